What follows belongs to an exercise in optimizing a design on an open flow for small area, a short achievable clock period and few clock cycles; a production flow would make more cautious choices.
Where RTL was checked, it was by simulation tests only, not by an equivalence proof against the original.
Runs are listed by start time; runs that overlapped did not see each other's results, and the first one shown may already differ from the original design.
Not every run is shown, and edits may drop behaviour that the tests do not exercise.
For runs 5, 8 to 17, 19 to 29, 32, 33, 38 to 50, 52 to 56, 62 and 63, only the layout was checked, not whether the RTL still works.

File: flow/design.v
`timescale 1ns / 1ps
module mul12(
input logic[11:0] input0,
input logic[11:0] input1,
output logic[23:0] output0
);
always_comb begin
	output0 <= input0 * input1;
end
endmodule
`timescale 1ns / 1ps
module mul24_ins(
input  logic clk,
input  logic rst,  
input  logic start,
output logic ready,
input  logic[23:0] input0,
input  logic[23:0] input1,
output logic[47:0] output0
);
logic [11:0] mul1_input0, mul1_input1;
logic [23:0] mul1_output0;
mul12 mul12_1 ( 
	.input0(mul1_input0),
	.input1(mul1_input1),
	.output0(mul1_output0)
);
logic [11:0] a0, a1, b0, b1;  
assign a0 = input0[11:0];
assign a1 = input0[23:12];
assign b0 = input1[11:0];
assign b1 = input1[23:12];
logic [23:0] tmp;  
logic [47:0] result;
assign output0 = result;
enum {
	IDLE=0, 
	P0, 
	P1, 
	P2, 
	DONE
} state;
always_ff @(posedge clk) begin: fsm
	if (rst) begin
		state <= IDLE;
		ready <= 1'b0;
	end else
	case(state)
		IDLE: begin
			ready <= 1'b0;  
			if ( start == 1'b0) begin
				state <= IDLE;
			end else begin
				ready <= 1'b0;
				result <= 48'h0;
				tmp <= mul1_output0;  
				state <= P0;
			end
		end
		P0: begin
			result[23:0] <= tmp;
			tmp <= mul1_output0;  
			state <= P1;
		end
		P1: begin
			result[35:12] <= result[35:12] + tmp;
			tmp <= mul1_output0;  
			state <= P2;
		end
		P2: begin
			result[36:12] <= result[35:12] + tmp;
			tmp <= mul1_output0;  
			state <= DONE;
		end
		DONE: begin
			result[47:24] <= result[47:24] + tmp;
			ready <= 1'b1;
			state <= IDLE;
		end
	endcase
end: fsm
always_comb begin
	case(state)
		IDLE: begin
			mul1_input0 = a0; mul1_input1 = b0;  
		end
		P0: begin
			mul1_input0 = a1; mul1_input1 = b0;  
		end
		P1: begin
			mul1_input0 = a0; mul1_input1 = b1;  
		end
		P2: begin
			mul1_input0 = a1; mul1_input1 = b1;  
		end
		default: begin
			mul1_input0 = a0; mul1_input1 = b0;
		end
	endcase;
end
endmodule
`timescale 1ns / 1ps
module full_reciprocal(
input logic clk,
input logic rst,  
input logic start,
output logic ready,
input logic [15:0] input0,
output logic [23:0] output0  
);
localparam logic [23:0] A    = 24'h0F0F0D;  
localparam logic [23:0] B    = 24'h169696;  
localparam logic [23:0] HALF = 24'h040000;  
localparam logic [23:0] TWO  = 24'h100000;  
logic [4:0]   scaling;    
logic [47:0] mulResult;  
logic [23:0] scaledVal;
logic [23:0] approxVal;
logic [23:0] newVal;
logic mul_start;
logic mul_ready;
logic[23:0] mul_input0;
logic[23:0] mul_input1;
logic[47:0] mul_output0;
mul24_ins mul24_0( 
	.clk(clk),
	.rst(rst),
	.start(mul_start),
	.ready(mul_ready),
	.input0(mul_input0),
	.input1(mul_input1),
	.output0(mul_output0) 
);
enum {
	IDLE=0, 
	COMP_AND_SCALE, 
	MUL_A,
	SUB_B, 
	MUL_SCALED, 
	SUB_2, 
	MUL_NEW,
	CHECK_EQ, 
	ASSIGN_NEW, 
	MUL_SCALING, 
	DONE
} state;
always_ff @(posedge clk) begin: fsm
	if (rst) begin
		state <= IDLE;
		ready <= 1'b0;
	end else
	case(state)
		IDLE: begin
			ready <= 1'b0;
			if (start == 1'b0) begin
				state <= IDLE;
			end else begin
				scaledVal <= input0;
				scaling = 5'd19;
				state <= COMP_AND_SCALE;
			end
		end
		COMP_AND_SCALE: begin
			if( scaledVal < HALF ) begin
				scaledVal <= scaledVal << 1;
				scaling --;
				state <= COMP_AND_SCALE;
			end else begin
				state <= MUL_A;
			end
		end
		MUL_A: begin
			if ( mul_ready == 1'b1 ) begin
				mulResult <= mul_output0;
				state <= SUB_B;
			end else begin
				state <= MUL_A;  
			end
		end
		SUB_B: begin
			approxVal <= B - mulResult[42:19];
			state <= MUL_SCALED;
		end
		MUL_SCALED: begin
			if ( mul_ready == 1'b1 ) begin
				mulResult <= mul_output0;
				state <= SUB_2;
			end else begin
				state <= MUL_SCALED;  
			end
		end
		SUB_2: begin
			newVal <= TWO - mulResult[42:19];
			state <= MUL_NEW;
		end
		MUL_NEW: begin
			if ( mul_ready == 1'b1 ) begin
				mulResult <= mul_output0;
				state <= CHECK_EQ;
			end else begin
				state <= MUL_NEW;  
			end
		end
		CHECK_EQ: begin
			if ( approxVal == mulResult[42:19] ) begin
				state <= DONE;
			end else begin
				state <= ASSIGN_NEW;
				newVal <= mulResult[42:19];
			end
		end
		ASSIGN_NEW: begin
			approxVal <= newVal;
			state <= MUL_SCALED;
		end
		DONE: begin
			output0 <= (approxVal >> scaling);
			ready <= 1'b1;
			state <= IDLE;
		end
	endcase
end: fsm
always_comb begin
	case(state)
		MUL_A: begin
			mul_start <= ~mul_ready;
			mul_input0 <= A;
			mul_input1 <= scaledVal;
		end
		MUL_SCALING: begin
			mul_start <= ~mul_ready;
			mul_input0 <= scaling;
			mul_input1 <= approxVal;
		end
		MUL_SCALED: begin
			mul_start <= ~mul_ready;
			mul_input0 <= approxVal;
			mul_input1 <= scaledVal;
		end
		MUL_NEW: begin
			mul_start <= ~mul_ready;
			mul_input0 <= newVal;
			mul_input1 <= approxVal;
		end
		default: begin
			mul_start <= 1'b0;
			mul_input0 <= A;
			mul_input1 <= scaledVal;
		end
	endcase
end
endmodule
File: flow/run.sh
#!/bin/bash
# synth_recipe.tcl (not shown) runs the flow's synth.tcl, then flattens the netlist and writes it again
# the make line also repeats each setting of config.mk as NAME=value (left out here)
make -C /OpenROAD-flow-scripts/flow DESIGN_CONFIG=/design/flow/config.mk WORK_HOME=/design/flow/orfs CLKGATE_MAP_FILE= SYNTH_SCRIPT=/design/flow/synth_recipe.tcl finish
File: flow/config.mk
export PLATFORM = sky130hd
export DESIGN_NAME = full_reciprocal
export DESIGN_NICKNAME = full_reciprocal
export VERILOG_FILES = /design/flow/design.v
export SDC_FILE = /design/flow/constraint.sdc
export NUM_CORES = 4
export LEC_CHECK = 0
export CAP_MARGIN = 20
export CORE_MARGIN = 2
export CORE_UTILIZATION = 40
export SLEW_MARGIN = 20
File: flow/constraint.sdc
create_clock -name core_clock -period 8.0 [get_ports {clk}]
set_input_delay 1.6000 -clock core_clock [delete_from_list [all_inputs] [get_ports {clk}]]
set_output_delay 1.6000 -clock core_clock [all_outputs]
set_load 0.01 [all_outputs]
==> results of run 1 <==
registers in the layout (all words and copies together) (netlist names):
signal,cells
newVal,24
output0,24
mulResult,24
state,4
mul24_0.tmp,24
mul24_0.result,31
scaledVal,24
scaling,5
mul24_0.ready,1
ready,1
approxVal,24
mul24_0.state,3
critical path, delay by kind of cell (launching register included):
kind            cells  cell delay, ps
fa+ha+maj           6            2820
compound gates      7            1430
simple gates        5            1370
flops               1             710
buf+inv             4             380
xor+xnor            1             160
routing by layer:
layer  vias up  part of all wire, %
met2       446                   48
met1      6279                   43
met5         -                    0
li1       6040                    -
met4         0                  3.6
met3        80                  5.5
synthesized netlist by cell type, drive strengths merged (33+ instances only):
| library cell | instances |
|---|---|
| a21o | 33 |
| a21oi | 109 |
| and2 | 36 |
| buf | 39 |
| clkbuf | 60 |
| edfxtp | 180 |
| fa | 102 |
| ha | 107 |
| inv | 166 |
| nand2 | 196 |
| nor2 | 132 |
| o21ai | 83 |
| xnor2 | 60 |
| xor2 | 59 |
cell families after synthesis:
logic type,count (synthesis),share of synthesized area [%]
and+or+nand+nor,510,14.3
AOI/OAI and AO/OA,379,14.5
buffers and inverters,265,6.21
adders and majority gates,209,20.1
DFF,189,33.2
xor gates and xnor gates,119,6.20
muxes,65,5.44
worst max-delay path by stage:
stage,startpoint,endpoint,slack (ps),cells past startpoint
6_report,state[0]$_SDFFE_PP0P_,mul24_0.tmp[22]$_DFFE_PP_,860,23
5_1_grt,state[0]$_SDFFE_PP0P_,mul24_0.tmp[22]$_DFFE_PP_,510,24
4_1_cts,state[0]$_SDFFE_PP0P_,mul24_0.tmp[22]$_DFFE_PP_,890,23
3_5_place_dp,state[0]$_SDFFE_PP0P_,mul24_0.tmp[22]$_DFFE_PP_,930,23
3_3_place_gp,state[0]$_SDFFE_PP0P_,mul24_0.tmp[22]$_DFFE_PP_,1060,23
2_1_floorplan,state[2]$_SDFFE_PP0P_,mul24_0.tmp[22]$_DFFE_PP_,1700,25
through the flow:
| stage | util (%) | area, um2 | hold slack (ps) | setup WS, ps |
|---|---|---|---|---|
| floorplan | - | 16800 | 431 | 1700 |
| global placement | 42.4 | 17700 | 456 | 1060 |
| detailed placement | 42.4 | 17700 | 464 | 933 |
| CTS | 43.9 | 18300 | 482 | 893 |
| global route | 43.9 | 18400 | 500 | 511 |
| finish | 43.9 | 18400 | 482 | 863 |
area by class of cell:
type | count | share of cell area [%]
sequential | 189 | 30.4
inverter | 166 | 3.40
clock buffer | 17 | 2.32
clock inverter | 15 | 1.08
tap | 539 | 3.68
timing repair buffer | 69 | 3.41
multi-input combinational | 1282 | 55.7
==> notes.md, run 1 <==
Using the TritonRoute via totals, the vias-per-cell ratio works out to 5.64. The logs give 4 for the H-tree level count and 0 for the final max-slew violation count. Counting along the longest clock path gives a buffer depth of 2. The hold-critical path endpoint was mulResult[36]$_DFFE_PP_. The setup check on the worst reg-to-reg path leaves a slack of 860 ps. The register bit total from synthesis was 189. The tools report the start of the worst register-to-register path as state[0]$_SDFFE_PP0P_. The worst hold path begins at mul24_0.result[36]$_SDFFCE_PP0P_.

The logs give 12.8k for the overall via count from detail_route and 0 for the antenna diode count. Between clock sinks in the finished design, the worst skew comes to 14.3 ps. Yosys attributes the largest share of cell area to edfxtp_1 32%, fa_1 12%, ha_1 8.0%. The sequential cells in the finished layout cover a total of 5590 um2. For this run, the slowest stage of the critical path takes 710 ps. The length in cells of the worst reg-to-reg path works out to 23. The die footprint came out at 43700 um2. The run gives 1953 as the final net count.

The count of nets left with antenna violations once routing finished came out at 0. For this run, the number of Yosys warnings is 3. Global routing finished with a remaining overflow of 0. The run gives 44 as the I/O pin total. The clock edge transition at the registers on the reported setup and hold paths came out at 80 ps. Synthesis handed over a netlist of 1736 instances. The global routing met2 resource utilization was 36.0%; the post-route fraction of the period consumed by the critical path was 89.2%.

The busiest layer in global routing is met2. The worst setup path is captured at a register. Entering global routing, the biggest net connects 36 pins. The tools report the library cell used as clock root buffer as clkbuf_16. The total global-route track usage was 21.8%. The cell area after technology mapping is 16800 um2. The hold path depth was 0; the average cell area after synthesis was 9.68 um2.

The first routing iteration left 1031 violations. The library cells used most frequently in the layout, excluding fill and tap cells, are 195 x nand2_1, 180 x edfxtp_1, 161 x inv_1. The tools report the final-report hold violation count as 0.

The path class of the tightest hold or removal check is reg2reg. The accumulated negative setup slack is 0 ps, and the count of TritonRoute iterations in the first routing pass is 5. The total detailed-routing wirelength is 46.6 mm, and the area share of the largest cell type after synthesis is 32.2%.

Post-CTS setup-driven buffer insertion count: 0. The finished layout holds 2277 standard cells, fillers aside. The number of global-route vias before repair is 12.5k, and the routability-driven placement congestion ratio is 0.926. The count of distinct cell types in the synthesized netlist was 81. Setup repair after global routing left no endpoint under its margin.

The first global-routing pass estimated 73.2 mm of wire. The critical path goes through and4bb_1 > a21o_4 > nand2_2 > a221o_1 > a21o_1 > o221ai_2 > buf_4 > or2_1 > fa_1 > fa_1 > inv_1 > fa_1 > fa_1 > inv_1 > fa_1 > inv_1 > ha_1 > or3_1 > nor3_1 > a221oi_1 > a2111oi_0 > o31ai_1 > xor2_1. The endpoint identified for the worst register-to-register timing path is mul24_0.tmp[22]$_DFFE_PP_. Among all flip-flop cells after synthesis, the most frequent one is edfxtp_1. The global routing usage on met1 came out at 29.3%. Summed over all instances, the cell type with the most area after synthesis is edfxtp_1. Insertion delay to the later sink of the worst-skew pair: 460 ps. The layout filler cell count came out at 4000. Once detailed placement completed, the half-perimeter wirelength came to 36.8 mm. Counting flops with a built-in enable in the synthesized netlist gives 180.

The run finished with no timing, DRC or antenna violations. For the pin with the worst max-slew slack, the measured transition is 1120 ps. The placed cell count was 2245; the area of the core was 41800 um2. For met3 alone, demand over resource in global routing was 2.86%. The width of the die works out to 209 um.

Startpoint type of the worst setup path: a register. The relative area change from synthesis to final layout came out at 9.15%. Counting flops with an async set or reset pin after synthesis yields a share of 0%.

The slowest stage of the critical path is the dfxtp_1 cell. The logs give 0 for the max-cap check violation count and 0 for the post-detailed-route DRC marker count. Buffers placed on the I/O ports in this run total 43.

The total setup violations reported at the end of the flow was 0; the fraction of final layout cells with drive strength greater than 1 was 7.71%. Sequential elements use 33.2% of the synthesized area. Counting stages on the worst path, the most repeated cell is fa_1. TritonCTS built the clock tree. Kind of critical path: reg2reg.

The initial antenna violation count was 0. The clock drives 189 sinks. The run gives 10200 um2 as the footprint of the multi-input gates.

The average wire length per cell after detail routing is 20.5 um. The required time reported for the critical path endpoint is 8200 ps, and the placement row count is 75. In this run the vertical extent of the chip is 209 um. Of all nets on the critical path, the largest fanout is 16.

The number of clock buffers added by TritonCTS is 17. Static timing analysis puts the maximum clock frequency at 140 MHz. The post-cts hold buffer count is 0. Measured against its own limit, the worst slew margin works out to 25.0%.

The commonest non-fill, non-tap cell in the layout is nand2_1. In this run, post-CTS repair resized a total of 0 instances. STA puts the critical path data arrival time at 7340 ps. The time the final worst path needs with I/O delays and setup is 7140 ps.

The initial core utilization came out at 40.3%.
Testbench counts, summed over its fixed seeds: cycles 87,368.
Power of run 1 is left out: the tool's default activity adds up to more than one toggle a clock period on the data nets, which glitch-free logic cannot reach.
==> inputs of run 2 (changes only) <==
==> flow/design.v (replaced) <==
`timescale 1ns / 1ps
module full_reciprocal(
input logic clk,
input logic rst,  
input logic start,
output logic ready,
input logic [15:0] input0,
output logic [23:0] output0  
);
logic        busy;
logic [15:0] x;      
logic [16:0] p;      
logic [19:0] q;      
logic [19:0] res;    
assign output0 = {4'b0, res};
logic [15:0] sm;     
always_comb begin
	sm[15] = input0[15];
	for (int i = 14; i >= 0; i--) sm[i] = sm[i+1] | input0[i];
end
logic [16:0] p0;
assign p0 = {sm, 1'b1} & ~{1'b0, sm};
logic [16:0] diff;
logic        qb;
logic [15:0] r;
assign diff = p - {1'b0, x};
assign qb   = ~diff[16] | p[16];
assign r    = qb ? diff[15:0] : p[15:0];
logic        pow2;
logic [15:0] xrev;
assign pow2 = (x & (x - 16'd1)) == 16'd0;
always_comb for (int i = 0; i < 16; i++) xrev[i] = x[15-i];
logic done;
assign done = busy & q[19];
always_ff @(posedge clk) begin
	if (!busy) begin
		x <= input0;
		p <= p0;
		q <= {3'b0, p0};
	end else begin
		p <= {r, 1'b0};
		q <= {q[18:0], qb};
	end
	if (done && !rst)
		res <= pow2 ? {xrev, 4'b0} : {q[18:0], qb};
	if (rst) begin
		busy  <= 1'b0;
		ready <= 1'b0;
	end else begin
		busy  <= busy ? ~q[19] : start;
		ready <= done;
	end
end
endmodule
==> run 2 against run 1 <==
Compared with the run above:
- maximum frequency is 87% higher
- die area is 76% lower
- worst hold slack worse by 29 ps
- global-route usage is 3.7 points lower
- still clean on timing, DRC and antenna
- final area is 75% lower
- clock skew is 6.3 ps lower
- non-clock buffer count is 26 lower
==> notes.md, run 2 <==
The nature of the critical path endpoint was a register (unchanged). The max-cap check violation count is 0 (unchanged). The run gives 35 (was 75) as the placement row count. Accumulated negative setup slack: 0 ps (unchanged). The number of input and output port buffers inserted is 39 (was 43).

Beginning of the critical path: input0[14] (was state[0]$_SDFFE_PP0P_). Average cell area after synthesis: 10.5 um2 (was 9.68 um2). The startpoint type of the worst setup path was an input pin (was a register). Number of global-route vias before repair: 2731 (was 12.5k).

The start of the worst register-to-register path was x[0]$_DFFE_PN_ (was state[0]$_SDFFE_PP0P_). The run gives 2 (unchanged) as the maximum buffer depth of the clock tree. The tools report the die footprint as 10400 um2 (was 43700 um2). Library cell occupying the most area in the post-synthesis netlist: edfxtp_1 (unchanged).

The family with the most delay on the worst path was simple AND/OR/NAND/NOR gates (was adder cells). The total detailed-routing wirelength was 8.65 mm (was 46.6 mm); the share of the yosys chip area belonging to registers was 48.4% (was 33.2%). H-tree level count: 3 (was 4). The relative area change from synthesis to final layout is 18.6% (was 9.15%). The initial core utilization was 41.4% (was 40.3%); the time the final worst path needs with I/O delays and setup was 3820 ps (was 7140 ps). The run gives 8310 ps (was 8200 ps) as the required time reported for the critical path endpoint. For the global routing usage on met1, the log shows 23.2% (was 29.3%).

The total setup violations reported at the end of the flow was 0 (unchanged). The insertion delay to the later sink of the worst-skew pair was 360 ps (was 460 ps); the data arrival time at the worst-slack endpoint was 4140 ps (was 7340 ps). The logs give 416 um (was 2.58 mm) for the routed length on met3 and 18.0% (was 21.8%) for the total global-route track usage. The post-cts hold buffer count is 0 (unchanged). TritonCTS built the clock tree. Fraction of final layout cells with drive strength greater than 1: 10.4% (was 7.71%).

Path type of the worst min-delay path: reg2reg (unchanged). The kind of critical path was in2reg (was reg2reg). The average wire length per cell after detail routing is 15.9 um (was 20.5 um). End point of the critical path: q[0]$_DFF_P_ (was mul24_0.tmp[22]$_DFFE_PP_). The highest cell delay on the worst timing path was 510 ps (was 710 ps); the count of synthesis-stage warnings from yosys was 1 (was 3).

The chip height is 102 um (was 209 um). The largest registers in the layout are q: 20 flops, res: 20 flops, p: 17 flops. Count of distinct cell types in the synthesized netlist: 58 (was 81).

The run finished with no timing, DRC or antenna violations. The number of nets still failing antenna checks after routing is 0 (unchanged), and the largest fanout on the critical path is 6 (was 16). The I/O pin total was 44 (unchanged).

The area share of the largest cell type after synthesis works out to 28.1% (was 32.2%). The count of TritonRoute iterations in the first routing pass is 4 (was 5), and the met2 wire length is 4.01 mm (was 22.2 mm). Highest achievable clock rate: 262 MHz (was 140 MHz). The run gives 98 (was 1031) as the DRC marker count from the first detailed-route iteration. The length in cells of the worst reg-to-reg path was 10 (was 23).
[run 2: cell count changes after synthesis, moves of 57 or more]
cell      delta
fa_1       -101
nor2_1     -107
edfxtp_1   -144
xor2_1      -57
a21oi_1     -95
nand2_1    -162
inv_1      -135
ha_1        -91
[run 2: kinds of logic (layout without fill, tap and decap cells)]
group,Yosys count,after routing,share of synthesized area (%)
simple gates,112,112,14.7
flops,75,75,48.4
buf+inv,39,86,4.85
xor+xnor,9,9,2.05
fa+ha+maj,19,19,6.25
other cells,1,4,0.0976
mux,27,27,8.50
compound gates,83,83,15.1
[run 2: worst min path at each step]
stage	from	to	slack [ps]	cells past startpoint
3_3_place_gp	q[16]$_DFF_P_	q[17]$_SDFF_PN0_	430	1
5_1_grt	q[17]$_SDFF_PN0_	q[18]$_SDFF_PN0_	470	1
3_5_place_dp	q[16]$_DFF_P_	q[17]$_SDFF_PN0_	440	1
2_1_floorplan	q[2]$_DFF_P_	q[3]$_DFF_P_	420	2
4_1_cts	q[0]$_DFF_P_	q[1]$_DFF_P_	460	2
6_report	q[0]$_DFF_P_	q[1]$_DFF_P_	450	2
[run 2: per-stage QoR]
stage / hold WS [ps] / cells / cell area (um2) / setup slack (ps) / utilization, %
after floorplan: 418 / 368 / 3850 / 4890 / -
after global placement: 430 / 528 / 4350 / 3880 / 46.9
after detailed placement: 439 / 528 / 4350 / 3760 / 46.9
after CTS: 459 / 544 / 4560 / 4140 / 49.1
after global routing: 474 / 544 / 4560 / 3900 / 49.1
final: 454 / 544 / 4560 / 4180 / 49.1
[run 2: final cells by class]
| type | count | area (um2) |
|---|---|---|
| tap | 129 | 161 |
| sequential | 75 | 1860 |
| clock buffer | 10 | 138 |
| multi-input combinational | 254 | 1810 |
| timing repair buffer | 43 | 420 |
| fill | 862 | 4720 |
| clock inverter | 6 | 70.1 |
| inverter | 27 | 101 |
[run 2: tightest hold or removal path: stages, from the launching register on]
cell	delay [ps]
dfxtp_1	320
nand2_1	60
nand2_1	40
Testbench counts for the RTL of run 2, summed over its fixed seeds: cycles 7,283.
Power of run 2 is not shown: the default activity estimate is doubtful for this run.
==> inputs of run 3 (changes only) <==
--- a/flow/config.mk
+++ b/flow/config.mk
@@ -5,7 +5,9 @@
 export SDC_FILE = /design/flow/constraint.sdc
 export NUM_CORES = 4
 export LEC_CHECK = 0
+export ABC_CLOCK_PERIOD_IN_PS = 2500
 export CAP_MARGIN = 20
 export CORE_MARGIN = 2
 export CORE_UTILIZATION = 40
+export SETUP_SLACK_MARGIN = 5
 export SLEW_MARGIN = 20
==> run 3 against run 2 <==
Compared with the run above:
- still clean on timing, DRC and antenna
- routed wire length increased by 2.3%
- sequential share of layout area decreased by 2.2 points
- worst hold slack got worse by 3.5 ps
- die area did not move
- register-to-register slack gained 420 ps
- synthesized cell count unchanged
- global-route usage fell by 0.70 points
- setup slack improved by 910 ps
- flip-flop and latch count unchanged
- cell count rose by 3.1%
==> notes.md, run 3 <==
Hold-critical path endpoint: q[3]$_DFF_P_ (was q[1]$_DFF_P_). The clock edge transition at the registers on the reported setup and hold paths works out to 90 ps (was 80 ps). The tightest hold margin was 450 ps (was 454 ps). The detail-routed via count per cell works out to 5.26 (was 5.21).

The count of distinct cell types in the synthesized netlist came out at 58 (unchanged). Detailed placer's ending HPWL: 6.24 mm (was 6.47 mm). TritonCTS built the clock tree.

For the number of buffers added by the clock tree synthesis step, the log shows 9 (unchanged). The routability-driven placement congestion ratio is 0.875 (was 0.852). The hold path depth was 2 (unchanged); the area of the core was 9280 um2 (unchanged).

The area fraction in compound gates after synthesis is 15.1% (unchanged), and the relative area change from synthesis to final layout is 25.3% (was 18.6%). The tools report the maximum buffer depth of the clock tree as 2 (unchanged). The average cell area after synthesis was 10.5 um2 (unchanged); the required time reported for the critical path endpoint was 8110 ps (was 8310 ps). Antenna diode count: 0 (unchanged). The kind of critical path is reg2reg (was in2reg). XOR/XNOR share of the synthesized area: 2.05% (unchanged). Top library cells by usage in the layout, fill and taps aside: 39 x dfxtp_1, 36 x edfxtp_1, 32 x nand2_1, 32 x clkdlybuf4s50_1 (was 39 x dfxtp_1, 39 x clkdlybuf4s50_1, 36 x edfxtp_1).

Largest registers: q: 20 flops, res: 20 flops, p: 17 flops (unchanged). The area share of the largest cell type after synthesis was 28.1% (unchanged); the DRC marker count from the first detailed-route iteration was 171 (was 98). The run gives 51.9% (was 49.1%) as the final cell utilization of the core.

The final max-slew violation count came out at 0 (unchanged). Slowest cell on the critical path: edfxtp_1 (was clkdlybuf4s50_1). The insertion delay to the later sink of the worst-skew pair is 350 ps (was 360 ps). Dominant combinational cell family by area after synthesis: compound AO/OA/AOI/OAI gates (unchanged).

The path type of the worst min-delay path was reg2reg (unchanged). The H-tree level count is 3 (unchanged). Time the final worst path needs with I/O delays and setup: 2910 ps (was 3820 ps). The width of the die is 102 um (unchanged). Setup repair after global routing left no endpoint under its margin. The post-layout worst setup margin was 5090 ps (was 4180 ps).

The commonest non-fill, non-tap cell in the layout is dfxtp_1. Count of synthesis-stage warnings from yosys: 1 (unchanged). The tools report the total global-route track usage as 17.3% (was 18.0%). The family with the most delay on the worst path was compound AO/OA/AOI/OAI gates (was simple AND/OR/NAND/NOR gates).

The number of input and output port buffers inserted works out to 39 (unchanged). The reg-to-reg endpoint was res[16]$_DFFE_PP_ (was p[9]$_DFF_P_). The number of instances in the synthesized netlist was 365 (unchanged). Post-CTS setup-driven buffer insertion count: 5 (was 0). The flow ran to the end and the layout has no timing, DRC or antenna violations. The post-route fraction of the period consumed by the critical path works out to 36.4% (was 47.8%). Most instantiated cells after synthesis: 39 x dfxtp_1, 36 x edfxtp_1, 33 x nand2_1 (unchanged). The register bit total from synthesis was 75 (unchanged); the cell area after technology mapping was 3840 um2 (unchanged). The largest net degree at the start of global routing is 33 (unchanged), and the slack of the worst reg-to-reg path is 5090 ps (was 4670 ps).
## run 3: cell counts after synthesis
Identical to the previous run, type by type.
## run 3: how the worst max path moves through the flow
| stage | startpoint | endpoint | slack, ps | depth (start not counted) |
|---|---|---|---|---|
| after floorplan | input0[14] | q[0]$_DFF_P_ | 5010 | 7 |
| after global placement | input0[14] | q[0]$_DFF_P_ | 4110 | 8 |
| after detailed placement | input0[14] | q[0]$_DFF_P_ | 4070 | 8 |
| after CTS | input0[14] | q[0]$_DFF_P_ | 4960 | 8 |
| after global routing | input0[14] | q[0]$_DFF_P_ | 4990 | 8 |
| final | x[0]$_DFFE_PN_ | res[16]$_DFFE_PP_ | 5090 | 9 |
## run 3: cell type report
| type | count | area, um2 |
|---|---|---|
| fill | 843 | 4470 |
| multi-input combinational | 256 | 1950 |
| sequential | 75 | 1860 |
| timing repair buffer | 58 | 544 |
| tap | 129 | 161 |
| clock buffer | 9 | 124 |
| inverter | 27 | 101 |
| clock inverter | 7 | 75.1 |
## run 3: worst min-delay path: stages (launching register included)
cell	delay, ps
dfxtp_1	310
nand2_1	60
nand2_1	40
## run 3: routing by layer
layer	GRT usage, %	vias to the layer above	wire length (um)
met3	3.28	12	342
met5	0	-	0
met1	23.4	1439	4200
met2	28.2	51	4180
met4	5.54	0	125
li1	-	1448	-
## run 3: cells by family after synthesis
family                     count (synthesis)
other                                      1
and+or+nand+nor                          112
muxes                                     27
AOI/OAI and AO/OA                         83
buffers and inverters                     39
xor gates and xnor gates                   9
adders and majority gates                 19
DFF                                       75
## run 3: stage by stage
| step | cell area [um2] | cells |
|---|---|---|
| 6_report | 4810 | 561 |
| 3_3_place_gp | 4360 | 527 |
| 5_1_grt | 4810 | 561 |
| 3_5_place_dp | 4360 | 527 |
| 4_1_cts | 4680 | 549 |
| 2_1_floorplan | 3870 | 368 |
Power of run 3 is not shown: the default activity estimate is doubtful for this run.
==> inputs of run 4 (changes only) <==
--- a/flow/config.mk
+++ b/flow/config.mk
@@ -9,5 +9,4 @@
 export CAP_MARGIN = 20
 export CORE_MARGIN = 2
 export CORE_UTILIZATION = 40
-export SETUP_SLACK_MARGIN = 5
 export SLEW_MARGIN = 20
==> run 4 against run 3 <==
Compared with the run above:
- via count decreased by 4.0%
- final area decreased by 5.3%
- clock-buffer cell count increased by 1
- die area unchanged
- critical path depth decreased by 1
- register-to-register slack got worse by 420 ps
- clock skew decreased by 3.2 ps
- first-iteration DRC count decreased by 43%
- setup slack got worse by 910 ps
- critical endpoint is now q[0]$_DFF_P_
- highest routed layer unchanged
==> notes.md, run 4 <==
The flow ran to the end and the layout has no timing, DRC or antenna violations. The path type of the worst min-delay path is reg2reg (unchanged). The clock sink count is 75 (unchanged). The XOR/XNOR share of the synthesized area was 2.05% (unchanged).

Initial core utilization: 41.4% (unchanged). The highest achievable clock rate is 262 MHz (was 343 MHz). The average wire length per cell after detail routing is 15.9 um (was 15.8 um).

Library cell occupying the most area in the post-synthesis netlist: edfxtp_1 (unchanged). The antenna diode count was 0 (unchanged). The tools report the startpoint type of the worst setup path as an input pin (was a register). The length in cells of the worst reg-to-reg path works out to 10 (was 9). The number of input and output port buffers inserted is 39 (unchanged). The top metal layer carrying routed signals is met4 (unchanged). For the layout filler cell count, the log shows 862 (was 843).

The run gives 365 (unchanged) as the number of instances in the synthesized netlist. The logs give 10400 um2 (unchanged) for the die footprint and 0 (unchanged) for the max-cap check violation count. The area of the core is 9280 um2 (unchanged). The arithmetic-cell share of the synthesized area counting full adders, half adders and majority gates came out at 6.25% (unchanged).

The time the final worst path needs with I/O delays and setup was 3820 ps (was 2910 ps). Accumulated negative setup slack: 0 ps (unchanged). Nature of the critical path endpoint: a register (unchanged). Largest registers: q: 20 flops, res: 20 flops, p: 17 flops (unchanged). The hold-critical path endpoint is q[1]$_DFF_P_ (was q[3]$_DFF_P_). The area share of the largest cell type after synthesis is 28.1% (unchanged). The largest fanout on the critical path came out at 6 (was 5). The total setup violations reported at the end of the flow was 0 (unchanged); the H-tree level count was 3 (unchanged).

The detail-routed via count per cell is 5.21 (was 5.26). The tools report the routed length on met3 as 416 um (was 342 um). The tools report the reg-to-reg endpoint as p[9]$_DFF_P_ (was res[16]$_DFFE_PP_). The clock edge transition at the registers on the reported setup and hold paths came out at 80 ps (was 90 ps). The tools report the start of the worst register-to-register path as x[0]$_DFFE_PN_ (unchanged). For the met2 wire length, the log shows 4.01 mm (was 4.18 mm).

The share of the yosys chip area belonging to registers is 48.4% (unchanged), and the width of the die is 102 um (unchanged). The count of TritonRoute iterations in the first routing pass is 4 (unchanged), and the mux cell area share after synthesis is 8.50% (unchanged). The chip height came out at 102 um (unchanged).

Kind of critical path: in2reg (was reg2reg). The post-CTS setup-driven buffer insertion count came out at 0 (was 5). The run gives 49.1% (was 51.9%) as the final cell utilization of the core. The overall via count from detail_route was 2832 (was 2950); the hold path depth was 2 (unchanged). The worst clock skew was 8.01 ps (was 11.2 ps); the post-layout worst setup margin was 4180 ps (was 5090 ps). The run gives 0 (unchanged) as the final max-slew violation count.

The total detailed-routing wirelength was 8.65 mm (was 8.85 mm); the number of nets still failing antenna checks after routing was 0 (unchanged).
[run 4: cell counts after synthesis]
No cell type changed its count.
[run 4: cell families after synthesis]
| kind of cell | after synthesis |
|---|---|
| buf+inv | 39 |
| xor+xnor | 9 |
| simple gates | 112 |
| compound gates | 83 |
| fa+ha+maj | 19 |
| other cells | 1 |
| flops | 75 |
| mux | 27 |
[run 4: per-layer routing]
layer	track usage (%)	vias to the layer above
met5	0	-
met4	6.87	0
met3	4.79	13
met2	29.2	61
met1	23.2	1341
li1	-	1417
[run 4: layout make-up]
type	count	area (um2)	area share, %
clock inverters	6	70.1	1.54
multi-input cells	254	1810	39.6
well taps	129	161	3.54
repair buffers	43	420	9.22
flip-flops and latches	75	1860	40.8
inverters	27	101	2.22
clock buffers	10	138	3.02
[run 4: worst max path at each step]
stage / endpoint / slack [ps] / cells past startpoint
floorplan: q[0]$_DFF_P_ / 4890 / 7
global placement: q[0]$_DFF_P_ / 3880 / 8
detailed placement: q[0]$_DFF_P_ / 3760 / 8
CTS: q[0]$_DFF_P_ / 4140 / 8
global route: q[0]$_DFF_P_ / 3900 / 8
finish: q[0]$_DFF_P_ / 4180 / 8
[run 4: tightest hold or removal path: cells and delay by family (launching register included)]
kind | cells | cell delay (ps)
flip-flops | 1 | 320
AND/OR/NAND/NOR | 2 | 100
[run 4: metrics by stage]
| step | hold WS [ps] | std cells |
|---|---|---|
| after CTS | 459 | 544 |
| after global routing | 474 | 544 |
| final | 454 | 544 |
| after detailed placement | 439 | 528 |
| after global placement | 430 | 528 |
| after floorplan | 418 | 368 |
Power of run 4 is not shown: the default activity estimate is doubtful for this run.
==> inputs of run 5 (changes only) <==
==> flow/design.v (replaced) <==
`timescale 1ns / 1ps
module full_reciprocal(
input logic clk,
input logic rst,  
input logic start,
output logic ready,
input logic [15:0] input0,
output logic [23:0] output0  
);
localparam int FL = 15;           
localparam int XW = FL - 1;       
localparam int KMAX = 1 << (20 - FL);
logic          busy;
logic [XW-1:0] x;      
logic [XW:0]   p;      
logic [19:0]   q;      
logic [19:0]   res;    
assign output0 = {4'b0, res};
logic fast;
assign fast = |input0[15:FL-1];
logic [KMAX+1:8] t;    
always_comb begin
	for (int k = 8; k <= KMAX; k++) t[k] = ({4'b0, input0} <= 20'(524288 / k));
	t[KMAX+1] = 1'b0;
end
logic [19:0] fq;
always_comb begin
	fq = '0;
	for (int k = 8; k <= KMAX; k++)
		if (t[k] & ~t[k+1]) fq = fq | 20'(k);
end
logic [XW:0] p0;
always_comb begin
	logic any;
	any = 1'b0;
	for (int i = XW; i >= 1; i--) begin
		p0[i] = input0[i-1] & ~any;
		any = any | input0[i-1];
	end
	p0[0] = ~any;
end
logic [XW+1:0] diff;
logic          qb;
logic [XW-1:0] r;
assign diff = {1'b0, p} - {2'b0, x};
assign qb   = ~diff[XW+1];
assign r    = qb ? diff[XW-1:0] : p[XW-1:0];
logic        pow2;
logic [19:0] xrev;
always_ff @(posedge clk) pow2 <= (x & (x - 1'b1)) == '0;
always_comb begin
	xrev = '0;
	for (int i = 0; i < XW; i++) xrev[19-i] = x[i];
end
logic done;
assign done = busy & q[19];
always_ff @(posedge clk) begin
	if (!busy) begin
		x <= input0[XW-1:0];
		p <= p0;
		q <= {{(19-XW){1'b0}}, p0};
	end else begin
		p <= {r, 1'b0};
		q <= {q[18:0], qb};
	end
	if (!rst) begin
		if (done)
			res <= pow2 ? xrev : {q[18:0], qb};
		else if (!busy && start && fast)
			res <= fq;
	end
	if (rst) begin
		busy  <= 1'b0;
		ready <= 1'b0;
	end else begin
		busy  <= busy ? ~q[19] : start & ~fast;
		ready <= done | (~busy & start & fast);
	end
end
endmodule
--- a/flow/config.mk
+++ b/flow/config.mk
@@ -5,8 +5,8 @@
 export SDC_FILE = /design/flow/constraint.sdc
 export NUM_CORES = 4
 export LEC_CHECK = 0
-export ABC_CLOCK_PERIOD_IN_PS = 2500
 export CAP_MARGIN = 20
 export CORE_MARGIN = 2
 export CORE_UTILIZATION = 40
+export SETUP_SLACK_MARGIN = 5
 export SLEW_MARGIN = 20
==> run 5 against run 4 <==
Compared with the run above:
- via count rose by 80%
- flip-flop and latch count fell by 3
- cell count rose by 44%
- sequential share of layout area fell by 15 points
- critical endpoint is now res[1]$_DFFE_PP_
- final area rose by 49%
- synthesized cell count rose by 57%
- largest cell class is now multi-input combinational cells
- critical path depth did not move
- clock skew fell by 1.1 ps
- clock-buffer cell count rose by 1
- maximum frequency rose by 15%
- still clean
- highest routed layer is now met5
- register-to-register slack improved by 540 ps
- synthesized area rose by 27%
==> notes.md, run 5 <==
The register bit total from synthesis is 72 (was 75). Biggest cell category by area in the final layout: multi-input combinational cells (was sequential cells). The number of sequential cells in the layout was 72 (was 75); the proportion of synthesized flip-flops having asynchronous set or reset was 0% (unchanged). The kind of critical path is in2reg (unchanged).

The post-cts hold buffer count came out at 0 (unchanged). The dominant synthesized flop cell was dfxtp_1 (unchanged). The slowest cell on the critical path was nor3_1 (was clkdlybuf4s50_1).

The footprint of the multi-input gates was 3330 um2 (was 1810 um2). The post-route fraction of the period consumed by the critical path came out at 41.7% (was 47.8%). The largest net degree at the start of global routing was 33 (unchanged); the fraction of final layout cells with drive strength greater than 1 was 26.1% (was 10.4%). Path type of the worst min-delay path: reg2reg (unchanged).

The logs give 300 MHz (was 262 MHz) for the highest achievable clock rate and 6.90 ps (was 8.01 ps) for the worst clock skew. The dominant combinational cell family by area after synthesis was simple AND/OR/NAND/NOR gates (was compound AO/OA/AOI/OAI gates). Count of inverters not on the clock network in the layout: 24 (was 27).

The total global-route track usage was 27.5% (was 18.0%); the I/O pin total was 44 (unchanged). Ordered cell list for the critical path: clkbuf_4 > inv_1 > nand4b_1 > nor4_2 > nor3_1 > nor2_1 > nor4_4 > a21oi_2 (was clkdlybuf4s50_1 > nor4_1 > nand3_1 > nor4_2 > nand2_1 > nor3_1 > nor3b_1 > a21o_1). The tools report the origin of the worst min-delay path as q[2]$_DFF_P_ (was q[0]$_DFF_P_).

The max-cap check violation count came out at 0 (unchanged). The DRC marker count from the first detailed-route iteration is 630 (was 98). Most instantiated cells after synthesis: 59 x nor2_1, 45 x nand2_1, 38 x clkbuf_1, 38 x dfxtp_1 (was 39 x dfxtp_1, 36 x edfxtp_1, 33 x nand2_1). Total setup violations reported at the end of the flow: 0 (unchanged). Largest registers: q: 20 flops, res: 20 flops, p: 15 flops (was q: 20 flops, res: 20 flops, p: 17 flops). The detailed placer's ending HPWL is 11.5 mm (was 6.47 mm), and the accumulated negative setup slack is 0 ps (unchanged).

The length in cells of the worst reg-to-reg path works out to 9 (was 10). Library cell occupying the most area in the post-synthesis netlist: edfxtp_1 (unchanged). The initial antenna violation count was 1 (was 0); the count of distinct cell types in the synthesized netlist was 76 (was 58). The maximum buffer depth of the clock tree is 2 (unchanged), and the overall via count from detail_route is 5097 (was 2832). The flow ran to the end and the layout has no timing, DRC or antenna violations. The startpoint type of the worst setup path is an input pin (unchanged). The hold-critical path endpoint is q[3]$_DFF_P_ (was q[1]$_DFF_P_). For the placement row count, the log shows 40 (was 35). The run gives 11 (was 10) as the number of clock buffers in the layout. The time the final worst path needs with I/O delays and setup was 3340 ps (was 3820 ps). Top library cells by usage in the layout, fill and taps aside: 53 x nor2_1, 41 x nand2_1, 38 x dfxtp_1 (was 39 x dfxtp_1, 39 x clkdlybuf4s50_1, 36 x edfxtp_1). The required time reported for the critical path endpoint is 8080 ps (was 8310 ps).

The arithmetic-cell share of the synthesized area counting full adders, half adders and majority gates is 4.64% (was 6.25%). The hold path depth was 2 (unchanged). The sequential portion of the cell area was 26.2% (was 40.8%); the tap cell count was 147 (was 129). The H-tree level count was 3 (unchanged); the layout filler cell count was 1093 (was 862). Total detailed-routing wirelength: 18.3 mm (was 8.65 mm).
run 5: cells by family (layout without fill, tap and decap cells):
kind of cell,Yosys count,after routing
AOI/OAI and AO/OA,150,151
xor gates and xnor gates,10,10
adders and majority gates,18,18
buffers and inverters,70,130
DFF,72,72
muxes,25,25
other,1,4
and+or+nand+nor,227,227
run 5: timing repair:
item	in CTS	in global routing
setup buffers	25	15
endpoints found under the setup margin	52	38
endpoints found under the hold margin	0	0
gates resized for setup	171	47
pin swaps	23	30
gates cloned	6	2
run 5: how the worst max path moves through the flow:
stage          startpoint                to  slack, ps  cells past startpoint
2_1_floorplan  input0[13]  res[1]$_DFFE_PP_       4520                      7
3_3_place_gp   input0[13]  res[1]$_DFFE_PP_       3090                      7
3_5_place_dp   input0[13]  res[1]$_DFFE_PP_       3180                      7
4_1_cts        input0[12]  res[1]$_DFFE_PP_       4590                      7
5_1_grt         input0[6]  res[0]$_DFFE_PP_       4640                      9
6_report       input0[15]  res[1]$_DFFE_PP_       4660                      8
run 5: metal layers:
layer  up-vias  global-route usage, %  wire length [um]
met3       105                   10.1              2310
met1      2371                   36.2              7380
met2       361                   40.6              7830
li1       2258                      -                 -
met4         2                   11.7               796
met5         -                      0                13
run 5: worst register-to-register path: stages (launching register included):
cell and delay, ps:
edfxtp_1 500, inv_1 80, ha_1 360, and2_1 170, o21ai_0 210, and3_1 250, o21ai_1 170, a31oi_2 460
mux2_2 390, o21ai_1 130
run 5: per-stage QoR:
step / setup WS (ps) / utilization, % / cell area [um2] / hold WS [ps] / cells
3_5_place_dp: 3180 / 45.0 / 5390 / 438 / 720
6_report: 4660 / 56.8 / 6800 / 448 / 784
2_1_floorplan: 4520 / - / 5010 / 425 / 576
4_1_cts: 4590 / 53.8 / 6430 / 451 / 767
3_3_place_gp: 3090 / 45.0 / 5390 / 440 / 720
5_1_grt: 4640 / 56.8 / 6800 / 477 / 784
Power of run 5 is not shown: the default activity estimate is doubtful for this run.
==> inputs of run 6 (changes only) <==
--- a/flow/design.v
+++ b/flow/design.v
@@ -7,7 +7,7 @@
 input logic [15:0] input0,
 output logic [23:0] output0  
 );
-localparam int FL = 15;           
+localparam int FL = 16;           
 localparam int XW = FL - 1;       
 localparam int KMAX = 1 << (20 - FL);
 logic          busy;
--- a/flow/config.mk
+++ b/flow/config.mk
@@ -5,6 +5,7 @@
 export SDC_FILE = /design/flow/constraint.sdc
 export NUM_CORES = 4
 export LEC_CHECK = 0
+export ABC_AREA = 1
 export CAP_MARGIN = 20
 export CORE_MARGIN = 2
 export CORE_UTILIZATION = 40
==> run 6 against run 5 <==
Compared with the run above:
- sequential share of layout area increased by 8.0 points
- critical path type unchanged
- final area decreased by 21%
- still clean
- synthesized cell count increased by 13%
- flip-flop and latch count increased by 2
- cell count increased by 6.3%
==> notes.md, run 6 <==
Count of TritonRoute iterations in the first routing pass: 4 (was 8). The run finished with no timing, DRC or antenna violations. The tools report the origin of the worst min-delay path as q[15]$_DFF_P_ (was q[2]$_DFF_P_). The logs give 4314 (was 5097) for the overall via count from detail_route and 11300 um2 (was 12000 um2) for the area of the core.

The overall overflow remaining after global route was 0 (unchanged). For the count of synthesis-stage warnings from yosys, the log shows 1 (unchanged). The accumulated negative setup slack was 0 ps (unchanged); the total setup violations reported at the end of the flow was 0 (unchanged).

For the routability-driven placement congestion ratio, the log shows 0.961 (was 0.970). The dominant combinational cell family by area after synthesis was simple AND/OR/NAND/NOR gates (unchanged). Clock sink count: 74 (was 72). The detailed placer's ending HPWL is 9.81 mm (was 11.5 mm). The logs give 37.1% (was 35.1%) for the remaining max-slew budget at the tightest pin and 649 (was 573) for the number of instances in the synthesized netlist.

The logs give 12.5 mm (was 18.3 mm) for the total detailed-routing wirelength and 2390 um2 (was 3330 um2) for the footprint of the multi-input gates. The data arrival time at the worst-slack endpoint was 2930 ps (was 3420 ps). The width of the die was 111 um (was 115 um).

Ordered cell list for the critical path: clkdlybuf4s50_1 > nand3_1 > a21oi_2 > buf_4 (was clkbuf_4 > inv_1 > nand4b_1 > nor4_2 > nor3_1 > nor2_1 > nor4_4 > a21oi_2). The count of distinct cell types in the synthesized netlist was 39 (was 76); the post-route fraction of the period consumed by the critical path was 36.3% (was 41.7%). The die footprint was 12400 um2 (was 13100 um2); the post-route standard cell area excluding fillers was 5350 um2 (was 6800 um2). The tools report the cell area after technology mapping as 4620 um2 (was 4880 um2). The number of input and output port buffers inserted was 39 (unchanged); the post-placement cell area was 5080 um2 (was 5390 um2). The tools report the required time reported for the critical path endpoint as 8020 ps (was 8080 ps).

The H-tree level count is 3 (unchanged). The slack of the worst reg-to-reg path is 5470 ps (was 5210 ps). The highest achievable clock rate is 344 MHz (was 300 MHz), and the mux cell area share after synthesis is 0% (was 5.17%).

Most instantiated cells after synthesis: 203 x nand2_1, 86 x nor2_1, 79 x inv_1 (was 59 x nor2_1, 45 x nand2_1, 38 x clkbuf_1, 38 x dfxtp_1). Start of the worst register-to-register path: x[0]$_DFFE_PN_ (was x[3]$_DFFE_PN_). The maximum buffer depth of the clock tree is 2 (unchanged). The chip height was 111 um (was 115 um).

The proportion of synthesized flip-flops having asynchronous set or reset is 0% (unchanged), and the highest cell delay on the worst timing path is 520 ps (was 380 ps). Length in cells of the worst reg-to-reg path: 11 (was 9). Main area contributors after synthesis: edfxtp_1 23%, dfxtp_1 17%, nand2_1 17% (was edfxtp_1 21%, dfxtp_1 16%, mux2i_1 4.7%). Commonest non-fill, non-tap cell in the layout: nand2_1 (was nor2_1). The tools report the max-cap check violation count as 0 (unchanged). TritonCTS built the clock tree. The total number of cells along the worst setup path was 4 (was 8). The largest fanout on the critical path is 18 (was 22). The run gives 0 (unchanged) as the post-cts hold buffer count. Buffering stage count on the worst path with inverters included: 2 (unchanged). The hold path depth was 2 (unchanged); the number of nets still failing antenna checks after routing was 0 (unchanged).
run 6: changes by cell type after synthesis, moves of 11 or more:
cell and delta:
nor2_1 +27, nand3_1 +28, clkbuf_1 -31, nand2_1 +158
a31oi_1 -11, mux2i_1 -23, inv_1 +55
run 6: layout make-up:
class | instances | share of cell area (%)
Inverter | 79 | 5.54
Timing Repair Buffer | 43 | 6.71
Multi-Input combinational cell | 478 | 44.6
Sequential cell | 74 | 34.2
Clock inverter | 5 | 1.01
Clock buffer | 11 | 4.54
Tap cell | 143 | 3.35
run 6: through the flow:
step	std cells	hold slack [ps]
4_1_cts	833	433
3_5_place_dp	815	423
2_1_floorplan	652	408
5_1_grt	833	441
6_report	833	432
3_3_place_gp	815	415
run 6: cells by family after synthesis:
| logic type | after synthesis |
|---|---|
| AOI/OAI and AO/OA | 83 |
| xor gates and xnor gates | 7 |
| adders and majority gates | 18 |
| buffers and inverters | 100 |
| DFF | 74 |
| other | 1 |
| and+or+nand+nor | 366 |
run 6: worst paths after layout:
path / end
min: q[16]$_SDFF_PN0_
max: res[11]$_SDFFCE_PN0P_
min reg2reg: q[16]$_SDFF_PN0_
max reg2reg: p[12]$_DFF_P_
run 6: worst reg2reg max path, stage by stage, from the launching register on:
cell	delay, ps
edfxtp_1	440
ha_1	260
fa_1	430
o21ai_2	270
nand2_2	100
nand2_4	100
nand3_4	130
nand2_4	280
nand2_1	230
nand2_1	110
nand2_1	60
nand2_1	60
run 6: per-layer routing:
metal | vias to the layer above | track usage (%) | part of all wire (%) | routed length, um
met1 | 1989 | 26.4 | 44 | 5440
met5 | - | 0 | 0 | 0
met2 | 127 | 34.6 | 48 | 5960
met3 | 33 | 3.76 | 5.1 | 635
met4 | 0 | 8.72 | 3.3 | 415
li1 | 2165 | - | - | -
run 6: timing repair:
action / in CTS / in global routing
setup endpoints to repair: 31 / 3
resized for setup: 28 / 28
buffers inserted: 2 / 0
pin swaps: 2 / 1
Testbench counts for the RTL of run 6, summed over its fixed seeds: cycles 4,975.
Power of run 6 is not shown: the default activity estimate is doubtful for this run.
==> inputs of run 7 (changes only) <==
==> flow/flow/run.sh (new file) <==
#!/bin/bash
set -euo pipefail
MARGIN=$(cat flow/margin.txt)
bash standard.sh SETUP_SLACK_MARGIN=$MARGIN finish > standard_flow.log 2>&1
==> flow/flow/margin.txt (new file) <==
5.5
==> flow/standard.sh (new file) <==
#!/bin/bash
# synth_recipe.tcl (not shown) runs the flow's synth.tcl, then flattens the netlist and writes it again
# the make line also repeats each setting of config.mk as NAME=value (left out here)
make -C /OpenROAD-flow-scripts/flow DESIGN_CONFIG=/design/flow/config.mk WORK_HOME=/design/flow/orfs CLKGATE_MAP_FILE= SYNTH_SCRIPT=/design/flow/synth_recipe.tcl "${@:-finish}"
--- a/flow/config.mk
+++ b/flow/config.mk
@@ -5,9 +5,7 @@
 export SDC_FILE = /design/flow/constraint.sdc
 export NUM_CORES = 4
 export LEC_CHECK = 0
-export ABC_AREA = 1
 export CAP_MARGIN = 20
 export CORE_MARGIN = 2
 export CORE_UTILIZATION = 40
-export SETUP_SLACK_MARGIN = 5
 export SLEW_MARGIN = 20
removed: flow/run.sh
==> run 7 against run 6 <==
Compared with the run above:
- via count is 17% lower
- clock-buffer cell count stayed put
- maximum frequency is 1.9% lower
- sequential share of layout area is 0.65 points higher
- synthesized area is 9.6% lower
- critical endpoint is now p[2]$_DFF_P_
==> notes.md, run 7 <==
The detailed placer's ending HPWL is 7.81 mm (was 9.81 mm). The beginning of the critical path was input0[12] (was start). Overall overflow remaining after global route: 0 (unchanged).

The average wire length per cell after detail routing works out to 17.2 um (was 15.0 um). Detail-routed via count per cell: 5.58 (was 5.18). The run gives 5250 um2 (was 5350 um2) as the post-route standard cell area excluding fillers. The most numerous cell in the Yosys netlist was nand2_1 (unchanged). The reg-to-reg endpoint is res[0]$_DFFE_PP_ (was p[12]$_DFF_P_). The total setup violations reported at the end of the flow came out at 0 (unchanged). The accumulated negative setup slack came out at 0 ps (unchanged). The largest fanout on the critical path is 6 (was 18). Path type of the worst min-delay path: reg2reg (unchanged).

The logs give 44 (unchanged) for the I/O pin total and 350 ps (was 330 ps) for the insertion delay to the later sink of the worst-skew pair. Main area contributors after synthesis: edfxtp_1 25%, dfxtp_1 19%, ha_1 4.5% (was edfxtp_1 23%, dfxtp_1 17%, nand2_1 17%). The number of nets still failing antenna checks after routing is 0 (unchanged), and the DRC marker count from the first detailed-route iteration is 230 (was 251). The length in cells of the worst reg-to-reg path is 8 (was 11), and the final cell utilization of the core is 51.3% (was 47.2%). The proportion of synthesized flip-flops having asynchronous set or reset is 0% (unchanged). End point of the critical path: p[2]$_DFF_P_ (was res[11]$_SDFFCE_PN0P_). Largest registers: q: 20 flops, res: 20 flops, p: 16 flops (unchanged). Number of global-route vias before repair: 3407 (was 4203). The area of the core came out at 10200 um2 (was 11300 um2). The post-detailed-route DRC marker count is 0 (unchanged), and the time the final worst path needs with I/O delays and setup is 2960 ps (was 2910 ps).

The data arrival time at the worst-slack endpoint is 3200 ps (was 2930 ps), and the average cell area after synthesis is 9.23 um2 (was 7.11 um2). For the final-report hold violation count, the log shows 0 (unchanged). Library cell occupying the most area in the post-synthesis netlist: edfxtp_1 (unchanged). The run gives 68 (was 39) as the count of distinct cell types in the synthesized netlist.

The post-route fraction of the period consumed by the critical path was 37.0% (was 36.3%). The clock edge transition at the registers on the reported setup and hold paths is 80 ps (was 60 ps), and the remaining max-slew budget at the tightest pin is 38.7% (was 37.1%). The flow ran to the end and the layout has no timing, DRC or antenna violations. The tools report the slack of the worst reg-to-reg path as 5560 ps (was 5470 ps).

The routability-driven placement congestion ratio came out at 0.833 (was 0.961). The measured slew at the worst slew-check pin is 918 ps (was 943 ps). For the share of the yosys chip area belonging to registers, the log shows 43.9% (was 39.7%). The tools report the origin of the worst min-delay path as q[6]$_DFF_P_ (was q[15]$_DFF_P_). The start of the worst register-to-register path is x[11]$_DFFE_PN_ (was x[0]$_DFFE_PN_). Top library cells by usage in the layout, fill and taps aside: 41 x nand2_1, 39 x dfxtp_1, 38 x nor2_1 (was 201 x nand2_1, 80 x nor2_1, 75 x inv_1). Most instantiated cells after synthesis: 43 x nand2_1, 41 x nor2_1, 39 x dfxtp_1 (was 203 x nand2_1, 86 x nor2_1, 79 x inv_1). The final net count was 539 (was 720); the footprint of the multi-input gates was 2370 um2 (was 2390 um2).

The post-placement cell area is 4680 um2 (was 5080 um2), and the maximum buffer depth of the clock tree is 2 (unchanged). The dominant synthesized flop cell is dfxtp_1 (unchanged). Fraction of final layout cells with drive strength greater than 1: 24.6% (was 9.28%).
==> run 7: kinds of logic after synthesis <==
family	after synthesis	share of synthesized area (%)
and+or+nand+nor	176	21.9
buffers and inverters	51	5.28
other	1	0.0899
DFF	74	43.9
adders and majority gates	20	5.94
xor gates and xnor gates	8	1.68
muxes	16	3.84
AOI/OAI and AO/OA	106	17.3
==> run 7: how the worst min path moves through the flow <==
stage	end	slack [ps]	cells after the start
2_1_floorplan	q[1]$_DFF_P_	420	2
3_3_place_gp	q[14]$_DFF_P_	440	1
3_5_place_dp	q[14]$_DFF_P_	440	1
4_1_cts	q[14]$_DFF_P_	460	1
5_1_grt	q[7]$_DFF_P_	470	2
6_report	q[7]$_DFF_P_	460	2
==> run 7: layout make-up <==
class,count,share of cell area [%]
Multi-Input combinational cell,331,45.2
Sequential cell,74,34.9
Timing Repair Buffer,68,11.3
Tap cell,136,3.24
Clock buffer,11,3.10
Inverter,20,1.43
Clock inverter,5,0.810
==> run 7: worst max-delay path, stage by stage <==
cell and delay [ps]:
buf_12 100, or3_4 390, nor3_4 220, nand2_2 70
or2_4 250, nor4b_4 210, buf_4 190, nand2_1 60
o311ai_1 90
==> run 7: repair_timing <==
action                     CTS  global route
resized for setup          207            32
pin swaps                   17            18
hold buffers                 0             0
cloned                       1             0
setup endpoints to repair   77            45
setup buffers               17            10
==> run 7: routing by layer <==
metal / share of wire, % / vias up / global-route usage (%) / wire [um]
li1: - / 1762 / - / -
met1: 46 / 1706 / 28.8 / 5060
met2: 48 / 124 / 33.7 / 5330
met3: 5.2 / 9 / 3.56 / 581
met4: 1.1 / 0 / 5.36 / 120
met5: 0 / - / 0 / 0
==> run 7: stage by stage <==
| stage | std cells | setup WS [ps] |
|---|---|---|
| after CTS | 635 | 5060 |
| after detailed placement | 601 | 3990 |
| final | 645 | 5040 |
| after floorplan | 455 | 4770 |
| after global placement | 601 | 4010 |
| after global routing | 645 | 4980 |
Power of run 7 is not shown: the default activity estimate is doubtful for this run.
==> inputs of run 8 (changes only) <==
--- a/flow/design.v
+++ b/flow/design.v
@@ -10,7 +10,8 @@
 localparam int FL = 16;           
 localparam int XW = FL - 1;       
 localparam int KMAX = 1 << (20 - FL);
-logic          busy;
+logic          busy;   
+logic          first;  
 logic [XW-1:0] x;      
 logic [XW:0]   p;      
 logic [19:0]   q;      
@@ -29,16 +30,15 @@
 	for (int k = 8; k <= KMAX; k++)
 		if (t[k] & ~t[k+1]) fq = fq | 20'(k);
 end
-logic [XW:0] p0;
+logic [XW-1:0] msk;    
+logic [XW-1:0] msb;    
 always_comb begin
-	logic any;
-	any = 1'b0;
-	for (int i = XW; i >= 1; i--) begin
-		p0[i] = input0[i-1] & ~any;
-		any = any | input0[i-1];
-	end
-	p0[0] = ~any;
+	msk[XW-1] = x[XW-1];
+	for (int i = XW-2; i >= 0; i--) msk[i] = msk[i+1] | x[i];
+	msb = x & ~(msk >> 1);
 end
+logic [XW-1:0] r1;
+assign r1 = (-x) & msk;
 logic [XW+1:0] diff;
 logic          qb;
 logic [XW-1:0] r;
@@ -53,12 +53,13 @@
 	for (int i = 0; i < XW; i++) xrev[19-i] = x[i];
 end
 logic done;
-assign done = busy & q[19];
+assign done = busy & ~first & q[19];
 always_ff @(posedge clk) begin
-	if (!busy) begin
+	if (!busy)
 		x <= input0[XW-1:0];
-		p <= p0;
-		q <= {{(19-XW){1'b0}}, p0};
+	if (first) begin
+		p <= {r1, 1'b0};
+		q <= {{(18-XW){1'b0}}, msb, 2'b01};
 	end else begin
 		p <= {r, 1'b0};
 		q <= {q[18:0], qb};
@@ -71,9 +72,11 @@
 	end
 	if (rst) begin
 		busy  <= 1'b0;
+		first <= 1'b0;
 		ready <= 1'b0;
 	end else begin
-		busy  <= busy ? ~q[19] : start & ~fast;
+		busy  <= busy ? ~done : start & ~fast;
+		first <= ~busy & start & ~fast;
 		ready <= done | (~busy & start & fast);
 	end
 end
==> flow/run.sh (new file) <==
#!/bin/bash
# synth_recipe.tcl (not shown) runs the flow's synth.tcl, then flattens the netlist and writes it again
# the make line also repeats each setting of config.mk as NAME=value (left out here)
make -C /OpenROAD-flow-scripts/flow DESIGN_CONFIG=/design/flow/config.mk WORK_HOME=/design/flow/orfs CLKGATE_MAP_FILE= SYNTH_SCRIPT=/design/flow/synth_recipe.tcl finish
--- a/flow/config.mk
+++ b/flow/config.mk
@@ -8,4 +8,5 @@
 export CAP_MARGIN = 20
 export CORE_MARGIN = 2
 export CORE_UTILIZATION = 40
+export SETUP_SLACK_MARGIN = 5
 export SLEW_MARGIN = 20
removed: flow/flow/run.sh
removed: flow/flow/margin.txt
removed: flow/standard.sh
==> run 8 against run 7 <==
Compared with the run above:
- still clean
- setup slack got worse by 200 ps
- first-iteration DRC count increased by 19%
- routed wire length increased by 3.3%
- via count increased by 6.8%
- sequential share of layout area increased by 0.32 points
- register-to-register slack got worse by 430 ps
- critical path type unchanged
- largest cell class unchanged
- highest routed layer unchanged
==> notes.md, run 8 <==
The flow ran to the end and the layout has no timing, DRC or antenna violations. The kind of critical path is in2reg (unchanged). The relative area change from synthesis to final layout was 16.2% (was 25.8%); the post-detailed-route DRC marker count was 0 (unchanged). Library cell used as clock root buffer: clkbuf_8 (unchanged).

The library cell occupying the most area in the post-synthesis netlist was edfxtp_1 (unchanged). The tools report the final-report hold violation count as 0 (unchanged). The run gives 676 (was 645) as the post-layout instance count excluding filler cells. The tools report the count of synthesis-stage warnings from yosys as 1 (unchanged). Area share of the largest cell type after synthesis: 23.5% (was 25.2%). TritonCTS built the clock tree. The H-tree level count was 3 (unchanged); the clock sink count was 74 (unchanged). Setup repair after global routing could not meet its margin everywhere. The overall via count from detail_route is 3846 (was 3601). The post-cts hold buffer count is 0 (unchanged). The logs give 0 ps (unchanged) for the accumulated negative setup slack and 0 (unchanged) for the number of nets still failing antenna checks after routing. The final max-slew violation count was 0 (unchanged). Slowest cell on the critical path: or3_4 (unchanged).

The count of TritonRoute iterations in the first routing pass came out at 4 (was 7). The dominant synthesized flop cell is dfxtp_1 (unchanged). The final cell utilization of the core is 47.8% (was 51.3%), and the highest achievable clock rate is 316 MHz (was 338 MHz). The tools report the detailed placer's ending HPWL as 8.33 mm (was 7.81 mm). The DRC marker count from the first detailed-route iteration came out at 274 (was 230). Ordered cell list for the critical path: buf_8 > or3_4 > nor4_4 > nand4_1 > o41ai_4 > o22ai_1 > o32a_1 (was buf_12 > or3_4 > nor3_4 > nand2_2 > or2_4 > nor4b_4 > buf_4 > nand2_1 > o311ai_1). The maximum buffer depth of the clock tree was 2 (unchanged). The die footprint is 12100 um2 (was 11300 um2), and the initial antenna violation count is 0 (unchanged).

The worst clock skew was 15.8 ps (was 7.50 ps); the placed cell count was 650 (was 601). The width of the die is 110 um (was 106 um). Most numerous cell in the Yosys netlist: nor2_1 (was nand2_1). The initial core utilization was 41.1% (was 40.8%).

For the tightest hold margin, the log shows 457 ps (was 463 ps). The time the final worst path needs with I/O delays and setup works out to 3170 ps (was 2960 ps). The data arrival time at the worst-slack endpoint is 3270 ps (was 3200 ps). The area of the core is 10900 um2 (was 10200 um2), and the worst-case setup slack after placement is 3930 ps (was 3990 ps). The highest cell delay on the worst timing path came out at 400 ps (was 390 ps).

The proportion of synthesized flip-flops having asynchronous set or reset was 0% (unchanged). Number of global-route vias before repair: 3666 (was 3407). The cell area after technology mapping is 4480 um2 (was 4170 um2). For the number of instances in the synthesized netlist, the log shows 505 (was 452).

Main area contributors after synthesis: edfxtp_1 23%, dfxtp_1 17%, mux2i_1 5.8% (was edfxtp_1 25%, dfxtp_1 19%, ha_1 4.5%). The total detailed-routing wirelength came out at 11.5 mm (was 11.1 mm). The total setup violations reported at the end of the flow is 0 (unchanged). The final net count was 568 (was 539).
==> run 8: critical path, delay by kind of cell <==
family                 cells  cell delay (ps)
AOI/OAI and AO/OA          3              790
and+or+nand+nor            3              770
buffers and inverters      1              100
==> run 8: worst paths after layout <==
kind / start / to / slack, ps / cells past startpoint
setup / recovery: input0[5] / res[0]$_DFFE_PP_ / 4830 / 7
hold / removal: q[12]$_DFF_P_ / q[13]$_DFF_P_ / 460 / 2
setup reg to reg: x[11]$_DFFE_PN_ / res[0]$_DFFE_PP_ / 5130 / 9
hold reg to reg: q[12]$_DFF_P_ / q[13]$_DFF_P_ / 460 / 2
==> run 8: routing by layer <==
layer | GRT usage, % | part of all wire, % | up-vias
met4 | 6.42 | 1.3 | 0
met2 | 32.8 | 48 | 100
met5 | 0 | 0 | -
met1 | 25.5 | 46 | 1847
li1 | - | - | 1886
met3 | 2.96 | 4.4 | 13
==> run 8: area by class of cell <==
| cell class | count | area, um2 |
|---|---|---|
| clock buffer | 9 | 124 |
| inverter | 37 | 139 |
| fill | 1064 | 5680 |
| multi-input combinational | 360 | 2440 |
| clock inverter | 7 | 82.6 |
| tap | 140 | 175 |
| timing repair buffer | 49 | 412 |
| sequential | 74 | 1830 |
==> run 8: timing repair <==
| action | CTS | global route |
|---|---|---|
| resized for setup | 42 | 37 |
| setup endpoints to repair | 28 | 24 |
| cloned | 1 | 0 |
| pin swaps | 7 | 8 |
| buffers inserted | 4 | 5 |
==> run 8: cells by family (layout without fill, tap and decap cells) <==
logic type	after synthesis	count (layout)	share of synthesized area, %
compound gates	126	127	19.3
flops	74	74	40.9
buf+inv	75	102	7.01
other cells	1	4	0.0837
fa+ha+maj	20	20	5.64
mux	28	28	6.31
xor+xnor	11	11	2.15
simple gates	170	170	18.6
Power of run 8 is not shown: the default activity estimate is doubtful for this run.
==> inputs of run 9 (changes only) <==
==> flow/flow/run.sh (new file) <==
#!/bin/bash
set -euo pipefail
MARGIN=$(cat flow/margin.txt)
bash standard.sh SETUP_SLACK_MARGIN=$MARGIN finish > standard_flow.log 2>&1
==> flow/flow/margin.txt (new file) <==
5.5
==> flow/standard.sh (new file) <==
#!/bin/bash
# synth_recipe.tcl (not shown) runs the flow's synth.tcl, then flattens the netlist and writes it again
# the make line also repeats each setting of config.mk as NAME=value (left out here)
make -C /OpenROAD-flow-scripts/flow DESIGN_CONFIG=/design/flow/config.mk WORK_HOME=/design/flow/orfs CLKGATE_MAP_FILE= SYNTH_SCRIPT=/design/flow/synth_recipe.tcl "${@:-finish}"
--- a/flow/config.mk
+++ b/flow/config.mk
@@ -8,5 +8,4 @@
 export CAP_MARGIN = 20
 export CORE_MARGIN = 2
 export CORE_UTILIZATION = 40
-export SETUP_SLACK_MARGIN = 5
 export SLEW_MARGIN = 20
removed: flow/run.sh
==> run 9 against run 8 <==
Compared with the run above:
- maximum frequency is 2.9% lower
- routed wire length is 8.0% higher
- setup slack worse by 95 ps
- clock-buffer cell count stayed put
- die area stayed put
- register-to-register slack better by 330 ps
- critical path depth stayed put
- synthesized area stayed put
- worst hold slack better by 5.3 ps
- non-clock buffer count is 35 higher
- cell count is 5.3% higher
- critical path type unchanged
- highest routed layer unchanged
==> notes.md, run 9 <==
The remaining max-slew budget at the tightest pin was 34.0% (was 29.5%); the required time reported for the critical path endpoint was 8110 ps (about the same). The fraction of final layout cells with drive strength greater than 1 is 25.3% (was 11.8%). The flow ran to the end and the layout has no timing, DRC or antenna violations. The logs give 19.2 mm (was 18.0 mm) for the wire length of the first global-routing pass and 1012 (was 1064) for the layout filler cell count.

The clock distribution area overhead in the final layout is 3.70% (was 3.97%), and the time the final worst path needs with I/O delays and setup is 3260 ps (was 3170 ps). The fraction of standard cell area in multi-input logic is 46.3% (was 46.9%). Main area contributors after synthesis: edfxtp_1 23%, dfxtp_1 17%, mux2i_1 5.8% (unchanged). For the total global-route track usage, the log shows 20.9% (was 19.5%). The fraction of cell area in non-clock buffers is 12.0% (was 7.91%), and the max-cap check violation count is 0 (unchanged).

The tools report the overall via count from detail_route as 4108 (was 3846). The final net count is 604 (was 568). Routability-driven placement congestion ratio: 0.845 (about the same). The multi-input gate count came out at 361 (was 360). The number of input and output port buffers inserted is 39 (unchanged), and the average cell area after synthesis is 8.87 um2 (unchanged). The tools report the number of sequential cells in the layout as 74 (unchanged). The footprint of the multi-input gates came out at 2620 um2 (was 2440 um2).

Setup repair after global routing could not meet its margin everywhere. Most instantiated cells after synthesis: 46 x nor2_1, 39 x dfxtp_1, 37 x inv_1 (unchanged). TritonCTS built the clock tree. Ordered cell list for the critical path: buf_8 > or3_4 > nor4_4 > nand4_1 > o41ai_4 > o22ai_1 > o32a_1 (unchanged).

The total setup violations reported at the end of the flow is 0 (unchanged), and the width of the die is 110 um (unchanged). The logs give 5 (was 4) for the count of TritonRoute iterations in the first routing pass and 140 (unchanged) for the tap cell count. The accumulated negative setup slack is 0 ps (unchanged), and the detail-routed via count per cell is 5.77 (was 5.69). The biggest cell category by area in the final layout is multi-input combinational cells (unchanged).

The post-route fraction of the period consumed by the critical path came out at 40.8% (was 39.6%). The dominant synthesized flop cell is dfxtp_1 (unchanged). The run gives 1 (unchanged) as the count of synthesis-stage warnings from yosys. The tools report the startpoint type of the worst setup path as an input pin (unchanged). The I/O pin total came out at 44 (unchanged).

For the placement row count, the log shows 38 (unchanged). The tools report the antenna diode count as 0 (unchanged). The count of distinct cell types in the synthesized netlist is 65 (unchanged), and the initial core utilization is 41.1% (unchanged). The logs give 505 (unchanged) for the number of instances in the synthesized netlist and 350 ps (was 360 ps) for the insertion delay to the later sink of the worst-skew pair.

The most numerous cell in the Yosys netlist was nor2_1 (unchanged). The proportion of synthesized flip-flops having asynchronous set or reset was 0% (unchanged). The logs give 0 (unchanged) for the post-detailed-route DRC marker count and 40.9% (unchanged) for the share of the yosys chip area belonging to registers. The average wire length per cell after detail routing is 17.4 um (was 16.9 um), and the total detailed-routing wirelength is 12.4 mm (was 11.5 mm).
-- run 9: worst max-delay path, delay by kind of cell --
kind	cells	cell delay [ps]
AND/OR/NAND/NOR	3	850
AO/OA/AOI/OAI	3	820
buffers and inverters	1	90
-- run 9: what timing repair did --
item                                    4_1_cts  5_1_grt
endpoints found under the setup margin       64       41
hold buffers                                  0        0
gates resized for setup                     150       56
setup buffers                                32       12
pin swaps                                    14       15
cloned                                        2        0
-- run 9: through the flow --
| stage | cells | utilization, % | hold WS (ps) | setup WS, ps | instance area [um2] |
|---|---|---|---|---|---|
| final | 712 | 51.9 | 462 | 4740 | 5650 |
| after global routing | 712 | 51.9 | 485 | 4610 | 5650 |
| after CTS | 700 | 49.5 | 464 | 4710 | 5390 |
| after detailed placement | 650 | 45.2 | 453 | 3930 | 4920 |
| after global placement | 650 | 45.2 | 443 | 4000 | 4920 |
| after floorplan | 508 | - | 429 | 4710 | 4550 |
-- run 9: per-layer routing --
metal  wire length, um  vias to the layer above  track usage, %
met3               585                       28            4.03
met2              5910                      144            33.5
met1              5550                     1977            28.2
met5                 0                        -               0
li1                  -                     1959               -
met4               329                        0            7.32
-- run 9: logic make-up after synthesis --
kind of cell	synth area share [%]
AO/OA/AOI/OAI	19.3
XOR/XNOR	2.15
adder cells (fa/ha/maj)	5.64
buffers and inverters	7.01
flip-flops	40.9
multiplexers	6.31
other	0.0837
AND/OR/NAND/NOR	18.6
-- run 9: path summary, 6_finish.rpt --
path / slack [ps] / start / end
setup / recovery: 4740 / input0[6] / res[0]$_DFFE_PP_
setup reg to reg: 5460 / x[0]$_DFFE_PN_ / p[2]$_DFF_P_
hold / removal: 460 / q[6]$_DFF_P_ / q[7]$_DFF_P_
hold reg to reg: 460 / q[6]$_DFF_P_ / q[7]$_DFF_P_
Power of run 9 is not shown: the default activity estimate is doubtful for this run.
==> inputs of run 10 (changes only) <==
==> flow/design.v (replaced) <==
`timescale 1ns / 1ps
module full_reciprocal(
input logic clk,
input logic rst,  
input logic start,
output logic ready,
input logic [15:0] input0,
output logic [23:0] output0  
);
localparam int FL = 15;           
localparam int XW = FL - 1;       
localparam int KMAX = 1 << (20 - FL);
logic          busy;   
logic          first;  
logic [15:0]   x;      
logic [XW:0]   p;      
logic [19:0]   q;      
logic [19:0]   res;    
assign output0 = {4'b0, res};
logic fast;
assign fast = |x[15:FL-1];
logic [KMAX+1:8] t;    
always_comb begin
	for (int k = 8; k <= KMAX; k++) t[k] = ({4'b0, x} <= 20'(524288 / k));
	t[KMAX+1] = 1'b0;
end
logic [19:0] fq;
always_comb begin
	fq = '0;
	for (int k = 8; k <= KMAX; k++)
		if (t[k] & ~t[k+1]) fq = fq | 20'(k);
end
logic [XW-1:0] xs;     
logic [XW-1:0] msk;    
logic [XW-1:0] msb;    
assign xs = x[XW-1:0];
always_comb begin
	msk[XW-1] = xs[XW-1];
	for (int i = XW-2; i >= 0; i--) msk[i] = msk[i+1] | xs[i];
	msb = xs & ~(msk >> 1);
end
logic [XW-1:0] r1;
assign r1 = (-xs) & msk;
logic [XW+1:0] diff;
logic          qb;
logic [XW-1:0] r;
assign diff = {1'b0, p} - {2'b0, xs};
assign qb   = ~diff[XW+1];
assign r    = qb ? diff[XW-1:0] : p[XW-1:0];
logic        pow2;
logic [19:0] xrev;
always_ff @(posedge clk) pow2 <= (xs & (xs - 1'b1)) == '0;
always_comb begin
	xrev = '0;
	for (int i = 0; i < XW; i++) xrev[19-i] = xs[i];
end
logic fdone, sdone;
assign fdone = first & fast;
assign sdone = busy & ~first & q[19];
always_ff @(posedge clk) begin
	if (!busy)
		x <= input0;
	if (first) begin
		p <= {r1, 1'b0};
		q <= {{(18-XW){1'b0}}, msb, 2'b01};
	end else begin
		p <= {r, 1'b0};
		q <= {q[18:0], qb};
	end
	if (!rst) begin
		if (sdone)
			res <= pow2 ? xrev : {q[18:0], qb};
		else if (fdone)
			res <= fq;
	end
	if (rst) begin
		busy  <= 1'b0;
		first <= 1'b0;
		ready <= 1'b0;
	end else begin
		busy  <= busy ? ~(fdone | sdone) : start;
		first <= ~busy & start;
		ready <= fdone | sdone;
	end
end
endmodule
==> flow/run.sh (new file) <==
#!/bin/bash
# synth_recipe.tcl (not shown) runs the flow's synth.tcl, then flattens the netlist and writes it again
# the make line also repeats each setting of config.mk as NAME=value (left out here)
make -C /OpenROAD-flow-scripts/flow DESIGN_CONFIG=/design/flow/config.mk WORK_HOME=/design/flow/orfs CLKGATE_MAP_FILE= SYNTH_SCRIPT=/design/flow/synth_recipe.tcl finish
--- a/flow/config.mk
+++ b/flow/config.mk
@@ -8,4 +8,5 @@
 export CAP_MARGIN = 20
 export CORE_MARGIN = 2
 export CORE_UTILIZATION = 40
+export SETUP_SLACK_MARGIN = 5
 export SLEW_MARGIN = 20
removed: flow/flow/run.sh
removed: flow/flow/margin.txt
removed: flow/standard.sh
==> run 10 against run 9 <==
Compared with the run above:
- still clean on timing, DRC and antenna
- clock-buffer cell count unchanged
- flip-flop and latch count unchanged
- register-to-register slack worse by 390 ps
- critical path depth unchanged
- routed wire length up 54%
- non-clock buffer count down 24
- critical endpoint unchanged
==> notes.md, run 10 <==
The library cell used as clock root buffer was clkbuf_16 (was clkbuf_8). The average cell area after synthesis is 8.44 um2 (was 8.87 um2). The mux cell area share after synthesis came out at 3.69% (was 6.31%). Count of synthesis-stage warnings from yosys: 1 (unchanged). The relative area change from synthesis to final layout came out at 15.5% (was 26.3%). The dominant synthesized flop cell was dfxtp_1 (unchanged). For the final net count, the log shows 708 (was 604). The run gives 8.16 mm (was 5.55 mm) as the met1 layer wirelength in the final routing. The commonest non-fill, non-tap cell in the layout was nor2_1 (unchanged).

The area share of the largest cell type after synthesis is 19.7% (was 23.5%). The nature of the critical path endpoint is a register (unchanged). The library cell occupying the most area in the post-synthesis netlist was edfxtp_1 (unchanged). The width of the die was 121 um (was 110 um). The flow ran to the end and the layout has no timing, DRC or antenna violations. Largest registers: q: 20 flops, res: 20 flops, x: 16 flops (was q: 20 flops, res: 20 flops). Origin of the worst min-delay path: q[9]$_DFF_P_ (was q[6]$_DFF_P_). For the accumulated negative setup slack, the log shows 0 ps (unchanged). The tools report the post-cts resize count as 3 (was 150). Top metal layer carrying routed signals: met4 (unchanged). Maximum buffer depth of the clock tree: 2 (unchanged). The post-CTS setup-driven buffer insertion count is 3 (was 32). The logs give 27.0% (was 20.9%) for the total global-route track usage and 36.1% (was 34.0%) for the remaining max-slew budget at the tightest pin. TritonCTS built the clock tree. The register bit total from synthesis came out at 74 (unchanged).

The run gives 13.0 mm (was 8.24 mm) as the detailed placer's ending HPWL. The total setup violations reported at the end of the flow came out at 0 (unchanged). The most numerous cell in the Yosys netlist was nor2_1 (unchanged). The area fraction in compound gates after synthesis is 22.5% (was 19.3%). Fraction of final layout cells with drive strength greater than 1: 10.2% (was 25.3%). The count of TritonRoute iterations in the first routing pass is 6 (was 5), and the share of the yosys chip area belonging to registers is 33.5% (was 40.9%). The end point of the critical path is res[0]$_DFFE_PP_ (unchanged).

The tools report the beginning of the critical path as x[9]$_DFFE_PN_ (was input0[6]). The hold path depth is 2 (unchanged). The initial core utilization came out at 41.2% (was 41.1%).

The kind of critical path was reg2reg (was in2reg). The run gives 590 (was 268) as the DRC marker count from the first detailed-route iteration. The average wire length per cell after detail routing came out at 22.3 um (was 17.4 um). The met2 wire length is 8.36 mm (was 5.91 mm). Placement row count: 42 (was 38). Dominant combinational cell family by area after synthesis: simple AND/OR/NAND/NOR gates (was compound AO/OA/AOI/OAI gates). The chip height came out at 121 um (was 110 um). The length in cells of the worst reg-to-reg path came out at 7 (was 10). The time the final worst path needs with I/O delays and setup is 2930 ps (was 3260 ps), and the largest net degree at the start of global routing is 47 (was 64). The startpoint type of the worst setup path was a register (was an input pin). The count of distinct cell types in the synthesized netlist is 83 (was 65), and the measured slew at the worst slew-check pin is 958 ps (was 988 ps).
run 10: cell count changes after synthesis, sizes merged, moves of 11 or more:
| cell | change |
|---|---|
| a31oi | +12 |
| nand2 | +16 |
| nor4 | +11 |
| o21ai | +20 |
| clkbuf | -14 |
| buf | +31 |
run 10: stage by stage:
| step | area [um2] | instances | hold slack, ps | util [%] | worst slack, ps |
|---|---|---|---|---|---|
| floorplan | 5520 | 655 | 428 | - | 5270 |
| global placement | 5930 | 829 | 445 | 44.4 | 4520 |
| detailed placement | 5930 | 829 | 450 | 44.4 | 4530 |
| CTS | 6270 | 848 | 459 | 47.0 | 5020 |
| global route | 6350 | 852 | 476 | 47.6 | 4990 |
| finish | 6350 | 852 | 456 | 47.6 | 5070 |
run 10: metal layers:
metal	vias to the layer above	GRT usage [%]
met4	0	13.5
li1	2502	-
met2	297	39.6
met5	-	0
met1	2528	36.8
met3	73	6.44
run 10: worst max-delay path, cell delays in order, from the launching register on:
cell and delay, ps:
edfxtp_1 350, buf_4 240, nor3_1 740, and4_1 340, a41oi_1 220, a22oi_1 310
o2111ai_1 130, o32a_1 340
run 10: area by class of cell:
type / instances / area, um2
Fill cell: 1335 / 7000
Multi-Input combinational cell: 493 / 3280
Sequential cell: 74 / 1840
Timing Repair Buffer: 60 / 583
Clock buffer: 9 / 225
Tap cell: 176 / 220
Inverter: 33 / 128
Clock inverter: 7 / 76.3
run 10: cells by family (layout without fill, tap and decap cells):
| family | Yosys count | in the layout |
|---|---|---|
| flip-flops | 74 | 74 |
| AND/OR/NAND/NOR | 259 | 259 |
| adder cells (fa/ha/maj) | 18 | 18 |
| buffers and inverters | 88 | 109 |
| other | 1 | 4 |
| XOR/XNOR | 11 | 11 |
| multiplexers | 20 | 20 |
| AO/OA/AOI/OAI | 181 | 181 |
Power of run 10 is not shown: the default activity estimate is doubtful for this run.
==> inputs of run 11 (changes only) <==
--- a/flow/design.v
+++ b/flow/design.v
@@ -7,7 +7,7 @@
 input logic [15:0] input0,
 output logic [23:0] output0  
 );
-localparam int FL = 15;           
+localparam int FL = 16;           
 localparam int XW = FL - 1;       
 localparam int KMAX = 1 << (20 - FL);
 logic          busy;   
==> run 11 against run 10 <==
Compared with the run above:
- die area fell by 16%
- sequential share of layout area rose by 5.2 points
- utilization rose by 0.53 points
- via count fell by 27%
- critical path depth rose by 2
- non-clock buffer count did not move
- cell count fell by 20%
- register-to-register slack improved by 80 ps
- synthesized cell count fell by 23%
- global-route usage fell by 7.3 points
- highest routed layer unchanged
==> notes.md, run 11 <==
The detailed placer's ending HPWL was 8.52 mm (was 13.0 mm); the count of TritonRoute iterations in the first routing pass was 5 (was 6). Top library cells by usage in the layout, fill and taps aside: 47 x nor2_1, 39 x nand2_1, 39 x dfxtp_1, 39 x clkdlybuf4s50_1, 36 x edfxtp_1 (was 52 x nor2_1, 49 x nand2_1, 39 x clkdlybuf4s50_1). The number of nets still failing antenna checks after routing is 0 (unchanged).

The dominant synthesized flop cell is dfxtp_1 (unchanged). Largest registers: q: 20 flops, res: 20 flops, x: 16 flops (unchanged). For the antenna diode count, the log shows 0 (unchanged).

The global routing usage on met1 is 26.4% (was 36.8%), and the largest net degree at the start of global routing is 37 (was 47). Overall via count from detail_route: 3924 (was 5400). The post-cts hold buffer count was 0 (unchanged). Reg-to-reg endpoint: res[0]$_DFFE_PP_ (unchanged). Library cell used as clock root buffer: clkbuf_16 (unchanged). The run gives 39 (was 42) as the placement row count. TritonCTS built the clock tree. The end point of the critical path was res[0]$_DFFE_PP_ (unchanged).

The number of input and output port buffers inserted works out to 39 (unchanged). The beginning of the critical path is x[8]$_DFFE_PN_ (was x[9]$_DFFE_PN_). The startpoint type of the worst setup path was a register (unchanged). The insertion delay to the later sink of the worst-skew pair was 340 ps (was 360 ps). The die footprint is 12400 um2 (was 14700 um2). For the routed length on met3, the log shows 925 um (was 1.60 mm). The data arrival time at the worst-slack endpoint is 2920 ps (was 3040 ps), and the measured slew at the worst slew-check pin is 905 ps (was 958 ps). Met1 layer wirelength in the final routing: 5.52 mm (was 8.16 mm). The family with the most delay on the worst path is compound AO/OA/AOI/OAI gates (was simple AND/OR/NAND/NOR gates). The footprint of the multi-input gates came out at 2420 um2 (was 3280 um2). The fraction of final layout cells with drive strength greater than 1 is 11.3% (was 10.2%), and the number of enable flip-flop cells after synthesis is 36 (unchanged). Number of global-route vias before repair: 3799 (was 5371).

The post-layout instance count excluding filler cells was 685 (was 852). The count of synthesis-stage warnings from yosys was 1 (unchanged); the largest fanout on the critical path was 13 (was 26). The length in cells of the worst reg-to-reg path is 9 (was 7), and the relative area change from synthesis to final layout is 18.0% (was 15.5%). The tools report the initial core utilization as 40.8% (was 41.2%).

The path type of the worst min-delay path was reg2reg (unchanged). The I/O pin total is 44 (unchanged). The most numerous cell in the Yosys netlist was nor2_1 (unchanged). The library cell occupying the most area in the post-synthesis netlist was edfxtp_1 (unchanged).

The flow ran to the end and the layout has no timing, DRC or antenna violations. The clock sink count was 75 (was 74); the highest cell delay on the worst timing path was 670 ps (was 740 ps). The tools report the maximum buffer depth of the clock tree as 2 (unchanged). Top metal layer carrying routed signals: met4 (unchanged). The time the final worst path needs with I/O delays and setup is 2850 ps (was 2930 ps). The run gives 8080 ps (was 8110 ps) as the required time reported for the critical path endpoint. The commonest non-fill, non-tap cell in the layout is nor2_1 (unchanged). The kind of critical path is reg2reg (unchanged).
[run 11: cell count changes in the layout (fill, tap and decap cells not counted), sizes merged, moves of 8 or more]
cell   change
a31oi      -9
nand2     -10
nand4      -8
nor3      -15
nor4      -10
[run 11: stage by stage]
stage | hold WS, ps | util [%] | area, um2 | setup WS (ps)
final | 455 | 48.1 | 5450 | 5150
after global routing | 471 | 48.1 | 5450 | 5010
after CTS | 457 | 47.0 | 5320 | 5030
after detailed placement | 444 | 43.8 | 4960 | 4530
after global placement | 441 | 43.8 | 4960 | 4620
after floorplan | 428 | - | 4630 | 5430
[run 11: what timing repair did]
item / 4_1_cts / 5_1_grt
resized for setup: 2 / 1
buffers inserted: 4 / 15
endpoints found under the setup margin: 28 / 37
pin swaps: 1 / 0
[run 11: cells by family (layout without fill, tap and decap cells)]
group	Yosys count	count (layout)	synth area share, %
AO/OA/AOI/OAI	138	138	21.0
XOR/XNOR	10	10	1.90
adder cells (fa/ha/maj)	19	19	5.31
multiplexers	25	25	5.53
flip-flops	75	75	40.3
buffers and inverters	65	105	7.86
AND/OR/NAND/NOR	166	166	18.0
other	1	4	0.0812
[run 11: area by class of cell]
cell class / instances / share of cell area [%]
Inverter: 29 / 2.07
Multi-Input combinational cell: 362 / 44.4
Timing Repair Buffer: 60 / 10.5
Sequential cell: 75 / 34.2
Clock inverter: 7 / 1.38
Tap cell: 143 / 3.29
Clock buffer: 9 / 4.14
[run 11: worst min-delay path by stage]
stage | start | end | slack, ps | depth (start not counted)
floorplan | q[14]$_DFF_P_ | q[15]$_DFF_P_ | 430 | 2
global placement | q[7]$_DFF_P_ | q[8]$_DFF_P_ | 440 | 1
detailed placement | q[11]$_DFF_P_ | q[12]$_DFF_P_ | 440 | 1
CTS | q[9]$_DFF_P_ | q[10]$_DFF_P_ | 460 | 1
global route | q[9]$_DFF_P_ | q[10]$_DFF_P_ | 470 | 1
finish | q[13]$_DFF_P_ | q[14]$_DFF_P_ | 450 | 2
Power of run 11 is not shown: the default activity estimate is doubtful for this run.
==> inputs of run 12 (changes only) <==
==> flow/flow/run.sh (new file) <==
#!/bin/bash
set -euo pipefail
MARGIN=$(cat flow/margin.txt)
bash standard.sh SETUP_SLACK_MARGIN=$MARGIN finish > standard_flow.log 2>&1
==> flow/flow/margin.txt (new file) <==
5.5
==> flow/standard.sh (new file) <==
#!/bin/bash
# synth_recipe.tcl (not shown) runs the flow's synth.tcl, then flattens the netlist and writes it again
# the make line also repeats each setting of config.mk as NAME=value (left out here)
make -C /OpenROAD-flow-scripts/flow DESIGN_CONFIG=/design/flow/config.mk WORK_HOME=/design/flow/orfs CLKGATE_MAP_FILE= SYNTH_SCRIPT=/design/flow/synth_recipe.tcl "${@:-finish}"
--- a/flow/config.mk
+++ b/flow/config.mk
@@ -8,5 +8,4 @@
 export CAP_MARGIN = 20
 export CORE_MARGIN = 2
 export CORE_UTILIZATION = 40
-export SETUP_SLACK_MARGIN = 5
 export SLEW_MARGIN = 20
removed: flow/run.sh
==> run 12 against run 11 <==
Compared with the run above:
- flip-flop and latch count unchanged
- global-route usage up 1.8 points
- synthesized area did not move
- cell count grew 2.0%
- first-iteration DRC count is 19% higher
- maximum frequency is 16% higher
- via count increased by 4.7%
- worst hold slack lost 1.6 ps
- sequential share of layout area decreased by 0.43 points
- utilization grew 0.62 points
- critical endpoint is now output0[6]
==> notes.md, run 12 <==
The flow ran to the end and the layout has no timing, DRC or antenna violations. Highest achievable clock rate: 407 MHz (was 351 MHz). The tools report the total global-route track usage as 21.5% (was 19.7%). The run gives 0 (unchanged) as the overall overflow remaining after global route. The chip height came out at 111 um (unchanged).

The die footprint is 12400 um2 (unchanged), and the highest cell delay on the worst timing path is 370 ps (was 670 ps). The largest net degree at the start of global routing was 37 (unchanged); the area fraction in compound gates after synthesis was 21.0% (unchanged). The share of the yosys chip area belonging to registers came out at 40.3% (unchanged). The run gives 21.4 mm (was 19.7 mm) as the wire length of the first global-routing pass.

TritonCTS built the clock tree. The maximum buffer depth of the clock tree is 2 (unchanged). The average wire length per cell after detail routing was 18.8 um (was 17.5 um).

Post-route fraction of the period consumed by the critical path: 30.7% (was 35.6%). Most instantiated cells after synthesis: 47 x nor2_1, 39 x dfxtp_1, 39 x nand2_1 (unchanged). The tools report the H-tree level count as 3 (unchanged). The tools report the post-cts hold buffer count as 0 (unchanged). Ordered cell list for the critical path: buf_2 (was inv_1 > ha_1 > a21oi_2 > o21ai_1 > a2111oi_4 > o21ai_4 > buf_4 > a21oi_1 > a31oi_1). The tools report the insertion delay to the later sink of the worst-skew pair as 340 ps (about the same).

The tools report the detailed placer's ending HPWL as 8.67 mm (was 8.52 mm). The number of instances in the synthesized netlist is 499 (unchanged). For the count of synthesis-stage warnings from yosys, the log shows 1 (unchanged).

The clock sink count was 75 (unchanged). The run gives 0 (unchanged) as the number of nets still failing antenna checks after routing. The post-route standard cell area excluding fillers was 5520 um2 (was 5450 um2); the layout filler cell count was 1060 (was 1084). For the number of global-route vias before repair, the log shows 4036 (was 3799). Largest registers: q: 20 flops, res: 20 flops, x: 16 flops (unchanged). The overall via count from detail_route was 4110 (was 3924); the number of input and output port buffers inserted was 39 (unchanged). The run gives 9 (unchanged) as the number of buffers added by the clock tree synthesis step.

The XOR/XNOR share of the synthesized area was 1.90% (unchanged). The placement row count is 39 (unchanged). The reg-to-reg endpoint was p[12]$_DFF_P_ (was res[0]$_DFFE_PP_). The slowest cell on the critical path is edfxtp_1 (unchanged). The arithmetic-cell share of the synthesized area counting full adders, half adders and majority gates came out at 5.31% (unchanged). The I/O pin total was 44 (unchanged); the flip-flop and latch area was 1860 um2 (unchanged). The measured slew at the worst slew-check pin came out at 972 ps (was 905 ps).

The logs give 589 (was 575) for the final net count and 5 (unchanged) for the count of TritonRoute iterations in the first routing pass. The clock edge transition at the registers on the reported setup and hold paths is 70 ps (was 60 ps), and the detail-routed via count per cell is 5.88 (was 5.73). Top library cells by usage in the layout, fill and taps aside: 44 x nor2_1, 39 x nand2_1, 39 x dfxtp_1 (was 47 x nor2_1, 39 x nand2_1, 39 x dfxtp_1, 39 x clkdlybuf4s50_1, 36 x edfxtp_1). Proportion of synthesized flip-flops having asynchronous set or reset: 0% (unchanged).

The total setup violations reported at the end of the flow was 0 (unchanged); the fraction of final layout cells with drive strength greater than 1 was 20.0% (was 11.3%). The dominant combinational cell family by area after synthesis was compound AO/OA/AOI/OAI gates (unchanged).
## run 12: worst max-delay path by stage
| stage | cells past startpoint | startpoint | end |
|---|---|---|---|
| global placement | 8 | x[9]$_DFFE_PN_ | res[0]$_DFFE_PP_ |
| floorplan | 11 | x[7]$_DFFE_PN_ | res[0]$_DFFE_PP_ |
| global route | 9 | x[6]$_DFFE_PN_ | p[5]$_DFF_P_ |
| detailed placement | 2 | rst | res[13]$_SDFFCE_PN0P_ |
| CTS | 1 | ready$_SDFF_PP0_ | ready |
| finish | 1 | res[6]$_SDFFCE_PN0P_ | output0[6] |
## run 12: cell type report
| type | count | share of cell area (%) |
|---|---|---|
| flip-flops and latches | 75 | 33.7 |
| clock inverters | 7 | 1.50 |
| multi-input cells | 364 | 45.2 |
| clock buffers | 9 | 4.08 |
| repair buffers | 72 | 10.2 |
| well taps | 143 | 3.24 |
| inverters | 29 | 1.97 |
## run 12: through the flow
step / worst slack, ps / instances / hold slack [ps]
6_report: 5540 / 699 / 453
5_1_grt: 5470 / 699 / 482
4_1_cts: 5510 / 695 / 456
2_1_floorplan: 5530 / 502 / 428
3_3_place_gp: 5020 / 651 / 439
3_5_place_dp: 4990 / 651 / 446
## run 12: cell families after synthesis
logic type,after synthesis
flops,75
buf+inv,65
fa+ha+maj,19
xor+xnor,10
other cells,1
mux,25
simple gates,166
compound gates,138
## run 12: what timing repair did
item	4_1_cts	5_1_grt
hold endpoints to repair	0	0
pin swaps	2	3
cloned	2	0
setup buffers	26	4
setup endpoints to repair	60	27
resized for setup	85	24
## run 12: routing by layer
layer	up-vias	GRT usage, %	part of all wire [%]
li1	1945	-	-
met1	1916	28.7	44
met2	213	33.6	44
met3	36	4.25	7.9
met4	0	10.1	3.8
met5	-	0	0
Power of run 12 is not shown: the default activity estimate is doubtful for this run.
==> inputs of run 13 (changes only) <==
==> flow/flow/margin.txt (replaced) <==
5.8
==> run 13 against run 12 <==
Compared with the run above:
- cell count up 3.6%
- maximum frequency up 0.68%
- die area unchanged
- setup slack better by 17 ps
- first-iteration DRC count down 5.4%
- sequential share of layout area down 3.6 points
- synthesized cell count unchanged
- routed wire length up 8.6%
- non-clock buffer count up 26
- still clean
- via count up 5.5%
- flip-flop and latch count unchanged
- clock skew down 6.2 ps
==> notes.md, run 13 <==
The number of instances in the synthesized netlist was 499 (unchanged). The tools report the overall via count from detail_route as 4334 (was 4110). Flip-flop and latch area: 1860 um2 (unchanged). The largest fanout on the critical path is 1 (unchanged), and the fraction of final layout cells with drive strength greater than 1 is 33.9% (was 20.0%). Ordered cell list for the critical path: buf_2 (unchanged).

The tools report the nature of the critical path endpoint as a primary output (unchanged). The family with the most delay on the worst path was flip-flops (unchanged). The average wire length per cell after detail routing came out at 19.7 um (was 18.8 um). The library cell occupying the most area in the post-synthesis netlist is edfxtp_1 (unchanged).

The run gives 420 (was 444) as the DRC marker count from the first detailed-route iteration. The final max-slew violation count was 0 (unchanged); the number of input and output port buffers inserted was 39 (unchanged). For the initial core utilization, the log shows 40.8% (unchanged).

The placement row count was 39 (unchanged). The register bit total from synthesis works out to 75 (unchanged). The clock edge transition at the registers on the reported setup and hold paths came out at 60 ps (was 70 ps). Slowest cell on the critical path: edfxtp_1 (unchanged).

The tools report the highest achievable clock rate as 410 MHz (was 407 MHz). The required time reported for the critical path endpoint is 6400 ps (about the same). Dominant synthesized flop cell: dfxtp_1 (unchanged). Accumulated negative setup slack: 0 ps (unchanged). The library cell used as clock root buffer is clkbuf_16 (unchanged).

The post-route fraction of the period consumed by the critical path was 30.5% (was 30.7%); the I/O pin total was 44 (unchanged). Width of the die: 111 um (unchanged). Top library cells by usage in the layout, fill and taps aside: 49 x buf_4, 42 x nor2_1, 39 x dfxtp_1 (was 44 x nor2_1, 39 x nand2_1, 39 x dfxtp_1). The logs give 0 (unchanged) for the antenna diode count and 614 (was 589) for the final net count.

The run gives 14.3 mm (was 13.1 mm) as the total detailed-routing wirelength. The count of TritonRoute iterations in the first routing pass is 6 (was 5). The largest net degree at the start of global routing is 37 (unchanged), and the layout filler cell count is 1003 (was 1060). The commonest non-fill, non-tap cell in the layout was buf_4 (was nor2_1).

The measured slew at the worst slew-check pin works out to 934 ps (was 972 ps). Most instantiated cells after synthesis: 47 x nor2_1, 39 x dfxtp_1, 39 x nand2_1 (unchanged). H-tree level count: 3 (unchanged). The wire length of the first global-routing pass was 21.8 mm (was 21.4 mm); the clock sink count was 75 (unchanged).

The tools report the area of the core as 11300 um2 (unchanged). The share of the yosys chip area belonging to registers came out at 40.3% (unchanged). For the cell area after technology mapping, the log shows 4620 um2 (unchanged). The path type of the worst min-delay path was reg2reg (unchanged). Maximum buffer depth of the clock tree: 2 (unchanged). The most numerous cell in the Yosys netlist was nor2_1 (unchanged). The flow ran to the end and the layout has no timing, DRC or antenna violations.

Detailed placer's ending HPWL: 8.82 mm (was 8.67 mm). Area share of the largest cell type after synthesis: 23.4% (unchanged). Largest registers: q: 20 flops, res: 20 flops, x: 16 flops (unchanged).
-- run 13: cell type report --
type	count	area share, %
well taps	143	2.90
clock buffers	10	4.05
inverters	29	1.80
clock inverters	6	0.749
repair buffers	98	13.1
flip-flops and latches	75	30.1
multi-input cells	363	47.3
-- run 13: per-stage QoR --
stage / util (%) / worst slack (ps) / area, um2 / instances
2_1_floorplan: - / 5650 / 4760 / 502
3_3_place_gp: 44.7 / 5030 / 5060 / 650
3_5_place_dp: 44.7 / 5000 / 5060 / 650
4_1_cts: 50.6 / 5550 / 5730 / 705
5_1_grt: 54.6 / 5510 / 6180 / 724
6_report: 54.6 / 5560 / 6180 / 724
-- run 13: routing by layer --
| metal | global-route usage, % | vias up | part of all wire, % |
|---|---|---|---|
| li1 | - | 1980 | - |
| met1 | 29.0 | 2038 | 41 |
| met2 | 36.2 | 250 | 46 |
| met3 | 4.19 | 66 | 7.7 |
| met4 | 8.40 | 0 | 4.6 |
| met5 | 0 | - | 0 |
-- run 13: final timing paths --
kind,from,to,slack [ps],cells after the start
hold / removal,q[7]$_DFF_P_,q[8]$_DFF_P_,450,1
hold reg to reg,q[7]$_DFF_P_,q[8]$_DFF_P_,450,1
setup / recovery,res[13]$_SDFFCE_PN0P_,output0[13],5560,1
setup reg to reg,x[2]$_DFFE_PN_,res[0]$_DFFE_PP_,5640,8
-- run 13: logic make-up after synthesis --
group,after synthesis,synth area share [%]
compound gates,138,21.0
simple gates,166,18.0
xor+xnor,10,1.90
fa+ha+maj,19,5.31
flops,75,40.3
mux,25,5.53
other cells,1,0.0812
buf+inv,65,7.86
-- run 13: what timing repair did --
action / 4_1_cts / 5_1_grt
pin swaps: 14 / 30
resized for setup: 123 / 59
cloned: 2 / 0
setup endpoints to repair: 64 / 63
buffers inserted: 37 / 19
Power of run 13 is not shown: the default activity estimate is doubtful for this run.
==> inputs of run 14 (changes only) <==
--- a/flow/design.v
+++ b/flow/design.v
@@ -7,7 +7,7 @@
 input logic [15:0] input0,
 output logic [23:0] output0  
 );
-localparam int FL = 16;           
+localparam int FL = 15;           
 localparam int XW = FL - 1;       
 localparam int KMAX = 1 << (20 - FL);
 logic          busy;   
@@ -31,29 +31,24 @@
 		if (t[k] & ~t[k+1]) fq = fq | 20'(k);
 end
 logic [XW-1:0] xs;     
+logic [XW-1:0] y;
 logic [XW-1:0] msk;    
 logic [XW-1:0] msb;    
 assign xs = x[XW-1:0];
+assign y  = xs - 1'b1;
 always_comb begin
-	msk[XW-1] = xs[XW-1];
-	for (int i = XW-2; i >= 0; i--) msk[i] = msk[i+1] | xs[i];
-	msb = xs & ~(msk >> 1);
+	msk[XW-1] = y[XW-1];
+	for (int i = XW-2; i >= 0; i--) msk[i] = msk[i+1] | y[i];
+	msb = y & ~(msk >> 1);
 end
 logic [XW-1:0] r1;
-assign r1 = (-xs) & msk;
+assign r1 = ~y & msk;
 logic [XW+1:0] diff;
 logic          qb;
 logic [XW-1:0] r;
 assign diff = {1'b0, p} - {2'b0, xs};
 assign qb   = ~diff[XW+1];
 assign r    = qb ? diff[XW-1:0] : p[XW-1:0];
-logic        pow2;
-logic [19:0] xrev;
-always_ff @(posedge clk) pow2 <= (xs & (xs - 1'b1)) == '0;
-always_comb begin
-	xrev = '0;
-	for (int i = 0; i < XW; i++) xrev[19-i] = xs[i];
-end
 logic fdone, sdone;
 assign fdone = first & fast;
 assign sdone = busy & ~first & q[19];
@@ -62,14 +57,14 @@
 		x <= input0;
 	if (first) begin
 		p <= {r1, 1'b0};
-		q <= {{(18-XW){1'b0}}, msb, 2'b01};
+		q <= {{(18-XW){1'b0}}, msb, ~msk[0], 1'b1};
 	end else begin
 		p <= {r, 1'b0};
 		q <= {q[18:0], qb};
 	end
 	if (!rst) begin
 		if (sdone)
-			res <= pow2 ? xrev : {q[18:0], qb};
+			res <= {q[18:0], qb};
 		else if (fdone)
 			res <= fq;
 	end
==> run 14 against run 13 <==
Compared with the run above:
- non-clock buffer count grew 37
- cell count grew 23%
- flip-flop and latch count down 2
- critical path type is now reg2reg
==> notes.md, run 14 <==
The flow ran to the end and the layout has no timing, DRC or antenna violations. The run gives 0 (unchanged) as the max-cap check violation count. The number of non-clock buffers is 135 (was 98), and the register bit total from synthesis is 73 (was 75).

The total number of cells along the worst setup path came out at 8 (was 1). The tools report the post-CTS setup-driven buffer insertion count as 70 (was 37). For the overall via count from detail_route, the log shows 5768 (was 4334). The time the final worst path needs with I/O delays and setup was 2740 ps (was 2440 ps); the remaining max-slew budget at the tightest pin was 49.2% (was 37.7%).

Ordered cell list for the critical path: buf_6 > nor3_4 > nand4_1 > a21o_1 > nor4_4 > nand4_4 > o311a_1 > a211o_1 (was buf_2). The logs give 784 (was 650) for the placed cell count and 3 (unchanged) for the H-tree level count. The initial antenna violation count came out at 0 (unchanged). Top library cells by usage in the layout, fill and taps aside: 72 x buf_4, 50 x nand2_1, 47 x nor2_1 (was 49 x buf_4, 42 x nor2_1, 39 x dfxtp_1).

Placement row count: 41 (was 39). The flip-flop and latch area is 1820 um2 (was 1860 um2). The run gives 9 (unchanged) as the number of buffers added by the clock tree synthesis step.

Most instantiated cells after synthesis: 54 x nor2_1, 53 x nand2_1, 37 x dfxtp_1 (was 47 x nor2_1, 39 x dfxtp_1, 39 x nand2_1). Path type of the worst min-delay path: reg2reg (unchanged). The tap cell count is 172 (was 143). The fraction of standard cell area in multi-input logic was 51.6% (was 47.3%); the average cell area after synthesis was 8.46 um2 (was 9.25 um2). Chip height: 118 um (was 111 um). The overall overflow remaining after global route was 0 (unchanged); the DRC marker count from the first detailed-route iteration was 709 (was 420).

The run gives 13800 um2 (was 12400 um2) as the die footprint. Main area contributors after synthesis: edfxtp_1 21%, dfxtp_1 14%, ha_1 4.1% (was edfxtp_1 23%, dfxtp_1 17%, mux2i_1 5.2%). Start of the worst register-to-register path: x[0]$_DFFE_PN_ (was x[2]$_DFFE_PN_).

Relative area change from synthesis to final layout: 45.5% (was 33.8%). The tools report the slack of the worst reg-to-reg path as 5260 ps (was 5640 ps). The total detailed-routing wirelength was 20.9 mm (was 14.3 mm).

The fraction of final layout cells with drive strength greater than 1 was 36.7% (was 33.9%). Library cell occupying the most area in the post-synthesis netlist: edfxtp_1 (unchanged). The proportion of synthesized flip-flops having asynchronous set or reset was 0% (unchanged). The post-layout instance count excluding filler cells is 894 (was 724).

The slowest cell on the critical path was edfxtp_1 (unchanged). The most numerous cell in the Yosys netlist is nor2_1 (unchanged). The total global-route track usage came out at 29.3% (was 22.1%). The fraction of cell area in non-clock buffers came out at 15.5% (was 13.1%).

The dominant synthesized flop cell was dfxtp_1 (unchanged). The final net count is 754 (was 614). TritonCTS built the clock tree. The nature of the critical path endpoint is a register (was a primary output). The number of global-route vias before repair was 5420 (was 4089); the total setup violations reported at the end of the flow was 0 (unchanged). The share of the yosys chip area belonging to registers was 35.3% (was 40.3%). Largest registers: q: 20 flops, res: 20 flops, x: 16 flops (unchanged). The detail-routed via count per cell came out at 6.45 (was 5.99). The antenna diode count was 0 (unchanged).
[run 14: cell count changes in the layout (fill, tap and decap cells not counted), moves of 10 or more]
cell,before,now
nand3_1,21,11
mux2i_1,22,3
and2_1,0,11
nand2_1,35,50
inv_2,12,2
buf_4,49,72
[run 14: kinds of logic (layout without fill, tap and decap cells)]
| logic type | Yosys count | after routing | synth area share [%] |
|---|---|---|---|
| compound gates | 167 | 168 | 23.2 |
| xor+xnor | 17 | 17 | 2.89 |
| fa+ha+maj | 18 | 18 | 4.51 |
| buf+inv | 73 | 179 | 5.87 |
| flops | 73 | 73 | 35.3 |
| mux | 3 | 3 | 0.582 |
| other cells | 1 | 4 | 0.0727 |
| simple gates | 258 | 260 | 27.6 |
[run 14: worst min-delay path by stage]
| stage | from | cells after the start | slack, ps | to |
|---|---|---|---|---|
| 6_report | q[16]$_SDFF_PP0_ | 1 | 470 | q[17]$_SDFF_PP0_ |
| 5_1_grt | q[17]$_SDFF_PP0_ | 1 | 490 | q[18]$_SDFF_PP0_ |
| 4_1_cts | q[16]$_SDFF_PP0_ | 1 | 470 | q[17]$_SDFF_PP0_ |
| 3_5_place_dp | q[16]$_SDFF_PP0_ | 1 | 460 | q[17]$_SDFF_PP0_ |
| 3_3_place_gp | q[16]$_SDFF_PP0_ | 1 | 460 | q[17]$_SDFF_PP0_ |
| 2_1_floorplan | q[5]$_DFF_P_ | 2 | 420 | q[6]$_DFF_P_ |
[run 14: through the flow]
stage / hold WS (ps) / worst slack, ps / util [%]
6_report: 470 / 5260 / 59.5
5_1_grt: 490 / 5210 / 59.5
4_1_cts: 474 / 5350 / 55.9
3_5_place_dp: 457 / 4660 / 45.4
3_3_place_gp: 457 / 4630 / 45.4
2_1_floorplan: 420 / 5340 / -
[run 14: layer usage]
metal	up-vias	global-route usage, %	part of all wire (%)
li1	2525	-	-
met1	2718	38.6	39
met2	411	45.7	44
met3	114	6.40	11
met4	0	14.2	5.3
met5	-	0	0
Power of run 14 is not shown: the default activity estimate is doubtful for this run.
==> inputs of run 15 (changes only) <==
==> flow/flow/margin.txt (replaced) <==
5.5
==> run 15 against run 14 <==
Compared with the run above:
- final area fell by 4.1%
- cell count fell by 0.11%
- clock skew rose by 4.3 ps
- via count fell by 3.0%
- register-to-register slack got worse by 30 ps
- worst hold slack barely moved
- die area did not move
- maximum frequency fell by 1.2%
- setup slack got worse by 32 ps
==> notes.md, run 15 <==
The width of the die is 118 um (unchanged), and the tap cell count is 172 (unchanged). Kind of critical path: reg2reg (unchanged). The clock distribution area overhead in the final layout came out at 4.05% (was 3.92%). The biggest cell category by area in the final layout was multi-input combinational cells (unchanged). The commonest non-fill, non-tap cell in the layout is buf_4 (unchanged).

The final-report hold violation count came out at 0 (unchanged). Fraction of cell area in non-clock buffers: 15.7% (was 15.5%). The tools report the number of sequential cells in the layout as 73 (unchanged). The hold-critical path endpoint is q[17]$_SDFF_PP0_ (unchanged).

The run gives 3610 um2 (was 3870 um2) as the footprint of the multi-input gates. The run gives 42 (unchanged) as the largest net degree at the start of global routing. The count of inverters not on the clock network in the layout was 28 (unchanged); the number of enable flip-flop cells after synthesis was 36 (unchanged). The post-route standard cell area excluding fillers is 7190 um2 (was 7500 um2). The run gives 0 (unchanged) as the post-cts hold buffer count.

Most instantiated cells after synthesis: 54 x nor2_1, 53 x nand2_1, 37 x dfxtp_1 (unchanged). The flip-flop and latch area is 1820 um2 (unchanged). The post-route fraction of the period consumed by the critical path was 34.6% (was 34.2%). The register bit total from synthesis was 73 (unchanged). The number of instances in the synthesized netlist was 610 (unchanged). The tools report the final max-slew violation count as 0 (unchanged). The dominant synthesized flop cell is dfxtp_1 (unchanged). The average cell area after synthesis works out to 8.46 um2 (unchanged). The measured slew at the worst slew-check pin is 733 ps (was 756 ps), and the insertion delay to the later sink of the worst-skew pair is 340 ps (about the same). Number of nets still failing antenna checks after routing: 0 (unchanged).

The run gives 0 (unchanged) as the overall overflow remaining after global route. The overall via count from detail_route is 5594 (was 5768). The proportion of synthesized flip-flops having asynchronous set or reset came out at 0% (unchanged).

Multi-input gate count: 468 (was 470). For the placement row count, the log shows 41 (unchanged). The run gives 9 (unchanged) as the number of buffers added by the clock tree synthesis step. Setup repair after global routing could not meet its margin everywhere. Main area contributors after synthesis: edfxtp_1 21%, dfxtp_1 14%, ha_1 4.1% (unchanged). The path type of the worst min-delay path is reg2reg (unchanged). The library cell occupying the most area in the post-synthesis netlist was edfxtp_1 (unchanged). The origin of the worst min-delay path was q[16]$_SDFF_PP0_ (unchanged). The tools report the start of the worst register-to-register path as x[6]$_DFFE_PN_ (was x[0]$_DFFE_PN_).

For the H-tree level count, the log shows 3 (unchanged). The detail-routed via count per cell was 6.26 (was 6.45); the fraction of final layout cells with drive strength greater than 1 was 32.3% (was 36.7%). The number of clock buffers in the layout is 11 (was 10). The flow ran to the end and the layout has no timing, DRC or antenna violations. For the DRC marker count from the first detailed-route iteration, the log shows 716 (was 709). The tools report the initial core utilization as 40.9% (unchanged).

The count of distinct cell types in the synthesized netlist was 83 (unchanged). The library cell used as clock root buffer is clkbuf_16 (unchanged). The sequential portion of the cell area was 25.3% (was 24.3%).
-- run 15: through the flow --
stage                     instances  setup slack, ps  hold WS [ps]
after global placement          781             4500           444
after detailed placement        781             4580           461
after global routing            893             5160           481
after CTS                       878             5320           478
final                           893             5230           470
after floorplan                 613             5340           420
-- run 15: worst max path at each step --
stage	start	endpoint	slack, ps	cells past startpoint
finish	x[6]$_DFFE_PN_	p[2]$_DFF_P_	5230	9
global route	x[12]$_DFFE_PN_	res[4]$_DFFE_PP_	5160	9
CTS	x[0]$_DFFE_PN_	res[4]$_DFFE_PP_	5320	9
detailed placement	x[6]$_DFFE_PN_	p[4]$_DFF_P_	4580	7
global placement	x[6]$_DFFE_PN_	p[4]$_DFF_P_	4500	7
floorplan	x[0]$_DFFE_PN_	p[4]$_DFF_P_	5340	8
-- run 15: what timing repair did --
| item | 4_1_cts | 5_1_grt |
|---|---|---|
| setup buffers | 79 | 15 |
| endpoints found under the setup margin | 74 | 38 |
| pin swaps | 15 | 21 |
| gates cloned | 2 | 0 |
| resized for setup | 162 | 38 |
-- run 15: metal layers --
layer | GRT usage [%] | vias to the layer above | part of all wire, %
li1 | - | 2523 | -
met1 | 38.2 | 2659 | 42
met2 | 44.4 | 354 | 45
met3 | 7.03 | 58 | 9.7
met4 | 12.7 | 0 | 3.7
met5 | 0 | - | 0
-- run 15: cells by family after synthesis --
group | Yosys count | share of synthesized area, %
buffers and inverters | 73 | 5.87
muxes | 3 | 0.582
DFF | 73 | 35.3
xor gates and xnor gates | 17 | 2.89
other | 1 | 0.0727
and+or+nand+nor | 258 | 27.6
AOI/OAI and AO/OA | 167 | 23.2
adders and majority gates | 18 | 4.51
-- run 15: critical path, stage by stage (launching register included) --
cell	delay [ps]
edfxtp_1	460
buf_4	210
nor4_4	400
nand4_1	210
xnor2_2	260
nor4_4	360
buf_4	220
nand2_1	110
a32oi_2	280
o21ai_0	130
Power of run 15 is not shown: the default activity estimate is doubtful for this run.
==> inputs of run 16 (changes only) <==
--- a/flow/design.v
+++ b/flow/design.v
@@ -34,12 +34,17 @@
 logic [XW-1:0] y;
 logic [XW-1:0] msk;    
 logic [XW-1:0] msb;    
+logic [XW:0]   hi;     
+logic [XW-1:0] lo;     
 assign xs = x[XW-1:0];
 assign y  = xs - 1'b1;
 always_comb begin
-	msk[XW-1] = y[XW-1];
-	for (int i = XW-2; i >= 0; i--) msk[i] = msk[i+1] | y[i];
-	msb = y & ~(msk >> 1);
+	hi[XW] = 1'b0;
+	for (int i = XW-1; i >= 0; i--) hi[i] = hi[i+1] | xs[i];
+	lo[0] = 1'b0;
+	for (int i = 1; i < XW; i++) lo[i] = lo[i-1] | xs[i-1];
+	for (int i = 0; i < XW; i++) msk[i] = hi[i+1] | (xs[i] & lo[i]);
+	msb = msk & ~(msk >> 1);
 end
 logic [XW-1:0] r1;
 assign r1 = ~y & msk;
@@ -52,21 +57,19 @@
 logic fdone, sdone;
 assign fdone = first & fast;
 assign sdone = busy & ~first & q[19];
+logic        res_en;
+logic [19:0] res_new;
+assign res_en  = ~rst & (sdone | fdone);
+assign res_new = sdone ? {q[18:0], qb} : fq;
 always_ff @(posedge clk) begin
-	if (!busy)
-		x <= input0;
+	x   <= (input0 & {16{~busy}}) | (x & {16{busy}});
+	res <= (res_new & {20{res_en}}) | (res & {20{~res_en}});
 	if (first) begin
 		p <= {r1, 1'b0};
 		q <= {{(18-XW){1'b0}}, msb, ~msk[0], 1'b1};
 	end else begin
 		p <= {r, 1'b0};
 		q <= {q[18:0], qb};
-	end
-	if (!rst) begin
-		if (sdone)
-			res <= {q[18:0], qb};
-		else if (fdone)
-			res <= fq;
 	end
 	if (rst) begin
 		busy  <= 1'b0;
==> run 16 against run 15 <==
Compared with the run above:
- clock-buffer cell count did not move
- still clean
- register-to-register slack barely moved
- first-iteration DRC count rose by 22%
- setup slack improved by 11 ps
==> notes.md, run 16 <==
The run finished with no timing, DRC or antenna violations. The logs give 13100 um2 (was 12600 um2) for the area of the core and 148 (was 162) for the post-cts resize count. The tools report the hold-critical path endpoint as q[10]$_DFF_P_ (was q[17]$_SDFF_PP0_).

Accumulated negative setup slack: 0 ps (unchanged). Routed length on met3: 2.02 mm (was 1.95 mm). Main area contributors after synthesis: edfxtp_1 20%, dfxtp_1 14%, ha_1 4.3% (was edfxtp_1 21%, dfxtp_1 14%, ha_1 4.1%). Most instantiated cells after synthesis: 56 x nor2_1, 44 x nand2_1, 37 x dfxtp_1 (was 54 x nor2_1, 53 x nand2_1, 37 x dfxtp_1). Top library cells by usage in the layout, fill and taps aside: 78 x buf_4, 49 x nor2_1, 43 x nand2_1 (was 81 x buf_4, 53 x nand2_1, 47 x nor2_1). The run gives 8.25 mm (was 8.40 mm) as the met1 layer wirelength in the final routing. Maximum buffer depth of the clock tree: 2 (unchanged).

The chip height works out to 119 um (was 118 um). Met3 layer usage reported by global route: 7.33% (was 7.03%). The global routing met2 resource utilization was 44.9% (was 44.4%). Origin of the worst min-delay path: q[9]$_DFF_P_ (was q[16]$_SDFF_PP0_).

The proportion of synthesized flip-flops having asynchronous set or reset was 0% (unchanged). The top metal layer carrying routed signals was met4 (unchanged). The tools report the nature of the critical path endpoint as a register (unchanged). The run gives 0.987 (was 0.943) as the routability-driven placement congestion ratio.

For the overall via count from detail_route, the log shows 5715 (was 5594). The tools report the final max-slew violation count as 0 (unchanged). The largest fanout on the critical path was 8 (was 5). The slack of the worst reg-to-reg path came out at 5240 ps (was 5230 ps). The run gives 3 (unchanged) as the H-tree level count. The width of the die is 119 um (was 118 um), and the die footprint is 14200 um2 (was 13800 um2). The total global-route track usage is 28.4% (was 28.7%). The count of synthesis-stage warnings from yosys is 1 (unchanged), and the average cell area after synthesis is 8.42 um2 (was 8.46 um2). For the final-report hold violation count, the log shows 0 (unchanged). Most numerous cell in the Yosys netlist: nor2_1 (unchanged). The share of the yosys chip area belonging to registers is 34.5% (was 35.3%). The kind of critical path is reg2reg (unchanged). For the placement row count, the log shows 42 (was 41). The number of buffers added by the clock tree synthesis step is 9 (unchanged), and the cell area after technology mapping is 5290 um2 (was 5160 um2). The required time reported for the critical path endpoint came out at 8100 ps (was 8220 ps). Setup repair after global routing could not meet its margin everywhere. The busiest layer in global routing was met2 (unchanged).

The initial core utilization is 40.4% (was 40.9%). The highest achievable clock rate is 363 MHz (was 361 MHz), and the count of distinct cell types in the synthesized netlist is 83 (unchanged). The tools report the largest net degree at the start of global routing as 61 (was 42).

The tools report the detailed placer's ending HPWL as 12.8 mm (was 12.4 mm). The data arrival time at the worst-slack endpoint is 2850 ps (was 2990 ps). The fraction of final layout cells with drive strength greater than 1 was 30.7% (was 32.3%). The remaining max-slew budget at the tightest pin is 37.6% (was 51.1%). The commonest non-fill, non-tap cell in the layout was buf_4 (unchanged). The detail-routed via count per cell is 6.27 (was 6.26).
## run 16: changes by cell type in the layout (fill, tap and decap cells not counted), sizes merged, moves of 4 or more
cell / before / now
or3: 8 / 3
o21ai: 28 / 41
inv: 23 / 35
a311o: 0 / 4
nand2: 53 / 44
mux2i: 3 / 12
a21oi: 28 / 37
nand3: 12 / 20
nand4: 17 / 12
o211ai: 6 / 10
## run 16: cells by family after synthesis
| group | count (synthesis) | share of synthesized area, % |
|---|---|---|
| xor gates and xnor gates | 13 | 2.15 |
| adders and majority gates | 19 | 4.64 |
| muxes | 14 | 2.70 |
| AOI/OAI and AO/OA | 183 | 24.8 |
| other | 1 | 0.0709 |
| buffers and inverters | 84 | 6.67 |
| and+or+nand+nor | 241 | 24.5 |
| DFF | 73 | 34.5 |
## run 16: critical path, cell delays in order (launching register included)
cell and delay (ps):
edfxtp_1 480, buf_12 200, buf_4 150, nor4_4 410, o31ai_1 130, a31oi_1 190
a21oi_2 70, a21boi_0 150, a2111o_1 430, o32a_1 290
## run 16: per-stage QoR
step | cells | setup WS [ps] | utilization [%] | hold slack [ps]
after floorplan | 631 | 5040 | - | 428
after global placement | 805 | 4460 | 44.2 | 441
after detailed placement | 805 | 4470 | 44.2 | 443
after CTS | 888 | 5290 | 52.4 | 451
after global routing | 911 | 5190 | 55.7 | 467
final | 911 | 5240 | 55.7 | 451
## run 16: final cells by class
class / instances / area (um2)
multi-input cells: 475 / 3630
repair buffers: 134 / 1160
well taps: 176 / 220
inverters: 37 / 159
flip-flops and latches: 73 / 1820
fillers: 1197 / 5800
clock inverters: 5 / 37.5
clock buffers: 11 / 254
## run 16: worst max-delay path by stage
stage / startpoint / endpoint / cells past startpoint
global placement: register / p[7]$_DFF_P_ / 9
finish: register / register / 9
CTS: register / p[7]$_DFF_P_ / 11
floorplan: register / register / 11
detailed placement: register / p[7]$_DFF_P_ / 9
global route: register / register / 8
Power of run 16 is not shown: the default activity estimate is doubtful for this run.
==> inputs of run 17 (changes only) <==
--- a/flow/design.v
+++ b/flow/design.v
@@ -7,7 +7,7 @@
 input logic [15:0] input0,
 output logic [23:0] output0  
 );
-localparam int FL = 15;           
+localparam int FL = 16;           
 localparam int XW = FL - 1;       
 localparam int KMAX = 1 << (20 - FL);
 logic          busy;   
@@ -57,19 +57,21 @@
 logic fdone, sdone;
 assign fdone = first & fast;
 assign sdone = busy & ~first & q[19];
-logic        res_en;
-logic [19:0] res_new;
-assign res_en  = ~rst & (sdone | fdone);
-assign res_new = sdone ? {q[18:0], qb} : fq;
 always_ff @(posedge clk) begin
-	x   <= (input0 & {16{~busy}}) | (x & {16{busy}});
-	res <= (res_new & {20{res_en}}) | (res & {20{~res_en}});
+	if (!busy)
+		x <= input0;
 	if (first) begin
 		p <= {r1, 1'b0};
 		q <= {{(18-XW){1'b0}}, msb, ~msk[0], 1'b1};
 	end else begin
 		p <= {r, 1'b0};
 		q <= {q[18:0], qb};
+	end
+	if (!rst) begin
+		if (sdone)
+			res <= {q[18:0], qb};
+		else if (fdone)
+			res <= fq;
 	end
 	if (rst) begin
 		busy  <= 1'b0;
==> run 17 against run 16 <==
Compared with the run above:
- global-route usage down 4.7 points
- die area down 12%
- routed wire length down 27%
- register-to-register slack better by 230 ps
- sequential share of layout area up 6.3 points
- setup slack better by 230 ps
- synthesized area down 12%
- worst hold slack better by 15 ps
==> notes.md, run 17 <==
The run finished with no timing, DRC or antenna violations. The met1 layer wirelength in the final routing was 6.12 mm (was 8.25 mm). The accumulated negative setup slack was 0 ps (unchanged). The number of enable flip-flop cells after synthesis was 36 (unchanged). Ordered cell list for the critical path: or4_4 > or3_4 > o21ai_4 > o22ai_1 > a41oi_1 > a31oi_1 (was buf_12 > buf_4 > nor4_4 > o31ai_1 > a31oi_1 > a21oi_2 > a21boi_0 > a2111o_1 > o32a_1).

The number of buffers added by the clock tree synthesis step came out at 9 (unchanged). For the share of the yosys chip area belonging to registers, the log shows 39.7% (was 34.5%). Dominant synthesized flop cell: dfxtp_1 (unchanged). The DRC marker count from the first detailed-route iteration was 631 (was 872); the count of distinct cell types in the synthesized netlist was 68 (was 83). The global routing usage on met1 came out at 31.9% (was 36.7%).

The nature of the critical path endpoint is a register (unchanged). The clock edge transition at the registers on the reported setup and hold paths was 60 ps (about the same). The number of input and output port buffers inserted came out at 39 (unchanged).

Top library cells by usage in the layout, fill and taps aside: 51 x nand2_1, 50 x nor2_1, 45 x buf_4 (was 78 x buf_4, 49 x nor2_1, 43 x nand2_1). The post-route fraction of the period consumed by the critical path was 31.6% (was 34.5%). The commonest non-fill, non-tap cell in the layout is nand2_1 (was buf_4). The max-cap check violation count was 0 (unchanged). The logs give 0.957 (was 0.987) for the routability-driven placement congestion ratio and 23.6% (was 28.4%) for the total global-route track usage. The antenna diode count is 0 (unchanged). The die footprint came out at 12500 um2 (was 14200 um2).

The run gives 1084 (was 1197) as the layout filler cell count. The time the final worst path needs with I/O delays and setup is 2530 ps (was 2760 ps), and the met3 layer usage reported by global route is 5.28% (was 7.33%). The run gives 8040 ps (was 8100 ps) as the required time reported for the critical path endpoint. The top metal layer carrying routed signals is met4 (unchanged). The largest registers in the layout are q: 20 flops, res: 20 flops, x: 16 flops. The largest fanout on the critical path was 6 (was 8); the footprint of the multi-input gates was 2750 um2 (was 3630 um2). The area of the core was 11400 um2 (was 13100 um2); the remaining max-slew budget at the tightest pin was 53.2% (was 37.6%). TritonCTS built the clock tree. The routed length on met3 came out at 1.37 mm (was 2.02 mm).

The initial antenna violation count was 0 (was 1). The startpoint type of the worst setup path is a register (unchanged). Path type of the worst min-delay path: reg2reg (unchanged).

The final net count is 649 (was 768). Register bit total from synthesis: 74 (was 73). The run gives 44 (unchanged) as the I/O pin total.

The family with the most delay on the worst path was simple AND/OR/NAND/NOR gates (was compound AO/OA/AOI/OAI gates). The total setup violations reported at the end of the flow is 0 (unchanged), and the measured slew at the worst slew-check pin is 695 ps (was 926 ps). The tools report the final max-slew violation count as 0 (unchanged). The tools report the library cell used as clock root buffer as clkbuf_16 (unchanged). The kind of critical path is reg2reg (unchanged).

Busiest layer in global routing: met2 (unchanged). Post-detailed-route DRC marker count: 0 (unchanged). The data arrival time at the worst-slack endpoint was 2570 ps (was 2850 ps).
run 17: cell types whose count changed after synthesis, moves of 7 or more:
| cell | previous run | this run |
|---|---|---|
| mux2i_1 | 12 | 2 |
| a21oi_1 | 36 | 27 |
| or3_1 | 3 | 12 |
| o21ai_1 | 14 | 1 |
| nand2_1 | 44 | 51 |
run 17: path summary, 6_finish.rpt:
path                                       start                to  slack, ps  cells past startpoint
worst max register to register   x[11]$_DFFE_PN_  res[0]$_DFFE_PP_       5470                      6
worst max-delay path             x[11]$_DFFE_PN_  res[0]$_DFFE_PP_       5470                      6
worst min-delay path            q[17]$_SDFF_PP0_  q[18]$_SDFF_PP0_        470                      1
worst min register to register  q[17]$_SDFF_PP0_  q[18]$_SDFF_PP0_        470                      1
run 17: layout make-up:
class | instances | share of cell area [%]
Multi-Input combinational cell | 405 | 46.8
Sequential cell | 74 | 31.3
Timing Repair Buffer | 90 | 11.8
Clock buffer | 10 | 3.89
Tap cell | 143 | 3.04
Inverter | 31 | 1.98
Clock inverter | 6 | 1.13
run 17: per-stage QoR:
stage	hold WS, ps	area [um2]	std cells	setup WS, ps	utilization, %
6_report	466	5880	759	5470	51.7
5_1_grt	483	5880	759	5410	51.7
3_3_place_gp	445	5100	693	5000	44.9
4_1_cts	465	5670	743	5420	49.9
3_5_place_dp	453	5100	693	4860	44.9
2_1_floorplan	420	4680	544	5520	-
run 17: what timing repair did:
item                                    CTS  global route
endpoints found under the hold margin     0             0
setup buffers                            33            16
pin swaps                                 6            16
endpoints found under the setup margin   65            42
cloned                                    1             0
gates resized for setup                 106            27
run 17: cells by family after synthesis:
logic type,count (synthesis),synth area share (%)
AO/OA/AOI/OAI,143,21.4
XOR/XNOR,10,1.89
multiplexers,5,1.16
flip-flops,74,39.7
AND/OR/NAND/NOR,223,24.7
adder cells (fa/ha/maj),19,5.28
other,1,0.0808
buffers and inverters,66,5.82
Power of run 17 is not shown: the default activity estimate is doubtful for this run.
==> inputs of run 18 (changes only) <==
==> flow/design.v (replaced) <==
`timescale 1ns / 1ps
module full_reciprocal(
input logic clk,
input logic rst,  
input logic start,
output logic ready,
input logic [15:0] input0,
output logic [23:0] output0  
);
localparam int FL = 16;           
localparam int XW = FL - 1;       
localparam int KMAX = 1 << (20 - FL);
logic          busy;
logic [XW-1:0] x;      
logic [XW:0]   p;      
logic [19:0]   q;      
logic [19:0]   res;    
assign output0 = {4'b0, res};
logic fast;
assign fast = |input0[15:FL-1];
logic [KMAX+1:8] t;    
always_comb begin
	for (int k = 8; k <= KMAX; k++) t[k] = ({4'b0, input0} <= 20'(524288 / k));
	t[KMAX+1] = 1'b0;
end
logic [19:0] fq;
always_comb begin
	fq = '0;
	for (int k = 8; k <= KMAX; k++)
		if (t[k] & ~t[k+1]) fq = fq | 20'(k);
end
logic [XW:0] p0;
always_comb begin
	logic any;
	any = 1'b0;
	for (int i = XW; i >= 1; i--) begin
		p0[i] = input0[i-1] & ~any;
		any = any | input0[i-1];
	end
	p0[0] = ~any;
end
logic [XW+1:0] diff;
logic          qb;
logic [XW-1:0] r;
assign diff = {1'b0, p} - {2'b0, x};
assign qb   = ~diff[XW+1];
assign r    = qb ? diff[XW-1:0] : p[XW-1:0];
logic        pow2;
logic [19:0] xrev;
always_ff @(posedge clk) pow2 <= (x & (x - 1'b1)) == '0;
always_comb begin
	xrev = '0;
	for (int i = 0; i < XW; i++) xrev[19-i] = x[i];
end
logic done;
assign done = busy & q[19];
always_ff @(posedge clk) begin
	if (!busy) begin
		x <= input0[XW-1:0];
		p <= p0;
		q <= {{(19-XW){1'b0}}, p0};
	end else begin
		p <= {r, 1'b0};
		q <= {q[18:0], qb};
	end
	if (!rst) begin
		if (done)
			res <= pow2 ? xrev : {q[18:0], qb};
		else if (!busy && start && fast)
			res <= fq;
	end
	if (rst) begin
		busy  <= 1'b0;
		ready <= 1'b0;
	end else begin
		busy  <= busy ? ~q[19] : start & ~fast;
		ready <= done | (~busy & start & fast);
	end
end
endmodule
==> flow/run.sh (new file) <==
#!/bin/bash
# synth_recipe.tcl (not shown) runs the flow's synth.tcl, then flattens the netlist and writes it again
# the make line also repeats each setting of config.mk as NAME=value (left out here)
make -C /OpenROAD-flow-scripts/flow DESIGN_CONFIG=/design/flow/config.mk WORK_HOME=/design/flow/orfs CLKGATE_MAP_FILE= SYNTH_SCRIPT=/design/flow/synth_recipe.tcl finish
--- a/flow/config.mk
+++ b/flow/config.mk
@@ -8,4 +8,5 @@
 export CAP_MARGIN = 20
 export CORE_MARGIN = 2
 export CORE_UTILIZATION = 40
+export SETUP_SLACK_MARGIN = 5
 export SLEW_MARGIN = 20
removed: flow/flow/run.sh
removed: flow/flow/margin.txt
removed: flow/standard.sh
==> run 18 against run 17 <==
Compared with the run above:
- still clean on timing, DRC and antenna
- final area decreased by 17%
- flip-flop and latch count unchanged
- synthesized cell count decreased by 16%
- global-route usage decreased by 3.6 points
- maximum frequency decreased by 14%
- register-to-register slack got worse by 240 ps
- clock skew increased by 1.0 ps
- critical path type is now in2reg
- highest routed layer unchanged
==> notes.md, run 18 <==
The run gives 4 (was 6) as the count of TritonRoute iterations in the first routing pass. The largest fanout on the critical path works out to 11 (was 6). The run gives 3030 ps (was 2570 ps) as the data arrival time at the worst-slack endpoint. The DRC marker count from the first detailed-route iteration came out at 225 (was 631). The post-placement cell area is 4640 um2 (was 5100 um2).

The die footprint was 11300 um2 (was 12500 um2). Origin of the worst min-delay path: q[9]$_DFF_P_ (was q[17]$_SDFF_PP0_). The average cell area after synthesis is 9.23 um2 (was 8.58 um2), and the number of input and output port buffers inserted is 39 (unchanged). Start of the worst register-to-register path: x[1]$_DFFE_PN_ (was x[11]$_DFFE_PN_). The measured slew at the worst slew-check pin is 871 ps (was 695 ps), and the time the final worst path needs with I/O delays and setup is 2930 ps (was 2530 ps).

The worst-case setup slack after placement came out at 3920 ps (was 4860 ps). The reg-to-reg endpoint is p[11]$_DFF_P_ (was res[0]$_DFFE_PP_). The count of synthesis-stage warnings from yosys was 1 (unchanged). The nature of the critical path endpoint is a register (unchanged). Most instantiated cells after synthesis: 43 x nand2_1, 41 x nor2_1, 39 x dfxtp_1 (was 51 x nand2_1, 51 x nor2_1, 38 x dfxtp_1). The final-report hold violation count is 0 (unchanged). The detail-routed via count per cell was 5.68 (was 6.08). TritonCTS built the clock tree. Path type of the worst min-delay path: reg2reg (unchanged). Placed cell count: 601 (was 693). The flow ran to the end and the layout has no timing, DRC or antenna violations. Ordered cell list for the critical path: clkbuf_4 > nor2b_4 > nand2b_1 > o311a_1 > a311oi_2 > nor2_1 > nor2_1 > a21oi_1 (was or4_4 > or3_4 > o21ai_4 > o22ai_1 > a41oi_1 > a31oi_1). The number of enable flip-flop cells after synthesis came out at 35 (was 36). Top library cells by usage in the layout, fill and taps aside: 43 x nand2_1, 40 x nor2_1, 39 x dfxtp_1 (was 51 x nand2_1, 50 x nor2_1, 45 x buf_4). The layout filler cell count came out at 1002 (was 1084). Insertion delay to the later sink of the worst-skew pair: 360 ps (was 330 ps). The post-route fraction of the period consumed by the critical path works out to 36.6% (was 31.6%).

Main area contributors after synthesis: edfxtp_1 25%, dfxtp_1 19%, ha_1 4.5% (was edfxtp_1 23%, dfxtp_1 16%, ha_1 4.9%). Library cell occupying the most area in the post-synthesis netlist: edfxtp_1 (unchanged). The logs give 3 (unchanged) for the H-tree level count and 5070 ps (was 5470 ps) for the post-layout worst setup margin. The run gives 43.9% (was 39.7%) as the share of the yosys chip area belonging to registers.

The final net count came out at 515 (was 649). The total number of cells along the worst setup path is 8 (was 6), and the tightest hold margin is 455 ps (was 466 ps). The count of distinct cell types in the synthesized netlist is 68 (unchanged), and the width of the die is 106 um (was 112 um). The antenna diode count was 0 (unchanged); the post-layout instance count excluding filler cells was 621 (was 759). The run gives 0.938 (was 0.957) as the routability-driven placement congestion ratio. The proportion of synthesized flip-flops having asynchronous set or reset is 0% (unchanged). For the detailed placer's ending HPWL, the log shows 7.95 mm (was 9.73 mm). The final max-slew violation count came out at 0 (unchanged).

Clock sink count: 74 (unchanged). The library cell used as clock root buffer is clkbuf_8 (was clkbuf_16). Commonest non-fill, non-tap cell in the layout: nand2_1 (unchanged). Total setup violations reported at the end of the flow: 0 (unchanged).
==> run 18: cell types whose count changed after synthesis, moves of 7 or more <==
| cell | delta |
|---|---|
| nor2_1 | -10 |
| nand3_1 | +11 |
| nand2_1 | -8 |
| nand4_1 | -13 |
| o211ai_1 | -7 |
| mux2i_1 | +14 |
| nor3_1 | -7 |
| o22ai_1 | -8 |
| inv_1 | -11 |
| nor4_1 | -7 |
| or3_1 | -9 |
| o31ai_1 | -7 |
==> run 18: layer usage <==
layer / track usage [%] / up-vias / part of all wire, %
met5: 0 / - / 0
met4: 5.83 / 0 / 1.6
met3: 4.05 / 18 / 4.3
met2: 31.5 / 92 / 49
met1: 28.1 / 1709 / 46
li1: - / 1706 / -
==> run 18: area by class of cell <==
cell class                      count  area [um2]  area share (%)
Tap cell                          136         170            3.47
Sequential cell                    74        1830            37.3
Multi-Input combinational cell    330        2250            45.8
Clock inverter                      7        85.1            1.73
Inverter                           20        75.1            1.53
Timing Repair Buffer               45         373            7.60
Clock buffer                        9         124            2.53
==> run 18: what timing repair did <==
| item | CTS | global route |
|---|---|---|
| hold buffers | 0 | 0 |
| setup endpoints to repair | 49 | 38 |
| buffers inserted | 2 | 2 |
| pin swaps | 6 | 6 |
| resized for setup | 64 | 35 |
==> run 18: how the worst min path moves through the flow <==
stage          cells past startpoint             to
2_1_floorplan                      2   q[1]$_DFF_P_
3_3_place_gp                       2  q[10]$_DFF_P_
3_5_place_dp                       2  q[10]$_DFF_P_
4_1_cts                            2  q[10]$_DFF_P_
5_1_grt                            2   q[4]$_DFF_P_
6_report                           2  q[10]$_DFF_P_
==> run 18: cells by family after synthesis <==
family / share of synthesized area [%]
and+or+nand+nor: 21.9
AOI/OAI and AO/OA: 17.3
DFF: 43.9
buffers and inverters: 5.28
adders and majority gates: 5.94
muxes: 3.84
xor gates and xnor gates: 1.68
other: 0.0899
Testbench counts for the RTL of run 18, summed over its fixed seeds: cycles 4,975.
Power of run 18 is not shown: the default activity estimate is doubtful for this run.
==> run 19: too many edits to list; what changed since run 18 <==
flow/design.v: 80 -> 1098 lines; modules unchanged: 0
  full_reciprocal: edited, 79 -> 1097 lines, shown in part
==> module full_reciprocal, changes in run 19, first 36 of 1144 lines <==
@@ -6,74 +6,1092 @@
 input logic [15:0] input0,
 output logic [23:0] output0  
 );
-localparam int FL = 16;           
-localparam int XW = FL - 1;       
-localparam int KMAX = 1 << (20 - FL);
-logic          busy;
-logic [XW-1:0] x;      
-logic [XW:0]   p;      
-logic [19:0]   q;      
-logic [19:0]   res;    
+logic        busy;   
+logic        first;  
+logic [15:0] x;      
+logic [16:0] p;      
+logic [19:0] q;      
+logic [19:0] res;    
 assign output0 = {4'b0, res};
-logic fast;
-assign fast = |input0[15:FL-1];
-logic [KMAX+1:8] t;    
+logic          tab_e;    
+logic [6:0] tab_q;    
 always_comb begin
-	for (int k = 8; k <= KMAX; k++) t[k] = ({4'b0, input0} <= 20'(524288 / k));
-	t[KMAX+1] = 1'b0;
+	case (input0[15:6])
+		10'd0: begin tab_e = 1'b0; tab_q = 7'd63; end
+		10'd1: begin tab_e = 1'b0; tab_q = 7'd63; end
+		10'd2: begin tab_e = 1'b0; tab_q = 7'd63; end
+		10'd3: begin tab_e = 1'b0; tab_q = 7'd63; end
+		10'd4: begin tab_e = 1'b0; tab_q = 7'd63; end
+		10'd5: begin tab_e = 1'b0; tab_q = 7'd63; end
+		10'd6: begin tab_e = 1'b0; tab_q = 7'd63; end
+		10'd7: begin tab_e = 1'b0; tab_q = 7'd63; end
removed: flow/run.sh
==> flow/flow/run.sh (new file) <==
#!/bin/bash
set -euo pipefail
MARGIN=$(cat flow/margin.txt)
bash standard.sh SETUP_SLACK_MARGIN=$MARGIN finish > standard_flow.log 2>&1
==> flow/flow/margin.txt (new file) <==
5.5
==> flow/standard.sh (new file) <==
#!/bin/bash
# synth_recipe.tcl (not shown) runs the flow's synth.tcl, then flattens the netlist and writes it again
# the make line also repeats each setting of config.mk as NAME=value (left out here)
make -C /OpenROAD-flow-scripts/flow DESIGN_CONFIG=/design/flow/config.mk WORK_HOME=/design/flow/orfs CLKGATE_MAP_FILE= SYNTH_SCRIPT=/design/flow/synth_recipe.tcl "${@:-finish}"
--- a/flow/config.mk
+++ b/flow/config.mk
@@ -8,5 +8,4 @@
 export CAP_MARGIN = 20
 export CORE_MARGIN = 2
 export CORE_UTILIZATION = 40
-export SETUP_SLACK_MARGIN = 5
 export SLEW_MARGIN = 20
==> run 19 against run 18 <==
Compared with the run above:
- the run now fails in synthesis
==> notes.md, run 19 <==
The flow stopped in synthesis. The first error in the log reads "ERROR: TCL interpreter returned an error: Source files actually used in the design:". The run stopped with a tool error. The tools report the count of synthesis-stage warnings from yosys as 1 (unchanged).
==> inputs of run 20 (changes only) <==
==> flow/run.sh (new file) <==
#!/bin/bash
# synth_recipe.tcl (not shown) runs the flow's synth.tcl, then flattens the netlist and writes it again
# the make line also repeats each setting of config.mk as NAME=value (left out here)
make -C /OpenROAD-flow-scripts/flow DESIGN_CONFIG=/design/flow/config.mk WORK_HOME=/design/flow/orfs CLKGATE_MAP_FILE= SYNTH_SCRIPT=/design/flow/synth_recipe.tcl finish
--- a/flow/config.mk
+++ b/flow/config.mk
@@ -8,4 +8,5 @@
 export CAP_MARGIN = 20
 export CORE_MARGIN = 2
 export CORE_UTILIZATION = 40
+export SETUP_SLACK_MARGIN = 5
 export SLEW_MARGIN = 20
removed: flow/flow/run.sh
removed: flow/flow/margin.txt
removed: flow/standard.sh
==> run 20 against run 19 <==
Compared with the run above:
- the run again fails in synthesis
==> notes.md, run 20 <==
The stage where the run ended was synthesis (unchanged). The run stopped with a tool error. The count of synthesis-stage warnings from yosys was 1 (unchanged).

Error: ERROR: TCL interpreter returned an error: Source files actually used in the design: (unchanged).
==> inputs of run 21 (changes only) <==
==> flow/design.v (replaced) <==
`timescale 1ns / 1ps
module full_reciprocal(
input logic clk,
input logic rst,  
input logic start,
output logic ready,
input logic [15:0] input0,
output logic [23:0] output0  
);
logic        busy;   
logic        first;  
logic [15:0] x;      
logic [16:0] p;      
logic [19:0] q;      
logic [19:0] res;    
assign output0 = {4'b0, res};
logic          tab_e;    
logic [6:0] tab_q;    
logic [9:0] row;
logic [64:8] ge;
assign row = input0[15:6];
always_comb begin
	ge[8] = row <= 10'd1023;
	ge[9] = row <= 10'd909;
	ge[10] = row <= 10'd818;
	ge[11] = row <= 10'd743;
	ge[12] = row <= 10'd681;
	ge[13] = row <= 10'd629;
	ge[14] = row <= 10'd584;
	ge[15] = row <= 10'd545;
	ge[16] = row <= 10'd511;
	ge[17] = row <= 10'd480;
	ge[18] = row <= 10'd454;
	ge[19] = row <= 10'd430;
	ge[20] = row <= 10'd408;
	ge[21] = row <= 10'd389;
	ge[22] = row <= 10'd371;
	ge[23] = row <= 10'd355;
	ge[24] = row <= 10'd340;
	ge[25] = row <= 10'd326;
	ge[26] = row <= 10'd314;
	ge[27] = row <= 10'd302;
	ge[28] = row <= 10'd291;
	ge[29] = row <= 10'd281;
	ge[30] = row <= 10'd272;
	ge[31] = row <= 10'd263;
	ge[32] = row <= 10'd255;
	ge[33] = row <= 10'd247;
	ge[34] = row <= 10'd239;
	ge[35] = row <= 10'd233;
	ge[36] = row <= 10'd226;
	ge[37] = row <= 10'd220;
	ge[38] = row <= 10'd214;
	ge[39] = row <= 10'd209;
	ge[40] = row <= 10'd203;
	ge[41] = row <= 10'd198;
	ge[42] = row <= 10'd194;
	ge[43] = row <= 10'd189;
	ge[44] = row <= 10'd185;
	ge[45] = row <= 10'd181;
	ge[46] = row <= 10'd177;
	ge[47] = row <= 10'd173;
	ge[48] = row <= 10'd169;
	ge[49] = row <= 10'd166;
	ge[50] = row <= 10'd162;
	ge[51] = row <= 10'd159;
	ge[52] = row <= 10'd156;
	ge[53] = row <= 10'd153;
	ge[54] = row <= 10'd150;
	ge[55] = row <= 10'd147;
	ge[56] = row <= 10'd145;
	ge[57] = row <= 10'd142;
	ge[58] = row <= 10'd140;
	ge[59] = row <= 10'd137;
	ge[60] = row <= 10'd135;
	ge[61] = row <= 10'd133;
	ge[62] = row <= 10'd131;
	ge[63] = row <= 10'd129;
	ge[64] = 1'b0;
	tab_q = '0;
	for (int k = 8; k <= 63; k++)
		if (ge[k] & ~ge[k+1]) tab_q = tab_q | 7'(k);
end
assign tab_e = (row >= 10'd128) & ~((row == 10'd128) | (row == 10'd130) | (row == 10'd132) | (row == 10'd134) | (row == 10'd136) | (row == 10'd138) | (row == 10'd141) | (row == 10'd143) | (row == 10'd146) | (row == 10'd148) | (row == 10'd151) | (row == 10'd154) | (row == 10'd157) | (row == 10'd160) | (row == 10'd163) | (row == 10'd167) | (row == 10'd170) | (row == 10'd174) | (row == 10'd178) | (row == 10'd182) | (row == 10'd186) | (row == 10'd190) | (row == 10'd195) | (row == 10'd199) | (row == 10'd204) | (row == 10'd210) | (row == 10'd215) | (row == 10'd221) | (row == 10'd227) | (row == 10'd234) | (row == 10'd240) | (row == 10'd248) | (row == 10'd256) | (row == 10'd264) | (row == 10'd273) | (row == 10'd282) | (row == 10'd292) | (row == 10'd303) | (row == 10'd315) | (row == 10'd327) | (row == 10'd341) | (row == 10'd356) | (row == 10'd372) | (row == 10'd390) | (row == 10'd409) | (row == 10'd431) | (row == 10'd455) | (row == 10'd481) | (row == 10'd512) | (row == 10'd546) | (row == 10'd585) | (row == 10'd630) | (row == 10'd682) | (row == 10'd744) | (row == 10'd819) | (row == 10'd910));
logic [15:0] y;
logic [15:0] msk;    
logic [15:0] msb;    
logic [16:0] hi;     
logic [15:0] lo;     
assign y = x - 1'b1;
always_comb begin
	hi[16] = 1'b0;
	for (int i = 15; i >= 0; i--) hi[i] = hi[i+1] | x[i];
	lo[0] = 1'b0;
	for (int i = 1; i < 16; i++) lo[i] = lo[i-1] | x[i-1];
	for (int i = 0; i < 16; i++) msk[i] = hi[i+1] | (x[i] & lo[i]);
	msb = msk & ~(msk >> 1);
end
logic [15:0] r1;
assign r1 = ~y & msk;
logic [17:0] diff;
logic        qb;
logic [15:0] r;
assign diff = {1'b0, p} - {2'b0, x};
assign qb   = ~diff[17];
assign r    = qb ? diff[15:0] : p[15:0];
logic tdone, sdone;
assign tdone = ~busy & start & tab_e;
assign sdone = busy & ~first & q[19];
always_ff @(posedge clk) begin
	if (!busy)
		x <= input0;
	if (first) begin
		p <= {r1, 1'b0};
		q <= {2'b0, msb, ~msk[0], 1'b1};
	end else begin
		p <= {r, 1'b0};
		q <= {q[18:0], qb};
	end
	if (!rst) begin
		if (sdone)
			res <= {q[18:0], qb};
		else if (tdone)
			res <= 20'(tab_q);
	end
	if (rst) begin
		busy  <= 1'b0;
		first <= 1'b0;
		ready <= 1'b0;
	end else begin
		busy  <= busy ? ~sdone : start & ~tab_e;
		first <= ~busy & start & ~tab_e;
		ready <= sdone | tdone;
	end
end
endmodule
==> flow/flow/run.sh (new file) <==
#!/bin/bash
set -euo pipefail
MARGIN=$(cat flow/margin.txt)
bash standard.sh SETUP_SLACK_MARGIN=$MARGIN finish > standard_flow.log 2>&1
==> flow/flow/margin.txt (new file) <==
5.5
==> flow/standard.sh (new file) <==
#!/bin/bash
# synth_recipe.tcl (not shown) runs the flow's synth.tcl, then flattens the netlist and writes it again
# the make line also repeats each setting of config.mk as NAME=value (left out here)
make -C /OpenROAD-flow-scripts/flow DESIGN_CONFIG=/design/flow/config.mk WORK_HOME=/design/flow/orfs CLKGATE_MAP_FILE= SYNTH_SCRIPT=/design/flow/synth_recipe.tcl "${@:-finish}"
--- a/flow/config.mk
+++ b/flow/config.mk
@@ -8,5 +8,4 @@
 export CAP_MARGIN = 20
 export CORE_MARGIN = 2
 export CORE_UTILIZATION = 40
-export SETUP_SLACK_MARGIN = 5
 export SLEW_MARGIN = 20
removed: flow/run.sh
==> run 21 against run 20 <==
Compared with the run above:
- now clean on timing, DRC and antenna
==> notes.md, run 21 <==
The synthesized design devotes to its leading area cell type 17.1% of total area. Across all hold checks on the routed design, the worst slack comes to 470 ps. At the worst endpoint, the arrival time is 3700 ps. After floorplanning, the core was sized to cover 15300 um2.

The overall via count from detail_route is 7472. Routability-driven placement finished with a final weighted congestion of 1.01. The initial antenna violation count was 0.

Setup violations remaining at the end of the flow were counted as 0. The remaining max-slew budget at the tightest pin is 30.7%, and the number of input and output port buffers inserted is 39. In the global route stage, overall resource usage came out at 32.4%.

The number of instances in the synthesized netlist came out at 803. The startpoint type of the worst setup path is an input pin. The total number of cells along the worst setup path came out at 8.

Of all nets on the critical path, the largest fanout is 6. In the layout the commonest cells are 97 x buf_4, 61 x nand2_1, 48 x nor2_1. For this run, the slowest stage of the critical path takes 430 ps. Hold path depth: 1. The count of TritonRoute iterations in the first routing pass is 8, and the clock sink count is 75. The routed design has 28.1 mm of wire.

Fraction of final layout cells with drive strength greater than 1: 34.2%. Of all cell types, the one taking the most synthesized area is edfxtp_1. The wire length of the first global-routing pass is 41.1 mm. The highest achievable clock rate was 277 MHz; the global routing met2 resource utilization was 50.0%. For this run, the register share of the synthesized area comes to 29.5%. The detailed placer's ending HPWL was 16.3 mm; the max-cap check violation count was 0. The accumulated negative setup slack is 0 ps.

Dividing the detail-routed wire length by the instance count gives 24.6 um. The length in cells of the worst reg-to-reg path is 9. CTS placed an instance of clkbuf_16 at the clock tree root.

In the synthesized netlist, the cells that appear most often are 65 x nand2_1, 55 x nor2_1, 51 x a21oi_1. The die footprint was 16800 um2. The number of buffers added by the clock tree synthesis step is 9, and the chip height is 130 um. The busiest layer in global routing was met2.

The proportion of synthesized flip-flops having asynchronous set or reset works out to 0%. The setup path with the least slack is of type in2reg. The number of global-route vias before repair was 6904; the final max-slew violation count was 0.

The flow ran to the end and the layout has no timing, DRC or antenna violations. The DRC marker count from the first detailed-route iteration is 937. The cell family contributing the most delay on the critical path is simple AND/OR/NAND/NOR gates. In this run the number of H-tree levels came out at 3. The net count of the finished layout is 962. The largest net degree at the start of global routing is 62.

The count of nets left with antenna violations once routing finished came out at 0. After clock tree synthesis, the clock-pin slew on the worst setup and hold paths is 60 ps. For met3 alone, demand over resource in global routing was 7.06%.

The tools report the overall overflow remaining after global route as 0. By instance count, the cell type seen most on the critical path is buf_12. The I/O pin total was 44. In this run the worst hold path is classified as reg2reg. For this run, the leading register cell type out of synthesis is dfxtp_1. After synthesis, the cell types taking the most area are edfxtp_1 17%, dfxtp_1 12%, a21oi_1 4.0%. In the final layout, the registers with the most flip-flops are q: 20 flops, res: 20 flops.

The final-report hold violation count was 0; the cell area after technology mapping was 6310 um2. Global routing used 45.1% of the available met1 tracks. Using the TritonRoute via totals, the vias-per-cell ratio works out to 6.56.

In this run the deepest clock path goes through 2 buffers. After detailed routing, the number of remaining DRC violations is 0. The register bit total from synthesis came out at 75. Setup repair after global routing could not meet its margin everywhere. The buffering stage count on the worst path with inverters included was 2; the insertion delay to the later sink of the worst-skew pair was 340 ps.

The library cell used most frequently in the layout, excluding fill and tap cells, is buf_4. The measured slew at the worst slew-check pin is 1040 ps, and the placement row count is 45. The number of antenna diodes in the final layout is 0.

The netlist uses 85 different library cells. In the finished design, the share of the clock period the worst path needs comes to 45.2%. TritonCTS built the clock tree. Dividing the synthesized area by the synthesized cell count gives 7.86 um2.

The critical path goes through buf_12 > buf_12 > or3_4 > o41ai_4 > nor2_1 > nor4_2 > nand4_1 > o32a_1. The tools report the nature of the critical path endpoint as a register. On the critical path, the stage with the largest delay is an instance of or3_4. On the final layout, the worst clock skew is 10.6 ps. The relative area change from synthesis to final layout came out at 46.2%.

The tools report the initial core utilization as 41.2%. For the count of synthesis-stage warnings from yosys, the log shows 1 (unchanged). The most common cell in the synthesized netlist is nand2_1. Counting flops with a built-in enable in the synthesized netlist gives 36.

The smallest clock period supported by the final layout is computed as 3610 ps. The required time reported for the critical path endpoint was 8080 ps. In this run the horizontal extent of the chip is 130 um.
-- run 21: per-stage QoR --
stage	worst slack, ps	utilization (%)	cells	instance area (um2)
floorplan	4430	-	806	6560
global placement	2610	44.8	1002	6860
detailed placement	2750	44.8	1002	6860
CTS	4440	55.6	1094	8510
global route	4340	60.2	1139	9220
finish	4390	60.2	1139	9220
-- run 21: worst paths after layout --
kind | from | slack (ps) | end
min reg2reg | q[17]$_DFF_P_ | 470 | q[18]$_SDFF_PP0_
max | input0[8] | 4390 | res[4]$_DFFE_PP_
max reg2reg | x[4]$_DFFE_PN_ | 5330 | p[2]$_DFF_P_
min | q[17]$_DFF_P_ | 470 | q[18]$_SDFF_PP0_
-- run 21: cells by family (layout without fill, tap and decap cells) --
kind of cell	Yosys count	count (layout)	share of synthesized area, %
xor+xnor	17	17	2.36
mux	19	19	3.09
other cells	1	4	0.0594
fa+ha+maj	20	20	4.09
buf+inv	113	231	8.19
compound gates	236	240	25.3
simple gates	322	322	27.4
flops	75	75	29.5
-- run 21: final cells by class --
| class | count | area [um2] |
|---|---|---|
| Clock inverter | 6 | 46.3 |
| Inverter | 47 | 184 |
| Clock buffer | 10 | 250 |
| Multi-Input combinational cell | 622 | 4820 |
| Sequential cell | 75 | 1860 |
| Timing Repair Buffer | 168 | 1790 |
| Tap cell | 211 | 264 |
| Fill cell | 1339 | 6090 |
-- run 21: timing repair --
item,4_1_cts,5_1_grt
hold buffers,0,0
resized for setup,259,83
endpoints found under the setup margin,79,57
pin swaps,29,47
cloned,16,3
buffers inserted,60,42
-- run 21: per-layer routing --
metal | routed length (um) | part of all wire, % | up-vias
met5 | 0 | 0 | -
met4 | 1290 | 4.6 | 0
met3 | 2800 | 10 | 129
met2 | 12400 | 44 | 516
met1 | 11600 | 41 | 3559
li1 | - | - | 3268
Power of run 21 is not shown: the default activity estimate is doubtful for this run.
==> inputs of run 22 (changes only) <==
==> flow/run.sh (new file) <==
#!/bin/bash
# synth_recipe.tcl (not shown) runs the flow's synth.tcl, then flattens the netlist and writes it again
# the make line also repeats each setting of config.mk as NAME=value (left out here)
make -C /OpenROAD-flow-scripts/flow DESIGN_CONFIG=/design/flow/config.mk WORK_HOME=/design/flow/orfs CLKGATE_MAP_FILE= SYNTH_SCRIPT=/design/flow/synth_recipe.tcl finish
--- a/flow/config.mk
+++ b/flow/config.mk
@@ -8,4 +8,5 @@
 export CAP_MARGIN = 20
 export CORE_MARGIN = 2
 export CORE_UTILIZATION = 40
+export SETUP_SLACK_MARGIN = 5
 export SLEW_MARGIN = 20
removed: flow/flow/run.sh
removed: flow/flow/margin.txt
removed: flow/standard.sh
==> run 22 against run 21 <==
Compared with the run above:
- worst hold slack got worse by 4.3 ps
- final area decreased by 2.5%
- register-to-register slack got worse by 120 ps
- clock skew decreased by 2.7 ps
- die area is the same
- critical path depth stayed put
- synthesized area unchanged
- clock-buffer cell count fell by 1
- routed wire length decreased by 7.3%
==> notes.md, run 22 <==
The flow ran to the end and the layout has no timing, DRC or antenna violations. The dominant combinational cell family by area after synthesis is simple AND/OR/NAND/NOR gates (unchanged). The startpoint type of the worst setup path is an input pin (unchanged). The run gives 3 (unchanged) as the H-tree level count. Final-report hold violation count: 0 (unchanged). The nature of the critical path endpoint was a register (unchanged). The tools report the hold-critical path endpoint as q[18]$_SDFF_PP0_ (unchanged).

The register bit total from synthesis was 75 (unchanged). Origin of the worst min-delay path: q[17]$_DFF_P_ (unchanged). The time the final worst path needs with I/O delays and setup came out at 3550 ps (was 3610 ps). The measured slew at the worst slew-check pin works out to 1010 ps (was 1040 ps). For the number of global-route vias before repair, the log shows 6928 (was 6904). The kind of critical path was in2reg (unchanged).

Overall overflow remaining after global route: 0 (unchanged). The post-layout worst setup margin was 4450 ps (was 4390 ps). The tools report the placement row count as 45 (unchanged). The number of instances in the synthesized netlist is 803 (unchanged).

The run gives 0 (unchanged) as the antenna diode count. The start of the worst register-to-register path was x[4]$_DFFE_PN_ (unchanged). The count of TritonRoute iterations in the first routing pass is 7 (was 8).

Top library cells by usage in the layout, fill and taps aside: 73 x buf_4, 61 x nand2_1, 46 x nor2_1, 46 x a21oi_1, 42 x inv_1 (was 97 x buf_4, 61 x nand2_1, 48 x nor2_1). Setup repair after global routing could not meet its margin everywhere. Most numerous cell in the Yosys netlist: nand2_1 (unchanged). TritonCTS built the clock tree. The detail-routed via count per cell is 6.51 (was 6.56). Initial antenna violation count: 1 (was 0). Largest registers: q: 20 flops, res: 20 flops (unchanged). The count of distinct cell types in the synthesized netlist is 85 (unchanged), and the total detailed-routing wirelength is 26.0 mm (was 28.1 mm). For the total setup violations reported at the end of the flow, the log shows 0 (unchanged). Dominant synthesized flop cell: dfxtp_1 (unchanged). The largest net degree at the start of global routing is 62 (unchanged), and the largest fanout on the critical path is 7 (was 6).

The count of synthesis-stage warnings from yosys is 1 (unchanged), and the simple logic cell fraction of the synthesized area is 27.4% (unchanged). Reg-to-reg endpoint: p[2]$_DFF_P_ (unchanged). Clock edge transition at the registers on the reported setup and hold paths: 60 ps (about the same). The fraction of final layout cells with drive strength greater than 1 is 27.1% (was 34.2%). The routability-driven placement congestion ratio is 0.994 (was 1.01), and the share of the yosys chip area belonging to registers is 29.5% (unchanged). For the remaining max-slew budget at the tightest pin, the log shows 32.9% (was 30.7%). The run gives 282 MHz (was 277 MHz) as the highest achievable clock rate. The worst clock skew came out at 7.88 ps (was 10.6 ps).

The clock sink count is 75 (unchanged), and the width of the die is 130 um (unchanged). The post-route fraction of the period consumed by the critical path was 44.4% (was 45.2%); the wire length of the first global-routing pass was 40.7 mm (was 41.1 mm). The tools report the beginning of the critical path as input0[14] (was input0[8]). The tools report the detailed placer's ending HPWL as 15.8 mm (was 16.3 mm).
[run 22: metal layers]
metal / GRT usage, % / vias up
met5: 0 / -
met4: 15.6 / 0
met3: 8.63 / 146
met2: 47.6 / 491
met1: 42.9 / 3366
li1: - / 3234
[run 22: cells by family (layout without fill, tap and decap cells)]
group                      after synthesis  count (layout)
and+or+nand+nor                        322             322
AOI/OAI and AO/OA                      236             239
buffers and inverters                  113             205
DFF                                     75              75
adders and majority gates               20              20
muxes                                   19              19
xor gates and xnor gates                17              17
other                                    1               4
[run 22: critical path: stages]
cell and delay [ps]:
buf_6 110, buf_12 140, or4b_4 600, o211ai_1 240, o41ai_2 120, or4_1 420, nor4b_2 240, a32oi_1 130
[run 22: worst max-delay path by stage]
stage	endpoint	slack, ps
after floorplan	res[4]$_DFFE_PP_	4430
after global placement	res[4]$_DFFE_PP_	2860
after detailed placement	res[4]$_DFFE_PP_	2930
after CTS	res[0]$_DFFE_PP_	4450
after global routing	res[0]$_DFFE_PP_	4440
final	res[0]$_DFFE_PP_	4450
[run 22: stage by stage]
| step | cell area, um2 | hold WS [ps] | instances | util, % |
|---|---|---|---|---|
| finish | 8990 | 465 | 1112 | 58.7 |
| global route | 8990 | 484 | 1112 | 58.7 |
| CTS | 8780 | 471 | 1103 | 57.3 |
| detailed placement | 6800 | 453 | 1004 | 44.4 |
| global placement | 6800 | 457 | 1004 | 44.4 |
| floorplan | 6470 | 428 | 806 | - |
[run 22: timing repair]
item,CTS,global route
resized for setup,198,29
endpoints found under the setup margin,45,36
pin swaps,46,18
buffers inserted,65,9
gates cloned,18,0
[run 22: final cells by class]
type                    instances  area, um2  share of cell area, %
clock inverters                 7       75.1                  0.835
repair buffers                142       1720                   19.2
clock buffers                   9        225                   2.51
multi-input cells             621       4650                   51.7
well taps                     211        264                   2.94
inverters                      47        190                   2.12
flip-flops and latches         75       1860                   20.7
Power of run 22 is not shown: the default activity estimate is doubtful for this run.
==> inputs of run 23 (changes only) <==
==> flow/design.v (replaced) <==
`timescale 1ns / 1ps
module full_reciprocal(
input logic clk,
input logic rst,  
input logic start,
output logic ready,
input logic [15:0] input0,
output logic [23:0] output0  
);
localparam int FL = 16;           
localparam int XW = FL - 1;       
localparam int KMAX = 1 << (20 - FL);
logic          busy;   
logic          first;  
logic [15:0]   x;      
logic [XW:0]   p;      
logic [19:0]   q;      
logic [19:0]   res;    
assign output0 = {4'b0, res};
logic fast;
assign fast = |x[15:FL-1];
logic [KMAX+1:8] t;    
always_comb begin
	for (int k = 8; k <= KMAX; k++) t[k] = ({4'b0, x} <= 20'(524288 / k));
	t[KMAX+1] = 1'b0;
end
logic [19:0] fq;
always_comb begin
	fq = '0;
	for (int k = 8; k <= KMAX; k++)
		if (t[k] & ~t[k+1]) fq = fq | 20'(k);
end
logic [XW-1:0] xs;     
logic [XW-1:0] y;
logic [XW-1:0] msk;    
logic [XW-1:0] msb;    
logic [XW:0]   hi;     
logic [XW-1:0] lo;     
assign xs = x[XW-1:0];
assign y  = xs - 1'b1;
always_comb begin
	hi[XW] = 1'b0;
	for (int i = XW-1; i >= 0; i--) hi[i] = hi[i+1] | xs[i];
	lo[0] = 1'b0;
	for (int i = 1; i < XW; i++) lo[i] = lo[i-1] | xs[i-1];
	for (int i = 0; i < XW; i++) msk[i] = hi[i+1] | (xs[i] & lo[i]);
	msb = msk & ~(msk >> 1);
end
logic [XW-1:0] r1;
assign r1 = ~y & msk;
logic [XW+1:0] d2p;
logic [XW+2:0] d1, d2, d3;
logic [1:0]    qd;
logic [XW-1:0] r;
assign d2p = {p, 1'b0};
assign d1  = {1'b0, d2p} - {3'b0, xs};
assign d2  = {1'b0, d2p} - {2'b0, xs, 1'b0};
assign d3  = {1'b0, d2p} - {3'b0, xs} - {2'b0, xs, 1'b0};
always_comb begin
	if (!d3[XW+2])      begin qd = 2'd3; r = d3[XW-1:0]; end
	else if (!d2[XW+2]) begin qd = 2'd2; r = d2[XW-1:0]; end
	else if (!d1[XW+2]) begin qd = 2'd1; r = d1[XW-1:0]; end
	else                begin qd = 2'd0; r = d2p[XW-1:0]; end
end
logic fdone, sdone;
assign fdone = first & fast;
assign sdone = busy & ~first & (q[19] | q[18]);
always_ff @(posedge clk) begin
	if (!busy)
		x <= input0;
	if (first) begin
		p <= {r1, 1'b0};
		q <= {{(18-XW){1'b0}}, msb, ~msk[0], 1'b1};
	end else begin
		p <= {r, 1'b0};
		q <= {q[17:0], qd};
	end
	if (!rst) begin
		if (sdone)
			res <= q[19] ? {q[18:0], qd[1]} : {q[17:0], qd};
		else if (fdone)
			res <= fq;
	end
	if (rst) begin
		busy  <= 1'b0;
		first <= 1'b0;
		ready <= 1'b0;
	end else begin
		busy  <= busy ? ~(fdone | sdone) : start;
		first <= ~busy & start;
		ready <= fdone | sdone;
	end
end
endmodule
==> run 23 against run 22 <==
Compared with the run above:
- maximum frequency is 12% lower
- critical path depth is 12 higher
- utilization is 5.0 points lower
- setup slack worse by 470 ps
- synthesized area is 4.6% lower
- final area is 13% lower
- non-clock buffer count is 36 lower
- register-to-register slack worse by 1200 ps
- worst hold slack better by 9.6 ps
- sequential share of layout area is 2.8 points higher
- clock skew is 2.2 ps higher
- cell count is 13% lower
==> notes.md, run 23 <==
The chip height is 127 um (was 130 um). The logs give 1313 (was 1392) for the layout filler cell count and 249 MHz (was 282 MHz) for the highest achievable clock rate. Placed cell count: 886 (was 1004). The number of global-route vias before repair is 5585 (was 6928).

Overall via count from detail_route: 5764 (was 7237). The logs give 6020 um2 (was 6310 um2) for the cell area after technology mapping and 689 (was 803) for the number of instances in the synthesized netlist. Most instantiated cells after synthesis: 69 x nor2_1, 47 x ha_1, 46 x nand2_1 (was 65 x nand2_1, 55 x nor2_1, 51 x a21oi_1). The commonest non-fill, non-tap cell in the layout was nor2_1 (was buf_4). Origin of the worst min-delay path: q[11]$_DFF_P_ (was q[17]$_DFF_P_). Top library cells by usage in the layout, fill and taps aside: 66 x nor2_1, 57 x buf_4, 41 x nand2_1 (was 73 x buf_4, 61 x nand2_1, 46 x nor2_1, 46 x a21oi_1, 42 x inv_1).

The run gives 2 (unchanged) as the maximum buffer depth of the clock tree. Average cell area after synthesis: 8.73 um2 (was 7.86 um2). The tools report the I/O pin total as 44 (unchanged). Family with the most delay on the worst path: compound AO/OA/AOI/OAI gates (was simple AND/OR/NAND/NOR gates). The antenna diode count came out at 0 (unchanged). For the initial antenna violation count, the log shows 0 (was 1). The flow ran to the end and the layout has no timing, DRC or antenna violations. The routability-driven placement congestion ratio was 0.965 (was 0.994). The biggest cell category by area in the final layout is multi-input combinational cells (unchanged).

Setup repair after global routing could not meet its margin everywhere. Post-cts resize count: 41 (was 198). The count of TritonRoute iterations in the first routing pass was 5 (was 7); the multi-input gate count was 554 (was 621).

The highest cell delay on the worst timing path was 390 ps (was 600 ps); the total global-route track usage was 22.9% (was 32.0%). Fraction of standard cell area in multi-input logic: 55.3% (was 51.7%). The relative area change from synthesis to final layout works out to 30.2% (was 42.5%). The register bit total from synthesis was 74 (was 75); the worst clock skew was 10.1 ps (was 7.88 ps). Startpoint type of the worst setup path: a register (was an input pin).

The time the final worst path needs with I/O delays and setup works out to 4020 ps (was 3550 ps). The run gives 8220 ps (was 8070 ps) as the required time reported for the critical path endpoint. The largest fanout on the critical path came out at 6 (was 7).

Nature of the critical path endpoint: a register (unchanged). The slack of the worst reg-to-reg path came out at 3980 ps (was 5210 ps). For the accumulated negative setup slack, the log shows 0 ps (unchanged). TritonCTS built the clock tree. The average wire length per cell after detail routing works out to 19.7 um (was 23.4 um). Flip-flop and latch area: 1840 um2 (was 1860 um2). Largest registers: q: 20 flops, res: 20 flops, x: 16 flops (was q: 20 flops, res: 20 flops). The logs give 46 (was 62) for the largest net degree at the start of global routing and 44 (was 45) for the placement row count. The fraction of final layout cells with drive strength greater than 1 works out to 21.8% (was 27.1%).

The total detailed-routing wirelength was 19.0 mm (was 26.0 mm); the final max-slew violation count was 0 (unchanged). The run gives 14600 um2 (was 15300 um2) as the area of the core. Fraction of cell area in non-clock buffers: 11.9% (was 19.2%).
-- run 23: cell count changes in the layout (fill, tap and decap cells not counted), moves of 13 or more --
cell	change
a21oi_1	-13
buf_12	-15
buf_4	-16
ha_1	+20
inv_1	-24
mux2i_1	+20
nand2_1	-20
nand3_1	-14
nand4_1	-15
nor2_1	+20
nor3_1	-16
xnor2_1	+22
-- run 23: per-layer routing --
layer,vias to the layer above,global-route usage [%],part of all wire (%)
met2,246,38.0,47
met1,2708,30.1,43
li1,2761,-,-
met4,0,6.85,3.3
met5,-,0,0
met3,49,4.85,6.7
-- run 23: through the flow --
stage | hold slack, ps | setup slack (ps) | util (%) | instance area, um2
floorplan | 442 | 4020 | - | 6170
global placement | 461 | 3260 | 45.4 | 6630
detailed placement | 472 | 3090 | 45.4 | 6630
CTS | 478 | 3970 | 51.0 | 7440
global route | 498 | 3850 | 53.7 | 7830
finish | 475 | 3980 | 53.7 | 7830
-- run 23: logic make-up after synthesis --
logic type      Yosys count  synth area share (%)
other cells               1                0.0623
xor+xnor                 41                  5.97
buf+inv                  65                  4.64
mux                      37                  6.20
flops                    74                  30.6
simple gates            207                  16.2
fa+ha+maj                49                  10.4
compound gates          215                  25.9
-- run 23: path summary, 6_finish.rpt --
kind | end | cells past startpoint
max | p[5]$_DFF_P_ | 20
min | q[13]$_DFF_P_ | 2
max reg2reg | p[5]$_DFF_P_ | 20
min reg2reg | q[13]$_DFF_P_ | 2
-- run 23: worst register-to-register path: stages, from the launching register on --
cell,delay (ps)
edfxtp_1,390
inv_2,80
ha_4,280
buf_6,90
nor3b_4,260
o221ai_4,150
o211ai_1,200
buf_4,160
nand2_2,70
o21bai_1,200
a21oi_1,120
xor2_1,160
ha_1,330
nand3_2,110
o31ai_4,290
buf_6,150
a21oi_4,40
buf_6,140
o21bai_4,280
nor2_4,130
a211o_1,290
Power of run 23 is not shown: the default activity estimate is doubtful for this run.
==> inputs of run 24 (changes only) <==
==> flow/flow/run.sh (new file) <==
#!/bin/bash
set -euo pipefail
MARGIN=$(cat flow/margin.txt)
bash standard.sh SETUP_SLACK_MARGIN=$MARGIN finish > standard_flow.log 2>&1
==> flow/flow/margin.txt (new file) <==
5.5
==> flow/standard.sh (new file) <==
#!/bin/bash
# synth_recipe.tcl (not shown) runs the flow's synth.tcl, then flattens the netlist and writes it again
# the make line also repeats each setting of config.mk as NAME=value (left out here)
make -C /OpenROAD-flow-scripts/flow DESIGN_CONFIG=/design/flow/config.mk WORK_HOME=/design/flow/orfs CLKGATE_MAP_FILE= SYNTH_SCRIPT=/design/flow/synth_recipe.tcl "${@:-finish}"
--- a/flow/config.mk
+++ b/flow/config.mk
@@ -8,5 +8,4 @@
 export CAP_MARGIN = 20
 export CORE_MARGIN = 2
 export CORE_UTILIZATION = 40
-export SETUP_SLACK_MARGIN = 5
 export SLEW_MARGIN = 20
removed: flow/run.sh
==> run 24 against run 23 <==
Compared with the run above:
- still clean
- clock skew decreased by 0.81 ps
- via count decreased by 1.2%
- critical path depth down 3
- sequential share of layout area is 0.25 points higher
- cell count decreased by 1.2%
==> notes.md, run 24 <==
The routability-driven placement congestion ratio is 0.981 (was 0.965), and the area fraction in compound gates after synthesis is 25.9% (unchanged). Nature of the critical path endpoint: a register (unchanged). The flow ran to the end and the layout has no timing, DRC or antenna violations.

The reg-to-reg endpoint was res[1]$_DFFE_PP_ (was p[5]$_DFF_P_). The required time reported for the critical path endpoint is 8100 ps (was 8220 ps). The final-report hold violation count was 0 (unchanged); the width of the die was 127 um (unchanged). The run gives 0 (unchanged) as the overall overflow remaining after global route. The most numerous cell in the Yosys netlist is nor2_1 (unchanged). The final max-slew violation count is 0 (unchanged). The tools report the post-placement cell area as 6630 um2 (unchanged).

The cell area after technology mapping came out at 6020 um2 (unchanged). For the post-route standard cell area excluding fillers, the log shows 7750 um2 (was 7830 um2). The tools report the initial core utilization as 41.2% (unchanged). The H-tree level count was 3 (unchanged); the area share of the largest cell type after synthesis was 18.0% (unchanged).

The average wire length per cell after detail routing was 19.7 um (about the same); the average cell area after synthesis was 8.73 um2 (unchanged). The share of the yosys chip area belonging to registers came out at 30.6% (unchanged). The library cell occupying the most area in the post-synthesis netlist was edfxtp_1 (unchanged). Most instantiated cells after synthesis: 69 x nor2_1, 47 x ha_1, 46 x nand2_1 (unchanged).

Dominant synthesized flop cell: dfxtp_1 (unchanged). The wire length of the first global-routing pass was 29.7 mm (was 29.3 mm). The time the final worst path needs with I/O delays and setup came out at 4040 ps (was 4020 ps). The path type of the worst min-delay path is reg2reg (unchanged).

The tools report the library cell used as clock root buffer as clkbuf_16 (unchanged). The final net count is 832 (was 844). The run gives 76 (unchanged) as the count of distinct cell types in the synthesized netlist. The commonest non-fill, non-tap cell in the layout was nor2_1 (unchanged).

The post-route fraction of the period consumed by the critical path works out to 50.4% (was 50.2%). Clock sink count: 74 (unchanged). The number of enable flip-flop cells after synthesis is 36 (unchanged), and the measured slew at the worst slew-check pin is 977 ps (was 938 ps). Number of buffers added by the clock tree synthesis step: 9 (unchanged). The die footprint was 16000 um2 (unchanged); the largest net degree at the start of global routing was 46 (unchanged).

Largest registers: q: 20 flops, res: 20 flops, x: 16 flops (unchanged). The total detailed-routing wirelength was 18.8 mm (was 19.0 mm). TritonCTS built the clock tree. The origin of the worst min-delay path is q[8]$_DFF_P_ (was q[11]$_DFF_P_). The mux cell area share after synthesis came out at 6.20% (unchanged).

The run gives 5695 (was 5764) as the overall via count from detail_route. The remaining max-slew budget at the tightest pin is 34.9% (was 37.4%), and the routed length on met3 is 1.19 mm (was 1.28 mm). The run gives 4130 ps (was 4240 ps) as the data arrival time at the worst-slack endpoint. The area of the core was 14600 um2 (unchanged). The largest fanout on the critical path was 4 (was 6). Main area contributors after synthesis: edfxtp_1 18%, dfxtp_1 13%, ha_1 9.8% (unchanged). The run gives 23.4% (was 22.9%) as the total global-route track usage.

Kind of critical path: reg2reg (unchanged). The clock edge transition at the registers on the reported setup and hold paths is 60 ps (about the same), and the hold path depth is 2 (unchanged). Placement row count: 44 (unchanged). The tools report the placed cell count as 885 (was 886). The run gives 13.1 mm (was 13.4 mm) as the detailed placer's ending HPWL.

The beginning of the critical path is x[2]$_DFFE_PN_ (unchanged). The initial antenna violation count was 0 (unchanged). Top metal layer carrying routed signals: met4 (unchanged). The maximum buffer depth of the clock tree was 2 (unchanged). Number of input and output port buffers inserted: 39 (unchanged). The run gives 5 (unchanged) as the count of TritonRoute iterations in the first routing pass. The slack of the worst reg-to-reg path is 3960 ps (was 3980 ps), and the DRC marker count from the first detailed-route iteration is 450 (was 580). For the I/O pin total, the log shows 44 (unchanged). The antenna diode count came out at 0 (unchanged).

The highest achievable clock rate was 248 MHz (was 249 MHz); the detail-routed via count per cell was 5.98 (was 5.97). For the number of instances in the synthesized netlist, the log shows 689 (unchanged). The tools report the met1 layer wirelength in the final routing as 8.34 mm (was 8.16 mm).

The chip height came out at 127 um (unchanged).
-- run 24: cell counts after synthesis --
No cell type changed its count.
-- run 24: worst min path at each step --
stage,end,slack [ps]
detailed placement,q[10]$_DFF_P_,470
global route,q[3]$_DFF_P_,500
floorplan,q[10]$_DFF_P_,440
CTS,q[10]$_DFF_P_,470
finish,q[10]$_DFF_P_,470
global placement,q[10]$_DFF_P_,460
-- run 24: critical path, stage by stage, from the launching register on --
cell	delay [ps]
edfxtp_1	430
inv_2	110
ha_4	210
a211o_4	360
a2111oi_4	420
or3_4	230
a21oi_2	50
o31a_1	320
ha_4	190
nor3_4	210
nand2_2	90
a21oi_4	170
o31ai_4	100
buf_6	140
a21oi_4	210
o21ba_4	230
nand2_2	70
o31a_1	260
-- run 24: area by class of cell --
cell class | instances | area [um2]
Fill cell | 1322 | 6840
Multi-Input combinational cell | 555 | 4490
Sequential cell | 74 | 1840
Timing Repair Buffer | 93 | 724
Clock buffer | 12 | 256
Tap cell | 184 | 230
Inverter | 31 | 133
Clock inverter | 4 | 73.8
-- run 24: per-stage QoR --
stage | utilization (%) | setup WS, ps
after floorplan | - | 4020
final | 53.1 | 3960
after detailed placement | 45.4 | 3340
after CTS | 49.9 | 3970
after global placement | 45.4 | 3440
after global routing | 53.1 | 3830
-- run 24: metal layers --
| layer | global-route usage, % | vias up |
|---|---|---|
| li1 | - | 2726 |
| met1 | 30.9 | 2717 |
| met2 | 37.7 | 210 |
| met3 | 5.61 | 42 |
| met4 | 8.08 | 0 |
| met5 | 0 | - |
-- run 24: timing repair --
| item | CTS | global route |
|---|---|---|
| resized for setup | 125 | 64 |
| hold buffers | 0 | 0 |
| setup endpoints to repair | 71 | 50 |
| gates cloned | 2 | 0 |
| pin swaps | 17 | 36 |
| setup buffers | 28 | 22 |
Power of run 24 is not shown: the default activity estimate is doubtful for this run.
==> inputs of run 25 (changes only) <==
==> flow/design.v (replaced) <==
`timescale 1ns / 1ps
module full_reciprocal(
input logic clk,
input logic rst,  
input logic start,
output logic ready,
input logic [15:0] input0,
output logic [23:0] output0  
);
logic        busy;   
logic        first;  
logic [15:0] x;      
logic [16:0] p;      
logic [19:0] q;      
logic [19:0] res;    
assign output0 = {4'b0, res};
logic          ta_e;
logic [3:0] ta_q;
logic [5:0] rowa;
assign rowa = input0[15:10];
logic [16:8] ta_ge;    
always_comb begin
	ta_ge[8] = rowa <= 6'd63;
	ta_ge[9] = rowa <= 6'd55;
	ta_ge[10] = rowa <= 6'd50;
	ta_ge[11] = rowa <= 6'd45;
	ta_ge[12] = rowa <= 6'd41;
	ta_ge[13] = rowa <= 6'd38;
	ta_ge[14] = rowa <= 6'd35;
	ta_ge[15] = rowa <= 6'd33;
	ta_ge[16] = 1'b0;
	ta_q = '0;
	for (int k = 8; k <= 15; k++)
		if (ta_ge[k] & ~ta_ge[k+1]) ta_q = ta_q | 4'(k);
end
assign ta_e = (rowa >= 6'd32) & ~((rowa == 6'd32) | (rowa == 6'd34) | (rowa == 6'd36) | (rowa == 6'd39) | (rowa == 6'd42) | (rowa == 6'd46) | (rowa == 6'd51) | (rowa == 6'd56));
logic          tb_e;
logic [5:0] tb_q;
logic [9:0] rowb;
assign rowb = x[15:6];
logic [64:8] tb_ge;    
always_comb begin
	tb_ge[8] = rowb <= 10'd1023;
	tb_ge[9] = rowb <= 10'd909;
	tb_ge[10] = rowb <= 10'd818;
	tb_ge[11] = rowb <= 10'd743;
	tb_ge[12] = rowb <= 10'd681;
	tb_ge[13] = rowb <= 10'd629;
	tb_ge[14] = rowb <= 10'd584;
	tb_ge[15] = rowb <= 10'd545;
	tb_ge[16] = rowb <= 10'd511;
	tb_ge[17] = rowb <= 10'd480;
	tb_ge[18] = rowb <= 10'd454;
	tb_ge[19] = rowb <= 10'd430;
	tb_ge[20] = rowb <= 10'd408;
	tb_ge[21] = rowb <= 10'd389;
	tb_ge[22] = rowb <= 10'd371;
	tb_ge[23] = rowb <= 10'd355;
	tb_ge[24] = rowb <= 10'd340;
	tb_ge[25] = rowb <= 10'd326;
	tb_ge[26] = rowb <= 10'd314;
	tb_ge[27] = rowb <= 10'd302;
	tb_ge[28] = rowb <= 10'd291;
	tb_ge[29] = rowb <= 10'd281;
	tb_ge[30] = rowb <= 10'd272;
	tb_ge[31] = rowb <= 10'd263;
	tb_ge[32] = rowb <= 10'd255;
	tb_ge[33] = rowb <= 10'd247;
	tb_ge[34] = rowb <= 10'd239;
	tb_ge[35] = rowb <= 10'd233;
	tb_ge[36] = rowb <= 10'd226;
	tb_ge[37] = rowb <= 10'd220;
	tb_ge[38] = rowb <= 10'd214;
	tb_ge[39] = rowb <= 10'd209;
	tb_ge[40] = rowb <= 10'd203;
	tb_ge[41] = rowb <= 10'd198;
	tb_ge[42] = rowb <= 10'd194;
	tb_ge[43] = rowb <= 10'd189;
	tb_ge[44] = rowb <= 10'd185;
	tb_ge[45] = rowb <= 10'd181;
	tb_ge[46] = rowb <= 10'd177;
	tb_ge[47] = rowb <= 10'd173;
	tb_ge[48] = rowb <= 10'd169;
	tb_ge[49] = rowb <= 10'd166;
	tb_ge[50] = rowb <= 10'd162;
	tb_ge[51] = rowb <= 10'd159;
	tb_ge[52] = rowb <= 10'd156;
	tb_ge[53] = rowb <= 10'd153;
	tb_ge[54] = rowb <= 10'd150;
	tb_ge[55] = rowb <= 10'd147;
	tb_ge[56] = rowb <= 10'd145;
	tb_ge[57] = rowb <= 10'd142;
	tb_ge[58] = rowb <= 10'd140;
	tb_ge[59] = rowb <= 10'd137;
	tb_ge[60] = rowb <= 10'd135;
	tb_ge[61] = rowb <= 10'd133;
	tb_ge[62] = rowb <= 10'd131;
	tb_ge[63] = rowb <= 10'd129;
	tb_ge[64] = 1'b0;
	tb_q = '0;
	for (int k = 8; k <= 63; k++)
		if (tb_ge[k] & ~tb_ge[k+1]) tb_q = tb_q | 6'(k);
end
assign tb_e = (rowb >= 10'd128) & ~((rowb == 10'd128) | (rowb == 10'd130) | (rowb == 10'd132) | (rowb == 10'd134) | (rowb == 10'd136) | (rowb == 10'd138) | (rowb == 10'd141) | (rowb == 10'd143) | (rowb == 10'd146) | (rowb == 10'd148) | (rowb == 10'd151) | (rowb == 10'd154) | (rowb == 10'd157) | (rowb == 10'd160) | (rowb == 10'd163) | (rowb == 10'd167) | (rowb == 10'd170) | (rowb == 10'd174) | (rowb == 10'd178) | (rowb == 10'd182) | (rowb == 10'd186) | (rowb == 10'd190) | (rowb == 10'd195) | (rowb == 10'd199) | (rowb == 10'd204) | (rowb == 10'd210) | (rowb == 10'd215) | (rowb == 10'd221) | (rowb == 10'd227) | (rowb == 10'd234) | (rowb == 10'd240) | (rowb == 10'd248) | (rowb == 10'd256) | (rowb == 10'd264) | (rowb == 10'd273) | (rowb == 10'd282) | (rowb == 10'd292) | (rowb == 10'd303) | (rowb == 10'd315) | (rowb == 10'd327) | (rowb == 10'd341) | (rowb == 10'd356) | (rowb == 10'd372) | (rowb == 10'd390) | (rowb == 10'd409) | (rowb == 10'd431) | (rowb == 10'd455) | (rowb == 10'd481) | (rowb == 10'd512) | (rowb == 10'd546) | (rowb == 10'd585) | (rowb == 10'd630) | (rowb == 10'd682) | (rowb == 10'd744) | (rowb == 10'd819) | (rowb == 10'd910));
logic [15:0] y;
logic [15:0] msk;    
logic [15:0] msb;    
logic [16:0] hi;     
logic [15:0] lo;     
assign y = x - 1'b1;
always_comb begin
	hi[16] = 1'b0;
	for (int i = 15; i >= 0; i--) hi[i] = hi[i+1] | x[i];
	lo[0] = 1'b0;
	for (int i = 1; i < 16; i++) lo[i] = lo[i-1] | x[i-1];
	for (int i = 0; i < 16; i++) msk[i] = hi[i+1] | (x[i] & lo[i]);
	msb = msk & ~(msk >> 1);
end
logic [15:0] r1;
assign r1 = ~y & msk;
logic [17:0] diff;
logic        qb;
logic [15:0] r;
assign diff = {1'b0, p} - {2'b0, x};
assign qb   = ~diff[17];
assign r    = qb ? diff[15:0] : p[15:0];
logic adone, bdone, sdone;
assign adone = ~busy & start & ta_e;
assign bdone = first & tb_e;
assign sdone = busy & ~first & q[19];
always_ff @(posedge clk) begin
	if (!busy)
		x <= input0;
	if (first) begin
		p <= {r1, 1'b0};
		q <= {2'b0, msb, ~msk[0], 1'b1};
	end else begin
		p <= {r, 1'b0};
		q <= {q[18:0], qb};
	end
	if (!rst) begin
		if (sdone)
			res <= {q[18:0], qb};
		else if (bdone)
			res <= 20'(tb_q);
		else if (adone)
			res <= 20'(ta_q);
	end
	if (rst) begin
		busy  <= 1'b0;
		first <= 1'b0;
		ready <= 1'b0;
	end else begin
		busy  <= busy ? ~(bdone | sdone) : start & ~ta_e;
		first <= ~busy & start & ~ta_e;
		ready <= adone | bdone | sdone;
	end
end
endmodule
==> run 25 against run 24 <==
Compared with the run above:
- utilization increased by 6.7 points
- critical path type unchanged
- worst hold slack got worse by 18 ps
- critical endpoint is now res[2]$_DFFE_PP_
- routed wire length increased by 61%
- final area increased by 21%
==> notes.md, run 25 <==
The run finished with no timing, DRC or antenna violations. The cell area after technology mapping is 6360 um2 (was 6020 um2), and the clock edge transition at the registers on the reported setup and hold paths is 60 ps (about the same). The proportion of synthesized flip-flops having asynchronous set or reset is 0% (unchanged). Family with the most delay on the worst path: compound AO/OA/AOI/OAI gates (unchanged).

The max-cap check violation count is 0 (unchanged), and the I/O pin total is 44 (unchanged). The count of TritonRoute iterations in the first routing pass came out at 8 (was 5). The tools report the count of synthesis-stage warnings from yosys as 1 (unchanged). TritonCTS built the clock tree. The DRC marker count from the first detailed-route iteration is 1138 (was 450), and the hold path depth is 2 (unchanged). Register bit total from synthesis: 75 (was 74). The beginning of the critical path was x[13]$_DFFE_PN_ (was x[2]$_DFFE_PN_). For the initial antenna violation count, the log shows 0 (unchanged). The area of the core was 15700 um2 (was 14600 um2); the initial core utilization was 40.5% (was 41.2%).

The layout filler cell count came out at 1353 (was 1322). The tools report the worst-case setup slack after placement as 4000 ps (was 3340 ps). Ordered cell list for the critical path: buf_6 > clkbuf_16 > a21oi_2 > a21oi_1 > a21oi_1 > nand2b_1 > o2111ai_1 > or4_1 > nor4_2 > a21oi_1 (was inv_2 > ha_4 > a211o_4 > a2111oi_4 > or3_4 > a21oi_2 > o31a_1 > ha_4 > nor3_4 > nand2_2 > a21oi_4 > o31ai_4 > buf_6 > a21oi_4 > o21ba_4 > nand2_2 > o31a_1).

The post-route fraction of the period consumed by the critical path works out to 38.0% (was 50.4%). The run gives 38.5% (was 34.9%) as the remaining max-slew budget at the tightest pin. Antenna diode count: 0 (unchanged). The final net count was 986 (was 832). The kind of critical path is reg2reg (unchanged).

The startpoint type of the worst setup path was a register (unchanged). Average wire length per cell after detail routing: 25.9 um (was 19.7 um). The placed cell count was 1032 (was 885).

Start of the worst register-to-register path: x[13]$_DFFE_PN_ (was x[2]$_DFFE_PN_). The number of nets still failing antenna checks after routing came out at 0 (unchanged). The post-detailed-route DRC marker count was 0 (unchanged); the total setup violations reported at the end of the flow was 0 (unchanged). The cell that appears most often on the critical path is a21oi_1. The tools report the detailed placer's ending HPWL as 17.9 mm (was 13.1 mm).

The library cell used as clock root buffer was clkbuf_16 (unchanged). The maximum buffer depth of the clock tree was 2 (unchanged); the overall overflow remaining after global route was 0 (unchanged). The slowest cell on the critical path was or4_1 (was edfxtp_1). The origin of the worst min-delay path is q[10]$_DFF_P_ (was q[8]$_DFF_P_). The highest cell delay on the worst timing path is 590 ps (was 430 ps). The largest fanout on the critical path is 6 (was 4). Width of the die: 130 um (was 127 um). The tools report the largest net degree at the start of global routing as 41 (was 46). The tools report the accumulated negative setup slack as 0 ps (unchanged). The run gives 59.8% (was 53.1%) as the final cell utilization of the core. The measured slew at the worst slew-check pin was 911 ps (was 977 ps). The data arrival time at the worst-slack endpoint is 3110 ps (was 4130 ps), and the number of input and output port buffers inserted is 39 (unchanged). Post-layout worst setup margin: 4960 ps (was 3960 ps).
run 25: cell types whose count changed after synthesis, moves of 9 or more:
cell | before | now
nand2_1 | 46 | 90
nor2b_1 | 9 | 22
xnor2_1 | 35 | 13
buf_2 | 4 | 20
o21a_1 | 13 | 3
ha_1 | 47 | 19
nor3_1 | 21 | 31
nand3_1 | 21 | 31
nand2b_1 | 5 | 14
a21oi_1 | 43 | 53
a21o_1 | 13 | 3
mux2i_1 | 35 | 15
a31oi_1 | 10 | 23
o22ai_1 | 3 | 14
run 25: cell type report:
type,count,area [um2],share of cell area (%)
multi-input cells,659,4900,52.2
repair buffers,172,1880,20.0
flip-flops and latches,75,1860,19.8
well taps,216,270,2.88
clock buffers,9,225,2.40
inverters,30,159,1.69
clock inverters,7,98.8,1.05
run 25: final timing paths:
check,to,slack (ps)
max,res[2]$_DFFE_PP_,4960
min,q[11]$_DFF_P_,450
max reg2reg,res[2]$_DFFE_PP_,4960
min reg2reg,q[11]$_DFF_P_,450
run 25: logic make-up (layout without fill, tap and decap cells):
family | count (synthesis) | count (layout) | share of synthesized area, %
buffers and inverters | 96 | 218 | 7.36
flip-flops | 75 | 75 | 29.3
AO/OA/AOI/OAI | 242 | 244 | 25.0
adder cells (fa/ha/maj) | 20 | 20 | 4.05
other | 1 | 4 | 0.0590
multiplexers | 17 | 17 | 2.71
AND/OR/NAND/NOR | 353 | 353 | 28.7
XOR/XNOR | 21 | 21 | 2.89
run 25: layer usage:
metal	vias up	track usage (%)	wire length, um
li1	3328	-	-
met2	642	50.9	12800
met3	197	10.9	4040
met4	0	19.2	2010
met1	3741	43.4	11400
met5	-	0	0
run 25: what timing repair did:
action	CTS	global route
gates resized for setup	235	93
hold buffers	0	0
cloned	11	5
setup endpoints to repair	75	56
hold endpoints to repair	0	0
setup buffers	62	42
pin swaps	27	46
Power of run 25 is not shown: the default activity estimate is doubtful for this run.
==> inputs of run 26 (changes only) <==
==> flow/design.v (replaced) <==
`timescale 1ns / 1ps
module full_reciprocal(
input logic clk,
input logic rst,  
input logic start,
output logic ready,
input logic [15:0] input0,
output logic [23:0] output0  
);
localparam int FL = 16;           
localparam int XW = FL - 1;       
localparam int KMAX = 1 << (20 - FL);
logic          busy;
logic [XW-1:0] x;      
logic [XW:0]   p;      
logic [19:0]   q;      
logic [19:0]   res;    
assign output0 = {4'b0, res};
logic fast;
assign fast = |input0[15:FL-1];
logic [KMAX+1:8] t;    
always_comb begin
	for (int k = 8; k <= KMAX; k++) t[k] = ({4'b0, input0} <= 20'(524288 / k));
	t[KMAX+1] = 1'b0;
end
logic [19:0] fq;
always_comb begin
	fq = '0;
	for (int k = 8; k <= KMAX; k++)
		if (t[k] & ~t[k+1]) fq = fq | 20'(k);
end
logic [XW:0] p0;
always_comb begin
	logic any;
	any = 1'b0;
	for (int i = XW; i >= 1; i--) begin
		p0[i] = input0[i-1] & ~any;
		any = any | input0[i-1];
	end
	p0[0] = ~any;
end
logic [XW+1:0] d2p;
logic [XW+2:0] d1, d2, d3;
logic [1:0]    qd;
logic [XW-1:0] r;
assign d2p = {p, 1'b0};
assign d1  = {1'b0, d2p} - {3'b0, x};
assign d2  = {1'b0, d2p} - {2'b0, x, 1'b0};
assign d3  = {1'b0, d2p} - {3'b0, x} - {2'b0, x, 1'b0};
always_comb begin
	if (!d3[XW+2])      begin qd = 2'd3; r = d3[XW-1:0]; end
	else if (!d2[XW+2]) begin qd = 2'd2; r = d2[XW-1:0]; end
	else if (!d1[XW+2]) begin qd = 2'd1; r = d1[XW-1:0]; end
	else                begin qd = 2'd0; r = d2p[XW-1:0]; end
end
logic        pow2;
logic [19:0] xrev;
always_ff @(posedge clk) pow2 <= (x & (x - 1'b1)) == '0;
always_comb begin
	xrev = '0;
	for (int i = 0; i < XW; i++) xrev[19-i] = x[i];
end
logic done;
assign done = busy & (q[19] | q[18]);
always_ff @(posedge clk) begin
	if (!busy) begin
		x <= input0[XW-1:0];
		p <= p0;
		q <= {{(19-XW){1'b0}}, p0};
	end else begin
		p <= {r, 1'b0};
		q <= {q[17:0], qd};
	end
	if (!rst) begin
		if (done)
			res <= pow2 ? xrev : q[19] ? {q[18:0], qd[1]} : {q[17:0], qd};
		else if (!busy && start && fast)
			res <= fq;
	end
	if (rst) begin
		busy  <= 1'b0;
		ready <= 1'b0;
	end else begin
		busy  <= busy ? ~done : start & ~fast;
		ready <= done | (~busy & start & fast);
	end
end
endmodule
==> flow/run.sh (new file) <==
#!/bin/bash
# synth_recipe.tcl (not shown) runs the flow's synth.tcl, then flattens the netlist and writes it again
# the make line also repeats each setting of config.mk as NAME=value (left out here)
make -C /OpenROAD-flow-scripts/flow DESIGN_CONFIG=/design/flow/config.mk WORK_HOME=/design/flow/orfs CLKGATE_MAP_FILE= SYNTH_SCRIPT=/design/flow/synth_recipe.tcl finish
--- a/flow/config.mk
+++ b/flow/config.mk
@@ -8,4 +8,5 @@
 export CAP_MARGIN = 20
 export CORE_MARGIN = 2
 export CORE_UTILIZATION = 40
+export SETUP_SLACK_MARGIN = 5
 export SLEW_MARGIN = 20
removed: flow/flow/run.sh
removed: flow/flow/margin.txt
removed: flow/standard.sh
==> run 26 against run 25 <==
Compared with the run above:
- critical path depth increased by 6
- worst hold slack improved by 24 ps
- first-iteration DRC count shrank 53%
- utilization is 8.8 points lower
- synthesized area down 8.0%
- register-to-register slack worse by 1100 ps
- routed wire length fell by 39%
- synthesized cell count down 18%
- final area is 22% lower
- setup slack got worse by 1100 ps
- clock-buffer cell count unchanged
- highest routed layer unchanged
==> notes.md, run 26 <==
Beginning of the critical path: x[1]$_DFFE_PN_ (was x[13]$_DFFE_PN_). The average wire length per cell after detail routing came out at 20.0 um (was 25.9 um). The highest achievable clock rate is 239 MHz (was 329 MHz), and the count of synthesis-stage warnings from yosys is 1 (unchanged).

The overall via count from detail_route was 5605 (was 7908); the antenna diode count was 0 (unchanged). The run finished with no timing, DRC or antenna violations. The relative area change from synthesis to final layout was 25.9% (was 47.8%); the largest fanout on the critical path was 4 (was 6). The run gives 0 (unchanged) as the final-report hold violation count.

Library cell used as clock root buffer: clkbuf_16 (unchanged). For the post-cts hold buffer count, the log shows 0 (unchanged). The die footprint is 15600 um2 (was 16900 um2). The insertion delay to the later sink of the worst-skew pair was 340 ps (was 350 ps). The tools report the max-cap check violation count as 0 (unchanged). The area fraction in compound gates after synthesis came out at 26.8% (was 25.0%).

The tools report the number of global-route vias before repair as 5397 (was 7274). Ordered cell list for the critical path: buf_4 > fa_2 > nand2b_4 > a21o_1 > nand2_2 > xor2_2 > ha_2 > o21a_1 > o21a_1 > a41o_1 > a31o_1 > a221o_1 > a21oi_4 > o22ai_4 > o31ai_4 > o31ai_2 (was buf_6 > clkbuf_16 > a21oi_2 > a21oi_1 > a21oi_1 > nand2b_1 > o2111ai_1 > or4_1 > nor4_2 > a21oi_1). Most instantiated cells after synthesis: 66 x nand2_1, 44 x ha_1, 39 x dfxtp_1 (was 90 x nand2_1, 76 x nor2_1, 53 x a21oi_1). The width of the die was 125 um (was 130 um). For the final cell utilization of the core, the log shows 51.0% (was 59.8%).

The kind of critical path was reg2reg (unchanged). The slack of the worst reg-to-reg path was 3820 ps (was 4960 ps); the clock edge transition at the registers on the reported setup and hold paths was 60 ps (about the same). Start of the worst register-to-register path: x[1]$_DFFE_PN_ (was x[13]$_DFFE_PN_).

The count of TritonRoute iterations in the first routing pass is 5 (was 8). For the number of nets still failing antenna checks after routing, the log shows 0 (unchanged). The number of input and output port buffers inserted was 39 (unchanged).

The dominant synthesized flop cell was dfxtp_1 (unchanged). The DRC marker count from the first detailed-route iteration is 531 (was 1138). The commonest non-fill, non-tap cell in the layout is nand2_1 (unchanged). The tools report the end point of the critical path as res[1]$_DFFE_PP_ (was res[2]$_DFFE_PP_). The origin of the worst min-delay path was q[9]$_DFF_P_ (was q[10]$_DFF_P_). Most used cell along the critical path: o21a_1 (was a21oi_1).

The most numerous cell in the Yosys netlist is nand2_1 (unchanged). TritonCTS built the clock tree. The run gives 75 (was 87) as the count of distinct cell types in the synthesized netlist. The proportion of synthesized flip-flops having asynchronous set or reset works out to 0% (unchanged). The run gives 9.23 ps (was 10.5 ps) as the worst clock skew. For the post-detailed-route DRC marker count, the log shows 0 (unchanged). The largest net degree at the start of global routing is 46 (was 41), and the arithmetic-cell share of the synthesized area counting full adders, half adders and majority gates is 10.8% (was 4.05%).

Dominant combinational cell family by area after synthesis: compound AO/OA/AOI/OAI gates (was simple AND/OR/NAND/NOR gates). The logs give 8060 ps (about the same) for the required time reported for the critical path endpoint and 40.6% (was 40.5%) for the initial core utilization. The total number of cells along the worst setup path is 16 (was 10). The startpoint type of the worst setup path was a register (unchanged). The time the final worst path needs with I/O delays and setup was 4180 ps (was 3040 ps); the highest cell delay on the worst timing path was 450 ps (was 590 ps).
## run 26: changes by cell type after synthesis, sizes merged, moves of 9 or more
cell    before  now
nor2        76   37
buf         43    9
a211oi       7   36
o21ai       59   32
ha          19   44
nand2       90   66
nor3        32   13
a31oi       23    5
a21oi       53   37
o21a         3   17
nor4        16    4
nand3       31   20
o22ai       14    5
## run 26: worst min-delay path by stage
stage | to | slack [ps] | cells after the start
2_1_floorplan | q[5]$_DFF_P_ | 430 | 2
3_3_place_gp | q[13]$_DFF_P_ | 460 | 2
3_5_place_dp | q[11]$_DFF_P_ | 460 | 2
4_1_cts | q[7]$_DFF_P_ | 470 | 2
5_1_grt | q[4]$_DFF_P_ | 500 | 2
6_report | q[11]$_DFF_P_ | 470 | 2
## run 26: stage by stage
step,setup slack [ps],hold WS [ps],cell area [um2],instances
final,3820,475,7360,924
after global routing,3670,502,7360,924
after CTS,3890,472,7290,918
after detailed placement,3240,458,6430,865
after global placement,3360,460,6430,865
after floorplan,4100,431,5960,677
## run 26: routing by layer
| metal | track usage, % | up-vias |
|---|---|---|
| met3 | 4.88 | 52 |
| met1 | 31.2 | 2644 |
| met2 | 37.0 | 269 |
| li1 | - | 2640 |
| met5 | 0 | - |
| met4 | 9.15 | 0 |
## run 26: layout make-up
| class | count | area (um2) |
|---|---|---|
| multi-input combinational | 535 | 4150 |
| sequential | 74 | 1830 |
| fill | 1316 | 7060 |
| timing repair buffer | 85 | 741 |
| tap | 184 | 230 |
| clock inverter | 7 | 70.1 |
| inverter | 30 | 115 |
| clock buffer | 9 | 225 |
## run 26: kinds of logic (layout without fill, tap and decap cells)
group,Yosys count,in the layout
compound gates,217,218
simple gates,210,210
flops,74,74
buf+inv,69,131
fa+ha+maj,49,49
xor+xnor,35,35
mux,19,19
other cells,1,4
## run 26: what timing repair did
item / CTS / global route
setup buffers: 36 / 6
setup endpoints to repair: 53 / 25
gates resized for setup: 130 / 10
cloned: 1 / 0
pin swaps: 25 / 18
Power of run 26 is not shown: the default activity estimate is doubtful for this run.
==> inputs of run 27 (changes only) <==
==> flow/design.v (replaced) <==
`timescale 1ns / 1ps
module full_reciprocal(
input logic clk,
input logic rst,  
input logic start,
output logic ready,
input logic [15:0] input0,
output logic [23:0] output0  
);
localparam int FL = 16;           
localparam int XW = FL - 1;       
localparam int KMAX = 1 << (20 - FL);
logic          busy;   
logic          first;  
logic [15:0]   x;      
logic [XW:0]   p;      
logic [19:0]   q;      
logic [19:0]   res;    
assign output0 = {4'b0, res};
logic fast;
assign fast = |x[15:FL-1];
logic [KMAX+1:8] t;    
always_comb begin
	for (int k = 8; k <= KMAX; k++) t[k] = ({4'b0, x} <= 20'(524288 / k));
	t[KMAX+1] = 1'b0;
end
logic [19:0] fq;
always_comb begin
	fq = '0;
	for (int k = 8; k <= KMAX; k++)
		if (t[k] & ~t[k+1]) fq = fq | 20'(k);
end
logic [XW-1:0] xs;     
logic [XW-1:0] msk;    
logic [XW-1:0] msb;    
assign xs = x[XW-1:0];
always_comb begin
	msk[XW-1] = xs[XW-1];
	for (int i = XW-2; i >= 0; i--) msk[i] = msk[i+1] | xs[i];
	msb = xs & ~(msk >> 1);
end
logic [XW-1:0] r1;
assign r1 = (-xs) & msk;
logic [XW+1:0] diff;
logic          qb;
logic [XW-1:0] r;
assign diff = {1'b0, p} - {2'b0, xs};
assign qb   = ~diff[XW+1];
assign r    = qb ? diff[XW-1:0] : p[XW-1:0];
logic        pow2;
logic [19:0] xrev;
always_ff @(posedge clk) pow2 <= (xs & (xs - 1'b1)) == '0;
always_comb begin
	xrev = '0;
	for (int i = 0; i < XW; i++) xrev[19-i] = xs[i];
end
logic fdone, sdone;
assign fdone = first & fast;
assign sdone = busy & ~first & q[19];
always_ff @(posedge clk) begin
	if (!busy)
		x <= input0;
	if (first) begin
		p <= {r1, 1'b0};
		q <= {{(18-XW){1'b0}}, msb, 2'b01};
	end else begin
		p <= {r, 1'b0};
		q <= {q[18:0], qb};
	end
	if (!rst) begin
		if (sdone)
			res <= pow2 ? xrev : {q[18:0], qb};
		else if (fdone)
			res <= fq;
	end
	if (rst) begin
		busy  <= 1'b0;
		first <= 1'b0;
		ready <= 1'b0;
	end else begin
		busy  <= busy ? ~(fdone | sdone) : start;
		first <= ~busy & start;
		ready <= fdone | sdone;
	end
end
endmodule
==> flow/flow/run.sh (new file) <==
#!/bin/bash
set -euo pipefail
MARGIN=$(cat flow/margin.txt)
bash standard.sh SETUP_SLACK_MARGIN=$MARGIN finish > standard_flow.log 2>&1
==> flow/flow/margin.txt (new file) <==
5.5
==> flow/standard.sh (new file) <==
#!/bin/bash
# synth_recipe.tcl (not shown) runs the flow's synth.tcl, then flattens the netlist and writes it again
# the make line also repeats each setting of config.mk as NAME=value (left out here)
make -C /OpenROAD-flow-scripts/flow DESIGN_CONFIG=/design/flow/config.mk WORK_HOME=/design/flow/orfs CLKGATE_MAP_FILE= SYNTH_SCRIPT=/design/flow/synth_recipe.tcl "${@:-finish}"
--- a/flow/config.mk
+++ b/flow/config.mk
@@ -8,5 +8,6 @@
 export CAP_MARGIN = 20
 export CORE_MARGIN = 2
 export CORE_UTILIZATION = 40
-export SETUP_SLACK_MARGIN = 5
+export CTS_CLUSTER_DIAMETER = 300
+export CTS_CLUSTER_SIZE = 100
 export SLEW_MARGIN = 20
removed: flow/run.sh
==> run 27 against run 26 <==
Compared with the run above:
- routed wire length fell by 29%
- final area down 25%
- register-to-register slack improved by 1800 ps
- flip-flop and latch count rose by 1
- critical endpoint is now output0[6]
- utilization decreased by 2.3 points
- critical path type is now reg2out
- synthesized cell count shrank 26%
- critical path depth decreased by 15
- via count decreased by 27%
- worst hold slack worse by 21 ps
- cell count decreased by 24%
- non-clock buffer count down 13
- clock-buffer cell count is the same
==> notes.md, run 27 <==
The detail-routed via count per cell was 5.88 (was 6.07); the register bit total from synthesis was 75 (was 74). The largest net degree at the start of global routing is 37 (was 46), and the overall overflow remaining after global route is 0 (unchanged). The initial core utilization is 40.8% (was 40.6%), and the count of distinct cell types in the synthesized netlist is 79 (was 75).

Remaining max-slew budget at the tightest pin: 35.0% (was 38.4%). Setup repair after global routing left no endpoint under its margin. The measured slew at the worst slew-check pin came out at 972 ps (was 923 ps).

The chip height came out at 111 um (was 125 um). For the clock sink count, the log shows 75 (was 74). The highest cell delay on the worst timing path came out at 370 ps (was 450 ps). Ordered cell list for the critical path: buf_2 (was buf_4 > fa_2 > nand2b_4 > a21o_1 > nand2_2 > xor2_2 > ha_2 > o21a_1 > o21a_1 > a41o_1 > a31o_1 > a221o_1 > a21oi_4 > o22ai_4 > o31ai_4 > o31ai_2).

Average wire length per cell after detail routing: 18.8 um (was 20.0 um). The startpoint type of the worst setup path was a register (unchanged). The post-detailed-route DRC marker count was 0 (unchanged); the total global-route track usage was 21.5% (was 23.3%). The total setup violations reported at the end of the flow came out at 0 (unchanged). The post-route fraction of the period consumed by the critical path is 30.7% (was 52.3%).

The insertion delay to the later sink of the worst-skew pair is 340 ps (about the same), and the number of nets still failing antenna checks after routing is 0 (unchanged). For the total detailed-routing wirelength, the log shows 13.1 mm (was 18.4 mm). The worst clock skew was 13.5 ps (was 9.23 ps). The path type of the worst min-delay path was reg2reg (unchanged).

The largest fanout on the critical path came out at 1 (was 4). The H-tree level count came out at 3 (unchanged). The DRC marker count from the first detailed-route iteration was 444 (was 531); the final net count was 589 (was 801).

The dominant synthesized flop cell is dfxtp_1 (unchanged). For the max-cap check violation count, the log shows 0 (unchanged). The share of the yosys chip area belonging to registers is 40.3% (was 31.3%), and the area share of the largest cell type after synthesis is 23.4% (was 18.0%).

The logs give 12400 um2 (was 15600 um2) for the die footprint and 0 (unchanged) for the final max-slew violation count. The highest achievable clock rate came out at 407 MHz (was 239 MHz). Most instantiated cells after synthesis: 47 x nor2_1, 39 x dfxtp_1, 39 x nand2_1 (was 66 x nand2_1, 44 x ha_1, 39 x dfxtp_1). Cell area after technology mapping: 4620 um2 (was 5850 um2). The count of TritonRoute iterations in the first routing pass is 5 (unchanged). Number of instances in the synthesized netlist: 499 (was 674). The overall via count from detail_route came out at 4110 (was 5605).

Nature of the critical path endpoint: a primary output (was a register). The initial antenna violation count is 0 (unchanged). The flow ran to the end and the layout has no timing, DRC or antenna violations. The kind of critical path is reg2out (was reg2reg).

The average cell area after synthesis works out to 9.25 um2 (was 8.68 um2). The fraction of final layout cells with drive strength greater than 1 is 20.0% (was 20.7%). Number of enable flip-flop cells after synthesis: 36 (was 35). The logs give 11300 um2 (was 14400 um2) for the area of the core and 453 ps (was 475 ps) for the tightest hold margin.
[run 27: cell types whose count changed after synthesis, moves of 10 or more]
cell and delta:
a211oi_1 -31, nand2_1 -27, ha_1 -26, nor2b_1 -19, clkbuf_1 -17, xor2_1 -13, o21a_1 -12, xnor2_1 -12
nor2_1 +10
[run 27: cell families after synthesis]
| group | synth area share, % |
|---|---|
| DFF | 40.3 |
| muxes | 5.53 |
| other | 0.0812 |
| and+or+nand+nor | 18.0 |
| xor gates and xnor gates | 1.90 |
| AOI/OAI and AO/OA | 21.0 |
| adders and majority gates | 5.31 |
| buffers and inverters | 7.86 |
[run 27: final timing paths]
path	start	end	cells after the start
worst max-delay path	res[6]$_SDFFCE_PN0P_	output0[6]	1
worst min register to register	q[8]$_DFF_P_	q[9]$_DFF_P_	2
worst min-delay path	q[8]$_DFF_P_	q[9]$_DFF_P_	2
worst max register to register	x[2]$_DFFE_PN_	p[12]$_DFF_P_	9
[run 27: repair_timing]
item,in CTS,in global routing
pin swaps,2,3
hold buffers,0,0
endpoints found under the hold margin,0,0
gates cloned,2,0
endpoints found under the setup margin,60,27
resized for setup,85,24
buffers inserted,26,4
[run 27: area by class of cell]
type / count / area (um2)
Inverter: 29 / 109
Tap cell: 143 / 179
Fill cell: 1060 / 5800
Timing Repair Buffer: 72 / 564
Sequential cell: 75 / 1860
Multi-Input combinational cell: 364 / 2490
Clock inverter: 7 / 82.6
Clock buffer: 9 / 225
[run 27: per-stage QoR]
step                      util, %  setup slack (ps)  std cells
after floorplan                 -              5530        502
after global placement       44.0              5020        651
after detailed placement     44.0              4990        651
after CTS                    47.9              5510        695
after global routing         48.7              5470        699
final                        48.7              5540        699
[run 27: routing by layer]
layer	wire length, um	GRT usage (%)
met1	5780	28.7
met2	5820	33.6
met3	1040	4.25
met4	496	10.1
met5	0	0
Power of run 27 is not shown: the default activity estimate is doubtful for this run.
==> inputs of run 28 (changes only) <==
==> flow/design.v (replaced) <==
`timescale 1ns / 1ps
module full_reciprocal(
input logic clk,
input logic rst,  
input logic start,
output logic ready,
input logic [15:0] input0,
output logic [23:0] output0  
);
localparam int FL = 16;           
localparam int XW = FL - 1;       
localparam int KMAX = 1 << (20 - FL);
logic          busy;
logic [XW-1:0] x;      
logic [XW:0]   p;      
logic [19:0]   q;      
logic [19:0]   res;    
assign output0 = {4'b0, res};
logic fast;
assign fast = |input0[15:FL-1];
logic [KMAX+1:8] t;    
always_comb begin
	for (int k = 8; k <= KMAX; k++) t[k] = ({4'b0, input0} <= 20'(524288 / k));
	t[KMAX+1] = 1'b0;
end
logic [19:0] fq;
always_comb begin
	fq = '0;
	for (int k = 8; k <= KMAX; k++)
		if (t[k] & ~t[k+1]) fq = fq | 20'(k);
end
logic [XW:0] p0;
always_comb begin
	logic any;
	any = 1'b0;
	for (int i = XW; i >= 1; i--) begin
		p0[i] = input0[i-1] & ~any;
		any = any | input0[i-1];
	end
	p0[0] = ~any;
end
logic [XW+1:0] da, db;
logic          qa, qb;
logic [XW-1:0] ra, rb;
logic [1:0]    qd;
assign da = {1'b0, p} - {2'b0, x};
assign qa = ~da[XW+1];
assign ra = qa ? da[XW-1:0] : p[XW-1:0];
assign db = {1'b0, ra, 1'b0} - {2'b0, x};
assign qb = ~db[XW+1];
assign rb = qb ? db[XW-1:0] : {ra[XW-2:0], 1'b0};
assign qd = {qa, qb};
logic        pow2;
logic [19:0] xrev;
always_ff @(posedge clk) pow2 <= (x & (x - 1'b1)) == '0;
always_comb begin
	xrev = '0;
	for (int i = 0; i < XW; i++) xrev[19-i] = x[i];
end
logic done;
assign done = busy & (q[19] | q[18]);
always_ff @(posedge clk) begin
	if (!busy) begin
		x <= input0[XW-1:0];
		p <= p0;
		q <= {{(19-XW){1'b0}}, p0};
	end else begin
		p <= {rb, 1'b0};
		q <= {q[17:0], qd};
	end
	if (!rst) begin
		if (done)
			res <= pow2 ? xrev : q[19] ? {q[18:0], qd[1]} : {q[17:0], qd};
		else if (!busy && start && fast)
			res <= fq;
	end
	if (rst) begin
		busy  <= 1'b0;
		ready <= 1'b0;
	end else begin
		busy  <= busy ? ~done : start & ~fast;
		ready <= done | (~busy & start & fast);
	end
end
endmodule
==> flow/run.sh (new file) <==
#!/bin/bash
# synth_recipe.tcl (not shown) runs the flow's synth.tcl, then flattens the netlist and writes it again
# the make line also repeats each setting of config.mk as NAME=value (left out here)
make -C /OpenROAD-flow-scripts/flow DESIGN_CONFIG=/design/flow/config.mk WORK_HOME=/design/flow/orfs CLKGATE_MAP_FILE= SYNTH_SCRIPT=/design/flow/synth_recipe.tcl finish
--- a/flow/config.mk
+++ b/flow/config.mk
@@ -8,6 +8,5 @@
 export CAP_MARGIN = 20
 export CORE_MARGIN = 2
 export CORE_UTILIZATION = 40
-export CTS_CLUSTER_DIAMETER = 300
-export CTS_CLUSTER_SIZE = 100
+export SETUP_SLACK_MARGIN = 4.5
 export SLEW_MARGIN = 20
removed: flow/flow/run.sh
removed: flow/flow/margin.txt
removed: flow/standard.sh
==> run 28 against run 27 <==
Compared with the run above:
- synthesized area is 8.6% higher
- synthesized cell count up 11%
- utilization is 5.2 points higher
- critical path depth up 16
- routed wire length up 14%
- maximum frequency decreased by 45%
- still clean on timing, DRC and antenna
- clock skew down 4.9 ps
- highest routed layer unchanged
- die area rose by 8.3%
- largest cell class unchanged
- clock-buffer cell count unchanged
- sequential share of layout area fell by 5.7 points
==> notes.md, run 28 <==
The number of global-route vias before repair was 4401 (was 4036). The count of distinct cell types in the synthesized netlist is 64 (was 79), and the required time reported for the critical path endpoint is 8230 ps (was 6400 ps). The overall via count from detail_route was 4611 (was 4110); the final net count was 666 (was 589). For the count of synthesis-stage warnings from yosys, the log shows 1 (unchanged). The final-report hold violation count was 0 (unchanged); the post-route fraction of the period consumed by the critical path was 56.3% (was 30.7%). The start of the worst register-to-register path is x[0]$_DFFE_PN_ (was x[2]$_DFFE_PN_). The post-CTS setup-driven buffer insertion count came out at 19 (was 26). Number of enable flip-flop cells after synthesis: 35 (was 36). Worst clock skew: 8.64 ps (was 13.5 ps). The startpoint type of the worst setup path is a register (unchanged). Main area contributors after synthesis: edfxtp_1 21%, dfxtp_1 16%, ha_1 7.2% (was edfxtp_1 23%, dfxtp_1 17%, mux2i_1 5.2%).

The detailed placer's ending HPWL came out at 10.4 mm (was 8.67 mm). Max-cap check violation count: 0 (unchanged). The post-layout instance count excluding filler cells was 789 (was 699); the average wire length per cell after detail routing was 19.0 um (was 18.8 um).

The chip height works out to 116 um (was 111 um). Dominant synthesized flop cell: dfxtp_1 (unchanged). The proportion of synthesized flip-flops having asynchronous set or reset was 0% (unchanged). The largest fanout on the critical path is 7 (was 1), and the initial antenna violation count is 0 (unchanged). The run gives 0 (unchanged) as the antenna diode count. The number of input and output port buffers inserted came out at 39 (unchanged).

Top library cells by usage in the layout, fill and taps aside: 39 x dfxtp_1, 38 x buf_4, 35 x edfxtp_1 (was 44 x nor2_1, 39 x nand2_1, 39 x dfxtp_1). Ordered cell list for the critical path: ha_4 > fa_2 > nor2b_4 > o31ai_4 > a21oi_2 > o21a_2 > a21o_4 > mux2i_4 > ha_4 > nor2b_4 > o31a_1 > o41ai_4 > a31oi_2 > a41o_1 > a211o_4 > mux2_2 > a32o_1 (was buf_2). The H-tree level count came out at 3 (unchanged). The measured slew at the worst slew-check pin came out at 643 ps (was 972 ps). The run gives 364 (was 444) as the DRC marker count from the first detailed-route iteration.

The run finished with no timing, DRC or antenna violations. The tools report the I/O pin total as 44 (unchanged). The maximum buffer depth of the clock tree was 2 (unchanged); the highest achievable clock rate was 222 MHz (was 407 MHz).

The post-detailed-route DRC marker count was 0 (unchanged); the register bit total from synthesis was 74 (was 75). The commonest non-fill, non-tap cell in the layout was dfxtp_1 (was nor2_1). The tools report the area of the core as 12100 um2 (was 11300 um2). The width of the die came out at 116 um (was 111 um). The placement row count is 40 (was 39). The run gives 5010 um2 (was 4620 um2) as the cell area after technology mapping. The tools report the footprint of the multi-input gates as 3320 um2 (was 2490 um2). Total setup violations reported at the end of the flow: 0 (unchanged). Remaining max-slew budget at the tightest pin: 57.0% (was 35.0%). The tools report the beginning of the critical path as x[0]$_DFFE_PN_ (was res[6]$_SDFFCE_PN0P_).

The area share of the largest cell type after synthesis came out at 21.0% (was 23.4%). The number of buffers added by the clock tree synthesis step was 9 (unchanged); the fraction of final layout cells with drive strength greater than 1 was 21.6% (was 20.0%). The run gives 0 (unchanged) as the overall overflow remaining after global route.
## run 28: cell types whose count changed after synthesis, sizes merged, moves of 6 or more
cell,delta
nand2,-6
o21a,+8
a211oi,+29
nor2,-17
nor2b,+13
mux2i,-13
a21o,+9
ha,+11
and3,+7
mux2,+10
buf,-8
## run 28: final timing paths
kind	cells past startpoint	slack, ps	to
hold reg to reg	2	460	q[12]$_DFF_P_
setup reg to reg	17	3500	p[11]$_DFF_P_
setup / recovery	17	3500	p[11]$_DFF_P_
hold / removal	2	460	q[12]$_DFF_P_
## run 28: logic make-up after synthesis
| group | Yosys count | share of synthesized area (%) |
|---|---|---|
| compound gates | 180 | 25.3 |
| simple gates | 165 | 17.3 |
| flops | 74 | 36.5 |
| buf+inv | 60 | 4.82 |
| fa+ha+maj | 32 | 8.24 |
| mux | 22 | 4.67 |
| xor+xnor | 18 | 3.14 |
| other cells | 1 | 0.0748 |
## run 28: cell type report
class | instances | area share [%]
Multi-Input combinational cell | 422 | 50.8
Sequential cell | 74 | 28.0
Timing Repair Buffer | 82 | 11.7
Clock buffer | 9 | 3.45
Tap cell | 168 | 3.22
Inverter | 27 | 1.55
Clock inverter | 7 | 1.19
## run 28: metal layers
layer,track usage (%),part of all wire (%),wire length [um]
met3,3.87,4.4,653
met2,36.0,48,7170
met1,28.9,45,6730
met5,0,0,0
met4,8.33,2.8,427
## run 28: through the flow
step,cell area (um2),utilization [%],hold slack (ps),setup slack [ps]
after global routing,6530,53.9,507,3370
after global placement,5570,46.0,455,2630
after CTS,6160,50.9,460,3340
after floorplan,5080,-,440,3500
final,6530,53.9,459,3500
after detailed placement,5570,46.0,456,2540
## run 28: critical path, delay by kind of cell, from the launching register on
family | cells | cell delay, ps
flops | 1 | 460
compound gates | 10 | 2240
simple gates | 2 | 270
mux | 2 | 570
fa+ha+maj | 3 | 830
Power of run 28 is not shown: the default activity estimate is doubtful for this run.
==> inputs of run 29 (changes only) <==
--- a/flow/config.mk
+++ b/flow/config.mk
@@ -8,5 +8,5 @@
 export CAP_MARGIN = 20
 export CORE_MARGIN = 2
 export CORE_UTILIZATION = 40
-export SETUP_SLACK_MARGIN = 4.5
+export SETUP_SLACK_MARGIN = 5
 export SLEW_MARGIN = 20
==> run 29 against run 28 <==
Compared with the run above:
- synthesized cell count unchanged
- final area decreased by 0.88%
- die area unchanged
- non-clock buffer count decreased by 3
- synthesized area unchanged
- clock-buffer cell count unchanged
- register-to-register slack got worse by 100 ps
- routed wire length about the same
- sequential share of layout area increased by 0.25 points
- critical path depth decreased by 1
- first-iteration DRC count increased by 12%
- worst hold slack improved by 4.9 ps
- critical endpoint unchanged
- highest routed layer unchanged
==> notes.md, run 29 <==
The routability-driven placement congestion ratio was 0.901 (was 0.910); the tap cell count was 168 (unchanged). The average wire length per cell after detail routing is 19.1 um (was 19.0 um). For the count of synthesis-stage warnings from yosys, the log shows 1 (unchanged). Kind of critical path: reg2reg (unchanged).

Detail-routed via count per cell: 5.91 (was 5.84). The logs give 41.4% (unchanged) for the initial core utilization and 8230 ps (about the same) for the required time reported for the critical path endpoint. The area share of the largest cell type after synthesis works out to 21.0% (unchanged). The run gives 3320 um2 (about the same) as the footprint of the multi-input gates. Dominant combinational cell family by area after synthesis: compound AO/OA/AOI/OAI gates (unchanged). The fraction of cell area in non-clock buffers is 10.4% (was 11.7%). The total setup violations reported at the end of the flow was 0 (unchanged).

The run gives 13400 um2 (unchanged) as the die footprint. Setup repair after global routing could not meet its margin everywhere. The slack of the worst reg-to-reg path was 3400 ps (was 3500 ps). The XOR/XNOR share of the synthesized area is 3.14% (unchanged), and the total global-route track usage is 22.7% (was 21.9%). The simple logic cell fraction of the synthesized area is 17.3% (unchanged), and the number of clock buffers in the layout is 9 (unchanged). The share of the yosys chip area belonging to registers was 36.5% (unchanged). The run gives 12100 um2 (unchanged) as the area of the core. The DRC marker count from the first detailed-route iteration was 407 (was 364). The tools report the final-report hold violation count as 0 (unchanged).

The placement row count came out at 40 (unchanged). The logs give 552 (unchanged) for the number of instances in the synthesized netlist and 44 (unchanged) for the I/O pin total. The largest fanout on the critical path is 6 (was 7). Largest registers: q: 20 flops, res: 20 flops, p: 16 flops (unchanged). The max-cap check violation count is 0 (unchanged), and the number of buffers added by the clock tree synthesis step is 9 (unchanged). The maximum buffer depth of the clock tree is 2 (unchanged), and the arithmetic-cell share of the synthesized area counting full adders, half adders and majority gates is 8.24% (unchanged).

The library cell used as clock root buffer is clkbuf_16 (unchanged). The count of distinct cell types in the synthesized netlist is 64 (unchanged). The run finished with no timing, DRC or antenna violations. The register bit total from synthesis was 74 (unchanged); the number of non-clock buffers was 79 (was 82).

The clock edge transition at the registers on the reported setup and hold paths is 60 ps (was 70 ps). The largest net degree at the start of global routing was 42 (unchanged). The sequential portion of the cell area is 28.3% (was 28.0%), and the count of inverters not on the clock network in the layout is 27 (unchanged). Fraction of standard cell area in multi-input logic: 51.2% (was 50.8%). The flip-flop and latch area is 1830 um2 (unchanged), and the number of input and output port buffers inserted is 39 (unchanged).

The detailed placer's ending HPWL is 10.4 mm (about the same), and the total detailed-routing wirelength is 15.0 mm (about the same). Most numerous cell in the Yosys netlist: dfxtp_1 (unchanged). The tools report the wire length of the first global-routing pass as 23.4 mm (was 22.7 mm).
==> run 29: stage by stage <==
step	util, %	std cells	hold slack (ps)	setup WS [ps]	cell area (um2)
after floorplan	-	555	440	3500	5120
after global placement	46.2	734	456	2640	5600
after detailed placement	46.2	734	452	2540	5600
after CTS	51.6	774	463	3380	6250
after global routing	53.5	787	484	3270	6480
final	53.5	787	464	3400	6480
==> run 29: path summary, 6_finish.rpt <==
check                 start             to  cells after the start
max          x[4]$_DFFE_PN_  p[11]$_DFF_P_                     16
min reg2reg    q[8]$_DFF_P_  q[10]$_DFF_P_                      2
min            q[8]$_DFF_P_  q[10]$_DFF_P_                      2
max reg2reg  x[4]$_DFFE_PN_  p[11]$_DFF_P_                     16
==> run 29: critical path: stages (launching register included) <==
cell,delay [ps]
edfxtp_1,450
inv_1,280
ha_4,270
o21a_1,140
o31ai_4,80
a21oi_2,110
o21a_2,250
buf_4,150
a21oi_1,630
o21ai_0,350
ha_1,330
and2_1,180
o21a_1,180
a41o_4,270
a211o_4,320
mux2_4,310
a32o_1,200
==> run 29: cell families (layout without fill, tap and decap cells) <==
| group | Yosys count | count (layout) |
|---|---|---|
| AO/OA/AOI/OAI | 180 | 182 |
| AND/OR/NAND/NOR | 165 | 165 |
| flip-flops | 74 | 74 |
| buffers and inverters | 60 | 122 |
| adder cells (fa/ha/maj) | 32 | 32 |
| multiplexers | 22 | 22 |
| XOR/XNOR | 18 | 18 |
| other | 1 | 4 |
==> run 29: repair_timing <==
action,CTS,global route
gates cloned,2,0
pin swaps,11,16
resized for setup,63,50
setup buffers,22,13
setup endpoints to repair,50,24
hold buffers,0,0
==> run 29: per-layer routing <==
layer	global-route usage [%]	vias up	part of all wire, %
li1	-	2217	-
met1	30.2	2217	45
met2	36.3	189	46
met3	4.39	32	5.6
met4	9.37	0	3.4
met5	0	-	0
Power of run 29 is not shown: the default activity estimate is doubtful for this run.
==> inputs of run 30 (changes only) <==
--- a/flow/design.v
+++ b/flow/design.v
@@ -39,17 +39,12 @@
 	end
 	p0[0] = ~any;
 end
-logic [XW+1:0] da, db;
-logic          qa, qb;
-logic [XW-1:0] ra, rb;
-logic [1:0]    qd;
-assign da = {1'b0, p} - {2'b0, x};
-assign qa = ~da[XW+1];
-assign ra = qa ? da[XW-1:0] : p[XW-1:0];
-assign db = {1'b0, ra, 1'b0} - {2'b0, x};
-assign qb = ~db[XW+1];
-assign rb = qb ? db[XW-1:0] : {ra[XW-2:0], 1'b0};
-assign qd = {qa, qb};
+logic [XW+1:0] diff;
+logic          qb;
+logic [XW-1:0] r;
+assign diff = {1'b0, p} - {2'b0, x};
+assign qb   = ~diff[XW+1];
+assign r    = qb ? diff[XW-1:0] : p[XW-1:0];
 logic        pow2;
 logic [19:0] xrev;
 always_ff @(posedge clk) pow2 <= (x & (x - 1'b1)) == '0;
@@ -58,19 +53,19 @@
 	for (int i = 0; i < XW; i++) xrev[19-i] = x[i];
 end
 logic done;
-assign done = busy & (q[19] | q[18]);
+assign done = busy & q[19];
 always_ff @(posedge clk) begin
 	if (!busy) begin
 		x <= input0[XW-1:0];
 		p <= p0;
 		q <= {{(19-XW){1'b0}}, p0};
 	end else begin
-		p <= {rb, 1'b0};
-		q <= {q[17:0], qd};
+		p <= {r, 1'b0};
+		q <= {q[18:0], qb};
 	end
 	if (!rst) begin
 		if (done)
-			res <= pow2 ? xrev : q[19] ? {q[18:0], qd[1]} : {q[17:0], qd};
+			res <= pow2 ? xrev : {q[18:0], qb};
 		else if (!busy && start && fast)
 			res <= fq;
 	end
@@ -78,7 +73,7 @@
 		busy  <= 1'b0;
 		ready <= 1'b0;
 	end else begin
-		busy  <= busy ? ~done : start & ~fast;
+		busy  <= busy ? ~q[19] : start & ~fast;
 		ready <= done | (~busy & start & fast);
 	end
 end
--- a/flow/config.mk
+++ b/flow/config.mk
@@ -5,8 +5,8 @@
 export SDC_FILE = /design/flow/constraint.sdc
 export NUM_CORES = 4
 export LEC_CHECK = 0
-export CAP_MARGIN = 20
+export CAP_MARGIN = 0
 export CORE_MARGIN = 2
 export CORE_UTILIZATION = 40
 export SETUP_SLACK_MARGIN = 5
-export SLEW_MARGIN = 20
+export SLEW_MARGIN = 0
==> run 30 against run 29 <==
Compared with the run above:
- highest routed layer unchanged
- non-clock buffer count decreased by 34
- maximum frequency increased by 57%
- worst hold slack got worse by 9.4 ps
- still clean
- setup slack improved by 1700 ps
- first-iteration DRC count decreased by 45%
- flip-flop and latch count unchanged
- clock-buffer cell count unchanged
- global-route usage decreased by 2.6 points
- sequential share of layout area increased by 9.1 points
- utilization decreased by 5.5 points
- via count decreased by 24%
==> notes.md, run 30 <==
The flow ran to the end and the layout has no timing, DRC or antenna violations. The dominant synthesized flop cell is dfxtp_1 (unchanged). The top metal layer carrying routed signals was met4 (unchanged). The DRC marker count from the first detailed-route iteration is 225 (was 407), and the time the final worst path needs with I/O delays and setup is 2930 ps (was 4600 ps).

The H-tree level count was 3 (unchanged); the chip height was 106 um (was 116 um). The required time reported for the critical path endpoint came out at 8100 ps (was 8230 ps). Initial core utilization: 40.8% (was 41.4%). Top library cells by usage in the layout, fill and taps aside: 43 x nand2_1, 40 x nor2_1, 39 x dfxtp_1 (was 39 x dfxtp_1, 35 x buf_4, 35 x edfxtp_1). The total global-route track usage came out at 20.1% (was 22.7%). The startpoint type of the worst setup path was an input pin (was a register).

The tools report the total setup violations reported at the end of the flow as 0 (unchanged). The routed length on met3 is 470 um (was 834 um). The area share of the largest cell type after synthesis is 25.2% (was 21.0%). Number of buffers added by the clock tree synthesis step: 9 (unchanged). The tools report the highest achievable clock rate as 341 MHz (was 217 MHz). The run gives 47.9% (was 53.5%) as the final cell utilization of the core. The run gives 4.98 mm (was 6.72 mm) as the met1 layer wirelength in the final routing.

Final-report hold violation count: 0 (unchanged). The tightest hold margin is 455 ps (was 464 ps), and the number of input and output port buffers inserted is 39 (unchanged). For the largest net degree at the start of global routing, the log shows 45 (was 42). The largest fanout on the critical path is 11 (was 6), and the detail-routed via count per cell is 5.68 (was 5.91). The remaining max-slew budget at the tightest pin was 41.8% (was 45.5%); the average wire length per cell after detail routing was 17.6 um (was 19.1 um). Path type of the worst min-delay path: reg2reg (unchanged).

The library cell occupying the most area in the post-synthesis netlist is edfxtp_1 (unchanged). The nature of the critical path endpoint is a register (unchanged). The wire length of the first global-routing pass is 17.6 mm (was 23.4 mm), and the buffering stage count on the worst path with inverters included is 1 (was 2).

For the count of TritonRoute iterations in the first routing pass, the log shows 4 (was 9). The routability-driven placement congestion ratio was 0.938 (was 0.901); the width of the die was 106 um (was 116 um). The count of synthesis-stage warnings from yosys came out at 1 (unchanged).

The proportion of synthesized flip-flops having asynchronous set or reset is 0% (unchanged), and the count of distinct cell types in the synthesized netlist is 68 (was 64). Final net count: 515 (was 664). The library cell used as clock root buffer was clkbuf_8 (was clkbuf_16). The family with the most delay on the worst path is compound AO/OA/AOI/OAI gates (unchanged).

The kind of critical path was in2reg (was reg2reg). The run gives 360 ps (was 340 ps) as the insertion delay to the later sink of the worst-skew pair. Commonest non-fill, non-tap cell in the layout: nand2_1 (was dfxtp_1).

Maximum buffer depth of the clock tree: 2 (unchanged). The most numerous cell in the Yosys netlist is nand2_1 (was dfxtp_1). The number of enable flip-flop cells after synthesis was 35 (unchanged).

The measured slew at the worst slew-check pin is 871 ps (was 817 ps). The share of the yosys chip area belonging to registers came out at 43.9% (was 36.5%).
[run 30: cells by family (layout without fill, tap and decap cells)]
| kind of cell | count (synthesis) | in the layout | share of synthesized area [%] |
|---|---|---|---|
| adder cells (fa/ha/maj) | 20 | 20 | 5.94 |
| flip-flops | 74 | 74 | 43.9 |
| XOR/XNOR | 8 | 8 | 1.68 |
| other | 1 | 4 | 0.0899 |
| AO/OA/AOI/OAI | 106 | 106 | 17.3 |
| AND/OR/NAND/NOR | 176 | 176 | 21.9 |
| multiplexers | 16 | 16 | 3.84 |
| buffers and inverters | 51 | 81 | 5.28 |
[run 30: area by class of cell]
type,instances,area (um2),area share [%]
multi-input cells,330,2250,45.8
flip-flops and latches,74,1830,37.3
repair buffers,45,373,7.60
well taps,136,170,3.47
clock buffers,9,124,2.53
clock inverters,7,85.1,1.73
inverters,20,75.1,1.53
[run 30: path summary, 6_finish.rpt]
check                           slack [ps]  cells past startpoint           start                to
worst max-delay path                  5070                      8       input0[9]  res[2]$_DFFE_PP_
worst min-delay path                   450                      2    q[9]$_DFF_P_     q[10]$_DFF_P_
worst max register to register        5230                      8  x[1]$_DFFE_PN_     p[11]$_DFF_P_
worst min register to register         450                      2    q[9]$_DFF_P_     q[10]$_DFF_P_
[run 30: timing repair]
action / in CTS / in global routing
setup endpoints to repair: 49 / 38
setup buffers: 2 / 2
resized for setup: 64 / 35
pin swaps: 6 / 6
[run 30: per-stage QoR]
stage                     area [um2]  std cells  setup slack, ps
after global placement          4640        601             3980
after global routing            4900        621             4980
after CTS                       4890        619             4990
after floorplan                 4220        455             4770
after detailed placement        4640        601             3920
final                           4900        621             5070
[run 30: routing by layer]
metal  up-vias  track usage, %
met5         -               0
met3        18            4.05
met4         0            5.83
li1       1706               -
met1      1709            28.1
met2        92            31.5
Testbench counts for the RTL of run 30, summed over its fixed seeds: cycles 4,975.
Power of run 30 is not shown: the default activity estimate is doubtful for this run.
==> inputs of run 31 (changes only) <==
--- a/flow/config.mk
+++ b/flow/config.mk
@@ -5,8 +5,9 @@
 export SDC_FILE = /design/flow/constraint.sdc
 export NUM_CORES = 4
 export LEC_CHECK = 0
-export CAP_MARGIN = 0
+export CAP_MARGIN = 20
 export CORE_MARGIN = 2
-export CORE_UTILIZATION = 40
+export CORE_UTILIZATION = 60
+export PLACE_DENSITY = 0.7
 export SETUP_SLACK_MARGIN = 5
-export SLEW_MARGIN = 0
+export SLEW_MARGIN = 20
==> run 31 against run 30 <==
Compared with the run above:
- first-iteration DRC count shrank 5.8%
- final area is 0.13% higher
- synthesized cell count unchanged
- clock-buffer cell count is 1 higher
- utilization increased by 25 points
- die area down 32%
- non-clock buffer count up 7
- maximum frequency decreased by 1.4%
- flip-flop and latch count unchanged
- critical path type unchanged
- critical endpoint is now p[3]$_DFF_P_
==> notes.md, run 31 <==
The final max-slew violation count was 0 (unchanged). The logs give 3218 (was 3375) for the number of global-route vias before repair and 0 (unchanged) for the total setup violations reported at the end of the flow. The width of the die came out at 87.4 um (was 106 um).

The largest fanout on the critical path is 6 (was 11). The post-detailed-route DRC marker count is 0 (unchanged), and the number of instances in the synthesized netlist is 452 (unchanged). The register bit total from synthesis was 74 (unchanged); the largest net degree at the start of global routing was 45 (unchanged).

The average cell area after synthesis came out at 9.23 um2 (unchanged). Detailed placer's ending HPWL: 7.48 mm (was 7.95 mm). Reg-to-reg endpoint: p[11]$_DFF_P_ (unchanged). The tools report the end point of the critical path as p[3]$_DFF_P_ (was res[2]$_DFFE_PP_).

The count of synthesis-stage warnings from yosys came out at 1 (unchanged). The tools report the startpoint type of the worst setup path as an input pin (unchanged). The wire length of the first global-routing pass is 16.4 mm (was 17.6 mm), and the final-report hold violation count is 0 (unchanged). The chip height came out at 87.4 um (was 106 um). The hold-critical path endpoint is q[15]$_DFF_P_ (was q[10]$_DFF_P_). The number of nets still failing antenna checks after routing was 0 (unchanged). The run gives 44 (unchanged) as the I/O pin total. The run finished with no timing, DRC or antenna violations. The detail-routed via count per cell works out to 6.20 (was 5.68). The H-tree level count is 3 (unchanged). Beginning of the critical path: input0[13] (was input0[9]).

The placement row count is 30 (was 37). The time the final worst path needs with I/O delays and setup is 2970 ps (was 2930 ps), and the die footprint is 7640 um2 (was 11300 um2). The tools report the share of the yosys chip area belonging to registers as 43.9% (unchanged). The tools report the highest achievable clock rate as 337 MHz (was 341 MHz).

The run gives 212 (was 225) as the DRC marker count from the first detailed-route iteration. Kind of critical path: in2reg (unchanged). Routability-driven placement congestion ratio: 0.905 (was 0.938). The post-route fraction of the period consumed by the critical path is 37.1% (was 36.6%).

Hold path depth: 2 (unchanged). The measured slew at the worst slew-check pin is 859 ps (was 871 ps), and the max-cap check violation count is 0 (unchanged). The average wire length per cell after detail routing works out to 18.2 um (was 17.6 um).

The required time reported for the critical path endpoint is 8240 ps (was 8100 ps). TritonCTS built the clock tree. The logs give 6 (was 4) for the count of TritonRoute iterations in the first routing pass and 0 (unchanged) for the initial antenna violation count.

The relative area change from synthesis to final layout was 17.7% (was 17.5%). Top library cells by usage in the layout, fill and taps aside: 40 x nand2_1, 40 x nor2_1, 39 x dfxtp_1 (was 43 x nand2_1, 40 x nor2_1, 39 x dfxtp_1). For the overall via count from detail_route, the log shows 3546 (was 3525). The number of input and output port buffers inserted works out to 39 (unchanged). The path type of the worst min-delay path was reg2reg (unchanged). For the number of buffers added by the clock tree synthesis step, the log shows 9 (unchanged). Largest registers: q: 20 flops, res: 20 flops, p: 16 flops (unchanged).
## run 31: layout make-up
class / instances / area [um2]
inverters: 20 / 75.1
clock inverters: 6 / 57.6
repair buffers: 52 / 459
flip-flops and latches: 74 / 1830
fillers: 526 / 1850
well taps: 80 / 100
multi-input cells: 330 / 2260
clock buffers: 10 / 128
## run 31: per-stage QoR
| step | cell area [um2] | setup WS (ps) | hold slack, ps | utilization [%] | cells |
|---|---|---|---|---|---|
| floorplan | 4220 | 4770 | 419 | - | 455 |
| global placement | 4570 | 4020 | 434 | 67.6 | 545 |
| detailed placement | 4570 | 3980 | 443 | 67.6 | 545 |
| CTS | 4830 | 5000 | 464 | 71.5 | 565 |
| global route | 4910 | 4970 | 490 | 72.7 | 572 |
| finish | 4910 | 5030 | 460 | 72.7 | 572 |
## run 31: cells by family after synthesis
family          after synthesis  synth area share [%]
compound gates              106                  17.3
xor+xnor                      8                  1.68
fa+ha+maj                    20                  5.94
buf+inv                      51                  5.28
flops                        74                  43.9
mux                          16                  3.84
other cells                   1                0.0899
simple gates                176                  21.9
## run 31: timing repair
| item | in CTS | in global routing |
|---|---|---|
| gates cloned | 0 | 0 |
| endpoints found under the setup margin | 48 | 16 |
| gates resized for setup | 69 | 40 |
| buffers inserted | 4 | 7 |
| endpoints found under the hold margin | 0 | 0 |
| pin swaps | 7 | 6 |
## run 31: critical path, cell delays in order
cell and delay (ps):
buf_12 110, or3_4 400, nor3_4 160, nand2_2 80
or2_4 270, nor4b_4 280, buf_4 190, nand2_2 50
o311ai_2 70
## run 31: metal layers
| metal | GRT usage, % | vias up | part of all wire, % |
|---|---|---|---|
| met5 | 0 | - | 0 |
| li1 | - | 1713 | - |
| met3 | 3.98 | 13 | 6.8 |
| met4 | 7.83 | 0 | 0.98 |
| met2 | 46.2 | 137 | 49 |
| met1 | 38.7 | 1683 | 43 |
Power of run 31 is not shown: the default activity estimate is doubtful for this run.
==> inputs of run 32 (changes only) <==
--- a/flow/design.v
+++ b/flow/design.v
@@ -29,15 +29,19 @@
 	for (int k = 8; k <= KMAX; k++)
 		if (t[k] & ~t[k+1]) fq = fq | 20'(k);
 end
-logic [XW:0] p0;
+logic [XW-1:0] xi;     
+logic [XW:0]   ihi;    
+logic [XW-1:0] ilo;    
+logic [XW-1:0] imsk;   
+logic [XW:0]   p0;
+assign xi = input0[XW-1:0];
 always_comb begin
-	logic any;
-	any = 1'b0;
-	for (int i = XW; i >= 1; i--) begin
-		p0[i] = input0[i-1] & ~any;
-		any = any | input0[i-1];
-	end
-	p0[0] = ~any;
+	ihi[XW] = 1'b0;
+	for (int i = XW-1; i >= 0; i--) ihi[i] = ihi[i+1] | xi[i];
+	ilo[0] = 1'b0;
+	for (int i = 1; i < XW; i++) ilo[i] = ilo[i-1] | xi[i-1];
+	for (int i = 0; i < XW; i++) imsk[i] = ihi[i+1] | (xi[i] & ilo[i]);
+	p0 = {imsk, 1'b1} & ~{1'b0, imsk};
 end
 logic [XW+1:0] diff;
 logic          qb;
@@ -45,13 +49,6 @@
 assign diff = {1'b0, p} - {2'b0, x};
 assign qb   = ~diff[XW+1];
 assign r    = qb ? diff[XW-1:0] : p[XW-1:0];
-logic        pow2;
-logic [19:0] xrev;
-always_ff @(posedge clk) pow2 <= (x & (x - 1'b1)) == '0;
-always_comb begin
-	xrev = '0;
-	for (int i = 0; i < XW; i++) xrev[19-i] = x[i];
-end
 logic done;
 assign done = busy & q[19];
 always_ff @(posedge clk) begin
@@ -65,7 +62,7 @@
 	end
 	if (!rst) begin
 		if (done)
-			res <= pow2 ? xrev : {q[18:0], qb};
+			res <= {q[18:0], qb};
 		else if (!busy && start && fast)
 			res <= fq;
 	end
--- a/flow/config.mk
+++ b/flow/config.mk
@@ -7,7 +7,6 @@
 export LEC_CHECK = 0
 export CAP_MARGIN = 20
 export CORE_MARGIN = 2
-export CORE_UTILIZATION = 60
-export PLACE_DENSITY = 0.7
+export CORE_UTILIZATION = 40
 export SETUP_SLACK_MARGIN = 5
 export SLEW_MARGIN = 20
==> run 32 against run 31 <==
Compared with the run above:
- routed wire length is 8.0% higher
- cell count is 15% higher
- die area is 49% higher
- utilization is 20 points lower
- maximum frequency is 3.5% lower
- final area is 11% higher
- non-clock buffer count is 28 higher
- clock skew is 1.7 ps higher
- first-iteration DRC count is 9.0% lower
- critical endpoint is now res[1]$_DFFE_PP_
- largest cell class unchanged
==> notes.md, run 32 <==
The number of buffers added by the clock tree synthesis step is 9 (unchanged), and the remaining max-slew budget at the tightest pin is 53.0% (was 42.6%). The logs give 452 (unchanged) for the number of instances in the synthesized netlist and 0 (unchanged) for the total setup violations reported at the end of the flow. The run gives 0 (unchanged) as the max-cap check violation count.

The tools report the startpoint type of the worst setup path as an input pin (unchanged). Detail-routed via count per cell: 5.61 (was 6.20). The proportion of synthesized flip-flops having asynchronous set or reset was 0% (unchanged).

The routability-driven placement congestion ratio is 0.931 (was 0.905). The tools report the placement row count as 37 (was 30). Top library cells by usage in the layout, fill and taps aside: 40 x buf_4, 38 x nand2_1, 38 x dfxtp_1 (was 40 x nand2_1, 40 x nor2_1, 39 x dfxtp_1). Highest achievable clock rate: 325 MHz (was 337 MHz). Initial core utilization: 41.0% (was 61.8%).

TritonCTS built the clock tree. The run gives 39 (was 45) as the largest net degree at the start of global routing. The logs give 5270 ps (was 5230 ps) for the slack of the worst reg-to-reg path and 73 (was 74) for the clock sink count. The overall overflow remaining after global route was 0 (unchanged).

The reg-to-reg endpoint was p[13]$_DFF_P_ (was p[11]$_DFF_P_). The met1 layer wirelength in the final routing came out at 5.06 mm (was 4.52 mm). The worst clock skew came out at 9.08 ps (was 7.42 ps). The number of input and output port buffers inserted is 39 (unchanged). Measured slew at the worst slew-check pin: 704 ps (was 859 ps).

The hold path depth is 2 (unchanged). Library cell occupying the most area in the post-synthesis netlist: edfxtp_1 (unchanged). The final net count was 550 (was 522). The nature of the critical path endpoint is a register (unchanged).

Busiest layer in global routing: met2 (unchanged). The initial antenna violation count was 0 (unchanged). The number of enable flip-flop cells after synthesis was 35 (unchanged).

The kind of critical path was in2reg (unchanged). The flow ran to the end and the layout has no timing, DRC or antenna violations. The data arrival time at the worst-slack endpoint was 3160 ps (was 3200 ps). The run gives 3681 (was 3546) as the overall via count from detail_route. Register bit total from synthesis: 73 (was 74).

The global routing usage on met1 was 26.0% (was 38.7%). The run gives 3406 (was 3218) as the number of global-route vias before repair. The met3 layer usage reported by global route was 3.28% (was 3.98%); the count of synthesis-stage warnings from yosys was 1 (unchanged). Setup repair after global routing could not meet its margin everywhere. The width of the die came out at 107 um (was 87.4 um). Main area contributors after synthesis: edfxtp_1 25%, dfxtp_1 18%, ha_1 4.5% (was edfxtp_1 25%, dfxtp_1 19%, ha_1 4.5%). The top metal layer carrying routed signals was met4 (unchanged). The tools report the origin of the worst min-delay path as q[11]$_DFF_P_ (was q[14]$_DFF_P_). The H-tree level count is 3 (unchanged), and the length in cells of the worst reg-to-reg path is 11 (was 9). Dominant synthesized flop cell: dfxtp_1 (unchanged).

The largest fanout on the critical path came out at 6 (unchanged). The run gives 7.64 mm (was 7.48 mm) as the detailed placer's ending HPWL.
## run 32: changes by cell type in the layout (fill, tap and decap cells not counted), sizes merged, moves of 4 or more
| cell | before | now |
|---|---|---|
| buf | 25 | 57 |
| a31oi | 10 | 3 |
| inv | 20 | 30 |
| and3 | 4 | 16 |
| nor2 | 41 | 35 |
| o21ai | 23 | 28 |
| mux2i | 16 | 10 |
| maj3 | 4 | 0 |
| nor3b | 1 | 6 |
| nand2 | 44 | 39 |
| a21oi | 21 | 32 |
| nand3 | 29 | 12 |
## run 32: worst max-delay path, cell delays in order
cell,delay (ps)
buf_12,110
or3b_4,420
nor4_4,310
buf_4,160
a21oi_2,50
a21oi_2,230
nor2b_1,80
a21oi_1,120
a21oi_1,70
## run 32: layout make-up
type,instances,area share (%)
multi-input cells,324,43.5
flip-flops and latches,73,33.3
repair buffers,80,14.7
well taps,136,3.13
clock buffers,9,2.28
inverters,27,1.87
clock inverters,7,1.17
## run 32: cells by family (layout without fill, tap and decap cells)
family / count (synthesis) / after routing / share of synthesized area [%]
AND/OR/NAND/NOR: 170 / 170 / 22.5
flip-flops: 73 / 73 / 43.0
other: 1 / 4 / 0.0890
XOR/XNOR: 10 / 10 / 2.08
buffers and inverters: 58 / 123 / 6.68
adder cells (fa/ha/maj): 16 / 16 / 4.93
multiplexers: 10 / 10 / 2.38
AO/OA/AOI/OAI: 114 / 114 / 18.3
## run 32: timing repair
action	4_1_cts	5_1_grt
setup buffers	22	17
endpoints found under the setup margin	57	24
hold buffers	0	0
hold endpoints to repair	0	0
pin swaps	16	12
gates resized for setup	138	28
## run 32: per-stage QoR
stage	instances	worst slack [ps]	hold slack (ps)	util, %	cell area (um2)
after detailed placement	601	3650	440	45.3	4660
after CTS	639	4950	452	50.1	5150
after global routing	656	4870	472	52.9	5430
after global placement	601	3720	431	45.3	4660
final	656	4920	452	52.9	5430
after floorplan	455	4650	420	-	4270
Power of run 32 is not shown: the default activity estimate is doubtful for this run.
==> inputs of run 33 (changes only) <==
--- a/flow/design.v
+++ b/flow/design.v
@@ -29,6 +29,17 @@
 	for (int k = 8; k <= KMAX; k++)
 		if (t[k] & ~t[k+1]) fq = fq | 20'(k);
 end
+logic [33:16] t2;      
+always_comb begin
+	for (int k = 16; k <= 32; k++) t2[k] = ({5'b0, x} <= 20'(524288 / k));
+	t2[33] = 1'b0;
+end
+logic [19:0] fq2;
+always_comb begin
+	fq2 = '0;
+	for (int k = 16; k <= 32; k++)
+		if (t2[k] & ~t2[k+1]) fq2 = fq2 | 20'(k);
+end
 logic [XW-1:0] xi;     
 logic [XW:0]   ihi;    
 logic [XW-1:0] ilo;    
@@ -49,8 +60,9 @@
 assign diff = {1'b0, p} - {2'b0, x};
 assign qb   = ~diff[XW+1];
 assign r    = qb ? diff[XW-1:0] : p[XW-1:0];
-logic done;
-assign done = busy & q[19];
+logic done, done2;
+assign done  = busy & q[19];
+assign done2 = busy & x[XW-1];
 always_ff @(posedge clk) begin
 	if (!busy) begin
 		x <= input0[XW-1:0];
@@ -61,7 +73,9 @@
 		q <= {q[18:0], qb};
 	end
 	if (!rst) begin
-		if (done)
+		if (done2)
+			res <= fq2;
+		else if (done)
 			res <= {q[18:0], qb};
 		else if (!busy && start && fast)
 			res <= fq;
@@ -70,8 +84,8 @@
 		busy  <= 1'b0;
 		ready <= 1'b0;
 	end else begin
-		busy  <= busy ? ~q[19] : start & ~fast;
-		ready <= done | (~busy & start & fast);
+		busy  <= busy ? ~(done | done2) : start & ~fast;
+		ready <= done | done2 | (~busy & start & fast);
 	end
 end
 endmodule
==> run 33 against run 32 <==
Compared with the run above:
- worst hold slack got worse by 11 ps
- routed wire length increased by 43%
- synthesized area increased by 17%
- maximum frequency decreased by 10%
- critical endpoint is now q[14]$_DFF_P_
- largest cell class unchanged
==> notes.md, run 33 <==
The number of global-route vias before repair came out at 4577 (was 3406). Final net count: 672 (was 550). The required time reported for the critical path endpoint is 8220 ps (was 8080 ps). The busiest layer in global routing is met2 (unchanged). For the post-route standard cell area excluding fillers, the log shows 6200 um2 (was 5430 um2). The time the final worst path needs with I/O delays and setup is 3430 ps (was 3080 ps), and the total detailed-routing wirelength is 16.1 mm (was 11.3 mm). The logs give 592 (was 452) for the number of instances in the synthesized netlist and 52.4% (was 53.0%) for the remaining max-slew budget at the tightest pin. The average wire length per cell after detail routing came out at 20.4 um (was 17.2 um). Number of enable flip-flop cells after synthesis: 35 (unchanged). For the layout filler cell count, the log shows 1135 (was 965). The initial antenna violation count is 0 (unchanged), and the width of the die is 115 um (was 107 um). The count of synthesis-stage warnings from yosys is 1 (unchanged). For the cell area after technology mapping, the log shows 4930 um2 (was 4210 um2). The worst clock skew is 5.42 ps (was 9.08 ps), and the data arrival time at the worst-slack endpoint is 3640 ps (was 3160 ps). Fraction of final layout cells with drive strength greater than 1: 20.6% (was 22.5%). The nature of the critical path endpoint is a register (unchanged). Die footprint: 13200 um2 (was 11400 um2). The measured slew at the worst slew-check pin is 705 ps (was 704 ps). The total global-route track usage was 24.6% (was 19.5%); the clock edge transition at the registers on the reported setup and hold paths was 60 ps (was 90 ps). Largest registers: q: 20 flops, res: 20 flops, p: 16 flops (unchanged). The tools report the DRC marker count from the first detailed-route iteration as 606 (was 193).

The path type of the worst min-delay path is reg2reg (unchanged). The chip height is 115 um (was 107 um), and the highest achievable clock rate is 292 MHz (was 325 MHz). The tools report the reg-to-reg endpoint as p[5]$_DFF_P_ (was p[13]$_DFF_P_). For the met1 layer wirelength in the final routing, the log shows 7.09 mm (was 5.06 mm). The startpoint type of the worst setup path is an input pin (unchanged). The top metal layer carrying routed signals is met4 (unchanged).

The logs give 5090 ps (was 5270 ps) for the slack of the worst reg-to-reg path and 12000 um2 (was 10300 um2) for the area of the core. The total setup violations reported at the end of the flow came out at 0 (unchanged). The number of nets still failing antenna checks after routing was 0 (unchanged); the number of input and output port buffers inserted was 39 (unchanged).

The hold-critical path endpoint was q[10]$_DFF_P_ (was q[12]$_DFF_P_). Start of the worst register-to-register path: x[2]$_DFFE_PN_ (was x[0]$_DFFE_PN_). Maximum buffer depth of the clock tree: 2 (unchanged).

TritonCTS built the clock tree. Clock sink count: 73 (unchanged). The met3 layer usage reported by global route is 4.01% (was 3.28%), and the relative area change from synthesis to final layout is 25.8% (was 29.0%). The detailed placer's ending HPWL came out at 11.3 mm (was 7.64 mm).

The insertion delay to the later sink of the worst-skew pair is 330 ps (was 350 ps). The register bit total from synthesis is 73 (unchanged). The run finished with no timing, DRC or antenna violations.
run 33: cells by family (layout without fill, tap and decap cells):
family / Yosys count / in the layout / share of synthesized area [%]
xor gates and xnor gates: 10 / 10 / 1.78
buffers and inverters: 67 / 113 / 6.07
other: 1 / 4 / 0.0761
AOI/OAI and AO/OA: 153 / 153 / 21.4
adders and majority gates: 16 / 16 / 4.21
and+or+nand+nor: 262 / 263 / 27.5
muxes: 10 / 10 / 2.13
DFF: 73 / 73 / 36.8
run 33: final cells by class:
cell class	instances	area, um2	area share (%)
inverter	22	82.6	1.33
timing repair buffer	75	674	10.9
clock buffer	10	229	3.69
tap	147	184	2.97
sequential	73	1810	29.2
clock inverter	6	90.1	1.45
multi-input combinational	456	3130	50.5
run 33: critical path: stages:
cell     delay, ps
buf_8          110
or3_4          360
or4_4          430
or2_4          290
buf_4          150
nor4_4         200
and2b_1        180
o21ai_2         60
mux2_4         260
run 33: timing repair:
action,4_1_cts,5_1_grt
setup endpoints to repair,57,53
pin swaps,20,26
buffers inserted,19,15
gates resized for setup,101,49
cloned,1,0
run 33: per-stage QoR:
step	util, %	instances	setup slack, ps	hold slack [ps]
floorplan	-	595	4290	421
global placement	44.6	738	3550	432
detailed placement	44.6	738	3400	438
CTS	49.7	774	4480	452
global route	51.6	789	4510	459
finish	51.6	789	4570	441
run 33: worst max path at each step:
stage	start	end	slack, ps	depth (start not counted)
floorplan	input0[0]	res[0]$_DFFE_PP_	4290	8
global placement	input0[2]	res[0]$_DFFE_PP_	3550	8
detailed placement	input0[2]	res[0]$_DFFE_PP_	3400	8
CTS	input0[2]	p[12]$_DFF_P_	4480	8
finish	input0[0]	q[14]$_DFF_P_	4570	9
global route	input0[2]	res[0]$_DFFE_PP_	4510	8
Power of run 33 is not shown: the default activity estimate is doubtful for this run.
==> inputs of run 34 (changes only) <==
==> flow/design.v (replaced) <==
`timescale 1ns / 1ps
module full_reciprocal(
input logic clk,
input logic rst,  
input logic start,
output logic ready,
input logic [15:0] input0,
output logic [23:0] output0  
);
localparam int FL = 16;           
localparam int XW = FL - 1;       
localparam int KMAX = 1 << (20 - FL);
logic          busy;
logic [XW-1:0] x;      
logic [XW:0]   p;      
logic [19:0]   q;      
logic [19:0]   res;    
assign output0 = {4'b0, res};
logic fast;
assign fast = |input0[15:FL-1];
logic [KMAX+1:8] t;    
always_comb begin
	for (int k = 8; k <= KMAX; k++) t[k] = ({4'b0, input0} <= 20'(524288 / k));
	t[KMAX+1] = 1'b0;
end
logic [19:0] fq;
always_comb begin
	fq = '0;
	for (int k = 8; k <= KMAX; k++)
		if (t[k] & ~t[k+1]) fq = fq | 20'(k);
end
logic [XW:0] p0;
always_comb begin
	logic any;
	any = 1'b0;
	for (int i = XW; i >= 1; i--) begin
		p0[i] = input0[i-1] & ~any;
		any = any | input0[i-1];
	end
	p0[0] = ~any;
end
logic [XW+1:0] diff;
logic          qb;
logic [XW-1:0] r;
assign diff = {1'b0, p} - {2'b0, x};
assign qb   = ~diff[XW+1];
assign r    = qb ? diff[XW-1:0] : p[XW-1:0];
logic        pow2;
logic [19:0] xrev;
always_ff @(posedge clk) pow2 <= (x & (x - 1'b1)) == '0;
always_comb begin
	xrev = '0;
	for (int i = 0; i < XW; i++) xrev[19-i] = x[i];
end
logic done;
assign done = busy & q[19];
always_ff @(posedge clk) begin
	if (!busy) begin
		x <= input0[XW-1:0];
		p <= p0;
		q <= {{(19-XW){1'b0}}, p0};
	end else begin
		p <= {r, 1'b0};
		q <= {q[18:0], qb};
	end
	if (!rst) begin
		if (done)
			res <= pow2 ? xrev : {q[18:0], qb};
		else if (!busy && start && fast)
			res <= fq;
	end
	if (rst) begin
		busy  <= 1'b0;
		ready <= 1'b0;
	end else begin
		busy  <= busy ? ~q[19] : start & ~fast;
		ready <= done | (~busy & start & fast);
	end
end
endmodule
==> flow/flow/run.sh (new file) <==
#!/bin/bash
set -euo pipefail
MARGIN=$(cat flow/margin.txt)
bash standard.sh SETUP_SLACK_MARGIN=$MARGIN finish > standard_flow.log 2>&1
==> flow/flow/margin.txt (new file) <==
5.2
==> flow/standard.sh (new file) <==
#!/bin/bash
# synth_recipe.tcl (not shown) runs the flow's synth.tcl, then flattens the netlist and writes it again
# the make line also repeats each setting of config.mk as NAME=value (left out here)
make -C /OpenROAD-flow-scripts/flow DESIGN_CONFIG=/design/flow/config.mk WORK_HOME=/design/flow/orfs CLKGATE_MAP_FILE= SYNTH_SCRIPT=/design/flow/synth_recipe.tcl "${@:-finish}"
--- a/flow/config.mk
+++ b/flow/config.mk
@@ -8,5 +8,4 @@
 export CAP_MARGIN = 20
 export CORE_MARGIN = 2
 export CORE_UTILIZATION = 40
-export SETUP_SLACK_MARGIN = 5
 export SLEW_MARGIN = 20
removed: flow/run.sh
==> run 34 against run 33 <==
Compared with the run above:
- still clean on timing, DRC and antenna
- clock skew rose by 4.7 ps
- non-clock buffer count fell by 26
- register-to-register slack improved by 130 ps
- final area fell by 19%
- highest routed layer unchanged
==> notes.md, run 34 <==
The dominant synthesized flop cell was dfxtp_1 (unchanged). Most instantiated cells after synthesis: 43 x nand2_1, 41 x nor2_1, 39 x dfxtp_1 (was 68 x nand2_1, 61 x nor2_1, 42 x o21ai_0). The number of buffers added by the clock tree synthesis step came out at 9 (unchanged). Library cell used as clock root buffer: clkbuf_8 (was clkbuf_16). The average wire length per cell after detail routing is 17.6 um (was 20.4 um). The data arrival time at the worst-slack endpoint was 3110 ps (was 3640 ps); the die footprint was 11300 um2 (was 13200 um2).

The run gives 20.0% (was 24.6%) as the total global-route track usage. The initial antenna violation count came out at 0 (unchanged). The tools report the total detailed-routing wirelength as 11.0 mm (was 16.1 mm). The number of enable flip-flop cells after synthesis is 35 (unchanged).

The family with the most delay on the worst path was simple AND/OR/NAND/NOR gates (unchanged). The run finished with no timing, DRC or antenna violations. The logs give 0 (unchanged) for the final max-slew violation count and 3577 (was 4895) for the overall via count from detail_route.

The commonest non-fill, non-tap cell in the layout is nand2_1 (unchanged). The run gives 520 (was 672) as the final net count. The slowest cell on the critical path was or3_4 (was or4_4). Main area contributors after synthesis: edfxtp_1 25%, dfxtp_1 19%, ha_1 4.5% (was edfxtp_1 21%, dfxtp_1 15%, nand2_1 5.2%). The logs give 4170 um2 (was 4930 um2) for the cell area after technology mapping and 17.4 mm (was 25.0 mm) for the wire length of the first global-routing pass. The tools report the I/O pin total as 44 (unchanged). The highest achievable clock rate was 352 MHz (was 292 MHz); the share of the yosys chip area belonging to registers was 43.9% (was 36.8%). The relative area change from synthesis to final layout was 21.0% (was 25.8%); the number of instances in the synthesized netlist was 452 (was 592).

The number of nets still failing antenna checks after routing is 0 (unchanged), and the post-placement cell area is 4650 um2 (was 5350 um2). The logs give 0 (unchanged) for the max-cap check violation count and 10.1 ps (was 5.42 ps) for the worst clock skew. Largest net degree at the start of global routing: 45 (was 41). Detail-routed via count per cell: 5.71 (was 6.20). Measured slew at the worst slew-check pin: 958 ps (was 705 ps). The chip height works out to 106 um (was 115 um). The tools report the startpoint type of the worst setup path as an input pin (unchanged).

The detailed placer's ending HPWL is 7.79 mm (was 11.3 mm), and the register bit total from synthesis is 74 (was 73). Top library cells by usage in the layout, fill and taps aside: 41 x nand2_1, 39 x dfxtp_1, 38 x nor2_1 (was 62 x nand2_1, 56 x nor2_1, 38 x dfxtp_1). Largest registers: q: 20 flops, res: 20 flops, p: 16 flops (unchanged).

For the maximum buffer depth of the clock tree, the log shows 2 (unchanged). For the routability-driven placement congestion ratio, the log shows 0.827 (was 1.02). The count of synthesis-stage warnings from yosys was 1 (unchanged); the area share of the largest cell type after synthesis was 25.2% (was 21.3%). The count of TritonRoute iterations in the first routing pass came out at 5 (was 6).

The largest fanout on the critical path is 6 (was 9). The tools report the nature of the critical path endpoint as a register (unchanged). Tightest hold margin: 458 ps (was 441 ps). The highest cell delay on the worst timing path is 390 ps (was 430 ps).

The run gives 2300 um2 (was 3130 um2) as the footprint of the multi-input gates.
## run 34: cell count changes after synthesis, moves of 8 or more
| cell | before | now |
|---|---|---|
| nand2_1 | 68 | 43 |
| o21ai_0 | 42 | 20 |
| nor2_1 | 61 | 41 |
| clkbuf_1 | 31 | 18 |
| nand4_1 | 16 | 4 |
| nor4_1 | 13 | 2 |
| nand3_1 | 20 | 28 |
## run 34: worst paths after layout
check                      start          endpoint  slack [ps]  depth (start not counted)
setup reg to reg  x[7]$_DFFE_PN_  res[0]$_DFFE_PP_        5220                          9
hold / removal     q[14]$_DFF_P_     q[15]$_DFF_P_         460                          2
hold reg to reg    q[14]$_DFF_P_     q[15]$_DFF_P_         460                          2
setup / recovery      input0[12]      p[1]$_DFF_P_        5160                          9
## run 34: routing by layer
layer	up-vias	GRT usage [%]	part of all wire, %
li1	1715	-	-
met1	1705	26.8	45
met2	131	31.3	47
met3	26	5.15	6.2
met4	0	6.86	2.4
met5	-	0	0
## run 34: layout make-up
class | count | area share [%]
multi-input cells | 331 | 45.6
flip-flops and latches | 74 | 36.3
repair buffers | 49 | 9.09
well taps | 136 | 3.37
clock buffers | 9 | 2.45
clock inverters | 7 | 1.71
inverters | 20 | 1.49
## run 34: repair_timing
action | 4_1_cts | 5_1_grt
resized for setup | 131 | 29
setup endpoints to repair | 73 | 40
cloned | 0 | 1
pin swaps | 9 | 16
setup buffers | 7 | 1
## run 34: cell families (layout without fill, tap and decap cells)
| logic type | count (synthesis) | count (layout) | share of synthesized area [%] |
|---|---|---|---|
| AO/OA/AOI/OAI | 106 | 107 | 17.3 |
| XOR/XNOR | 8 | 8 | 1.68 |
| adder cells (fa/ha/maj) | 20 | 20 | 5.94 |
| buffers and inverters | 51 | 85 | 5.28 |
| flip-flops | 74 | 74 | 43.9 |
| multiplexers | 16 | 16 | 3.84 |
| other | 1 | 4 | 0.0899 |
| AND/OR/NAND/NOR | 176 | 176 | 21.9 |
Testbench counts for the RTL of run 34, summed over its fixed seeds: cycles 4,975.
Power of run 34 is not shown: the default activity estimate is doubtful for this run.
==> inputs of run 35 (changes only) <==
==> flow/flow/margin.txt (replaced) <==
5.1
==> run 35 against run 34 <==
Compared with the run above:
- still clean on timing, DRC and antenna
- register-to-register slack gained 40 ps
- die area is the same
- first-iteration DRC count decreased by 15%
- worst hold slack worse by 2.9 ps
- setup slack improved by 7.0 ps
- via count down 1.5%
- synthesized area is the same
- sequential share of layout area rose by 0.14 points
==> notes.md, run 35 <==
The detail-routed via count per cell was 5.64 (was 5.71); the fraction of final layout cells with drive strength greater than 1 was 14.1% (was 15.7%). The tools report the die footprint as 11300 um2 (unchanged). The number of nets still failing antenna checks after routing is 0 (unchanged), and the post-detailed-route DRC marker count is 0 (unchanged).

The mux cell area share after synthesis is 3.84% (unchanged). The layout filler cell count was 971 (was 954). The logs give 3522 (was 3577) for the overall via count from detail_route and 3271 (was 3282) for the number of global-route vias before repair. The placement row count was 37 (unchanged). The worst clock skew was 15.6 ps (was 10.1 ps). The most numerous cell in the Yosys netlist is nand2_1 (unchanged). Origin of the worst min-delay path: q[6]$_DFF_P_ (was q[14]$_DFF_P_). Insertion delay to the later sink of the worst-skew pair: 360 ps (about the same).

The tools report the global routing usage on met1 as 27.7% (was 26.8%). The busiest layer in global routing was met2 (unchanged). The hold path depth came out at 2 (unchanged). The proportion of synthesized flip-flops having asynchronous set or reset is 0% (unchanged), and the number of enable flip-flop cells after synthesis is 35 (unchanged). The total detailed-routing wirelength is 10.8 mm (was 11.0 mm). The time the final worst path needs with I/O delays and setup was 2830 ps (was 2840 ps); the clock edge transition at the registers on the reported setup and hold paths was 90 ps (was 80 ps).

The tools report the nature of the critical path endpoint as a primary output (was a register). For the area of the core, the log shows 10200 um2 (unchanged). Ordered cell list for the critical path: clkdlybuf4s50_1 (was buf_12 > or3_4 > nor3_4 > nand2_2 > or2_4 > nor4b_4 > buf_6 > nand3_4 > o311ai_2). The arithmetic-cell share of the synthesized area counting full adders, half adders and majority gates is 5.94% (unchanged). The kind of critical path is reg2out (was in2reg). The buffering stage count on the worst path with inverters included was 1 (was 2).

The library cell used as clock root buffer is clkbuf_8 (unchanged). The logs give 5260 ps (was 5220 ps) for the slack of the worst reg-to-reg path and 5170 ps (was 5160 ps) for the post-layout worst setup margin. The final cell utilization of the core came out at 49.2% (was 49.4%). The final max-slew violation count was 0 (unchanged); the required time reported for the critical path endpoint was 6400 ps (was 8270 ps). The tools report the share of the yosys chip area belonging to registers as 43.9% (unchanged). The flow ran to the end and the layout has no timing, DRC or antenna violations. The length in cells of the worst reg-to-reg path works out to 9 (unchanged). The start of the worst register-to-register path is x[0]$_DFFE_PN_ (was x[7]$_DFFE_PN_). The dominant synthesized flop cell was dfxtp_1 (unchanged).

The dominant combinational cell family by area after synthesis was simple AND/OR/NAND/NOR gates (unchanged). The XOR/XNOR share of the synthesized area came out at 1.68% (unchanged). The tools report the reg-to-reg endpoint as p[11]$_DFF_P_ (was res[0]$_DFFE_PP_). Most instantiated cells after synthesis: 43 x nand2_1, 41 x nor2_1, 39 x dfxtp_1 (unchanged). The area share of the largest cell type after synthesis is 25.2% (unchanged).

The total setup violations reported at the end of the flow was 0 (unchanged). The cell area after technology mapping is 4170 um2 (unchanged). The startpoint type of the worst setup path was a register (was an input pin). The post-cts hold buffer count was 0 (unchanged). Commonest non-fill, non-tap cell in the layout: nand2_1 (unchanged).
run 35: cell count changes in the layout (fill, tap and decap cells not counted), sizes merged:
cell / before / now
a21oi: 22 / 21
buf: 25 / 20
clkbuf: 10 / 13
clkdlybuf4s15: 0 / 1
clkdlybuf4s50: 2 / 23
clkinv: 2 / 0
clkinvlp: 1 / 2
dlygate4sd2: 21 / 0
inv: 23 / 24
run 35: through the flow:
stage	cell area (um2)	std cells	hold WS, ps
after detailed placement	4650	601	444
after global placement	4650	601	440
after floorplan	4280	455	419
final	5030	624	455
after CTS	4930	622	455
after global routing	5030	624	487
run 35: logic make-up after synthesis:
kind of cell / Yosys count
adder cells (fa/ha/maj): 20
AO/OA/AOI/OAI: 106
multiplexers: 16
AND/OR/NAND/NOR: 176
flip-flops: 74
XOR/XNOR: 8
other: 1
buffers and inverters: 51
run 35: how the worst max path moves through the flow:
stage | from | to | slack, ps | cells past startpoint
after floorplan | input0[14] | p[1]$_DFF_P_ | 4770 | 8
after global placement | input0[12] | p[1]$_DFF_P_ | 4010 | 8
after detailed placement | input0[12] | p[1]$_DFF_P_ | 3930 | 8
final | res[18]$_SDFFCE_PN0P_ | output0[18] | 5170 | 1
after global routing | input0[1] | res[0]$_DFFE_PP_ | 5080 | 8
after CTS | input0[14] | p[1]$_DFF_P_ | 5060 | 9
run 35: what timing repair did:
item                       in CTS  in global routing
resized for setup              99                 31
setup buffers                   5                  2
pin swaps                       9                 14
setup endpoints to repair      51                 14
run 35: cell type report:
type / instances / area, um2 / area share [%]
Timing Repair Buffer: 48 / 472 / 9.37
Inverter: 20 / 75.1 / 1.49
Clock inverter: 7 / 82.6 / 1.64
Sequential cell: 74 / 1830 / 36.4
Multi-Input combinational cell: 330 / 2280 / 45.3
Clock buffer: 9 / 124 / 2.46
Tap cell: 136 / 170 / 3.38
Power of run 35 is not shown: the default activity estimate is doubtful for this run.
==> inputs of run 36 (changes only) <==
==> flow/run.sh (new file) <==
#!/bin/bash
# synth_recipe.tcl (not shown) runs the flow's synth.tcl, then flattens the netlist and writes it again
# the make line also repeats each setting of config.mk as NAME=value (left out here)
make -C /OpenROAD-flow-scripts/flow DESIGN_CONFIG=/design/flow/config.mk WORK_HOME=/design/flow/orfs CLKGATE_MAP_FILE= SYNTH_SCRIPT=/design/flow/synth_recipe.tcl finish
--- a/flow/config.mk
+++ b/flow/config.mk
@@ -8,4 +8,6 @@
 export CAP_MARGIN = 20
 export CORE_MARGIN = 2
 export CORE_UTILIZATION = 40
+export CTS_BUF_LIST = sky130_fd_sc_hd__clkbuf_8
+export SETUP_SLACK_MARGIN = 5
 export SLEW_MARGIN = 20
removed: flow/flow/run.sh
removed: flow/flow/margin.txt
removed: flow/standard.sh
==> run 36 against run 35 <==
Compared with the run above:
- still clean on timing, DRC and antenna
- highest routed layer unchanged
- critical endpoint is now res[2]$_DFFE_PP_
- global-route usage about the same
- critical path depth rose by 7
- synthesized area unchanged
- setup slack worse by 94 ps
- non-clock buffer count decreased by 3
- sequential share of layout area is 0.95 points higher
==> notes.md, run 36 <==
The flow ran to the end and the layout has no timing, DRC or antenna violations. The placement row count is 37 (unchanged). The register bit total from synthesis works out to 74 (unchanged). Largest net degree at the start of global routing: 45 (unchanged). The most numerous cell in the Yosys netlist was nand2_1 (unchanged). Ordered cell list for the critical path: clkbuf_4 > nor2b_4 > nand2b_1 > o311a_1 > a311oi_2 > nor2_1 > nor2_1 > a21oi_1 (was clkdlybuf4s50_1). TritonCTS built the clock tree.

The average cell area after synthesis was 9.23 um2 (unchanged). Path type of the worst min-delay path: reg2reg (unchanged). The detail-routed via count per cell came out at 5.68 (was 5.64).

The accumulated negative setup slack is 0 ps (unchanged). The number of input and output port buffers inserted came out at 39 (unchanged). The clock edge transition at the registers on the reported setup and hold paths came out at 90 ps (about the same).

The overall via count from detail_route is 3525 (was 3522). The wire length of the first global-routing pass is 17.6 mm (was 17.4 mm). The post-cts hold buffer count was 0 (unchanged); the count of TritonRoute iterations in the first routing pass was 4 (was 5). The logs give 360 ps (about the same) for the insertion delay to the later sink of the worst-skew pair and 341 MHz (was 353 MHz) for the highest achievable clock rate. Worst clock skew: 10.7 ps (was 15.6 ps).

The width of the die came out at 106 um (unchanged). The maximum buffer depth of the clock tree came out at 2 (unchanged). Kind of critical path: in2reg (was reg2out).

The tools report the I/O pin total as 44 (unchanged). The area share of the largest cell type after synthesis is 25.2% (unchanged). The startpoint type of the worst setup path was an input pin (was a register). The number of global-route vias before repair is 3375 (was 3271). The chip height was 106 um (unchanged). The total global-route track usage came out at 20.1% (about the same). The global routing met2 resource utilization is 31.5% (was 32.6%), and the max-cap check violation count is 0 (unchanged).

The number of enable flip-flop cells after synthesis came out at 35 (unchanged). The run gives 452 (unchanged) as the number of instances in the synthesized netlist. The tools report the area of the core as 10200 um2 (unchanged). Dominant synthesized flop cell: dfxtp_1 (unchanged). The global routing usage on met1 is 28.1% (was 27.7%). Library cell used as clock root buffer: clkbuf_8 (unchanged).

Share of the yosys chip area belonging to registers: 43.9% (unchanged). The die footprint is 11300 um2 (unchanged), and the overall overflow remaining after global route is 0 (unchanged). The nature of the critical path endpoint was a register (was a primary output).

The met1 layer wirelength in the final routing was 4.98 mm (was 5.11 mm); the total detailed-routing wirelength was 10.9 mm (was 10.8 mm). The count of distinct cell types in the synthesized netlist was 68 (unchanged); the total setup violations reported at the end of the flow was 0 (unchanged). For the flip-flop and latch area, the log shows 1830 um2 (unchanged). The measured slew at the worst slew-check pin came out at 871 ps (was 980 ps).

The logs give 225 (was 253) for the DRC marker count from the first detailed-route iteration and 8100 ps (was 6400 ps) for the required time reported for the critical path endpoint.
-- run 36: cell counts after synthesis --
Identical to the previous run, type by type.
-- run 36: cell families (layout without fill, tap and decap cells) --
family	Yosys count	count (layout)	synth area share [%]
xor gates and xnor gates	8	8	1.68
buffers and inverters	51	81	5.28
other	1	4	0.0899
muxes	16	16	3.84
adders and majority gates	20	20	5.94
DFF	74	74	43.9
and+or+nand+nor	176	176	21.9
AOI/OAI and AO/OA	106	106	17.3
-- run 36: final cells by class --
| class | count | area share, % |
|---|---|---|
| clock buffer | 9 | 2.53 |
| clock inverter | 7 | 1.73 |
| inverter | 20 | 1.53 |
| sequential | 74 | 37.3 |
| tap | 136 | 3.47 |
| multi-input combinational | 330 | 45.8 |
| timing repair buffer | 45 | 7.60 |
-- run 36: per-stage QoR --
step / hold WS [ps] / setup slack (ps) / cells / area (um2) / util, %
3_3_place_gp: 443 / 3980 / 601 / 4640 / 45.3
3_5_place_dp: 440 / 3920 / 601 / 4640 / 45.3
5_1_grt: 484 / 4980 / 621 / 4900 / 47.9
4_1_cts: 454 / 4990 / 619 / 4890 / 47.8
2_1_floorplan: 419 / 4770 / 455 / 4220 / -
6_report: 455 / 5070 / 621 / 4900 / 47.9
-- run 36: worst paths after layout --
check | endpoint | cells past startpoint | from
min reg2reg | q[10]$_DFF_P_ | 2 | q[9]$_DFF_P_
max | res[2]$_DFFE_PP_ | 8 | input0[9]
min | q[10]$_DFF_P_ | 2 | q[9]$_DFF_P_
max reg2reg | p[11]$_DFF_P_ | 8 | x[1]$_DFFE_PN_
-- run 36: timing repair --
| action | in CTS | in global routing |
|---|---|---|
| resized for setup | 64 | 35 |
| pin swaps | 6 | 6 |
| buffers inserted | 2 | 2 |
| endpoints found under the setup margin | 49 | 38 |
-- run 36: worst max-delay path: cells and delay by family --
family | cells | cell delay (ps)
AOI/OAI and AO/OA | 3 | 730
and+or+nand+nor | 4 | 490
buffers and inverters | 1 | 200
Power of run 36 is not shown: the default activity estimate is doubtful for this run.
==> inputs of run 37 (changes only) <==
--- a/flow/config.mk
+++ b/flow/config.mk
@@ -8,6 +8,6 @@
 export CAP_MARGIN = 20
 export CORE_MARGIN = 2
 export CORE_UTILIZATION = 40
-export CTS_BUF_LIST = sky130_fd_sc_hd__clkbuf_8
+export CTS_BUF_LIST = sky130_fd_sc_hd__clkbuf_4 sky130_fd_sc_hd__clkbuf_8
 export SETUP_SLACK_MARGIN = 5
 export SLEW_MARGIN = 20
==> run 37 against run 36 <==
Compared with the run above:
- register-to-register slack hardly changed
- synthesized area stayed put
- routed wire length stayed put
- die area stayed put
- via count stayed put
- flip-flop and latch count stayed put
- largest cell class unchanged
==> notes.md, run 37 <==
The flow ran to the end and the layout has no timing, DRC or antenna violations. The tools report the die footprint as 11300 um2 (unchanged). The tools report the hold-critical path endpoint as q[10]$_DFF_P_ (unchanged). The start of the worst register-to-register path was x[1]$_DFFE_PN_ (unchanged). The average cell area after synthesis is 9.23 um2 (unchanged). Top library cells by usage in the layout, fill and taps aside: 43 x nand2_1, 40 x nor2_1, 39 x dfxtp_1 (unchanged). The detail-routed via count per cell was 5.68 (unchanged).

The run gives 3 (unchanged) as the H-tree level count. The final net count came out at 515 (unchanged). The share of the yosys chip area belonging to registers is 43.9% (unchanged). The length in cells of the worst reg-to-reg path works out to 8 (unchanged). Most instantiated cells after synthesis: 43 x nand2_1, 41 x nor2_1, 39 x dfxtp_1 (unchanged). The tools report the max-cap check violation count as 0 (unchanged).

The register bit total from synthesis is 74 (unchanged), and the highest achievable clock rate is 341 MHz (unchanged). The final-report hold violation count is 0 (unchanged). The post-route fraction of the period consumed by the critical path is 36.6% (unchanged), and the count of TritonRoute iterations in the first routing pass is 4 (unchanged). Count of synthesis-stage warnings from yosys: 1 (unchanged).

The largest fanout on the critical path is 11 (unchanged), and the insertion delay to the later sink of the worst-skew pair is 360 ps (about the same). Data arrival time at the worst-slack endpoint: 3030 ps (about the same). The global routing met2 resource utilization came out at 31.5% (unchanged). The total setup violations reported at the end of the flow is 0 (unchanged). For the footprint of the multi-input gates, the log shows 2250 um2 (unchanged). Main area contributors after synthesis: edfxtp_1 25%, dfxtp_1 19%, ha_1 4.5% (unchanged). Library cell used as clock root buffer: clkbuf_8 (unchanged).

The placed cell count is 601 (unchanged), and the initial antenna violation count is 0 (unchanged). The run gives 225 (unchanged) as the DRC marker count from the first detailed-route iteration. TritonCTS built the clock tree.

For the flip-flop and latch area, the log shows 1830 um2 (unchanged). Most numerous cell in the Yosys netlist: nand2_1 (unchanged). The number of input and output port buffers inserted came out at 39 (unchanged).

Largest registers: q: 20 flops, res: 20 flops, p: 16 flops (unchanged). The number of enable flip-flop cells after synthesis was 35 (unchanged); the largest net degree at the start of global routing was 45 (unchanged). The proportion of synthesized flip-flops having asynchronous set or reset was 0% (unchanged). The logs give 41.8% (unchanged) for the remaining max-slew budget at the tightest pin and 17.6 mm (unchanged) for the wire length of the first global-routing pass. The routability-driven placement congestion ratio was 0.938 (unchanged). The run gives 9 (unchanged) as the number of buffers added by the clock tree synthesis step.

The average wire length per cell after detail routing works out to 17.6 um (unchanged). The count of distinct cell types in the synthesized netlist was 68 (unchanged). The logs give 74 (unchanged) for the clock sink count and 0 (unchanged) for the number of nets still failing antenna checks after routing. Setup repair after global routing could not meet its margin everywhere. The slack of the worst reg-to-reg path was 5230 ps (about the same). The hold path depth is 2 (unchanged).
-- run 37: cell counts after synthesis --
Identical to the previous run, type by type.
-- run 37: timing repair --
action                     4_1_cts  5_1_grt
pin swaps                        6        6
setup endpoints to repair       49       38
setup buffers                    2        2
gates cloned                     0        0
resized for setup               64       35
-- run 37: worst max-delay path by stage --
stage / end / slack, ps
after floorplan: p[1]$_DFF_P_ / 4770
after global placement: p[1]$_DFF_P_ / 3980
after detailed placement: p[1]$_DFF_P_ / 3920
after CTS: p[1]$_DFF_P_ / 4990
after global routing: res[2]$_DFFE_PP_ / 4980
final: res[2]$_DFFE_PP_ / 5070
-- run 37: metal layers --
| metal | share of wire (%) | routed length, um |
|---|---|---|
| met3 | 4.3 | 470 |
| met5 | 0 | 0 |
| met4 | 1.6 | 170 |
| met1 | 46 | 4980 |
| met2 | 49 | 5320 |
-- run 37: cell families (layout without fill, tap and decap cells) --
kind of cell,count (synthesis),after routing,synth area share [%]
AOI/OAI and AO/OA,106,106,17.3
muxes,16,16,3.84
adders and majority gates,20,20,5.94
buffers and inverters,51,81,5.28
DFF,74,74,43.9
other,1,4,0.0899
xor gates and xnor gates,8,8,1.68
and+or+nand+nor,176,176,21.9
-- run 37: critical path, stage by stage --
cell      delay (ps)
clkbuf_4         200
nor2b_4          240
nand2b_1          90
o311a_1          380
a311oi_2         280
nor2_1            70
nor2_1            90
a21oi_1           70
-- run 37: area by class of cell --
cell class / instances / share of cell area [%]
clock inverters: 7 / 1.73
well taps: 136 / 3.47
inverters: 20 / 1.53
flip-flops and latches: 74 / 37.3
repair buffers: 45 / 7.60
multi-input cells: 330 / 45.8
clock buffers: 9 / 2.53
-- run 37: through the flow --
step                      utilization, %  hold slack, ps  instance area [um2]  worst slack (ps)
after global routing                47.9             484                 4900              4980
final                               47.9             455                 4900              5070
after detailed placement            45.3             440                 4640              3920
after CTS                           47.8             454                 4890              4990
after global placement              45.3             443                 4640              3980
after floorplan                        -             419                 4220              4770
Power of run 37 is not shown: the default activity estimate is doubtful for this run.
==> inputs of run 38 (changes only) <==
==> flow/design.v (replaced) <==
`timescale 1ns / 1ps
module full_reciprocal(
input logic clk,
input logic rst,  
input logic start,
output logic ready,
input logic [15:0] input0,
output logic [23:0] output0  
);
localparam int FL = 16;           
localparam int XW = FL - 1;       
localparam int KMAX = 1 << (20 - FL);
logic          busy;   
logic          first;  
logic [15:0]   x;      
logic [XW:0]   p;      
logic [19:0]   q;      
logic [19:0]   res;    
assign output0 = {4'b0, res};
logic          ta_e;    
logic [4:0]    ta_q;    
logic [7:0]    rowa;
logic [32:8]  ta_ge;   
assign rowa = input0[15:8];
always_comb begin
	ta_ge[8] = rowa <= 8'd255;
	ta_ge[9] = rowa <= 8'd226;
	ta_ge[10] = rowa <= 8'd203;
	ta_ge[11] = rowa <= 8'd185;
	ta_ge[12] = rowa <= 8'd169;
	ta_ge[13] = rowa <= 8'd156;
	ta_ge[14] = rowa <= 8'd145;
	ta_ge[15] = rowa <= 8'd135;
	ta_ge[16] = rowa <= 8'd127;
	ta_ge[17] = rowa <= 8'd119;
	ta_ge[18] = rowa <= 8'd112;
	ta_ge[19] = rowa <= 8'd106;
	ta_ge[20] = rowa <= 8'd101;
	ta_ge[21] = rowa <= 8'd96;
	ta_ge[22] = rowa <= 8'd92;
	ta_ge[23] = rowa <= 8'd88;
	ta_ge[24] = rowa <= 8'd84;
	ta_ge[25] = rowa <= 8'd80;
	ta_ge[26] = rowa <= 8'd77;
	ta_ge[27] = rowa <= 8'd74;
	ta_ge[28] = rowa <= 8'd72;
	ta_ge[29] = rowa <= 8'd69;
	ta_ge[30] = rowa <= 8'd67;
	ta_ge[31] = rowa <= 8'd65;
	ta_ge[32] = 1'b0;
	ta_q = '0;
	for (int k = 8; k <= 31; k++)
		if (ta_ge[k] & ~ta_ge[k+1]) ta_q = ta_q | 5'(k);
end
assign ta_e = (rowa >= 8'd64) & ~((rowa == 8'd64) | (rowa == 8'd66) | (rowa == 8'd68) | (rowa == 8'd70) | (rowa == 8'd73) | (rowa == 8'd75) | (rowa == 8'd78) | (rowa == 8'd81) | (rowa == 8'd85) | (rowa == 8'd89) | (rowa == 8'd93) | (rowa == 8'd97) | (rowa == 8'd102) | (rowa == 8'd107) | (rowa == 8'd113) | (rowa == 8'd120) | (rowa == 8'd128) | (rowa == 8'd136) | (rowa == 8'd146) | (rowa == 8'd157) | (rowa == 8'd170) | (rowa == 8'd186) | (rowa == 8'd204) | (rowa == 8'd227));
logic fast;
assign fast = |x[15:FL-1];
logic [KMAX+1:8] t;    
always_comb begin
	for (int k = 8; k <= KMAX; k++) t[k] = ({4'b0, x} <= 20'(524288 / k));
	t[KMAX+1] = 1'b0;
end
logic [19:0] fq;
always_comb begin
	fq = '0;
	for (int k = 8; k <= KMAX; k++)
		if (t[k] & ~t[k+1]) fq = fq | 20'(k);
end
logic [XW-1:0] xs;     
logic [XW-1:0] msk;    
logic [XW-1:0] msb;    
assign xs = x[XW-1:0];
always_comb begin
	msk[XW-1] = xs[XW-1];
	for (int i = XW-2; i >= 0; i--) msk[i] = msk[i+1] | xs[i];
	msb = xs & ~(msk >> 1);
end
logic [XW-1:0] r1;
assign r1 = (-xs) & msk;
logic [XW+1:0] diff;
logic          qb;
logic [XW-1:0] r;
assign diff = {1'b0, p} - {2'b0, xs};
assign qb   = ~diff[XW+1];
assign r    = qb ? diff[XW-1:0] : p[XW-1:0];
logic        pow2;
logic [19:0] xrev;
always_ff @(posedge clk) pow2 <= (xs & (xs - 1'b1)) == '0;
always_comb begin
	xrev = '0;
	for (int i = 0; i < XW; i++) xrev[19-i] = xs[i];
end
logic tdone, fdone, sdone;
assign tdone = ~busy & start & ta_e;
assign fdone = first & fast;
assign sdone = busy & ~first & q[19];
always_ff @(posedge clk) begin
	if (!busy)
		x <= input0;
	if (first) begin
		p <= {r1, 1'b0};
		q <= {{(18-XW){1'b0}}, msb, 2'b01};
	end else begin
		p <= {r, 1'b0};
		q <= {q[18:0], qb};
	end
	if (!rst) begin
		if (sdone)
			res <= pow2 ? xrev : {q[18:0], qb};
		else if (fdone)
			res <= fq;
		else if (tdone)
			res <= 20'(ta_q);
	end
	if (rst) begin
		busy  <= 1'b0;
		first <= 1'b0;
		ready <= 1'b0;
	end else begin
		busy  <= busy ? ~(fdone | sdone) : start & ~ta_e;
		first <= ~busy & start & ~ta_e;
		ready <= fdone | sdone | tdone;
	end
end
endmodule
==> flow/flow/run.sh (new file) <==
#!/bin/bash
set -euo pipefail
MARGIN=$(cat flow/margin.txt)
bash standard.sh SETUP_SLACK_MARGIN=$MARGIN finish > standard_flow.log 2>&1
==> flow/flow/margin.txt (new file) <==
5.5
==> flow/standard.sh (new file) <==
#!/bin/bash
# synth_recipe.tcl (not shown) runs the flow's synth.tcl, then flattens the netlist and writes it again
# the make line also repeats each setting of config.mk as NAME=value (left out here)
make -C /OpenROAD-flow-scripts/flow DESIGN_CONFIG=/design/flow/config.mk WORK_HOME=/design/flow/orfs CLKGATE_MAP_FILE= SYNTH_SCRIPT=/design/flow/synth_recipe.tcl "${@:-finish}"
--- a/flow/config.mk
+++ b/flow/config.mk
@@ -8,6 +8,4 @@
 export CAP_MARGIN = 20
 export CORE_MARGIN = 2
 export CORE_UTILIZATION = 40
-export CTS_BUF_LIST = sky130_fd_sc_hd__clkbuf_4 sky130_fd_sc_hd__clkbuf_8
-export SETUP_SLACK_MARGIN = 5
 export SLEW_MARGIN = 20
removed: flow/run.sh
==> run 38 against run 37 <==
Compared with the run above:
- maximum frequency shrank 9.8%
- die area grew 24%
- global-route usage grew 3.7 points
==> notes.md, run 38 <==
The insertion delay to the later sink of the worst-skew pair was 350 ps (was 360 ps). Fraction of final layout cells with drive strength greater than 1: 29.7% (was 12.8%). The count of synthesis-stage warnings from yosys was 1 (unchanged). The chip height was 118 um (was 106 um); the detailed placer's ending HPWL was 10.3 mm (was 7.95 mm). The run gives 39.8% (was 31.5%) as the global routing met2 resource utilization. The origin of the worst min-delay path is q[6]$_DFF_P_ (was q[9]$_DFF_P_). Busiest layer in global routing: met2 (unchanged).

The run gives 4.99% (was 4.05%) as the met3 layer usage reported by global route. The tools report the overall via count from detail_route as 5303 (was 3525). Main area contributors after synthesis: edfxtp_1 21%, dfxtp_1 15%, mux2i_1 5.0% (was edfxtp_1 25%, dfxtp_1 19%, ha_1 4.5%). The run gives 0 (unchanged) as the number of nets still failing antenna checks after routing. The post-cts hold buffer count was 0 (unchanged); the highest achievable clock rate was 308 MHz (was 341 MHz). The logs give 447 (was 225) for the DRC marker count from the first detailed-route iteration and 56.7% (was 47.9%) for the final cell utilization of the core. The total detailed-routing wirelength came out at 17.1 mm (was 10.9 mm). The clock edge transition at the registers on the reported setup and hold paths was 60 ps (was 90 ps); the worst clock skew was 8.75 ps (was 10.7 ps). Reg-to-reg endpoint: res[0]$_DFFE_PP_ (was p[11]$_DFF_P_).

Placed cell count: 788 (was 601). The run gives 2 (unchanged) as the maximum buffer depth of the clock tree. The H-tree level count was 3 (unchanged). The library cell occupying the most area in the post-synthesis netlist is edfxtp_1 (unchanged).

Measured slew at the worst slew-check pin: 887 ps (was 871 ps). The routability-driven placement congestion ratio was 0.878 (was 0.938). Top library cells by usage in the layout, fill and taps aside: 53 x nor2_1, 49 x buf_4, 38 x nand2_1, 38 x dfxtp_1, 36 x edfxtp_1 (was 43 x nand2_1, 40 x nor2_1, 39 x dfxtp_1).

The register bit total from synthesis is 75 (was 74). The number of buffers added by the clock tree synthesis step was 9 (unchanged); the share of the yosys chip area belonging to registers was 35.8% (was 43.9%). The logs give 41.0% (was 40.8%) for the initial core utilization and 5200 um2 (was 4170 um2) for the cell area after technology mapping.

The run finished with no timing, DRC or antenna violations. The proportion of synthesized flip-flops having asynchronous set or reset came out at 0% (unchanged). Most instantiated cells after synthesis: 56 x nor2_1, 44 x nand2_1, 43 x o21ai_0 (was 43 x nand2_1, 41 x nor2_1, 39 x dfxtp_1). The tools report the start of the worst register-to-register path as x[5]$_DFFE_PN_ (was x[1]$_DFFE_PN_). The post-placement cell area came out at 5680 um2 (was 4640 um2). The slowest cell on the critical path was or4_4 (was o311a_1). The antenna diode count is 0 (unchanged). Number of instances in the synthesized netlist: 619 (was 452). Most numerous cell in the Yosys netlist: nor2_1 (was nand2_1). For the footprint of the multi-input gates, the log shows 3440 um2 (was 2250 um2). The beginning of the critical path is input0[14] (was input0[9]). Ordered cell list for the critical path: buf_16 > buf_6 > a2111oi_4 > a21oi_1 > a31oi_1 > o211ai_1 > or4_4 > o31ai_4 > o22ai_2 (was clkbuf_4 > nor2b_4 > nand2b_1 > o311a_1 > a311oi_2 > nor2_1 > nor2_1 > a21oi_1). The tools report the slack of the worst reg-to-reg path as 5180 ps (was 5230 ps). The library cell used as clock root buffer was clkbuf_16 (was clkbuf_8).

The post-layout instance count excluding filler cells came out at 876 (was 621). The startpoint type of the worst setup path is an input pin (unchanged). The final-report hold violation count was 0 (unchanged).
[run 38: cell count changes after synthesis, sizes merged, moves of 11 or more]
cell   change
o21ai     +21
inv       +19
nor2      +17
a21oi     +15
nor3      +11
[run 38: layout make-up]
cell class	count	area share (%)
Clock buffer	10	3.19
Tap cell	172	3.00
Inverter	40	2.23
Clock inverter	6	1.03
Multi-Input combinational cell	461	47.9
Sequential cell	75	25.9
Timing Repair Buffer	112	16.8
[run 38: kinds of logic (layout without fill, tap and decap cells)]
family / count (synthesis) / count (layout) / share of synthesized area (%)
xor+xnor: 18 / 18 / 3.03
compound gates: 167 / 168 / 21.3
flops: 75 / 75 / 35.8
mux: 27 / 27 / 5.22
other cells: 1 / 4 / 0.0722
fa+ha+maj: 21 / 21 / 5.10
buf+inv: 87 / 168 / 7.20
simple gates: 223 / 223 / 22.2
[run 38: what timing repair did]
| item | CTS | global route |
|---|---|---|
| gates resized for setup | 232 | 45 |
| pin swaps | 34 | 22 |
| endpoints found under the setup margin | 71 | 49 |
| cloned | 8 | 1 |
| setup buffers | 50 | 12 |
| endpoints found under the hold margin | 0 | 0 |
[run 38: worst min path at each step]
| stage | endpoint | slack, ps | cells after the start |
|---|---|---|---|
| after floorplan | q[11]$_DFF_P_ | 430 | 2 |
| after global placement | q[5]$_DFF_P_ | 440 | 2 |
| after detailed placement | q[7]$_DFF_P_ | 450 | 2 |
| after CTS | q[7]$_DFF_P_ | 450 | 2 |
| after global routing | q[11]$_DFF_P_ | 470 | 2 |
| final | q[7]$_DFF_P_ | 450 | 2 |
[run 38: per-layer routing]
layer / up-vias / wire length (um) / share of wire, %
met5: - / 0 / 0
met2: 249 / 8100 / 48
li1: 2456 / - / -
met4: 0 / 632 / 3.7
met1: 2538 / 7100 / 42
met3: 60 / 1220 / 7.1
Power of run 38 is not shown: the default activity estimate is doubtful for this run.
==> inputs of run 39 (changes only) <==
==> flow/run.sh (new file) <==
#!/bin/bash
# synth_recipe.tcl (not shown) runs the flow's synth.tcl, then flattens the netlist and writes it again
# the make line also repeats each setting of config.mk as NAME=value (left out here)
make -C /OpenROAD-flow-scripts/flow DESIGN_CONFIG=/design/flow/config.mk WORK_HOME=/design/flow/orfs CLKGATE_MAP_FILE= SYNTH_SCRIPT=/design/flow/synth_recipe.tcl finish
--- a/flow/config.mk
+++ b/flow/config.mk
@@ -8,4 +8,5 @@
 export CAP_MARGIN = 20
 export CORE_MARGIN = 2
 export CORE_UTILIZATION = 40
+export SETUP_SLACK_MARGIN = 5
 export SLEW_MARGIN = 20
removed: flow/flow/run.sh
removed: flow/flow/margin.txt
removed: flow/standard.sh
==> run 39 against run 38 <==
Compared with the run above:
- global-route usage is 2.2 points lower
- die area is the same
- synthesized cell count unchanged
==> notes.md, run 39 <==
The run gives 0 (unchanged) as the overall overflow remaining after global route. The XOR/XNOR share of the synthesized area came out at 3.03% (unchanged). The H-tree level count came out at 3 (unchanged). The run gives 0 (unchanged) as the antenna diode count. Ordered cell list for the critical path: buf_8 > buf_12 > buf_4 > or2b_1 > o21ai_1 > and3_1 > or4_4 > or3_4 > a32o_1 (was buf_16 > buf_6 > a2111oi_4 > a21oi_1 > a31oi_1 > o211ai_1 > or4_4 > o31ai_4 > o22ai_2). The number of instances in the synthesized netlist is 619 (unchanged), and the die footprint is 13900 um2 (unchanged).

The logs give 294 MHz (was 308 MHz) for the highest achievable clock rate and 0.886 (was 0.878) for the routability-driven placement congestion ratio. Startpoint type of the worst setup path: an input pin (unchanged). The path type of the worst min-delay path was reg2reg (unchanged).

The data arrival time at the worst-slack endpoint came out at 3490 ps (was 3320 ps). The fraction of final layout cells with drive strength greater than 1 came out at 16.0% (was 29.7%). The time the final worst path needs with I/O delays and setup is 3400 ps (was 3250 ps), and the buffering stage count on the worst path with inverters included is 3 (was 2). The run gives 41 (unchanged) as the placement row count.

The maximum buffer depth of the clock tree is 2 (unchanged), and the total setup violations reported at the end of the flow is 0 (unchanged). The area fraction in compound gates after synthesis is 21.3% (unchanged), and the DRC marker count from the first detailed-route iteration is 383 (was 447). The average wire length per cell after detail routing is 18.0 um (was 19.5 um), and the total detailed-routing wirelength is 15.2 mm (was 17.1 mm). Main area contributors after synthesis: edfxtp_1 21%, dfxtp_1 15%, mux2i_1 5.0% (unchanged). The most numerous cell in the Yosys netlist was nor2_1 (unchanged).

The run finished with no timing, DRC or antenna violations. Reg-to-reg endpoint: res[0]$_DFFE_PP_ (unchanged). The clock edge transition at the registers on the reported setup and hold paths was 60 ps (about the same); the worst clock skew was 7.34 ps (was 8.75 ps). Mux cell area share after synthesis: 5.22% (unchanged). The post-placement cell area was 5640 um2 (was 5680 um2). The insertion delay to the later sink of the worst-skew pair is 340 ps (was 350 ps), and the count of TritonRoute iterations in the first routing pass is 5 (was 6).

The run gives 10.1 mm (was 10.3 mm) as the detailed placer's ending HPWL. For the final max-slew violation count, the log shows 0 (unchanged). The initial core utilization is 41.0% (unchanged), and the hold path depth is 2 (unchanged).

The library cell used as clock root buffer was clkbuf_16 (unchanged). The tools report the overall via count from detail_route as 5001 (was 5303). The logs give 44 (unchanged) for the I/O pin total and 12700 um2 (unchanged) for the area of the core. The commonest non-fill, non-tap cell in the layout is nor2_1 (unchanged). The share of the yosys chip area belonging to registers is 35.8% (unchanged). The start of the worst register-to-register path was x[5]$_DFFE_PN_ (unchanged).

Most instantiated cells after synthesis: 56 x nor2_1, 44 x nand2_1, 43 x o21ai_0 (unchanged). The proportion of synthesized flip-flops having asynchronous set or reset works out to 0% (unchanged). The run gives 0 (unchanged) as the final-report hold violation count. The largest net degree at the start of global routing was 67 (unchanged); the clock sink count was 75 (unchanged).

The wire length of the first global-routing pass came out at 24.2 mm (was 26.5 mm).
==> run 39: repair_timing <==
| item | CTS | global route |
|---|---|---|
| gates cloned | 2 | 0 |
| hold buffers | 0 | 0 |
| resized for setup | 76 | 26 |
| pin swaps | 11 | 10 |
| setup endpoints to repair | 44 | 39 |
| setup buffers | 26 | 8 |
==> run 39: worst max-delay path by stage <==
stage | from | end | slack [ps]
final | input0[9] | res[3]$_DFFE_PP_ | 4600
after floorplan | input0[13] | res[0]$_DFFE_PP_ | 4500
after global placement | input0[15] | res[10]$_SDFFCE_PN0P_ | 3040
after CTS | input0[9] | res[3]$_DFFE_PP_ | 4580
after global routing | input0[9] | res[3]$_DFFE_PP_ | 4570
after detailed placement | input0[15] | res[12]$_SDFFCE_PN0P_ | 2940
==> run 39: layer usage <==
layer	GRT usage, %	part of all wire, %	vias up
met5	0	0	-
met4	9.86	3.7	0
met2	34.0	46	217
li1	-	-	2383
met3	3.83	6.0	55
met1	28.7	44	2346
==> run 39: stage by stage <==
step | hold WS, ps | instances | util, % | worst slack (ps)
3_5_place_dp | 443 | 789 | 44.5 | 2940
2_1_floorplan | 429 | 622 | - | 4500
6_report | 446 | 842 | 51.1 | 4600
3_3_place_gp | 442 | 789 | 44.5 | 3040
4_1_cts | 445 | 833 | 49.6 | 4580
5_1_grt | 478 | 842 | 51.1 | 4570
==> run 39: cell type report <==
cell class / instances / area [um2]
Fill cell: 1204 / 6200
Multi-Input combinational cell: 461 / 3160
Sequential cell: 75 / 1860
Timing Repair Buffer: 78 / 786
Clock buffer: 9 / 225
Tap cell: 172 / 215
Inverter: 40 / 158
Clock inverter: 7 / 65.1
==> run 39: cell families after synthesis <==
group,count (synthesis)
other,1
xor gates and xnor gates,18
buffers and inverters,87
adders and majority gates,21
DFF,75
AOI/OAI and AO/OA,167
muxes,27
and+or+nand+nor,223
==> run 39: worst min-delay path, stage by stage (launching register included) <==
cell     delay, ps
dfxtp_1        310
inv_1           40
o21ai_0         50
Power of run 39 is not shown: the default activity estimate is doubtful for this run.
==> inputs of run 40 (changes only) <==
==> flow/design.v (replaced) <==
`timescale 1ns / 1ps
module full_reciprocal(
input logic clk,
input logic rst,  
input logic start,
output logic ready,
input logic [15:0] input0,
output logic [23:0] output0  
);
localparam int FL = 16;           
localparam int XW = FL - 1;       
localparam int KMAX = 1 << (20 - FL);
logic          busy;   
logic          first;  
logic [15:0]   x;      
logic [XW:0]   p;      
logic [19:0]   q;      
logic [19:0]   res;    
assign output0 = {4'b0, res};
logic fast;
assign fast = |x[15:FL-1];
logic [KMAX+1:8] t;    
always_comb begin
	for (int k = 8; k <= KMAX; k++) t[k] = ({4'b0, x} <= 20'(524288 / k));
	t[KMAX+1] = 1'b0;
end
logic [19:0] fq;
always_comb begin
	fq = '0;
	for (int k = 8; k <= KMAX; k++)
		if (t[k] & ~t[k+1]) fq = fq | 20'(k);
end
logic [XW-1:0] xs;     
logic [XW-1:0] msk;    
logic [XW-1:0] msb;    
assign xs = x[XW-1:0];
always_comb begin
	msk[XW-1] = xs[XW-1];
	for (int i = XW-2; i >= 0; i--) msk[i] = msk[i+1] | xs[i];
	msb = xs & ~(msk >> 1);
end
logic [XW-1:0] r1;
assign r1 = (-xs) & msk;
logic [XW+1:0] diff;
logic          qb;
logic [XW-1:0] r;
assign diff = {1'b0, p} - {2'b0, xs};
assign qb   = ~diff[XW+1];
assign r    = qb ? diff[XW-1:0] : p[XW-1:0];
logic        pow2;
logic [19:0] xrev;
always_ff @(posedge clk) pow2 <= (xs & (xs - 1'b1)) == '0;
always_comb begin
	xrev = '0;
	for (int i = 0; i < XW; i++) xrev[19-i] = xs[i];
end
logic fdone, sdone;
assign fdone = first & fast;
assign sdone = busy & ~first & q[19];
always_ff @(posedge clk) begin
	if (!busy)
		x <= input0;
	if (first) begin
		p <= {r1, 1'b0};
		q <= {{(18-XW){1'b0}}, msb, 2'b01};
	end else begin
		p <= {r, 1'b0};
		q <= {q[18:0], qb};
	end
	if (!rst) begin
		if (sdone)
			res <= pow2 ? xrev : {q[18:0], qb};
		else if (fdone)
			res <= fq;
	end
	if (rst) begin
		busy  <= 1'b0;
		first <= 1'b0;
		ready <= 1'b0;
	end else begin
		busy  <= busy ? ~(fdone | sdone) : start;
		first <= ~busy & start;
		ready <= fdone | sdone;
	end
end
endmodule
==> flow/flow/run.sh (new file) <==
#!/bin/bash
set -euo pipefail
MARGIN=$(cat flow/margin.txt)
bash standard.sh SETUP_SLACK_MARGIN=$MARGIN finish > standard_flow.log 2>&1
==> flow/flow/margin.txt (new file) <==
5.4
==> flow/standard.sh (new file) <==
#!/bin/bash
# synth_recipe.tcl (not shown) runs the flow's synth.tcl, then flattens the netlist and writes it again
# the make line also repeats each setting of config.mk as NAME=value (left out here)
make -C /OpenROAD-flow-scripts/flow DESIGN_CONFIG=/design/flow/config.mk WORK_HOME=/design/flow/orfs CLKGATE_MAP_FILE= SYNTH_SCRIPT=/design/flow/synth_recipe.tcl "${@:-finish}"
--- a/flow/config.mk
+++ b/flow/config.mk
@@ -8,5 +8,4 @@
 export CAP_MARGIN = 20
 export CORE_MARGIN = 2
 export CORE_UTILIZATION = 40
-export SETUP_SLACK_MARGIN = 5
 export SLEW_MARGIN = 20
removed: flow/run.sh
==> run 40 against run 39 <==
Compared with the run above:
- first-iteration DRC count fell by 8.6%
- cell count shrank 18%
- non-clock buffer count down 12
- worst hold slack gained 7.9 ps
- synthesized cell count shrank 19%
- routed wire length decreased by 16%
- utilization shrank 2.6 points
- maximum frequency up 32%
- clock skew grew 6.8 ps
- die area down 11%
- clock-buffer cell count unchanged
- via count down 18%
==> notes.md, run 40 <==
The measured slew at the worst slew-check pin came out at 917 ps (was 909 ps). The run gives 3 (unchanged) as the H-tree level count. The number of enable flip-flop cells after synthesis works out to 36 (unchanged).

The run gives 12400 um2 (was 13900 um2) as the die footprint. The overall overflow remaining after global route was 0 (unchanged); the layout filler cell count was 1078 (was 1204). The data arrival time at the worst-slack endpoint is 970 ps (was 3490 ps).

The most numerous cell in the Yosys netlist was nor2_1 (unchanged). The post-route fraction of the period consumed by the critical path works out to 32.2% (was 42.5%). The run gives 4.74% (was 3.83%) as the met3 layer usage reported by global route. The detail-routed via count per cell came out at 5.90 (was 5.94). The I/O pin total was 44 (unchanged); the cell area after technology mapping was 4620 um2 (was 5200 um2).

The tools report the number of instances in the synthesized netlist as 499 (was 619). Global routing met2 resource utilization: 32.0% (was 34.0%). Most instantiated cells after synthesis: 47 x nor2_1, 39 x dfxtp_1, 39 x nand2_1 (was 56 x nor2_1, 44 x nand2_1, 43 x o21ai_0). The tools report the insertion delay to the later sink of the worst-skew pair as 340 ps (about the same). The nature of the critical path endpoint is a primary output (was a register). Library cell occupying the most area in the post-synthesis netlist: edfxtp_1 (unchanged).

For the detailed placer's ending HPWL, the log shows 8.52 mm (was 10.1 mm). The final-report hold violation count came out at 0 (unchanged). Commonest non-fill, non-tap cell in the layout: nor2_1 (unchanged). The area share of the largest cell type after synthesis is 23.4% (was 20.8%), and the final net count is 583 (was 703). For the count of synthesis-stage warnings from yosys, the log shows 1 (unchanged).

Largest registers: q: 20 flops, res: 20 flops, x: 16 flops (unchanged). Main area contributors after synthesis: edfxtp_1 23%, dfxtp_1 17%, mux2i_1 5.2% (was edfxtp_1 21%, dfxtp_1 15%, mux2i_1 5.0%). The antenna diode count was 0 (unchanged). The beginning of the critical path is res[9]$_SDFFCE_PN0P_ (was input0[9]). The clock sink count is 75 (unchanged). The tools report the share of the yosys chip area belonging to registers as 40.3% (was 35.8%). The kind of critical path is reg2out (was in2reg). The slowest cell on the critical path was edfxtp_1 (was or4_4). The footprint of the multi-input gates is 2440 um2 (was 3160 um2). The number of input and output port buffers inserted is 39 (unchanged). The highest achievable clock rate came out at 389 MHz (was 294 MHz). The flow ran to the end and the layout has no timing, DRC or antenna violations. Path type of the worst min-delay path: reg2reg (unchanged).

The reg-to-reg endpoint was res[0]$_DFFE_PP_ (unchanged). The tools report the placement row count as 39 (was 41). The register bit total from synthesis works out to 75 (unchanged). Family with the most delay on the worst path: flip-flops (was simple AND/OR/NAND/NOR gates).

Startpoint type of the worst setup path: a register (was an input pin). Accumulated negative setup slack: 0 ps (unchanged). TritonCTS built the clock tree. The relative area change from synthesis to final layout was 18.9% (was 24.5%); the number of global-route vias before repair was 3905 (was 4745). The largest fanout on the critical path is 1 (was 3), and the post-detailed-route DRC marker count is 0 (unchanged).
[run 40: worst max-delay path by stage]
stage / to / slack, ps / depth (start not counted)
final: output0[9] / 5430 / 1
after detailed placement: res[13]$_SDFFCE_PN0P_ / 4530 / 4
after floorplan: res[0]$_DFFE_PP_ / 5430 / 1
after global placement: res[14]$_SDFFCE_PN0P_ / 4620 / 4
after global routing: res[0]$_DFFE_PP_ / 5370 / 9
after CTS: output0[12] / 5400 / 1
[run 40: area by class of cell]
| type | instances | area share (%) |
|---|---|---|
| Clock inverter | 7 | 1.37 |
| Timing Repair inverter | 1 | 0.0911 |
| Timing Repair Buffer | 66 | 10.9 |
| Inverter | 29 | 2.05 |
| Sequential cell | 75 | 33.9 |
| Tap cell | 143 | 3.26 |
| Clock buffer | 9 | 4.10 |
| Multi-Input combinational cell | 363 | 44.4 |
[run 40: per-layer routing]
metal | up-vias | wire length (um)
li1 | 1929 | -
met3 | 35 | 1140
met2 | 218 | 5600
met5 | - | 0
met4 | 0 | 476
met1 | 1908 | 5500
[run 40: stage by stage]
step                      hold WS, ps  cells  instance area [um2]  util, %  setup slack, ps
after CTS                         456    685                 5420     47.9             5400
after floorplan                   428    502                 4630        -             5430
after global routing              471    693                 5490     48.5             5370
final                             454    693                 5490     48.5             5430
after detailed placement          444    650                 4960     43.8             4530
after global placement            441    650                 4960     43.8             4620
[run 40: what timing repair did]
action / in CTS / in global routing
pin swaps: 2 / 2
gates resized for setup: 28 / 13
setup endpoints to repair: 61 / 25
setup buffers: 18 / 7
gates cloned: 1 / 1
[run 40: cell families after synthesis]
kind of cell	after synthesis	synth area share [%]
AO/OA/AOI/OAI	138	21.0
XOR/XNOR	10	1.90
adder cells (fa/ha/maj)	19	5.31
buffers and inverters	65	7.86
flip-flops	75	40.3
multiplexers	25	5.53
other	1	0.0812
AND/OR/NAND/NOR	166	18.0
Power of run 40 is not shown: the default activity estimate is doubtful for this run.
==> inputs of run 41 (changes only) <==
--- a/flow/design.v
+++ b/flow/design.v
@@ -7,7 +7,7 @@
 input logic [15:0] input0,
 output logic [23:0] output0  
 );
-localparam int FL = 16;           
+localparam int FL = 15;           
 localparam int XW = FL - 1;       
 localparam int KMAX = 1 << (20 - FL);
 logic          busy;   
==> flow/flow/margin.txt (replaced) <==
5.5
==> run 41 against run 40 <==
Compared with the run above:
- via count up 49%
- first-iteration DRC count increased to 2.8 times the previous value
- worst hold slack better by 1.1 ps
- die area up 18%
- non-clock buffer count is 75 higher
- critical endpoint is now res[0]$_DFFE_PP_
- critical path type is now reg2reg
- still clean
==> notes.md, run 41 <==
The max-cap check violation count was 0 (unchanged); the total detailed-routing wirelength was 23.3 mm (was 12.7 mm). The run gives 13.9 mm (was 8.52 mm) as the detailed placer's ending HPWL. The overall overflow remaining after global route is 0 (unchanged). The dominant synthesized flop cell is dfxtp_1 (unchanged). Setup repair after global routing could not meet its margin everywhere.

The tools report the beginning of the critical path as x[10]$_DFFE_PN_ (was res[9]$_SDFFCE_PN0P_). The flow ran to the end and the layout has no timing, DRC or antenna violations. The data arrival time at the worst-slack endpoint is 2760 ps (was 970 ps). The layout filler cell count is 1206 (was 1078), and the register bit total from synthesis is 74 (was 75).

Ordered cell list for the critical path: buf_12 > buf_8 > buf_4 > nand4b_1 > buf_4 > a311oi_2 > a211oi_2 > nor3_4 > buf_12 > a22oi_2 > o2111ai_2 > o32a_1 (was dlygate4sd2_1). The highest cell delay on the worst timing path came out at 440 ps (was 350 ps). TritonCTS built the clock tree. The chip height was 121 um (was 111 um); the final-report hold violation count was 0 (unchanged). Cell area after technology mapping: 5500 um2 (was 4620 um2). The average wire length per cell after detail routing came out at 24.9 um (was 18.3 um). Largest registers: q: 20 flops, res: 20 flops, x: 16 flops (unchanged). Worst-case setup slack after placement: 4230 ps (was 4530 ps).

The origin of the worst min-delay path is q[11]$_DFF_P_ (was q[9]$_DFF_P_). The run gives 41.2% (was 40.8%) as the initial core utilization. The number of input and output port buffers inserted was 39 (unchanged); the footprint of the multi-input gates was 3760 um2 (was 2440 um2). The kind of critical path is reg2reg (was reg2out). The clock sink count is 74 (was 75), and the post-route fraction of the period consumed by the critical path is 33.1% (was 32.2%). The clock edge transition at the registers on the reported setup and hold paths works out to 60 ps (about the same).

Startpoint type of the worst setup path: a register (unchanged). The total global-route track usage was 30.0% (was 20.7%). The tools report the I/O pin total as 44 (unchanged). The H-tree level count came out at 3 (unchanged). The run gives 5705 (was 3905) as the number of global-route vias before repair. Count of distinct cell types in the synthesized netlist: 83 (was 79). Most instantiated cells after synthesis: 52 x nor2_1, 49 x nand2_1, 38 x a21oi_1, 38 x dfxtp_1, 36 x edfxtp_1 (was 47 x nor2_1, 39 x dfxtp_1, 39 x nand2_1). For the flip-flop and latch area, the log shows 1840 um2 (was 1860 um2).

The logs give 14700 um2 (was 12400 um2) for the die footprint and 33.5% (was 40.3%) for the share of the yosys chip area belonging to registers. The tools report the post-detailed-route DRC marker count as 0 (unchanged). The run gives 0 ps (unchanged) as the accumulated negative setup slack.

Count of synthesis-stage warnings from yosys: 1 (unchanged). Library cell used as clock root buffer: clkbuf_16 (unchanged). The family with the most delay on the worst path was compound AO/OA/AOI/OAI gates (was flip-flops). The final net count was 790 (was 583); the fraction of final layout cells with drive strength greater than 1 was 32.3% (was 12.9%).

The path type of the worst min-delay path was reg2reg (unchanged). The post-cts hold buffer count was 0 (unchanged); the detail-routed via count per cell was 6.54 (was 5.90). The average cell area after synthesis came out at 8.44 um2 (was 9.25 um2).
-- run 41: changes by cell type after synthesis, moves of 8 or more --
cell,before,now
nand2_1,39,49
o21ai_0,26,34
a31oi_1,6,15
nor4_1,4,12
buf_2,1,25
nor3_1,12,28
-- run 41: cell type report --
type                    count  area share (%)
inverters                  33            2.05
well taps                 176            2.84
multi-input cells         494            48.6
flip-flops and latches     74            23.8
clock inverters             7            1.10
repair buffers            141            18.7
clock buffers               9            2.91
-- run 41: cell families after synthesis --
kind of cell | Yosys count | synth area share [%]
other cells | 1 | 0.0682
mux | 20 | 3.69
simple gates | 259 | 26.6
fa+ha+maj | 18 | 4.23
flops | 74 | 33.5
xor+xnor | 11 | 1.75
buf+inv | 88 | 7.69
compound gates | 181 | 22.5
-- run 41: per-layer routing --
| metal | vias to the layer above | GRT usage (%) | wire length, um |
|---|---|---|---|
| li1 | 2677 | - | - |
| met1 | 2895 | 40.5 | 9510 |
| met2 | 432 | 46.5 | 10100 |
| met3 | 108 | 6.53 | 2430 |
| met4 | 0 | 12.2 | 1280 |
| met5 | - | 0 | 0 |
-- run 41: stage by stage --
step	util, %	area, um2	cells
final	58.0	7740	934
after detailed placement	44.6	5960	829
after global placement	44.6	5960	829
after global routing	58.0	7740	934
after floorplan	-	5580	655
after CTS	53.1	7090	897
-- run 41: final timing paths --
path                                         end  slack (ps)  cells past startpoint
worst max-delay path            res[0]$_DFFE_PP_        5350                     12
worst min-delay path               q[12]$_DFF_P_         450                      1
worst max register to register  res[0]$_DFFE_PP_        5350                     12
worst min register to register     q[12]$_DFF_P_         450                      1
-- run 41: repair_timing --
item / 4_1_cts / 5_1_grt
resized for setup: 175 / 61
endpoints found under the setup margin: 63 / 23
hold endpoints to repair: 0 / 0
buffers inserted: 48 / 31
gates cloned: 4 / 6
pin swaps: 22 / 24
Power of run 41 is not shown: the default activity estimate is doubtful for this run.
==> inputs of run 42 (changes only) <==
--- a/flow/design.v
+++ b/flow/design.v
@@ -7,7 +7,7 @@
 input logic [15:0] input0,
 output logic [23:0] output0  
 );
-localparam int FL = 15;           
+localparam int FL = 16;           
 localparam int XW = FL - 1;       
 localparam int KMAX = 1 << (20 - FL);
 logic          busy;   
@@ -30,17 +30,19 @@
 	for (int k = 8; k <= KMAX; k++)
 		if (t[k] & ~t[k+1]) fq = fq | 20'(k);
 end
-logic [XW-1:0] xs;     
+logic [XW-1:0] xi;     
 logic [XW-1:0] msk;    
 logic [XW-1:0] msb;    
+logic [XW-1:0] r1;
+logic [XW-1:0] xs;     
+assign xi = input0[XW-1:0];
 assign xs = x[XW-1:0];
 always_comb begin
-	msk[XW-1] = xs[XW-1];
-	for (int i = XW-2; i >= 0; i--) msk[i] = msk[i+1] | xs[i];
-	msb = xs & ~(msk >> 1);
+	msk[XW-1] = xi[XW-1];
+	for (int i = XW-2; i >= 0; i--) msk[i] = msk[i+1] | xi[i];
+	msb = xi & ~(msk >> 1);
 end
-logic [XW-1:0] r1;
-assign r1 = (-xs) & msk;
+assign r1 = (-xi) & msk;
 logic [XW+1:0] diff;
 logic          qb;
 logic [XW-1:0] r;
@@ -56,11 +58,10 @@
 end
 logic fdone, sdone;
 assign fdone = first & fast;
-assign sdone = busy & ~first & q[19];
+assign sdone = busy & q[19];
 always_ff @(posedge clk) begin
-	if (!busy)
+	if (!busy) begin
 		x <= input0;
-	if (first) begin
 		p <= {r1, 1'b0};
 		q <= {{(18-XW){1'b0}}, msb, 2'b01};
 	end else begin
==> run 42 against run 41 <==
Compared with the run above:
- first-iteration DRC count is 65% lower
- worst hold slack better by 3.9 ps
- setup slack got worse by 350 ps
- sequential share of layout area is 6.8 points higher
- clock-buffer cell count is the same
- cell count down 21%
- maximum frequency down 12%
- non-clock buffer count is 39 lower
- highest routed layer unchanged
==> notes.md, run 42 <==
The flow ran to the end and the layout has no timing, DRC or antenna violations. For the total global-route track usage, the log shows 22.2% (was 30.0%). The largest net degree at the start of global routing was 64 (was 47); the register bit total from synthesis was 75 (was 74). The detail-routed via count per cell is 5.96 (was 6.54). Family with the most delay on the worst path: simple AND/OR/NAND/NOR gates (was compound AO/OA/AOI/OAI gates).

The routed length on met3 was 874 um (was 2.43 mm). The run gives 4124 (was 5705) as the number of global-route vias before repair. Number of nets still failing antenna checks after routing: 0 (unchanged). Chip height: 111 um (was 121 um).

The antenna diode count is 0 (unchanged), and the final max-slew violation count is 0 (unchanged). The width of the die works out to 111 um (was 121 um). The average cell area after synthesis came out at 8.94 um2 (was 8.44 um2). The dominant combinational cell family by area after synthesis is simple AND/OR/NAND/NOR gates (unchanged). The overall overflow remaining after global route was 0 (unchanged). The arithmetic-cell share of the synthesized area counting full adders, half adders and majority gates works out to 4.56% (was 4.23%). Count of distinct cell types in the synthesized netlist: 77 (was 83). The met1 layer wirelength in the final routing came out at 6.01 mm (was 9.51 mm). Library cell occupying the most area in the post-synthesis netlist: edfxtp_1 (unchanged). Post-cts hold buffer count: 0 (unchanged). The tools report the total detailed-routing wirelength as 13.9 mm (was 23.3 mm). Kind of critical path: in2reg (was reg2reg). The library cell used as clock root buffer was clkbuf_16 (unchanged).

The run gives 510 (was 652) as the number of instances in the synthesized netlist. Setup repair after global routing could not meet its margin everywhere. The initial antenna violation count is 0 (unchanged), and the XOR/XNOR share of the synthesized area is 2.11% (was 1.75%). Busiest layer in global routing: met2 (unchanged). The initial core utilization is 41.5% (was 41.2%). The count of TritonRoute iterations in the first routing pass is 4 (was 6), and the DRC marker count from the first detailed-route iteration is 343 (was 991). The area of the core was 11000 um2 (was 13300 um2); the hold path depth was 2 (was 1). The run gives 3220 ps (was 2760 ps) as the data arrival time at the worst-slack endpoint. Main area contributors after synthesis: edfxtp_1 24%, dfxtp_1 17%, nand2_1 4.4% (was edfxtp_1 20%, dfxtp_1 14%, ha_1 3.9%). Average wire length per cell after detail routing: 18.9 um (was 24.9 um).

For the highest achievable clock rate, the log shows 333 MHz (was 377 MHz). The tools report the clock sink count as 75 (was 74). Path type of the worst min-delay path: reg2reg (unchanged). The most numerous cell in the Yosys netlist was nand2_1 (was nor2_1). The highest cell delay on the worst timing path was 400 ps (was 440 ps); the max-cap check violation count was 0 (unchanged). The tools report the final net count as 626 (was 790).

The reg-to-reg endpoint is p[4]$_DFF_P_ (was res[0]$_DFFE_PP_). The required time reported for the critical path endpoint came out at 8220 ps (was 8110 ps). Layout filler cell count: 977 (was 1206). Commonest non-fill, non-tap cell in the layout: buf_4 (unchanged).

The run gives 0 (unchanged) as the post-detailed-route DRC marker count.
[run 42: cell count changes in the layout (fill, tap and decap cells not counted), moves of 7 or more]
cell,delta
clkdlybuf4s50_1,-16
nand3_1,-14
nor3_1,-12
a21oi_1,-10
a31oi_1,-10
buf_4,-10
a311oi_1,+9
nand4_1,-9
o31ai_1,-9
buf_12,-8
ha_1,+8
ha_4,-7
nor2_1,-7
[run 42: area by class of cell]
cell class / instances / share of cell area [%]
inverters: 26 / 1.60
multi-input cells: 377 / 45.8
well taps: 140 / 2.87
flip-flops and latches: 75 / 30.5
repair buffers: 102 / 13.8
clock buffers: 9 / 3.69
clock inverters: 7 / 1.64
[run 42: logic make-up after synthesis]
family	Yosys count
simple gates	195
buf+inv	62
mux	18
flops	75
xor+xnor	11
other cells	1
compound gates	132
fa+ha+maj	16
[run 42: tightest hold or removal path, stage by stage, from the launching register on]
cell	delay, ps
dfxtp_1	330
nand2_1	50
o21ai_0	50
[run 42: worst max-delay path by stage]
stage	cells past startpoint	from	slack, ps	end
floorplan	6	input0[14]	4880	p[2]$_DFF_P_
global placement	7	input0[14]	4080	p[3]$_DFF_P_
detailed placement	7	input0[14]	4030	p[2]$_DFF_P_
CTS	8	input0[12]	5010	p[2]$_DFF_P_
global route	9	input0[14]	4920	p[7]$_DFF_P_
finish	8	input0[14]	5000	p[3]$_DFF_P_
[run 42: stage by stage]
step	setup slack [ps]	instances	instance area, um2
2_1_floorplan	4880	513	4690
3_3_place_gp	4080	658	5090
3_5_place_dp	4030	658	5090
4_1_cts	5010	713	5780
5_1_grt	4920	736	6100
6_report	5000	736	6100
[run 42: repair_timing]
action	CTS	global route
setup endpoints to repair	69	45
resized for setup	207	36
pin swaps	22	21
setup buffers	38	23
cloned	1	0
Power of run 42 is not shown: the default activity estimate is doubtful for this run.
==> inputs of run 43 (changes only) <==
--- a/flow/design.v
+++ b/flow/design.v
@@ -17,6 +17,26 @@
 logic [19:0]   q;      
 logic [19:0]   res;    
 assign output0 = {4'b0, res};
+logic          ta_e;    
+logic [3:0]    ta_q;    
+logic [7:0]    rowa;
+logic [16:8]  ta_ge;   
+assign rowa = input0[15:8];
+always_comb begin
+	ta_ge[8] = rowa <= 8'd255;
+	ta_ge[9] = rowa <= 8'd226;
+	ta_ge[10] = rowa <= 8'd203;
+	ta_ge[11] = rowa <= 8'd185;
+	ta_ge[12] = rowa <= 8'd169;
+	ta_ge[13] = rowa <= 8'd156;
+	ta_ge[14] = rowa <= 8'd145;
+	ta_ge[15] = rowa <= 8'd135;
+	ta_ge[16] = 1'b0;
+	ta_q = '0;
+	for (int k = 8; k <= 15; k++)
+		if (ta_ge[k] & ~ta_ge[k+1]) ta_q = ta_q | 4'(k);
+end
+assign ta_e = (rowa >= 8'd128) & ~((rowa == 8'd128) | (rowa == 8'd136) | (rowa == 8'd146) | (rowa == 8'd157) | (rowa == 8'd170) | (rowa == 8'd186) | (rowa == 8'd204) | (rowa == 8'd227));
 logic fast;
 assign fast = |x[15:FL-1];
 logic [KMAX+1:8] t;    
@@ -30,19 +50,17 @@
 	for (int k = 8; k <= KMAX; k++)
 		if (t[k] & ~t[k+1]) fq = fq | 20'(k);
 end
-logic [XW-1:0] xi;     
+logic [XW-1:0] xs;     
 logic [XW-1:0] msk;    
 logic [XW-1:0] msb;    
-logic [XW-1:0] r1;
-logic [XW-1:0] xs;     
-assign xi = input0[XW-1:0];
 assign xs = x[XW-1:0];
 always_comb begin
-	msk[XW-1] = xi[XW-1];
-	for (int i = XW-2; i >= 0; i--) msk[i] = msk[i+1] | xi[i];
-	msb = xi & ~(msk >> 1);
+	msk[XW-1] = xs[XW-1];
+	for (int i = XW-2; i >= 0; i--) msk[i] = msk[i+1] | xs[i];
+	msb = xs & ~(msk >> 1);
 end
-assign r1 = (-xi) & msk;
+logic [XW-1:0] r1;
+assign r1 = (-xs) & msk;
 logic [XW+1:0] diff;
 logic          qb;
 logic [XW-1:0] r;
@@ -56,12 +74,14 @@
 	xrev = '0;
 	for (int i = 0; i < XW; i++) xrev[19-i] = xs[i];
 end
-logic fdone, sdone;
+logic tdone, fdone, sdone;
+assign tdone = ~busy & start & ta_e;
 assign fdone = first & fast;
-assign sdone = busy & q[19];
+assign sdone = busy & ~first & q[19];
 always_ff @(posedge clk) begin
-	if (!busy) begin
+	if (!busy)
 		x <= input0;
+	if (first) begin
 		p <= {r1, 1'b0};
 		q <= {{(18-XW){1'b0}}, msb, 2'b01};
 	end else begin
@@ -73,15 +93,17 @@
 			res <= pow2 ? xrev : {q[18:0], qb};
 		else if (fdone)
 			res <= fq;
+		else if (tdone)
+			res <= 20'(ta_q);
 	end
 	if (rst) begin
 		busy  <= 1'b0;
 		first <= 1'b0;
 		ready <= 1'b0;
 	end else begin
-		busy  <= busy ? ~(fdone | sdone) : start;
-		first <= ~busy & start;
-		ready <= fdone | sdone;
+		busy  <= busy ? ~(fdone | sdone) : start & ~ta_e;
+		first <= ~busy & start & ~ta_e;
+		ready <= fdone | sdone | tdone;
 	end
 end
 endmodule
==> run 43 against run 42 <==
Compared with the run above:
- still clean
- first-iteration DRC count up 41%
- non-clock buffer count is 17 higher
- cell count increased by 8.2%
- clock skew rose by 1.6 ps
- setup slack better by 110 ps
- register-to-register slack lost 260 ps
- final area grew 5.7%
- synthesized area rose by 5.1%
- flip-flop and latch count stayed put
- critical endpoint is now res[10]$_SDFFCE_PN0P_
==> notes.md, run 43 <==
XOR/XNOR share of the synthesized area: 2.74% (was 2.11%). The share of the yosys chip area belonging to registers was 38.9% (was 40.8%). Setup repair after global routing could not meet its margin everywhere.

The total setup violations reported at the end of the flow was 0 (unchanged). The mux cell area share after synthesis was 6.53% (was 4.01%). The final cell utilization of the core is 55.7% (was 55.5%).

The kind of critical path is in2reg (unchanged). Area fraction in compound gates after synthesis: 20.4% (was 20.6%). Measured slew at the worst slew-check pin: 1030 ps (was 904 ps). The post-detailed-route DRC marker count was 0 (unchanged); the average wire length per cell after detail routing was 18.7 um (was 18.9 um).

The most numerous cell in the Yosys netlist is nor2_1 (was nand2_1). Final net count: 686 (was 626). Largest registers: q: 20 flops, res: 20 flops, x: 16 flops (unchanged).

The flow ran to the end and the layout has no timing, DRC or antenna violations. The register bit total from synthesis is 75 (unchanged). Top library cells by usage in the layout, fill and taps aside: 67 x buf_4, 58 x nor2_1, 39 x dfxtp_1 (was 56 x buf_4, 52 x nand2_1, 38 x dfxtp_1).

The fraction of final layout cells with drive strength greater than 1 came out at 26.2% (was 29.0%). For the die footprint, the log shows 12900 um2 (was 12300 um2). The cell area after technology mapping was 4790 um2 (was 4560 um2).

The run gives 1051 (was 977) as the layout filler cell count. The chip height was 113 um (was 111 um). The placement row count was 39 (was 38). The clock edge transition at the registers on the reported setup and hold paths was 60 ps (about the same). Slowest cell on the critical path: a31oi_4 (was or3_4). The number of global-route vias before repair is 4421 (was 4124). The post-cts hold buffer count came out at 0 (unchanged). The average cell area after synthesis came out at 8.65 um2 (was 8.94 um2).

The logs give 75 (unchanged) for the clock sink count and 5250 um2 (was 5090 um2) for the post-placement cell area. The time the final worst path needs with I/O delays and setup was 2890 ps (was 3000 ps). The tools report the nature of the critical path endpoint as a register (unchanged). The H-tree level count is 3 (unchanged). The width of the die was 113 um (was 111 um); the initial antenna violation count was 0 (unchanged). The final-report hold violation count was 0 (unchanged); the area share of the largest cell type after synthesis was 22.6% (was 23.7%). The arithmetic-cell share of the synthesized area counting full adders, half adders and majority gates came out at 5.12% (was 4.56%).

The number of nets still failing antenna checks after routing is 0 (unchanged). The post-route fraction of the period consumed by the critical path came out at 36.2% (was 37.5%). The largest net degree at the start of global routing was 51 (was 64).

Ordered cell list for the critical path: buf_12 > nor3b_4 > o211ai_1 > o21ai_1 > nor2_2 > nand3_2 > a31oi_4 > buf_12 (was buf_8 > or3_4 > nor4b_4 > buf_6 > and3_4 > or3_1 > a21oi_1 > a311o_1). The library cell used as clock root buffer is clkbuf_16 (unchanged). The final max-slew violation count is 0 (unchanged). For the overall overflow remaining after global route, the log shows 0 (unchanged). Main area contributors after synthesis: edfxtp_1 23%, dfxtp_1 16%, mux2i_1 6.1% (was edfxtp_1 24%, dfxtp_1 17%, nand2_1 4.4%). For the total detailed-routing wirelength, the log shows 14.9 mm (was 13.9 mm).

The run gives 9 (unchanged) as the number of buffers added by the clock tree synthesis step. The dominant combinational cell family by area after synthesis was compound AO/OA/AOI/OAI gates (was simple AND/OR/NAND/NOR gates).
[run 43: cell count changes in the layout (fill, tap and decap cells not counted), sizes merged, moves of 7 or more]
cell	delta
nand2	-24
nor2	+16
mux2i	+13
a311oi	-11
a21oi	+10
buf	+9
o31ai	+9
a211oi	-8
clkdlybuf4s50	+8
nand3	+8
nor2b	+8
o21a	+8
nor4	-7
[run 43: timing repair]
action / 4_1_cts / 5_1_grt
setup endpoints to repair: 65 / 40
gates resized for setup: 163 / 38
buffers inserted: 51 / 24
pin swaps: 14 / 17
gates cloned: 3 / 1
hold endpoints to repair: 0 / 0
[run 43: worst paths after layout]
check                               startpoint               endpoint  slack [ps]  depth (start not counted)
worst max-delay path                input0[11]  res[10]$_SDFFCE_PN0P_        5110                          8
worst min-delay path             q[12]$_DFF_P_          q[13]$_DFF_P_         450                          2
worst max register to register  x[2]$_DFFE_PN_       res[1]$_DFFE_PP_        5230                          7
worst min register to register   q[12]$_DFF_P_          q[13]$_DFF_P_         450                          2
[run 43: logic make-up (layout without fill, tap and decap cells)]
family,count (synthesis),count (layout)
adder cells (fa/ha/maj),19,19
other,1,4
buffers and inverters,73,167
multiplexers,31,31
XOR/XNOR,15,15
AND/OR/NAND/NOR,191,191
AO/OA/AOI/OAI,149,151
flip-flops,75,75
[run 43: routing by layer]
layer / global-route usage [%] / vias to the layer above / part of all wire, %
li1: - / 2229 / -
met1: 30.2 / 2217 / 42
met2: 38.1 / 203 / 48
met3: 4.04 / 47 / 7.8
met4: 7.64 / 0 / 2.7
met5: 0 / - / 0
[run 43: tightest hold or removal path, cell delays in order, from the launching register on]
cell and delay, ps:
dfxtp_1 310, inv_1 40, o21ai_0 60
[run 43: final cells by class]
type	count	area [um2]	area share (%)
inverter	32	133	2.06
timing repair buffer	119	1020	15.9
clock buffer	13	304	4.72
multi-input combinational	411	2920	45.3
tap	143	179	2.78
clock inverter	3	22.5	0.349
sequential	75	1860	28.9
Power of run 43 is not shown: the default activity estimate is doubtful for this run.
==> inputs of run 44 (changes only) <==
==> flow/run.sh (new file) <==
#!/bin/bash
# synth_recipe.tcl (not shown) runs the flow's synth.tcl, then flattens the netlist and writes it again
# the make line also repeats each setting of config.mk as NAME=value (left out here)
make -C /OpenROAD-flow-scripts/flow DESIGN_CONFIG=/design/flow/config.mk WORK_HOME=/design/flow/orfs CLKGATE_MAP_FILE= SYNTH_SCRIPT=/design/flow/synth_recipe.tcl finish
--- a/flow/config.mk
+++ b/flow/config.mk
@@ -8,4 +8,5 @@
 export CAP_MARGIN = 20
 export CORE_MARGIN = 2
 export CORE_UTILIZATION = 40
+export SETUP_SLACK_MARGIN = 5
 export SLEW_MARGIN = 20
removed: flow/flow/run.sh
removed: flow/flow/margin.txt
removed: flow/standard.sh
==> run 44 against run 43 <==
Compared with the run above:
- synthesized area did not move
- critical endpoint is now res[0]$_DFFE_PP_
- flip-flop and latch count unchanged
- maximum frequency down 1.9%
- clock-buffer cell count shrank 4
- synthesized cell count did not move
- register-to-register slack worse by 70 ps
- cell count fell by 4.6%
- non-clock buffer count shrank 36
- utilization is 3.6 points lower
- critical path depth grew 1
- routed wire length shrank 7.0%
==> notes.md, run 44 <==
The run finished with no timing, DRC or antenna violations. The time the final worst path needs with I/O delays and setup was 2950 ps (was 2890 ps); the count of synthesis-stage warnings from yosys was 1 (unchanged). Largest registers: q: 20 flops, res: 20 flops, x: 16 flops (unchanged).

The number of global-route vias before repair came out at 4202 (was 4421). The highest cell delay on the worst timing path is 200 ps (was 370 ps), and the chip height is 113 um (unchanged). For the post-layout instance count excluding filler cells, the log shows 759 (was 796). The overall via count from detail_route came out at 4566 (was 4696). The dominant synthesized flop cell was dfxtp_1 (unchanged).

The tools report the wire length of the first global-routing pass as 21.2 mm (was 23.2 mm). Proportion of synthesized flip-flops having asynchronous set or reset: 0% (unchanged). The data arrival time at the worst-slack endpoint came out at 3000 ps (was 2940 ps). The highest achievable clock rate is 339 MHz (was 346 MHz). Most used cell along the critical path: buf_6 (was buf_12). The run gives 649 (was 686) as the final net count. Path type of the worst min-delay path: reg2reg (unchanged).

Commonest non-fill, non-tap cell in the layout: nor2_1 (was buf_4). The logs give 38.9% (unchanged) for the share of the yosys chip area belonging to registers and 10.2 ps (was 8.63 ps) for the worst clock skew. For the initial antenna violation count, the log shows 0 (unchanged). The average wire length per cell after detail routing is 18.3 um (was 18.7 um).

The insertion delay to the later sink of the worst-skew pair is 340 ps (about the same), and the post-cts hold buffer count is 0 (unchanged). The library cell occupying the most area in the post-synthesis netlist is edfxtp_1 (unchanged). The accumulated negative setup slack was 0 ps (unchanged); the clock sink count was 75 (unchanged). Ordered cell list for the critical path: buf_6 > nor4b_2 > a31oi_2 > o21ai_2 > nor2_2 > nand3_2 > buf_6 > a31oi_4 > buf_6 (was buf_12 > nor3b_4 > o211ai_1 > o21ai_1 > nor2_2 > nand3_2 > a31oi_4 > buf_12). The width of the die works out to 113 um (unchanged).

The tools report the total setup violations reported at the end of the flow as 0 (unchanged). The tools report the routability-driven placement congestion ratio as 0.928 (was 0.936). The cell area after technology mapping was 4790 um2 (unchanged); the detail-routed via count per cell was 6.02 (was 5.90). The final max-slew violation count is 0 (unchanged). TritonCTS built the clock tree. The register bit total from synthesis came out at 75 (unchanged). The tools report the placed cell count as 702 (was 701). The area share of the largest cell type after synthesis is 22.6% (unchanged). Origin of the worst min-delay path: q[12]$_DFF_P_ (unchanged). The number of instances in the synthesized netlist came out at 554 (unchanged). The number of enable flip-flop cells after synthesis is 36 (unchanged), and the measured slew at the worst slew-check pin is 1030 ps (about the same). The tools report the beginning of the critical path as input0[9] (was input0[11]). The tightest hold margin is 452 ps (was 447 ps), and the max-cap check violation count is 0 (unchanged). For the global routing usage on met1, the log shows 26.8% (was 30.2%). The library cell used as clock root buffer was clkbuf_16 (unchanged). The run gives 2 (unchanged) as the maximum buffer depth of the clock tree.

Count of TritonRoute iterations in the first routing pass: 7 (was 5).
run 44: layout make-up:
class                   instances  area, um2
clock buffers                   9        225
inverters                      32        120
multi-input cells             410       2780
fillers                      1079       5540
clock inverters                 7       66.3
flip-flops and latches         75       1860
repair buffers                 83        793
well taps                     143        179
run 44: worst paths after layout:
path                            cells past startpoint                to  slack, ps
worst min register to register                      2     q[13]$_DFF_P_        450
worst max register to register                      6  res[2]$_DFFE_PP_       5160
worst max-delay path                                9  res[0]$_DFFE_PP_       5050
worst min-delay path                                2     q[13]$_DFF_P_        450
run 44: cell families (layout without fill, tap and decap cells):
kind of cell               count (synthesis)  in the layout  share of synthesized area [%]
xor gates and xnor gates                  15             15                           2.74
and+or+nand+nor                          191            191                           20.2
AOI/OAI and AO/OA                        149            150                           20.4
DFF                                       75             75                           38.9
muxes                                     31             31                           6.53
other                                      1              4                         0.0783
adders and majority gates                 19             19                           5.12
buffers and inverters                     73            131                           6.14
run 44: metrics by stage:
| step | setup slack (ps) | instance area, um2 | util, % |
|---|---|---|---|
| floorplan | 4750 | 4850 | - |
| global placement | 3970 | 5250 | 45.4 |
| detailed placement | 3870 | 5250 | 45.4 |
| CTS | 5020 | 5670 | 49.0 |
| global route | 4980 | 6030 | 52.1 |
| finish | 5050 | 6030 | 52.1 |
run 44: worst max-delay path: cells and delay by family:
kind / cells / cell delay (ps)
compound gates: 3 / 480
simple gates: 3 / 440
buf+inv: 3 / 480
run 44: what timing repair did:
item | 4_1_cts | 5_1_grt
endpoints found under the setup margin | 38 | 38
pin swaps | 4 | 6
cloned | 2 | 1
resized for setup | 39 | 41
buffers inserted | 9 | 29
run 44: layer usage:
layer | vias to the layer above | part of all wire, %
li1 | 2140 | -
met1 | 2178 | 42
met2 | 211 | 49
met3 | 37 | 7.3
met4 | 0 | 2.1
met5 | - | 0
Power of run 44 is not shown: the default activity estimate is doubtful for this run.
==> inputs of run 45 (changes only) <==
--- a/flow/design.v
+++ b/flow/design.v
@@ -17,26 +17,6 @@
 logic [19:0]   q;      
 logic [19:0]   res;    
 assign output0 = {4'b0, res};
-logic          ta_e;    
-logic [3:0]    ta_q;    
-logic [7:0]    rowa;
-logic [16:8]  ta_ge;   
-assign rowa = input0[15:8];
-always_comb begin
-	ta_ge[8] = rowa <= 8'd255;
-	ta_ge[9] = rowa <= 8'd226;
-	ta_ge[10] = rowa <= 8'd203;
-	ta_ge[11] = rowa <= 8'd185;
-	ta_ge[12] = rowa <= 8'd169;
-	ta_ge[13] = rowa <= 8'd156;
-	ta_ge[14] = rowa <= 8'd145;
-	ta_ge[15] = rowa <= 8'd135;
-	ta_ge[16] = 1'b0;
-	ta_q = '0;
-	for (int k = 8; k <= 15; k++)
-		if (ta_ge[k] & ~ta_ge[k+1]) ta_q = ta_q | 4'(k);
-end
-assign ta_e = (rowa >= 8'd128) & ~((rowa == 8'd128) | (rowa == 8'd136) | (rowa == 8'd146) | (rowa == 8'd157) | (rowa == 8'd170) | (rowa == 8'd186) | (rowa == 8'd204) | (rowa == 8'd227));
 logic fast;
 assign fast = |x[15:FL-1];
 logic [KMAX+1:8] t;    
@@ -74,8 +54,7 @@
 	xrev = '0;
 	for (int i = 0; i < XW; i++) xrev[19-i] = xs[i];
 end
-logic tdone, fdone, sdone;
-assign tdone = ~busy & start & ta_e;
+logic fdone, sdone;
 assign fdone = first & fast;
 assign sdone = busy & ~first & q[19];
 always_ff @(posedge clk) begin
@@ -93,17 +72,15 @@
 			res <= pow2 ? xrev : {q[18:0], qb};
 		else if (fdone)
 			res <= fq;
-		else if (tdone)
-			res <= 20'(ta_q);
 	end
 	if (rst) begin
 		busy  <= 1'b0;
 		first <= 1'b0;
 		ready <= 1'b0;
 	end else begin
-		busy  <= busy ? ~(fdone | sdone) : start & ~ta_e;
-		first <= ~busy & start & ~ta_e;
-		ready <= fdone | sdone | tdone;
+		busy  <= busy ? ~(fdone | sdone) : start;
+		first <= ~busy & start;
+		ready <= fdone | sdone;
 	end
 end
 endmodule
==> flow/flow/run.sh (new file) <==
#!/bin/bash
set -euo pipefail
MARGIN=$(cat flow/margin.txt)
bash standard.sh SETUP_SLACK_MARGIN=$MARGIN finish > standard_flow.log 2>&1
==> flow/flow/margin.txt (new file) <==
5.5
==> flow/standard.sh (new file) <==
#!/bin/bash
# synth_recipe.tcl (not shown) runs the flow's synth.tcl, then flattens the netlist and writes it again
# the make line also repeats each setting of config.mk as NAME=value (left out here)
make -C /OpenROAD-flow-scripts/flow DESIGN_CONFIG=/design/flow/config.mk WORK_HOME=/design/flow/orfs CLKGATE_MAP_FILE= SYNTH_SCRIPT=/design/flow/synth_recipe.tcl "${@:-finish}"
--- a/flow/config.mk
+++ b/flow/config.mk
@@ -5,8 +5,8 @@
 export SDC_FILE = /design/flow/constraint.sdc
 export NUM_CORES = 4
 export LEC_CHECK = 0
+export ABC_AREA = 1
 export CAP_MARGIN = 20
 export CORE_MARGIN = 2
 export CORE_UTILIZATION = 40
-export SETUP_SLACK_MARGIN = 5
 export SLEW_MARGIN = 20
removed: flow/run.sh
==> run 45 against run 44 <==
Compared with the run above:
- setup slack better by 480 ps
- via count up 7.9%
- critical path depth down 6
- worst hold slack worse by 30 ps
- non-clock buffer count down 11
- synthesized cell count up 31%
- flip-flop and latch count unchanged
- critical path type unchanged
- critical endpoint is now res[14]$_SDFFCE_PN0P_
- largest cell class unchanged
==> notes.md, run 45 <==
The run gives 0 (unchanged) as the post-detailed-route DRC marker count. The worst clock skew is 7.05 ps (was 10.2 ps). The total detailed-routing wirelength was 15.0 mm (was 13.9 mm); the chip height was 116 um (was 113 um). The tools report the DRC marker count from the first detailed-route iteration as 415 (was 357). Ordered cell list for the critical path: clkdlybuf4s50_1 > nor2_4 > buf_12 (was buf_6 > nor4b_2 > a31oi_2 > o21ai_2 > nor2_2 > nand3_2 > buf_6 > a31oi_4 > buf_6). The remaining max-slew budget at the tightest pin was 40.9% (was 30.8%).

The run gives 2 (unchanged) as the maximum buffer depth of the clock tree. The measured slew at the worst slew-check pin is 885 ps (was 1030 ps), and the final max-slew violation count is 0 (unchanged). The startpoint type of the worst setup path was an input pin (unchanged). Setup repair after global routing left no endpoint under its margin.

Accumulated negative setup slack: 0 ps (unchanged). The number of global-route vias before repair is 4539 (was 4202). The insertion delay to the later sink of the worst-skew pair was 340 ps (about the same).

Main area contributors after synthesis: edfxtp_1 22%, nand2_1 16%, dfxtp_1 16% (was edfxtp_1 23%, dfxtp_1 16%, mux2i_1 6.1%). The run gives 44 (unchanged) as the I/O pin total. The library cell occupying the most area in the post-synthesis netlist was edfxtp_1 (unchanged).

The flow ran to the end and the layout has no timing, DRC or antenna violations. The average wire length per cell after detail routing is 15.7 um (was 18.3 um). Length in cells of the worst reg-to-reg path: 12 (was 6). The total number of cells along the worst setup path is 3 (was 9). The run gives 12100 um2 (was 11600 um2) as the area of the core.

The final-report hold violation count is 0 (unchanged). The path type of the worst min-delay path is reg2reg (unchanged). The die footprint is 13400 um2 (was 12900 um2).

Total setup violations reported at the end of the flow: 0 (unchanged). The nature of the critical path endpoint is a register (unchanged). Most instantiated cells after synthesis: 209 x nand2_1, 102 x nor2_1, 96 x inv_1 (was 59 x nor2_1, 39 x dfxtp_1, 36 x edfxtp_1, 36 x o21ai_0, 33 x a21oi_1). The tools report the antenna diode count as 0 (unchanged). The logs give 6.84 mm (was 6.79 mm) for the met2 wire length and 23.0% (was 20.7%) for the total global-route track usage. The slowest cell on the critical path was clkdlybuf4s50_1 (was a31oi_4). Commonest non-fill, non-tap cell in the layout: nand2_1 (was nor2_1). The logs give 723 (was 554) for the number of instances in the synthesized netlist and 32.0% (was 26.8%) for the global routing usage on met1. The top metal layer carrying routed signals was met4 (unchanged).

The fraction of final layout cells with drive strength greater than 1 is 13.7% (was 15.3%), and the H-tree level count is 3 (unchanged). The number of nets still failing antenna checks after routing came out at 0 (unchanged). Largest registers: q: 20 flops, res: 20 flops, x: 16 flops (unchanged). Busiest layer in global routing: met2 (unchanged). The tools report the count of distinct cell types in the synthesized netlist as 42 (was 67). The logs give 40 (was 39) for the placement row count and 23.7 mm (was 21.2 mm) for the wire length of the first global-routing pass.

Family with the most delay on the worst path: buffers and inverters (was compound AO/OA/AOI/OAI gates). The global routing met2 resource utilization is 36.5% (was 34.7%). The register bit total from synthesis was 75 (unchanged). The library cell used as clock root buffer was clkbuf_16 (unchanged).
==> run 45: cell types whose count changed after synthesis, sizes merged, moves of 15 or more <==
cell    change
nand3      +17
nand2     +183
clkbuf     -23
mux2i      -29
o21ai      +15
nor2       +57
inv        +69
==> run 45: kinds of logic (layout without fill, tap and decap cells) <==
logic type	after synthesis	after routing	share of synthesized area (%)
adder cells (fa/ha/maj)	19	19	4.92
XOR/XNOR	9	9	1.58
buffers and inverters	130	189	11.8
AO/OA/AOI/OAI	96	96	11.1
flip-flops	75	75	37.3
multiplexers	1	1	0.226
other	1	4	0.0752
AND/OR/NAND/NOR	392	393	33.0
==> run 45: final cells by class <==
| type | instances | area (um2) |
|---|---|---|
| clock buffers | 11 | 254 |
| clock inverters | 5 | 58.8 |
| fillers | 1248 | 6190 |
| inverters | 101 | 383 |
| multi-input cells | 522 | 2600 |
| flip-flops and latches | 75 | 1860 |
| well taps | 168 | 210 |
| repair buffers | 72 | 558 |
==> run 45: through the flow <==
stage / hold slack, ps / area, um2 / setup slack, ps / instances / util [%]
floorplan: 403 / 5010 / 5700 / 726 / -
global placement: 407 / 5400 / 5040 / 905 / 44.6
detailed placement: 414 / 5400 / 5000 / 905 / 44.6
CTS: 423 / 5710 / 5360 / 930 / 47.2
global route: 446 / 5920 / 5460 / 954 / 48.9
finish: 422 / 5920 / 5530 / 954 / 48.9
==> run 45: what timing repair did <==
action                     in CTS  in global routing
resized for setup              83                  8
pin swaps                       1                  3
cloned                          1                  0
setup endpoints to repair      56                 39
setup buffers                   8                 24
==> run 45: worst paths after layout <==
path / start / endpoint / slack (ps)
setup / recovery: rst / res[14]$_SDFFCE_PN0P_ / 5530
hold / removal: q[16]$_DFF_P_ / q[17]$_SDFF_PP0_ / 420
setup reg to reg: x[1]$_DFFE_PN_ / res[1]$_DFFE_PP_ / 5580
hold reg to reg: q[16]$_DFF_P_ / q[17]$_SDFF_PP0_ / 420
Power of run 45 is not shown: the default activity estimate is doubtful for this run.
==> inputs of run 46 (changes only) <==
--- a/flow/config.mk
+++ b/flow/config.mk
@@ -5,8 +5,8 @@
 export SDC_FILE = /design/flow/constraint.sdc
 export NUM_CORES = 4
 export LEC_CHECK = 0
-export ABC_AREA = 1
 export CAP_MARGIN = 20
 export CORE_MARGIN = 2
 export CORE_UTILIZATION = 40
+export CTS_BUF_LIST = sky130_fd_sc_hd__clkbuf_8
 export SLEW_MARGIN = 20
==> run 46 against run 45 <==
Compared with the run above:
- sequential share of layout area rose by 2.8 points
- via count is 17% lower
- worst hold slack gained 33 ps
- die area fell by 7.2%
- non-clock buffer count up 1
- global-route usage fell by 1.6 points
- register-to-register slack is essentially flat
- synthesized area fell by 7.4%
==> notes.md, run 46 <==
The share of the yosys chip area belonging to registers came out at 40.3% (was 37.3%). The flow ran to the end and the layout has no timing, DRC or antenna violations. The logs give 2 (unchanged) for the maximum buffer depth of the clock tree and 4620 um2 (was 4990 um2) for the cell area after technology mapping. Count of distinct cell types in the synthesized netlist: 79 (was 42).

The number of input and output port buffers inserted was 39 (unchanged). The tools report the library cell used as clock root buffer as clkbuf_8 (was clkbuf_16). Top library cells by usage in the layout, fill and taps aside: 44 x nor2_1, 39 x nand2_1, 39 x dfxtp_1 (was 209 x nand2_1, 101 x nor2_1, 94 x inv_1). The remaining max-slew budget at the tightest pin was 35.0% (was 40.9%); the initial core utilization was 40.8% (was 41.2%). The number of nets still failing antenna checks after routing is 0 (unchanged).

The nature of the critical path endpoint is a primary output (was a register). The post-route fraction of the period consumed by the critical path was 31.1% (was 30.8%). Beginning of the critical path: res[6]$_SDFFCE_PN0P_ (was rst). The tools report the final max-slew violation count as 0 (unchanged). The run gives 8.67 mm (was 10.9 mm) as the detailed placer's ending HPWL. Largest net degree at the start of global routing: 37 (was 42). TritonCTS built the clock tree. The time the final worst path needs with I/O delays and setup was 2490 ps (was 2470 ps); the number of buffers added by the clock tree synthesis step was 9 (unchanged). The buffering stage count on the worst path with inverters included was 1 (was 2). Clock edge transition at the registers on the reported setup and hold paths: 100 ps (was 60 ps). The data arrival time at the worst-slack endpoint was 890 ps (was 2520 ps); the max-cap check violation count was 0 (unchanged).

The count of TritonRoute iterations in the first routing pass came out at 5 (unchanged). Setup repair after global routing could not meet its margin everywhere. Main area contributors after synthesis: edfxtp_1 23%, dfxtp_1 17%, mux2i_1 5.2% (was edfxtp_1 22%, nand2_1 16%, dfxtp_1 16%). The slowest cell on the critical path is edfxtp_1 (was clkdlybuf4s50_1). Chip height: 111 um (was 116 um). The mux cell area share after synthesis came out at 5.53% (was 0.226%). Largest registers: q: 20 flops, res: 20 flops, x: 16 flops (unchanged).

Most instantiated cells after synthesis: 47 x nor2_1, 39 x dfxtp_1, 39 x nand2_1 (was 209 x nand2_1, 102 x nor2_1, 96 x inv_1). The DRC marker count from the first detailed-route iteration was 469 (was 415). The arithmetic-cell share of the synthesized area counting full adders, half adders and majority gates was 5.31% (was 4.92%). Startpoint type of the worst setup path: a register (was an input pin). The origin of the worst min-delay path was q[8]$_DFF_P_ (was q[16]$_DFF_P_). Measured slew at the worst slew-check pin: 973 ps (was 885 ps).

The XOR/XNOR share of the synthesized area was 1.90% (was 1.58%); the initial antenna violation count was 0 (unchanged). The area of the core is 11300 um2 (was 12100 um2), and the average cell area after synthesis is 9.25 um2 (was 6.90 um2). The highest cell delay on the worst timing path was 380 ps (was 580 ps); the fraction of final layout cells with drive strength greater than 1 was 19.7% (was 13.7%). The post-detailed-route DRC marker count was 0 (unchanged). The relative area change from synthesis to final layout was 17.7% (was 18.7%); the proportion of synthesized flip-flops having asynchronous set or reset was 0% (unchanged). The dominant synthesized flop cell is dfxtp_1 (unchanged). The largest fanout on the critical path works out to 1 (was 10). The family with the most delay on the worst path was flip-flops (was buffers and inverters).
-- run 46: cell count changes after synthesis, moves of 7 or more --
| cell | delta |
|---|---|
| nor2b_1 | +7 |
| o21ai_0 | -22 |
| inv_1 | -68 |
| nor2_2 | -11 |
| nand3_1 | -15 |
| nand2_1 | -170 |
| nor2_1 | -55 |
| mux2i_1 | +24 |
-- run 46: per-layer routing --
metal	share of wire, %	global-route usage [%]	vias up
li1	-	-	1948
met1	43	28.7	1898
met2	44	33.2	199
met3	8.7	4.41	45
met4	4.5	10.2	0
met5	0	0	-
-- run 46: kinds of logic after synthesis --
family,count (synthesis)
compound gates,138
simple gates,166
flops,75
mux,25
other cells,1
fa+ha+maj,19
buf+inv,65
xor+xnor,10
-- run 46: repair_timing --
action / CTS / global route
gates cloned: 2 / 0
gates resized for setup: 87 / 21
endpoints found under the setup margin: 60 / 28
pin swaps: 2 / 4
setup buffers: 24 / 7
-- run 46: worst paths after layout --
check | endpoint | slack [ps] | depth (start not counted)
worst max-delay path | output0[6] | 5510 | 1
worst min register to register | q[9]$_DFF_P_ | 460 | 2
worst min-delay path | q[9]$_DFF_P_ | 460 | 2
worst max register to register | p[2]$_DFF_P_ | 5580 | 9
-- run 46: stage by stage --
stage,std cells,hold slack (ps)
final,700,455
after CTS,693,456
after global placement,651,439
after detailed placement,651,446
after floorplan,502,428
after global routing,700,486
-- run 46: layout make-up --
| type | count | area (um2) |
|---|---|---|
| fillers | 1079 | 5890 |
| multi-input cells | 364 | 2500 |
| flip-flops and latches | 75 | 1860 |
| repair buffers | 73 | 573 |
| well taps | 143 | 179 |
| clock buffers | 9 | 124 |
| inverters | 29 | 109 |
| clock inverters | 7 | 82.6 |
Power of run 46 is not shown: the default activity estimate is doubtful for this run.
==> inputs of run 47 (changes only) <==
--- a/flow/design.v
+++ b/flow/design.v
@@ -17,6 +17,26 @@
 logic [19:0]   q;      
 logic [19:0]   res;    
 assign output0 = {4'b0, res};
+logic          ta_e;    
+logic [3:0]    ta_q;    
+logic [5:0]    rowa;
+logic [16:8]  ta_ge;   
+assign rowa = input0[15:10];
+always_comb begin
+	ta_ge[8] = rowa <= 6'd63;
+	ta_ge[9] = rowa <= 6'd55;
+	ta_ge[10] = rowa <= 6'd50;
+	ta_ge[11] = rowa <= 6'd45;
+	ta_ge[12] = rowa <= 6'd41;
+	ta_ge[13] = rowa <= 6'd38;
+	ta_ge[14] = rowa <= 6'd35;
+	ta_ge[15] = rowa <= 6'd33;
+	ta_ge[16] = 1'b0;
+	ta_q = '0;
+	for (int k = 8; k <= 15; k++)
+		if (ta_ge[k] & ~ta_ge[k+1]) ta_q = ta_q | 4'(k);
+end
+assign ta_e = (rowa >= 6'd32) & ~((rowa == 6'd32) | (rowa == 6'd34) | (rowa == 6'd36) | (rowa == 6'd39) | (rowa == 6'd42) | (rowa == 6'd46) | (rowa == 6'd51) | (rowa == 6'd56));
 logic fast;
 assign fast = |x[15:FL-1];
 logic [KMAX+1:8] t;    
@@ -54,7 +74,8 @@
 	xrev = '0;
 	for (int i = 0; i < XW; i++) xrev[19-i] = xs[i];
 end
-logic fdone, sdone;
+logic tdone, fdone, sdone;
+assign tdone = ~busy & start & ta_e;
 assign fdone = first & fast;
 assign sdone = busy & ~first & q[19];
 always_ff @(posedge clk) begin
@@ -72,15 +93,17 @@
 			res <= pow2 ? xrev : {q[18:0], qb};
 		else if (fdone)
 			res <= fq;
+		else if (tdone)
+			res <= 20'(ta_q);
 	end
 	if (rst) begin
 		busy  <= 1'b0;
 		first <= 1'b0;
 		ready <= 1'b0;
 	end else begin
-		busy  <= busy ? ~(fdone | sdone) : start;
-		first <= ~busy & start;
-		ready <= fdone | sdone;
+		busy  <= busy ? ~(fdone | sdone) : start & ~ta_e;
+		first <= ~busy & start & ~ta_e;
+		ready <= fdone | sdone | tdone;
 	end
 end
 endmodule
--- a/flow/config.mk
+++ b/flow/config.mk
@@ -8,5 +8,4 @@
 export CAP_MARGIN = 20
 export CORE_MARGIN = 2
 export CORE_UTILIZATION = 40
-export CTS_BUF_LIST = sky130_fd_sc_hd__clkbuf_8
 export SLEW_MARGIN = 20
==> run 47 against run 46 <==
Compared with the run above:
- still clean on timing, DRC and antenna
- critical path depth up 7
- routed wire length up 1.8%
- die area grew 0.31%
- setup slack got worse by 340 ps
- final area rose by 11%
- via count is 3.5% higher
- utilization is 4.8 points higher
- maximum frequency is 12% lower
- synthesized cell count grew 1.6%
==> notes.md, run 47 <==
The total detailed-routing wirelength is 13.2 mm (was 13.0 mm), and the simple logic cell fraction of the synthesized area is 19.2% (was 18.0%). The tools report the highest achievable clock rate as 354 MHz (was 402 MHz). The data arrival time at the worst-slack endpoint was 2890 ps (was 890 ps). The overall via count from detail_route was 4235 (was 4090); the final-report hold violation count was 0 (unchanged). Startpoint type of the worst setup path: an input pin (was a register). The run gives 11400 um2 (was 11300 um2) as the area of the core. The time the final worst path needs with I/O delays and setup is 2830 ps (was 2490 ps), and the number of instances in the synthesized netlist is 507 (was 499).

The overall overflow remaining after global route is 0 (unchanged). The path type of the worst min-delay path was reg2reg (unchanged). The dominant synthesized flop cell was dfxtp_1 (unchanged).

The tools report the maximum buffer depth of the clock tree as 2 (unchanged). The chip height works out to 112 um (was 111 um). The relative area change from synthesis to final layout was 29.7% (was 17.7%); the I/O pin total was 44 (unchanged). The count of TritonRoute iterations in the first routing pass is 5 (unchanged), and the number of input and output port buffers inserted is 39 (unchanged). Largest fanout on the critical path: 5 (was 1). The flow ran to the end and the layout has no timing, DRC or antenna violations. The tools report the wire length of the first global-routing pass as 21.5 mm (was 21.3 mm). The average cell area after synthesis was 9.14 um2 (was 9.25 um2). Library cell used as clock root buffer: clkbuf_16 (was clkbuf_8). Main area contributors after synthesis: edfxtp_1 23%, dfxtp_1 17%, mux2i_1 7.1% (was edfxtp_1 23%, dfxtp_1 17%, mux2i_1 5.2%).

TritonCTS built the clock tree. For the cell area after technology mapping, the log shows 4630 um2 (was 4620 um2). The detail-routed via count per cell was 5.81 (was 5.84).

The tools report the share of the yosys chip area belonging to registers as 40.2% (was 40.3%). Most numerous cell in the Yosys netlist: nor2_1 (unchanged). The routability-driven placement congestion ratio was 0.916 (was 0.913). The nature of the critical path endpoint was a register (was a primary output). Top library cells by usage in the layout, fill and taps aside: 43 x nor2_1, 43 x buf_4, 39 x nand2_1, 39 x dfxtp_1, 36 x edfxtp_1 (was 44 x nor2_1, 39 x nand2_1, 39 x dfxtp_1). The measured slew at the worst slew-check pin was 957 ps (was 973 ps). Count of distinct cell types in the synthesized netlist: 65 (was 79). The placement row count came out at 39 (unchanged). The largest net degree at the start of global routing was 42 (was 37); the die footprint was 12500 um2 (was 12400 um2). The post-route fraction of the period consumed by the critical path is 35.3% (was 31.1%). For the number of nets still failing antenna checks after routing, the log shows 0 (unchanged). Post-detailed-route DRC marker count: 0 (unchanged). The arithmetic-cell share of the synthesized area counting full adders, half adders and majority gates came out at 5.29% (was 5.31%). The width of the die was 112 um (was 111 um).

Setup repair after global routing could not meet its margin everywhere. The number of global-route vias before repair is 4042 (was 4053). The total setup violations reported at the end of the flow is 0 (unchanged), and the number of enable flip-flop cells after synthesis is 36 (unchanged). Most instantiated cells after synthesis: 45 x nor2_1, 40 x nand2_1, 39 x dfxtp_1 (was 47 x nor2_1, 39 x dfxtp_1, 39 x nand2_1). The post-route standard cell area excluding fillers was 6010 um2 (was 5430 um2).
run 47: cell types whose count changed in the layout (fill, tap and decap cells not counted), moves of 5 or more:
cell,previous run,this run
a21oi_1,31,26
buf_12,2,7
buf_4,31,43
buf_6,0,6
clkbuf_16,0,9
clkbuf_8,9,0
clkdlybuf4s50_1,18,11
mux2i_1,24,32
nor3_1,12,19
run 47: routing by layer:
layer / GRT usage (%) / part of all wire (%) / vias to the layer above
met5: 0 / 0 / -
met1: 29.8 / 44 / 1982
met2: 33.7 / 45 / 186
li1: - / - / 2024
met4: 9.22 / 3.5 / 0
met3: 3.76 / 7.6 / 43
run 47: layout make-up:
type	count	area [um2]
Clock buffer	9	225
Clock inverter	7	80.1
Fill cell	1052	5360
Inverter	29	113
Multi-Input combinational cell	370	2680
Sequential cell	75	1860
Tap cell	143	179
Timing Repair Buffer	96	871
run 47: worst max-delay path, cell delays in order:
cell and delay [ps]:
buf_12 110, xor2_1 150, a31oi_1 170, o21ai_2 90, nand3b_1 170, buf_6 170
a31oi_4 270, buf_16 160
run 47: worst paths after layout:
| path | slack (ps) | depth (start not counted) | start | to |
|---|---|---|---|---|
| worst min register to register | 460 | 2 | q[13]$_DFF_P_ | q[14]$_DFF_P_ |
| worst max-delay path | 5170 | 8 | input0[14] | res[17]$_SDFFCE_PN0P_ |
| worst min-delay path | 460 | 2 | q[13]$_DFF_P_ | q[14]$_DFF_P_ |
| worst max register to register | 5490 | 10 | x[2]$_DFFE_PN_ | res[0]$_DFFE_PP_ |
run 47: through the flow:
stage,worst slack (ps),utilization (%),std cells
2_1_floorplan,4830,-,510
3_3_place_gp,4140,44.4,656
3_5_place_dp,4050,44.4,656
4_1_cts,5180,51.2,718
5_1_grt,5110,52.8,729
6_report,5170,52.8,729
run 47: timing repair:
action                                  in CTS  in global routing
endpoints found under the setup margin      82                 39
setup buffers                               43                 11
cloned                                       3                  0
pin swaps                                   12                 10
resized for setup                          143                 21
Power of run 47 is not shown: the default activity estimate is doubtful for this run.
==> inputs of run 48 (changes only) <==
--- a/flow/config.mk
+++ b/flow/config.mk
@@ -8,4 +8,5 @@
 export CAP_MARGIN = 20
 export CORE_MARGIN = 2
 export CORE_UTILIZATION = 40
+export CTS_BUF_LIST = sky130_fd_sc_hd__clkbuf_8
 export SLEW_MARGIN = 20
==> run 48 against run 47 <==
Compared with the run above:
- still clean on timing, DRC and antenna
- setup slack gained 43 ps
- sequential share of layout area grew 0.83 points
- critical path depth grew 2
- via count grew 0.45%
- global-route usage shrank 0.33 points
- flip-flop and latch count is the same
- worst hold slack gained 3.3 ps
- cell count shrank 0.41%
- critical path type unchanged
- largest cell class unchanged
==> notes.md, run 48 <==
The highest achievable clock rate came out at 359 MHz (was 354 MHz). The beginning of the critical path was input0[12] (was input0[14]). Top library cells by usage in the layout, fill and taps aside: 43 x nor2_1, 40 x buf_4, 39 x nand2_1 (was 43 x nor2_1, 43 x buf_4, 39 x nand2_1, 39 x dfxtp_1, 36 x edfxtp_1).

Setup repair after global routing could not meet its margin everywhere. Placement row count: 39 (unchanged). For the share of the yosys chip area belonging to registers, the log shows 40.2% (unchanged). The area share of the largest cell type after synthesis was 23.3% (unchanged); the die footprint was 12500 um2 (unchanged). The clock sink count is 75 (unchanged), and the area fraction in compound gates after synthesis is 18.4% (unchanged). Worst clock skew: 12.2 ps (was 8.25 ps). The run gives 35.9% (was 36.1%) as the remaining max-slew budget at the tightest pin. Number of enable flip-flop cells after synthesis: 36 (unchanged). The post-route standard cell area excluding fillers was 5850 um2 (was 6010 um2). The clock edge transition at the registers on the reported setup and hold paths was 80 ps (was 60 ps). Largest registers: q: 20 flops, res: 20 flops, x: 16 flops (unchanged). The tools report the library cell used as clock root buffer as clkbuf_8 (was clkbuf_16).

The accumulated negative setup slack came out at 0 ps (unchanged). The kind of critical path is in2reg (unchanged). The post-detailed-route DRC marker count came out at 0 (unchanged). The library cell occupying the most area in the post-synthesis netlist was edfxtp_1 (unchanged). The tools report the post-layout instance count excluding filler cells as 726 (was 729). The H-tree level count is 3 (unchanged). The run gives 13.1 mm (was 13.2 mm) as the total detailed-routing wirelength. The initial antenna violation count is 0 (unchanged). Slowest cell on the critical path: o31a_1 (was a31oi_4). Relative area change from synthesis to final layout: 26.4% (was 29.7%). The tools report the hold-critical path endpoint as q[14]$_DFF_P_ (unchanged). The data arrival time at the worst-slack endpoint is 2870 ps (was 2890 ps), and the slack of the worst reg-to-reg path is 5430 ps (was 5490 ps). The maximum buffer depth of the clock tree is 2 (unchanged). Dominant combinational cell family by area after synthesis: simple AND/OR/NAND/NOR gates (unchanged).

The logs give 4630 um2 (unchanged) for the cell area after technology mapping and 1 (unchanged) for the count of synthesis-stage warnings from yosys. The flow ran to the end and the layout has no timing, DRC or antenna violations. The number of nets still failing antenna checks after routing is 0 (unchanged), and the area of the core is 11400 um2 (unchanged). The average cell area after synthesis works out to 9.14 um2 (unchanged). Leaving out fill and tap cells, the most frequent cell in the layout is nor2_1.

The insertion delay to the later sink of the worst-skew pair is 360 ps (was 340 ps). Number of instances in the synthesized netlist: 507 (unchanged). The placed cell count is 656 (unchanged), and the number of buffers added by the clock tree synthesis step is 9 (unchanged).

XOR/XNOR share of the synthesized area: 2.84% (unchanged). The most numerous cell in the Yosys netlist was nor2_1 (unchanged). Busiest layer in global routing: met2 (unchanged).

The tools report the startpoint type of the worst setup path as an input pin (unchanged). Count of distinct cell types in the synthesized netlist: 65 (unchanged). The largest fanout on the critical path came out at 9 (was 5).
==> run 48: cell count changes in the layout (fill, tap and decap cells not counted), moves of 2 or more <==
cell       before  now
clkbuf_16       9    0
clkbuf_8        0    9
buf_4          43   40
buf_12          7    5
buf_6           6    8
==> run 48: layout make-up <==
type                            instances  area share (%)
Clock buffer                            9            2.12
Inverter                               29            1.86
Timing Repair Buffer                   93            14.1
Multi-Input combinational cell        370            45.7
Sequential cell                        75            31.8
Clock inverter                          7            1.37
Tap cell                              143            3.06
==> run 48: kinds of logic (layout without fill, tap and decap cells) <==
family | count (synthesis) | after routing
AND/OR/NAND/NOR | 173 | 173
AO/OA/AOI/OAI | 123 | 124
flip-flops | 75 | 75
buffers and inverters | 66 | 138
multiplexers | 35 | 35
adder cells (fa/ha/maj) | 19 | 19
XOR/XNOR | 15 | 15
other | 1 | 4
==> run 48: worst max-delay path: cells and delay by family <==
family / cells / cell delay [ps]
AO/OA/AOI/OAI: 3 / 390
buffers and inverters: 4 / 530
multiplexers: 1 / 130
AND/OR/NAND/NOR: 2 / 220
==> run 48: timing repair <==
action                                  CTS  global route
setup buffers                            41            10
gates resized for setup                 144            24
hold buffers                              0             0
pin swaps                                12            11
endpoints found under the setup margin   82            54
gates cloned                              3             0
==> run 48: metal layers <==
metal | wire length, um | up-vias
li1 | - | 2015
met1 | 5760 | 1976
met2 | 5840 | 213
met4 | 475 | 0
met5 | 0 | -
met3 | 1050 | 50
==> run 48: through the flow <==
step	worst slack (ps)	hold slack, ps
6_report	5220	461
5_1_grt	5140	478
4_1_cts	5230	461
3_5_place_dp	4050	448
3_3_place_gp	4140	441
2_1_floorplan	4830	423
Power of run 48 is not shown: the default activity estimate is doubtful for this run.
==> inputs of run 49 (changes only) <==
==> flow/design.v (replaced) <==
`timescale 1ns / 1ps
module full_reciprocal(
input logic clk,
input logic rst,  
input logic start,
output logic ready,
input logic [15:0] input0,
output logic [23:0] output0  
);
localparam int FL = 16;           
localparam int XW = FL - 1;       
localparam int KMAX = 1 << (20 - FL);
logic          busy;
logic [XW-1:0] x;      
logic [XW:0]   p;      
logic [19:0]   q;      
logic [19:0]   res;    
assign output0 = {4'b0, res};
logic fast;
assign fast = |input0[15:FL-1];
logic [KMAX+1:8] t;    
always_comb begin
	for (int k = 8; k <= KMAX; k++) t[k] = ({4'b0, input0} <= 20'(524288 / k));
	t[KMAX+1] = 1'b0;
end
logic [19:0] fq;
always_comb begin
	fq = '0;
	for (int k = 8; k <= KMAX; k++)
		if (t[k] & ~t[k+1]) fq = fq | 20'(k);
end
logic          t15_e;    
logic [4:0]    t15_q;    
logic [8:0]    t15_row;
logic [32:16]  t15_ge;   
assign t15_row = {1'b0, x[14:7]};
always_comb begin
	t15_ge[16] = t15_row <= 9'd255;
	t15_ge[17] = t15_row <= 9'd239;
	t15_ge[18] = t15_row <= 9'd226;
	t15_ge[19] = t15_row <= 9'd214;
	t15_ge[20] = t15_row <= 9'd203;
	t15_ge[21] = t15_row <= 9'd194;
	t15_ge[22] = t15_row <= 9'd185;
	t15_ge[23] = t15_row <= 9'd177;
	t15_ge[24] = t15_row <= 9'd169;
	t15_ge[25] = t15_row <= 9'd162;
	t15_ge[26] = t15_row <= 9'd156;
	t15_ge[27] = t15_row <= 9'd150;
	t15_ge[28] = t15_row <= 9'd145;
	t15_ge[29] = t15_row <= 9'd140;
	t15_ge[30] = t15_row <= 9'd135;
	t15_ge[31] = t15_row <= 9'd131;
	t15_ge[32] = 1'b0;
end
assign t15_q[0] = (t15_ge[17] & ~t15_ge[18]) | (t15_ge[19] & ~t15_ge[20]) | (t15_ge[21] & ~t15_ge[22]) | (t15_ge[23] & ~t15_ge[24]) | (t15_ge[25] & ~t15_ge[26]) | (t15_ge[27] & ~t15_ge[28]) | (t15_ge[29] & ~t15_ge[30]) | (t15_ge[31] & ~t15_ge[32]);
assign t15_q[1] = (t15_ge[18] & ~t15_ge[19]) | (t15_ge[19] & ~t15_ge[20]) | (t15_ge[22] & ~t15_ge[23]) | (t15_ge[23] & ~t15_ge[24]) | (t15_ge[26] & ~t15_ge[27]) | (t15_ge[27] & ~t15_ge[28]) | (t15_ge[30] & ~t15_ge[31]) | (t15_ge[31] & ~t15_ge[32]);
assign t15_q[2] = (t15_ge[20] & ~t15_ge[21]) | (t15_ge[21] & ~t15_ge[22]) | (t15_ge[22] & ~t15_ge[23]) | (t15_ge[23] & ~t15_ge[24]) | (t15_ge[28] & ~t15_ge[29]) | (t15_ge[29] & ~t15_ge[30]) | (t15_ge[30] & ~t15_ge[31]) | (t15_ge[31] & ~t15_ge[32]);
assign t15_q[3] = (t15_ge[24] & ~t15_ge[25]) | (t15_ge[25] & ~t15_ge[26]) | (t15_ge[26] & ~t15_ge[27]) | (t15_ge[27] & ~t15_ge[28]) | (t15_ge[28] & ~t15_ge[29]) | (t15_ge[29] & ~t15_ge[30]) | (t15_ge[30] & ~t15_ge[31]) | (t15_ge[31] & ~t15_ge[32]);
assign t15_q[4] = (t15_ge[16] & ~t15_ge[17]) | (t15_ge[17] & ~t15_ge[18]) | (t15_ge[18] & ~t15_ge[19]) | (t15_ge[19] & ~t15_ge[20]) | (t15_ge[20] & ~t15_ge[21]) | (t15_ge[21] & ~t15_ge[22]) | (t15_ge[22] & ~t15_ge[23]) | (t15_ge[23] & ~t15_ge[24]) | (t15_ge[24] & ~t15_ge[25]) | (t15_ge[25] & ~t15_ge[26]) | (t15_ge[26] & ~t15_ge[27]) | (t15_ge[27] & ~t15_ge[28]) | (t15_ge[28] & ~t15_ge[29]) | (t15_ge[29] & ~t15_ge[30]) | (t15_ge[30] & ~t15_ge[31]) | (t15_ge[31] & ~t15_ge[32]);
assign t15_e = ~((t15_row == 9'd128) | (t15_row == 9'd132) | (t15_row == 9'd136) | (t15_row == 9'd141) | (t15_row == 9'd146) | (t15_row == 9'd151) | (t15_row == 9'd157) | (t15_row == 9'd163) | (t15_row == 9'd170) | (t15_row == 9'd178) | (t15_row == 9'd186) | (t15_row == 9'd195) | (t15_row == 9'd204) | (t15_row == 9'd215) | (t15_row == 9'd227) | (t15_row == 9'd240));
logic t15_sel;    
assign t15_sel = x[14];
logic          t14_e;    
logic [5:0]    t14_q;    
logic [9:0]    t14_row;
logic [64:32]  t14_ge;   
assign t14_row = {1'b0, x[14:6]};
always_comb begin
	t14_ge[32] = t14_row <= 10'd255;
	t14_ge[33] = t14_row <= 10'd247;
	t14_ge[34] = t14_row <= 10'd239;
	t14_ge[35] = t14_row <= 10'd233;
	t14_ge[36] = t14_row <= 10'd226;
	t14_ge[37] = t14_row <= 10'd220;
	t14_ge[38] = t14_row <= 10'd214;
	t14_ge[39] = t14_row <= 10'd209;
	t14_ge[40] = t14_row <= 10'd203;
	t14_ge[41] = t14_row <= 10'd198;
	t14_ge[42] = t14_row <= 10'd194;
	t14_ge[43] = t14_row <= 10'd189;
	t14_ge[44] = t14_row <= 10'd185;
	t14_ge[45] = t14_row <= 10'd181;
	t14_ge[46] = t14_row <= 10'd177;
	t14_ge[47] = t14_row <= 10'd173;
	t14_ge[48] = t14_row <= 10'd169;
	t14_ge[49] = t14_row <= 10'd166;
	t14_ge[50] = t14_row <= 10'd162;
	t14_ge[51] = t14_row <= 10'd159;
	t14_ge[52] = t14_row <= 10'd156;
	t14_ge[53] = t14_row <= 10'd153;
	t14_ge[54] = t14_row <= 10'd150;
	t14_ge[55] = t14_row <= 10'd147;
	t14_ge[56] = t14_row <= 10'd145;
	t14_ge[57] = t14_row <= 10'd142;
	t14_ge[58] = t14_row <= 10'd140;
	t14_ge[59] = t14_row <= 10'd137;
	t14_ge[60] = t14_row <= 10'd135;
	t14_ge[61] = t14_row <= 10'd133;
	t14_ge[62] = t14_row <= 10'd131;
	t14_ge[63] = t14_row <= 10'd129;
	t14_ge[64] = 1'b0;
end
assign t14_q[0] = (t14_ge[33] & ~t14_ge[34]) | (t14_ge[35] & ~t14_ge[36]) | (t14_ge[37] & ~t14_ge[38]) | (t14_ge[39] & ~t14_ge[40]) | (t14_ge[41] & ~t14_ge[42]) | (t14_ge[43] & ~t14_ge[44]) | (t14_ge[45] & ~t14_ge[46]) | (t14_ge[47] & ~t14_ge[48]) | (t14_ge[49] & ~t14_ge[50]) | (t14_ge[51] & ~t14_ge[52]) | (t14_ge[53] & ~t14_ge[54]) | (t14_ge[55] & ~t14_ge[56]) | (t14_ge[57] & ~t14_ge[58]) | (t14_ge[59] & ~t14_ge[60]) | (t14_ge[61] & ~t14_ge[62]) | (t14_ge[63] & ~t14_ge[64]);
assign t14_q[1] = (t14_ge[34] & ~t14_ge[35]) | (t14_ge[35] & ~t14_ge[36]) | (t14_ge[38] & ~t14_ge[39]) | (t14_ge[39] & ~t14_ge[40]) | (t14_ge[42] & ~t14_ge[43]) | (t14_ge[43] & ~t14_ge[44]) | (t14_ge[46] & ~t14_ge[47]) | (t14_ge[47] & ~t14_ge[48]) | (t14_ge[50] & ~t14_ge[51]) | (t14_ge[51] & ~t14_ge[52]) | (t14_ge[54] & ~t14_ge[55]) | (t14_ge[55] & ~t14_ge[56]) | (t14_ge[58] & ~t14_ge[59]) | (t14_ge[59] & ~t14_ge[60]) | (t14_ge[62] & ~t14_ge[63]) | (t14_ge[63] & ~t14_ge[64]);
assign t14_q[2] = (t14_ge[36] & ~t14_ge[37]) | (t14_ge[37] & ~t14_ge[38]) | (t14_ge[38] & ~t14_ge[39]) | (t14_ge[39] & ~t14_ge[40]) | (t14_ge[44] & ~t14_ge[45]) | (t14_ge[45] & ~t14_ge[46]) | (t14_ge[46] & ~t14_ge[47]) | (t14_ge[47] & ~t14_ge[48]) | (t14_ge[52] & ~t14_ge[53]) | (t14_ge[53] & ~t14_ge[54]) | (t14_ge[54] & ~t14_ge[55]) | (t14_ge[55] & ~t14_ge[56]) | (t14_ge[60] & ~t14_ge[61]) | (t14_ge[61] & ~t14_ge[62]) | (t14_ge[62] & ~t14_ge[63]) | (t14_ge[63] & ~t14_ge[64]);
assign t14_q[3] = (t14_ge[40] & ~t14_ge[41]) | (t14_ge[41] & ~t14_ge[42]) | (t14_ge[42] & ~t14_ge[43]) | (t14_ge[43] & ~t14_ge[44]) | (t14_ge[44] & ~t14_ge[45]) | (t14_ge[45] & ~t14_ge[46]) | (t14_ge[46] & ~t14_ge[47]) | (t14_ge[47] & ~t14_ge[48]) | (t14_ge[56] & ~t14_ge[57]) | (t14_ge[57] & ~t14_ge[58]) | (t14_ge[58] & ~t14_ge[59]) | (t14_ge[59] & ~t14_ge[60]) | (t14_ge[60] & ~t14_ge[61]) | (t14_ge[61] & ~t14_ge[62]) | (t14_ge[62] & ~t14_ge[63]) | (t14_ge[63] & ~t14_ge[64]);
assign t14_q[4] = (t14_ge[48] & ~t14_ge[49]) | (t14_ge[49] & ~t14_ge[50]) | (t14_ge[50] & ~t14_ge[51]) | (t14_ge[51] & ~t14_ge[52]) | (t14_ge[52] & ~t14_ge[53]) | (t14_ge[53] & ~t14_ge[54]) | (t14_ge[54] & ~t14_ge[55]) | (t14_ge[55] & ~t14_ge[56]) | (t14_ge[56] & ~t14_ge[57]) | (t14_ge[57] & ~t14_ge[58]) | (t14_ge[58] & ~t14_ge[59]) | (t14_ge[59] & ~t14_ge[60]) | (t14_ge[60] & ~t14_ge[61]) | (t14_ge[61] & ~t14_ge[62]) | (t14_ge[62] & ~t14_ge[63]) | (t14_ge[63] & ~t14_ge[64]);
assign t14_q[5] = (t14_ge[32] & ~t14_ge[33]) | (t14_ge[33] & ~t14_ge[34]) | (t14_ge[34] & ~t14_ge[35]) | (t14_ge[35] & ~t14_ge[36]) | (t14_ge[36] & ~t14_ge[37]) | (t14_ge[37] & ~t14_ge[38]) | (t14_ge[38] & ~t14_ge[39]) | (t14_ge[39] & ~t14_ge[40]) | (t14_ge[40] & ~t14_ge[41]) | (t14_ge[41] & ~t14_ge[42]) | (t14_ge[42] & ~t14_ge[43]) | (t14_ge[43] & ~t14_ge[44]) | (t14_ge[44] & ~t14_ge[45]) | (t14_ge[45] & ~t14_ge[46]) | (t14_ge[46] & ~t14_ge[47]) | (t14_ge[47] & ~t14_ge[48]) | (t14_ge[48] & ~t14_ge[49]) | (t14_ge[49] & ~t14_ge[50]) | (t14_ge[50] & ~t14_ge[51]) | (t14_ge[51] & ~t14_ge[52]) | (t14_ge[52] & ~t14_ge[53]) | (t14_ge[53] & ~t14_ge[54]) | (t14_ge[54] & ~t14_ge[55]) | (t14_ge[55] & ~t14_ge[56]) | (t14_ge[56] & ~t14_ge[57]) | (t14_ge[57] & ~t14_ge[58]) | (t14_ge[58] & ~t14_ge[59]) | (t14_ge[59] & ~t14_ge[60]) | (t14_ge[60] & ~t14_ge[61]) | (t14_ge[61] & ~t14_ge[62]) | (t14_ge[62] & ~t14_ge[63]) | (t14_ge[63] & ~t14_ge[64]);
assign t14_e = ~((t14_row == 10'd128) | (t14_row == 10'd130) | (t14_row == 10'd132) | (t14_row == 10'd134) | (t14_row == 10'd136) | (t14_row == 10'd138) | (t14_row == 10'd141) | (t14_row == 10'd143) | (t14_row == 10'd146) | (t14_row == 10'd148) | (t14_row == 10'd151) | (t14_row == 10'd154) | (t14_row == 10'd157) | (t14_row == 10'd160) | (t14_row == 10'd163) | (t14_row == 10'd167) | (t14_row == 10'd170) | (t14_row == 10'd174) | (t14_row == 10'd178) | (t14_row == 10'd182) | (t14_row == 10'd186) | (t14_row == 10'd190) | (t14_row == 10'd195) | (t14_row == 10'd199) | (t14_row == 10'd204) | (t14_row == 10'd210) | (t14_row == 10'd215) | (t14_row == 10'd221) | (t14_row == 10'd227) | (t14_row == 10'd234) | (t14_row == 10'd240) | (t14_row == 10'd248));
logic t14_sel;    
assign t14_sel = x[13] & ~|x[14:14];
logic        tdone;    
logic [19:0] tq;
assign tdone = busy & ((t15_sel & t15_e) | (t14_sel & t14_e));
always_comb begin
	tq = '0;
	if (t15_sel) tq = tq | 20'(t15_q);
	if (t14_sel) tq = tq | 20'(t14_q);
end
logic [XW:0] p0;
always_comb begin
	logic any;
	any = 1'b0;
	for (int i = XW; i >= 1; i--) begin
		p0[i] = input0[i-1] & ~any;
		any = any | input0[i-1];
	end
	p0[0] = ~any;
end
logic [XW+1:0] diff;
logic          qb;
logic [XW-1:0] r;
assign diff = {1'b0, p} - {2'b0, x};
assign qb   = ~diff[XW+1];
assign r    = qb ? diff[XW-1:0] : p[XW-1:0];
logic        pow2;
logic [19:0] xrev;
always_ff @(posedge clk) pow2 <= (x & (x - 1'b1)) == '0;
always_comb begin
	xrev = '0;
	for (int i = 0; i < XW; i++) xrev[19-i] = x[i];
end
logic done;
assign done = busy & q[19];
always_ff @(posedge clk) begin
	if (!busy) begin
		x <= input0[XW-1:0];
		p <= p0;
		q <= {{(19-XW){1'b0}}, p0};
	end else begin
		p <= {r, 1'b0};
		q <= {q[18:0], qb};
	end
	if (!rst) begin
		if (tdone)
			res <= tq;
		else if (done)
			res <= pow2 ? xrev : {q[18:0], qb};
		else if (!busy && start && fast)
			res <= fq;
	end
	if (rst) begin
		busy  <= 1'b0;
		ready <= 1'b0;
	end else begin
		busy  <= busy ? ~(done | tdone) : start & ~fast;
		ready <= done | tdone | (~busy & start & fast);
	end
end
endmodule
==> flow/run.sh (new file) <==
#!/bin/bash
# synth_recipe.tcl (not shown) runs the flow's synth.tcl, then flattens the netlist and writes it again
# the make line also repeats each setting of config.mk as NAME=value (left out here)
make -C /OpenROAD-flow-scripts/flow DESIGN_CONFIG=/design/flow/config.mk WORK_HOME=/design/flow/orfs CLKGATE_MAP_FILE= SYNTH_SCRIPT=/design/flow/synth_recipe.tcl finish
--- a/flow/config.mk
+++ b/flow/config.mk
@@ -8,5 +8,5 @@
 export CAP_MARGIN = 20
 export CORE_MARGIN = 2
 export CORE_UTILIZATION = 40
-export CTS_BUF_LIST = sky130_fd_sc_hd__clkbuf_8
+export SETUP_SLACK_MARGIN = 5
 export SLEW_MARGIN = 20
removed: flow/flow/run.sh
removed: flow/flow/margin.txt
removed: flow/standard.sh
==> run 49 against run 48 <==
Compared with the run above:
- sequential share of layout area decreased by 6.7 points
- first-iteration DRC count increased by 89%
- clock-buffer cell count is 2 higher
- routed wire length is 63% higher
- global-route usage up 5.0 points
- utilization fell by 1.4 points
- maximum frequency is 13% lower
- final area increased by 24%
- via count is 45% higher
==> notes.md, run 49 <==
The routability-driven placement congestion ratio is 0.985 (was 0.916). The initial antenna violation count was 0 (unchanged); the simple logic cell fraction of the synthesized area was 25.4% (was 19.2%). The XOR/XNOR share of the synthesized area is 1.33% (was 2.84%), and the remaining max-slew budget at the tightest pin is 44.5% (was 35.9%). The proportion of synthesized flip-flops having asynchronous set or reset works out to 0% (unchanged).

The library cell occupying the most area in the post-synthesis netlist was edfxtp_1 (unchanged). For the overall via count from detail_route, the log shows 6175 (was 4254). Library cell used as clock root buffer: clkbuf_16 (was clkbuf_8).

The nature of the critical path endpoint was a register (unchanged). The placed cell count is 907 (was 656), and the chip height is 126 um (was 112 um). The count of synthesis-stage warnings from yosys was 1 (unchanged). TritonCTS built the clock tree. The width of the die is 126 um (was 112 um). The largest fanout on the critical path is 35 (was 9), and the number of input and output port buffers inserted is 39 (unchanged). The logs give 1396 (was 1071) for the layout filler cell count and 0 (unchanged) for the final max-slew violation count. DRC marker count from the first detailed-route iteration: 765 (was 404). The largest net degree at the start of global routing came out at 43 (was 42). The kind of critical path is reg2reg (was in2reg). The post-layout instance count excluding filler cells was 952 (was 726); the average wire length per cell after detail routing was 22.5 um (was 18.1 um). The run finished with no timing, DRC or antenna violations. Top library cells by usage in the layout, fill and taps aside: 60 x nand2_1, 59 x nor2_1, 43 x o21ai_0 (was 43 x nor2_1, 40 x buf_4, 39 x nand2_1).

The run gives 2 (unchanged) as the maximum buffer depth of the clock tree. The register bit total from synthesis works out to 74 (was 75). Detailed placer's ending HPWL: 14.8 mm (was 8.24 mm). Most instantiated cells after synthesis: 62 x nand2_1, 62 x nor2_1, 47 x o21ai_0 (was 45 x nor2_1, 40 x nand2_1, 39 x dfxtp_1).

The number of buffers added by the clock tree synthesis step is 9 (unchanged). Main area contributors after synthesis: edfxtp_1 18%, dfxtp_1 13%, mux2i_1 4.2% (was edfxtp_1 23%, dfxtp_1 17%, mux2i_1 7.1%). Required time reported for the critical path endpoint: 8070 ps (was 8080 ps). Largest registers: q: 20 flops, res: 20 flops, p: 16 flops (was q: 20 flops, res: 20 flops, x: 16 flops). The average cell area after synthesis is 8.17 um2 (was 9.14 um2). For the clock sink count, the log shows 74 (was 75). For the final cell utilization of the core, the log shows 50.1% (was 51.5%). The area share of the largest cell type after synthesis was 17.7% (was 23.3%); the H-tree level count was 3 (unchanged). The post-detailed-route DRC marker count is 0 (unchanged).

The count of TritonRoute iterations in the first routing pass is 5 (was 10), and the post-route fraction of the period consumed by the critical path is 40.0% (was 34.8%). The highest achievable clock rate came out at 312 MHz (was 359 MHz). Beginning of the critical path: x[12]$_DFFE_PN_ (was input0[12]). The run gives 21.4 mm (was 13.1 mm) as the total detailed-routing wirelength. The tools report the cell area after technology mapping as 5930 um2 (was 4630 um2).

The relative area change from synthesis to final layout was 22.7% (was 26.4%). The share of the yosys chip area belonging to registers was 30.9% (was 40.2%). The tools report the overall overflow remaining after global route as 0 (unchanged).
[run 49: changes by cell type after synthesis, sizes merged, moves of 11 or more]
cell   delta
nand2    +22
o21ai    +21
a21oi    +18
buf      +17
nor2     +17
and2     +11
[run 49: cell type report]
type | instances | area (um2) | area share, %
clock buffer | 11 | 254 | 3.49
clock inverter | 5 | 60.1 | 0.825
inverter | 27 | 111 | 1.53
multi-input combinational | 569 | 3980 | 54.7
sequential | 74 | 1830 | 25.2
tap | 184 | 230 | 3.16
timing repair buffer | 82 | 815 | 11.2
[run 49: routing by layer]
layer | wire length (um) | up-vias | global-route usage (%)
met5 | 0 | - | 0
met4 | 1040 | 0 | 13.2
met3 | 1400 | 83 | 3.82
met2 | 9800 | 294 | 41.3
met1 | 9170 | 2972 | 35.4
li1 | - | 2826 | -
[run 49: worst paths after layout]
path,to,slack [ps],depth (start not counted)
max,res[0]$_DFFE_PP_,4800,8
min,q[6]$_DFF_P_,450,2
max reg2reg,res[0]$_DFFE_PP_,4800,8
min reg2reg,q[6]$_DFF_P_,450,2
[run 49: repair_timing]
item,CTS,global route
hold endpoints to repair,0,0
hold buffers,0,0
cloned,1,0
resized for setup,139,39
setup buffers,19,9
pin swaps,13,13
setup endpoints to repair,52,36
[run 49: metrics by stage]
| step | setup slack, ps | area [um2] | hold slack, ps |
|---|---|---|---|
| 2_1_floorplan | 4580 | 5990 | 419 |
| 3_3_place_gp | 3840 | 6390 | 437 |
| 3_5_place_dp | 3760 | 6390 | 441 |
| 4_1_cts | 4800 | 7030 | 453 |
| 5_1_grt | 4760 | 7280 | 471 |
| 6_report | 4800 | 7280 | 454 |
[run 49: worst min-delay path, stage by stage (launching register included)]
cell and delay (ps):
dfxtp_1 310, nand2_1 60, nand2_1 40
Power of run 49 is not shown: the default activity estimate is doubtful for this run.
==> inputs of run 50 (changes only) <==
==> flow/design.v (replaced) <==
`timescale 1ns / 1ps
module full_reciprocal(
input logic clk,
input logic rst,  
input logic start,
output logic ready,
input logic [15:0] input0,
output logic [23:0] output0  
);
localparam int FL = 16;           
localparam int XW = FL - 1;       
localparam int KMAX = 1 << (20 - FL);
logic          busy;
logic [XW-1:0] x;      
logic [XW:0]   p;      
logic [19:0]   q;      
logic [19:0]   res;    
assign output0 = {4'b0, res};
logic fast;
assign fast = |input0[15:FL-1];
logic [KMAX+1:8] t;    
always_comb begin
	for (int k = 8; k <= KMAX; k++) t[k] = ({4'b0, input0} <= 20'(524288 / k));
	t[KMAX+1] = 1'b0;
end
logic [19:0] fq;
always_comb begin
	fq = '0;
	for (int k = 8; k <= KMAX; k++)
		if (t[k] & ~t[k+1]) fq = fq | 20'(k);
end
logic          t15_e;    
logic [4:0]    t15_q;    
logic [8:0]    t15_row;
logic [32:16]  t15_ge;   
assign t15_row = {1'b0, x[14:7]};
always_comb begin
	t15_ge[16] = t15_row <= 9'd255;
	t15_ge[17] = t15_row <= 9'd239;
	t15_ge[18] = t15_row <= 9'd226;
	t15_ge[19] = t15_row <= 9'd214;
	t15_ge[20] = t15_row <= 9'd203;
	t15_ge[21] = t15_row <= 9'd194;
	t15_ge[22] = t15_row <= 9'd185;
	t15_ge[23] = t15_row <= 9'd177;
	t15_ge[24] = t15_row <= 9'd169;
	t15_ge[25] = t15_row <= 9'd162;
	t15_ge[26] = t15_row <= 9'd156;
	t15_ge[27] = t15_row <= 9'd150;
	t15_ge[28] = t15_row <= 9'd145;
	t15_ge[29] = t15_row <= 9'd140;
	t15_ge[30] = t15_row <= 9'd135;
	t15_ge[31] = t15_row <= 9'd131;
	t15_ge[32] = 1'b0;
end
assign t15_q[0] = (t15_ge[17] & ~t15_ge[18]) | (t15_ge[19] & ~t15_ge[20]) | (t15_ge[21] & ~t15_ge[22]) | (t15_ge[23] & ~t15_ge[24]) | (t15_ge[25] & ~t15_ge[26]) | (t15_ge[27] & ~t15_ge[28]) | (t15_ge[29] & ~t15_ge[30]) | (t15_ge[31] & ~t15_ge[32]);
assign t15_q[1] = (t15_ge[18] & ~t15_ge[19]) | (t15_ge[19] & ~t15_ge[20]) | (t15_ge[22] & ~t15_ge[23]) | (t15_ge[23] & ~t15_ge[24]) | (t15_ge[26] & ~t15_ge[27]) | (t15_ge[27] & ~t15_ge[28]) | (t15_ge[30] & ~t15_ge[31]) | (t15_ge[31] & ~t15_ge[32]);
assign t15_q[2] = (t15_ge[20] & ~t15_ge[21]) | (t15_ge[21] & ~t15_ge[22]) | (t15_ge[22] & ~t15_ge[23]) | (t15_ge[23] & ~t15_ge[24]) | (t15_ge[28] & ~t15_ge[29]) | (t15_ge[29] & ~t15_ge[30]) | (t15_ge[30] & ~t15_ge[31]) | (t15_ge[31] & ~t15_ge[32]);
assign t15_q[3] = (t15_ge[24] & ~t15_ge[25]) | (t15_ge[25] & ~t15_ge[26]) | (t15_ge[26] & ~t15_ge[27]) | (t15_ge[27] & ~t15_ge[28]) | (t15_ge[28] & ~t15_ge[29]) | (t15_ge[29] & ~t15_ge[30]) | (t15_ge[30] & ~t15_ge[31]) | (t15_ge[31] & ~t15_ge[32]);
assign t15_q[4] = (t15_ge[16] & ~t15_ge[17]) | (t15_ge[17] & ~t15_ge[18]) | (t15_ge[18] & ~t15_ge[19]) | (t15_ge[19] & ~t15_ge[20]) | (t15_ge[20] & ~t15_ge[21]) | (t15_ge[21] & ~t15_ge[22]) | (t15_ge[22] & ~t15_ge[23]) | (t15_ge[23] & ~t15_ge[24]) | (t15_ge[24] & ~t15_ge[25]) | (t15_ge[25] & ~t15_ge[26]) | (t15_ge[26] & ~t15_ge[27]) | (t15_ge[27] & ~t15_ge[28]) | (t15_ge[28] & ~t15_ge[29]) | (t15_ge[29] & ~t15_ge[30]) | (t15_ge[30] & ~t15_ge[31]) | (t15_ge[31] & ~t15_ge[32]);
assign t15_e = ~((t15_row == 9'd128) | (t15_row == 9'd132) | (t15_row == 9'd136) | (t15_row == 9'd141) | (t15_row == 9'd146) | (t15_row == 9'd151) | (t15_row == 9'd157) | (t15_row == 9'd163) | (t15_row == 9'd170) | (t15_row == 9'd178) | (t15_row == 9'd186) | (t15_row == 9'd195) | (t15_row == 9'd204) | (t15_row == 9'd215) | (t15_row == 9'd227) | (t15_row == 9'd240));
logic t15_sel;    
assign t15_sel = x[14];
logic        tdone;    
logic [19:0] tq;
assign tdone = busy & ((t15_sel & t15_e));
always_comb begin
	tq = '0;
	if (t15_sel) tq = tq | 20'(t15_q);
end
logic [XW:0] p0;
always_comb begin
	logic any;
	any = 1'b0;
	for (int i = XW; i >= 1; i--) begin
		p0[i] = input0[i-1] & ~any;
		any = any | input0[i-1];
	end
	p0[0] = ~any;
end
logic [XW+1:0] diff;
logic          qb;
logic [XW-1:0] r;
assign diff = {1'b0, p} - {2'b0, x};
assign qb   = ~diff[XW+1];
assign r    = qb ? diff[XW-1:0] : p[XW-1:0];
logic        pow2;
logic [19:0] xrev;
always_ff @(posedge clk) pow2 <= (x & (x - 1'b1)) == '0;
always_comb begin
	xrev = '0;
	for (int i = 0; i < XW; i++) xrev[19-i] = x[i];
end
logic done;
assign done = busy & q[19];
always_ff @(posedge clk) begin
	if (!busy) begin
		x <= input0[XW-1:0];
		p <= p0;
		q <= {{(19-XW){1'b0}}, p0};
	end else begin
		p <= {r, 1'b0};
		q <= {q[18:0], qb};
	end
	if (!rst) begin
		if (tdone)
			res <= tq;
		else if (done)
			res <= pow2 ? xrev : {q[18:0], qb};
		else if (!busy && start && fast)
			res <= fq;
	end
	if (rst) begin
		busy  <= 1'b0;
		ready <= 1'b0;
	end else begin
		busy  <= busy ? ~(done | tdone) : start & ~fast;
		ready <= done | tdone | (~busy & start & fast);
	end
end
endmodule
==> run 50 against run 49 <==
Compared with the run above:
- still clean on timing, DRC and antenna
- sequential share of layout area rose by 6.4 points
- global-route usage fell by 4.8 points
- die area fell by 21%
- synthesized area fell by 22%
- clock-buffer cell count rose by 1
- first-iteration DRC count fell by 63%
- critical path type is now in2reg
- highest routed layer unchanged
==> notes.md, run 50 <==
The flow ran to the end and the layout has no timing, DRC or antenna violations. The chip height was 112 um (was 126 um); the post-CTS setup-driven buffer insertion count was 15 (was 19). Top library cells by usage in the layout, fill and taps aside: 49 x nor2_1, 40 x nand2_1, 39 x dfxtp_1 (was 60 x nand2_1, 59 x nor2_1, 43 x o21ai_0). Most numerous cell in the Yosys netlist: nor2_1. Measured slew at the worst slew-check pin: 942 ps (was 821 ps). The average wire length per cell after detail routing is 18.5 um (was 22.5 um). The max-cap check violation count was 0 (unchanged); the required time reported for the critical path endpoint was 8080 ps (was 8070 ps).

The commonest non-fill, non-tap cell in the layout was nor2_1 (was nand2_1). The tools report the maximum buffer depth of the clock tree as 2 (unchanged). Most instantiated cells after synthesis: 51 x nor2_1, 41 x nand2_1, 39 x dfxtp_1 (was 62 x nand2_1, 62 x nor2_1, 47 x o21ai_0).

The kind of critical path is in2reg (was reg2reg). Share of the yosys chip area belonging to registers: 39.4% (was 30.9%). The run gives 12500 um2 (was 15800 um2) as the die footprint. DRC marker count from the first detailed-route iteration: 286 (was 765).

Largest registers: q: 20 flops, res: 20 flops, p: 16 flops (unchanged). The logs give 0 (unchanged) for the antenna diode count and 39 (was 44) for the placement row count. The tools report the final max-slew violation count as 0 (unchanged). The dominant combinational cell family by area after synthesis was compound AO/OA/AOI/OAI gates (unchanged). The tools report the nature of the critical path endpoint as a register (unchanged). The tools report the total detailed-routing wirelength as 13.2 mm (was 21.4 mm).

The number of enable flip-flop cells after synthesis came out at 35 (unchanged). The post-cts hold buffer count is 0 (unchanged). The tools report the accumulated negative setup slack as 0 ps (unchanged).

The tools report the number of buffers added by the clock tree synthesis step as 9 (unchanged). The number of global-route vias before repair is 3991 (was 5830), and the total setup violations reported at the end of the flow is 0 (unchanged). The post-detailed-route DRC marker count was 0 (unchanged); the initial antenna violation count was 0 (unchanged). The detail-routed via count per cell is 5.86 (was 6.49).

The detailed placer's ending HPWL came out at 9.42 mm (was 14.8 mm). The run gives 3 (unchanged) as the H-tree level count. The number of nets still failing antenna checks after routing came out at 0 (unchanged). The final-report hold violation count came out at 0 (unchanged). The proportion of synthesized flip-flops having asynchronous set or reset is 0% (unchanged), and the total global-route track usage is 21.5% (was 26.3%). The fraction of final layout cells with drive strength greater than 1 is 18.8% (was 18.5%), and the area fraction in compound gates after synthesis is 22.3% (was 27.2%).

The count of synthesis-stage warnings from yosys is 1 (unchanged), and the time the final worst path needs with I/O delays and setup is 3120 ps (was 3200 ps). Main area contributors after synthesis: edfxtp_1 23%, dfxtp_1 17%, mux2i_1 5.2% (was edfxtp_1 18%, dfxtp_1 13%, mux2i_1 4.2%). Setup repair after global routing could not meet its margin everywhere. The routability-driven placement congestion ratio is 0.934 (was 0.985). The clock edge transition at the registers on the reported setup and hold paths came out at 60 ps (about the same). For the worst clock skew, the log shows 8.49 ps (was 7.23 ps).

The remaining max-slew budget at the tightest pin is 37.1% (was 44.5%), and the area share of the largest cell type after synthesis is 22.6% (was 17.7%).
## run 50: cell count changes in the layout (fill, tap and decap cells not counted), moves of 6 or more
cell,before,now
a21oi_1,41,20
nand2_1,60,40
o21ai_0,43,25
nor2_1,59,49
nor3_1,20,12
nor4_1,10,3
buf_12,8,2
buf_4,32,38
## run 50: layer usage
metal,vias to the layer above,wire [um],track usage (%)
met5,-,0,0
met3,24,823,5.39
met2,173,6110,33.9
met4,0,265,6.91
met1,1982,6030,29.0
li1,2017,-,-
## run 50: worst paths after layout
check	slack [ps]	from	to	cells past startpoint
setup / recovery	4880	input0[13]	res[2]$_DFFE_PP_	8
hold / removal	460	q[14]$_DFF_P_	q[15]$_DFF_P_	2
setup reg to reg	5100	x[0]$_DFFE_PN_	res[0]$_DFFE_PP_	10
hold reg to reg	460	q[14]$_DFF_P_	q[15]$_DFF_P_	2
## run 50: cell type report
cell class | instances | area [um2]
Clock buffer | 12 | 256
Clock inverter | 4 | 51.3
Fill cell | 1068 | 5560
Inverter | 26 | 98.8
Multi-Input combinational cell | 382 | 2730
Sequential cell | 74 | 1830
Tap cell | 143 | 179
Timing Repair Buffer | 75 | 667
## run 50: cell families after synthesis
logic type	count (synthesis)
fa+ha+maj	18
other cells	1
buf+inv	64
xor+xnor	10
simple gates	183
mux	24
flops	74
compound gates	143
## run 50: critical path, cell delays in order
cell and delay [ps]:
buf_2 160, or3_4 420, buf_4 160, o31ai_4 200, nor3_2 90, a31o_4 220, a311oi_2 200, o311ai_1 140
## run 50: metrics by stage
step | area [um2] | instances | setup WS (ps) | hold WS, ps
after floorplan | 4760 | 520 | 4740 | 421
after CTS | 5610 | 699 | 4980 | 458
after detailed placement | 5130 | 668 | 3900 | 449
after global routing | 5810 | 716 | 4850 | 475
final | 5810 | 716 | 4880 | 456
after global placement | 5130 | 668 | 3900 | 447
Power of run 50 is not shown: the default activity estimate is doubtful for this run.
==> inputs of run 51 (changes only) <==
==> flow/design.v (replaced) <==
`timescale 1ns / 1ps
module full_reciprocal(
input logic clk,
input logic rst,  
input logic start,
output logic ready,
input logic [15:0] input0,
output logic [23:0] output0  
);
localparam int FL = 16;           
localparam int XW = FL - 1;       
localparam int KMAX = 1 << (20 - FL);
logic          busy;
logic [XW-1:0] x;      
logic [XW:0]   p;      
logic [19:0]   q;      
logic [19:0]   res;    
assign output0 = {4'b0, res};
logic fast;
assign fast = |input0[15:FL-1];
logic [KMAX+1:8] t;    
always_comb begin
	for (int k = 8; k <= KMAX; k++) t[k] = ({4'b0, input0} <= 20'(524288 / k));
	t[KMAX+1] = 1'b0;
end
logic [19:0] fq;
always_comb begin
	fq = '0;
	for (int k = 8; k <= KMAX; k++)
		if (t[k] & ~t[k+1]) fq = fq | 20'(k);
end
logic [33:16] t2;      
always_comb begin
	for (int k = 16; k <= 32; k++) t2[k] = ({5'b0, x} <= 20'(524288 / k));
	t2[33] = 1'b0;
end
logic [19:0] fq2;
always_comb begin
	fq2 = '0;
	for (int k = 16; k <= 32; k++)
		if (t2[k] & ~t2[k+1]) fq2 = fq2 | 20'(k);
end
logic [XW:0] p0;
always_comb begin
	logic any;
	any = 1'b0;
	for (int i = XW; i >= 1; i--) begin
		p0[i] = input0[i-1] & ~any;
		any = any | input0[i-1];
	end
	p0[0] = ~any;
end
logic [XW+1:0] diff;
logic          qb;
logic [XW-1:0] r;
assign diff = {1'b0, p} - {2'b0, x};
assign qb   = ~diff[XW+1];
assign r    = qb ? diff[XW-1:0] : p[XW-1:0];
logic        pow2;
logic [19:0] xrev;
always_ff @(posedge clk) pow2 <= (x & (x - 1'b1)) == '0;
always_comb begin
	xrev = '0;
	for (int i = 0; i < XW; i++) xrev[19-i] = x[i];
end
logic done, done2;
assign done  = busy & q[19];
assign done2 = busy & x[XW-1];
always_ff @(posedge clk) begin
	if (!busy) begin
		x <= input0[XW-1:0];
		p <= p0;
		q <= {{(19-XW){1'b0}}, p0};
	end else begin
		p <= {r, 1'b0};
		q <= {q[18:0], qb};
	end
	if (!rst) begin
		if (done2)
			res <= fq2;
		else if (done)
			res <= pow2 ? xrev : {q[18:0], qb};
		else if (!busy && start && fast)
			res <= fq;
	end
	if (rst) begin
		busy  <= 1'b0;
		ready <= 1'b0;
	end else begin
		busy  <= busy ? ~(done | done2) : start & ~fast;
		ready <= done | done2 | (~busy & start & fast);
	end
end
endmodule
==> run 51 against run 50 <==
Compared with the run above:
- synthesized cell count up 13%
- critical path depth up 2
- non-clock buffer count down 17
- highest routed layer unchanged
- via count up 14%
- final area down 0.93%
- synthesized area up 5.7%
- flip-flop and latch count unchanged
- still clean
- routed wire length up 23%
==> notes.md, run 51 <==
The initial core utilization is 40.9% (about the same), and the post-CTS setup-driven buffer insertion count is 16 (was 15). The startpoint type of the worst setup path was a register (was an input pin). The tools report the slack of the worst reg-to-reg path as 4980 ps (was 5100 ps). Register bit total from synthesis: 74 (unchanged).

The logs give 0 (unchanged) for the post-cts hold buffer count and 0 (unchanged) for the overall overflow remaining after global route. The run gives 643 (was 603) as the final net count. The logs give 3 (unchanged) for the H-tree level count and 0 ps (unchanged) for the accumulated negative setup slack.

The logs give 0 (unchanged) for the max-cap check violation count and 0 (unchanged) for the initial antenna violation count. The measured slew at the worst slew-check pin works out to 893 ps (was 942 ps). The clock edge transition at the registers on the reported setup and hold paths was 70 ps (was 60 ps). The required time reported for the critical path endpoint is 8080 ps (about the same). The tools report the I/O pin total as 44 (unchanged). The maximum buffer depth of the clock tree came out at 2 (unchanged).

The hold path depth was 2 (unchanged). The area of the core is 12000 um2 (was 11400 um2), and the fraction of final layout cells with drive strength greater than 1 is 13.2% (was 18.8%). The run gives 13200 um2 (was 12500 um2) as the die footprint. The DRC marker count from the first detailed-route iteration was 505 (was 286). The tools report the insertion delay to the later sink of the worst-skew pair as 340 ps (was 350 ps).

The chip height was 115 um (was 112 um). The flow ran to the end and the layout has no timing, DRC or antenna violations. Main area contributors after synthesis: edfxtp_1 21%, dfxtp_1 16%, nand2_1 4.8% (was edfxtp_1 23%, dfxtp_1 17%, mux2i_1 5.2%). The worst clock skew came out at 12.0 ps (was 8.49 ps). The most numerous cell in the Yosys netlist is nand2_1 (was nor2_1). Count of synthesis-stage warnings from yosys: 1 (unchanged).

The detail-routed via count per cell works out to 6.31 (was 5.86). Setup repair after global routing could not meet its margin everywhere. The number of global-route vias before repair is 4478 (was 3991). The final-report hold violation count was 0 (unchanged); the final max-slew violation count was 0 (unchanged). The kind of critical path is reg2reg (was in2reg).

Relative area change from synthesis to final layout: 17.1% (was 24.9%). The tools report the cell area after technology mapping as 4920 um2 (was 4650 um2). The post-cts resize count is 85 (was 111), and the length in cells of the worst reg-to-reg path is 10 (unchanged).

TritonCTS built the clock tree. Remaining max-slew budget at the tightest pin: 40.4% (was 37.1%). The commonest non-fill, non-tap cell in the layout is nand2_1 (was nor2_1). The detailed placer's ending HPWL was 11.3 mm (was 9.42 mm); the count of distinct cell types in the synthesized netlist was 77 (was 81). The overall via count from detail_route was 4798 (was 4196).

For the number of buffers added by the clock tree synthesis step, the log shows 9 (unchanged). The total detailed-routing wirelength came out at 16.2 mm (was 13.2 mm). The total setup violations reported at the end of the flow is 0 (unchanged), and the time the final worst path needs with I/O delays and setup is 3020 ps (was 3120 ps).
run 51: metrics by stage:
step	std cells	cell area (um2)	worst slack, ps	hold slack [ps]	utilization (%)
finish	760	5760	4980	450	47.9
global route	760	5760	4910	474	47.9
CTS	759	5700	4990	450	47.4
detailed placement	727	5340	4010	437	44.4
global placement	727	5340	4050	434	44.4
floorplan	585	5030	4910	419	-
run 51: final cells by class:
type,count,area (um2)
inverter,25,93.8
sequential,74,1830
timing repair buffer,58,477
tap,147,184
multi-input combinational,440,2880
fill,1174,6250
clock inverter,5,36.3
clock buffer,11,254
run 51: cells by family (layout without fill, tap and decap cells):
family	after synthesis	in the layout	synth area share, %
xor+xnor	9	9	1.60
flops	74	74	37.3
fa+ha+maj	18	18	4.63
buf+inv	71	99	6.72
compound gates	164	164	23.1
simple gates	223	223	22.2
mux	22	22	4.48
other cells	1	4	0.0763
run 51: metal layers:
metal  GRT usage (%)  part of all wire, %  vias up
li1                -                    -     2216
met1            34.3                   42     2250
met2            40.4                   46      279
met3            4.80                  8.5       53
met4            9.24                  3.6        0
met5               0                    0        -
run 51: worst max-delay path by stage:
| stage | depth (start not counted) | slack (ps) | start | end |
|---|---|---|---|---|
| final | 10 | 4980 | x[2]$_DFFE_PN_ | res[0]$_DFFE_PP_ |
| after global placement | 8 | 4050 | input0[6] | res[0]$_DFFE_PP_ |
| after global routing | 10 | 4910 | x[2]$_DFFE_PN_ | res[0]$_DFFE_PP_ |
| after detailed placement | 8 | 4010 | input0[14] | res[0]$_DFFE_PP_ |
| after floorplan | 8 | 4910 | input0[10] | res[0]$_DFFE_PP_ |
| after CTS | 9 | 4990 | input0[2] | res[0]$_DFFE_PP_ |
run 51: worst max-delay path, cell delays in order, from the launching register on:
cell and delay, ps:
edfxtp_1 440, inv_2 150, ha_1 290, nor2b_4 150
o31a_1 300, o211ai_2 230, o21ai_2 120, a31o_4 260
a211o_2 460, a21oi_1 270, a211oi_1 90
Testbench counts for the RTL of run 51, summed over its fixed seeds: cycles 3,763.
Power of run 51 is not shown: the default activity estimate is doubtful for this run.
==> inputs of run 52 (changes only) <==
--- a/flow/design.v
+++ b/flow/design.v
@@ -29,15 +29,15 @@
 	for (int k = 8; k <= KMAX; k++)
 		if (t[k] & ~t[k+1]) fq = fq | 20'(k);
 end
-logic [33:16] t2;      
+logic [65:16] t2;      
 always_comb begin
-	for (int k = 16; k <= 32; k++) t2[k] = ({5'b0, x} <= 20'(524288 / k));
-	t2[33] = 1'b0;
+	for (int k = 16; k <= 64; k++) t2[k] = ({5'b0, x} <= 20'(524288 / k));
+	t2[65] = 1'b0;
 end
 logic [19:0] fq2;
 always_comb begin
 	fq2 = '0;
-	for (int k = 16; k <= 32; k++)
+	for (int k = 16; k <= 64; k++)
 		if (t2[k] & ~t2[k+1]) fq2 = fq2 | 20'(k);
 end
 logic [XW:0] p0;
@@ -65,7 +65,7 @@
 end
 logic done, done2;
 assign done  = busy & q[19];
-assign done2 = busy & x[XW-1];
+assign done2 = busy & (x[XW-1] | x[XW-2]);
 always_ff @(posedge clk) begin
 	if (!busy) begin
 		x <= input0[XW-1:0];
==> run 52 against run 51 <==
Compared with the run above:
- still clean
- clock skew down 3.5 ps
- synthesized area increased by 39%
- die area is 38% higher
- clock-buffer cell count is 1 higher
- flip-flop and latch count unchanged
- synthesized cell count rose by 54%
- cell count up 56%
- routed wire length increased by 120%
- register-to-register slack lost 300 ps
- non-clock buffer count increased by 78
==> notes.md, run 52 <==
The slowest cell on the critical path is a2111oi_1 (was a211o_2). The number of global-route vias before repair was 7946 (was 4478); the largest fanout on the critical path was 19 (was 9). The post-detailed-route DRC marker count is 0 (unchanged), and the average cell area after synthesis is 7.60 um2 (was 8.45 um2). The detail-routed via count per cell came out at 7.28 (was 6.31).

The run finished with no timing, DRC or antenna violations. Final max-slew violation count: 0 (unchanged). The tools report the reg-to-reg endpoint as res[0]$_DFFE_PP_ (unchanged). The number of input and output port buffers inserted was 39 (unchanged); the cell area after technology mapping was 6840 um2 (was 4920 um2). The total setup violations reported at the end of the flow came out at 0 (unchanged).

The kind of critical path is reg2reg (unchanged). The remaining max-slew budget at the tightest pin was 37.2% (was 40.4%). The relative area change from synthesis to final layout came out at 37.4% (was 17.1%).

The number of nets still failing antenna checks after routing was 0 (unchanged); the time the final worst path needs with I/O delays and setup was 3320 ps (was 3020 ps). Overall via count from detail_route: 8643 (was 4798). Main area contributors after synthesis: edfxtp_1 15%, dfxtp_1 11%, nor2_1 4.4% (was edfxtp_1 21%, dfxtp_1 16%, nand2_1 4.8%). For the accumulated negative setup slack, the log shows 0 ps (unchanged).

The average wire length per cell after detail routing works out to 29.8 um (was 21.4 um). The measured slew at the worst slew-check pin works out to 941 ps (was 893 ps). The chip height came out at 135 um (was 115 um). Top library cells by usage in the layout, fill and taps aside: 78 x buf_4, 75 x nor2_1, 69 x nand2_1 (was 62 x nand2_1, 57 x nor2_1, 39 x dfxtp_1). The post-route standard cell area excluding fillers is 9390 um2 (was 5760 um2), and the highest cell delay on the worst timing path is 560 ps (was 460 ps).

The total global-route track usage came out at 37.4% (was 25.3%). The final-report hold violation count is 0 (unchanged). For the placed cell count, the log shows 1096 (was 727). Clock edge transition at the registers on the reported setup and hold paths: 60 ps (was 70 ps). The wire length of the first global-routing pass was 50.6 mm (was 25.6 mm).

Commonest non-fill, non-tap cell in the layout: buf_4 (was nand2_1). The logs give 34 (was 16) for the post-CTS setup-driven buffer insertion count and 8090 ps (was 8080 ps) for the required time reported for the critical path endpoint. The tools report the flip-flop and latch area as 1830 um2 (unchanged). The path type of the worst min-delay path is reg2reg (unchanged). The footprint of the multi-input gates came out at 5410 um2 (was 2880 um2).

The tools report the post-layout worst setup margin as 4680 ps (was 4980 ps). The detailed placer's ending HPWL is 22.8 mm (was 11.3 mm). The proportion of synthesized flip-flops having asynchronous set or reset was 0% (unchanged); the number of instances in the synthesized netlist was 899 (was 582). The clock sink count is 74 (unchanged), and the hold path depth is 2 (unchanged).

The run gives 41.1% (was 40.9%) as the initial core utilization. Setup repair after global routing could not meet its margin everywhere. Ordered cell list for the critical path: clkbuf_16 > nor2_1 > a31oi_1 > o211ai_1 > o21ai_0 > a2111oi_1 > nand3b_1 > nor4_2 > nor3_1 (was inv_2 > ha_1 > nor2b_4 > o31a_1 > o211ai_2 > o21ai_2 > a31o_4 > a211o_2 > a21oi_1 > a211oi_1). Library cell used as clock root buffer: clkbuf_16 (unchanged). The tools report the highest achievable clock rate as 301 MHz (was 331 MHz).

The run gives 1 (unchanged) as the count of synthesis-stage warnings from yosys.
-- run 52: changes by cell type after synthesis, moves of 17 or more --
cell	previous run	this run
clkbuf_1	24	60
o21ai_0	26	53
nor2_1	60	80
a31oi_1	5	24
nor4_1	5	23
nor2b_1	1	18
-- run 52: worst max path at each step --
| stage | startpoint | endpoint | slack [ps] | cells after the start |
|---|---|---|---|---|
| floorplan | input0[1] | res[0]$_DFFE_PP_ | 4660 | 8 |
| global placement | input0[10] | res[3]$_DFFE_PP_ | 3340 | 9 |
| detailed placement | input0[10] | res[2]$_DFFE_PP_ | 3420 | 9 |
| CTS | x[11]$_DFFE_PN_ | res[0]$_DFFE_PP_ | 4800 | 9 |
| global route | input0[1] | res[0]$_DFFE_PP_ | 4710 | 8 |
| finish | x[3]$_DFFE_PN_ | res[0]$_DFFE_PP_ | 4680 | 9 |
-- run 52: critical path, delay by kind of cell, from the launching register on --
kind,cells,cell delay [ps]
buffers and inverters,1,260
and+or+nand+nor,4,870
DFF,1,530
AOI/OAI and AO/OA,4,1400
-- run 52: layer usage --
metal | share of wire (%) | global-route usage, %
met5 | 0 | 1.39
met4 | 9.1 | 23.2
met3 | 12 | 10.6
met2 | 43 | 58.7
met1 | 36 | 45.2
-- run 52: logic make-up (layout without fill, tap and decap cells) --
kind of cell | count (synthesis) | in the layout | share of synthesized area [%]
adder cells (fa/ha/maj) | 17 | 17 | 3.19
XOR/XNOR | 10 | 10 | 1.28
flip-flops | 74 | 74 | 26.8
buffers and inverters | 109 | 174 | 6.50
other | 1 | 4 | 0.0549
AND/OR/NAND/NOR | 392 | 393 | 31.1
multiplexers | 26 | 26 | 3.81
AO/OA/AOI/OAI | 270 | 270 | 27.3
-- run 52: layout make-up --
class / instances / area share (%)
clock buffers: 12 / 2.84
clock inverters: 4 / 0.599
inverters: 22 / 1.07
multi-input cells: 720 / 57.6
flip-flops and latches: 74 / 19.5
well taps: 220 / 2.93
repair buffers: 136 / 15.5
Power of run 52 is not shown: the default activity estimate is doubtful for this run.
==> inputs of run 53 (changes only) <==
--- a/flow/design.v
+++ b/flow/design.v
@@ -12,7 +12,7 @@
 localparam int KMAX = 1 << (20 - FL);
 logic          busy;
 logic [XW-1:0] x;      
-logic [XW:0]   p;      
+logic [XW-1:0] p;      
 logic [19:0]   q;      
 logic [19:0]   res;    
 assign output0 = {4'b0, res};
@@ -29,48 +29,51 @@
 	for (int k = 8; k <= KMAX; k++)
 		if (t[k] & ~t[k+1]) fq = fq | 20'(k);
 end
-logic [65:16] t2;      
+logic [33:16] t2;      
 always_comb begin
-	for (int k = 16; k <= 64; k++) t2[k] = ({5'b0, x} <= 20'(524288 / k));
-	t2[65] = 1'b0;
+	for (int k = 16; k <= 32; k++) t2[k] = ({5'b0, x} <= 20'(524288 / k));
+	t2[33] = 1'b0;
 end
 logic [19:0] fq2;
 always_comb begin
 	fq2 = '0;
-	for (int k = 16; k <= 64; k++)
+	for (int k = 16; k <= 32; k++)
 		if (t2[k] & ~t2[k+1]) fq2 = fq2 | 20'(k);
 end
-logic [XW:0] p0;
+localparam int SW = XW - 1;       
+logic [SW-1:0] xs;
+logic [SW:0]   p0;
+assign xs = x[SW-1:0];
 always_comb begin
 	logic any;
 	any = 1'b0;
-	for (int i = XW; i >= 1; i--) begin
+	for (int i = SW; i >= 1; i--) begin
 		p0[i] = input0[i-1] & ~any;
 		any = any | input0[i-1];
 	end
 	p0[0] = ~any;
 end
-logic [XW+1:0] diff;
+logic [SW+1:0] diff;
 logic          qb;
-logic [XW-1:0] r;
-assign diff = {1'b0, p} - {2'b0, x};
-assign qb   = ~diff[XW+1];
-assign r    = qb ? diff[XW-1:0] : p[XW-1:0];
+logic [SW-1:0] r;
+assign diff = {1'b0, p} - {2'b0, xs};
+assign qb   = ~diff[SW+1];
+assign r    = qb ? diff[SW-1:0] : p[SW-1:0];
 logic        pow2;
 logic [19:0] xrev;
-always_ff @(posedge clk) pow2 <= (x & (x - 1'b1)) == '0;
+always_ff @(posedge clk) pow2 <= (xs & (xs - 1'b1)) == '0;
 always_comb begin
 	xrev = '0;
-	for (int i = 0; i < XW; i++) xrev[19-i] = x[i];
+	for (int i = 0; i < SW; i++) xrev[19-i] = xs[i];
 end
 logic done, done2;
 assign done  = busy & q[19];
-assign done2 = busy & (x[XW-1] | x[XW-2]);
+assign done2 = busy & x[XW-1];
 always_ff @(posedge clk) begin
 	if (!busy) begin
 		x <= input0[XW-1:0];
 		p <= p0;
-		q <= {{(19-XW){1'b0}}, p0};
+		q <= {{(19-SW){1'b0}}, p0};
 	end else begin
 		p <= {r, 1'b0};
 		q <= {q[18:0], qb};
==> run 53 against run 52 <==
Compared with the run above:
- flip-flop and latch count is 1 lower
- routed wire length fell by 51%
- non-clock buffer count shrank 73
- highest routed layer unchanged
- final area decreased by 37%
- cell count decreased by 37%
- critical path depth is 1 lower
- synthesized cell count shrank 37%
- global-route usage decreased by 10 points
- critical path type is now in2reg
==> notes.md, run 53 <==
The tools report the clock sink count as 73 (was 74). The H-tree level count is 3 (unchanged). The logs give 0 (unchanged) for the post-cts hold buffer count and 4850 um2 (was 6840 um2) for the cell area after technology mapping.

The tools report the wire length of the first global-routing pass as 27.0 mm (was 50.6 mm). The insertion delay to the later sink of the worst-skew pair is 350 ps (was 340 ps), and the met1 layer wirelength in the final routing is 7.07 mm (was 12.6 mm). The commonest non-fill, non-tap cell in the layout was nor2_1 (was buf_4).

The average cell area after synthesis works out to 8.54 um2 (was 7.60 um2). Most instantiated cells after synthesis: 60 x nor2_1, 53 x nand2_1, 38 x dfxtp_1 (was 80 x nor2_1, 72 x nand2_1, 60 x clkbuf_1). Largest registers: q: 20 flops, res: 20 flops (was q: 20 flops, res: 20 flops, p: 16 flops).

The overall overflow remaining after global route was 0 (unchanged); the number of buffers added by the clock tree synthesis step was 9 (unchanged). The final max-slew violation count came out at 0 (unchanged). For the antenna diode count, the log shows 0 (unchanged).

The tools report the final net count as 635 (was 998). The share of the yosys chip area belonging to registers came out at 37.3% (was 26.8%). The logs give 0 ps (unchanged) for the accumulated negative setup slack and 4920 ps (was 4680 ps) for the post-layout worst setup margin. The detail-routed via count per cell came out at 6.42 (was 7.28). The run gives 457 ps (was 449 ps) as the tightest hold margin. Die footprint: 13000 um2 (was 18100 um2). The family with the most delay on the worst path was simple AND/OR/NAND/NOR gates (was compound AO/OA/AOI/OAI gates).

The worst-case setup slack after placement was 3950 ps (was 3420 ps); the number of nets still failing antenna checks after routing was 0 (unchanged). The max-cap check violation count is 0 (unchanged), and the highest achievable clock rate is 325 MHz (was 301 MHz). The number of enable flip-flop cells after synthesis is 35 (unchanged), and the buffering stage count on the worst path with inverters included is 1 (unchanged). The final cell utilization of the core came out at 49.4% (was 56.4%). Overall via count from detail_route: 4831 (was 8643). TritonCTS built the clock tree. The average wire length per cell after detail routing came out at 22.9 um (was 29.8 um). The tools report the number of instances in the synthesized netlist as 568 (was 899).

The global routing met2 resource utilization was 43.3% (was 58.7%); the total setup violations reported at the end of the flow was 0 (unchanged). Maximum buffer depth of the clock tree: 2 (unchanged). The chip height is 114 um (was 135 um). Ordered cell list for the critical path: clkdlybuf4s18_2 > nor2b_4 > and3b_1 > a41oi_1 > nand2_1 > a21oi_1 > nor4_2 > a211oi_1 (was clkbuf_16 > nor2_1 > a31oi_1 > o211ai_1 > o21ai_0 > a2111oi_1 > nand3b_1 > nor4_2 > nor3_1).

The post-route fraction of the period consumed by the critical path was 38.4% (was 41.5%). The flow ran to the end and the layout has no timing, DRC or antenna violations. The post-detailed-route DRC marker count came out at 0 (unchanged).

The post-route standard cell area excluding fillers is 5890 um2 (was 9390 um2), and the total detailed-routing wirelength is 17.3 mm (was 35.4 mm). Startpoint type of the worst setup path: an input pin (was a register). For the worst clock skew, the log shows 7.96 ps (was 8.54 ps).

Busiest layer in global routing: met2 (unchanged). The number of global-route vias before repair was 4678 (was 7946). The library cell occupying the most area in the post-synthesis netlist is edfxtp_1 (unchanged).
## run 53: cell types whose count changed in the layout (fill, tap and decap cells not counted), moves of 12 or more
| cell | change |
|---|---|
| nand2_1 | -16 |
| nor2_1 | -17 |
| buf_4 | -55 |
| a31oi_1 | -12 |
| buf_12 | -12 |
| o21ai_0 | -29 |
| nor3_1 | -16 |
| a21oi_1 | -20 |
## run 53: what timing repair did
item,4_1_cts,5_1_grt
gates cloned,1,0
pin swaps,8,3
gates resized for setup,72,21
setup buffers,15,5
endpoints found under the setup margin,47,12
## run 53: cell type report
type                            count  area [um2]
Fill cell                        1171        6030
Sequential cell                    73        1810
Tap cell                          147         184
Clock buffer                       10         229
Inverter                           22        86.3
Timing Repair Buffer               63         542
Multi-Input combinational cell    432        2920
Clock inverter                      6         114
## run 53: kinds of logic (layout without fill, tap and decap cells)
family                   Yosys count  after routing  share of synthesized area, %
XOR/XNOR                           8              8                          1.44
multiplexers                      19             19                          3.95
buffers and inverters             67            101                          5.93
AO/OA/AOI/OAI                    152            152                          22.5
adder cells (fa/ha/maj)           17             17                          4.44
flip-flops                        73             73                          37.3
other                              1              4                        0.0773
AND/OR/NAND/NOR                  231            232                          24.3
## run 53: path summary, 6_finish.rpt
path / slack, ps / cells past startpoint / startpoint / to
min reg2reg: 460 / 2 / q[5]$_DFF_P_ / q[6]$_DFF_P_
max reg2reg: 5080 / 9 / x[11]$_DFFE_PN_ / res[0]$_DFFE_PP_
max: 4920 / 8 / input0[11] / res[0]$_DFFE_PP_
min: 460 / 2 / q[5]$_DFF_P_ / q[6]$_DFF_P_
## run 53: worst register-to-register path: cells and delay by family (launching register included)
family | cells | cell delay (ps)
fa+ha+maj | 1 | 420
simple gates | 2 | 300
buf+inv | 2 | 380
compound gates | 4 | 930
flops | 1 | 720
Power of run 53 is not shown: the default activity estimate is doubtful for this run.
==> inputs of run 54 (changes only) <==
--- a/flow/design.v
+++ b/flow/design.v
@@ -42,17 +42,18 @@
 end
 localparam int SW = XW - 1;       
 logic [SW-1:0] xs;
-logic [SW:0]   p0;
+logic [SW-1:0] xi;     
+logic [SW-1:0] msk;    
+logic [SW-1:0] msb;    
+logic [SW-1:0] r1;
 assign xs = x[SW-1:0];
+assign xi = input0[SW-1:0];
 always_comb begin
-	logic any;
-	any = 1'b0;
-	for (int i = SW; i >= 1; i--) begin
-		p0[i] = input0[i-1] & ~any;
-		any = any | input0[i-1];
-	end
-	p0[0] = ~any;
+	msk[SW-1] = xi[SW-1];
+	for (int i = SW-2; i >= 0; i--) msk[i] = msk[i+1] | xi[i];
+	msb = xi & ~(msk >> 1);
 end
+assign r1 = (-xi) & msk;
 logic [SW+1:0] diff;
 logic          qb;
 logic [SW-1:0] r;
@@ -72,8 +73,8 @@
 always_ff @(posedge clk) begin
 	if (!busy) begin
 		x <= input0[XW-1:0];
-		p <= p0;
-		q <= {{(19-SW){1'b0}}, p0};
+		p <= {r1, 1'b0};
+		q <= {{(18-SW){1'b0}}, msb, 2'b01};
 	end else begin
 		p <= {r, 1'b0};
 		q <= {q[18:0], qb};
==> run 54 against run 53 <==
Compared with the run above:
- utilization rose by 1.7 points
- critical path type unchanged
- routed wire length is 3.1% higher
- worst hold slack better by 0.98 ps
- highest routed layer unchanged
- global-route usage down 2.4 points
- cell count increased by 13%
==> notes.md, run 54 <==
The tools report the routability-driven placement congestion ratio as 0.994 (was 0.985). The simple logic cell fraction of the synthesized area is 27.6% (was 24.3%), and the average cell area after synthesis is 8.24 um2 (was 8.54 um2). The logs give 330 ps (was 350 ps) for the insertion delay to the later sink of the worst-skew pair and 707 (was 635) for the final net count. The post-route fraction of the period consumed by the critical path was 39.4% (was 38.4%). Time the final worst path needs with I/O delays and setup: 3150 ps (was 3080 ps).

The kind of critical path was in2reg (unchanged). The overall via count from detail_route is 5325 (was 4831). The die footprint is 13800 um2 (was 13000 um2), and the initial core utilization is 41.0% (was 40.7%).

Family with the most delay on the worst path: simple AND/OR/NAND/NOR gates (unchanged). The logs give 625 (was 568) for the number of instances in the synthesized netlist and 44.8% (was 32.6%) for the remaining max-slew budget at the tightest pin. The register bit total from synthesis is 72 (was 73). TritonCTS built the clock tree. The post-CTS setup-driven buffer insertion count is 29 (was 15). The run finished with no timing, DRC or antenna violations. The tools report the wire length of the first global-routing pass as 27.6 mm (was 27.0 mm). The logs give 0 (unchanged) for the max-cap check violation count and 0 (unchanged) for the total setup violations reported at the end of the flow.

The highest cell delay on the worst timing path came out at 360 ps (was 340 ps). The run gives 0 (unchanged) as the post-cts hold buffer count. The most numerous cell in the Yosys netlist is nand2_1 (was nor2_1). The tools report the count of distinct cell types in the synthesized netlist as 75 (was 78).

Layout filler cell count: 1174 (was 1171). Library cell occupying the most area in the post-synthesis netlist: edfxtp_1 (unchanged). The nature of the critical path endpoint is a register (unchanged). The count of TritonRoute iterations in the first routing pass was 6 (was 5). The mux cell area share after synthesis is 3.74% (was 3.95%).

Proportion of synthesized flip-flops having asynchronous set or reset: 0% (unchanged). The logs give 25.1% (was 27.4%) for the total global-route track usage and 3 (unchanged) for the H-tree level count. The met2 wire length is 8.16 mm (was 7.88 mm), and the total detailed-routing wirelength is 17.8 mm (was 17.3 mm).

The area fraction in compound gates after synthesis is 21.7% (was 22.5%). The slowest cell on the critical path is nor4_2 (was clkdlybuf4s18_2). Main area contributors after synthesis: edfxtp_1 20%, dfxtp_1 14%, nand2_1 4.9% (was edfxtp_1 22%, dfxtp_1 16%, nor2_1 4.6%). The clock edge transition at the registers on the reported setup and hold paths works out to 60 ps (about the same). The overall overflow remaining after global route is 0 (unchanged), and the routed length on met3 is 1.35 mm (was 1.31 mm). The average wire length per cell after detail routing was 21.0 um (was 22.9 um). The cell area after technology mapping was 5150 um2 (was 4850 um2). The DRC marker count from the first detailed-route iteration was 562 (was 393); the fraction of final layout cells with drive strength greater than 1 was 19.4% (was 14.4%). The run gives 8.90 ps (was 7.96 ps) as the worst clock skew. The path type of the worst min-delay path was reg2reg (unchanged). Final max-slew violation count: 0 (unchanged). The detailed placer's ending HPWL came out at 11.9 mm (was 12.0 mm).
[run 54: cell types whose count changed after synthesis, moves of 10 or more]
cell and delta:
o21ai_1 -12, nor3_1 +15, o311ai_1 -11, a21oi_1 +12
or2_2 +10, nand2_1 +14
[run 54: cells by family (layout without fill, tap and decap cells)]
| logic type | count (synthesis) | count (layout) |
|---|---|---|
| compound gates | 160 | 160 |
| simple gates | 268 | 268 |
| other cells | 1 | 4 |
| flops | 72 | 72 |
| fa+ha+maj | 18 | 18 |
| buf+inv | 78 | 127 |
| xor+xnor | 9 | 9 |
| mux | 19 | 19 |
[run 54: worst min-delay path, delay by kind of cell (launching register included)]
family,cells,cell delay [ps]
flip-flops,1,330
AND/OR/NAND/NOR,1,50
AO/OA/AOI/OAI,1,50
[run 54: final timing paths]
| path | start | end | slack, ps | cells past startpoint |
|---|---|---|---|---|
| worst max-delay path | input0[9] | res[1]$_DFFE_PP_ | 4850 | 8 |
| worst min-delay path | q[11]$_DFF_P_ | q[12]$_DFF_P_ | 460 | 2 |
| worst max register to register | x[8]$_DFFE_PN_ | res[0]$_DFFE_PP_ | 5080 | 8 |
| worst min register to register | q[11]$_DFF_P_ | q[12]$_DFF_P_ | 460 | 2 |
[run 54: area by class of cell]
type / count / area share, %
multi-input cells: 478 / 51.0
inverters: 26 / 1.52
clock inverters: 6 / 0.681
well taps: 172 / 3.35
flip-flops and latches: 72 / 27.9
clock buffers: 10 / 3.56
repair buffers: 85 / 12.0
[run 54: metrics by stage]
stage                     area, um2  setup WS, ps  utilization [%]  hold slack [ps]
after floorplan                5280          4740                -              422
after global placement         5660          3760             45.0              438
after detailed placement       5660          3700             45.0              446
after CTS                      6220          4950             49.5              461
after global routing           6430          4850             51.1              486
final                          6430          4850             51.1              458
[run 54: per-layer routing]
layer	up-vias	global-route usage, %
met5	-	0
met4	0	10.2
met3	54	3.73
met2	270	39.7
met1	2561	34.4
li1	2440	-
Power of run 54 is not shown: the default activity estimate is doubtful for this run.
==> inputs of run 55 (changes only) <==
==> flow/design.v (replaced) <==
`timescale 1ns / 1ps
module full_reciprocal(
input logic clk,
input logic rst,  
input logic start,
output logic ready,
input logic [15:0] input0,
output logic [23:0] output0  
);
localparam int FL = 16;           
localparam int XW = FL - 1;       
localparam int KMAX = 1 << (20 - FL);
logic          busy;
logic [XW-1:0] x;      
logic [XW:0]   p;      
logic [19:0]   q;      
logic [19:0]   res;    
assign output0 = {4'b0, res};
logic fast;
assign fast = |input0[15:FL-1];
logic [KMAX+1:8] t;    
always_comb begin
	for (int k = 8; k <= KMAX; k++) t[k] = ({4'b0, input0} <= 20'(524288 / k));
	t[KMAX+1] = 1'b0;
end
logic [19:0] fq;
always_comb begin
	fq = '0;
	for (int k = 8; k <= KMAX; k++)
		if (t[k] & ~t[k+1]) fq = fq | 20'(k);
end
logic [48:16] t2;      
always_comb begin
	for (int k = 16; k <= 47; k++) t2[k] = ({5'b0, x} <= 20'(524288 / k));
	t2[48] = 1'b0;
end
logic [19:0] fq2;
always_comb begin
	fq2 = '0;
	for (int k = 16; k <= 47; k++)
		if (t2[k] & ~t2[k+1]) fq2 = fq2 | 20'(k);
end
logic [XW:0] p0;
always_comb begin
	logic any;
	any = 1'b0;
	for (int i = XW; i >= 1; i--) begin
		p0[i] = input0[i-1] & ~any;
		any = any | input0[i-1];
	end
	p0[0] = ~any;
end
logic [XW+1:0] diff;
logic          qb;
logic [XW-1:0] r;
assign diff = {1'b0, p} - {2'b0, x};
assign qb   = ~diff[XW+1];
assign r    = qb ? diff[XW-1:0] : p[XW-1:0];
logic        pow2;
logic [19:0] xrev;
always_ff @(posedge clk) pow2 <= (x & (x - 1'b1)) == '0;
always_comb begin
	xrev = '0;
	for (int i = 0; i < XW; i++) xrev[19-i] = x[i];
end
logic done, done2;
assign done  = busy & q[19];
assign done2 = busy & (x > 15'd10922);
always_ff @(posedge clk) begin
	if (!busy) begin
		x <= input0[XW-1:0];
		p <= p0;
		q <= {{(19-XW){1'b0}}, p0};
	end else begin
		p <= {r, 1'b0};
		q <= {q[18:0], qb};
	end
	if (!rst) begin
		if (done2)
			res <= fq2;
		else if (done)
			res <= pow2 ? xrev : {q[18:0], qb};
		else if (!busy && start && fast)
			res <= fq;
	end
	if (rst) begin
		busy  <= 1'b0;
		ready <= 1'b0;
	end else begin
		busy  <= busy ? ~(done | done2) : start & ~fast;
		ready <= done | done2 | (~busy & start & fast);
	end
end
endmodule
==> run 55 against run 54 <==
Compared with the run above:
- sequential share of layout area is 4.2 points lower
- worst hold slack gained 4.8 ps
- synthesized cell count increased by 21%
- register-to-register slack lost 220 ps
- final area rose by 20%
- utilization down 0.33 points
- die area up 20%
- first-iteration DRC count is 43% higher
- critical path depth did not move
- critical path type unchanged
- largest cell class unchanged
==> notes.md, run 55 <==
The length in cells of the worst reg-to-reg path is 8 (unchanged). The final net count was 819 (was 707). The tools report the die footprint as 16600 um2 (was 13800 um2).

Most instantiated cells after synthesis: 60 x nand2_1, 56 x nor2_1, 41 x a21oi_1 (was 67 x nand2_1, 53 x nor2_1, 37 x dfxtp_1). The run finished with no timing, DRC or antenna violations. The max-cap check violation count was 0 (unchanged); the number of buffers added by the clock tree synthesis step was 9 (unchanged).

The worst clock skew was 6.57 ps (was 8.90 ps). The run gives 4860 ps (was 5080 ps) as the slack of the worst reg-to-reg path. The commonest non-fill, non-tap cell in the layout was nand2_1 (unchanged).

The sequential portion of the cell area was 23.7% (was 27.9%). TritonCTS built the clock tree. The count of TritonRoute iterations in the first routing pass was 6 (unchanged); the width of the die was 129 um (was 117 um). The logs give 0 (unchanged) for the antenna diode count and 45 (was 41) for the placement row count.

The run gives 188 (was 172) as the tap cell count. The startpoint type of the worst setup path is an input pin (unchanged). Routability-driven placement congestion ratio: 0.974 (was 0.994). The biggest cell category by area in the final layout was multi-input combinational cells (unchanged). The origin of the worst min-delay path is q[9]$_DFF_P_ (was q[11]$_DFF_P_). The largest net degree at the start of global routing was 42 (was 33); the average cell area after synthesis was 8.19 um2 (was 8.24 um2).

The count of synthesis-stage warnings from yosys came out at 1 (unchanged). The largest fanout on the critical path works out to 7 (was 15). Number of sequential cells in the layout: 74 (was 72). The logs give 3250 ps (was 3320 ps) for the data arrival time at the worst-slack endpoint and 0 (unchanged) for the post-detailed-route DRC marker count. The final max-slew violation count is 0 (unchanged).

The kind of critical path was in2reg (unchanged). The area of the core was 15200 um2 (was 12600 um2). The DRC marker count from the first detailed-route iteration was 802 (was 562). Clock distribution area overhead in the final layout: 4.29% (was 4.24%). The highest achievable clock rate is 316 MHz (was 318 MHz), and the total detailed-routing wirelength is 26.8 mm (was 17.8 mm). The cell area after technology mapping was 6220 um2 (was 5150 um2); the fraction of final layout cells with drive strength greater than 1 was 18.4% (was 19.4%). The tools report the detailed placer's ending HPWL as 18.3 mm (was 11.9 mm). Setup repair after global routing could not meet its margin everywhere.

The dominant synthesized flop cell was dfxtp_1 (unchanged). The area share of the largest cell type after synthesis was 16.9% (was 20.4%); the count of inverters not on the clock network in the layout was 26 (unchanged). The tools report the wire length of the first global-routing pass as 40.4 mm (was 27.6 mm). Main area contributors after synthesis: edfxtp_1 17%, dfxtp_1 13%, nand2_1 3.6% (was edfxtp_1 20%, dfxtp_1 14%, nand2_1 4.9%).

The relative area change from synthesis to final layout is 24.3% (was 24.9%). The average wire length per cell after detail routing is 27.5 um (was 21.0 um). The detail-routed via count per cell came out at 6.98 (was 6.27). Top library cells by usage in the layout, fill and taps aside: 60 x nand2_1, 50 x nor2_1, 39 x a21oi_1, 39 x dfxtp_1, 35 x edfxtp_1 (was 65 x nand2_1, 52 x nor2_1, 48 x buf_4). The tools report the accumulated negative setup slack as 0 ps (unchanged).
-- run 55: cell count changes after synthesis, moves of 7 or more --
cell	previous run	this run
nand4bb_1	1	9
nand3_1	15	34
nand2_1	67	60
o211ai_1	1	11
a21oi_1	34	41
and2_1	9	16
buf_2	9	25
o21ai_0	26	37
a211o_1	1	9
-- run 55: metrics by stage --
step	utilization (%)	instances	instance area (um2)	hold slack, ps	worst slack [ps]
floorplan	-	762	6360	419	4630
global placement	44.1	937	6700	437	3800
detailed placement	44.1	937	6700	445	3710
CTS	49.4	969	7510	453	4740
global route	50.8	977	7730	479	4790
finish	50.8	977	7730	463	4830
-- run 55: worst max-delay path: stages --
cell	delay (ps)
buf_8	110
o211ai_1	200
a21oi_2	100
o311a_1	300
o311a_1	340
a2111oi_4	320
a21oi_1	90
o32a_1	190
-- run 55: cells by family after synthesis --
kind of cell	after synthesis	synth area share, %
other	1	0.0603
adders and majority gates	16	3.34
and+or+nand+nor	314	28.9
muxes	22	3.56
DFF	74	29.5
AOI/OAI and AO/OA	228	26.0
buffers and inverters	96	7.57
xor gates and xnor gates	8	1.13
-- run 55: routing by layer --
metal  GRT usage (%)  up-vias  routed length, um
met3            6.90       95               2280
met4            16.7        0               1490
li1                -     2994                  -
met5               0        -                  0
met1            40.9     3283              10600
met2            52.5      443              12500
-- run 55: worst min-delay path by stage --
| stage | endpoint | slack, ps |
|---|---|---|
| final | q[10]$_DFF_P_ | 460 |
| after CTS | q[4]$_DFF_P_ | 450 |
| after detailed placement | q[4]$_DFF_P_ | 450 |
| after global routing | q[10]$_DFF_P_ | 480 |
| after global placement | q[4]$_DFF_P_ | 440 |
| after floorplan | q[4]$_DFF_P_ | 420 |
-- run 55: what timing repair did --
action | CTS | global route
gates cloned | 1 | 1
setup endpoints to repair | 61 | 43
endpoints found under the hold margin | 0 | 0
hold buffers | 0 | 0
pin swaps | 24 | 20
buffers inserted | 15 | 7
resized for setup | 166 | 34
Power of run 55 is not shown: the default activity estimate is doubtful for this run.
==> inputs of run 56 (changes only) <==
--- a/flow/design.v
+++ b/flow/design.v
@@ -29,15 +29,15 @@
 	for (int k = 8; k <= KMAX; k++)
 		if (t[k] & ~t[k+1]) fq = fq | 20'(k);
 end
-logic [48:16] t2;      
+logic [40:16] t2;      
 always_comb begin
-	for (int k = 16; k <= 47; k++) t2[k] = ({5'b0, x} <= 20'(524288 / k));
-	t2[48] = 1'b0;
+	for (int k = 16; k <= 39; k++) t2[k] = ({5'b0, x} <= 20'(524288 / k));
+	t2[40] = 1'b0;
 end
 logic [19:0] fq2;
 always_comb begin
 	fq2 = '0;
-	for (int k = 16; k <= 47; k++)
+	for (int k = 16; k <= 39; k++)
 		if (t2[k] & ~t2[k+1]) fq2 = fq2 | 20'(k);
 end
 logic [XW:0] p0;
@@ -65,7 +65,7 @@
 end
 logic done, done2;
 assign done  = busy & q[19];
-assign done2 = busy & (x > 15'd10922);
+assign done2 = busy & (x > 15'd13107);
 always_ff @(posedge clk) begin
 	if (!busy) begin
 		x <= input0[XW-1:0];
==> run 56 against run 55 <==
Compared with the run above:
- still clean on timing, DRC and antenna
- flip-flop and latch count unchanged
- first-iteration DRC count decreased by 12%
- setup slack got worse by 81 ps
- register-to-register slack gained 90 ps
- critical path type unchanged
==> notes.md, run 56 <==
The number of global-route vias before repair came out at 5281 (was 6490). Average wire length per cell after detail routing: 23.4 um (was 27.5 um). The proportion of synthesized flip-flops having asynchronous set or reset was 0% (unchanged); the largest net degree at the start of global routing was 38 (was 42). The wire length of the first global-routing pass came out at 30.8 mm (was 40.4 mm).

Total detailed-routing wirelength: 19.9 mm (was 26.8 mm). The run gives 2 (unchanged) as the maximum buffer depth of the clock tree. Slowest cell on the critical path: or4_4 (was o311a_1). The area share of the largest cell type after synthesis was 19.5% (was 16.9%); the DRC marker count from the first detailed-route iteration was 709 (was 802). TritonCTS built the clock tree. The dominant synthesized flop cell was dfxtp_1 (unchanged). The antenna diode count was 0 (unchanged).

The slack of the worst reg-to-reg path is 4950 ps (was 4860 ps). The tools report the library cell used as clock root buffer as clkbuf_16 (unchanged). The flow ran to the end and the layout has no timing, DRC or antenna violations. The measured slew at the worst slew-check pin is 657 ps (was 1000 ps), and the initial antenna violation count is 0 (was 1). The most numerous cell in the Yosys netlist was nand2_1 (unchanged). The buffering stage count on the worst path with inverters included is 1 (unchanged), and the clock edge transition at the registers on the reported setup and hold paths is 50 ps (was 70 ps). The post-route standard cell area excluding fillers came out at 6610 um2 (was 7730 um2). The logs give 44 (unchanged) for the I/O pin total and 13.3 mm (was 18.3 mm) for the detailed placer's ending HPWL.

The count of distinct cell types in the synthesized netlist was 86 (was 83); the count of synthesis-stage warnings from yosys was 1 (unchanged). Highest cell delay on the worst timing path: 410 ps (was 340 ps). The register bit total from synthesis works out to 74 (unchanged). The logs give 457 ps (was 463 ps) for the tightest hold margin and 4750 ps (was 4830 ps) for the post-layout worst setup margin. The family with the most delay on the worst path is compound AO/OA/AOI/OAI gates (unchanged).

The tools report the post-placement cell area as 5790 um2 (was 6700 um2). The commonest non-fill, non-tap cell in the layout is nand2_1 (unchanged). For the number of buffers added by the clock tree synthesis step, the log shows 9 (unchanged).

The logs give 1830 um2 (about the same) for the flip-flop and latch area and 0 (unchanged) for the post-detailed-route DRC marker count. The final-report hold violation count came out at 0 (unchanged). Post-route fraction of the period consumed by the critical path: 40.6% (was 39.6%).

For the data arrival time at the worst-slack endpoint, the log shows 3320 ps (was 3250 ps). The average cell area after synthesis is 8.56 um2 (was 8.19 um2), and the chip height is 120 um (was 129 um). The global routing usage on met1 was 37.6% (was 40.9%).

Final cell utilization of the core: 50.1% (was 50.8%). The logs give 40.9% (about the same) for the initial core utilization and 1220 (was 1435) for the layout filler cell count. The largest fanout on the critical path was 8 (was 7); the total global-route track usage was 27.7% (was 32.4%).

For the accumulated negative setup slack, the log shows 0 ps (unchanged). The highest achievable clock rate came out at 308 MHz (was 316 MHz).
run 56: changes by cell type after synthesis, sizes merged, moves of 8 or more:
cell,before,now
nand2,60,51
clkbuf,29,20
nand3,34,14
o21ai,41,49
nor2,57,49
a211o,9,1
nor4bb,9,1
run 56: area by class of cell:
type	instances	area share, %
Timing Repair Buffer	78	11.0
Sequential cell	74	27.7
Tap cell	176	3.33
Clock buffer	12	3.58
Inverter	26	1.48
Multi-Input combinational cell	480	51.8
Clock inverter	4	1.15
run 56: logic make-up (layout without fill, tap and decap cells):
logic type                 after synthesis  count (layout)  share of synthesized area [%]
AOI/OAI and AO/OA                      199             200                           25.9
xor gates and xnor gates                 9               9                           1.46
adders and majority gates               17              17                           4.04
buffers and inverters                   80             120                           7.24
DFF                                     74              74                           34.0
muxes                                   26              26                           4.87
other                                    1               4                         0.0695
and+or+nand+nor                        224             224                           22.5
run 56: timing repair:
item | CTS | global route
endpoints found under the setup margin | 69 | 43
buffers inserted | 27 | 8
gates cloned | 1 | 0
gates resized for setup | 97 | 48
pin swaps | 10 | 11
run 56: final timing paths:
| check | startpoint | endpoint | depth (start not counted) |
|---|---|---|---|
| max | input0[1] | res[0]$_DFFE_PP_ | 8 |
| min | q[3]$_DFF_P_ | q[4]$_DFF_P_ | 2 |
| max reg2reg | x[1]$_DFFE_PN_ | res[1]$_DFFE_PP_ | 8 |
| min reg2reg | q[3]$_DFF_P_ | q[4]$_DFF_P_ | 2 |
run 56: per-layer routing:
metal  routed length (um)  up-vias
met5                    0        -
met4                 1090        0
met3                 1690      100
met2                 8940      366
met1                 8150     2585
li1                     -     2485
run 56: worst register-to-register path: stages, from the launching register on:
cell      delay (ps)
edfxtp_1         510
buf_4            240
nor4_1           320
nor3b_2          410
nand2_1          160
o21ai_2          260
inv_1            120
a222oi_1         520
a41oi_2          210
Power of run 56 is not shown: the default activity estimate is doubtful for this run.
==> inputs of run 57 (changes only) <==
--- a/flow/design.v
+++ b/flow/design.v
@@ -29,15 +29,15 @@
 	for (int k = 8; k <= KMAX; k++)
 		if (t[k] & ~t[k+1]) fq = fq | 20'(k);
 end
-logic [40:16] t2;      
+logic [33:16] t2;      
 always_comb begin
-	for (int k = 16; k <= 39; k++) t2[k] = ({5'b0, x} <= 20'(524288 / k));
-	t2[40] = 1'b0;
+	for (int k = 16; k <= 32; k++) t2[k] = ({5'b0, x} <= 20'(524288 / k));
+	t2[33] = 1'b0;
 end
 logic [19:0] fq2;
 always_comb begin
 	fq2 = '0;
-	for (int k = 16; k <= 39; k++)
+	for (int k = 16; k <= 32; k++)
 		if (t2[k] & ~t2[k+1]) fq2 = fq2 | 20'(k);
 end
 logic [XW:0] p0;
@@ -65,7 +65,7 @@
 end
 logic done, done2;
 assign done  = busy & q[19];
-assign done2 = busy & (x > 15'd13107);
+assign done2 = busy & x[XW-1];
 always_ff @(posedge clk) begin
 	if (!busy) begin
 		x <= input0[XW-1:0];
--- a/flow/config.mk
+++ b/flow/config.mk
@@ -7,6 +7,6 @@
 export LEC_CHECK = 0
 export CAP_MARGIN = 20
 export CORE_MARGIN = 2
-export CORE_UTILIZATION = 40
+export CORE_UTILIZATION = 50
 export SETUP_SLACK_MARGIN = 5
 export SLEW_MARGIN = 20
==> run 57 against run 56 <==
Compared with the run above:
- flip-flop and latch count is the same
- global-route usage is 2.6 points higher
- synthesized area is 8.9% lower
- critical path depth unchanged
- routed wire length down 20%
- maximum frequency increased by 8.4%
- non-clock buffer count decreased by 14
- die area down 26%
- clock-buffer cell count shrank 3
- sequential share of layout area rose by 3.9 points
- final area is 12% lower
- cell count fell by 12%
- critical endpoint is now res[1]$_DFFE_PP_
==> notes.md, run 57 <==
The clock sink count was 74 (unchanged); the number of input and output port buffers inserted was 39 (unchanged). The tightest hold margin is 454 ps (was 457 ps). For the area of the core, the log shows 9640 um2 (was 13200 um2). The total global-route track usage came out at 30.3% (was 27.7%). The final max-slew violation count is 0 (unchanged), and the die footprint is 10600 um2 (was 14400 um2). The worst clock skew is 13.1 ps (was 8.34 ps), and the overall overflow remaining after global route is 0 (unchanged).

The post-cts resize count was 80 (was 97). The register bit total from synthesis is 74 (unchanged). The width of the die is 103 um (was 120 um). The top metal layer carrying routed signals is met4 (unchanged).

The kind of critical path is in2reg (unchanged). The slowest cell on the critical path is a221o_1 (was or4_4). The placement row count was 36 (was 42). The post-CTS setup-driven buffer insertion count is 18 (was 27). The H-tree level count is 3 (unchanged), and the count of synthesis-stage warnings from yosys is 1 (unchanged). Ordered cell list for the critical path: buf_6 > o21ai_4 > a21oi_2 > o211a_1 > a2111oi_4 > a311o_1 > o22ai_2 > a221o_1 (was buf_12 > o31a_1 > or4_4 > a32oi_2 > a41oi_2 > a21boi_4 > nor4b_4 > a211oi_2).

The measured slew at the worst slew-check pin is 840 ps (was 657 ps). For the wire length of the first global-routing pass, the log shows 24.4 mm (was 30.8 mm). The most numerous cell in the Yosys netlist is nand2_1 (unchanged). Dominant synthesized flop cell: dfxtp_1 (unchanged). Area share of the largest cell type after synthesis: 21.4% (was 19.5%). The routability-driven placement congestion ratio came out at 0.990 (was 0.950). Largest registers: q: 20 flops, res: 20 flops, p: 16 flops (unchanged). The accumulated negative setup slack is 0 ps (unchanged), and the total detailed-routing wirelength is 15.9 mm (was 19.9 mm).

Top library cells by usage in the layout, fill and taps aside: 62 x nand2_1, 58 x nor2_1, 39 x dfxtp_1 (was 50 x nand2_1, 48 x nor2_1, 44 x o21ai_0). The final net count is 649 (was 704), and the post-route fraction of the period consumed by the critical path is 37.4% (was 40.6%). Setup repair after global routing could not meet its margin everywhere. The detailed placer's ending HPWL is 11.0 mm (was 13.3 mm). The clock edge transition at the registers on the reported setup and hold paths was 80 ps (was 50 ps); the met1 layer wirelength in the final routing was 6.42 mm (was 8.15 mm).

The share of the yosys chip area belonging to registers is 37.3% (was 34.0%), and the average wire length per cell after detail routing is 21.1 um (was 23.4 um). The logs give 0 (unchanged) for the antenna diode count and 44 (unchanged) for the I/O pin total. For the post-cts hold buffer count, the log shows 0 (unchanged). Number of enable flip-flop cells after synthesis: 35 (unchanged). The fraction of final layout cells with drive strength greater than 1 was 15.0% (was 18.2%). The number of buffers added by the clock tree synthesis step is 9 (unchanged). The routed length on met3 is 1.44 mm (was 1.69 mm). The flow ran to the end and the layout has no timing, DRC or antenna violations. Startpoint type of the worst setup path: an input pin (unchanged). The commonest non-fill, non-tap cell in the layout is nand2_1 (unchanged).

Most instantiated cells after synthesis: 63 x nand2_1, 60 x nor2_1, 39 x dfxtp_1 (was 51 x nand2_1, 49 x nor2_1, 46 x o21ai_0).
[run 57: cell count changes after synthesis, moves of 7 or more]
cell | before | now
buf_2 | 18 | 9
and2_1 | 12 | 5
nand2_1 | 51 | 63
o21ai_1 | 2 | 10
nand3_1 | 14 | 26
nand4_1 | 17 | 10
nand2b_1 | 8 | 1
nor2_1 | 49 | 60
o21ai_0 | 46 | 26
[run 57: final cells by class]
class                      count  area [um2]  share of cell area (%)
multi-input combinational    440        2920                    50.4
sequential                    74        1830                    31.6
clock inverter                 7        85.1                    1.47
clock buffer                   9         124                    2.14
inverter                      25        97.6                    1.69
timing repair buffer          64         568                    9.81
tap                          133         166                    2.87
[run 57: kinds of logic (layout without fill, tap and decap cells)]
logic type	count (synthesis)	count (layout)	synth area share, %
simple gates	223	223	22.2
compound gates	164	164	23.1
flops	74	74	37.3
buf+inv	71	105	6.72
mux	22	22	4.48
fa+ha+maj	18	18	4.63
xor+xnor	9	9	1.60
other cells	1	4	0.0763
[run 57: path summary, 6_finish.rpt]
| check | startpoint | to | slack (ps) | cells past startpoint |
|---|---|---|---|---|
| min | q[3]$_DFF_P_ | q[4]$_DFF_P_ | 450 | 2 |
| max reg2reg | x[14]$_DFFE_PN_ | res[0]$_DFFE_PP_ | 5040 | 7 |
| max | input0[1] | res[1]$_DFFE_PP_ | 5010 | 8 |
| min reg2reg | q[3]$_DFF_P_ | q[4]$_DFF_P_ | 450 | 2 |
[run 57: through the flow]
stage,util (%),area (um2),cells,worst slack [ps]
floorplan,-,5030,585,4910
global placement,55.2,5320,713,4010
detailed placement,55.2,5320,713,3940
CTS,58.6,5650,747,5000
global route,60.1,5790,752,4980
finish,60.1,5790,752,5010
[run 57: layer usage]
| layer | global-route usage, % | vias up |
|---|---|---|
| met4 | 13.6 | 0 |
| li1 | - | 2230 |
| met3 | 5.51 | 50 |
| met1 | 40.2 | 2289 |
| met5 | 0 | - |
| met2 | 48.4 | 292 |
Testbench counts for the RTL of run 57, summed over its fixed seeds: cycles 3,763.
Power of run 57 is not shown: the default activity estimate is doubtful for this run.
==> inputs of run 58 (changes only) <==
--- a/flow/config.mk
+++ b/flow/config.mk
@@ -7,6 +7,6 @@
 export LEC_CHECK = 0
 export CAP_MARGIN = 20
 export CORE_MARGIN = 2
-export CORE_UTILIZATION = 50
+export CORE_UTILIZATION = 30
 export SETUP_SLACK_MARGIN = 5
 export SLEW_MARGIN = 20
==> run 58 against run 57 <==
Compared with the run above:
- setup slack lost 66 ps
- synthesized cell count stayed put
- largest cell class unchanged
- non-clock buffer count is 1 higher
- clock-buffer cell count is 4 higher
- flip-flop and latch count stayed put
- routed wire length is 7.6% higher
- highest routed layer unchanged
==> notes.md, run 58 <==
The run finished with no timing, DRC or antenna violations. Relative area change from synthesis to final layout: 22.4% (was 17.8%). Placement row count: 46 (was 36).

The library cell occupying the most area in the post-synthesis netlist was edfxtp_1 (unchanged). The footprint of the multi-input gates came out at 2970 um2 (was 2920 um2). The tools report the number of global-route vias before repair as 4614 (was 4478). The arithmetic-cell share of the synthesized area counting full adders, half adders and majority gates was 4.63% (unchanged); the maximum buffer depth of the clock tree was 2 (unchanged). The count of TritonRoute iterations in the first routing pass is 8 (was 6), and the simple logic cell fraction of the synthesized area is 22.2% (unchanged).

Number of nets still failing antenna checks after routing: 0 (unchanged). Insertion delay to the later sink of the worst-skew pair: 350 ps (was 360 ps). The logs give 0 (unchanged) for the initial antenna violation count and 1618 (was 907) for the layout filler cell count. XOR/XNOR share of the synthesized area: 1.60% (unchanged).

H-tree level count: 3 (unchanged). Main area contributors after synthesis: edfxtp_1 21%, dfxtp_1 16%, nand2_1 4.8% (unchanged). The run gives 582 (unchanged) as the number of instances in the synthesized netlist. TritonCTS built the clock tree. The commonest non-fill, non-tap cell in the layout is nand2_1 (unchanged). Setup repair after global routing could not meet its margin everywhere. The overall overflow remaining after global route is 0 (unchanged), and the routability-driven placement congestion ratio is 0.931 (was 0.990). The clock edge transition at the registers on the reported setup and hold paths came out at 60 ps (was 80 ps). Number of enable flip-flop cells after synthesis: 35 (unchanged). The remaining max-slew budget at the tightest pin was 34.6% (was 43.2%); the chip height was 132 um (was 103 um).

The fraction of final layout cells with drive strength greater than 1 works out to 15.3% (was 15.0%). The overall via count from detail_route came out at 4861 (unchanged). The count of distinct cell types in the synthesized netlist is 77 (unchanged). The proportion of synthesized flip-flops having asynchronous set or reset was 0% (unchanged). The most numerous cell in the Yosys netlist is nand2_1 (unchanged). The final cell utilization of the core is 37.7% (was 60.1%), and the area of the core is 15900 um2 (was 9640 um2). The max-cap check violation count is 0 (unchanged), and the final net count is 650 (was 649). The dominant combinational cell family by area after synthesis was compound AO/OA/AOI/OAI gates (unchanged). The tools report the detailed placer's ending HPWL as 12.0 mm (was 11.0 mm). Average wire length per cell after detail routing: 20.4 um (was 21.1 um). The width of the die came out at 132 um (was 103 um). The tools report the startpoint type of the worst setup path as an input pin (unchanged). Average cell area after synthesis: 8.45 um2 (unchanged).

The data arrival time at the worst-slack endpoint is 3120 ps (was 3100 ps). The detail-routed via count per cell works out to 5.81 (was 6.46). The post-route fraction of the period consumed by the critical path works out to 38.3% (was 37.4%). The dominant synthesized flop cell was dfxtp_1 (unchanged).

Measured slew at the worst slew-check pin: 980 ps (was 840 ps). The total global-route track usage was 19.4% (was 30.3%); the total detailed-routing wirelength was 17.1 mm (was 15.9 mm).
run 58: final cells by class:
cell class                      count  share of cell area (%)
Multi-Input combinational cell    440                    49.4
Sequential cell                    74                    30.4
Timing Repair Buffer               65                    9.38
Clock buffer                       13                    4.49
Tap cell                          216                    4.49
Inverter                           25                    1.56
Clock inverter                      3                   0.229
run 58: cell families (layout without fill, tap and decap cells):
kind of cell    after synthesis  count (layout)
xor+xnor                      9               9
mux                          22              22
compound gates              164             164
simple gates                223             223
buf+inv                      71             106
fa+ha+maj                    18              18
other cells                   1               4
flops                        74              74
run 58: worst max-delay path: stages:
cell and delay (ps):
buf_6 130, nor4bb_4 310, o211a_1 230, a2111oi_4 40, a311o_1 370, buf_4 150, buf_4 120, nand3_1 90
a211oi_2 70
run 58: layer usage:
metal / share of wire (%) / global-route usage (%) / wire, um / up-vias
met5: 0 / 0 / 0 / -
met4: 3.2 / 7.85 / 548 / 0
met3: 8.4 / 4.73 / 1430 / 50
met2: 45 / 30.2 / 7720 / 254
met1: 43 / 25.9 / 7380 / 2320
li1: - / - / - / 2237
run 58: what timing repair did:
action / in CTS / in global routing
gates resized for setup: 96 / 34
endpoints found under the setup margin: 50 / 12
hold buffers: 0 / 0
endpoints found under the hold margin: 0 / 0
setup buffers: 19 / 5
pin swaps: 9 / 4
run 58: metrics by stage:
step                hold WS, ps  setup WS [ps]  std cells
floorplan                   419           4910        585
global placement            448           3860        796
detailed placement          447           3880        796
CTS                         456           4920        831
global route                478           4900        836
finish                      455           4940        836
run 58: final timing paths:
check	from	end	slack [ps]	cells after the start
max	input0[8]	res[2]$_DFFE_PP_	4940	9
min	q[11]$_DFF_P_	q[12]$_DFF_P_	450	2
max reg2reg	x[2]$_DFFE_PN_	res[0]$_DFFE_PP_	5030	10
min reg2reg	q[11]$_DFF_P_	q[12]$_DFF_P_	450	2
Power of run 58 is not shown: the default activity estimate is doubtful for this run.
==> inputs of run 59 (changes only) <==
--- a/flow/config.mk
+++ b/flow/config.mk
@@ -7,6 +7,6 @@
 export LEC_CHECK = 0
 export CAP_MARGIN = 20
 export CORE_MARGIN = 2
-export CORE_UTILIZATION = 30
-export SETUP_SLACK_MARGIN = 5
+export CORE_UTILIZATION = 40
+export SETUP_SLACK_MARGIN = 4.8
 export SLEW_MARGIN = 20
==> run 59 against run 58 <==
Compared with the run above:
- setup slack got worse by 170 ps
- synthesized cell count unchanged
- first-iteration DRC count rose by 5.8%
- worst hold slack got worse by 2.9 ps
- maximum frequency is 5.1% lower
- clock skew shrank 1.8 ps
- critical path depth is the same
- non-clock buffer count unchanged
- via count rose by 0.31%
- flip-flop and latch count is the same
==> notes.md, run 59 <==
The measured slew at the worst slew-check pin came out at 986 ps (was 980 ps). Main area contributors after synthesis: edfxtp_1 21%, dfxtp_1 16%, nand2_1 4.8% (unchanged). The post-route fraction of the period consumed by the critical path is 40.3% (was 38.3%), and the detailed placer's ending HPWL is 11.8 mm (was 12.0 mm).

The mux cell area share after synthesis is 4.48% (unchanged). The run gives 6.86 ps (was 8.63 ps) as the worst clock skew. Clock edge transition at the registers on the reported setup and hold paths: 60 ps (about the same). The overall via count from detail_route was 4876 (was 4861); the area of the core was 12000 um2 (was 15900 um2). The XOR/XNOR share of the synthesized area works out to 1.60% (unchanged). The run gives 0 (unchanged) as the post-detailed-route DRC marker count. The run gives 37.3% (unchanged) as the share of the yosys chip area belonging to registers.

For the required time reported for the critical path endpoint, the log shows 8180 ps (was 8060 ps). TritonCTS built the clock tree. The flow ran to the end and the layout has no timing, DRC or antenna violations.

Top library cells by usage in the layout, fill and taps aside: 63 x nand2_1, 58 x nor2_1, 39 x dfxtp_1 (was 61 x nand2_1, 57 x nor2_1, 39 x dfxtp_1). Final net count: 650 (unchanged). Fraction of final layout cells with drive strength greater than 1: 13.5% (was 15.3%). The number of global-route vias before repair is 4562 (was 4614). The time the final worst path needs with I/O delays and setup works out to 3230 ps (was 3060 ps). The DRC marker count from the first detailed-route iteration is 455 (was 430). Number of buffers added by the clock tree synthesis step: 9 (unchanged).

The remaining max-slew budget at the tightest pin is 34.2% (was 34.6%), and the overall overflow remaining after global route is 0 (unchanged). The count of distinct cell types in the synthesized netlist is 77 (unchanged), and the number of input and output port buffers inserted is 39 (unchanged). The tools report the die footprint as 13200 um2 (was 17400 um2).

The wire length of the first global-routing pass was 25.6 mm (was 26.4 mm). The library cell occupying the most area in the post-synthesis netlist is edfxtp_1 (unchanged). The run gives 4770 ps (was 4940 ps) as the post-layout worst setup margin.

The run gives 0 (unchanged) as the max-cap check violation count. The commonest non-fill, non-tap cell in the layout is nand2_1 (unchanged). The run gives 340 ps (was 350 ps) as the insertion delay to the later sink of the worst-skew pair. Largest registers: q: 20 flops, res: 20 flops, p: 16 flops (unchanged).

The proportion of synthesized flip-flops having asynchronous set or reset came out at 0% (unchanged). The largest net degree at the start of global routing was 42 (was 43). The dominant combinational cell family by area after synthesis is compound AO/OA/AOI/OAI gates (unchanged). The area share of the largest cell type after synthesis is 21.4% (unchanged). The tools report the nature of the critical path endpoint as a register (unchanged). The kind of critical path is in2reg (unchanged). Arithmetic-cell share of the synthesized area counting full adders, half adders and majority gates: 4.63% (unchanged). The logs give 1183 (was 1618) for the layout filler cell count and 0 (unchanged) for the antenna diode count. The initial core utilization was 40.9% (was 30.8%); the average wire length per cell after detail routing was 21.5 um (was 20.4 um). For the post-cts hold buffer count, the log shows 0 (unchanged). The tools report the cell area after technology mapping as 4920 um2 (unchanged). The chip height was 115 um (was 132 um); the maximum buffer depth of the clock tree was 2 (unchanged).
## run 59: cell counts after synthesis
No cell type changed its count.
## run 59: final timing paths
check / from / to / slack, ps / cells past startpoint
worst max register to register: x[3]$_DFFE_PN_ / res[0]$_DFFE_PP_ / 4820 / 10
worst min-delay path: q[14]$_DFF_P_ / q[15]$_DFF_P_ / 450 / 2
worst max-delay path: input0[15] / res[0]$_DFFE_PP_ / 4770 / 9
worst min register to register: q[14]$_DFF_P_ / q[15]$_DFF_P_ / 450 / 2
## run 59: cells by family (layout without fill, tap and decap cells)
group                      count (synthesis)  count (layout)
adders and majority gates                 18              18
and+or+nand+nor                          223             223
AOI/OAI and AO/OA                        164             164
DFF                                       74              74
buffers and inverters                     71             106
muxes                                     22              22
other                                      1               4
xor gates and xnor gates                   9               9
## run 59: area by class of cell
cell class                 instances  area (um2)  share of cell area (%)
clock inverter                     5        58.8                    1.01
tap                              147         184                    3.16
timing repair buffer              65         518                    8.89
inverter                          25        93.8                    1.61
clock buffer                      11         254                    4.36
sequential                        74        1830                    31.4
multi-input combinational        440        2890                    49.5
## run 59: routing by layer
metal / share of wire (%) / up-vias / global-route usage, %
met5: 0 / - / 0
met4: 5.0 / 0 / 12.0
met3: 9.9 / 77 / 4.22
met2: 45 / 315 / 40.9
met1: 40 / 2251 / 33.6
li1: - / 2233 / -
## run 59: worst max-delay path: stages
cell	delay, ps
clkdlybuf4s15_1	440
nand2_1	180
o2111ai_1	250
a21oi_1	110
o41ai_1	350
nand2_1	130
o21ai_2	80
a311oi_2	60
a211oi_1	200
## run 59: repair_timing
item	in CTS	in global routing
resized for setup	54	42
pin swaps	4	4
setup buffers	9	14
setup endpoints to repair	43	15
## run 59: stage by stage
stage / area (um2) / hold WS [ps]
floorplan: 4960 / 419
global placement: 5320 / 440
detailed placement: 5320 / 439
CTS: 5720 / 454
global route: 5830 / 466
finish: 5830 / 452
Power of run 59 is not shown: the default activity estimate is doubtful for this run.
==> inputs of run 60 (changes only) <==
--- a/flow/config.mk
+++ b/flow/config.mk
@@ -8,5 +8,6 @@
 export CAP_MARGIN = 20
 export CORE_MARGIN = 2
 export CORE_UTILIZATION = 40
-export SETUP_SLACK_MARGIN = 4.8
+export CTS_BUF_LIST = sky130_fd_sc_hd__clkbuf_8
+export SETUP_SLACK_MARGIN = 5
 export SLEW_MARGIN = 20
==> run 60 against run 59 <==
Compared with the run above:
- via count down 1.1%
- flip-flop and latch count unchanged
- first-iteration DRC count up 12%
- utilization down 1.6 points
- die area unchanged
- routed wire length down 1.8%
- global-route usage down 0.083 points
- critical endpoint unchanged
- cell count down 1.0%
- non-clock buffer count down 8
==> notes.md, run 60 <==
The detail-routed via count per cell is 6.36 (about the same), and the share of the yosys chip area belonging to registers is 37.3% (unchanged). Largest fanout on the critical path: 9 (was 12). The slowest cell on the critical path is edfxtp_1 (was clkdlybuf4s15_1). The post-placement cell area was 5340 um2 (was 5320 um2); the register bit total from synthesis was 74 (unchanged). Dominant synthesized flop cell: dfxtp_1 (unchanged). Main area contributors after synthesis: edfxtp_1 21%, dfxtp_1 16%, nand2_1 4.8% (unchanged). The worst clock skew was 15.6 ps (was 6.86 ps); the max-cap check violation count was 0 (unchanged).

The total global-route track usage was 25.4% (was 25.5%); the count of distinct cell types in the synthesized netlist was 77 (unchanged). The run gives 0 (unchanged) as the antenna diode count. The H-tree level count was 3 (unchanged); the length in cells of the worst reg-to-reg path was 10 (unchanged). The DRC marker count from the first detailed-route iteration was 511 (was 455); the total detailed-routing wirelength was 16.2 mm (was 16.5 mm).

The chip height works out to 115 um (unchanged). The flow ran to the end and the layout has no timing, DRC or antenna violations. Commonest non-fill, non-tap cell in the layout: nand2_1 (unchanged). The maximum buffer depth of the clock tree was 2 (unchanged); the remaining max-slew budget at the tightest pin was 40.9% (was 34.2%). The logs give 0 (unchanged) for the overall overflow remaining after global route and 0 (unchanged) for the number of nets still failing antenna checks after routing.

The most used cell along the critical path was a21o_1 (was nand2_1). The clock edge transition at the registers on the reported setup and hold paths is 90 ps (was 60 ps), and the count of synthesis-stage warnings from yosys is 1 (unchanged). The die footprint came out at 13200 um2 (unchanged). Initial core utilization: 40.9% (unchanged). The kind of critical path was reg2reg (was in2reg). The tools report the largest net degree at the start of global routing as 43 (was 42). The logs give 4482 (was 4562) for the number of global-route vias before repair and 12000 um2 (unchanged) for the area of the core. The insertion delay to the later sink of the worst-skew pair was 360 ps (was 340 ps). The fraction of final layout cells with drive strength greater than 1 is 12.9% (was 13.5%). The tools report the final-report hold violation count as 0 (unchanged). The library cell occupying the most area in the post-synthesis netlist was edfxtp_1 (unchanged). The average cell area after synthesis is 8.45 um2 (unchanged). For the placement row count, the log shows 40 (unchanged). The layout filler cell count was 1191 (was 1183).

The tools report the clock sink count as 74 (unchanged). Ordered cell list for the critical path: inv_1 > ha_1 > a21o_1 > a21o_1 > a21oi_2 > o21ai_2 > a31o_4 > a211o_4 > a21oi_1 > a211oi_1 (was clkdlybuf4s15_1 > nand2_1 > o2111ai_1 > a21oi_1 > o41ai_1 > nand2_1 > o21ai_2 > a311oi_2 > a211oi_1). The area share of the largest cell type after synthesis came out at 21.4% (unchanged). Largest registers: q: 20 flops, res: 20 flops, p: 16 flops (unchanged). Top library cells by usage in the layout, fill and taps aside: 62 x nand2_1, 57 x nor2_1, 39 x dfxtp_1 (was 63 x nand2_1, 58 x nor2_1, 39 x dfxtp_1). Time the final worst path needs with I/O delays and setup: 2990 ps (was 3230 ps).

The tools report the cell area after technology mapping as 4920 um2 (unchanged). The logs give 9 (unchanged) for the number of buffers added by the clock tree synthesis step and 0 (unchanged) for the post-detailed-route DRC marker count.
-- run 60: area by class of cell --
cell class,count,area (um2),share of cell area (%)
sequential,74,1830,32.5
clock buffer,9,124,2.20
inverter,25,93.8,1.67
multi-input combinational,440,2870,50.9
timing repair buffer,57,459,8.16
tap,147,184,3.27
clock inverter,7,70.1,1.24
-- run 60: final timing paths --
check                 start          endpoint  slack, ps
max          x[9]$_DFFE_PN_  res[0]$_DFFE_PP_       5010
min           q[14]$_DFF_P_     q[15]$_DFF_P_        450
max reg2reg  x[9]$_DFFE_PN_  res[0]$_DFFE_PP_       5010
min reg2reg   q[14]$_DFF_P_     q[15]$_DFF_P_        450
-- run 60: cells by family after synthesis --
logic type | Yosys count | share of synthesized area (%)
adders and majority gates | 18 | 4.63
muxes | 22 | 4.48
xor gates and xnor gates | 9 | 1.60
and+or+nand+nor | 223 | 22.2
DFF | 74 | 37.3
buffers and inverters | 71 | 6.72
AOI/OAI and AO/OA | 164 | 23.1
other | 1 | 0.0763
-- run 60: layer usage --
layer	wire (um)	global-route usage (%)
met5	0	0
met4	742	10.5
met3	1580	4.96
met2	7220	40.0
met1	6640	34.4
-- run 60: what timing repair did --
item | CTS | global route
pin swaps | 5 | 4
resized for setup | 81 | 11
setup buffers | 16 | 0
setup endpoints to repair | 47 | 9
endpoints found under the hold margin | 0 | 0
cloned | 0 | 0
-- run 60: worst max-delay path: cells and delay by family, from the launching register on --
| kind | cells | cell delay (ps) |
|---|---|---|
| AOI/OAI and AO/OA | 8 | 1630 |
| DFF | 1 | 470 |
| adders and majority gates | 1 | 360 |
| buffers and inverters | 1 | 280 |
-- run 60: stage by stage --
step / cells / setup WS (ps)
5_1_grt: 759 / 4910
2_1_floorplan: 585 / 4910
6_report: 759 / 5010
3_3_place_gp: 727 / 4050
4_1_cts: 759 / 5000
3_5_place_dp: 727 / 4010
Power of run 60 is not shown: the default activity estimate is doubtful for this run.
==> inputs of run 61 (changes only) <==
--- a/flow/config.mk
+++ b/flow/config.mk
@@ -7,7 +7,7 @@
 export LEC_CHECK = 0
 export CAP_MARGIN = 20
 export CORE_MARGIN = 2
-export CORE_UTILIZATION = 40
+export CORE_UTILIZATION = 50
 export CTS_BUF_LIST = sky130_fd_sc_hd__clkbuf_8
 export SETUP_SLACK_MARGIN = 5
 export SLEW_MARGIN = 20
==> run 61 against run 60 <==
Compared with the run above:
- setup slack about the same
- clock skew decreased by 2.5 ps
- utilization increased by 13 points
- clock-buffer cell count unchanged
- synthesized cell count unchanged
- register-to-register slack improved by 30 ps
- critical path depth decreased by 2
- flip-flop and latch count unchanged
- final area increased by 2.9%
- die area decreased by 19%
- first-iteration DRC count decreased by 5.7%
- via count increased by 0.77%
- largest cell class unchanged
==> notes.md, run 61 <==
The flow ran to the end and the layout has no timing, DRC or antenna violations. The run gives 51.0% (was 40.9%) as the initial core utilization. Kind of critical path: in2reg (was reg2reg). Top library cells by usage in the layout, fill and taps aside: 62 x nand2_1, 58 x nor2_1, 39 x dfxtp_1 (was 62 x nand2_1, 57 x nor2_1, 39 x dfxtp_1).

The run gives 334 MHz (about the same) as the highest achievable clock rate. The die footprint was 10600 um2 (was 13200 um2). The logs give 36 (was 40) for the placement row count and 0 (unchanged) for the max-cap check violation count. The proportion of synthesized flip-flops having asynchronous set or reset was 0% (unchanged).

For the worst-case setup slack after placement, the log shows 3940 ps (was 4010 ps). The post-layout instance count excluding filler cells was 752 (was 759). Most instantiated cells after synthesis: 63 x nand2_1, 60 x nor2_1, 39 x dfxtp_1 (unchanged). Overall via count from detail_route: 4861 (was 4824).

Startpoint type of the worst setup path: an input pin (was a register). Largest net degree at the start of global routing: 43 (unchanged). Total setup violations reported at the end of the flow: 0 (unchanged). The logs give 9 (unchanged) for the number of buffers added by the clock tree synthesis step and 907 (was 1191) for the layout filler cell count.

The chip height was 103 um (was 115 um); the clock edge transition at the registers on the reported setup and hold paths was 80 ps (was 90 ps). The final-report hold violation count is 0 (unchanged), and the fraction of final layout cells with drive strength greater than 1 is 15.0% (was 12.9%). For the flip-flop and latch area, the log shows 1830 um2 (unchanged). The overall overflow remaining after global route is 0 (unchanged). The count of synthesis-stage warnings from yosys is 1 (unchanged). The post-route fraction of the period consumed by the critical path was 37.4% (about the same); the area share of the largest cell type after synthesis was 21.4% (unchanged). The placed cell count came out at 713 (was 727).

The accumulated negative setup slack was 0 ps (unchanged). The tools report the remaining max-slew budget at the tightest pin as 43.2% (was 40.9%). Post-detailed-route DRC marker count: 0 (unchanged).

The initial antenna violation count is 0 (unchanged). The tap cell count was 133 (was 147). The biggest cell category by area in the final layout is multi-input combinational cells (unchanged). Share of the yosys chip area belonging to registers: 37.3% (unchanged).

The required time reported for the critical path endpoint is 8110 ps (about the same). The library cell occupying the most area in the post-synthesis netlist was edfxtp_1 (unchanged). For the data arrival time at the worst-slack endpoint, the log shows 3100 ps (about the same). The fraction of cell area in non-clock buffers was 9.81% (was 8.16%); the sequential portion of the cell area was 31.6% (was 32.5%).

The library cell used as clock root buffer was clkbuf_8 (unchanged). The final max-slew violation count was 0 (unchanged). The cell area after technology mapping is 4920 um2 (unchanged).

The number of instances in the synthesized netlist was 582 (unchanged); the H-tree level count was 3 (unchanged). The commonest non-fill, non-tap cell in the layout was nand2_1 (unchanged). For the post-placement cell area, the log shows 5320 um2 (was 5340 um2). The relative area change from synthesis to final layout is 17.8% (was 14.5%). Dominant synthesized flop cell: dfxtp_1 (unchanged).
## run 61: cell count changes in the layout (fill, tap and decap cells not counted), moves of 2 or more
cell        change
buf_6           +3
nor2_2          -2
buf_4           +5
a21oi_1         -2
a21oi_2         +2
inv_8           +2
buf_12          +2
buf_2           -4
clkinvlp_4      +2
## run 61: per-layer routing
layer | global-route usage, % | up-vias | wire length (um)
met5 | 0 | - | 0
met4 | 13.6 | 0 | 606
met3 | 5.51 | 50 | 1440
met2 | 48.4 | 292 | 7420
met1 | 40.2 | 2289 | 6420
li1 | - | 2230 | -
## run 61: repair_timing
| action | CTS | global route |
|---|---|---|
| gates resized for setup | 80 | 42 |
| setup endpoints to repair | 49 | 11 |
| pin swaps | 5 | 10 |
| setup buffers | 18 | 5 |
| hold buffers | 0 | 0 |
## run 61: cells by family (layout without fill, tap and decap cells)
kind of cell,Yosys count,after routing,synth area share [%]
other,1,4,0.0763
AOI/OAI and AO/OA,164,164,23.1
DFF,74,74,37.3
and+or+nand+nor,223,223,22.2
adders and majority gates,18,18,4.63
xor gates and xnor gates,9,9,1.60
buffers and inverters,71,105,6.72
muxes,22,22,4.48
## run 61: critical path: stages
cell and delay [ps]:
buf_6 120, o21ai_4 160, a21oi_2 70, o211a_1 230, a2111oi_4 200, a311o_1 250, o22ai_2 110, a221o_1 350
## run 61: metrics by stage
step                util [%]  hold slack (ps)
detailed placement      55.2              440
CTS                     58.6              450
floorplan                  -              419
global route            60.1              479
global placement        55.2              441
finish                  60.1              454
## run 61: worst paths after layout
path                                      start               end  slack [ps]  depth (start not counted)
worst min register to register     q[3]$_DFF_P_      q[4]$_DFF_P_         450                          2
worst max-delay path                  input0[1]  res[1]$_DFFE_PP_        5010                          8
worst max register to register  x[14]$_DFFE_PN_  res[0]$_DFFE_PP_        5040                          7
worst min-delay path               q[3]$_DFF_P_      q[4]$_DFF_P_         450                          2
Power of run 61 is not shown: the default activity estimate is doubtful for this run.
==> inputs of run 62 (changes only) <==
--- a/flow/design.v
+++ b/flow/design.v
@@ -11,6 +11,7 @@
 localparam int XW = FL - 1;       
 localparam int KMAX = 1 << (20 - FL);
 logic          busy;
+logic          first;  
 logic [XW-1:0] x;      
 logic [XW:0]   p;      
 logic [19:0]   q;      
@@ -29,11 +30,11 @@
 	for (int k = 8; k <= KMAX; k++)
 		if (t[k] & ~t[k+1]) fq = fq | 20'(k);
 end
+logic [32:17] c2;      
+always_comb
+	for (int k = 17; k <= 32; k++) c2[k] = ({4'b0, input0} <= 20'(524288 / k));
 logic [33:16] t2;      
-always_comb begin
-	for (int k = 16; k <= 32; k++) t2[k] = ({5'b0, x} <= 20'(524288 / k));
-	t2[33] = 1'b0;
-end
+assign t2 = {1'b0, q[15:0], 1'b1};
 logic [19:0] fq2;
 always_comb begin
 	fq2 = '0;
@@ -64,13 +65,16 @@
 	for (int i = 0; i < XW; i++) xrev[19-i] = x[i];
 end
 logic done, done2;
-assign done  = busy & q[19];
+assign done  = busy & ~first & q[19];
 assign done2 = busy & x[XW-1];
 always_ff @(posedge clk) begin
 	if (!busy) begin
 		x <= input0[XW-1:0];
 		p <= p0;
-		q <= {{(19-XW){1'b0}}, p0};
+		q <= {4'b0, c2};
+	end else if (first) begin
+		p <= {r, 1'b0};
+		q <= {{(18-XW){1'b0}}, p, qb};
 	end else begin
 		p <= {r, 1'b0};
 		q <= {q[18:0], qb};
@@ -85,8 +89,10 @@
 	end
 	if (rst) begin
 		busy  <= 1'b0;
+		first <= 1'b0;
 		ready <= 1'b0;
 	end else begin
+		first <= ~busy & start & ~fast;
 		busy  <= busy ? ~(done | done2) : start & ~fast;
 		ready <= done | done2 | (~busy & start & fast);
 	end
--- a/flow/config.mk
+++ b/flow/config.mk
@@ -7,7 +7,6 @@
 export LEC_CHECK = 0
 export CAP_MARGIN = 20
 export CORE_MARGIN = 2
-export CORE_UTILIZATION = 50
-export CTS_BUF_LIST = sky130_fd_sc_hd__clkbuf_8
+export CORE_UTILIZATION = 40
 export SETUP_SLACK_MARGIN = 5
 export SLEW_MARGIN = 20
==> run 62 against run 61 <==
Compared with the run above:
- routed wire length rose by 21%
- global-route usage is 3.3 points lower
- cell count grew 14%
- critical path type unchanged
- worst hold slack gained 6.3 ps
- die area grew 33%
- first-iteration DRC count fell by 5.0%
- clock-buffer cell count is 5 higher
- still clean on timing, DRC and antenna
==> notes.md, run 62 <==
The run finished with no timing, DRC or antenna violations. Ordered cell list for the critical path: buf_6 > or4_4 > or4_4 > o31a_1 > o21a_1 > a21oi_2 > a221oi_2 (was buf_6 > o21ai_4 > a21oi_2 > o211a_1 > a2111oi_4 > a311o_1 > o22ai_2 > a221o_1). The cell area after technology mapping is 5290 um2 (was 4920 um2), and the post-route fraction of the period consumed by the critical path is 41.9% (was 37.4%). The remaining max-slew budget at the tightest pin is 27.5% (was 43.2%), and the area share of the largest cell type after synthesis is 19.9% (was 21.4%).

The proportion of synthesized flip-flops having asynchronous set or reset is 0% (unchanged). The count of distinct cell types in the synthesized netlist came out at 66 (was 77). Top library cells by usage in the layout, fill and taps aside: 55 x nor2_1, 40 x dfxtp_1, 38 x mux2i_1 (was 62 x nand2_1, 58 x nor2_1, 39 x dfxtp_1). The overall via count from detail_route came out at 5395 (was 4861). Nature of the critical path endpoint: a register (unchanged). The most used cell along the critical path is or4_4. The hold path depth was 1 (was 2).

Insertion delay to the later sink of the worst-skew pair: 340 ps (was 360 ps). Max-cap check violation count: 0 (unchanged). The slack of the worst reg-to-reg path is 5030 ps (was 5040 ps). The overall overflow remaining after global route was 0 (unchanged); the die footprint was 14200 um2 (was 10600 um2).

The logs give 42 (was 36) for the placement row count and 0 (unchanged) for the initial antenna violation count. The count of TritonRoute iterations in the first routing pass came out at 5 (was 6). Initial core utilization: 40.4% (was 51.0%).

Kind of critical path: in2reg (unchanged). The path type of the worst min-delay path was reg2reg (unchanged). Start of the worst register-to-register path: busy$_SDFF_PP0_ (was x[14]$_DFFE_PN_). The tools report the number of nets still failing antenna checks after routing as 0 (unchanged). The tools report the share of the yosys chip area belonging to registers as 35.0% (was 37.3%).

Startpoint type of the worst setup path: an input pin (unchanged). The detail-routed via count per cell is 6.31 (was 6.46), and the post-cts hold buffer count is 0 (unchanged). The highest achievable clock rate is 298 MHz (was 334 MHz).

For the number of instances in the synthesized netlist, the log shows 628 (was 582). The final net count was 709 (was 649). Setup repair after global routing could not meet its margin everywhere. The number of buffers added by the clock tree synthesis step came out at 9 (unchanged). Library cell occupying the most area in the post-synthesis netlist: edfxtp_1 (unchanged).

The logs give 43 (unchanged) for the largest net degree at the start of global routing and 7.38 ps (was 13.1 ps) for the worst clock skew. The maximum buffer depth of the clock tree was 2 (unchanged). Family with the most delay on the worst path: simple AND/OR/NAND/NOR gates (was compound AO/OA/AOI/OAI gates).

The I/O pin total was 44 (unchanged); the largest fanout on the critical path was 19 (was 9). The highest cell delay on the worst timing path came out at 530 ps (was 350 ps). The run gives 0 ps (unchanged) as the accumulated negative setup slack. The tools report the total global-route track usage as 27.0% (was 30.3%). The buffering stage count on the worst path with inverters included was 1 (unchanged); the H-tree level count was 3 (unchanged).

The origin of the worst min-delay path was q[16]$_SDFF_PN0_ (was q[3]$_DFF_P_). The reg-to-reg endpoint is res[0]$_DFFE_PP_ (unchanged).
run 62: cell type report:
cell class,count,share of cell area (%)
Clock buffer,14,3.78
Clock inverter,2,0.186
Tap cell,176,3.28
Inverter,29,1.62
Timing Repair Buffer,74,11.9
Sequential cell,75,27.6
Multi-Input combinational cell,485,51.6
run 62: per-layer routing:
metal	wire length, um	global-route usage [%]	vias up
li1	-	-	2458
met1	7780	33.6	2623
met2	9320	44.3	263
met3	1550	7.85	51
met4	546	10.1	0
met5	0	0	-
run 62: logic make-up (layout without fill, tap and decap cells):
family / count (synthesis) / in the layout / share of synthesized area [%]
AOI/OAI and AO/OA: 175 / 176 / 22.3
adders and majority gates: 17 / 17 / 4.11
DFF: 75 / 75 / 35.0
muxes: 38 / 38 / 7.19
and+or+nand+nor: 238 / 238 / 23.9
other: 1 / 4 / 0.0709
buffers and inverters: 72 / 119 / 5.41
xor gates and xnor gates: 12 / 12 / 1.99
run 62: worst max path at each step:
stage	start	to	cells after the start
2_1_floorplan	input0[12]	res[2]$_DFFE_PP_	6
3_3_place_gp	input0[12]	res[2]$_DFFE_PP_	7
3_5_place_dp	input0[12]	res[0]$_DFFE_PP_	6
4_1_cts	input0[11]	res[3]$_DFFE_PP_	8
5_1_grt	input0[4]	res[2]$_DFFE_PP_	8
6_report	input0[14]	res[2]$_DFFE_PP_	7
run 62: through the flow:
stage	util [%]	std cells	hold slack [ps]	setup WS [ps]
floorplan	-	631	429	4600
global placement	44.5	812	442	3430
detailed placement	44.5	812	448	3370
CTS	50.0	851	464	4580
global route	51.3	855	481	4600
finish	51.3	855	460	4650
run 62: repair_timing:
| item | CTS | global route |
|---|---|---|
| gates resized for setup | 112 | 49 |
| pin swaps | 13 | 8 |
| endpoints found under the setup margin | 56 | 52 |
| buffers inserted | 19 | 2 |
| endpoints found under the hold margin | 0 | 0 |
| cloned | 4 | 2 |
Power of run 62 is not shown: the default activity estimate is doubtful for this run.
==> inputs of run 63 (changes only) <==
--- a/flow/config.mk
+++ b/flow/config.mk
@@ -8,5 +8,6 @@
 export CAP_MARGIN = 20
 export CORE_MARGIN = 2
 export CORE_UTILIZATION = 40
+export CTS_BUF_LIST = sky130_fd_sc_hd__clkbuf_8
 export SETUP_SLACK_MARGIN = 5
 export SLEW_MARGIN = 20
==> run 63 against run 62 <==
Compared with the run above:
- first-iteration DRC count up 11%
- cell count down 0.23%
- setup slack better by 24 ps
- worst hold slack better by 4.1 ps
- synthesized area unchanged
- global-route usage down 0.14 points
- critical path depth unchanged
- clock skew up 6.6 ps
- utilization down 1.2 points
- routed wire length down 0.70%
==> notes.md, run 63 <==
The average wire length per cell after detail routing is 22.3 um (was 22.4 um). Top library cells by usage in the layout, fill and taps aside: 54 x nor2_1, 40 x dfxtp_1, 38 x mux2i_1 (was 55 x nor2_1, 40 x dfxtp_1, 38 x mux2i_1). The proportion of synthesized flip-flops having asynchronous set or reset came out at 0% (unchanged). The highest cell delay on the worst timing path is 530 ps (about the same), and the register bit total from synthesis is 75 (unchanged).

The clock sink count is 75 (unchanged), and the chip height is 119 um (unchanged). The flow ran to the end and the layout has no timing, DRC or antenna violations. The relative area change from synthesis to final layout came out at 24.0% (was 26.9%). The average cell area after synthesis is 8.43 um2 (unchanged). The run gives 29.6 mm (about the same) as the wire length of the first global-routing pass. Main area contributors after synthesis: edfxtp_1 20%, dfxtp_1 15%, mux2i_1 7.2% (unchanged). Largest registers: q: 20 flops, res: 20 flops, p: 16 flops (unchanged). The routability-driven placement congestion ratio is 0.954 (unchanged). Number of enable flip-flop cells after synthesis: 35 (unchanged). Count of distinct cell types in the synthesized netlist: 66 (unchanged).

The path type of the worst min-delay path was reg2reg (unchanged). The library cell used as clock root buffer was clkbuf_8 (was clkbuf_16). The run gives 5290 um2 (unchanged) as the cell area after technology mapping.

The tools report the nature of the critical path endpoint as a register (unchanged). Post-detailed-route DRC marker count: 0 (unchanged). The tools report the largest net degree at the start of global routing as 43 (unchanged). The tools report the H-tree level count as 3 (unchanged).

The logs give 42 (unchanged) for the placement row count and 35.0% (unchanged) for the share of the yosys chip area belonging to registers. The tools report the count of TritonRoute iterations in the first routing pass as 5 (unchanged). The buffering stage count on the worst path with inverters included is 1 (unchanged).

The fraction of final layout cells with drive strength greater than 1 was 17.3% (was 17.8%); the total detailed-routing wirelength was 19.1 mm (was 19.2 mm). Accumulated negative setup slack: 0 ps (unchanged). The run gives 12.8 mm (unchanged) as the detailed placer's ending HPWL.

The post-route fraction of the period consumed by the critical path came out at 41.6% (was 41.9%). The measured slew at the worst slew-check pin is 1090 ps (about the same). The logs give 507 (was 458) for the DRC marker count from the first detailed-route iteration and 2 (unchanged) for the maximum buffer depth of the clock tree.

The layout filler cell count was 1277 (was 1253); the time the final worst path needs with I/O delays and setup was 3330 ps (was 3350 ps). Most used cell along the critical path: or4_4 (unchanged). The tools report the number of instances in the synthesized netlist as 628 (unchanged). For the overall overflow remaining after global route, the log shows 0 (unchanged). The overall via count from detail_route is 5332 (was 5395), and the number of nets still failing antenna checks after routing is 0 (unchanged). The width of the die is 119 um (unchanged), and the area of the core is 13100 um2 (unchanged). The slowest cell on the critical path was or4_4 (unchanged). The run gives 26.9% (was 27.0%) as the total global-route track usage. The clock edge transition at the registers on the reported setup and hold paths was 80 ps (was 60 ps); the number of global-route vias before repair was 5329 (was 5318). The footprint of the multi-input gates was 3460 um2 (unchanged).
==> run 63: cell counts after synthesis <==
Identical to the previous run, type by type.
==> run 63: cell families after synthesis <==
| logic type | share of synthesized area, % |
|---|---|
| simple gates | 23.9 |
| compound gates | 22.3 |
| flops | 35.0 |
| buf+inv | 5.41 |
| mux | 7.19 |
| fa+ha+maj | 4.11 |
| xor+xnor | 1.99 |
| other cells | 0.0709 |
==> run 63: what timing repair did <==
| item | 4_1_cts | 5_1_grt |
|---|---|---|
| setup buffers | 17 | 3 |
| gates resized for setup | 108 | 51 |
| gates cloned | 4 | 1 |
| pin swaps | 16 | 11 |
| endpoints found under the setup margin | 56 | 51 |
==> run 63: path summary, 6_finish.rpt <==
kind / start / end / cells after the start
worst max-delay path: input0[14] / res[2]$_DFFE_PP_ / 7
worst min-delay path: q[16]$_SDFF_PN0_ / q[17]$_SDFF_PP0_ / 1
worst max register to register: busy$_SDFF_PP0_ / res[0]$_DFFE_PP_ / 8
worst min register to register: q[16]$_SDFF_PN0_ / q[17]$_SDFF_PP0_ / 1
==> run 63: area by class of cell <==
class,instances,area share (%)
multi-input cells,485,52.8
well taps,176,3.36
repair buffers,72,11.5
inverters,29,1.66
clock inverters,6,0.419
clock buffers,10,2.10
flip-flops and latches,75,28.2
==> run 63: layer usage <==
layer | track usage [%] | vias up | part of all wire [%]
met5 | 0 | - | 0
met3 | 7.61 | 53 | 7.8
li1 | - | 2440 | -
met1 | 33.5 | 2594 | 41
met2 | 44.3 | 245 | 48
met4 | 9.75 | 0 | 2.9
==> run 63: metrics by stage <==
step           util, %  instance area [um2]  cells  setup slack, ps  hold WS (ps)
2_1_floorplan        -                 5320    631             4600           429
3_3_place_gp      44.5                 5830    812             3430           442
3_5_place_dp      44.5                 5830    812             3370           448
4_1_cts           49.2                 6440    849             4570           468
5_1_grt           50.2                 6560    853             4660           486
6_report          50.2                 6560    853             4670           464
Power of run 63 is not shown: the default activity estimate is doubtful for this run.

## static timing again, ports no longer ideal
How much do the figures lean on ideal ports? The routed layouts below were timed once more, with nothing changed but the port constraints. Step 1 (the two cells are an assumption about what drives the block):
set clk [get_ports {clk}]
set_driving_cell -lib_cell sky130_fd_sc_hd__clkbuf_16 $clk
set_driving_cell -lib_cell sky130_fd_sc_hd__buf_2 [delete_from_list [all_inputs] $clk]
Step 2 times the ports against the registers' clock, not the clock port: input delays grow and output delays shrink by t, the midpoint of the rising clock arrivals with the driver on. a / b / c = no drivers / after step 1 / after step 2; a / b = the first two.
run	t (ns)	setup WS [ns]	hold slack, ns	slew at the worst register clock pin (ns)	worst slew at a driven data input, ns
run 1	0.497	0.863 / 0.863 / 0.863	0.482 / 0.482 / 0.482	0.08 / 0.08	0.06
run 2	0.392	4.177 / 4.185 / 3.793	0.454 / 0.454 / 0.454	0.09 / 0.09	0.04
run 3	0.376	5.087 / 5.087 / 4.734	0.450 / 0.450 / 0.450	0.09 / 0.09	0.04
run 4	0.392	4.177 / 4.185 / 3.793	0.454 / 0.454 / 0.454	0.09 / 0.09	0.04
run 5	0.373	4.662 / 4.601 / 4.227	0.448 / 0.448 / 0.448	0.06 / 0.06	0.15
run 6	0.370	5.094 / 5.107 / 4.736	0.432 / 0.432 / 0.432	0.06 / 0.06	0.04
run 7	0.378	5.038 / 5.024 / 4.647	0.463 / 0.463 / 0.463	0.08 / 0.08	0.07
run 8	0.382	4.835 / 4.830 / 4.448	0.457 / 0.457 / 0.457	0.09 / 0.09	0.05
run 9	0.383	4.739 / 4.738 / 4.356	0.462 / 0.462 / 0.462	0.09 / 0.09	0.05
run 10	0.395	5.069 / 5.069 / 4.986	0.456 / 0.456 / 0.456	0.07 / 0.07	0.04
run 11	0.376	5.153 / 5.153 / 5.010	0.455 / 0.455 / 0.455	0.07 / 0.07	0.03
run 12	0.376	5.542 / 5.501 / 5.547	0.453 / 0.453 / 0.453	0.07 / 0.07	0.04
run 13	0.376	5.559 / 5.519 / 5.527	0.454 / 0.454 / 0.454	0.07 / 0.07	0.04
run 14	0.382	5.264 / 5.264 / 5.264	0.470 / 0.470 / 0.470	0.06 / 0.06	0.03
run 15	0.384	5.232 / 5.232 / 5.184	0.470 / 0.470 / 0.470	0.07 / 0.07	0.03
run 16	0.392	5.243 / 5.243 / 5.243	0.451 / 0.451 / 0.451	0.06 / 0.06	0.05
run 17	0.363	5.470 / 5.470 / 5.470	0.466 / 0.466 / 0.466	0.07 / 0.07	0.03
run 18	0.383	5.071 / 5.071 / 4.689	0.455 / 0.455 / 0.455	0.09 / 0.09	0.04
run 21	0.377	4.387 / 4.376 / 3.999	0.470 / 0.470 / 0.470	0.07 / 0.07	0.10
run 22	0.379	4.451 / 4.461 / 4.082	0.465 / 0.465 / 0.465	0.06 / 0.06	0.06
run 23	0.359	3.980 / 3.980 / 3.980	0.475 / 0.475 / 0.475	0.06 / 0.06	0.04
run 24	0.385	3.965 / 3.965 / 3.965	0.468 / 0.468 / 0.468	0.06 / 0.06	0.03
run 25	0.386	4.959 / 4.959 / 4.614	0.450 / 0.450 / 0.450	0.07 / 0.07	0.05
run 26	0.375	3.815 / 3.815 / 3.815	0.475 / 0.475 / 0.475	0.06 / 0.06	0.06
run 27	0.376	5.542 / 5.501 / 5.547	0.453 / 0.453 / 0.453	0.07 / 0.07	0.04
run 28	0.374	3.499 / 3.499 / 3.499	0.459 / 0.459 / 0.459	0.07 / 0.07	0.03
run 29	0.369	3.399 / 3.399 / 3.399	0.464 / 0.464 / 0.464	0.06 / 0.06	0.03
run 30	0.383	5.071 / 5.071 / 4.689	0.455 / 0.455 / 0.455	0.09 / 0.09	0.04
run 31	0.364	5.031 / 5.008 / 4.644	0.460 / 0.460 / 0.460	0.08 / 0.08	0.07
run 32	0.378	4.924 / 4.911 / 4.533	0.452 / 0.452 / 0.452	0.09 / 0.09	0.07
run 33	0.363	4.575 / 4.562 / 4.199	0.441 / 0.441 / 0.441	0.06 / 0.06	0.06
run 34	0.392	5.158 / 5.146 / 4.754	0.458 / 0.458 / 0.458	0.09 / 0.09	0.06
run 35	0.388	5.165 / 5.131 / 4.782	0.455 / 0.455 / 0.455	0.09 / 0.09	0.06
run 36	0.383	5.071 / 5.071 / 4.689	0.455 / 0.455 / 0.455	0.09 / 0.09	0.04
run 37	0.383	5.071 / 5.071 / 4.689	0.455 / 0.455 / 0.455	0.09 / 0.09	0.04
run 38	0.382	4.751 / 4.646 / 4.264	0.448 / 0.448 / 0.448	0.06 / 0.06	0.19
run 39	0.376	4.602 / 4.591 / 4.215	0.446 / 0.446 / 0.446	0.07 / 0.07	0.06
run 40	0.376	5.428 / 5.387 / 5.124	0.454 / 0.454 / 0.454	0.07 / 0.07	0.03
run 41	0.398	5.349 / 5.349 / 5.157	0.455 / 0.455 / 0.455	0.07 / 0.07	0.04
run 42	0.367	4.996 / 4.984 / 4.617	0.459 / 0.459 / 0.459	0.06 / 0.06	0.06
run 43	0.370	5.106 / 5.099 / 4.729	0.447 / 0.447 / 0.447	0.06 / 0.06	0.06
run 44	0.374	5.050 / 5.017 / 4.642	0.452 / 0.452 / 0.452	0.06 / 0.06	0.11
run 45	0.371	5.533 / 5.496 / 5.175	0.422 / 0.422 / 0.422	0.06 / 0.06	0.03
run 46	0.392	5.510 / 5.473 / 5.163	0.455 / 0.455 / 0.455	0.10 / 0.10	0.04
run 47	0.375	5.173 / 5.164 / 4.789	0.457 / 0.457 / 0.457	0.07 / 0.07	0.06
run 48	0.391	5.216 / 5.200 / 4.809	0.461 / 0.461 / 0.461	0.09 / 0.09	0.06
run 49	0.377	4.799 / 4.799 / 4.426	0.454 / 0.454 / 0.454	0.06 / 0.06	0.07
run 50	0.379	4.884 / 4.900 / 4.521	0.456 / 0.456 / 0.456	0.06 / 0.06	0.06
run 51	0.373	4.976 / 4.976 / 4.665	0.450 / 0.450 / 0.450	0.07 / 0.07	0.04
run 52	0.394	4.677 / 4.677 / 4.329	0.449 / 0.449 / 0.449	0.06 / 0.06	0.07
run 53	0.384	4.924 / 4.938 / 4.554	0.457 / 0.457 / 0.457	0.06 / 0.06	0.03
run 54	0.367	4.852 / 4.867 / 4.499	0.458 / 0.458 / 0.458	0.06 / 0.06	0.07
run 55	0.382	4.835 / 4.785 / 4.403	0.463 / 0.463 / 0.463	0.07 / 0.07	0.14
run 56	0.368	4.753 / 4.742 / 4.374	0.457 / 0.457 / 0.457	0.06 / 0.06	0.07
run 57	0.388	5.005 / 5.008 / 4.621	0.454 / 0.454 / 0.454	0.09 / 0.09	0.06
run 58	0.384	4.939 / 4.933 / 4.550	0.455 / 0.455 / 0.455	0.06 / 0.06	0.06
run 59	0.376	4.773 / 4.785 / 4.410	0.452 / 0.452 / 0.452	0.06 / 0.06	0.03
run 60	0.391	5.006 / 5.006 / 4.669	0.452 / 0.452 / 0.452	0.09 / 0.09	0.03
run 61	0.388	5.005 / 5.008 / 4.621	0.454 / 0.454 / 0.454	0.09 / 0.09	0.06
run 62	0.377	4.650 / 4.621 / 4.245	0.460 / 0.460 / 0.460	0.06 / 0.06	0.15
run 63	0.382	4.674 / 4.662 / 4.280	0.464 / 0.464 / 0.464	0.08 / 0.08	0.07
After both steps setup and hold are still met in every run listed. The setup slack of run 38, which loses most, moves by -0.105 ns with the drivers and by -0.487 ns with both steps.
